From an optimization exercise on the open Yosys and OpenROAD flow, aimed at small area and a short achievable clock period; shortcuts taken in it are not production practice.
Where RTL was checked, it was by simulation tests only, not by an equivalence proof against the original.
Order is by start time. A run may have started before the one above it ended, and the first run may already hold edits.
The series may have gaps, and a smaller design here may also do less where the tests do not look.
Function not checked in runs 3 to 5, 8, 9, 11, 13, 18 and 19: the RTL went through the layout flow alone.

[flow/config.mk]
export PLATFORM = sky130hd
export DESIGN_NAME = PWM_duty_cycle
export DESIGN_NICKNAME = PWM_duty_cycle
export VERILOG_FILES = /design/flow/design.v
export SDC_FILE = /design/flow/constraint.sdc
export NUM_CORES = 4
export LEC_CHECK = 0
export CAP_MARGIN = 20
export CORE_MARGIN = 2
export CORE_UTILIZATION = 40
export SLEW_MARGIN = 20
[flow/constraint.sdc]
create_clock -name core_clock -period 110.0 [get_ports {clk}]
set_input_delay 22.0000 -clock core_clock [delete_from_list [all_inputs] [get_ports {clk}]]
set_output_delay 22.0000 -clock core_clock [all_outputs]
set_load 0.01 [all_outputs]
[flow/design.v]
module PWM_duty_cycle (
    input clk,            
    input rst,            
    input pwm_in,         
    output reg [7:0] duty_cycle   
);
    reg [15:0] high_count, total_count;   
    reg pwm_prev;        
    reg update_flag;     
    reg first_period;    
    always @(posedge clk or posedge rst) begin
        if (rst) begin
            high_count <= 0;
            total_count <= 0;
            duty_cycle <= 0;
            pwm_prev <= 0;
            update_flag <= 0;
            first_period <= 1;   
        end else begin
            total_count <= total_count + 1;
            if (pwm_in) high_count <= high_count + 1;
            if (pwm_prev && ~pwm_in) begin
                if (!first_period && total_count > 0) begin
                    duty_cycle <= (high_count * 100) / total_count;   
                end
                first_period <= 0;   
                high_count <= 0;
                total_count <= 0;
            end
            pwm_prev <= pwm_in;   
        end
    end
endmodule
[flow/run.sh]
#!/bin/bash
# synth_recipe.tcl (not shown) runs the flow's synth.tcl, then flattens the netlist and writes it again
# the make line also repeats each setting of config.mk as NAME=value (left out here)
make -C /OpenROAD-flow-scripts/flow DESIGN_CONFIG=/design/flow/config.mk WORK_HOME=/design/flow/orfs CLKGATE_MAP_FILE= SYNTH_SCRIPT=/design/flow/synth_recipe.tcl finish
==> results of run 1 <==
state kept, by name, summed over array words and instances (netlist names):
register,count
high_count,16
duty_cycle,8
pwm_prev,1
first_period,1
total_count,16
routing by layer:
metal | track usage, % | vias to the layer above | wire length (um)
met4 | 10.5 | 2 | 6490
met2 | 45.5 | 1655 | 67000
li1 | - | 20996 | -
met5 | 0 | - | 14
met3 | 2.63 | 354 | 10300
met1 | 36.0 | 20492 | 64300
synthesized netlist by cell type, types with 73 or more instances:
cell      number  share of area (%)
a21o_1       223                4.2
a21oi_1      573                7.2
clkbuf_1      73               0.68
ha_1         448                 14
inv_1        199                1.9
mux2_2       115                3.2
nand2_1      401                3.8
nand2b_1     102                1.6
nand3_1      168                2.1
nand4_1      124                1.9
nor2_1       594                5.6
nor3_1       174                2.2
o21a_1        96                1.8
o21ai_0      320                4.0
xnor2_1      316                6.9
xor2_1       165                3.6
layout make-up:
cell class / instances / area, um^2
clock inverters: 3 / 28.8
repair buffers: 119 / 968
well taps: 1298 / 1620
multi-input cells: 5189 / 37400
diodes: 1 / 2.50
inverters: 206 / 787
fillers: 10382 / 57700
clock buffers: 5 / 125
flip-flops and latches: 42 / 1050
layout by cell type, fill, tap and decap left out, drive strengths merged, types with 21 or more instances in the layout:
cell type | synthesis | final
nand4 | 132 | 132
nand2b | 103 | 103
or3 | 52 | 52
inv | 204 | 200
a41oi | 27 | 27
o21bai | 41 | 41
a31o | 21 | 21
nand3 | 174 | 174
a211oi | 42 | 42
buf | 70 | 109
o21ai | 350 | 350
nor3 | 187 | 187
or2 | 53 | 54
a2111oi | 25 | 25
nor4 | 78 | 78
dfrtp | 41 | 41
and3 | 67 | 67
o211ai | 37 | 37
a21o | 243 | 243
o21a | 99 | 99
o31ai | 59 | 59
a21boi | 24 | 24
a31oi | 53 | 53
a211o | 21 | 21
mux2i | 50 | 50
nand2 | 424 | 425
ha | 448 | 448
a21oi | 598 | 598
and2 | 88 | 88
or4 | 24 | 25
o2111ai | 20 | 21
xnor2 | 328 | 328
xor2 | 170 | 170
mux2 | 122 | 122
nor2b | 70 | 70
nor2 | 607 | 607
what timing repair did:
action | CTS | global route
pin swaps | 0 | 19
cloned | 0 | 6
endpoints found under the setup margin | 1 | 3
endpoints found under the hold margin | 0 | 0
hold buffers | 0 | 0
setup buffers | 0 | 43
gates resized for setup | 5 | 90
cells by family (layout without fill, tap and decap cells):
kind of cell | Yosys count | count (layout) | share of synthesized area [%]
xor+xnor | 501 | 501 | 11.4
fa+ha+maj | 461 | 461 | 14.6
compound gates | 1869 | 1870 | 32.5
simple gates | 2180 | 2185 | 29.0
buf+inv | 381 | 333 | 5.14
other cells | 0 | 1 | 0
mux | 172 | 172 | 4.75
flops | 42 | 42 | 2.63
through the flow:
step           cells  setup slack, ns  utilization, %
2_1_floorplan   5606             9.31               -
3_3_place_gp    6804             1.24            41.1
3_5_place_dp    6804            -1.18            41.1
4_1_cts         6812            0.127            41.3
5_1_grt         6862           -0.317            42.2
6_report        6863             8.16            42.2
==> impl_metrics.env, run 1 <==
export IMPL_outcome="finished clean"
export IMPL_port_buffers=10
export IMPL_grt_max_degree=45
export IMPL_path_common_cell="a21oi_1"
export IMPL_post_dp_cell_area_um2=41000
export IMPL_critPathBufInv=34
export IMPL_die_w_um=320
export IMPL_start_util_pct=40.2
export IMPL_cpLargestDelayFamily="compound AO/OA/AOI/OAI gates"
export IMPL_grt_util_all_layers_pct=27.2
export IMPL_synth_edf_count=0
export IMPL_dieHeight_um=320
export IMPL_dr_first_iter_drc_count=3722
export IMPL_gp_congestion=0.963
export IMPL_synth_area_um2=40000
export IMPL_dieArea_um2=103000
export IMPL_r2r_setup_slack_ns=8.16
export IMPL_wl_per_cell_um=21.6
export IMPL_hold_path_class="reg -> reg"
export IMPL_synth_cell_types=192
export IMPL_cp_max_fo=44
export IMPL_io_pins=11
export IMPL_holdWs_ns=0.490
export IMPL_layout_nets=6026
export IMPL_postRouteAntennaNets=0
export IMPL_syn_area_per_cell_um2=7.14
export IMPL_seq_area_frac_synth_pct=2.63
export IMPL_cts_tree="yes"
export IMPL_setup_worst_path_start="high_count[9]"
export IMPL_cts_sinks=42
export IMPL_hold_path_depth=1
export IMPL_gr_total_overflow=0
export IMPL_hold_viol=0
export IMPL_drive_gt1_share_pct=13.3
export IMPL_fp_row_count=116
export IMPL_slowest_delay_ns=0.69
export IMPL_fin_tns_setup_ns=0
export IMPL_clkLatencyLatePin_ns=0.31
export IMPL_synth_top_flop_cell="dfrtp_1"
export IMPL_min_to="first_period"
export IMPL_route_detailed_drc=0
export IMPL_coreArea_um2=99700
export IMPL_min_period_over_period_pct=92.6
export IMPL_cp_slowest_cell="or4_4"
export IMPL_fmax_mhz=9.82
export IMPL_worstReg2RegEnd="duty_cycle[0]"
export IMPL_clk_pin_slew_ns=0.07
export IMPL_wl_mm=148
export IMPL_antenna_found_initial=3
export IMPL_vias_per_cell=6.34
export IMPL_hold_start="first_period"
export IMPL_grt_pass1_vias=40162
export IMPL_slew_headroom_pct=22.7
export IMPL_hpwl_mm=114
export IMPL_cts_buffers=5
export IMPL_cts_root_buf="clkbuf_16"
export IMPL_design_area_um2=42000
export IMPL_synth_cells=5606
export IMPL_worst_pin_slew_ns=1.15
export IMPL_syn_nets=6069
export IMPL_cts_buffer_depth=2
export IMPL_critPathLaunchType="flip-flop"
export IMPL_reg2reg_from="high_count[9]"
export IMPL_async_reset_ff_share_pct=100
export IMPL_cap_violations=0
export IMPL_synth_seq_cells=42
export IMPL_crit_path_end="duty_cycle[0]"
export IMPL_grt_pass1_wl_mm=226
export IMPL_critical_path_class="reg -> reg"
export IMPL_yosys_warnings=1
export IMPL_path_depth=538
export IMPL_drv_slew=0
export IMPL_finalSetupViolCount=0
export IMPL_htreeDepth=2
export IMPL_synthToLayoutAreaGrowth_pct=4.98
export IMPL_vias=43499
export IMPL_cp_arrival_ns=102.00
export IMPL_worst_r2r_path_depth=538
export IMPL_period_needed_ns=101.84
export IMPL_drt_pre_antenna_iters=7
export IMPL_end_kind="flip-flop"
export IMPL_worst_ep_required_time_ns=110.16
export IMPL_clock_skew_ns=0.0128
Power of run 1 is not shown: the default activity estimate is doubtful for this run.
==> run 2, diff against run 1 <==
==> flow/design.v (replaced) <==
module PWM_duty_cycle (
    input clk,
    input rst,
    input pwm_in,
    output reg [7:0] duty_cycle
);
    reg [20:0] a;                        
    reg [15:0] t;                        
    reg        p;                        
    reg        first;                    
    reg [15:0] rem;                      
    wire        fe = p & ~pwm_in;
    wire [15:0] t1 = t + 16'd1;
    wire        a_top = (a == 21'd1638375);  
    wire [20:0] a_inc = a_top ? 21'd0 : a + 21'd25;
    wire [16:0] tz1, tz2;
    assign tz1[16] = 1'b1;
    assign tz2[16] = 1'b1;
    genvar gi;
    generate for (gi = 0; gi < 16; gi = gi + 1) begin : g_tz
        assign tz1[gi] = tz1[gi+1] & ~t1[gi];
        assign tz2[gi] = tz2[gi+1] & ~t[gi];
    end endgenerate
    wire [22:0] n1 = {a, 2'b00};
    wire [0:0] s1v22 = n1[22];
    wire [1:0] s1b22;
    wire [0:0] s1d22, s1g22, s1p22;
    assign s1b22[0] = 1'b0;
    assign s1g22[0] = ~s1v22[0] & t1[0];
    assign s1p22[0] = ~(s1v22[0] ^ t1[0]);
    assign s1d22[0] = s1v22[0] ^ t1[0] ^ s1b22[0];
    assign s1b22[1] = s1g22[0] | (s1p22[0] & s1b22[0]);
    wire s1ge22 = ~s1b22[1] & tz1[1];
    wire [0:0] s1r22 = s1ge22 ? s1d22[0:0] : s1v22[0:0];
    wire [1:0] s1v21 = {s1r22[0:0], n1[21]};
    wire [2:0] s1b21;
    wire [1:0] s1d21, s1g21, s1p21;
    assign s1b21[0] = 1'b0;
    assign s1g21[0] = ~s1v21[0] & t1[0];
    assign s1p21[0] = ~(s1v21[0] ^ t1[0]);
    assign s1d21[0] = s1v21[0] ^ t1[0] ^ s1b21[0];
    assign s1g21[1] = ~s1v21[1] & t1[1];
    assign s1p21[1] = ~(s1v21[1] ^ t1[1]);
    assign s1d21[1] = s1v21[1] ^ t1[1] ^ s1b21[1];
    assign s1b21[1] = s1g21[0] | (s1p21[0] & s1b21[0]);
    assign s1b21[2] = s1g21[1] | (s1p21[1] & s1g21[0]) | (s1p21[1] & s1p21[0] & s1b21[0]);
    wire s1ge21 = ~s1b21[2] & tz1[2];
    wire [1:0] s1r21 = s1ge21 ? s1d21[1:0] : s1v21[1:0];
    wire [2:0] s1v20 = {s1r21[1:0], n1[20]};
    wire [3:0] s1b20;
    wire [2:0] s1d20, s1g20, s1p20;
    assign s1b20[0] = 1'b0;
    assign s1g20[0] = ~s1v20[0] & t1[0];
    assign s1p20[0] = ~(s1v20[0] ^ t1[0]);
    assign s1d20[0] = s1v20[0] ^ t1[0] ^ s1b20[0];
    assign s1g20[1] = ~s1v20[1] & t1[1];
    assign s1p20[1] = ~(s1v20[1] ^ t1[1]);
    assign s1d20[1] = s1v20[1] ^ t1[1] ^ s1b20[1];
    assign s1g20[2] = ~s1v20[2] & t1[2];
    assign s1p20[2] = ~(s1v20[2] ^ t1[2]);
    assign s1d20[2] = s1v20[2] ^ t1[2] ^ s1b20[2];
    assign s1b20[1] = s1g20[0] | (s1p20[0] & s1b20[0]);
    assign s1b20[2] = s1g20[1] | (s1p20[1] & s1g20[0]) | (s1p20[1] & s1p20[0] & s1b20[0]);
    assign s1b20[3] = s1g20[2] | (s1p20[2] & s1b20[2]);
    wire s1ge20 = ~s1b20[3] & tz1[3];
    wire [2:0] s1r20 = s1ge20 ? s1d20[2:0] : s1v20[2:0];
    wire [3:0] s1v19 = {s1r20[2:0], n1[19]};
    wire [4:0] s1b19;
    wire [3:0] s1d19, s1g19, s1p19;
    assign s1b19[0] = 1'b0;
    assign s1g19[0] = ~s1v19[0] & t1[0];
    assign s1p19[0] = ~(s1v19[0] ^ t1[0]);
    assign s1d19[0] = s1v19[0] ^ t1[0] ^ s1b19[0];
    assign s1g19[1] = ~s1v19[1] & t1[1];
    assign s1p19[1] = ~(s1v19[1] ^ t1[1]);
    assign s1d19[1] = s1v19[1] ^ t1[1] ^ s1b19[1];
    assign s1g19[2] = ~s1v19[2] & t1[2];
    assign s1p19[2] = ~(s1v19[2] ^ t1[2]);
    assign s1d19[2] = s1v19[2] ^ t1[2] ^ s1b19[2];
    assign s1g19[3] = ~s1v19[3] & t1[3];
    assign s1p19[3] = ~(s1v19[3] ^ t1[3]);
    assign s1d19[3] = s1v19[3] ^ t1[3] ^ s1b19[3];
    assign s1b19[1] = s1g19[0] | (s1p19[0] & s1b19[0]);
    assign s1b19[2] = s1g19[1] | (s1p19[1] & s1g19[0]) | (s1p19[1] & s1p19[0] & s1b19[0]);
    assign s1b19[3] = s1g19[2] | (s1p19[2] & s1b19[2]);
    assign s1b19[4] = s1g19[3] | (s1p19[3] & s1g19[2]) | (s1p19[3] & s1p19[2] & s1b19[2]);
    wire s1ge19 = ~s1b19[4] & tz1[4];
    wire [3:0] s1r19 = s1ge19 ? s1d19[3:0] : s1v19[3:0];
    wire [4:0] s1v18 = {s1r19[3:0], n1[18]};
    wire [5:0] s1b18;
    wire [4:0] s1d18, s1g18, s1p18;
    assign s1b18[0] = 1'b0;
    assign s1g18[0] = ~s1v18[0] & t1[0];
    assign s1p18[0] = ~(s1v18[0] ^ t1[0]);
    assign s1d18[0] = s1v18[0] ^ t1[0] ^ s1b18[0];
    assign s1g18[1] = ~s1v18[1] & t1[1];
    assign s1p18[1] = ~(s1v18[1] ^ t1[1]);
    assign s1d18[1] = s1v18[1] ^ t1[1] ^ s1b18[1];
    assign s1g18[2] = ~s1v18[2] & t1[2];
    assign s1p18[2] = ~(s1v18[2] ^ t1[2]);
    assign s1d18[2] = s1v18[2] ^ t1[2] ^ s1b18[2];
    assign s1g18[3] = ~s1v18[3] & t1[3];
    assign s1p18[3] = ~(s1v18[3] ^ t1[3]);
    assign s1d18[3] = s1v18[3] ^ t1[3] ^ s1b18[3];
    assign s1g18[4] = ~s1v18[4] & t1[4];
    assign s1p18[4] = ~(s1v18[4] ^ t1[4]);
    assign s1d18[4] = s1v18[4] ^ t1[4] ^ s1b18[4];
    assign s1b18[1] = s1g18[0] | (s1p18[0] & s1b18[0]);
    assign s1b18[2] = s1g18[1] | (s1p18[1] & s1g18[0]) | (s1p18[1] & s1p18[0] & s1b18[0]);
    assign s1b18[3] = s1g18[2] | (s1p18[2] & s1b18[2]);
    assign s1b18[4] = s1g18[3] | (s1p18[3] & s1g18[2]) | (s1p18[3] & s1p18[2] & s1b18[2]);
    assign s1b18[5] = s1g18[4] | (s1p18[4] & s1b18[4]);
    wire s1ge18 = ~s1b18[5] & tz1[5];
    wire [4:0] s1r18 = s1ge18 ? s1d18[4:0] : s1v18[4:0];
    wire [5:0] s1v17 = {s1r18[4:0], n1[17]};
    wire [6:0] s1b17;
    wire [5:0] s1d17, s1g17, s1p17;
    assign s1b17[0] = 1'b0;
    assign s1g17[0] = ~s1v17[0] & t1[0];
    assign s1p17[0] = ~(s1v17[0] ^ t1[0]);
    assign s1d17[0] = s1v17[0] ^ t1[0] ^ s1b17[0];
    assign s1g17[1] = ~s1v17[1] & t1[1];
    assign s1p17[1] = ~(s1v17[1] ^ t1[1]);
    assign s1d17[1] = s1v17[1] ^ t1[1] ^ s1b17[1];
    assign s1g17[2] = ~s1v17[2] & t1[2];
    assign s1p17[2] = ~(s1v17[2] ^ t1[2]);
    assign s1d17[2] = s1v17[2] ^ t1[2] ^ s1b17[2];
    assign s1g17[3] = ~s1v17[3] & t1[3];
    assign s1p17[3] = ~(s1v17[3] ^ t1[3]);
    assign s1d17[3] = s1v17[3] ^ t1[3] ^ s1b17[3];
    assign s1g17[4] = ~s1v17[4] & t1[4];
    assign s1p17[4] = ~(s1v17[4] ^ t1[4]);
    assign s1d17[4] = s1v17[4] ^ t1[4] ^ s1b17[4];
    assign s1g17[5] = ~s1v17[5] & t1[5];
    assign s1p17[5] = ~(s1v17[5] ^ t1[5]);
    assign s1d17[5] = s1v17[5] ^ t1[5] ^ s1b17[5];
    assign s1b17[1] = s1g17[0] | (s1p17[0] & s1b17[0]);
    assign s1b17[2] = s1g17[1] | (s1p17[1] & s1g17[0]) | (s1p17[1] & s1p17[0] & s1b17[0]);
    assign s1b17[3] = s1g17[2] | (s1p17[2] & s1b17[2]);
    assign s1b17[4] = s1g17[3] | (s1p17[3] & s1g17[2]) | (s1p17[3] & s1p17[2] & s1b17[2]);
    assign s1b17[5] = s1g17[4] | (s1p17[4] & s1b17[4]);
    assign s1b17[6] = s1g17[5] | (s1p17[5] & s1g17[4]) | (s1p17[5] & s1p17[4] & s1b17[4]);
    wire s1ge17 = ~s1b17[6] & tz1[6];
    wire [5:0] s1r17 = s1ge17 ? s1d17[5:0] : s1v17[5:0];
    wire [6:0] s1v16 = {s1r17[5:0], n1[16]};
    wire [7:0] s1b16;
    wire [6:0] s1d16, s1g16, s1p16;
    assign s1b16[0] = 1'b0;
    assign s1g16[0] = ~s1v16[0] & t1[0];
    assign s1p16[0] = ~(s1v16[0] ^ t1[0]);
    assign s1d16[0] = s1v16[0] ^ t1[0] ^ s1b16[0];
    assign s1g16[1] = ~s1v16[1] & t1[1];
    assign s1p16[1] = ~(s1v16[1] ^ t1[1]);
    assign s1d16[1] = s1v16[1] ^ t1[1] ^ s1b16[1];
    assign s1g16[2] = ~s1v16[2] & t1[2];
    assign s1p16[2] = ~(s1v16[2] ^ t1[2]);
    assign s1d16[2] = s1v16[2] ^ t1[2] ^ s1b16[2];
    assign s1g16[3] = ~s1v16[3] & t1[3];
    assign s1p16[3] = ~(s1v16[3] ^ t1[3]);
    assign s1d16[3] = s1v16[3] ^ t1[3] ^ s1b16[3];
    assign s1g16[4] = ~s1v16[4] & t1[4];
    assign s1p16[4] = ~(s1v16[4] ^ t1[4]);
    assign s1d16[4] = s1v16[4] ^ t1[4] ^ s1b16[4];
    assign s1g16[5] = ~s1v16[5] & t1[5];
    assign s1p16[5] = ~(s1v16[5] ^ t1[5]);
    assign s1d16[5] = s1v16[5] ^ t1[5] ^ s1b16[5];
    assign s1g16[6] = ~s1v16[6] & t1[6];
    assign s1p16[6] = ~(s1v16[6] ^ t1[6]);
    assign s1d16[6] = s1v16[6] ^ t1[6] ^ s1b16[6];
    assign s1b16[1] = s1g16[0] | (s1p16[0] & s1b16[0]);
    assign s1b16[2] = s1g16[1] | (s1p16[1] & s1g16[0]) | (s1p16[1] & s1p16[0] & s1b16[0]);
    assign s1b16[3] = s1g16[2] | (s1p16[2] & s1b16[2]);
    assign s1b16[4] = s1g16[3] | (s1p16[3] & s1g16[2]) | (s1p16[3] & s1p16[2] & s1b16[2]);
    assign s1b16[5] = s1g16[4] | (s1p16[4] & s1b16[4]);
    assign s1b16[6] = s1g16[5] | (s1p16[5] & s1g16[4]) | (s1p16[5] & s1p16[4] & s1b16[4]);
    assign s1b16[7] = s1g16[6] | (s1p16[6] & s1b16[6]);
    wire s1ge16 = ~s1b16[7] & tz1[7];
    wire [6:0] s1r16 = s1ge16 ? s1d16[6:0] : s1v16[6:0];
    wire [7:0] s1v15 = {s1r16[6:0], n1[15]};
    wire [8:0] s1b15;
    wire [7:0] s1d15, s1g15, s1p15;
    assign s1b15[0] = 1'b0;
    assign s1g15[0] = ~s1v15[0] & t1[0];
    assign s1p15[0] = ~(s1v15[0] ^ t1[0]);
    assign s1d15[0] = s1v15[0] ^ t1[0] ^ s1b15[0];
    assign s1g15[1] = ~s1v15[1] & t1[1];
    assign s1p15[1] = ~(s1v15[1] ^ t1[1]);
    assign s1d15[1] = s1v15[1] ^ t1[1] ^ s1b15[1];
    assign s1g15[2] = ~s1v15[2] & t1[2];
    assign s1p15[2] = ~(s1v15[2] ^ t1[2]);
    assign s1d15[2] = s1v15[2] ^ t1[2] ^ s1b15[2];
    assign s1g15[3] = ~s1v15[3] & t1[3];
    assign s1p15[3] = ~(s1v15[3] ^ t1[3]);
    assign s1d15[3] = s1v15[3] ^ t1[3] ^ s1b15[3];
    assign s1g15[4] = ~s1v15[4] & t1[4];
    assign s1p15[4] = ~(s1v15[4] ^ t1[4]);
    assign s1d15[4] = s1v15[4] ^ t1[4] ^ s1b15[4];
    assign s1g15[5] = ~s1v15[5] & t1[5];
    assign s1p15[5] = ~(s1v15[5] ^ t1[5]);
    assign s1d15[5] = s1v15[5] ^ t1[5] ^ s1b15[5];
    assign s1g15[6] = ~s1v15[6] & t1[6];
    assign s1p15[6] = ~(s1v15[6] ^ t1[6]);
    assign s1d15[6] = s1v15[6] ^ t1[6] ^ s1b15[6];
    assign s1g15[7] = ~s1v15[7] & t1[7];
    assign s1p15[7] = ~(s1v15[7] ^ t1[7]);
    assign s1d15[7] = s1v15[7] ^ t1[7] ^ s1b15[7];
    assign s1b15[1] = s1g15[0] | (s1p15[0] & s1b15[0]);
    assign s1b15[2] = s1g15[1] | (s1p15[1] & s1g15[0]) | (s1p15[1] & s1p15[0] & s1b15[0]);
    assign s1b15[3] = s1g15[2] | (s1p15[2] & s1b15[2]);
    assign s1b15[4] = s1g15[3] | (s1p15[3] & s1g15[2]) | (s1p15[3] & s1p15[2] & s1b15[2]);
    assign s1b15[5] = s1g15[4] | (s1p15[4] & s1b15[4]);
    assign s1b15[6] = s1g15[5] | (s1p15[5] & s1g15[4]) | (s1p15[5] & s1p15[4] & s1b15[4]);
    assign s1b15[7] = s1g15[6] | (s1p15[6] & s1b15[6]);
    assign s1b15[8] = s1g15[7] | (s1p15[7] & s1g15[6]) | (s1p15[7] & s1p15[6] & s1b15[6]);
    wire s1ge15 = ~s1b15[8] & tz1[8];
    wire [7:0] s1r15 = s1ge15 ? s1d15[7:0] : s1v15[7:0];
    wire [8:0] s1v14 = {s1r15[7:0], n1[14]};
    wire [9:0] s1b14;
    wire [8:0] s1d14, s1g14, s1p14;
    assign s1b14[0] = 1'b0;
    assign s1g14[0] = ~s1v14[0] & t1[0];
    assign s1p14[0] = ~(s1v14[0] ^ t1[0]);
    assign s1d14[0] = s1v14[0] ^ t1[0] ^ s1b14[0];
    assign s1g14[1] = ~s1v14[1] & t1[1];
    assign s1p14[1] = ~(s1v14[1] ^ t1[1]);
    assign s1d14[1] = s1v14[1] ^ t1[1] ^ s1b14[1];
    assign s1g14[2] = ~s1v14[2] & t1[2];
    assign s1p14[2] = ~(s1v14[2] ^ t1[2]);
    assign s1d14[2] = s1v14[2] ^ t1[2] ^ s1b14[2];
    assign s1g14[3] = ~s1v14[3] & t1[3];
    assign s1p14[3] = ~(s1v14[3] ^ t1[3]);
    assign s1d14[3] = s1v14[3] ^ t1[3] ^ s1b14[3];
    assign s1g14[4] = ~s1v14[4] & t1[4];
    assign s1p14[4] = ~(s1v14[4] ^ t1[4]);
    assign s1d14[4] = s1v14[4] ^ t1[4] ^ s1b14[4];
    assign s1g14[5] = ~s1v14[5] & t1[5];
    assign s1p14[5] = ~(s1v14[5] ^ t1[5]);
    assign s1d14[5] = s1v14[5] ^ t1[5] ^ s1b14[5];
    assign s1g14[6] = ~s1v14[6] & t1[6];
    assign s1p14[6] = ~(s1v14[6] ^ t1[6]);
    assign s1d14[6] = s1v14[6] ^ t1[6] ^ s1b14[6];
    assign s1g14[7] = ~s1v14[7] & t1[7];
    assign s1p14[7] = ~(s1v14[7] ^ t1[7]);
    assign s1d14[7] = s1v14[7] ^ t1[7] ^ s1b14[7];
    assign s1g14[8] = ~s1v14[8] & t1[8];
    assign s1p14[8] = ~(s1v14[8] ^ t1[8]);
    assign s1d14[8] = s1v14[8] ^ t1[8] ^ s1b14[8];
    assign s1b14[1] = s1g14[0] | (s1p14[0] & s1b14[0]);
    assign s1b14[2] = s1g14[1] | (s1p14[1] & s1g14[0]) | (s1p14[1] & s1p14[0] & s1b14[0]);
    assign s1b14[3] = s1g14[2] | (s1p14[2] & s1b14[2]);
    assign s1b14[4] = s1g14[3] | (s1p14[3] & s1g14[2]) | (s1p14[3] & s1p14[2] & s1b14[2]);
    assign s1b14[5] = s1g14[4] | (s1p14[4] & s1b14[4]);
    assign s1b14[6] = s1g14[5] | (s1p14[5] & s1g14[4]) | (s1p14[5] & s1p14[4] & s1b14[4]);
    assign s1b14[7] = s1g14[6] | (s1p14[6] & s1b14[6]);
    assign s1b14[8] = s1g14[7] | (s1p14[7] & s1g14[6]) | (s1p14[7] & s1p14[6] & s1b14[6]);
    assign s1b14[9] = s1g14[8] | (s1p14[8] & s1b14[8]);
    wire s1ge14 = ~s1b14[9] & tz1[9];
    wire [8:0] s1r14 = s1ge14 ? s1d14[8:0] : s1v14[8:0];
    wire [9:0] s1v13 = {s1r14[8:0], n1[13]};
    wire [10:0] s1b13;
    wire [9:0] s1d13, s1g13, s1p13;
    assign s1b13[0] = 1'b0;
    assign s1g13[0] = ~s1v13[0] & t1[0];
    assign s1p13[0] = ~(s1v13[0] ^ t1[0]);
    assign s1d13[0] = s1v13[0] ^ t1[0] ^ s1b13[0];
    assign s1g13[1] = ~s1v13[1] & t1[1];
    assign s1p13[1] = ~(s1v13[1] ^ t1[1]);
    assign s1d13[1] = s1v13[1] ^ t1[1] ^ s1b13[1];
    assign s1g13[2] = ~s1v13[2] & t1[2];
    assign s1p13[2] = ~(s1v13[2] ^ t1[2]);
    assign s1d13[2] = s1v13[2] ^ t1[2] ^ s1b13[2];
    assign s1g13[3] = ~s1v13[3] & t1[3];
    assign s1p13[3] = ~(s1v13[3] ^ t1[3]);
    assign s1d13[3] = s1v13[3] ^ t1[3] ^ s1b13[3];
    assign s1g13[4] = ~s1v13[4] & t1[4];
    assign s1p13[4] = ~(s1v13[4] ^ t1[4]);
    assign s1d13[4] = s1v13[4] ^ t1[4] ^ s1b13[4];
    assign s1g13[5] = ~s1v13[5] & t1[5];
    assign s1p13[5] = ~(s1v13[5] ^ t1[5]);
    assign s1d13[5] = s1v13[5] ^ t1[5] ^ s1b13[5];
    assign s1g13[6] = ~s1v13[6] & t1[6];
    assign s1p13[6] = ~(s1v13[6] ^ t1[6]);
    assign s1d13[6] = s1v13[6] ^ t1[6] ^ s1b13[6];
    assign s1g13[7] = ~s1v13[7] & t1[7];
    assign s1p13[7] = ~(s1v13[7] ^ t1[7]);
    assign s1d13[7] = s1v13[7] ^ t1[7] ^ s1b13[7];
    assign s1g13[8] = ~s1v13[8] & t1[8];
    assign s1p13[8] = ~(s1v13[8] ^ t1[8]);
    assign s1d13[8] = s1v13[8] ^ t1[8] ^ s1b13[8];
    assign s1g13[9] = ~s1v13[9] & t1[9];
    assign s1p13[9] = ~(s1v13[9] ^ t1[9]);
    assign s1d13[9] = s1v13[9] ^ t1[9] ^ s1b13[9];
    assign s1b13[1] = s1g13[0] | (s1p13[0] & s1b13[0]);
    assign s1b13[2] = s1g13[1] | (s1p13[1] & s1g13[0]) | (s1p13[1] & s1p13[0] & s1b13[0]);
    assign s1b13[3] = s1g13[2] | (s1p13[2] & s1b13[2]);
    assign s1b13[4] = s1g13[3] | (s1p13[3] & s1g13[2]) | (s1p13[3] & s1p13[2] & s1b13[2]);
    assign s1b13[5] = s1g13[4] | (s1p13[4] & s1b13[4]);
    assign s1b13[6] = s1g13[5] | (s1p13[5] & s1g13[4]) | (s1p13[5] & s1p13[4] & s1b13[4]);
    assign s1b13[7] = s1g13[6] | (s1p13[6] & s1b13[6]);
    assign s1b13[8] = s1g13[7] | (s1p13[7] & s1g13[6]) | (s1p13[7] & s1p13[6] & s1b13[6]);
    assign s1b13[9] = s1g13[8] | (s1p13[8] & s1b13[8]);
    assign s1b13[10] = s1g13[9] | (s1p13[9] & s1g13[8]) | (s1p13[9] & s1p13[8] & s1b13[8]);
    wire s1ge13 = ~s1b13[10] & tz1[10];
    wire [9:0] s1r13 = s1ge13 ? s1d13[9:0] : s1v13[9:0];
    wire [10:0] s1v12 = {s1r13[9:0], n1[12]};
    wire [11:0] s1b12;
    wire [10:0] s1d12, s1g12, s1p12;
    assign s1b12[0] = 1'b0;
    assign s1g12[0] = ~s1v12[0] & t1[0];
    assign s1p12[0] = ~(s1v12[0] ^ t1[0]);
    assign s1d12[0] = s1v12[0] ^ t1[0] ^ s1b12[0];
    assign s1g12[1] = ~s1v12[1] & t1[1];
    assign s1p12[1] = ~(s1v12[1] ^ t1[1]);
    assign s1d12[1] = s1v12[1] ^ t1[1] ^ s1b12[1];
    assign s1g12[2] = ~s1v12[2] & t1[2];
    assign s1p12[2] = ~(s1v12[2] ^ t1[2]);
    assign s1d12[2] = s1v12[2] ^ t1[2] ^ s1b12[2];
    assign s1g12[3] = ~s1v12[3] & t1[3];
    assign s1p12[3] = ~(s1v12[3] ^ t1[3]);
    assign s1d12[3] = s1v12[3] ^ t1[3] ^ s1b12[3];
    assign s1g12[4] = ~s1v12[4] & t1[4];
    assign s1p12[4] = ~(s1v12[4] ^ t1[4]);
    assign s1d12[4] = s1v12[4] ^ t1[4] ^ s1b12[4];
    assign s1g12[5] = ~s1v12[5] & t1[5];
    assign s1p12[5] = ~(s1v12[5] ^ t1[5]);
    assign s1d12[5] = s1v12[5] ^ t1[5] ^ s1b12[5];
    assign s1g12[6] = ~s1v12[6] & t1[6];
    assign s1p12[6] = ~(s1v12[6] ^ t1[6]);
    assign s1d12[6] = s1v12[6] ^ t1[6] ^ s1b12[6];
    assign s1g12[7] = ~s1v12[7] & t1[7];
    assign s1p12[7] = ~(s1v12[7] ^ t1[7]);
    assign s1d12[7] = s1v12[7] ^ t1[7] ^ s1b12[7];
    assign s1g12[8] = ~s1v12[8] & t1[8];
    assign s1p12[8] = ~(s1v12[8] ^ t1[8]);
    assign s1d12[8] = s1v12[8] ^ t1[8] ^ s1b12[8];
    assign s1g12[9] = ~s1v12[9] & t1[9];
    assign s1p12[9] = ~(s1v12[9] ^ t1[9]);
    assign s1d12[9] = s1v12[9] ^ t1[9] ^ s1b12[9];
    assign s1g12[10] = ~s1v12[10] & t1[10];
    assign s1p12[10] = ~(s1v12[10] ^ t1[10]);
    assign s1d12[10] = s1v12[10] ^ t1[10] ^ s1b12[10];
    assign s1b12[1] = s1g12[0] | (s1p12[0] & s1b12[0]);
    assign s1b12[2] = s1g12[1] | (s1p12[1] & s1g12[0]) | (s1p12[1] & s1p12[0] & s1b12[0]);
    assign s1b12[3] = s1g12[2] | (s1p12[2] & s1b12[2]);
    assign s1b12[4] = s1g12[3] | (s1p12[3] & s1g12[2]) | (s1p12[3] & s1p12[2] & s1b12[2]);
    assign s1b12[5] = s1g12[4] | (s1p12[4] & s1b12[4]);
    assign s1b12[6] = s1g12[5] | (s1p12[5] & s1g12[4]) | (s1p12[5] & s1p12[4] & s1b12[4]);
    assign s1b12[7] = s1g12[6] | (s1p12[6] & s1b12[6]);
    assign s1b12[8] = s1g12[7] | (s1p12[7] & s1g12[6]) | (s1p12[7] & s1p12[6] & s1b12[6]);
    assign s1b12[9] = s1g12[8] | (s1p12[8] & s1b12[8]);
    assign s1b12[10] = s1g12[9] | (s1p12[9] & s1g12[8]) | (s1p12[9] & s1p12[8] & s1b12[8]);
    assign s1b12[11] = s1g12[10] | (s1p12[10] & s1b12[10]);
    wire s1ge12 = ~s1b12[11] & tz1[11];
    wire [10:0] s1r12 = s1ge12 ? s1d12[10:0] : s1v12[10:0];
    wire [11:0] s1v11 = {s1r12[10:0], n1[11]};
    wire [12:0] s1b11;
    wire [11:0] s1d11, s1g11, s1p11;
    assign s1b11[0] = 1'b0;
    assign s1g11[0] = ~s1v11[0] & t1[0];
    assign s1p11[0] = ~(s1v11[0] ^ t1[0]);
    assign s1d11[0] = s1v11[0] ^ t1[0] ^ s1b11[0];
    assign s1g11[1] = ~s1v11[1] & t1[1];
    assign s1p11[1] = ~(s1v11[1] ^ t1[1]);
    assign s1d11[1] = s1v11[1] ^ t1[1] ^ s1b11[1];
    assign s1g11[2] = ~s1v11[2] & t1[2];
    assign s1p11[2] = ~(s1v11[2] ^ t1[2]);
    assign s1d11[2] = s1v11[2] ^ t1[2] ^ s1b11[2];
    assign s1g11[3] = ~s1v11[3] & t1[3];
    assign s1p11[3] = ~(s1v11[3] ^ t1[3]);
    assign s1d11[3] = s1v11[3] ^ t1[3] ^ s1b11[3];
    assign s1g11[4] = ~s1v11[4] & t1[4];
    assign s1p11[4] = ~(s1v11[4] ^ t1[4]);
    assign s1d11[4] = s1v11[4] ^ t1[4] ^ s1b11[4];
    assign s1g11[5] = ~s1v11[5] & t1[5];
    assign s1p11[5] = ~(s1v11[5] ^ t1[5]);
    assign s1d11[5] = s1v11[5] ^ t1[5] ^ s1b11[5];
    assign s1g11[6] = ~s1v11[6] & t1[6];
    assign s1p11[6] = ~(s1v11[6] ^ t1[6]);
    assign s1d11[6] = s1v11[6] ^ t1[6] ^ s1b11[6];
    assign s1g11[7] = ~s1v11[7] & t1[7];
    assign s1p11[7] = ~(s1v11[7] ^ t1[7]);
    assign s1d11[7] = s1v11[7] ^ t1[7] ^ s1b11[7];
    assign s1g11[8] = ~s1v11[8] & t1[8];
    assign s1p11[8] = ~(s1v11[8] ^ t1[8]);
    assign s1d11[8] = s1v11[8] ^ t1[8] ^ s1b11[8];
    assign s1g11[9] = ~s1v11[9] & t1[9];
    assign s1p11[9] = ~(s1v11[9] ^ t1[9]);
    assign s1d11[9] = s1v11[9] ^ t1[9] ^ s1b11[9];
    assign s1g11[10] = ~s1v11[10] & t1[10];
    assign s1p11[10] = ~(s1v11[10] ^ t1[10]);
    assign s1d11[10] = s1v11[10] ^ t1[10] ^ s1b11[10];
    assign s1g11[11] = ~s1v11[11] & t1[11];
    assign s1p11[11] = ~(s1v11[11] ^ t1[11]);
    assign s1d11[11] = s1v11[11] ^ t1[11] ^ s1b11[11];
    assign s1b11[1] = s1g11[0] | (s1p11[0] & s1b11[0]);
    assign s1b11[2] = s1g11[1] | (s1p11[1] & s1g11[0]) | (s1p11[1] & s1p11[0] & s1b11[0]);
    assign s1b11[3] = s1g11[2] | (s1p11[2] & s1b11[2]);
    assign s1b11[4] = s1g11[3] | (s1p11[3] & s1g11[2]) | (s1p11[3] & s1p11[2] & s1b11[2]);
    assign s1b11[5] = s1g11[4] | (s1p11[4] & s1b11[4]);
    assign s1b11[6] = s1g11[5] | (s1p11[5] & s1g11[4]) | (s1p11[5] & s1p11[4] & s1b11[4]);
    assign s1b11[7] = s1g11[6] | (s1p11[6] & s1b11[6]);
    assign s1b11[8] = s1g11[7] | (s1p11[7] & s1g11[6]) | (s1p11[7] & s1p11[6] & s1b11[6]);
    assign s1b11[9] = s1g11[8] | (s1p11[8] & s1b11[8]);
    assign s1b11[10] = s1g11[9] | (s1p11[9] & s1g11[8]) | (s1p11[9] & s1p11[8] & s1b11[8]);
    assign s1b11[11] = s1g11[10] | (s1p11[10] & s1b11[10]);
    assign s1b11[12] = s1g11[11] | (s1p11[11] & s1g11[10]) | (s1p11[11] & s1p11[10] & s1b11[10]);
    wire s1ge11 = ~s1b11[12] & tz1[12];
    wire [11:0] s1r11 = s1ge11 ? s1d11[11:0] : s1v11[11:0];
    wire [12:0] s1v10 = {s1r11[11:0], n1[10]};
    wire [13:0] s1b10;
    wire [12:0] s1d10, s1g10, s1p10;
    assign s1b10[0] = 1'b0;
    assign s1g10[0] = ~s1v10[0] & t1[0];
    assign s1p10[0] = ~(s1v10[0] ^ t1[0]);
    assign s1d10[0] = s1v10[0] ^ t1[0] ^ s1b10[0];
    assign s1g10[1] = ~s1v10[1] & t1[1];
    assign s1p10[1] = ~(s1v10[1] ^ t1[1]);
    assign s1d10[1] = s1v10[1] ^ t1[1] ^ s1b10[1];
    assign s1g10[2] = ~s1v10[2] & t1[2];
    assign s1p10[2] = ~(s1v10[2] ^ t1[2]);
    assign s1d10[2] = s1v10[2] ^ t1[2] ^ s1b10[2];
    assign s1g10[3] = ~s1v10[3] & t1[3];
    assign s1p10[3] = ~(s1v10[3] ^ t1[3]);
    assign s1d10[3] = s1v10[3] ^ t1[3] ^ s1b10[3];
    assign s1g10[4] = ~s1v10[4] & t1[4];
    assign s1p10[4] = ~(s1v10[4] ^ t1[4]);
    assign s1d10[4] = s1v10[4] ^ t1[4] ^ s1b10[4];
    assign s1g10[5] = ~s1v10[5] & t1[5];
    assign s1p10[5] = ~(s1v10[5] ^ t1[5]);
    assign s1d10[5] = s1v10[5] ^ t1[5] ^ s1b10[5];
    assign s1g10[6] = ~s1v10[6] & t1[6];
    assign s1p10[6] = ~(s1v10[6] ^ t1[6]);
    assign s1d10[6] = s1v10[6] ^ t1[6] ^ s1b10[6];
    assign s1g10[7] = ~s1v10[7] & t1[7];
    assign s1p10[7] = ~(s1v10[7] ^ t1[7]);
    assign s1d10[7] = s1v10[7] ^ t1[7] ^ s1b10[7];
    assign s1g10[8] = ~s1v10[8] & t1[8];
    assign s1p10[8] = ~(s1v10[8] ^ t1[8]);
    assign s1d10[8] = s1v10[8] ^ t1[8] ^ s1b10[8];
    assign s1g10[9] = ~s1v10[9] & t1[9];
    assign s1p10[9] = ~(s1v10[9] ^ t1[9]);
    assign s1d10[9] = s1v10[9] ^ t1[9] ^ s1b10[9];
    assign s1g10[10] = ~s1v10[10] & t1[10];
    assign s1p10[10] = ~(s1v10[10] ^ t1[10]);
    assign s1d10[10] = s1v10[10] ^ t1[10] ^ s1b10[10];
    assign s1g10[11] = ~s1v10[11] & t1[11];
    assign s1p10[11] = ~(s1v10[11] ^ t1[11]);
    assign s1d10[11] = s1v10[11] ^ t1[11] ^ s1b10[11];
    assign s1g10[12] = ~s1v10[12] & t1[12];
    assign s1p10[12] = ~(s1v10[12] ^ t1[12]);
    assign s1d10[12] = s1v10[12] ^ t1[12] ^ s1b10[12];
    assign s1b10[1] = s1g10[0] | (s1p10[0] & s1b10[0]);
    assign s1b10[2] = s1g10[1] | (s1p10[1] & s1g10[0]) | (s1p10[1] & s1p10[0] & s1b10[0]);
    assign s1b10[3] = s1g10[2] | (s1p10[2] & s1b10[2]);
    assign s1b10[4] = s1g10[3] | (s1p10[3] & s1g10[2]) | (s1p10[3] & s1p10[2] & s1b10[2]);
    assign s1b10[5] = s1g10[4] | (s1p10[4] & s1b10[4]);
    assign s1b10[6] = s1g10[5] | (s1p10[5] & s1g10[4]) | (s1p10[5] & s1p10[4] & s1b10[4]);
    assign s1b10[7] = s1g10[6] | (s1p10[6] & s1b10[6]);
    assign s1b10[8] = s1g10[7] | (s1p10[7] & s1g10[6]) | (s1p10[7] & s1p10[6] & s1b10[6]);
    assign s1b10[9] = s1g10[8] | (s1p10[8] & s1b10[8]);
    assign s1b10[10] = s1g10[9] | (s1p10[9] & s1g10[8]) | (s1p10[9] & s1p10[8] & s1b10[8]);
    assign s1b10[11] = s1g10[10] | (s1p10[10] & s1b10[10]);
    assign s1b10[12] = s1g10[11] | (s1p10[11] & s1g10[10]) | (s1p10[11] & s1p10[10] & s1b10[10]);
    assign s1b10[13] = s1g10[12] | (s1p10[12] & s1b10[12]);
    wire s1ge10 = ~s1b10[13] & tz1[13];
    wire [12:0] s1r10 = s1ge10 ? s1d10[12:0] : s1v10[12:0];
    wire [7:0] al = a[7:0] - 8'd25;
    wire [9:0] n2 = {al, 2'b00};
    wire [13:0] s2v9 = {rem[12:0], n2[9]};
    wire [14:0] s2b9;
    wire [13:0] s2d9, s2g9, s2p9;
    assign s2b9[0] = 1'b0;
    assign s2g9[0] = ~s2v9[0] & t[0];
    assign s2p9[0] = ~(s2v9[0] ^ t[0]);
    assign s2d9[0] = s2v9[0] ^ t[0] ^ s2b9[0];
    assign s2g9[1] = ~s2v9[1] & t[1];
    assign s2p9[1] = ~(s2v9[1] ^ t[1]);
    assign s2d9[1] = s2v9[1] ^ t[1] ^ s2b9[1];
    assign s2g9[2] = ~s2v9[2] & t[2];
    assign s2p9[2] = ~(s2v9[2] ^ t[2]);
    assign s2d9[2] = s2v9[2] ^ t[2] ^ s2b9[2];
    assign s2g9[3] = ~s2v9[3] & t[3];
    assign s2p9[3] = ~(s2v9[3] ^ t[3]);
    assign s2d9[3] = s2v9[3] ^ t[3] ^ s2b9[3];
    assign s2g9[4] = ~s2v9[4] & t[4];
    assign s2p9[4] = ~(s2v9[4] ^ t[4]);
    assign s2d9[4] = s2v9[4] ^ t[4] ^ s2b9[4];
    assign s2g9[5] = ~s2v9[5] & t[5];
    assign s2p9[5] = ~(s2v9[5] ^ t[5]);
    assign s2d9[5] = s2v9[5] ^ t[5] ^ s2b9[5];
    assign s2g9[6] = ~s2v9[6] & t[6];
    assign s2p9[6] = ~(s2v9[6] ^ t[6]);
    assign s2d9[6] = s2v9[6] ^ t[6] ^ s2b9[6];
    assign s2g9[7] = ~s2v9[7] & t[7];
    assign s2p9[7] = ~(s2v9[7] ^ t[7]);
    assign s2d9[7] = s2v9[7] ^ t[7] ^ s2b9[7];
    assign s2g9[8] = ~s2v9[8] & t[8];
    assign s2p9[8] = ~(s2v9[8] ^ t[8]);
    assign s2d9[8] = s2v9[8] ^ t[8] ^ s2b9[8];
    assign s2g9[9] = ~s2v9[9] & t[9];
    assign s2p9[9] = ~(s2v9[9] ^ t[9]);
    assign s2d9[9] = s2v9[9] ^ t[9] ^ s2b9[9];
    assign s2g9[10] = ~s2v9[10] & t[10];
    assign s2p9[10] = ~(s2v9[10] ^ t[10]);
    assign s2d9[10] = s2v9[10] ^ t[10] ^ s2b9[10];
    assign s2g9[11] = ~s2v9[11] & t[11];
    assign s2p9[11] = ~(s2v9[11] ^ t[11]);
    assign s2d9[11] = s2v9[11] ^ t[11] ^ s2b9[11];
    assign s2g9[12] = ~s2v9[12] & t[12];
    assign s2p9[12] = ~(s2v9[12] ^ t[12]);
    assign s2d9[12] = s2v9[12] ^ t[12] ^ s2b9[12];
    assign s2g9[13] = ~s2v9[13] & t[13];
    assign s2p9[13] = ~(s2v9[13] ^ t[13]);
    assign s2d9[13] = s2v9[13] ^ t[13] ^ s2b9[13];
    assign s2b9[1] = s2g9[0] | (s2p9[0] & s2b9[0]);
    assign s2b9[2] = s2g9[1] | (s2p9[1] & s2g9[0]) | (s2p9[1] & s2p9[0] & s2b9[0]);
    assign s2b9[3] = s2g9[2] | (s2p9[2] & s2b9[2]);
    assign s2b9[4] = s2g9[3] | (s2p9[3] & s2g9[2]) | (s2p9[3] & s2p9[2] & s2b9[2]);
    assign s2b9[5] = s2g9[4] | (s2p9[4] & s2b9[4]);
    assign s2b9[6] = s2g9[5] | (s2p9[5] & s2g9[4]) | (s2p9[5] & s2p9[4] & s2b9[4]);
    assign s2b9[7] = s2g9[6] | (s2p9[6] & s2b9[6]);
    assign s2b9[8] = s2g9[7] | (s2p9[7] & s2g9[6]) | (s2p9[7] & s2p9[6] & s2b9[6]);
    assign s2b9[9] = s2g9[8] | (s2p9[8] & s2b9[8]);
    assign s2b9[10] = s2g9[9] | (s2p9[9] & s2g9[8]) | (s2p9[9] & s2p9[8] & s2b9[8]);
    assign s2b9[11] = s2g9[10] | (s2p9[10] & s2b9[10]);
    assign s2b9[12] = s2g9[11] | (s2p9[11] & s2g9[10]) | (s2p9[11] & s2p9[10] & s2b9[10]);
    assign s2b9[13] = s2g9[12] | (s2p9[12] & s2b9[12]);
    assign s2b9[14] = s2g9[13] | (s2p9[13] & s2g9[12]) | (s2p9[13] & s2p9[12] & s2b9[12]);
    wire s2ge9 = ~s2b9[14] & tz2[14];
    wire [13:0] s2r9 = s2ge9 ? s2d9[13:0] : s2v9[13:0];
    wire [14:0] s2v8 = {s2r9[13:0], n2[8]};
    wire [15:0] s2b8;
    wire [14:0] s2d8, s2g8, s2p8;
    assign s2b8[0] = 1'b0;
    assign s2g8[0] = ~s2v8[0] & t[0];
    assign s2p8[0] = ~(s2v8[0] ^ t[0]);
    assign s2d8[0] = s2v8[0] ^ t[0] ^ s2b8[0];
    assign s2g8[1] = ~s2v8[1] & t[1];
    assign s2p8[1] = ~(s2v8[1] ^ t[1]);
    assign s2d8[1] = s2v8[1] ^ t[1] ^ s2b8[1];
    assign s2g8[2] = ~s2v8[2] & t[2];
    assign s2p8[2] = ~(s2v8[2] ^ t[2]);
    assign s2d8[2] = s2v8[2] ^ t[2] ^ s2b8[2];
    assign s2g8[3] = ~s2v8[3] & t[3];
    assign s2p8[3] = ~(s2v8[3] ^ t[3]);
    assign s2d8[3] = s2v8[3] ^ t[3] ^ s2b8[3];
    assign s2g8[4] = ~s2v8[4] & t[4];
    assign s2p8[4] = ~(s2v8[4] ^ t[4]);
    assign s2d8[4] = s2v8[4] ^ t[4] ^ s2b8[4];
    assign s2g8[5] = ~s2v8[5] & t[5];
    assign s2p8[5] = ~(s2v8[5] ^ t[5]);
    assign s2d8[5] = s2v8[5] ^ t[5] ^ s2b8[5];
    assign s2g8[6] = ~s2v8[6] & t[6];
    assign s2p8[6] = ~(s2v8[6] ^ t[6]);
    assign s2d8[6] = s2v8[6] ^ t[6] ^ s2b8[6];
    assign s2g8[7] = ~s2v8[7] & t[7];
    assign s2p8[7] = ~(s2v8[7] ^ t[7]);
    assign s2d8[7] = s2v8[7] ^ t[7] ^ s2b8[7];
    assign s2g8[8] = ~s2v8[8] & t[8];
    assign s2p8[8] = ~(s2v8[8] ^ t[8]);
    assign s2d8[8] = s2v8[8] ^ t[8] ^ s2b8[8];
    assign s2g8[9] = ~s2v8[9] & t[9];
    assign s2p8[9] = ~(s2v8[9] ^ t[9]);
    assign s2d8[9] = s2v8[9] ^ t[9] ^ s2b8[9];
    assign s2g8[10] = ~s2v8[10] & t[10];
    assign s2p8[10] = ~(s2v8[10] ^ t[10]);
    assign s2d8[10] = s2v8[10] ^ t[10] ^ s2b8[10];
    assign s2g8[11] = ~s2v8[11] & t[11];
    assign s2p8[11] = ~(s2v8[11] ^ t[11]);
    assign s2d8[11] = s2v8[11] ^ t[11] ^ s2b8[11];
    assign s2g8[12] = ~s2v8[12] & t[12];
    assign s2p8[12] = ~(s2v8[12] ^ t[12]);
    assign s2d8[12] = s2v8[12] ^ t[12] ^ s2b8[12];
    assign s2g8[13] = ~s2v8[13] & t[13];
    assign s2p8[13] = ~(s2v8[13] ^ t[13]);
    assign s2d8[13] = s2v8[13] ^ t[13] ^ s2b8[13];
    assign s2g8[14] = ~s2v8[14] & t[14];
    assign s2p8[14] = ~(s2v8[14] ^ t[14]);
    assign s2d8[14] = s2v8[14] ^ t[14] ^ s2b8[14];
    assign s2b8[1] = s2g8[0] | (s2p8[0] & s2b8[0]);
    assign s2b8[2] = s2g8[1] | (s2p8[1] & s2g8[0]) | (s2p8[1] & s2p8[0] & s2b8[0]);
    assign s2b8[3] = s2g8[2] | (s2p8[2] & s2b8[2]);
    assign s2b8[4] = s2g8[3] | (s2p8[3] & s2g8[2]) | (s2p8[3] & s2p8[2] & s2b8[2]);
    assign s2b8[5] = s2g8[4] | (s2p8[4] & s2b8[4]);
    assign s2b8[6] = s2g8[5] | (s2p8[5] & s2g8[4]) | (s2p8[5] & s2p8[4] & s2b8[4]);
    assign s2b8[7] = s2g8[6] | (s2p8[6] & s2b8[6]);
    assign s2b8[8] = s2g8[7] | (s2p8[7] & s2g8[6]) | (s2p8[7] & s2p8[6] & s2b8[6]);
    assign s2b8[9] = s2g8[8] | (s2p8[8] & s2b8[8]);
    assign s2b8[10] = s2g8[9] | (s2p8[9] & s2g8[8]) | (s2p8[9] & s2p8[8] & s2b8[8]);
    assign s2b8[11] = s2g8[10] | (s2p8[10] & s2b8[10]);
    assign s2b8[12] = s2g8[11] | (s2p8[11] & s2g8[10]) | (s2p8[11] & s2p8[10] & s2b8[10]);
    assign s2b8[13] = s2g8[12] | (s2p8[12] & s2b8[12]);
    assign s2b8[14] = s2g8[13] | (s2p8[13] & s2g8[12]) | (s2p8[13] & s2p8[12] & s2b8[12]);
    assign s2b8[15] = s2g8[14] | (s2p8[14] & s2b8[14]);
    wire s2ge8 = ~s2b8[15] & tz2[15];
    wire [14:0] s2r8 = s2ge8 ? s2d8[14:0] : s2v8[14:0];
    wire [15:0] s2v7 = {s2r8[14:0], n2[7]};
    wire [16:0] s2b7;
    wire [15:0] s2d7, s2g7, s2p7;
    assign s2b7[0] = 1'b0;
    assign s2g7[0] = ~s2v7[0] & t[0];
    assign s2p7[0] = ~(s2v7[0] ^ t[0]);
    assign s2d7[0] = s2v7[0] ^ t[0] ^ s2b7[0];
    assign s2g7[1] = ~s2v7[1] & t[1];
    assign s2p7[1] = ~(s2v7[1] ^ t[1]);
    assign s2d7[1] = s2v7[1] ^ t[1] ^ s2b7[1];
    assign s2g7[2] = ~s2v7[2] & t[2];
    assign s2p7[2] = ~(s2v7[2] ^ t[2]);
    assign s2d7[2] = s2v7[2] ^ t[2] ^ s2b7[2];
    assign s2g7[3] = ~s2v7[3] & t[3];
    assign s2p7[3] = ~(s2v7[3] ^ t[3]);
    assign s2d7[3] = s2v7[3] ^ t[3] ^ s2b7[3];
    assign s2g7[4] = ~s2v7[4] & t[4];
    assign s2p7[4] = ~(s2v7[4] ^ t[4]);
    assign s2d7[4] = s2v7[4] ^ t[4] ^ s2b7[4];
    assign s2g7[5] = ~s2v7[5] & t[5];
    assign s2p7[5] = ~(s2v7[5] ^ t[5]);
    assign s2d7[5] = s2v7[5] ^ t[5] ^ s2b7[5];
    assign s2g7[6] = ~s2v7[6] & t[6];
    assign s2p7[6] = ~(s2v7[6] ^ t[6]);
    assign s2d7[6] = s2v7[6] ^ t[6] ^ s2b7[6];
    assign s2g7[7] = ~s2v7[7] & t[7];
    assign s2p7[7] = ~(s2v7[7] ^ t[7]);
    assign s2d7[7] = s2v7[7] ^ t[7] ^ s2b7[7];
    assign s2g7[8] = ~s2v7[8] & t[8];
    assign s2p7[8] = ~(s2v7[8] ^ t[8]);
    assign s2d7[8] = s2v7[8] ^ t[8] ^ s2b7[8];
    assign s2g7[9] = ~s2v7[9] & t[9];
    assign s2p7[9] = ~(s2v7[9] ^ t[9]);
    assign s2d7[9] = s2v7[9] ^ t[9] ^ s2b7[9];
    assign s2g7[10] = ~s2v7[10] & t[10];
    assign s2p7[10] = ~(s2v7[10] ^ t[10]);
    assign s2d7[10] = s2v7[10] ^ t[10] ^ s2b7[10];
    assign s2g7[11] = ~s2v7[11] & t[11];
    assign s2p7[11] = ~(s2v7[11] ^ t[11]);
    assign s2d7[11] = s2v7[11] ^ t[11] ^ s2b7[11];
    assign s2g7[12] = ~s2v7[12] & t[12];
    assign s2p7[12] = ~(s2v7[12] ^ t[12]);
    assign s2d7[12] = s2v7[12] ^ t[12] ^ s2b7[12];
    assign s2g7[13] = ~s2v7[13] & t[13];
    assign s2p7[13] = ~(s2v7[13] ^ t[13]);
    assign s2d7[13] = s2v7[13] ^ t[13] ^ s2b7[13];
    assign s2g7[14] = ~s2v7[14] & t[14];
    assign s2p7[14] = ~(s2v7[14] ^ t[14]);
    assign s2d7[14] = s2v7[14] ^ t[14] ^ s2b7[14];
    assign s2g7[15] = ~s2v7[15] & t[15];
    assign s2p7[15] = ~(s2v7[15] ^ t[15]);
    assign s2d7[15] = s2v7[15] ^ t[15] ^ s2b7[15];
    assign s2b7[1] = s2g7[0] | (s2p7[0] & s2b7[0]);
    assign s2b7[2] = s2g7[1] | (s2p7[1] & s2g7[0]) | (s2p7[1] & s2p7[0] & s2b7[0]);
    assign s2b7[3] = s2g7[2] | (s2p7[2] & s2b7[2]);
    assign s2b7[4] = s2g7[3] | (s2p7[3] & s2g7[2]) | (s2p7[3] & s2p7[2] & s2b7[2]);
    assign s2b7[5] = s2g7[4] | (s2p7[4] & s2b7[4]);
    assign s2b7[6] = s2g7[5] | (s2p7[5] & s2g7[4]) | (s2p7[5] & s2p7[4] & s2b7[4]);
    assign s2b7[7] = s2g7[6] | (s2p7[6] & s2b7[6]);
    assign s2b7[8] = s2g7[7] | (s2p7[7] & s2g7[6]) | (s2p7[7] & s2p7[6] & s2b7[6]);
    assign s2b7[9] = s2g7[8] | (s2p7[8] & s2b7[8]);
    assign s2b7[10] = s2g7[9] | (s2p7[9] & s2g7[8]) | (s2p7[9] & s2p7[8] & s2b7[8]);
    assign s2b7[11] = s2g7[10] | (s2p7[10] & s2b7[10]);
    assign s2b7[12] = s2g7[11] | (s2p7[11] & s2g7[10]) | (s2p7[11] & s2p7[10] & s2b7[10]);
    assign s2b7[13] = s2g7[12] | (s2p7[12] & s2b7[12]);
    assign s2b7[14] = s2g7[13] | (s2p7[13] & s2g7[12]) | (s2p7[13] & s2p7[12] & s2b7[12]);
    assign s2b7[15] = s2g7[14] | (s2p7[14] & s2b7[14]);
    assign s2b7[16] = s2g7[15] | (s2p7[15] & s2g7[14]) | (s2p7[15] & s2p7[14] & s2b7[14]);
    wire s2ge7 = ~s2b7[16];
    wire [15:0] s2r7 = s2ge7 ? s2d7[15:0] : s2v7[15:0];
    wire [16:0] s2v6 = {s2r7[15:0], n2[6]};
    wire [17:0] s2b6;
    wire [16:0] s2d6, s2g6, s2p6;
    assign s2b6[0] = 1'b0;
    assign s2g6[0] = ~s2v6[0] & t[0];
    assign s2p6[0] = ~(s2v6[0] ^ t[0]);
    assign s2d6[0] = s2v6[0] ^ t[0] ^ s2b6[0];
    assign s2g6[1] = ~s2v6[1] & t[1];
    assign s2p6[1] = ~(s2v6[1] ^ t[1]);
    assign s2d6[1] = s2v6[1] ^ t[1] ^ s2b6[1];
    assign s2g6[2] = ~s2v6[2] & t[2];
    assign s2p6[2] = ~(s2v6[2] ^ t[2]);
    assign s2d6[2] = s2v6[2] ^ t[2] ^ s2b6[2];
    assign s2g6[3] = ~s2v6[3] & t[3];
    assign s2p6[3] = ~(s2v6[3] ^ t[3]);
    assign s2d6[3] = s2v6[3] ^ t[3] ^ s2b6[3];
    assign s2g6[4] = ~s2v6[4] & t[4];
    assign s2p6[4] = ~(s2v6[4] ^ t[4]);
    assign s2d6[4] = s2v6[4] ^ t[4] ^ s2b6[4];
    assign s2g6[5] = ~s2v6[5] & t[5];
    assign s2p6[5] = ~(s2v6[5] ^ t[5]);
    assign s2d6[5] = s2v6[5] ^ t[5] ^ s2b6[5];
    assign s2g6[6] = ~s2v6[6] & t[6];
    assign s2p6[6] = ~(s2v6[6] ^ t[6]);
    assign s2d6[6] = s2v6[6] ^ t[6] ^ s2b6[6];
    assign s2g6[7] = ~s2v6[7] & t[7];
    assign s2p6[7] = ~(s2v6[7] ^ t[7]);
    assign s2d6[7] = s2v6[7] ^ t[7] ^ s2b6[7];
    assign s2g6[8] = ~s2v6[8] & t[8];
    assign s2p6[8] = ~(s2v6[8] ^ t[8]);
    assign s2d6[8] = s2v6[8] ^ t[8] ^ s2b6[8];
    assign s2g6[9] = ~s2v6[9] & t[9];
    assign s2p6[9] = ~(s2v6[9] ^ t[9]);
    assign s2d6[9] = s2v6[9] ^ t[9] ^ s2b6[9];
    assign s2g6[10] = ~s2v6[10] & t[10];
    assign s2p6[10] = ~(s2v6[10] ^ t[10]);
    assign s2d6[10] = s2v6[10] ^ t[10] ^ s2b6[10];
    assign s2g6[11] = ~s2v6[11] & t[11];
    assign s2p6[11] = ~(s2v6[11] ^ t[11]);
    assign s2d6[11] = s2v6[11] ^ t[11] ^ s2b6[11];
    assign s2g6[12] = ~s2v6[12] & t[12];
    assign s2p6[12] = ~(s2v6[12] ^ t[12]);
    assign s2d6[12] = s2v6[12] ^ t[12] ^ s2b6[12];
    assign s2g6[13] = ~s2v6[13] & t[13];
    assign s2p6[13] = ~(s2v6[13] ^ t[13]);
    assign s2d6[13] = s2v6[13] ^ t[13] ^ s2b6[13];
    assign s2g6[14] = ~s2v6[14] & t[14];
    assign s2p6[14] = ~(s2v6[14] ^ t[14]);
    assign s2d6[14] = s2v6[14] ^ t[14] ^ s2b6[14];
    assign s2g6[15] = ~s2v6[15] & t[15];
    assign s2p6[15] = ~(s2v6[15] ^ t[15]);
    assign s2d6[15] = s2v6[15] ^ t[15] ^ s2b6[15];
    assign s2g6[16] = ~s2v6[16] & 1'b0;
    assign s2p6[16] = ~(s2v6[16] ^ 1'b0);
    assign s2d6[16] = s2v6[16] ^ 1'b0 ^ s2b6[16];
    assign s2b6[1] = s2g6[0] | (s2p6[0] & s2b6[0]);
    assign s2b6[2] = s2g6[1] | (s2p6[1] & s2g6[0]) | (s2p6[1] & s2p6[0] & s2b6[0]);
    assign s2b6[3] = s2g6[2] | (s2p6[2] & s2b6[2]);
    assign s2b6[4] = s2g6[3] | (s2p6[3] & s2g6[2]) | (s2p6[3] & s2p6[2] & s2b6[2]);
    assign s2b6[5] = s2g6[4] | (s2p6[4] & s2b6[4]);
    assign s2b6[6] = s2g6[5] | (s2p6[5] & s2g6[4]) | (s2p6[5] & s2p6[4] & s2b6[4]);
    assign s2b6[7] = s2g6[6] | (s2p6[6] & s2b6[6]);
    assign s2b6[8] = s2g6[7] | (s2p6[7] & s2g6[6]) | (s2p6[7] & s2p6[6] & s2b6[6]);
    assign s2b6[9] = s2g6[8] | (s2p6[8] & s2b6[8]);
    assign s2b6[10] = s2g6[9] | (s2p6[9] & s2g6[8]) | (s2p6[9] & s2p6[8] & s2b6[8]);
    assign s2b6[11] = s2g6[10] | (s2p6[10] & s2b6[10]);
    assign s2b6[12] = s2g6[11] | (s2p6[11] & s2g6[10]) | (s2p6[11] & s2p6[10] & s2b6[10]);
    assign s2b6[13] = s2g6[12] | (s2p6[12] & s2b6[12]);
    assign s2b6[14] = s2g6[13] | (s2p6[13] & s2g6[12]) | (s2p6[13] & s2p6[12] & s2b6[12]);
    assign s2b6[15] = s2g6[14] | (s2p6[14] & s2b6[14]);
    assign s2b6[16] = s2g6[15] | (s2p6[15] & s2g6[14]) | (s2p6[15] & s2p6[14] & s2b6[14]);
    assign s2b6[17] = s2g6[16] | (s2p6[16] & s2b6[16]);
    wire s2ge6 = ~s2b6[17];
    wire [15:0] s2r6 = s2ge6 ? s2d6[15:0] : s2v6[15:0];
    wire [16:0] s2v5 = {s2r6[15:0], n2[5]};
    wire [17:0] s2b5;
    wire [16:0] s2d5, s2g5, s2p5;
    assign s2b5[0] = 1'b0;
    assign s2g5[0] = ~s2v5[0] & t[0];
    assign s2p5[0] = ~(s2v5[0] ^ t[0]);
    assign s2d5[0] = s2v5[0] ^ t[0] ^ s2b5[0];
    assign s2g5[1] = ~s2v5[1] & t[1];
    assign s2p5[1] = ~(s2v5[1] ^ t[1]);
    assign s2d5[1] = s2v5[1] ^ t[1] ^ s2b5[1];
    assign s2g5[2] = ~s2v5[2] & t[2];
    assign s2p5[2] = ~(s2v5[2] ^ t[2]);
    assign s2d5[2] = s2v5[2] ^ t[2] ^ s2b5[2];
    assign s2g5[3] = ~s2v5[3] & t[3];
    assign s2p5[3] = ~(s2v5[3] ^ t[3]);
    assign s2d5[3] = s2v5[3] ^ t[3] ^ s2b5[3];
    assign s2g5[4] = ~s2v5[4] & t[4];
    assign s2p5[4] = ~(s2v5[4] ^ t[4]);
    assign s2d5[4] = s2v5[4] ^ t[4] ^ s2b5[4];
    assign s2g5[5] = ~s2v5[5] & t[5];
    assign s2p5[5] = ~(s2v5[5] ^ t[5]);
    assign s2d5[5] = s2v5[5] ^ t[5] ^ s2b5[5];
    assign s2g5[6] = ~s2v5[6] & t[6];
    assign s2p5[6] = ~(s2v5[6] ^ t[6]);
    assign s2d5[6] = s2v5[6] ^ t[6] ^ s2b5[6];
    assign s2g5[7] = ~s2v5[7] & t[7];
    assign s2p5[7] = ~(s2v5[7] ^ t[7]);
    assign s2d5[7] = s2v5[7] ^ t[7] ^ s2b5[7];
    assign s2g5[8] = ~s2v5[8] & t[8];
    assign s2p5[8] = ~(s2v5[8] ^ t[8]);
    assign s2d5[8] = s2v5[8] ^ t[8] ^ s2b5[8];
    assign s2g5[9] = ~s2v5[9] & t[9];
    assign s2p5[9] = ~(s2v5[9] ^ t[9]);
    assign s2d5[9] = s2v5[9] ^ t[9] ^ s2b5[9];
    assign s2g5[10] = ~s2v5[10] & t[10];
    assign s2p5[10] = ~(s2v5[10] ^ t[10]);
    assign s2d5[10] = s2v5[10] ^ t[10] ^ s2b5[10];
    assign s2g5[11] = ~s2v5[11] & t[11];
    assign s2p5[11] = ~(s2v5[11] ^ t[11]);
    assign s2d5[11] = s2v5[11] ^ t[11] ^ s2b5[11];
    assign s2g5[12] = ~s2v5[12] & t[12];
    assign s2p5[12] = ~(s2v5[12] ^ t[12]);
    assign s2d5[12] = s2v5[12] ^ t[12] ^ s2b5[12];
    assign s2g5[13] = ~s2v5[13] & t[13];
    assign s2p5[13] = ~(s2v5[13] ^ t[13]);
    assign s2d5[13] = s2v5[13] ^ t[13] ^ s2b5[13];
    assign s2g5[14] = ~s2v5[14] & t[14];
    assign s2p5[14] = ~(s2v5[14] ^ t[14]);
    assign s2d5[14] = s2v5[14] ^ t[14] ^ s2b5[14];
    assign s2g5[15] = ~s2v5[15] & t[15];
    assign s2p5[15] = ~(s2v5[15] ^ t[15]);
    assign s2d5[15] = s2v5[15] ^ t[15] ^ s2b5[15];
    assign s2g5[16] = ~s2v5[16] & 1'b0;
    assign s2p5[16] = ~(s2v5[16] ^ 1'b0);
    assign s2d5[16] = s2v5[16] ^ 1'b0 ^ s2b5[16];
    assign s2b5[1] = s2g5[0] | (s2p5[0] & s2b5[0]);
    assign s2b5[2] = s2g5[1] | (s2p5[1] & s2g5[0]) | (s2p5[1] & s2p5[0] & s2b5[0]);
    assign s2b5[3] = s2g5[2] | (s2p5[2] & s2b5[2]);
    assign s2b5[4] = s2g5[3] | (s2p5[3] & s2g5[2]) | (s2p5[3] & s2p5[2] & s2b5[2]);
    assign s2b5[5] = s2g5[4] | (s2p5[4] & s2b5[4]);
    assign s2b5[6] = s2g5[5] | (s2p5[5] & s2g5[4]) | (s2p5[5] & s2p5[4] & s2b5[4]);
    assign s2b5[7] = s2g5[6] | (s2p5[6] & s2b5[6]);
    assign s2b5[8] = s2g5[7] | (s2p5[7] & s2g5[6]) | (s2p5[7] & s2p5[6] & s2b5[6]);
    assign s2b5[9] = s2g5[8] | (s2p5[8] & s2b5[8]);
    assign s2b5[10] = s2g5[9] | (s2p5[9] & s2g5[8]) | (s2p5[9] & s2p5[8] & s2b5[8]);
    assign s2b5[11] = s2g5[10] | (s2p5[10] & s2b5[10]);
    assign s2b5[12] = s2g5[11] | (s2p5[11] & s2g5[10]) | (s2p5[11] & s2p5[10] & s2b5[10]);
    assign s2b5[13] = s2g5[12] | (s2p5[12] & s2b5[12]);
    assign s2b5[14] = s2g5[13] | (s2p5[13] & s2g5[12]) | (s2p5[13] & s2p5[12] & s2b5[12]);
    assign s2b5[15] = s2g5[14] | (s2p5[14] & s2b5[14]);
    assign s2b5[16] = s2g5[15] | (s2p5[15] & s2g5[14]) | (s2p5[15] & s2p5[14] & s2b5[14]);
    assign s2b5[17] = s2g5[16] | (s2p5[16] & s2b5[16]);
    wire s2ge5 = ~s2b5[17];
    wire [15:0] s2r5 = s2ge5 ? s2d5[15:0] : s2v5[15:0];
    wire [16:0] s2v4 = {s2r5[15:0], n2[4]};
    wire [17:0] s2b4;
    wire [16:0] s2d4, s2g4, s2p4;
    assign s2b4[0] = 1'b0;
    assign s2g4[0] = ~s2v4[0] & t[0];
    assign s2p4[0] = ~(s2v4[0] ^ t[0]);
    assign s2d4[0] = s2v4[0] ^ t[0] ^ s2b4[0];
    assign s2g4[1] = ~s2v4[1] & t[1];
    assign s2p4[1] = ~(s2v4[1] ^ t[1]);
    assign s2d4[1] = s2v4[1] ^ t[1] ^ s2b4[1];
    assign s2g4[2] = ~s2v4[2] & t[2];
    assign s2p4[2] = ~(s2v4[2] ^ t[2]);
    assign s2d4[2] = s2v4[2] ^ t[2] ^ s2b4[2];
    assign s2g4[3] = ~s2v4[3] & t[3];
    assign s2p4[3] = ~(s2v4[3] ^ t[3]);
    assign s2d4[3] = s2v4[3] ^ t[3] ^ s2b4[3];
    assign s2g4[4] = ~s2v4[4] & t[4];
    assign s2p4[4] = ~(s2v4[4] ^ t[4]);
    assign s2d4[4] = s2v4[4] ^ t[4] ^ s2b4[4];
    assign s2g4[5] = ~s2v4[5] & t[5];
    assign s2p4[5] = ~(s2v4[5] ^ t[5]);
    assign s2d4[5] = s2v4[5] ^ t[5] ^ s2b4[5];
    assign s2g4[6] = ~s2v4[6] & t[6];
    assign s2p4[6] = ~(s2v4[6] ^ t[6]);
    assign s2d4[6] = s2v4[6] ^ t[6] ^ s2b4[6];
    assign s2g4[7] = ~s2v4[7] & t[7];
    assign s2p4[7] = ~(s2v4[7] ^ t[7]);
    assign s2d4[7] = s2v4[7] ^ t[7] ^ s2b4[7];
    assign s2g4[8] = ~s2v4[8] & t[8];
    assign s2p4[8] = ~(s2v4[8] ^ t[8]);
    assign s2d4[8] = s2v4[8] ^ t[8] ^ s2b4[8];
    assign s2g4[9] = ~s2v4[9] & t[9];
    assign s2p4[9] = ~(s2v4[9] ^ t[9]);
    assign s2d4[9] = s2v4[9] ^ t[9] ^ s2b4[9];
    assign s2g4[10] = ~s2v4[10] & t[10];
    assign s2p4[10] = ~(s2v4[10] ^ t[10]);
    assign s2d4[10] = s2v4[10] ^ t[10] ^ s2b4[10];
    assign s2g4[11] = ~s2v4[11] & t[11];
    assign s2p4[11] = ~(s2v4[11] ^ t[11]);
    assign s2d4[11] = s2v4[11] ^ t[11] ^ s2b4[11];
    assign s2g4[12] = ~s2v4[12] & t[12];
    assign s2p4[12] = ~(s2v4[12] ^ t[12]);
    assign s2d4[12] = s2v4[12] ^ t[12] ^ s2b4[12];
    assign s2g4[13] = ~s2v4[13] & t[13];
    assign s2p4[13] = ~(s2v4[13] ^ t[13]);
    assign s2d4[13] = s2v4[13] ^ t[13] ^ s2b4[13];
    assign s2g4[14] = ~s2v4[14] & t[14];
    assign s2p4[14] = ~(s2v4[14] ^ t[14]);
    assign s2d4[14] = s2v4[14] ^ t[14] ^ s2b4[14];
    assign s2g4[15] = ~s2v4[15] & t[15];
    assign s2p4[15] = ~(s2v4[15] ^ t[15]);
    assign s2d4[15] = s2v4[15] ^ t[15] ^ s2b4[15];
    assign s2g4[16] = ~s2v4[16] & 1'b0;
    assign s2p4[16] = ~(s2v4[16] ^ 1'b0);
    assign s2d4[16] = s2v4[16] ^ 1'b0 ^ s2b4[16];
    assign s2b4[1] = s2g4[0] | (s2p4[0] & s2b4[0]);
    assign s2b4[2] = s2g4[1] | (s2p4[1] & s2g4[0]) | (s2p4[1] & s2p4[0] & s2b4[0]);
    assign s2b4[3] = s2g4[2] | (s2p4[2] & s2b4[2]);
    assign s2b4[4] = s2g4[3] | (s2p4[3] & s2g4[2]) | (s2p4[3] & s2p4[2] & s2b4[2]);
    assign s2b4[5] = s2g4[4] | (s2p4[4] & s2b4[4]);
    assign s2b4[6] = s2g4[5] | (s2p4[5] & s2g4[4]) | (s2p4[5] & s2p4[4] & s2b4[4]);
    assign s2b4[7] = s2g4[6] | (s2p4[6] & s2b4[6]);
    assign s2b4[8] = s2g4[7] | (s2p4[7] & s2g4[6]) | (s2p4[7] & s2p4[6] & s2b4[6]);
    assign s2b4[9] = s2g4[8] | (s2p4[8] & s2b4[8]);
    assign s2b4[10] = s2g4[9] | (s2p4[9] & s2g4[8]) | (s2p4[9] & s2p4[8] & s2b4[8]);
    assign s2b4[11] = s2g4[10] | (s2p4[10] & s2b4[10]);
    assign s2b4[12] = s2g4[11] | (s2p4[11] & s2g4[10]) | (s2p4[11] & s2p4[10] & s2b4[10]);
    assign s2b4[13] = s2g4[12] | (s2p4[12] & s2b4[12]);
    assign s2b4[14] = s2g4[13] | (s2p4[13] & s2g4[12]) | (s2p4[13] & s2p4[12] & s2b4[12]);
    assign s2b4[15] = s2g4[14] | (s2p4[14] & s2b4[14]);
    assign s2b4[16] = s2g4[15] | (s2p4[15] & s2g4[14]) | (s2p4[15] & s2p4[14] & s2b4[14]);
    assign s2b4[17] = s2g4[16] | (s2p4[16] & s2b4[16]);
    wire s2ge4 = ~s2b4[17];
    wire [15:0] s2r4 = s2ge4 ? s2d4[15:0] : s2v4[15:0];
    wire [16:0] s2v3 = {s2r4[15:0], n2[3]};
    wire [17:0] s2b3;
    wire [16:0] s2d3, s2g3, s2p3;
    assign s2b3[0] = 1'b0;
    assign s2g3[0] = ~s2v3[0] & t[0];
    assign s2p3[0] = ~(s2v3[0] ^ t[0]);
    assign s2d3[0] = s2v3[0] ^ t[0] ^ s2b3[0];
    assign s2g3[1] = ~s2v3[1] & t[1];
    assign s2p3[1] = ~(s2v3[1] ^ t[1]);
    assign s2d3[1] = s2v3[1] ^ t[1] ^ s2b3[1];
    assign s2g3[2] = ~s2v3[2] & t[2];
    assign s2p3[2] = ~(s2v3[2] ^ t[2]);
    assign s2d3[2] = s2v3[2] ^ t[2] ^ s2b3[2];
    assign s2g3[3] = ~s2v3[3] & t[3];
    assign s2p3[3] = ~(s2v3[3] ^ t[3]);
    assign s2d3[3] = s2v3[3] ^ t[3] ^ s2b3[3];
    assign s2g3[4] = ~s2v3[4] & t[4];
    assign s2p3[4] = ~(s2v3[4] ^ t[4]);
    assign s2d3[4] = s2v3[4] ^ t[4] ^ s2b3[4];
    assign s2g3[5] = ~s2v3[5] & t[5];
    assign s2p3[5] = ~(s2v3[5] ^ t[5]);
    assign s2d3[5] = s2v3[5] ^ t[5] ^ s2b3[5];
    assign s2g3[6] = ~s2v3[6] & t[6];
    assign s2p3[6] = ~(s2v3[6] ^ t[6]);
    assign s2d3[6] = s2v3[6] ^ t[6] ^ s2b3[6];
    assign s2g3[7] = ~s2v3[7] & t[7];
    assign s2p3[7] = ~(s2v3[7] ^ t[7]);
    assign s2d3[7] = s2v3[7] ^ t[7] ^ s2b3[7];
    assign s2g3[8] = ~s2v3[8] & t[8];
    assign s2p3[8] = ~(s2v3[8] ^ t[8]);
    assign s2d3[8] = s2v3[8] ^ t[8] ^ s2b3[8];
    assign s2g3[9] = ~s2v3[9] & t[9];
    assign s2p3[9] = ~(s2v3[9] ^ t[9]);
    assign s2d3[9] = s2v3[9] ^ t[9] ^ s2b3[9];
    assign s2g3[10] = ~s2v3[10] & t[10];
    assign s2p3[10] = ~(s2v3[10] ^ t[10]);
    assign s2d3[10] = s2v3[10] ^ t[10] ^ s2b3[10];
    assign s2g3[11] = ~s2v3[11] & t[11];
    assign s2p3[11] = ~(s2v3[11] ^ t[11]);
    assign s2d3[11] = s2v3[11] ^ t[11] ^ s2b3[11];
    assign s2g3[12] = ~s2v3[12] & t[12];
    assign s2p3[12] = ~(s2v3[12] ^ t[12]);
    assign s2d3[12] = s2v3[12] ^ t[12] ^ s2b3[12];
    assign s2g3[13] = ~s2v3[13] & t[13];
    assign s2p3[13] = ~(s2v3[13] ^ t[13]);
    assign s2d3[13] = s2v3[13] ^ t[13] ^ s2b3[13];
    assign s2g3[14] = ~s2v3[14] & t[14];
    assign s2p3[14] = ~(s2v3[14] ^ t[14]);
    assign s2d3[14] = s2v3[14] ^ t[14] ^ s2b3[14];
    assign s2g3[15] = ~s2v3[15] & t[15];
    assign s2p3[15] = ~(s2v3[15] ^ t[15]);
    assign s2d3[15] = s2v3[15] ^ t[15] ^ s2b3[15];
    assign s2g3[16] = ~s2v3[16] & 1'b0;
    assign s2p3[16] = ~(s2v3[16] ^ 1'b0);
    assign s2d3[16] = s2v3[16] ^ 1'b0 ^ s2b3[16];
    assign s2b3[1] = s2g3[0] | (s2p3[0] & s2b3[0]);
    assign s2b3[2] = s2g3[1] | (s2p3[1] & s2g3[0]) | (s2p3[1] & s2p3[0] & s2b3[0]);
    assign s2b3[3] = s2g3[2] | (s2p3[2] & s2b3[2]);
    assign s2b3[4] = s2g3[3] | (s2p3[3] & s2g3[2]) | (s2p3[3] & s2p3[2] & s2b3[2]);
    assign s2b3[5] = s2g3[4] | (s2p3[4] & s2b3[4]);
    assign s2b3[6] = s2g3[5] | (s2p3[5] & s2g3[4]) | (s2p3[5] & s2p3[4] & s2b3[4]);
    assign s2b3[7] = s2g3[6] | (s2p3[6] & s2b3[6]);
    assign s2b3[8] = s2g3[7] | (s2p3[7] & s2g3[6]) | (s2p3[7] & s2p3[6] & s2b3[6]);
    assign s2b3[9] = s2g3[8] | (s2p3[8] & s2b3[8]);
    assign s2b3[10] = s2g3[9] | (s2p3[9] & s2g3[8]) | (s2p3[9] & s2p3[8] & s2b3[8]);
    assign s2b3[11] = s2g3[10] | (s2p3[10] & s2b3[10]);
    assign s2b3[12] = s2g3[11] | (s2p3[11] & s2g3[10]) | (s2p3[11] & s2p3[10] & s2b3[10]);
    assign s2b3[13] = s2g3[12] | (s2p3[12] & s2b3[12]);
    assign s2b3[14] = s2g3[13] | (s2p3[13] & s2g3[12]) | (s2p3[13] & s2p3[12] & s2b3[12]);
    assign s2b3[15] = s2g3[14] | (s2p3[14] & s2b3[14]);
    assign s2b3[16] = s2g3[15] | (s2p3[15] & s2g3[14]) | (s2p3[15] & s2p3[14] & s2b3[14]);
    assign s2b3[17] = s2g3[16] | (s2p3[16] & s2b3[16]);
    wire s2ge3 = ~s2b3[17];
    wire [15:0] s2r3 = s2ge3 ? s2d3[15:0] : s2v3[15:0];
    wire [16:0] s2v2 = {s2r3[15:0], n2[2]};
    wire [17:0] s2b2;
    wire [16:0] s2d2, s2g2, s2p2;
    assign s2b2[0] = 1'b0;
    assign s2g2[0] = ~s2v2[0] & t[0];
    assign s2p2[0] = ~(s2v2[0] ^ t[0]);
    assign s2d2[0] = s2v2[0] ^ t[0] ^ s2b2[0];
    assign s2g2[1] = ~s2v2[1] & t[1];
    assign s2p2[1] = ~(s2v2[1] ^ t[1]);
    assign s2d2[1] = s2v2[1] ^ t[1] ^ s2b2[1];
    assign s2g2[2] = ~s2v2[2] & t[2];
    assign s2p2[2] = ~(s2v2[2] ^ t[2]);
    assign s2d2[2] = s2v2[2] ^ t[2] ^ s2b2[2];
    assign s2g2[3] = ~s2v2[3] & t[3];
    assign s2p2[3] = ~(s2v2[3] ^ t[3]);
    assign s2d2[3] = s2v2[3] ^ t[3] ^ s2b2[3];
    assign s2g2[4] = ~s2v2[4] & t[4];
    assign s2p2[4] = ~(s2v2[4] ^ t[4]);
    assign s2d2[4] = s2v2[4] ^ t[4] ^ s2b2[4];
    assign s2g2[5] = ~s2v2[5] & t[5];
    assign s2p2[5] = ~(s2v2[5] ^ t[5]);
    assign s2d2[5] = s2v2[5] ^ t[5] ^ s2b2[5];
    assign s2g2[6] = ~s2v2[6] & t[6];
    assign s2p2[6] = ~(s2v2[6] ^ t[6]);
    assign s2d2[6] = s2v2[6] ^ t[6] ^ s2b2[6];
    assign s2g2[7] = ~s2v2[7] & t[7];
    assign s2p2[7] = ~(s2v2[7] ^ t[7]);
    assign s2d2[7] = s2v2[7] ^ t[7] ^ s2b2[7];
    assign s2g2[8] = ~s2v2[8] & t[8];
    assign s2p2[8] = ~(s2v2[8] ^ t[8]);
    assign s2d2[8] = s2v2[8] ^ t[8] ^ s2b2[8];
    assign s2g2[9] = ~s2v2[9] & t[9];
    assign s2p2[9] = ~(s2v2[9] ^ t[9]);
    assign s2d2[9] = s2v2[9] ^ t[9] ^ s2b2[9];
    assign s2g2[10] = ~s2v2[10] & t[10];
    assign s2p2[10] = ~(s2v2[10] ^ t[10]);
    assign s2d2[10] = s2v2[10] ^ t[10] ^ s2b2[10];
    assign s2g2[11] = ~s2v2[11] & t[11];
    assign s2p2[11] = ~(s2v2[11] ^ t[11]);
    assign s2d2[11] = s2v2[11] ^ t[11] ^ s2b2[11];
    assign s2g2[12] = ~s2v2[12] & t[12];
    assign s2p2[12] = ~(s2v2[12] ^ t[12]);
    assign s2d2[12] = s2v2[12] ^ t[12] ^ s2b2[12];
    assign s2g2[13] = ~s2v2[13] & t[13];
    assign s2p2[13] = ~(s2v2[13] ^ t[13]);
    assign s2d2[13] = s2v2[13] ^ t[13] ^ s2b2[13];
    assign s2g2[14] = ~s2v2[14] & t[14];
    assign s2p2[14] = ~(s2v2[14] ^ t[14]);
    assign s2d2[14] = s2v2[14] ^ t[14] ^ s2b2[14];
    assign s2g2[15] = ~s2v2[15] & t[15];
    assign s2p2[15] = ~(s2v2[15] ^ t[15]);
    assign s2d2[15] = s2v2[15] ^ t[15] ^ s2b2[15];
    assign s2g2[16] = ~s2v2[16] & 1'b0;
    assign s2p2[16] = ~(s2v2[16] ^ 1'b0);
    assign s2d2[16] = s2v2[16] ^ 1'b0 ^ s2b2[16];
    assign s2b2[1] = s2g2[0] | (s2p2[0] & s2b2[0]);
    assign s2b2[2] = s2g2[1] | (s2p2[1] & s2g2[0]) | (s2p2[1] & s2p2[0] & s2b2[0]);
    assign s2b2[3] = s2g2[2] | (s2p2[2] & s2b2[2]);
    assign s2b2[4] = s2g2[3] | (s2p2[3] & s2g2[2]) | (s2p2[3] & s2p2[2] & s2b2[2]);
    assign s2b2[5] = s2g2[4] | (s2p2[4] & s2b2[4]);
    assign s2b2[6] = s2g2[5] | (s2p2[5] & s2g2[4]) | (s2p2[5] & s2p2[4] & s2b2[4]);
    assign s2b2[7] = s2g2[6] | (s2p2[6] & s2b2[6]);
    assign s2b2[8] = s2g2[7] | (s2p2[7] & s2g2[6]) | (s2p2[7] & s2p2[6] & s2b2[6]);
    assign s2b2[9] = s2g2[8] | (s2p2[8] & s2b2[8]);
    assign s2b2[10] = s2g2[9] | (s2p2[9] & s2g2[8]) | (s2p2[9] & s2p2[8] & s2b2[8]);
    assign s2b2[11] = s2g2[10] | (s2p2[10] & s2b2[10]);
    assign s2b2[12] = s2g2[11] | (s2p2[11] & s2g2[10]) | (s2p2[11] & s2p2[10] & s2b2[10]);
    assign s2b2[13] = s2g2[12] | (s2p2[12] & s2b2[12]);
    assign s2b2[14] = s2g2[13] | (s2p2[13] & s2g2[12]) | (s2p2[13] & s2p2[12] & s2b2[12]);
    assign s2b2[15] = s2g2[14] | (s2p2[14] & s2b2[14]);
    assign s2b2[16] = s2g2[15] | (s2p2[15] & s2g2[14]) | (s2p2[15] & s2p2[14] & s2b2[14]);
    assign s2b2[17] = s2g2[16] | (s2p2[16] & s2b2[16]);
    wire s2ge2 = ~s2b2[17];
    wire [15:0] s2r2 = s2ge2 ? s2d2[15:0] : s2v2[15:0];
    wire [16:0] s2v1 = {s2r2[15:0], n2[1]};
    wire [17:0] s2b1;
    wire [16:0] s2d1, s2g1, s2p1;
    assign s2b1[0] = 1'b0;
    assign s2g1[0] = ~s2v1[0] & t[0];
    assign s2p1[0] = ~(s2v1[0] ^ t[0]);
    assign s2d1[0] = s2v1[0] ^ t[0] ^ s2b1[0];
    assign s2g1[1] = ~s2v1[1] & t[1];
    assign s2p1[1] = ~(s2v1[1] ^ t[1]);
    assign s2d1[1] = s2v1[1] ^ t[1] ^ s2b1[1];
    assign s2g1[2] = ~s2v1[2] & t[2];
    assign s2p1[2] = ~(s2v1[2] ^ t[2]);
    assign s2d1[2] = s2v1[2] ^ t[2] ^ s2b1[2];
    assign s2g1[3] = ~s2v1[3] & t[3];
    assign s2p1[3] = ~(s2v1[3] ^ t[3]);
    assign s2d1[3] = s2v1[3] ^ t[3] ^ s2b1[3];
    assign s2g1[4] = ~s2v1[4] & t[4];
    assign s2p1[4] = ~(s2v1[4] ^ t[4]);
    assign s2d1[4] = s2v1[4] ^ t[4] ^ s2b1[4];
    assign s2g1[5] = ~s2v1[5] & t[5];
    assign s2p1[5] = ~(s2v1[5] ^ t[5]);
    assign s2d1[5] = s2v1[5] ^ t[5] ^ s2b1[5];
    assign s2g1[6] = ~s2v1[6] & t[6];
    assign s2p1[6] = ~(s2v1[6] ^ t[6]);
    assign s2d1[6] = s2v1[6] ^ t[6] ^ s2b1[6];
    assign s2g1[7] = ~s2v1[7] & t[7];
    assign s2p1[7] = ~(s2v1[7] ^ t[7]);
    assign s2d1[7] = s2v1[7] ^ t[7] ^ s2b1[7];
    assign s2g1[8] = ~s2v1[8] & t[8];
    assign s2p1[8] = ~(s2v1[8] ^ t[8]);
    assign s2d1[8] = s2v1[8] ^ t[8] ^ s2b1[8];
    assign s2g1[9] = ~s2v1[9] & t[9];
    assign s2p1[9] = ~(s2v1[9] ^ t[9]);
    assign s2d1[9] = s2v1[9] ^ t[9] ^ s2b1[9];
    assign s2g1[10] = ~s2v1[10] & t[10];
    assign s2p1[10] = ~(s2v1[10] ^ t[10]);
    assign s2d1[10] = s2v1[10] ^ t[10] ^ s2b1[10];
    assign s2g1[11] = ~s2v1[11] & t[11];
    assign s2p1[11] = ~(s2v1[11] ^ t[11]);
    assign s2d1[11] = s2v1[11] ^ t[11] ^ s2b1[11];
    assign s2g1[12] = ~s2v1[12] & t[12];
    assign s2p1[12] = ~(s2v1[12] ^ t[12]);
    assign s2d1[12] = s2v1[12] ^ t[12] ^ s2b1[12];
    assign s2g1[13] = ~s2v1[13] & t[13];
    assign s2p1[13] = ~(s2v1[13] ^ t[13]);
    assign s2d1[13] = s2v1[13] ^ t[13] ^ s2b1[13];
    assign s2g1[14] = ~s2v1[14] & t[14];
    assign s2p1[14] = ~(s2v1[14] ^ t[14]);
    assign s2d1[14] = s2v1[14] ^ t[14] ^ s2b1[14];
    assign s2g1[15] = ~s2v1[15] & t[15];
    assign s2p1[15] = ~(s2v1[15] ^ t[15]);
    assign s2d1[15] = s2v1[15] ^ t[15] ^ s2b1[15];
    assign s2g1[16] = ~s2v1[16] & 1'b0;
    assign s2p1[16] = ~(s2v1[16] ^ 1'b0);
    assign s2d1[16] = s2v1[16] ^ 1'b0 ^ s2b1[16];
    assign s2b1[1] = s2g1[0] | (s2p1[0] & s2b1[0]);
    assign s2b1[2] = s2g1[1] | (s2p1[1] & s2g1[0]) | (s2p1[1] & s2p1[0] & s2b1[0]);
    assign s2b1[3] = s2g1[2] | (s2p1[2] & s2b1[2]);
    assign s2b1[4] = s2g1[3] | (s2p1[3] & s2g1[2]) | (s2p1[3] & s2p1[2] & s2b1[2]);
    assign s2b1[5] = s2g1[4] | (s2p1[4] & s2b1[4]);
    assign s2b1[6] = s2g1[5] | (s2p1[5] & s2g1[4]) | (s2p1[5] & s2p1[4] & s2b1[4]);
    assign s2b1[7] = s2g1[6] | (s2p1[6] & s2b1[6]);
    assign s2b1[8] = s2g1[7] | (s2p1[7] & s2g1[6]) | (s2p1[7] & s2p1[6] & s2b1[6]);
    assign s2b1[9] = s2g1[8] | (s2p1[8] & s2b1[8]);
    assign s2b1[10] = s2g1[9] | (s2p1[9] & s2g1[8]) | (s2p1[9] & s2p1[8] & s2b1[8]);
    assign s2b1[11] = s2g1[10] | (s2p1[10] & s2b1[10]);
    assign s2b1[12] = s2g1[11] | (s2p1[11] & s2g1[10]) | (s2p1[11] & s2p1[10] & s2b1[10]);
    assign s2b1[13] = s2g1[12] | (s2p1[12] & s2b1[12]);
    assign s2b1[14] = s2g1[13] | (s2p1[13] & s2g1[12]) | (s2p1[13] & s2p1[12] & s2b1[12]);
    assign s2b1[15] = s2g1[14] | (s2p1[14] & s2b1[14]);
    assign s2b1[16] = s2g1[15] | (s2p1[15] & s2g1[14]) | (s2p1[15] & s2p1[14] & s2b1[14]);
    assign s2b1[17] = s2g1[16] | (s2p1[16] & s2b1[16]);
    wire s2ge1 = ~s2b1[17];
    wire [15:0] s2r1 = s2ge1 ? s2d1[15:0] : s2v1[15:0];
    wire [16:0] s2v0 = {s2r1[15:0], n2[0]};
    wire [17:0] s2b0;
    wire [16:0] s2d0, s2g0, s2p0;
    assign s2b0[0] = 1'b0;
    assign s2g0[0] = ~s2v0[0] & t[0];
    assign s2p0[0] = ~(s2v0[0] ^ t[0]);
    assign s2d0[0] = s2v0[0] ^ t[0] ^ s2b0[0];
    assign s2g0[1] = ~s2v0[1] & t[1];
    assign s2p0[1] = ~(s2v0[1] ^ t[1]);
    assign s2d0[1] = s2v0[1] ^ t[1] ^ s2b0[1];
    assign s2g0[2] = ~s2v0[2] & t[2];
    assign s2p0[2] = ~(s2v0[2] ^ t[2]);
    assign s2d0[2] = s2v0[2] ^ t[2] ^ s2b0[2];
    assign s2g0[3] = ~s2v0[3] & t[3];
    assign s2p0[3] = ~(s2v0[3] ^ t[3]);
    assign s2d0[3] = s2v0[3] ^ t[3] ^ s2b0[3];
    assign s2g0[4] = ~s2v0[4] & t[4];
    assign s2p0[4] = ~(s2v0[4] ^ t[4]);
    assign s2d0[4] = s2v0[4] ^ t[4] ^ s2b0[4];
    assign s2g0[5] = ~s2v0[5] & t[5];
    assign s2p0[5] = ~(s2v0[5] ^ t[5]);
    assign s2d0[5] = s2v0[5] ^ t[5] ^ s2b0[5];
    assign s2g0[6] = ~s2v0[6] & t[6];
    assign s2p0[6] = ~(s2v0[6] ^ t[6]);
    assign s2d0[6] = s2v0[6] ^ t[6] ^ s2b0[6];
    assign s2g0[7] = ~s2v0[7] & t[7];
    assign s2p0[7] = ~(s2v0[7] ^ t[7]);
    assign s2d0[7] = s2v0[7] ^ t[7] ^ s2b0[7];
    assign s2g0[8] = ~s2v0[8] & t[8];
    assign s2p0[8] = ~(s2v0[8] ^ t[8]);
    assign s2d0[8] = s2v0[8] ^ t[8] ^ s2b0[8];
    assign s2g0[9] = ~s2v0[9] & t[9];
    assign s2p0[9] = ~(s2v0[9] ^ t[9]);
    assign s2d0[9] = s2v0[9] ^ t[9] ^ s2b0[9];
    assign s2g0[10] = ~s2v0[10] & t[10];
    assign s2p0[10] = ~(s2v0[10] ^ t[10]);
    assign s2d0[10] = s2v0[10] ^ t[10] ^ s2b0[10];
    assign s2g0[11] = ~s2v0[11] & t[11];
    assign s2p0[11] = ~(s2v0[11] ^ t[11]);
    assign s2d0[11] = s2v0[11] ^ t[11] ^ s2b0[11];
    assign s2g0[12] = ~s2v0[12] & t[12];
    assign s2p0[12] = ~(s2v0[12] ^ t[12]);
    assign s2d0[12] = s2v0[12] ^ t[12] ^ s2b0[12];
    assign s2g0[13] = ~s2v0[13] & t[13];
    assign s2p0[13] = ~(s2v0[13] ^ t[13]);
    assign s2d0[13] = s2v0[13] ^ t[13] ^ s2b0[13];
    assign s2g0[14] = ~s2v0[14] & t[14];
    assign s2p0[14] = ~(s2v0[14] ^ t[14]);
    assign s2d0[14] = s2v0[14] ^ t[14] ^ s2b0[14];
    assign s2g0[15] = ~s2v0[15] & t[15];
    assign s2p0[15] = ~(s2v0[15] ^ t[15]);
    assign s2d0[15] = s2v0[15] ^ t[15] ^ s2b0[15];
    assign s2g0[16] = ~s2v0[16] & 1'b0;
    assign s2p0[16] = ~(s2v0[16] ^ 1'b0);
    assign s2d0[16] = s2v0[16] ^ 1'b0 ^ s2b0[16];
    assign s2b0[1] = s2g0[0] | (s2p0[0] & s2b0[0]);
    assign s2b0[2] = s2g0[1] | (s2p0[1] & s2g0[0]) | (s2p0[1] & s2p0[0] & s2b0[0]);
    assign s2b0[3] = s2g0[2] | (s2p0[2] & s2b0[2]);
    assign s2b0[4] = s2g0[3] | (s2p0[3] & s2g0[2]) | (s2p0[3] & s2p0[2] & s2b0[2]);
    assign s2b0[5] = s2g0[4] | (s2p0[4] & s2b0[4]);
    assign s2b0[6] = s2g0[5] | (s2p0[5] & s2g0[4]) | (s2p0[5] & s2p0[4] & s2b0[4]);
    assign s2b0[7] = s2g0[6] | (s2p0[6] & s2b0[6]);
    assign s2b0[8] = s2g0[7] | (s2p0[7] & s2g0[6]) | (s2p0[7] & s2p0[6] & s2b0[6]);
    assign s2b0[9] = s2g0[8] | (s2p0[8] & s2b0[8]);
    assign s2b0[10] = s2g0[9] | (s2p0[9] & s2g0[8]) | (s2p0[9] & s2p0[8] & s2b0[8]);
    assign s2b0[11] = s2g0[10] | (s2p0[10] & s2b0[10]);
    assign s2b0[12] = s2g0[11] | (s2p0[11] & s2g0[10]) | (s2p0[11] & s2p0[10] & s2b0[10]);
    assign s2b0[13] = s2g0[12] | (s2p0[12] & s2b0[12]);
    assign s2b0[14] = s2g0[13] | (s2p0[13] & s2g0[12]) | (s2p0[13] & s2p0[12] & s2b0[12]);
    assign s2b0[15] = s2g0[14] | (s2p0[14] & s2b0[14]);
    assign s2b0[16] = s2g0[15] | (s2p0[15] & s2g0[14]) | (s2p0[15] & s2p0[14] & s2b0[14]);
    assign s2b0[17] = s2g0[16] | (s2p0[16] & s2b0[16]);
    wire s2ge0 = ~s2b0[17];
    wire [15:0] s2r0 = s2ge0 ? s2d0[15:0] : s2v0[15:0];
    wire [7:0] q = {s2ge7, s2ge6, s2ge5, s2ge4, s2ge3, s2ge2, s2ge1, s2ge0};
    always @(posedge clk) rem <= s1r10;
    always @(posedge clk or posedge rst) begin
        if (rst) begin
            a <= 21'd25;
            t <= 16'd0;
            p <= 1'b0;
            first <= 1'b1;
            duty_cycle <= 8'd0;
        end else begin
            if (fe) begin
                if (!first && !tz2[0]) duty_cycle <= q;
                first <= 1'b0;
                a <= 21'd25;
                t <= 16'd0;
            end else begin
                t <= t1;
                if (pwm_in) a <= a_inc;
            end
            p <= pwm_in;
        end
    end
endmodule
==> run 2 against run 1 <==
Effect of this change:
- still clean
- area after synthesis decreased by 64%
- register-to-register slack improved by 71 ns
- core utilization increased by 1.1 points
- fmax grew to 3.3 times the previous value
- first-iteration DRC count shrank 86%
- via count is 73% lower
- critical endpoint is now rem[1]
==> impl_metrics.env, run 2 <==
export IMPL_period_needed_ns=30.53
export IMPL_fillers=3456
export IMPL_layout_common_cells="ha_1, inv_1, fa_1"
export IMPL_r2r_setup_slack_ns=79.47
export IMPL_fmax_mhz=32.8
export IMPL_synth_cells=1601
export IMPL_worstReg2RegEnd="rem[1]"
export IMPL_finalSetupViolCount=0
export IMPL_postRouteAntennaNets=0
export IMPL_port_buffers=10
export IMPL_yosys_top_cells_area="ha_1, fa_1, dfrtp_1"
export IMPL_grt_util_all_layers_pct=19.4
export IMPL_reg_largest_list="a x21, t x16, rem x13"
export IMPL_syn_nets=1943
export IMPL_synthMostInstantiatedCell="ha_1"
export IMPL_gr_total_overflow=0
export IMPL_io_pins=11
export IMPL_clkLatencyLatePin_ns=0.37
export IMPL_postCtsSetupRepairBufs=0
export IMPL_htreeDepth=3
export IMPL_cp_max_fo=19
export IMPL_reg2reg_from="t[0]"
export IMPL_multiInputGateArea_um2=12100
export IMPL_cts_root_buf="clkbuf_16"
export IMPL_die_w_um=193
export IMPL_yosys_warnings=1
export IMPL_seqCellArea_um2=1450
export IMPL_synth_seq_cells=60
export IMPL_wl_mm=34.0
export IMPL_cap_violations=0
export IMPL_min_period_over_period_pct=27.8
export IMPL_largest_reg_flops=21
export IMPL_post_synth_mux_area_share_pct=11.4
export IMPL_drive_gt1_share_pct=9.44
export IMPL_synth_top_family_by_area="adder cells"
export IMPL_cp_arrival_ns=30.77
export IMPL_fin_tns_setup_ns=0
export IMPL_synth_cell_types=82
export IMPL_start_util_pct=40.4
export IMPL_route_detailed_drc=0
export IMPL_critPathLaunchType="flip-flop"
export IMPL_slowest_delay_ns=0.74
export IMPL_layout_commonest_cell="ha_1"
export IMPL_seq_area_frac_synth_pct=10.1
export IMPL_hold_path_depth=1
export IMPL_clock_skew_ns=0.0201
export IMPL_rsz0062_at_grt="false"
export IMPL_path_common_cell="a21o_1"
export IMPL_hold_viol=0
export IMPL_antenna_found_initial=0
export IMPL_synthSimpleGateAreaFrac_pct=13.4
export IMPL_min_to="first"
export IMPL_hpwl_mm=27.2
export IMPL_drv_slew=0
export IMPL_synthToLayoutAreaGrowth_pct=7.12
export IMPL_dr_first_iter_drc_count=512
export IMPL_hold_start="first"
export IMPL_synth_edf_count=0
export IMPL_grt_pass1_wl_mm=58.6
export IMPL_syn_area_per_cell_um2=8.91
export IMPL_grt_pass1_vias=11776
export IMPL_cp_slowest_cell="dfrtp_1"
export IMPL_hold_buffers=0
export IMPL_dieHeight_um=193
export IMPL_diodes=0
export IMPL_synth_area_um2=14300
export IMPL_fp_row_count=69
export IMPL_end_kind="flip-flop"
export IMPL_clk_pin_slew_ns=0.07
export IMPL_worst_ep_required_time_ns=110.24
export IMPL_async_reset_ff_share_pct=78.3
export IMPL_outcome="finished clean"
export IMPL_grt_max_degree=48
export IMPL_synth_top_flop_cell="dfrtp_1"
export IMPL_yosys_area_share_xor_xnor_pct=6.81
export IMPL_synthTopCellsByCount="ha_1, inv_1, fa_1"
export IMPL_cts_sinks=60
export IMPL_vias=11543
export IMPL_holdWs_ns=0.482
export IMPL_cts_tree="yes"
export IMPL_drt_pre_antenna_iters=5
export IMPL_slew_headroom_pct=42.1
export IMPL_wl_per_cell_um=16.4
export IMPL_worst_pin_slew_ns=0.867
export IMPL_post_cts_resized=0
export IMPL_yosys_area_top_type="ha_1"
export IMPL_gp_congestion=0.851
export IMPL_hold_path_class="reg -> reg"
export IMPL_synth_fa_ha_area_share_pct=36.0
export IMPL_coreArea_um2=35300
export IMPL_top_register="a"
export IMPL_worst_r2r_path_depth=124
export IMPL_layout_nets=1947
export IMPL_synth_compound_area_share_pct=17.5
export IMPL_yosysTopAreaCellShare_pct=19.3
export IMPL_cts_buffer_depth=2
export IMPL_vias_per_cell=5.57
export IMPL_cts_buffers=9
export IMPL_dieArea_um2=37200
export IMPL_critical_path_class="reg -> reg"
## run 2: changes by cell type in the layout (fill, tap and decap cells not counted), moves of 138 or more
cell	before	now
nand3_1	167	29
a21oi_1	564	104
xnor2_1	313	61
a21o_1	223	80
ha_1	448	220
nand2_1	398	89
nor2_1	586	103
o21ai_0	314	81
## run 2: worst max-delay path, delay by kind of cell, from the launching register on
family | cells | cell delay [ns]
multiplexers | 9 | 3.54
buffers and inverters | 9 | 1.53
adder cells (fa/ha/maj) | 19 | 6.56
XOR/XNOR | 1 | 0.47
AND/OR/NAND/NOR | 27 | 6.10
flip-flops | 1 | 0.74
AO/OA/AOI/OAI | 59 | 11.39
## run 2: final cells by class
type | instances | area share (%)
timing repair buffer | 32 | 1.78
sequential | 60 | 9.45
clock buffer | 12 | 1.61
multi-input combinational | 1366 | 79.4
tap | 461 | 3.77
clock inverter | 4 | 0.638
inverter | 136 | 3.34
## run 2: cells by family after synthesis
logic type	Yosys count
muxes	148
AOI/OAI and AO/OA	383
DFF	60
buffers and inverters	175
and+or+nand+nor	385
adders and majority gates	339
xor gates and xnor gates	111
## run 2: metal layers
metal  up-vias  share of wire [%]  track usage (%)
met1      5636                 47             25.7
met5         -                  0                0
met2       156                 49             34.2
li1       5724                  -                -
met3        27                2.5             1.64
met4         0                1.4             4.55
## run 2: worst max path at each step
stage | startpoint | end | slack, ns
6_report | t[0] | rem[1] | 79.47
5_1_grt | t[0] | rem[1] | 76.80
4_1_cts | t[6] | rem[1] | 79.26
3_5_place_dp | t[6] | rem[1] | 79.35
3_3_place_gp | t[4] | rem[1] | 79.47
2_1_floorplan | t[2] | rem[9] | 82.89
## run 2: through the flow
step / cell area, um^2 / std cells / setup slack [ns] / utilization (%)
6_report: 15300 / 2071 / 79.47 / 43.3
4_1_cts: 15300 / 2071 / 79.26 / 43.3
5_1_grt: 15300 / 2071 / 76.80 / 43.3
2_1_floorplan: 14300 / 1601 / 82.89 / -
3_5_place_dp: 14900 / 2055 / 79.35 / 42.3
3_3_place_gp: 14900 / 2054 / 79.47 / 42.3
Power of run 2 is left out: the tool's default activity adds up to more than one toggle a clock period on the data nets, which glitch-free logic cannot reach.
## Run 3: large edit since run 2, in outline
flow/design.v: 1207 -> 1252 lines; modules unchanged: 0
  PWM_duty_cycle: edited, 1207 -> 1252 lines, shown in part
==> module PWM_duty_cycle, changes in run 3, first 50 of 2266 lines <==
@@ -8,103 +8,121 @@
     reg [15:0] t;                        
     reg        p;                        
     reg        first;                    
-    reg [15:0] rem;                      
     wire        fe = p & ~pwm_in;
-    wire [15:0] t1 = t + 16'd1;
     wire        a_top = (a == 21'd1638375);  
     wire [20:0] a_inc = a_top ? 21'd0 : a + 21'd25;
-    wire [16:0] tz1, tz2;
+    wire [22:0] n = {a, 2'b00};        
+    reg [8:0] pr2;
+    reg [14:0] pr3;
+    wire [15:0] T1 = t + 16'd2;
+    wire [16:0] tz1;               
     assign tz1[16] = 1'b1;
+    genvar g1;
+    generate for (g1 = 0; g1 < 16; g1 = g1 + 1) begin : g_tz1
+        assign tz1[g1] = tz1[g1+1] & ~T1[g1];
+    end endgenerate
+    wire [15:0] T2 = t + 16'd1;
+    wire [16:0] tz2;               
     assign tz2[16] = 1'b1;
-    genvar gi;
-    generate for (gi = 0; gi < 16; gi = gi + 1) begin : g_tz
-        assign tz1[gi] = tz1[gi+1] & ~t1[gi];
-        assign tz2[gi] = tz2[gi+1] & ~t[gi];
+    genvar g2;
+    generate for (g2 = 0; g2 < 16; g2 = g2 + 1) begin : g_tz2
+        assign tz2[g2] = tz2[g2+1] & ~T2[g2];
+    end endgenerate
+    wire [15:0] T3 = t;
+    wire [16:0] tz3;               
+    assign tz3[16] = 1'b1;
+    genvar g3;
+    generate for (g3 = 0; g3 < 16; g3 = g3 + 1) begin : g_tz3
+        assign tz3[g3] = tz3[g3+1] & ~T3[g3];
     end endgenerate
-    wire [22:0] n1 = {a, 2'b00};
-    wire [0:0] s1v22 = n1[22];
+    wire [0:0] s1v22 = n[22];
     wire [1:0] s1b22;
-    wire [0:0] s1d22, s1g22, s1p22;
+    wire [0:0] s1d22;
     assign s1b22[0] = 1'b0;
-    assign s1g22[0] = ~s1v22[0] & t1[0];
-    assign s1p22[0] = ~(s1v22[0] ^ t1[0]);
-    assign s1d22[0] = s1v22[0] ^ t1[0] ^ s1b22[0];
+    assign s1d22[0] = s1v22[0] ^ T1[0] ^ s1b22[0];
+    wire [0:0] s1g22, s1p22;
==> run 3 against run 2 <==
Effect of this change:
- still clean on timing, DRC and antenna
- synthesized cell count rose by 5.3%
- via count rose by 3.1%
- cell area rose by 5.5%
==> impl_metrics.env, run 3 <==
export IMPL_synth_cells=1686
export IMPL_synth_edf_count=0
export IMPL_clk_pin_slew_ns=0.07
export IMPL_finalSetupViolCount=0
export IMPL_reg_largest_list="a x21, t x16, pr3 x15"
export IMPL_slew_headroom_pct=28.6
export IMPL_drt_pre_antenna_iters=6
export IMPL_top_register="a"
export IMPL_grt_util_all_layers_pct=19.4
export IMPL_grt_pass1_wl_mm=61.9
export IMPL_period_needed_ns=24.14
export IMPL_post_route_util_pct=43.1
export IMPL_vias_per_cell=5.40
export IMPL_critPathLaunchType="input port"
export IMPL_port_buffers=10
export IMPL_end_kind="flip-flop"
export IMPL_cap_violations=0
export IMPL_gp_congestion=0.853
export IMPL_fmax_mhz=41.4
export IMPL_worst_ep_required_time_ns=110.24
export IMPL_place_inst=2188
export IMPL_yosys_top_cells_area="ha_1, fa_1, dfrtp_1"
export IMPL_vias=11899
export IMPL_r2r_setup_slack_ns=86.91
export IMPL_layout_nets=2034
export IMPL_syn_nets=2032
export IMPL_rsz0062_at_grt="false"
export IMPL_yosys_warnings=1
export IMPL_synth_seq_cells=71
export IMPL_synthTopCellsByCount="ha_1, inv_1, fa_1"
export IMPL_drv_slew=0
export IMPL_cts_sinks=71
export IMPL_setup_worst_path_start="pwm_in"
export IMPL_synth_cell_types=94
export IMPL_grt_pass1_vias=12449
export IMPL_post_cts_resized=0
export IMPL_critical_path_class="in -> reg"
export IMPL_outcome="finished clean"
export IMPL_wl_mm=35.6
export IMPL_route_detailed_drc=0
export IMPL_hpwl_mm=29.1
export IMPL_cts_buffers=9
export IMPL_antenna_found_initial=0
export IMPL_min_period_over_period_pct=21.9
export IMPL_postCtsSetupRepairBufs=0
export IMPL_async_reset_ff_share_pct=66.2
export IMPL_grt_max_degree=48
export IMPL_hold_viol=0
export IMPL_reg2reg_from="t[1]"
export IMPL_clock_skew_ns=0.00902
export IMPL_postRouteAntennaNets=0
export IMPL_start_util_pct=40.3
export IMPL_clkLatencyLatePin_ns=0.35
export IMPL_die_w_um=198
export IMPL_cts_tree="yes"
export IMPL_dieArea_um2=39200
export IMPL_cp_arrival_ns=24.38
export IMPL_drive_gt1_share_pct=10.5
export IMPL_layout_commonest_cell="ha_1"
export IMPL_worst_pin_slew_ns=1.07
export IMPL_seq_area_frac_synth_pct=11.0
export IMPL_cp_max_fo=14
export IMPL_htreeDepth=3
export IMPL_yosys_area_top_type="ha_1"
export IMPL_synth_top_flop_cell="dfrtp_1"
export IMPL_dr_first_iter_drc_count=544
export IMPL_post_dp_cell_area_um2=15800
export IMPL_design_area_um2=16100
export IMPL_largest_reg_flops=21
export IMPL_synth_area_um2=15100
export IMPL_layout_common_cells="ha_1, inv_1, fa_1"
export IMPL_cts_buffer_depth=2
export IMPL_fin_tns_setup_ns=0
export IMPL_coreArea_um2=37400
export IMPL_synthMostInstantiatedCell="ha_1"
export IMPL_diodes=0
export IMPL_syn_area_per_cell_um2=8.94
export IMPL_gr_total_overflow=0
export IMPL_cts_root_buf="clkbuf_16"
export IMPL_yosysTopAreaCellShare_pct=18.6
export IMPL_hold_buffers=0
export IMPL_fp_row_count=71
export IMPL_hold_path_class="reg -> reg"
export IMPL_instances_no_fill=2204
export IMPL_hold_start="duty_cycle[2]"
export IMPL_synthToLayoutAreaGrowth_pct=6.98
export IMPL_wl_per_cell_um=16.2
export IMPL_dieHeight_um=198
export IMPL_io_pins=11
run 3: layout make-up:
class                      count  area [um^2]
timing repair buffer          34          280
fill                        3707        21300
clock buffer                  12          268
tap                          511          639
multi-input combinational   1413        12600
clock inverter                 4         52.6
inverter                     159          598
sequential                    71         1660
run 3: metrics by stage:
| stage | hold slack, ns | worst slack, ns |
|---|---|---|
| 3_5_place_dp | 0.471 | 85.54 |
| 3_3_place_gp | 0.464 | 85.56 |
| 6_report | 0.483 | 85.86 |
| 4_1_cts | 0.486 | 85.88 |
| 5_1_grt | 0.509 | 84.81 |
| 2_1_floorplan | 0.472 | 86.49 |
run 3: kinds of logic after synthesis:
group,Yosys count,synth area share [%]
AOI/OAI and AO/OA,384,17.0
xor gates and xnor gates,131,7.61
adders and majority gates,343,34.4
buffers and inverters,202,5.26
DFF,71,11.0
muxes,144,10.7
and+or+nand+nor,411,13.9
run 3: final timing paths:
| check | cells after the start | to |
|---|---|---|
| min in group asynchronous | 2 | t[11] |
| setup reg to reg | 89 | duty_cycle[0] |
| max in group asynchronous | 2 | t[14] |
| setup / recovery | 9 | duty_cycle[0] |
| hold / removal | 2 | duty_cycle[2] |
| hold reg to reg | 2 | duty_cycle[2] |
run 3: critical path, stage by stage:
cell	delay, ns
clkdlybuf4s50_1	0.57
nand2b_1	0.32
a311o_1	0.37
buf_4	0.20
a221oi_1	0.23
o41ai_1	0.15
nor4b_1	0.28
o2bb2ai_1	0.15
a32oi_1	0.10
run 3: per-layer routing:
metal  up-vias  part of all wire (%)  global-route usage [%]
met5         -                     0                       0
met4         0                   1.8                    4.79
met3        39                   2.0                    2.04
met2       126                    48                    34.1
met1      5782                    48                    25.5
li1       5952                     -                       -
Power of run 3 is left out for the same reason.
==> run 4, diff against run 3 <==
--- a/flow/config.mk
+++ b/flow/config.mk
@@ -7,5 +7,5 @@
 export LEC_CHECK = 0
 export CAP_MARGIN = 20
 export CORE_MARGIN = 2
-export CORE_UTILIZATION = 40
+export CORE_UTILIZATION = 70
 export SLEW_MARGIN = 20
==> run 4 against run 3 <==
Effect of this change:
- final cell count shrank 11%
- count of clock-buffer cells in the layout shrank 1
- critical path depth shrank 1
- sequential share of layout area grew 0.24 points
- non-clock buffer count shrank 3
- worst hold slack lost 0.0021 ns
- synthesized cell count is the same
- still clean on timing, DRC and antenna
- clock skew is essentially flat
- global-route usage grew 13 points
- routed wire length shrank 1.9%
- setup slack lost 0.29 ns
==> impl_metrics.env, run 4 <==
export IMPL_grt_pass1_wl_mm=58.3
export IMPL_post_cts_resized=0
export IMPL_top_register="a"
export IMPL_async_reset_ff_share_pct=66.2
export IMPL_hold_buffers=0
export IMPL_top_layer="met4"
export IMPL_coreArea_um2=21100
export IMPL_synthToLayoutAreaGrowth_pct=4.58
export IMPL_fillers=1619
export IMPL_clk_pin_slew_ns=0.06
export IMPL_die_w_um=151
export IMPL_start_util_pct=71.5
export IMPL_hpwl_mm=28.2
export IMPL_synthMostInstantiatedCell="ha_1"
export IMPL_instances_no_fill=1965
export IMPL_wl_per_cell_um=17.8
export IMPL_largest_reg_flops=21
export IMPL_synth_cell_types=94
export IMPL_grt_max_degree=48
export IMPL_postCtsSetupRepairBufs=0
export IMPL_cts_root_buf="clkbuf_16"
export IMPL_worst_ep_required_time_ns=110.19
export IMPL_syn_area_per_cell_um2=8.94
export IMPL_drv_slew=0
export IMPL_layout_commonest_cell="ha_1"
export IMPL_postRouteAntennaNets=0
export IMPL_yosys_area_top_type="ha_1"
export IMPL_cts_tree="yes"
export IMPL_drt_pre_antenna_iters=5
export IMPL_vias_per_cell=6.22
export IMPL_cap_violations=0
export IMPL_wl_mm=35.0
export IMPL_clkLatencyLatePin_ns=0.35
export IMPL_hold_viol=0
export IMPL_period_needed_ns=24.44
export IMPL_reg_largest_list="a x21, t x16, pr3 x15"
export IMPL_fin_tns_setup_ns=0
export IMPL_drive_gt1_share_pct=10.3
export IMPL_route_detailed_drc=0
export IMPL_seq_area_frac_synth_pct=11.0
export IMPL_critPathLaunchType="input port"
export IMPL_dieArea_um2=22700
export IMPL_synth_top_flop_cell="dfrtp_1"
export IMPL_layout_common_cells="ha_1, inv_1, fa_1"
export IMPL_fin_ws_ns=85.56
export IMPL_worst_pin_slew_ns=1.07
export IMPL_fp_row_count=53
export IMPL_port_buffers=10
export IMPL_synth_area_um2=15100
export IMPL_synth_cells=1686
export IMPL_layout_nets=2031
export IMPL_synthTopCellsByCount="ha_1, inv_1, fa_1"
export IMPL_outcome="finished clean"
export IMPL_antenna_found_initial=0
export IMPL_yosys_warnings=1
export IMPL_wl_met2_mm=17.4
export IMPL_diodes=0
export IMPL_grt_pass1_vias=12256
export IMPL_cts_buffer_depth=2
export IMPL_grt_util_all_layers_pct=32.2
export IMPL_cp_max_fo=14
export IMPL_syn_nets=2032
export IMPL_met1Wirelength_mm=15.2
export IMPL_met3_length_mm=1.21
export IMPL_min_period_over_period_pct=22.2
export IMPL_cts_sinks=71
export IMPL_finalSetupViolCount=0
export IMPL_end_kind="flip-flop"
export IMPL_rsz0062_at_grt="false"
export IMPL_io_pins=11
export IMPL_slew_headroom_pct=28.9
export IMPL_dieHeight_um=151
export IMPL_yosys_top_cells_area="ha_1, fa_1, dfrtp_1"
export IMPL_synth_seq_cells=71
export IMPL_dp_slack_ns=85.26
export IMPL_fmax_mhz=40.9
export IMPL_yosysTopAreaCellShare_pct=18.6
export IMPL_gp_congestion=0.881
export IMPL_vias=12229
export IMPL_critical_path_class="in -> reg"
export IMPL_clock_skew_ns=0.00950
export IMPL_gr_total_overflow=0
export IMPL_cp_arrival_ns=24.63
export IMPL_htreeDepth=3
export IMPL_dr_first_iter_drc_count=607
export IMPL_synth_edf_count=0
export IMPL_cts_buffers=9
export IMPL_place_inst=1949
export IMPL_hold_path_class="reg -> reg"
[run 4: final cells by class]
| type | count | area, um^2 | share of cell area (%) |
|---|---|---|---|
| Multi-Input combinational cell | 1413 | 12600 | 80.1 |
| Sequential cell | 71 | 1660 | 10.5 |
| Inverter | 159 | 598 | 3.79 |
| Tap cell | 275 | 344 | 2.18 |
| Timing Repair Buffer | 31 | 258 | 1.64 |
| Clock buffer | 11 | 243 | 1.54 |
| Clock inverter | 5 | 35.0 | 0.222 |
[run 4: worst paths after layout]
path / startpoint / to / slack [ns] / cells past startpoint
worst max-delay path: pwm_in / duty_cycle[0] / 85.56 / 8
worst min-delay path: duty_cycle[3] / duty_cycle[3] / 0.48 / 2
worst max register to register: a[0] / duty_cycle[0] / 87.66 / 95
worst min register to register: duty_cycle[3] / duty_cycle[3] / 0.48 / 2
max in group asynchronous: rst / a[7] / 87.38 / 2
min in group asynchronous: rst / p / 22.11 / 2
[run 4: worst max-delay path: stages]
cell and delay [ns]:
clkdlybuf4s50_1 0.59, nand2b_1 0.32, a311o_1 0.61, a221oi_1 0.31
o41ai_1 0.15, nor4b_1 0.35, o2bb2ai_1 0.17, a32oi_1 0.11
[run 4: routing by layer]
layer  vias up  global-route usage, %
li1       5952                      -
met1      5944                   40.2
met2       248                   56.8
met3        85                   3.91
met4         0                   12.2
met5         -                      0
[run 4: kinds of logic (layout without fill, tap and decap cells)]
| kind of cell | after synthesis | count (layout) | share of synthesized area, % |
|---|---|---|---|
| buffers and inverters | 202 | 206 | 5.26 |
| muxes | 144 | 144 | 10.7 |
| xor gates and xnor gates | 131 | 131 | 7.61 |
| adders and majority gates | 343 | 343 | 34.4 |
| AOI/OAI and AO/OA | 384 | 384 | 17.0 |
| and+or+nand+nor | 411 | 411 | 13.9 |
| DFF | 71 | 71 | 11.0 |
[run 4: stage by stage]
stage,util [%],hold WS (ns),instance area [um^2]
final,74.7,0.481,15800
after global routing,74.7,0.500,15800
after CTS,74.7,0.485,15800
after detailed placement,73.4,0.471,15500
after global placement,73.4,0.461,15500
after floorplan,-,0.472,15100
Power of run 4 is left out for the same reason.
==> run 5, diff against run 4 <==
==> flow/design.v (replaced) <==
module PWM_duty_cycle (
    input clk,
    input rst,
    input pwm_in,
    output reg [7:0] duty_cycle
);
    reg [20:0] a;                        
    reg [15:0] t;                        
    reg        p;                        
    reg        first;                    
    reg        ok;                       
    reg  [7:0] q;                        
    reg [8:0] pr2;
    reg [12:0] pr3;
    reg [15:0] pr4;
    reg [0:0] qh;
    wire        fe = p & ~pwm_in;
    wire [20:0] a_inc = (a == 21'd1638375) ? 21'd0 : a + 21'd25;
    wire [22:0] n = {a, 2'b00};                         
    wire [15:0] T1 = t + 16'd4;
    wire [16:0] tz1;                   
    assign tz1[16] = 1'b1;
    genvar g1;
    generate for (g1 = 0; g1 < 16; g1 = g1 + 1) begin : g_tz1
        assign tz1[g1] = tz1[g1+1] & ~T1[g1];
    end endgenerate
    wire [15:0] T2 = t + 16'd3;
    wire [16:0] tz2;                   
    assign tz2[16] = 1'b1;
    genvar g2;
    generate for (g2 = 0; g2 < 16; g2 = g2 + 1) begin : g_tz2
        assign tz2[g2] = tz2[g2+1] & ~T2[g2];
    end endgenerate
    wire [15:0] T3 = t + 16'd2;
    wire [16:0] tz3;                   
    assign tz3[16] = 1'b1;
    genvar g3;
    generate for (g3 = 0; g3 < 16; g3 = g3 + 1) begin : g_tz3
        assign tz3[g3] = tz3[g3+1] & ~T3[g3];
    end endgenerate
    wire [15:0] T4 = t + 16'd1;
    wire [16:0] tz4;                   
    assign tz4[16] = 1'b1;
    genvar g4;
    generate for (g4 = 0; g4 < 16; g4 = g4 + 1) begin : g_tz4
        assign tz4[g4] = tz4[g4+1] & ~T4[g4];
    end endgenerate
    wire [0:0] s1v22 = n[22];
    wire [1:0] s1b22;
    wire [0:0] s1d22;
    assign s1b22[0] = 1'b0;
    assign s1d22[0] = s1v22[0] ^ T1[0] ^ s1b22[0];
    assign s1b22[1] = (~s1v22[0] & T1[0]) | (~(s1v22[0] ^ T1[0]) & s1b22[0]);
    wire s1ge22 = ~s1b22[1] & tz1[1];
    wire [0:0] s1r22 = s1ge22 ? s1d22[0:0] : s1v22[0:0];
    wire [1:0] s1v21 = {s1r22[0:0], n[21]};
    wire [2:0] s1b21;
    wire [1:0] s1d21;
    assign s1b21[0] = 1'b0;
    assign s1d21[0] = s1v21[0] ^ T1[0] ^ s1b21[0];
    assign s1d21[1] = s1v21[1] ^ T1[1] ^ s1b21[1];
    assign s1b21[1] = (~s1v21[0] & T1[0]) | (~(s1v21[0] ^ T1[0]) & s1b21[0]);
    assign s1b21[2] = (~s1v21[1] & T1[1]) | (~(s1v21[1] ^ T1[1]) & s1b21[1]);
    wire s1ge21 = ~s1b21[2] & tz1[2];
    wire [1:0] s1r21 = s1ge21 ? s1d21[1:0] : s1v21[1:0];
    wire [2:0] s1v20 = {s1r21[1:0], n[20]};
    wire [3:0] s1b20;
    wire [2:0] s1d20;
    assign s1b20[0] = 1'b0;
    assign s1d20[0] = s1v20[0] ^ T1[0] ^ s1b20[0];
    assign s1d20[1] = s1v20[1] ^ T1[1] ^ s1b20[1];
    assign s1d20[2] = s1v20[2] ^ T1[2] ^ s1b20[2];
    assign s1b20[1] = (~s1v20[0] & T1[0]) | (~(s1v20[0] ^ T1[0]) & s1b20[0]);
    assign s1b20[2] = (~s1v20[1] & T1[1]) | (~(s1v20[1] ^ T1[1]) & s1b20[1]);
    assign s1b20[3] = (~s1v20[2] & T1[2]) | (~(s1v20[2] ^ T1[2]) & s1b20[2]);
    wire s1ge20 = ~s1b20[3] & tz1[3];
    wire [2:0] s1r20 = s1ge20 ? s1d20[2:0] : s1v20[2:0];
    wire [3:0] s1v19 = {s1r20[2:0], n[19]};
    wire [4:0] s1b19;
    wire [3:0] s1d19;
    assign s1b19[0] = 1'b0;
    assign s1d19[0] = s1v19[0] ^ T1[0] ^ s1b19[0];
    assign s1d19[1] = s1v19[1] ^ T1[1] ^ s1b19[1];
    assign s1d19[2] = s1v19[2] ^ T1[2] ^ s1b19[2];
    assign s1d19[3] = s1v19[3] ^ T1[3] ^ s1b19[3];
    assign s1b19[1] = (~s1v19[0] & T1[0]) | (~(s1v19[0] ^ T1[0]) & s1b19[0]);
    assign s1b19[2] = (~s1v19[1] & T1[1]) | (~(s1v19[1] ^ T1[1]) & s1b19[1]);
    assign s1b19[3] = (~s1v19[2] & T1[2]) | (~(s1v19[2] ^ T1[2]) & s1b19[2]);
    assign s1b19[4] = (~s1v19[3] & T1[3]) | (~(s1v19[3] ^ T1[3]) & s1b19[3]);
    wire s1ge19 = ~s1b19[4] & tz1[4];
    wire [3:0] s1r19 = s1ge19 ? s1d19[3:0] : s1v19[3:0];
    wire [4:0] s1v18 = {s1r19[3:0], n[18]};
    wire [5:0] s1b18;
    wire [4:0] s1d18;
    assign s1b18[0] = 1'b0;
    assign s1d18[0] = s1v18[0] ^ T1[0] ^ s1b18[0];
    assign s1d18[1] = s1v18[1] ^ T1[1] ^ s1b18[1];
    assign s1d18[2] = s1v18[2] ^ T1[2] ^ s1b18[2];
    assign s1d18[3] = s1v18[3] ^ T1[3] ^ s1b18[3];
    assign s1d18[4] = s1v18[4] ^ T1[4] ^ s1b18[4];
    assign s1b18[1] = (~s1v18[0] & T1[0]) | (~(s1v18[0] ^ T1[0]) & s1b18[0]);
    assign s1b18[2] = (~s1v18[1] & T1[1]) | (~(s1v18[1] ^ T1[1]) & s1b18[1]);
    assign s1b18[3] = (~s1v18[2] & T1[2]) | (~(s1v18[2] ^ T1[2]) & s1b18[2]);
    assign s1b18[4] = (~s1v18[3] & T1[3]) | (~(s1v18[3] ^ T1[3]) & s1b18[3]);
    assign s1b18[5] = (~s1v18[4] & T1[4]) | (~(s1v18[4] ^ T1[4]) & s1b18[4]);
    wire s1ge18 = ~s1b18[5] & tz1[5];
    wire [4:0] s1r18 = s1ge18 ? s1d18[4:0] : s1v18[4:0];
    wire [5:0] s1v17 = {s1r18[4:0], n[17]};
    wire [6:0] s1b17;
    wire [5:0] s1d17;
    assign s1b17[0] = 1'b0;
    assign s1d17[0] = s1v17[0] ^ T1[0] ^ s1b17[0];
    assign s1d17[1] = s1v17[1] ^ T1[1] ^ s1b17[1];
    assign s1d17[2] = s1v17[2] ^ T1[2] ^ s1b17[2];
    assign s1d17[3] = s1v17[3] ^ T1[3] ^ s1b17[3];
    assign s1d17[4] = s1v17[4] ^ T1[4] ^ s1b17[4];
    assign s1d17[5] = s1v17[5] ^ T1[5] ^ s1b17[5];
    assign s1b17[1] = (~s1v17[0] & T1[0]) | (~(s1v17[0] ^ T1[0]) & s1b17[0]);
    assign s1b17[2] = (~s1v17[1] & T1[1]) | (~(s1v17[1] ^ T1[1]) & s1b17[1]);
    assign s1b17[3] = (~s1v17[2] & T1[2]) | (~(s1v17[2] ^ T1[2]) & s1b17[2]);
    assign s1b17[4] = (~s1v17[3] & T1[3]) | (~(s1v17[3] ^ T1[3]) & s1b17[3]);
    assign s1b17[5] = (~s1v17[4] & T1[4]) | (~(s1v17[4] ^ T1[4]) & s1b17[4]);
    assign s1b17[6] = (~s1v17[5] & T1[5]) | (~(s1v17[5] ^ T1[5]) & s1b17[5]);
    wire s1ge17 = ~s1b17[6] & tz1[6];
    wire [5:0] s1r17 = s1ge17 ? s1d17[5:0] : s1v17[5:0];
    wire [6:0] s1v16 = {s1r17[5:0], n[16]};
    wire [7:0] s1b16;
    wire [6:0] s1d16;
    assign s1b16[0] = 1'b0;
    assign s1d16[0] = s1v16[0] ^ T1[0] ^ s1b16[0];
    assign s1d16[1] = s1v16[1] ^ T1[1] ^ s1b16[1];
    assign s1d16[2] = s1v16[2] ^ T1[2] ^ s1b16[2];
    assign s1d16[3] = s1v16[3] ^ T1[3] ^ s1b16[3];
    assign s1d16[4] = s1v16[4] ^ T1[4] ^ s1b16[4];
    assign s1d16[5] = s1v16[5] ^ T1[5] ^ s1b16[5];
    assign s1d16[6] = s1v16[6] ^ T1[6] ^ s1b16[6];
    assign s1b16[1] = (~s1v16[0] & T1[0]) | (~(s1v16[0] ^ T1[0]) & s1b16[0]);
    assign s1b16[2] = (~s1v16[1] & T1[1]) | (~(s1v16[1] ^ T1[1]) & s1b16[1]);
    assign s1b16[3] = (~s1v16[2] & T1[2]) | (~(s1v16[2] ^ T1[2]) & s1b16[2]);
    assign s1b16[4] = (~s1v16[3] & T1[3]) | (~(s1v16[3] ^ T1[3]) & s1b16[3]);
    assign s1b16[5] = (~s1v16[4] & T1[4]) | (~(s1v16[4] ^ T1[4]) & s1b16[4]);
    assign s1b16[6] = (~s1v16[5] & T1[5]) | (~(s1v16[5] ^ T1[5]) & s1b16[5]);
    assign s1b16[7] = (~s1v16[6] & T1[6]) | (~(s1v16[6] ^ T1[6]) & s1b16[6]);
    wire s1ge16 = ~s1b16[7] & tz1[7];
    wire [6:0] s1r16 = s1ge16 ? s1d16[6:0] : s1v16[6:0];
    wire [7:0] s1v15 = {s1r16[6:0], n[15]};
    wire [8:0] s1b15;
    wire [7:0] s1d15;
    assign s1b15[0] = 1'b0;
    assign s1d15[0] = s1v15[0] ^ T1[0] ^ s1b15[0];
    assign s1d15[1] = s1v15[1] ^ T1[1] ^ s1b15[1];
    assign s1d15[2] = s1v15[2] ^ T1[2] ^ s1b15[2];
    assign s1d15[3] = s1v15[3] ^ T1[3] ^ s1b15[3];
    assign s1d15[4] = s1v15[4] ^ T1[4] ^ s1b15[4];
    assign s1d15[5] = s1v15[5] ^ T1[5] ^ s1b15[5];
    assign s1d15[6] = s1v15[6] ^ T1[6] ^ s1b15[6];
    assign s1d15[7] = s1v15[7] ^ T1[7] ^ s1b15[7];
    assign s1b15[1] = (~s1v15[0] & T1[0]) | (~(s1v15[0] ^ T1[0]) & s1b15[0]);
    assign s1b15[2] = (~s1v15[1] & T1[1]) | (~(s1v15[1] ^ T1[1]) & s1b15[1]);
    assign s1b15[3] = (~s1v15[2] & T1[2]) | (~(s1v15[2] ^ T1[2]) & s1b15[2]);
    assign s1b15[4] = (~s1v15[3] & T1[3]) | (~(s1v15[3] ^ T1[3]) & s1b15[3]);
    assign s1b15[5] = (~s1v15[4] & T1[4]) | (~(s1v15[4] ^ T1[4]) & s1b15[4]);
    assign s1b15[6] = (~s1v15[5] & T1[5]) | (~(s1v15[5] ^ T1[5]) & s1b15[5]);
    assign s1b15[7] = (~s1v15[6] & T1[6]) | (~(s1v15[6] ^ T1[6]) & s1b15[6]);
    assign s1b15[8] = (~s1v15[7] & T1[7]) | (~(s1v15[7] ^ T1[7]) & s1b15[7]);
    wire s1ge15 = ~s1b15[8] & tz1[8];
    wire [7:0] s1r15 = s1ge15 ? s1d15[7:0] : s1v15[7:0];
    wire [8:0] s1v14 = {s1r15[7:0], n[14]};
    wire [9:0] s1b14;
    wire [8:0] s1d14;
    assign s1b14[0] = 1'b0;
    assign s1d14[0] = s1v14[0] ^ T1[0] ^ s1b14[0];
    assign s1d14[1] = s1v14[1] ^ T1[1] ^ s1b14[1];
    assign s1d14[2] = s1v14[2] ^ T1[2] ^ s1b14[2];
    assign s1d14[3] = s1v14[3] ^ T1[3] ^ s1b14[3];
    assign s1d14[4] = s1v14[4] ^ T1[4] ^ s1b14[4];
    assign s1d14[5] = s1v14[5] ^ T1[5] ^ s1b14[5];
    assign s1d14[6] = s1v14[6] ^ T1[6] ^ s1b14[6];
    assign s1d14[7] = s1v14[7] ^ T1[7] ^ s1b14[7];
    assign s1d14[8] = s1v14[8] ^ T1[8] ^ s1b14[8];
    assign s1b14[1] = (~s1v14[0] & T1[0]) | (~(s1v14[0] ^ T1[0]) & s1b14[0]);
    assign s1b14[2] = (~s1v14[1] & T1[1]) | (~(s1v14[1] ^ T1[1]) & s1b14[1]);
    assign s1b14[3] = (~s1v14[2] & T1[2]) | (~(s1v14[2] ^ T1[2]) & s1b14[2]);
    assign s1b14[4] = (~s1v14[3] & T1[3]) | (~(s1v14[3] ^ T1[3]) & s1b14[3]);
    assign s1b14[5] = (~s1v14[4] & T1[4]) | (~(s1v14[4] ^ T1[4]) & s1b14[4]);
    assign s1b14[6] = (~s1v14[5] & T1[5]) | (~(s1v14[5] ^ T1[5]) & s1b14[5]);
    assign s1b14[7] = (~s1v14[6] & T1[6]) | (~(s1v14[6] ^ T1[6]) & s1b14[6]);
    assign s1b14[8] = (~s1v14[7] & T1[7]) | (~(s1v14[7] ^ T1[7]) & s1b14[7]);
    assign s1b14[9] = (~s1v14[8] & T1[8]) | (~(s1v14[8] ^ T1[8]) & s1b14[8]);
    wire s1ge14 = ~s1b14[9] & tz1[9];
    wire [8:0] s1r14 = s1ge14 ? s1d14[8:0] : s1v14[8:0];
    wire sm2 = (a[20:12] == 0);          
    wire cb2 = p & (a[11:0] < 12'd25);   
    wire [8:0] pi2 = pr2 + cb2;
    wire pe2 = ({7'd0, pi2} == T2);     
    wire [8:0] P2 = (sm2 | pe2) ? 9'd0 : pi2;
    wire [9:0] s2v13 = {P2[8:0], n[13]};
    wire [10:0] s2b13;
    wire [9:0] s2d13;
    assign s2b13[0] = 1'b0;
    assign s2d13[0] = s2v13[0] ^ T2[0] ^ s2b13[0];
    assign s2d13[1] = s2v13[1] ^ T2[1] ^ s2b13[1];
    assign s2d13[2] = s2v13[2] ^ T2[2] ^ s2b13[2];
    assign s2d13[3] = s2v13[3] ^ T2[3] ^ s2b13[3];
    assign s2d13[4] = s2v13[4] ^ T2[4] ^ s2b13[4];
    assign s2d13[5] = s2v13[5] ^ T2[5] ^ s2b13[5];
    assign s2d13[6] = s2v13[6] ^ T2[6] ^ s2b13[6];
    assign s2d13[7] = s2v13[7] ^ T2[7] ^ s2b13[7];
    assign s2d13[8] = s2v13[8] ^ T2[8] ^ s2b13[8];
    assign s2d13[9] = s2v13[9] ^ T2[9] ^ s2b13[9];
    assign s2b13[1] = (~s2v13[0] & T2[0]) | (~(s2v13[0] ^ T2[0]) & s2b13[0]);
    assign s2b13[2] = (~s2v13[1] & T2[1]) | (~(s2v13[1] ^ T2[1]) & s2b13[1]);
    assign s2b13[3] = (~s2v13[2] & T2[2]) | (~(s2v13[2] ^ T2[2]) & s2b13[2]);
    assign s2b13[4] = (~s2v13[3] & T2[3]) | (~(s2v13[3] ^ T2[3]) & s2b13[3]);
    assign s2b13[5] = (~s2v13[4] & T2[4]) | (~(s2v13[4] ^ T2[4]) & s2b13[4]);
    assign s2b13[6] = (~s2v13[5] & T2[5]) | (~(s2v13[5] ^ T2[5]) & s2b13[5]);
    assign s2b13[7] = (~s2v13[6] & T2[6]) | (~(s2v13[6] ^ T2[6]) & s2b13[6]);
    assign s2b13[8] = (~s2v13[7] & T2[7]) | (~(s2v13[7] ^ T2[7]) & s2b13[7]);
    assign s2b13[9] = (~s2v13[8] & T2[8]) | (~(s2v13[8] ^ T2[8]) & s2b13[8]);
    assign s2b13[10] = (~s2v13[9] & T2[9]) | (~(s2v13[9] ^ T2[9]) & s2b13[9]);
    wire s2ge13 = ~s2b13[10] & tz2[10];
    wire [9:0] s2r13 = s2ge13 ? s2d13[9:0] : s2v13[9:0];
    wire [10:0] s2v12 = {s2r13[9:0], n[12]};
    wire [11:0] s2b12;
    wire [10:0] s2d12;
    assign s2b12[0] = 1'b0;
    assign s2d12[0] = s2v12[0] ^ T2[0] ^ s2b12[0];
    assign s2d12[1] = s2v12[1] ^ T2[1] ^ s2b12[1];
    assign s2d12[2] = s2v12[2] ^ T2[2] ^ s2b12[2];
    assign s2d12[3] = s2v12[3] ^ T2[3] ^ s2b12[3];
    assign s2d12[4] = s2v12[4] ^ T2[4] ^ s2b12[4];
    assign s2d12[5] = s2v12[5] ^ T2[5] ^ s2b12[5];
    assign s2d12[6] = s2v12[6] ^ T2[6] ^ s2b12[6];
    assign s2d12[7] = s2v12[7] ^ T2[7] ^ s2b12[7];
    assign s2d12[8] = s2v12[8] ^ T2[8] ^ s2b12[8];
    assign s2d12[9] = s2v12[9] ^ T2[9] ^ s2b12[9];
    assign s2d12[10] = s2v12[10] ^ T2[10] ^ s2b12[10];
    assign s2b12[1] = (~s2v12[0] & T2[0]) | (~(s2v12[0] ^ T2[0]) & s2b12[0]);
    assign s2b12[2] = (~s2v12[1] & T2[1]) | (~(s2v12[1] ^ T2[1]) & s2b12[1]);
    assign s2b12[3] = (~s2v12[2] & T2[2]) | (~(s2v12[2] ^ T2[2]) & s2b12[2]);
    assign s2b12[4] = (~s2v12[3] & T2[3]) | (~(s2v12[3] ^ T2[3]) & s2b12[3]);
    assign s2b12[5] = (~s2v12[4] & T2[4]) | (~(s2v12[4] ^ T2[4]) & s2b12[4]);
    assign s2b12[6] = (~s2v12[5] & T2[5]) | (~(s2v12[5] ^ T2[5]) & s2b12[5]);
    assign s2b12[7] = (~s2v12[6] & T2[6]) | (~(s2v12[6] ^ T2[6]) & s2b12[6]);
    assign s2b12[8] = (~s2v12[7] & T2[7]) | (~(s2v12[7] ^ T2[7]) & s2b12[7]);
    assign s2b12[9] = (~s2v12[8] & T2[8]) | (~(s2v12[8] ^ T2[8]) & s2b12[8]);
    assign s2b12[10] = (~s2v12[9] & T2[9]) | (~(s2v12[9] ^ T2[9]) & s2b12[9]);
    assign s2b12[11] = (~s2v12[10] & T2[10]) | (~(s2v12[10] ^ T2[10]) & s2b12[10]);
    wire s2ge12 = ~s2b12[11] & tz2[11];
    wire [10:0] s2r12 = s2ge12 ? s2d12[10:0] : s2v12[10:0];
    wire [11:0] s2v11 = {s2r12[10:0], n[11]};
    wire [12:0] s2b11;
    wire [11:0] s2d11;
    assign s2b11[0] = 1'b0;
    assign s2d11[0] = s2v11[0] ^ T2[0] ^ s2b11[0];
    assign s2d11[1] = s2v11[1] ^ T2[1] ^ s2b11[1];
    assign s2d11[2] = s2v11[2] ^ T2[2] ^ s2b11[2];
    assign s2d11[3] = s2v11[3] ^ T2[3] ^ s2b11[3];
    assign s2d11[4] = s2v11[4] ^ T2[4] ^ s2b11[4];
    assign s2d11[5] = s2v11[5] ^ T2[5] ^ s2b11[5];
    assign s2d11[6] = s2v11[6] ^ T2[6] ^ s2b11[6];
    assign s2d11[7] = s2v11[7] ^ T2[7] ^ s2b11[7];
    assign s2d11[8] = s2v11[8] ^ T2[8] ^ s2b11[8];
    assign s2d11[9] = s2v11[9] ^ T2[9] ^ s2b11[9];
    assign s2d11[10] = s2v11[10] ^ T2[10] ^ s2b11[10];
    assign s2d11[11] = s2v11[11] ^ T2[11] ^ s2b11[11];
    assign s2b11[1] = (~s2v11[0] & T2[0]) | (~(s2v11[0] ^ T2[0]) & s2b11[0]);
    assign s2b11[2] = (~s2v11[1] & T2[1]) | (~(s2v11[1] ^ T2[1]) & s2b11[1]);
    assign s2b11[3] = (~s2v11[2] & T2[2]) | (~(s2v11[2] ^ T2[2]) & s2b11[2]);
    assign s2b11[4] = (~s2v11[3] & T2[3]) | (~(s2v11[3] ^ T2[3]) & s2b11[3]);
    assign s2b11[5] = (~s2v11[4] & T2[4]) | (~(s2v11[4] ^ T2[4]) & s2b11[4]);
    assign s2b11[6] = (~s2v11[5] & T2[5]) | (~(s2v11[5] ^ T2[5]) & s2b11[5]);
    assign s2b11[7] = (~s2v11[6] & T2[6]) | (~(s2v11[6] ^ T2[6]) & s2b11[6]);
    assign s2b11[8] = (~s2v11[7] & T2[7]) | (~(s2v11[7] ^ T2[7]) & s2b11[7]);
    assign s2b11[9] = (~s2v11[8] & T2[8]) | (~(s2v11[8] ^ T2[8]) & s2b11[8]);
    assign s2b11[10] = (~s2v11[9] & T2[9]) | (~(s2v11[9] ^ T2[9]) & s2b11[9]);
    assign s2b11[11] = (~s2v11[10] & T2[10]) | (~(s2v11[10] ^ T2[10]) & s2b11[10]);
    assign s2b11[12] = (~s2v11[11] & T2[11]) | (~(s2v11[11] ^ T2[11]) & s2b11[11]);
    wire s2ge11 = ~s2b11[12] & tz2[12];
    wire [11:0] s2r11 = s2ge11 ? s2d11[11:0] : s2v11[11:0];
    wire [12:0] s2v10 = {s2r11[11:0], n[10]};
    wire [13:0] s2b10;
    wire [12:0] s2d10;
    assign s2b10[0] = 1'b0;
    assign s2d10[0] = s2v10[0] ^ T2[0] ^ s2b10[0];
    assign s2d10[1] = s2v10[1] ^ T2[1] ^ s2b10[1];
    assign s2d10[2] = s2v10[2] ^ T2[2] ^ s2b10[2];
    assign s2d10[3] = s2v10[3] ^ T2[3] ^ s2b10[3];
    assign s2d10[4] = s2v10[4] ^ T2[4] ^ s2b10[4];
    assign s2d10[5] = s2v10[5] ^ T2[5] ^ s2b10[5];
    assign s2d10[6] = s2v10[6] ^ T2[6] ^ s2b10[6];
    assign s2d10[7] = s2v10[7] ^ T2[7] ^ s2b10[7];
    assign s2d10[8] = s2v10[8] ^ T2[8] ^ s2b10[8];
    assign s2d10[9] = s2v10[9] ^ T2[9] ^ s2b10[9];
    assign s2d10[10] = s2v10[10] ^ T2[10] ^ s2b10[10];
    assign s2d10[11] = s2v10[11] ^ T2[11] ^ s2b10[11];
    assign s2d10[12] = s2v10[12] ^ T2[12] ^ s2b10[12];
    assign s2b10[1] = (~s2v10[0] & T2[0]) | (~(s2v10[0] ^ T2[0]) & s2b10[0]);
    assign s2b10[2] = (~s2v10[1] & T2[1]) | (~(s2v10[1] ^ T2[1]) & s2b10[1]);
    assign s2b10[3] = (~s2v10[2] & T2[2]) | (~(s2v10[2] ^ T2[2]) & s2b10[2]);
    assign s2b10[4] = (~s2v10[3] & T2[3]) | (~(s2v10[3] ^ T2[3]) & s2b10[3]);
    assign s2b10[5] = (~s2v10[4] & T2[4]) | (~(s2v10[4] ^ T2[4]) & s2b10[4]);
    assign s2b10[6] = (~s2v10[5] & T2[5]) | (~(s2v10[5] ^ T2[5]) & s2b10[5]);
    assign s2b10[7] = (~s2v10[6] & T2[6]) | (~(s2v10[6] ^ T2[6]) & s2b10[6]);
    assign s2b10[8] = (~s2v10[7] & T2[7]) | (~(s2v10[7] ^ T2[7]) & s2b10[7]);
    assign s2b10[9] = (~s2v10[8] & T2[8]) | (~(s2v10[8] ^ T2[8]) & s2b10[8]);
    assign s2b10[10] = (~s2v10[9] & T2[9]) | (~(s2v10[9] ^ T2[9]) & s2b10[9]);
    assign s2b10[11] = (~s2v10[10] & T2[10]) | (~(s2v10[10] ^ T2[10]) & s2b10[10]);
    assign s2b10[12] = (~s2v10[11] & T2[11]) | (~(s2v10[11] ^ T2[11]) & s2b10[11]);
    assign s2b10[13] = (~s2v10[12] & T2[12]) | (~(s2v10[12] ^ T2[12]) & s2b10[12]);
    wire s2ge10 = ~s2b10[13] & tz2[13];
    wire [12:0] s2r10 = s2ge10 ? s2d10[12:0] : s2v10[12:0];
    wire sm3 = (a[20:8] == 0);          
    wire cb3 = p & (a[7:0] < 8'd25);   
    wire [12:0] pi3 = pr3 + cb3;
    wire pe3 = ({3'd0, pi3} == T3);     
    wire [12:0] P3 = (sm3 | pe3) ? 13'd0 : pi3;
    wire [13:0] s3v9 = {P3[12:0], n[9]};
    wire [14:0] s3b9;
    wire [13:0] s3d9;
    assign s3b9[0] = 1'b0;
    assign s3d9[0] = s3v9[0] ^ T3[0] ^ s3b9[0];
    assign s3d9[1] = s3v9[1] ^ T3[1] ^ s3b9[1];
    assign s3d9[2] = s3v9[2] ^ T3[2] ^ s3b9[2];
    assign s3d9[3] = s3v9[3] ^ T3[3] ^ s3b9[3];
    assign s3d9[4] = s3v9[4] ^ T3[4] ^ s3b9[4];
    assign s3d9[5] = s3v9[5] ^ T3[5] ^ s3b9[5];
    assign s3d9[6] = s3v9[6] ^ T3[6] ^ s3b9[6];
    assign s3d9[7] = s3v9[7] ^ T3[7] ^ s3b9[7];
    assign s3d9[8] = s3v9[8] ^ T3[8] ^ s3b9[8];
    assign s3d9[9] = s3v9[9] ^ T3[9] ^ s3b9[9];
    assign s3d9[10] = s3v9[10] ^ T3[10] ^ s3b9[10];
    assign s3d9[11] = s3v9[11] ^ T3[11] ^ s3b9[11];
    assign s3d9[12] = s3v9[12] ^ T3[12] ^ s3b9[12];
    assign s3d9[13] = s3v9[13] ^ T3[13] ^ s3b9[13];
    assign s3b9[1] = (~s3v9[0] & T3[0]) | (~(s3v9[0] ^ T3[0]) & s3b9[0]);
    assign s3b9[2] = (~s3v9[1] & T3[1]) | (~(s3v9[1] ^ T3[1]) & s3b9[1]);
    assign s3b9[3] = (~s3v9[2] & T3[2]) | (~(s3v9[2] ^ T3[2]) & s3b9[2]);
    assign s3b9[4] = (~s3v9[3] & T3[3]) | (~(s3v9[3] ^ T3[3]) & s3b9[3]);
    assign s3b9[5] = (~s3v9[4] & T3[4]) | (~(s3v9[4] ^ T3[4]) & s3b9[4]);
    assign s3b9[6] = (~s3v9[5] & T3[5]) | (~(s3v9[5] ^ T3[5]) & s3b9[5]);
    assign s3b9[7] = (~s3v9[6] & T3[6]) | (~(s3v9[6] ^ T3[6]) & s3b9[6]);
    assign s3b9[8] = (~s3v9[7] & T3[7]) | (~(s3v9[7] ^ T3[7]) & s3b9[7]);
    assign s3b9[9] = (~s3v9[8] & T3[8]) | (~(s3v9[8] ^ T3[8]) & s3b9[8]);
    assign s3b9[10] = (~s3v9[9] & T3[9]) | (~(s3v9[9] ^ T3[9]) & s3b9[9]);
    assign s3b9[11] = (~s3v9[10] & T3[10]) | (~(s3v9[10] ^ T3[10]) & s3b9[10]);
    assign s3b9[12] = (~s3v9[11] & T3[11]) | (~(s3v9[11] ^ T3[11]) & s3b9[11]);
    assign s3b9[13] = (~s3v9[12] & T3[12]) | (~(s3v9[12] ^ T3[12]) & s3b9[12]);
    assign s3b9[14] = (~s3v9[13] & T3[13]) | (~(s3v9[13] ^ T3[13]) & s3b9[13]);
    wire s3ge9 = ~s3b9[14] & tz3[14];
    wire [13:0] s3r9 = s3ge9 ? s3d9[13:0] : s3v9[13:0];
    wire [14:0] s3v8 = {s3r9[13:0], n[8]};
    wire [15:0] s3b8;
    wire [14:0] s3d8;
    assign s3b8[0] = 1'b0;
    assign s3d8[0] = s3v8[0] ^ T3[0] ^ s3b8[0];
    assign s3d8[1] = s3v8[1] ^ T3[1] ^ s3b8[1];
    assign s3d8[2] = s3v8[2] ^ T3[2] ^ s3b8[2];
    assign s3d8[3] = s3v8[3] ^ T3[3] ^ s3b8[3];
    assign s3d8[4] = s3v8[4] ^ T3[4] ^ s3b8[4];
    assign s3d8[5] = s3v8[5] ^ T3[5] ^ s3b8[5];
    assign s3d8[6] = s3v8[6] ^ T3[6] ^ s3b8[6];
    assign s3d8[7] = s3v8[7] ^ T3[7] ^ s3b8[7];
    assign s3d8[8] = s3v8[8] ^ T3[8] ^ s3b8[8];
    assign s3d8[9] = s3v8[9] ^ T3[9] ^ s3b8[9];
    assign s3d8[10] = s3v8[10] ^ T3[10] ^ s3b8[10];
    assign s3d8[11] = s3v8[11] ^ T3[11] ^ s3b8[11];
    assign s3d8[12] = s3v8[12] ^ T3[12] ^ s3b8[12];
    assign s3d8[13] = s3v8[13] ^ T3[13] ^ s3b8[13];
    assign s3d8[14] = s3v8[14] ^ T3[14] ^ s3b8[14];
    assign s3b8[1] = (~s3v8[0] & T3[0]) | (~(s3v8[0] ^ T3[0]) & s3b8[0]);
    assign s3b8[2] = (~s3v8[1] & T3[1]) | (~(s3v8[1] ^ T3[1]) & s3b8[1]);
    assign s3b8[3] = (~s3v8[2] & T3[2]) | (~(s3v8[2] ^ T3[2]) & s3b8[2]);
    assign s3b8[4] = (~s3v8[3] & T3[3]) | (~(s3v8[3] ^ T3[3]) & s3b8[3]);
    assign s3b8[5] = (~s3v8[4] & T3[4]) | (~(s3v8[4] ^ T3[4]) & s3b8[4]);
    assign s3b8[6] = (~s3v8[5] & T3[5]) | (~(s3v8[5] ^ T3[5]) & s3b8[5]);
    assign s3b8[7] = (~s3v8[6] & T3[6]) | (~(s3v8[6] ^ T3[6]) & s3b8[6]);
    assign s3b8[8] = (~s3v8[7] & T3[7]) | (~(s3v8[7] ^ T3[7]) & s3b8[7]);
    assign s3b8[9] = (~s3v8[8] & T3[8]) | (~(s3v8[8] ^ T3[8]) & s3b8[8]);
    assign s3b8[10] = (~s3v8[9] & T3[9]) | (~(s3v8[9] ^ T3[9]) & s3b8[9]);
    assign s3b8[11] = (~s3v8[10] & T3[10]) | (~(s3v8[10] ^ T3[10]) & s3b8[10]);
    assign s3b8[12] = (~s3v8[11] & T3[11]) | (~(s3v8[11] ^ T3[11]) & s3b8[11]);
    assign s3b8[13] = (~s3v8[12] & T3[12]) | (~(s3v8[12] ^ T3[12]) & s3b8[12]);
    assign s3b8[14] = (~s3v8[13] & T3[13]) | (~(s3v8[13] ^ T3[13]) & s3b8[13]);
    assign s3b8[15] = (~s3v8[14] & T3[14]) | (~(s3v8[14] ^ T3[14]) & s3b8[14]);
    wire s3ge8 = ~s3b8[15] & tz3[15];
    wire [14:0] s3r8 = s3ge8 ? s3d8[14:0] : s3v8[14:0];
    wire [15:0] s3v7 = {s3r8[14:0], n[7]};
    wire [16:0] s3b7;
    wire [15:0] s3d7;
    assign s3b7[0] = 1'b0;
    assign s3d7[0] = s3v7[0] ^ T3[0] ^ s3b7[0];
    assign s3d7[1] = s3v7[1] ^ T3[1] ^ s3b7[1];
    assign s3d7[2] = s3v7[2] ^ T3[2] ^ s3b7[2];
    assign s3d7[3] = s3v7[3] ^ T3[3] ^ s3b7[3];
    assign s3d7[4] = s3v7[4] ^ T3[4] ^ s3b7[4];
    assign s3d7[5] = s3v7[5] ^ T3[5] ^ s3b7[5];
    assign s3d7[6] = s3v7[6] ^ T3[6] ^ s3b7[6];
    assign s3d7[7] = s3v7[7] ^ T3[7] ^ s3b7[7];
    assign s3d7[8] = s3v7[8] ^ T3[8] ^ s3b7[8];
    assign s3d7[9] = s3v7[9] ^ T3[9] ^ s3b7[9];
    assign s3d7[10] = s3v7[10] ^ T3[10] ^ s3b7[10];
    assign s3d7[11] = s3v7[11] ^ T3[11] ^ s3b7[11];
    assign s3d7[12] = s3v7[12] ^ T3[12] ^ s3b7[12];
    assign s3d7[13] = s3v7[13] ^ T3[13] ^ s3b7[13];
    assign s3d7[14] = s3v7[14] ^ T3[14] ^ s3b7[14];
    assign s3d7[15] = s3v7[15] ^ T3[15] ^ s3b7[15];
    assign s3b7[1] = (~s3v7[0] & T3[0]) | (~(s3v7[0] ^ T3[0]) & s3b7[0]);
    assign s3b7[2] = (~s3v7[1] & T3[1]) | (~(s3v7[1] ^ T3[1]) & s3b7[1]);
    assign s3b7[3] = (~s3v7[2] & T3[2]) | (~(s3v7[2] ^ T3[2]) & s3b7[2]);
    assign s3b7[4] = (~s3v7[3] & T3[3]) | (~(s3v7[3] ^ T3[3]) & s3b7[3]);
    assign s3b7[5] = (~s3v7[4] & T3[4]) | (~(s3v7[4] ^ T3[4]) & s3b7[4]);
    assign s3b7[6] = (~s3v7[5] & T3[5]) | (~(s3v7[5] ^ T3[5]) & s3b7[5]);
    assign s3b7[7] = (~s3v7[6] & T3[6]) | (~(s3v7[6] ^ T3[6]) & s3b7[6]);
    assign s3b7[8] = (~s3v7[7] & T3[7]) | (~(s3v7[7] ^ T3[7]) & s3b7[7]);
    assign s3b7[9] = (~s3v7[8] & T3[8]) | (~(s3v7[8] ^ T3[8]) & s3b7[8]);
    assign s3b7[10] = (~s3v7[9] & T3[9]) | (~(s3v7[9] ^ T3[9]) & s3b7[9]);
    assign s3b7[11] = (~s3v7[10] & T3[10]) | (~(s3v7[10] ^ T3[10]) & s3b7[10]);
    assign s3b7[12] = (~s3v7[11] & T3[11]) | (~(s3v7[11] ^ T3[11]) & s3b7[11]);
    assign s3b7[13] = (~s3v7[12] & T3[12]) | (~(s3v7[12] ^ T3[12]) & s3b7[12]);
    assign s3b7[14] = (~s3v7[13] & T3[13]) | (~(s3v7[13] ^ T3[13]) & s3b7[13]);
    assign s3b7[15] = (~s3v7[14] & T3[14]) | (~(s3v7[14] ^ T3[14]) & s3b7[14]);
    assign s3b7[16] = (~s3v7[15] & T3[15]) | (~(s3v7[15] ^ T3[15]) & s3b7[15]);
    wire s3ge7 = ~s3b7[16];
    wire [15:0] s3r7 = s3ge7 ? s3d7[15:0] : s3v7[15:0];
    wire sm4 = (a[20:5] == 0);          
    wire cb4 = p & (a[4:0] < 5'd25);   
    wire [15:0] pi4 = pr4 + cb4;
    wire pe4 = (pi4 == T4);     
    wire [15:0] P4 = (sm4 | pe4) ? 16'd0 : pi4;
    wire [16:0] s4v6 = {P4[15:0], n[6]};
    wire [17:0] s4b6;
    wire [16:0] s4d6;
    assign s4b6[0] = 1'b0;
    assign s4d6[0] = s4v6[0] ^ T4[0] ^ s4b6[0];
    assign s4d6[1] = s4v6[1] ^ T4[1] ^ s4b6[1];
    assign s4d6[2] = s4v6[2] ^ T4[2] ^ s4b6[2];
    assign s4d6[3] = s4v6[3] ^ T4[3] ^ s4b6[3];
    assign s4d6[4] = s4v6[4] ^ T4[4] ^ s4b6[4];
    assign s4d6[5] = s4v6[5] ^ T4[5] ^ s4b6[5];
    assign s4d6[6] = s4v6[6] ^ T4[6] ^ s4b6[6];
    assign s4d6[7] = s4v6[7] ^ T4[7] ^ s4b6[7];
    assign s4d6[8] = s4v6[8] ^ T4[8] ^ s4b6[8];
    assign s4d6[9] = s4v6[9] ^ T4[9] ^ s4b6[9];
    assign s4d6[10] = s4v6[10] ^ T4[10] ^ s4b6[10];
    assign s4d6[11] = s4v6[11] ^ T4[11] ^ s4b6[11];
    assign s4d6[12] = s4v6[12] ^ T4[12] ^ s4b6[12];
    assign s4d6[13] = s4v6[13] ^ T4[13] ^ s4b6[13];
    assign s4d6[14] = s4v6[14] ^ T4[14] ^ s4b6[14];
    assign s4d6[15] = s4v6[15] ^ T4[15] ^ s4b6[15];
    assign s4d6[16] = s4v6[16] ^ 1'b0 ^ s4b6[16];
    wire [16:0] s4g6, s4p6;
    assign s4g6[0] = ~s4v6[0] & T4[0];
    assign s4p6[0] = ~(s4v6[0] ^ T4[0]);
    assign s4g6[1] = ~s4v6[1] & T4[1];
    assign s4p6[1] = ~(s4v6[1] ^ T4[1]);
    assign s4g6[2] = ~s4v6[2] & T4[2];
    assign s4p6[2] = ~(s4v6[2] ^ T4[2]);
    assign s4g6[3] = ~s4v6[3] & T4[3];
    assign s4p6[3] = ~(s4v6[3] ^ T4[3]);
    assign s4g6[4] = ~s4v6[4] & T4[4];
    assign s4p6[4] = ~(s4v6[4] ^ T4[4]);
    assign s4g6[5] = ~s4v6[5] & T4[5];
    assign s4p6[5] = ~(s4v6[5] ^ T4[5]);
    assign s4g6[6] = ~s4v6[6] & T4[6];
    assign s4p6[6] = ~(s4v6[6] ^ T4[6]);
    assign s4g6[7] = ~s4v6[7] & T4[7];
    assign s4p6[7] = ~(s4v6[7] ^ T4[7]);
    assign s4g6[8] = ~s4v6[8] & T4[8];
    assign s4p6[8] = ~(s4v6[8] ^ T4[8]);
    assign s4g6[9] = ~s4v6[9] & T4[9];
    assign s4p6[9] = ~(s4v6[9] ^ T4[9]);
    assign s4g6[10] = ~s4v6[10] & T4[10];
    assign s4p6[10] = ~(s4v6[10] ^ T4[10]);
    assign s4g6[11] = ~s4v6[11] & T4[11];
    assign s4p6[11] = ~(s4v6[11] ^ T4[11]);
    assign s4g6[12] = ~s4v6[12] & T4[12];
    assign s4p6[12] = ~(s4v6[12] ^ T4[12]);
    assign s4g6[13] = ~s4v6[13] & T4[13];
    assign s4p6[13] = ~(s4v6[13] ^ T4[13]);
    assign s4g6[14] = ~s4v6[14] & T4[14];
    assign s4p6[14] = ~(s4v6[14] ^ T4[14]);
    assign s4g6[15] = ~s4v6[15] & T4[15];
    assign s4p6[15] = ~(s4v6[15] ^ T4[15]);
    assign s4g6[16] = ~s4v6[16] & 1'b0;
    assign s4p6[16] = ~(s4v6[16] ^ 1'b0);
    assign s4b6[1] = s4g6[0] | (s4p6[0] & s4b6[0]);
    assign s4b6[2] = s4g6[1] | (s4p6[1] & s4g6[0]) | (s4p6[1] & s4p6[0] & s4b6[0]);
    assign s4b6[3] = s4g6[2] | (s4p6[2] & s4b6[2]);
    assign s4b6[4] = s4g6[3] | (s4p6[3] & s4g6[2]) | (s4p6[3] & s4p6[2] & s4b6[2]);
    assign s4b6[5] = s4g6[4] | (s4p6[4] & s4b6[4]);
    assign s4b6[6] = s4g6[5] | (s4p6[5] & s4g6[4]) | (s4p6[5] & s4p6[4] & s4b6[4]);
    assign s4b6[7] = s4g6[6] | (s4p6[6] & s4b6[6]);
    assign s4b6[8] = s4g6[7] | (s4p6[7] & s4g6[6]) | (s4p6[7] & s4p6[6] & s4b6[6]);
    assign s4b6[9] = s4g6[8] | (s4p6[8] & s4b6[8]);
    assign s4b6[10] = s4g6[9] | (s4p6[9] & s4g6[8]) | (s4p6[9] & s4p6[8] & s4b6[8]);
    assign s4b6[11] = s4g6[10] | (s4p6[10] & s4b6[10]);
    assign s4b6[12] = s4g6[11] | (s4p6[11] & s4g6[10]) | (s4p6[11] & s4p6[10] & s4b6[10]);
    assign s4b6[13] = s4g6[12] | (s4p6[12] & s4b6[12]);
    assign s4b6[14] = s4g6[13] | (s4p6[13] & s4g6[12]) | (s4p6[13] & s4p6[12] & s4b6[12]);
    assign s4b6[15] = s4g6[14] | (s4p6[14] & s4b6[14]);
    assign s4b6[16] = s4g6[15] | (s4p6[15] & s4g6[14]) | (s4p6[15] & s4p6[14] & s4b6[14]);
    assign s4b6[17] = s4g6[16] | (s4p6[16] & s4b6[16]);
    wire s4ge6 = ~s4b6[17];
    wire [15:0] s4r6 = s4ge6 ? s4d6[15:0] : s4v6[15:0];
    wire [16:0] s4v5 = {s4r6[15:0], n[5]};
    wire [17:0] s4b5;
    wire [16:0] s4d5;
    assign s4b5[0] = 1'b0;
    assign s4d5[0] = s4v5[0] ^ T4[0] ^ s4b5[0];
    assign s4d5[1] = s4v5[1] ^ T4[1] ^ s4b5[1];
    assign s4d5[2] = s4v5[2] ^ T4[2] ^ s4b5[2];
    assign s4d5[3] = s4v5[3] ^ T4[3] ^ s4b5[3];
    assign s4d5[4] = s4v5[4] ^ T4[4] ^ s4b5[4];
    assign s4d5[5] = s4v5[5] ^ T4[5] ^ s4b5[5];
    assign s4d5[6] = s4v5[6] ^ T4[6] ^ s4b5[6];
    assign s4d5[7] = s4v5[7] ^ T4[7] ^ s4b5[7];
    assign s4d5[8] = s4v5[8] ^ T4[8] ^ s4b5[8];
    assign s4d5[9] = s4v5[9] ^ T4[9] ^ s4b5[9];
    assign s4d5[10] = s4v5[10] ^ T4[10] ^ s4b5[10];
    assign s4d5[11] = s4v5[11] ^ T4[11] ^ s4b5[11];
    assign s4d5[12] = s4v5[12] ^ T4[12] ^ s4b5[12];
    assign s4d5[13] = s4v5[13] ^ T4[13] ^ s4b5[13];
    assign s4d5[14] = s4v5[14] ^ T4[14] ^ s4b5[14];
    assign s4d5[15] = s4v5[15] ^ T4[15] ^ s4b5[15];
    assign s4d5[16] = s4v5[16] ^ 1'b0 ^ s4b5[16];
    wire [16:0] s4g5, s4p5;
    assign s4g5[0] = ~s4v5[0] & T4[0];
    assign s4p5[0] = ~(s4v5[0] ^ T4[0]);
    assign s4g5[1] = ~s4v5[1] & T4[1];
    assign s4p5[1] = ~(s4v5[1] ^ T4[1]);
    assign s4g5[2] = ~s4v5[2] & T4[2];
    assign s4p5[2] = ~(s4v5[2] ^ T4[2]);
    assign s4g5[3] = ~s4v5[3] & T4[3];
    assign s4p5[3] = ~(s4v5[3] ^ T4[3]);
    assign s4g5[4] = ~s4v5[4] & T4[4];
    assign s4p5[4] = ~(s4v5[4] ^ T4[4]);
    assign s4g5[5] = ~s4v5[5] & T4[5];
    assign s4p5[5] = ~(s4v5[5] ^ T4[5]);
    assign s4g5[6] = ~s4v5[6] & T4[6];
    assign s4p5[6] = ~(s4v5[6] ^ T4[6]);
    assign s4g5[7] = ~s4v5[7] & T4[7];
    assign s4p5[7] = ~(s4v5[7] ^ T4[7]);
    assign s4g5[8] = ~s4v5[8] & T4[8];
    assign s4p5[8] = ~(s4v5[8] ^ T4[8]);
    assign s4g5[9] = ~s4v5[9] & T4[9];
    assign s4p5[9] = ~(s4v5[9] ^ T4[9]);
    assign s4g5[10] = ~s4v5[10] & T4[10];
    assign s4p5[10] = ~(s4v5[10] ^ T4[10]);
    assign s4g5[11] = ~s4v5[11] & T4[11];
    assign s4p5[11] = ~(s4v5[11] ^ T4[11]);
    assign s4g5[12] = ~s4v5[12] & T4[12];
    assign s4p5[12] = ~(s4v5[12] ^ T4[12]);
    assign s4g5[13] = ~s4v5[13] & T4[13];
    assign s4p5[13] = ~(s4v5[13] ^ T4[13]);
    assign s4g5[14] = ~s4v5[14] & T4[14];
    assign s4p5[14] = ~(s4v5[14] ^ T4[14]);
    assign s4g5[15] = ~s4v5[15] & T4[15];
    assign s4p5[15] = ~(s4v5[15] ^ T4[15]);
    assign s4g5[16] = ~s4v5[16] & 1'b0;
    assign s4p5[16] = ~(s4v5[16] ^ 1'b0);
    assign s4b5[1] = s4g5[0] | (s4p5[0] & s4b5[0]);
    assign s4b5[2] = s4g5[1] | (s4p5[1] & s4g5[0]) | (s4p5[1] & s4p5[0] & s4b5[0]);
    assign s4b5[3] = s4g5[2] | (s4p5[2] & s4b5[2]);
    assign s4b5[4] = s4g5[3] | (s4p5[3] & s4g5[2]) | (s4p5[3] & s4p5[2] & s4b5[2]);
    assign s4b5[5] = s4g5[4] | (s4p5[4] & s4b5[4]);
    assign s4b5[6] = s4g5[5] | (s4p5[5] & s4g5[4]) | (s4p5[5] & s4p5[4] & s4b5[4]);
    assign s4b5[7] = s4g5[6] | (s4p5[6] & s4b5[6]);
    assign s4b5[8] = s4g5[7] | (s4p5[7] & s4g5[6]) | (s4p5[7] & s4p5[6] & s4b5[6]);
    assign s4b5[9] = s4g5[8] | (s4p5[8] & s4b5[8]);
    assign s4b5[10] = s4g5[9] | (s4p5[9] & s4g5[8]) | (s4p5[9] & s4p5[8] & s4b5[8]);
    assign s4b5[11] = s4g5[10] | (s4p5[10] & s4b5[10]);
    assign s4b5[12] = s4g5[11] | (s4p5[11] & s4g5[10]) | (s4p5[11] & s4p5[10] & s4b5[10]);
    assign s4b5[13] = s4g5[12] | (s4p5[12] & s4b5[12]);
    assign s4b5[14] = s4g5[13] | (s4p5[13] & s4g5[12]) | (s4p5[13] & s4p5[12] & s4b5[12]);
    assign s4b5[15] = s4g5[14] | (s4p5[14] & s4b5[14]);
    assign s4b5[16] = s4g5[15] | (s4p5[15] & s4g5[14]) | (s4p5[15] & s4p5[14] & s4b5[14]);
    assign s4b5[17] = s4g5[16] | (s4p5[16] & s4b5[16]);
    wire s4ge5 = ~s4b5[17];
    wire [15:0] s4r5 = s4ge5 ? s4d5[15:0] : s4v5[15:0];
    wire [16:0] s4v4 = {s4r5[15:0], n[4]};
    wire [17:0] s4b4;
    wire [16:0] s4d4;
    assign s4b4[0] = 1'b0;
    assign s4d4[0] = s4v4[0] ^ T4[0] ^ s4b4[0];
    assign s4d4[1] = s4v4[1] ^ T4[1] ^ s4b4[1];
    assign s4d4[2] = s4v4[2] ^ T4[2] ^ s4b4[2];
    assign s4d4[3] = s4v4[3] ^ T4[3] ^ s4b4[3];
    assign s4d4[4] = s4v4[4] ^ T4[4] ^ s4b4[4];
    assign s4d4[5] = s4v4[5] ^ T4[5] ^ s4b4[5];
    assign s4d4[6] = s4v4[6] ^ T4[6] ^ s4b4[6];
    assign s4d4[7] = s4v4[7] ^ T4[7] ^ s4b4[7];
    assign s4d4[8] = s4v4[8] ^ T4[8] ^ s4b4[8];
    assign s4d4[9] = s4v4[9] ^ T4[9] ^ s4b4[9];
    assign s4d4[10] = s4v4[10] ^ T4[10] ^ s4b4[10];
    assign s4d4[11] = s4v4[11] ^ T4[11] ^ s4b4[11];
    assign s4d4[12] = s4v4[12] ^ T4[12] ^ s4b4[12];
    assign s4d4[13] = s4v4[13] ^ T4[13] ^ s4b4[13];
    assign s4d4[14] = s4v4[14] ^ T4[14] ^ s4b4[14];
    assign s4d4[15] = s4v4[15] ^ T4[15] ^ s4b4[15];
    assign s4d4[16] = s4v4[16] ^ 1'b0 ^ s4b4[16];
    wire [16:0] s4g4, s4p4;
    assign s4g4[0] = ~s4v4[0] & T4[0];
    assign s4p4[0] = ~(s4v4[0] ^ T4[0]);
    assign s4g4[1] = ~s4v4[1] & T4[1];
    assign s4p4[1] = ~(s4v4[1] ^ T4[1]);
    assign s4g4[2] = ~s4v4[2] & T4[2];
    assign s4p4[2] = ~(s4v4[2] ^ T4[2]);
    assign s4g4[3] = ~s4v4[3] & T4[3];
    assign s4p4[3] = ~(s4v4[3] ^ T4[3]);
    assign s4g4[4] = ~s4v4[4] & T4[4];
    assign s4p4[4] = ~(s4v4[4] ^ T4[4]);
    assign s4g4[5] = ~s4v4[5] & T4[5];
    assign s4p4[5] = ~(s4v4[5] ^ T4[5]);
    assign s4g4[6] = ~s4v4[6] & T4[6];
    assign s4p4[6] = ~(s4v4[6] ^ T4[6]);
    assign s4g4[7] = ~s4v4[7] & T4[7];
    assign s4p4[7] = ~(s4v4[7] ^ T4[7]);
    assign s4g4[8] = ~s4v4[8] & T4[8];
    assign s4p4[8] = ~(s4v4[8] ^ T4[8]);
    assign s4g4[9] = ~s4v4[9] & T4[9];
    assign s4p4[9] = ~(s4v4[9] ^ T4[9]);
    assign s4g4[10] = ~s4v4[10] & T4[10];
    assign s4p4[10] = ~(s4v4[10] ^ T4[10]);
    assign s4g4[11] = ~s4v4[11] & T4[11];
    assign s4p4[11] = ~(s4v4[11] ^ T4[11]);
    assign s4g4[12] = ~s4v4[12] & T4[12];
    assign s4p4[12] = ~(s4v4[12] ^ T4[12]);
    assign s4g4[13] = ~s4v4[13] & T4[13];
    assign s4p4[13] = ~(s4v4[13] ^ T4[13]);
    assign s4g4[14] = ~s4v4[14] & T4[14];
    assign s4p4[14] = ~(s4v4[14] ^ T4[14]);
    assign s4g4[15] = ~s4v4[15] & T4[15];
    assign s4p4[15] = ~(s4v4[15] ^ T4[15]);
    assign s4g4[16] = ~s4v4[16] & 1'b0;
    assign s4p4[16] = ~(s4v4[16] ^ 1'b0);
    assign s4b4[1] = s4g4[0] | (s4p4[0] & s4b4[0]);
    assign s4b4[2] = s4g4[1] | (s4p4[1] & s4g4[0]) | (s4p4[1] & s4p4[0] & s4b4[0]);
    assign s4b4[3] = s4g4[2] | (s4p4[2] & s4b4[2]);
    assign s4b4[4] = s4g4[3] | (s4p4[3] & s4g4[2]) | (s4p4[3] & s4p4[2] & s4b4[2]);
    assign s4b4[5] = s4g4[4] | (s4p4[4] & s4b4[4]);
    assign s4b4[6] = s4g4[5] | (s4p4[5] & s4g4[4]) | (s4p4[5] & s4p4[4] & s4b4[4]);
    assign s4b4[7] = s4g4[6] | (s4p4[6] & s4b4[6]);
    assign s4b4[8] = s4g4[7] | (s4p4[7] & s4g4[6]) | (s4p4[7] & s4p4[6] & s4b4[6]);
    assign s4b4[9] = s4g4[8] | (s4p4[8] & s4b4[8]);
    assign s4b4[10] = s4g4[9] | (s4p4[9] & s4g4[8]) | (s4p4[9] & s4p4[8] & s4b4[8]);
    assign s4b4[11] = s4g4[10] | (s4p4[10] & s4b4[10]);
    assign s4b4[12] = s4g4[11] | (s4p4[11] & s4g4[10]) | (s4p4[11] & s4p4[10] & s4b4[10]);
    assign s4b4[13] = s4g4[12] | (s4p4[12] & s4b4[12]);
    assign s4b4[14] = s4g4[13] | (s4p4[13] & s4g4[12]) | (s4p4[13] & s4p4[12] & s4b4[12]);
    assign s4b4[15] = s4g4[14] | (s4p4[14] & s4b4[14]);
    assign s4b4[16] = s4g4[15] | (s4p4[15] & s4g4[14]) | (s4p4[15] & s4p4[14] & s4b4[14]);
    assign s4b4[17] = s4g4[16] | (s4p4[16] & s4b4[16]);
    wire s4ge4 = ~s4b4[17];
    wire [15:0] s4r4 = s4ge4 ? s4d4[15:0] : s4v4[15:0];
    wire [16:0] s4v3 = {s4r4[15:0], n[3]};
    wire [17:0] s4b3;
    wire [16:0] s4d3;
    assign s4b3[0] = 1'b0;
    assign s4d3[0] = s4v3[0] ^ T4[0] ^ s4b3[0];
    assign s4d3[1] = s4v3[1] ^ T4[1] ^ s4b3[1];
    assign s4d3[2] = s4v3[2] ^ T4[2] ^ s4b3[2];
    assign s4d3[3] = s4v3[3] ^ T4[3] ^ s4b3[3];
    assign s4d3[4] = s4v3[4] ^ T4[4] ^ s4b3[4];
    assign s4d3[5] = s4v3[5] ^ T4[5] ^ s4b3[5];
    assign s4d3[6] = s4v3[6] ^ T4[6] ^ s4b3[6];
    assign s4d3[7] = s4v3[7] ^ T4[7] ^ s4b3[7];
    assign s4d3[8] = s4v3[8] ^ T4[8] ^ s4b3[8];
    assign s4d3[9] = s4v3[9] ^ T4[9] ^ s4b3[9];
    assign s4d3[10] = s4v3[10] ^ T4[10] ^ s4b3[10];
    assign s4d3[11] = s4v3[11] ^ T4[11] ^ s4b3[11];
    assign s4d3[12] = s4v3[12] ^ T4[12] ^ s4b3[12];
    assign s4d3[13] = s4v3[13] ^ T4[13] ^ s4b3[13];
    assign s4d3[14] = s4v3[14] ^ T4[14] ^ s4b3[14];
    assign s4d3[15] = s4v3[15] ^ T4[15] ^ s4b3[15];
    assign s4d3[16] = s4v3[16] ^ 1'b0 ^ s4b3[16];
    wire [16:0] s4g3, s4p3;
    assign s4g3[0] = ~s4v3[0] & T4[0];
    assign s4p3[0] = ~(s4v3[0] ^ T4[0]);
    assign s4g3[1] = ~s4v3[1] & T4[1];
    assign s4p3[1] = ~(s4v3[1] ^ T4[1]);
    assign s4g3[2] = ~s4v3[2] & T4[2];
    assign s4p3[2] = ~(s4v3[2] ^ T4[2]);
    assign s4g3[3] = ~s4v3[3] & T4[3];
    assign s4p3[3] = ~(s4v3[3] ^ T4[3]);
    assign s4g3[4] = ~s4v3[4] & T4[4];
    assign s4p3[4] = ~(s4v3[4] ^ T4[4]);
    assign s4g3[5] = ~s4v3[5] & T4[5];
    assign s4p3[5] = ~(s4v3[5] ^ T4[5]);
    assign s4g3[6] = ~s4v3[6] & T4[6];
    assign s4p3[6] = ~(s4v3[6] ^ T4[6]);
    assign s4g3[7] = ~s4v3[7] & T4[7];
    assign s4p3[7] = ~(s4v3[7] ^ T4[7]);
    assign s4g3[8] = ~s4v3[8] & T4[8];
    assign s4p3[8] = ~(s4v3[8] ^ T4[8]);
    assign s4g3[9] = ~s4v3[9] & T4[9];
    assign s4p3[9] = ~(s4v3[9] ^ T4[9]);
    assign s4g3[10] = ~s4v3[10] & T4[10];
    assign s4p3[10] = ~(s4v3[10] ^ T4[10]);
    assign s4g3[11] = ~s4v3[11] & T4[11];
    assign s4p3[11] = ~(s4v3[11] ^ T4[11]);
    assign s4g3[12] = ~s4v3[12] & T4[12];
    assign s4p3[12] = ~(s4v3[12] ^ T4[12]);
    assign s4g3[13] = ~s4v3[13] & T4[13];
    assign s4p3[13] = ~(s4v3[13] ^ T4[13]);
    assign s4g3[14] = ~s4v3[14] & T4[14];
    assign s4p3[14] = ~(s4v3[14] ^ T4[14]);
    assign s4g3[15] = ~s4v3[15] & T4[15];
    assign s4p3[15] = ~(s4v3[15] ^ T4[15]);
    assign s4g3[16] = ~s4v3[16] & 1'b0;
    assign s4p3[16] = ~(s4v3[16] ^ 1'b0);
    assign s4b3[1] = s4g3[0] | (s4p3[0] & s4b3[0]);
    assign s4b3[2] = s4g3[1] | (s4p3[1] & s4g3[0]) | (s4p3[1] & s4p3[0] & s4b3[0]);
    assign s4b3[3] = s4g3[2] | (s4p3[2] & s4b3[2]);
    assign s4b3[4] = s4g3[3] | (s4p3[3] & s4g3[2]) | (s4p3[3] & s4p3[2] & s4b3[2]);
    assign s4b3[5] = s4g3[4] | (s4p3[4] & s4b3[4]);
    assign s4b3[6] = s4g3[5] | (s4p3[5] & s4g3[4]) | (s4p3[5] & s4p3[4] & s4b3[4]);
    assign s4b3[7] = s4g3[6] | (s4p3[6] & s4b3[6]);
    assign s4b3[8] = s4g3[7] | (s4p3[7] & s4g3[6]) | (s4p3[7] & s4p3[6] & s4b3[6]);
    assign s4b3[9] = s4g3[8] | (s4p3[8] & s4b3[8]);
    assign s4b3[10] = s4g3[9] | (s4p3[9] & s4g3[8]) | (s4p3[9] & s4p3[8] & s4b3[8]);
    assign s4b3[11] = s4g3[10] | (s4p3[10] & s4b3[10]);
    assign s4b3[12] = s4g3[11] | (s4p3[11] & s4g3[10]) | (s4p3[11] & s4p3[10] & s4b3[10]);
    assign s4b3[13] = s4g3[12] | (s4p3[12] & s4b3[12]);
    assign s4b3[14] = s4g3[13] | (s4p3[13] & s4g3[12]) | (s4p3[13] & s4p3[12] & s4b3[12]);
    assign s4b3[15] = s4g3[14] | (s4p3[14] & s4b3[14]);
    assign s4b3[16] = s4g3[15] | (s4p3[15] & s4g3[14]) | (s4p3[15] & s4p3[14] & s4b3[14]);
    assign s4b3[17] = s4g3[16] | (s4p3[16] & s4b3[16]);
    wire s4ge3 = ~s4b3[17];
    wire [15:0] s4r3 = s4ge3 ? s4d3[15:0] : s4v3[15:0];
    wire [16:0] s4v2 = {s4r3[15:0], n[2]};
    wire [17:0] s4b2;
    wire [16:0] s4d2;
    assign s4b2[0] = 1'b0;
    assign s4d2[0] = s4v2[0] ^ T4[0] ^ s4b2[0];
    assign s4d2[1] = s4v2[1] ^ T4[1] ^ s4b2[1];
    assign s4d2[2] = s4v2[2] ^ T4[2] ^ s4b2[2];
    assign s4d2[3] = s4v2[3] ^ T4[3] ^ s4b2[3];
    assign s4d2[4] = s4v2[4] ^ T4[4] ^ s4b2[4];
    assign s4d2[5] = s4v2[5] ^ T4[5] ^ s4b2[5];
    assign s4d2[6] = s4v2[6] ^ T4[6] ^ s4b2[6];
    assign s4d2[7] = s4v2[7] ^ T4[7] ^ s4b2[7];
    assign s4d2[8] = s4v2[8] ^ T4[8] ^ s4b2[8];
    assign s4d2[9] = s4v2[9] ^ T4[9] ^ s4b2[9];
    assign s4d2[10] = s4v2[10] ^ T4[10] ^ s4b2[10];
    assign s4d2[11] = s4v2[11] ^ T4[11] ^ s4b2[11];
    assign s4d2[12] = s4v2[12] ^ T4[12] ^ s4b2[12];
    assign s4d2[13] = s4v2[13] ^ T4[13] ^ s4b2[13];
    assign s4d2[14] = s4v2[14] ^ T4[14] ^ s4b2[14];
    assign s4d2[15] = s4v2[15] ^ T4[15] ^ s4b2[15];
    assign s4d2[16] = s4v2[16] ^ 1'b0 ^ s4b2[16];
    wire [16:0] s4g2, s4p2;
    assign s4g2[0] = ~s4v2[0] & T4[0];
    assign s4p2[0] = ~(s4v2[0] ^ T4[0]);
    assign s4g2[1] = ~s4v2[1] & T4[1];
    assign s4p2[1] = ~(s4v2[1] ^ T4[1]);
    assign s4g2[2] = ~s4v2[2] & T4[2];
    assign s4p2[2] = ~(s4v2[2] ^ T4[2]);
    assign s4g2[3] = ~s4v2[3] & T4[3];
    assign s4p2[3] = ~(s4v2[3] ^ T4[3]);
    assign s4g2[4] = ~s4v2[4] & T4[4];
    assign s4p2[4] = ~(s4v2[4] ^ T4[4]);
    assign s4g2[5] = ~s4v2[5] & T4[5];
    assign s4p2[5] = ~(s4v2[5] ^ T4[5]);
    assign s4g2[6] = ~s4v2[6] & T4[6];
    assign s4p2[6] = ~(s4v2[6] ^ T4[6]);
    assign s4g2[7] = ~s4v2[7] & T4[7];
    assign s4p2[7] = ~(s4v2[7] ^ T4[7]);
    assign s4g2[8] = ~s4v2[8] & T4[8];
    assign s4p2[8] = ~(s4v2[8] ^ T4[8]);
    assign s4g2[9] = ~s4v2[9] & T4[9];
    assign s4p2[9] = ~(s4v2[9] ^ T4[9]);
    assign s4g2[10] = ~s4v2[10] & T4[10];
    assign s4p2[10] = ~(s4v2[10] ^ T4[10]);
    assign s4g2[11] = ~s4v2[11] & T4[11];
    assign s4p2[11] = ~(s4v2[11] ^ T4[11]);
    assign s4g2[12] = ~s4v2[12] & T4[12];
    assign s4p2[12] = ~(s4v2[12] ^ T4[12]);
    assign s4g2[13] = ~s4v2[13] & T4[13];
    assign s4p2[13] = ~(s4v2[13] ^ T4[13]);
    assign s4g2[14] = ~s4v2[14] & T4[14];
    assign s4p2[14] = ~(s4v2[14] ^ T4[14]);
    assign s4g2[15] = ~s4v2[15] & T4[15];
    assign s4p2[15] = ~(s4v2[15] ^ T4[15]);
    assign s4g2[16] = ~s4v2[16] & 1'b0;
    assign s4p2[16] = ~(s4v2[16] ^ 1'b0);
    assign s4b2[1] = s4g2[0] | (s4p2[0] & s4b2[0]);
    assign s4b2[2] = s4g2[1] | (s4p2[1] & s4g2[0]) | (s4p2[1] & s4p2[0] & s4b2[0]);
    assign s4b2[3] = s4g2[2] | (s4p2[2] & s4b2[2]);
    assign s4b2[4] = s4g2[3] | (s4p2[3] & s4g2[2]) | (s4p2[3] & s4p2[2] & s4b2[2]);
    assign s4b2[5] = s4g2[4] | (s4p2[4] & s4b2[4]);
    assign s4b2[6] = s4g2[5] | (s4p2[5] & s4g2[4]) | (s4p2[5] & s4p2[4] & s4b2[4]);
    assign s4b2[7] = s4g2[6] | (s4p2[6] & s4b2[6]);
    assign s4b2[8] = s4g2[7] | (s4p2[7] & s4g2[6]) | (s4p2[7] & s4p2[6] & s4b2[6]);
    assign s4b2[9] = s4g2[8] | (s4p2[8] & s4b2[8]);
    assign s4b2[10] = s4g2[9] | (s4p2[9] & s4g2[8]) | (s4p2[9] & s4p2[8] & s4b2[8]);
    assign s4b2[11] = s4g2[10] | (s4p2[10] & s4b2[10]);
    assign s4b2[12] = s4g2[11] | (s4p2[11] & s4g2[10]) | (s4p2[11] & s4p2[10] & s4b2[10]);
    assign s4b2[13] = s4g2[12] | (s4p2[12] & s4b2[12]);
    assign s4b2[14] = s4g2[13] | (s4p2[13] & s4g2[12]) | (s4p2[13] & s4p2[12] & s4b2[12]);
    assign s4b2[15] = s4g2[14] | (s4p2[14] & s4b2[14]);
    assign s4b2[16] = s4g2[15] | (s4p2[15] & s4g2[14]) | (s4p2[15] & s4p2[14] & s4b2[14]);
    assign s4b2[17] = s4g2[16] | (s4p2[16] & s4b2[16]);
    wire s4ge2 = ~s4b2[17];
    wire [15:0] s4r2 = s4ge2 ? s4d2[15:0] : s4v2[15:0];
    wire [16:0] s4v1 = {s4r2[15:0], n[1]};
    wire [17:0] s4b1;
    wire [16:0] s4d1;
    assign s4b1[0] = 1'b0;
    assign s4d1[0] = s4v1[0] ^ T4[0] ^ s4b1[0];
    assign s4d1[1] = s4v1[1] ^ T4[1] ^ s4b1[1];
    assign s4d1[2] = s4v1[2] ^ T4[2] ^ s4b1[2];
    assign s4d1[3] = s4v1[3] ^ T4[3] ^ s4b1[3];
    assign s4d1[4] = s4v1[4] ^ T4[4] ^ s4b1[4];
    assign s4d1[5] = s4v1[5] ^ T4[5] ^ s4b1[5];
    assign s4d1[6] = s4v1[6] ^ T4[6] ^ s4b1[6];
    assign s4d1[7] = s4v1[7] ^ T4[7] ^ s4b1[7];
    assign s4d1[8] = s4v1[8] ^ T4[8] ^ s4b1[8];
    assign s4d1[9] = s4v1[9] ^ T4[9] ^ s4b1[9];
    assign s4d1[10] = s4v1[10] ^ T4[10] ^ s4b1[10];
    assign s4d1[11] = s4v1[11] ^ T4[11] ^ s4b1[11];
    assign s4d1[12] = s4v1[12] ^ T4[12] ^ s4b1[12];
    assign s4d1[13] = s4v1[13] ^ T4[13] ^ s4b1[13];
    assign s4d1[14] = s4v1[14] ^ T4[14] ^ s4b1[14];
    assign s4d1[15] = s4v1[15] ^ T4[15] ^ s4b1[15];
    assign s4d1[16] = s4v1[16] ^ 1'b0 ^ s4b1[16];
    wire [16:0] s4g1, s4p1;
    assign s4g1[0] = ~s4v1[0] & T4[0];
    assign s4p1[0] = ~(s4v1[0] ^ T4[0]);
    assign s4g1[1] = ~s4v1[1] & T4[1];
    assign s4p1[1] = ~(s4v1[1] ^ T4[1]);
    assign s4g1[2] = ~s4v1[2] & T4[2];
    assign s4p1[2] = ~(s4v1[2] ^ T4[2]);
    assign s4g1[3] = ~s4v1[3] & T4[3];
    assign s4p1[3] = ~(s4v1[3] ^ T4[3]);
    assign s4g1[4] = ~s4v1[4] & T4[4];
    assign s4p1[4] = ~(s4v1[4] ^ T4[4]);
    assign s4g1[5] = ~s4v1[5] & T4[5];
    assign s4p1[5] = ~(s4v1[5] ^ T4[5]);
    assign s4g1[6] = ~s4v1[6] & T4[6];
    assign s4p1[6] = ~(s4v1[6] ^ T4[6]);
    assign s4g1[7] = ~s4v1[7] & T4[7];
    assign s4p1[7] = ~(s4v1[7] ^ T4[7]);
    assign s4g1[8] = ~s4v1[8] & T4[8];
    assign s4p1[8] = ~(s4v1[8] ^ T4[8]);
    assign s4g1[9] = ~s4v1[9] & T4[9];
    assign s4p1[9] = ~(s4v1[9] ^ T4[9]);
    assign s4g1[10] = ~s4v1[10] & T4[10];
    assign s4p1[10] = ~(s4v1[10] ^ T4[10]);
    assign s4g1[11] = ~s4v1[11] & T4[11];
    assign s4p1[11] = ~(s4v1[11] ^ T4[11]);
    assign s4g1[12] = ~s4v1[12] & T4[12];
    assign s4p1[12] = ~(s4v1[12] ^ T4[12]);
    assign s4g1[13] = ~s4v1[13] & T4[13];
    assign s4p1[13] = ~(s4v1[13] ^ T4[13]);
    assign s4g1[14] = ~s4v1[14] & T4[14];
    assign s4p1[14] = ~(s4v1[14] ^ T4[14]);
    assign s4g1[15] = ~s4v1[15] & T4[15];
    assign s4p1[15] = ~(s4v1[15] ^ T4[15]);
    assign s4g1[16] = ~s4v1[16] & 1'b0;
    assign s4p1[16] = ~(s4v1[16] ^ 1'b0);
    assign s4b1[1] = s4g1[0] | (s4p1[0] & s4b1[0]);
    assign s4b1[2] = s4g1[1] | (s4p1[1] & s4g1[0]) | (s4p1[1] & s4p1[0] & s4b1[0]);
    assign s4b1[3] = s4g1[2] | (s4p1[2] & s4b1[2]);
    assign s4b1[4] = s4g1[3] | (s4p1[3] & s4g1[2]) | (s4p1[3] & s4p1[2] & s4b1[2]);
    assign s4b1[5] = s4g1[4] | (s4p1[4] & s4b1[4]);
    assign s4b1[6] = s4g1[5] | (s4p1[5] & s4g1[4]) | (s4p1[5] & s4p1[4] & s4b1[4]);
    assign s4b1[7] = s4g1[6] | (s4p1[6] & s4b1[6]);
    assign s4b1[8] = s4g1[7] | (s4p1[7] & s4g1[6]) | (s4p1[7] & s4p1[6] & s4b1[6]);
    assign s4b1[9] = s4g1[8] | (s4p1[8] & s4b1[8]);
    assign s4b1[10] = s4g1[9] | (s4p1[9] & s4g1[8]) | (s4p1[9] & s4p1[8] & s4b1[8]);
    assign s4b1[11] = s4g1[10] | (s4p1[10] & s4b1[10]);
    assign s4b1[12] = s4g1[11] | (s4p1[11] & s4g1[10]) | (s4p1[11] & s4p1[10] & s4b1[10]);
    assign s4b1[13] = s4g1[12] | (s4p1[12] & s4b1[12]);
    assign s4b1[14] = s4g1[13] | (s4p1[13] & s4g1[12]) | (s4p1[13] & s4p1[12] & s4b1[12]);
    assign s4b1[15] = s4g1[14] | (s4p1[14] & s4b1[14]);
    assign s4b1[16] = s4g1[15] | (s4p1[15] & s4g1[14]) | (s4p1[15] & s4p1[14] & s4b1[14]);
    assign s4b1[17] = s4g1[16] | (s4p1[16] & s4b1[16]);
    wire s4ge1 = ~s4b1[17];
    wire [15:0] s4r1 = s4ge1 ? s4d1[15:0] : s4v1[15:0];
    wire [16:0] s4v0 = {s4r1[15:0], n[0]};
    wire [17:0] s4b0;
    wire [16:0] s4d0;
    assign s4b0[0] = 1'b0;
    assign s4d0[0] = s4v0[0] ^ T4[0] ^ s4b0[0];
    assign s4d0[1] = s4v0[1] ^ T4[1] ^ s4b0[1];
    assign s4d0[2] = s4v0[2] ^ T4[2] ^ s4b0[2];
    assign s4d0[3] = s4v0[3] ^ T4[3] ^ s4b0[3];
    assign s4d0[4] = s4v0[4] ^ T4[4] ^ s4b0[4];
    assign s4d0[5] = s4v0[5] ^ T4[5] ^ s4b0[5];
    assign s4d0[6] = s4v0[6] ^ T4[6] ^ s4b0[6];
    assign s4d0[7] = s4v0[7] ^ T4[7] ^ s4b0[7];
    assign s4d0[8] = s4v0[8] ^ T4[8] ^ s4b0[8];
    assign s4d0[9] = s4v0[9] ^ T4[9] ^ s4b0[9];
    assign s4d0[10] = s4v0[10] ^ T4[10] ^ s4b0[10];
    assign s4d0[11] = s4v0[11] ^ T4[11] ^ s4b0[11];
    assign s4d0[12] = s4v0[12] ^ T4[12] ^ s4b0[12];
    assign s4d0[13] = s4v0[13] ^ T4[13] ^ s4b0[13];
    assign s4d0[14] = s4v0[14] ^ T4[14] ^ s4b0[14];
    assign s4d0[15] = s4v0[15] ^ T4[15] ^ s4b0[15];
    assign s4d0[16] = s4v0[16] ^ 1'b0 ^ s4b0[16];
    wire [16:0] s4g0, s4p0;
    assign s4g0[0] = ~s4v0[0] & T4[0];
    assign s4p0[0] = ~(s4v0[0] ^ T4[0]);
    assign s4g0[1] = ~s4v0[1] & T4[1];
    assign s4p0[1] = ~(s4v0[1] ^ T4[1]);
    assign s4g0[2] = ~s4v0[2] & T4[2];
    assign s4p0[2] = ~(s4v0[2] ^ T4[2]);
    assign s4g0[3] = ~s4v0[3] & T4[3];
    assign s4p0[3] = ~(s4v0[3] ^ T4[3]);
    assign s4g0[4] = ~s4v0[4] & T4[4];
    assign s4p0[4] = ~(s4v0[4] ^ T4[4]);
    assign s4g0[5] = ~s4v0[5] & T4[5];
    assign s4p0[5] = ~(s4v0[5] ^ T4[5]);
    assign s4g0[6] = ~s4v0[6] & T4[6];
    assign s4p0[6] = ~(s4v0[6] ^ T4[6]);
    assign s4g0[7] = ~s4v0[7] & T4[7];
    assign s4p0[7] = ~(s4v0[7] ^ T4[7]);
    assign s4g0[8] = ~s4v0[8] & T4[8];
    assign s4p0[8] = ~(s4v0[8] ^ T4[8]);
    assign s4g0[9] = ~s4v0[9] & T4[9];
    assign s4p0[9] = ~(s4v0[9] ^ T4[9]);
    assign s4g0[10] = ~s4v0[10] & T4[10];
    assign s4p0[10] = ~(s4v0[10] ^ T4[10]);
    assign s4g0[11] = ~s4v0[11] & T4[11];
    assign s4p0[11] = ~(s4v0[11] ^ T4[11]);
    assign s4g0[12] = ~s4v0[12] & T4[12];
    assign s4p0[12] = ~(s4v0[12] ^ T4[12]);
    assign s4g0[13] = ~s4v0[13] & T4[13];
    assign s4p0[13] = ~(s4v0[13] ^ T4[13]);
    assign s4g0[14] = ~s4v0[14] & T4[14];
    assign s4p0[14] = ~(s4v0[14] ^ T4[14]);
    assign s4g0[15] = ~s4v0[15] & T4[15];
    assign s4p0[15] = ~(s4v0[15] ^ T4[15]);
    assign s4g0[16] = ~s4v0[16] & 1'b0;
    assign s4p0[16] = ~(s4v0[16] ^ 1'b0);
    assign s4b0[1] = s4g0[0] | (s4p0[0] & s4b0[0]);
    assign s4b0[2] = s4g0[1] | (s4p0[1] & s4g0[0]) | (s4p0[1] & s4p0[0] & s4b0[0]);
    assign s4b0[3] = s4g0[2] | (s4p0[2] & s4b0[2]);
    assign s4b0[4] = s4g0[3] | (s4p0[3] & s4g0[2]) | (s4p0[3] & s4p0[2] & s4b0[2]);
    assign s4b0[5] = s4g0[4] | (s4p0[4] & s4b0[4]);
    assign s4b0[6] = s4g0[5] | (s4p0[5] & s4g0[4]) | (s4p0[5] & s4p0[4] & s4b0[4]);
    assign s4b0[7] = s4g0[6] | (s4p0[6] & s4b0[6]);
    assign s4b0[8] = s4g0[7] | (s4p0[7] & s4g0[6]) | (s4p0[7] & s4p0[6] & s4b0[6]);
    assign s4b0[9] = s4g0[8] | (s4p0[8] & s4b0[8]);
    assign s4b0[10] = s4g0[9] | (s4p0[9] & s4g0[8]) | (s4p0[9] & s4p0[8] & s4b0[8]);
    assign s4b0[11] = s4g0[10] | (s4p0[10] & s4b0[10]);
    assign s4b0[12] = s4g0[11] | (s4p0[11] & s4g0[10]) | (s4p0[11] & s4p0[10] & s4b0[10]);
    assign s4b0[13] = s4g0[12] | (s4p0[12] & s4b0[12]);
    assign s4b0[14] = s4g0[13] | (s4p0[13] & s4g0[12]) | (s4p0[13] & s4p0[12] & s4b0[12]);
    assign s4b0[15] = s4g0[14] | (s4p0[14] & s4b0[14]);
    assign s4b0[16] = s4g0[15] | (s4p0[15] & s4g0[14]) | (s4p0[15] & s4p0[14] & s4b0[14]);
    assign s4b0[17] = s4g0[16] | (s4p0[16] & s4b0[16]);
    wire s4ge0 = ~s4b0[17];
    wire [15:0] s4r0 = s4ge0 ? s4d0[15:0] : s4v0[15:0];
    wire [0:0] qhc = sm4 ? 1'd0 : qh + pe4;
    wire [7:0] qn = {qhc, s4ge6, s4ge5, s4ge4, s4ge3, s4ge2, s4ge1, s4ge0};
    always @(posedge clk) begin
        pr2 <= s1r14;
        pr3 <= s2r10;
        pr4 <= s3r7;
        qh <= {s3ge7};
        q <= qn;
    end
    always @(posedge clk or posedge rst) begin
        if (rst) begin
            a <= 21'd25;
            t <= 16'd0;
            p <= 1'b0;
            first <= 1'b1;
            ok <= 1'b0;
            duty_cycle <= 8'd0;
        end else begin
            if (fe & ok) duty_cycle <= q;
            ok <= ~first & (t != 16'hffff);
            if (fe) begin
                first <= 1'b0;
                a <= 21'd25;
                t <= 16'd0;
            end else begin
                t <= T4;
                if (pwm_in) a <= a_inc;
            end
            p <= pwm_in;
        end
    end
endmodule
--- a/flow/config.mk
+++ b/flow/config.mk
@@ -7,5 +7,5 @@
 export LEC_CHECK = 0
 export CAP_MARGIN = 20
 export CORE_MARGIN = 2
-export CORE_UTILIZATION = 70
+export CORE_UTILIZATION = 40
 export SLEW_MARGIN = 20
==> run 5 against run 4 <==
Effect of this change:
- synthesized cell count down 1.8%
- sequential share of layout area is 2.8 points higher
- highest routed layer unchanged
- count of clock-buffer cells in the layout fell by 1
- non-clock buffer count decreased by 2
- still clean on timing, DRC and antenna
- critical endpoint is now q[0]
- area after synthesis is 0.57% higher
==> impl_metrics.env, run 5 <==
export IMPL_seq_area_frac_synth_pct=14.2
export IMPL_min_period_over_period_pct=21.6
export IMPL_critical_path_class="reg -> reg"
export IMPL_syn_area_per_cell_um2=9.15
export IMPL_port_buffers=10
export IMPL_cts_buffer_depth=2
export IMPL_vias=11712
export IMPL_cts_buffers=9
export IMPL_cp_arrival_ns=24.03
export IMPL_wl_mm=37.3
export IMPL_path_common_cell="o21ai_0"
export IMPL_top_register="a"
export IMPL_hpwl_mm=31.2
export IMPL_postRouteAntennaNets=0
export IMPL_clock_skew_ns=0.0224
export IMPL_end_kind="flip-flop"
export IMPL_fillers=3650
export IMPL_largest_reg_flops=21
export IMPL_grt_pass1_wl_mm=63.1
export IMPL_clkLatencyLatePin_ns=0.37
export IMPL_hold_viol=0
export IMPL_synthTopCellsByCount="fa_1, inv_1, ha_1"
export IMPL_fmax_mhz=42.1
export IMPL_finalSetupViolCount=0
export IMPL_synth_top_flop_cell="dfxtp_1"
export IMPL_grt_pass1_vias=12209
export IMPL_cts_root_buf="clkbuf_16"
export IMPL_design_area_um2=16100
export IMPL_hold_buffers=0
export IMPL_hold_path_class="reg -> reg"
export IMPL_synth_area_um2=15200
export IMPL_slew_headroom_pct=36.8
export IMPL_drt_pre_antenna_iters=5
export IMPL_wl_per_cell_um=17.3
export IMPL_vias_per_cell=5.44
export IMPL_syn_nets=1958
export IMPL_r2r_setup_slack_ns=86.24
export IMPL_layout_common_cells="fa_1, inv_1, ha_1"
export IMPL_gr_total_overflow=0
export IMPL_yosysTopAreaCellShare_pct=21.9
export IMPL_cp_slowest_cell="dfrtp_1"
export IMPL_yosys_warnings=1
export IMPL_antenna_found_initial=0
export IMPL_cp_max_fo=23
export IMPL_cap_violations=0
export IMPL_layout_commonest_cell="fa_1"
export IMPL_slowest_delay_ns=0.82
export IMPL_cts_tree="yes"
export IMPL_grt_util_all_layers_pct=20.2
export IMPL_synth_seq_cells=95
export IMPL_grt_max_degree=49
export IMPL_synth_edf_count=0
export IMPL_yosys_top_cells_area="fa_1, ha_1, dfrtp_1"
export IMPL_worst_pin_slew_ns=0.924
export IMPL_post_dp_cell_area_um2=15800
export IMPL_yosys_area_top_type="fa_1"
export IMPL_dieHeight_um=199
export IMPL_post_cts_resized=0
export IMPL_gp_congestion=0.871
export IMPL_reg_largest_list="a x21, pr4 x16, t x16"
export IMPL_diodes=0
export IMPL_drive_gt1_share_pct=7.98
export IMPL_multiInputGateArea_um2=12200
export IMPL_synthMostInstantiatedCell="fa_1"
export IMPL_async_reset_ff_share_pct=50.5
export IMPL_rsz0062_at_grt="false"
export IMPL_io_pins=11
export IMPL_synth_cells=1656
export IMPL_layout_nets=1939
export IMPL_clk_pin_slew_ns=0.08
export IMPL_dieArea_um2=39500
export IMPL_coreArea_um2=37500
export IMPL_route_detailed_drc=0
export IMPL_dr_first_iter_drc_count=564
export IMPL_htreeDepth=3
export IMPL_synth_cell_types=79
export IMPL_synthToLayoutAreaGrowth_pct=6.03
export IMPL_drv_slew=0
export IMPL_fin_tns_setup_ns=0
export IMPL_fp_row_count=71
export IMPL_outcome="finished clean"
export IMPL_period_needed_ns=23.76
export IMPL_start_util_pct=40.4
export IMPL_critPathLaunchType="flip-flop"
export IMPL_postCtsSetupRepairBufs=0
export IMPL_seqCellArea_um2=2150
export IMPL_cts_sinks=95
export IMPL_worst_ep_required_time_ns=110.27
export IMPL_die_w_um=199
==> run 5: cell types whose count changed after synthesis, sizes merged, moves of 19 or more <==
cell   before  now
xnor2      66   89
a21o       71   19
dfxtp      24   47
mux2i      65  101
ha        224  133
nand3      33   52
o21ai     109   84
fa        119  166
==> run 5: worst paths after layout <==
check,from,end,depth (start not counted)
min in group asynchronous,rst,duty_cycle[4],2
worst max-delay path,t[2],q[0],90
worst min-delay path,q[6],duty_cycle[6],1
max in group asynchronous,rst,t[10],2
worst max register to register,t[2],q[0],90
worst min register to register,q[6],duty_cycle[6],1
==> run 5: logic make-up (layout without fill, tap and decap cells) <==
logic type / count (synthesis) / in the layout / share of synthesized area (%)
xor gates and xnor gates: 164 / 164 / 9.48
buffers and inverters: 216 / 202 / 5.57
DFF: 95 / 95 / 14.2
muxes: 166 / 166 / 11.6
adders and majority gates: 299 / 299 / 32.9
AOI/OAI and AO/OA: 275 / 275 / 11.8
and+or+nand+nor: 441 / 441 / 14.4
==> run 5: final cells by class <==
cell class                 count  share of cell area, %
sequential                    95                   13.4
clock inverter                 6                  0.272
clock buffer                  10                   1.42
inverter                     157                   3.69
tap                          511                   3.98
timing repair buffer          29                   1.51
multi-input combinational   1345                   75.8
==> run 5: per-layer routing <==
layer | vias to the layer above | wire length (um) | global-route usage [%]
met5 | - | 0 | 0
met4 | 0 | 1140 | 7.24
met3 | 68 | 1290 | 2.37
met2 | 230 | 18200 | 35.2
met1 | 5742 | 16700 | 25.8
li1 | 5672 | - | -
==> run 5: through the flow <==
step	std cells	hold WS, ns	utilization (%)	setup WS (ns)
after floorplan	1656	0.440	-	86.86
after global placement	2136	0.448	42.1	85.93
after detailed placement	2136	0.452	42.1	85.88
after CTS	2152	0.468	42.8	86.18
after global routing	2153	0.480	42.9	84.49
final	2153	0.466	42.9	86.24
==> run 5: critical path: cells and delay by family, from the launching register on <==
kind,cells,cell delay [ns]
compound gates,44,10.97
simple gates,18,4.49
fa+ha+maj,8,2.56
mux,6,2.23
buf+inv,12,2.17
flops,1,0.82
xor+xnor,2,0.29
Power of run 5 is left out for the same reason.
==> run 6, diff against run 5 <==
--- a/flow/design.v
+++ b/flow/design.v
@@ -8,38 +8,37 @@
     reg [15:0] t;                        
     reg        p;                        
     reg        first;                    
-    reg        ok;                       
-    reg  [7:0] q;                        
+    wire        fe = p & ~pwm_in;
+    wire        a_top = (a == 21'd1638375);  
+    wire [20:0] a_inc = a_top ? 21'd0 : a + 21'd25;
+    wire [22:0] n = {a, 2'b00};        
     reg [8:0] pr2;
     reg [12:0] pr3;
     reg [15:0] pr4;
-    reg [0:0] qh;
-    wire        fe = p & ~pwm_in;
-    wire [20:0] a_inc = (a == 21'd1638375) ? 21'd0 : a + 21'd25;
-    wire [22:0] n = {a, 2'b00};                         
-    wire [15:0] T1 = t + 16'd4;
-    wire [16:0] tz1;                   
+    reg qr7;
+    wire [15:0] T1 = t + 16'd3;
+    wire [16:0] tz1;               
     assign tz1[16] = 1'b1;
     genvar g1;
     generate for (g1 = 0; g1 < 16; g1 = g1 + 1) begin : g_tz1
         assign tz1[g1] = tz1[g1+1] & ~T1[g1];
     end endgenerate
-    wire [15:0] T2 = t + 16'd3;
-    wire [16:0] tz2;                   
+    wire [15:0] T2 = t + 16'd2;
+    wire [16:0] tz2;               
     assign tz2[16] = 1'b1;
     genvar g2;
     generate for (g2 = 0; g2 < 16; g2 = g2 + 1) begin : g_tz2
         assign tz2[g2] = tz2[g2+1] & ~T2[g2];
     end endgenerate
-    wire [15:0] T3 = t + 16'd2;
-    wire [16:0] tz3;                   
+    wire [15:0] T3 = t + 16'd1;
+    wire [16:0] tz3;               
     assign tz3[16] = 1'b1;
     genvar g3;
     generate for (g3 = 0; g3 < 16; g3 = g3 + 1) begin : g_tz3
         assign tz3[g3] = tz3[g3+1] & ~T3[g3];
     end endgenerate
-    wire [15:0] T4 = t + 16'd1;
-    wire [16:0] tz4;                   
+    wire [15:0] T4 = t;
+    wire [16:0] tz4;               
     assign tz4[16] = 1'b1;
     genvar g4;
     generate for (g4 = 0; g4 < 16; g4 = g4 + 1) begin : g_tz4
@@ -189,10 +188,10 @@
     assign s1b14[9] = (~s1v14[8] & T1[8]) | (~(s1v14[8] ^ T1[8]) & s1b14[8]);
     wire s1ge14 = ~s1b14[9] & tz1[9];
     wire [8:0] s1r14 = s1ge14 ? s1d14[8:0] : s1v14[8:0];
-    wire sm2 = (a[20:12] == 0);          
+    wire sm2 = 1'b0;   
     wire cb2 = p & (a[11:0] < 12'd25);   
     wire [8:0] pi2 = pr2 + cb2;
-    wire pe2 = ({7'd0, pi2} == T2);     
+    wire pe2 = ({7'd0, pi2} == T2);
     wire [8:0] P2 = (sm2 | pe2) ? 9'd0 : pi2;
     wire [9:0] s2v13 = {P2[8:0], n[13]};
     wire [10:0] s2b13;
@@ -310,10 +309,10 @@
     assign s2b10[13] = (~s2v10[12] & T2[12]) | (~(s2v10[12] ^ T2[12]) & s2b10[12]);
     wire s2ge10 = ~s2b10[13] & tz2[13];
     wire [12:0] s2r10 = s2ge10 ? s2d10[12:0] : s2v10[12:0];
-    wire sm3 = (a[20:8] == 0);          
+    wire sm3 = (a[20:8] == 0);              
     wire cb3 = p & (a[7:0] < 8'd25);   
     wire [12:0] pi3 = pr3 + cb3;
-    wire pe3 = ({3'd0, pi3} == T3);     
+    wire pe3 = ({3'd0, pi3} == T3);
     wire [12:0] P3 = (sm3 | pe3) ? 13'd0 : pi3;
     wire [13:0] s3v9 = {P3[12:0], n[9]};
     wire [14:0] s3b9;
@@ -423,12 +422,10 @@
     assign s3b7[16] = (~s3v7[15] & T3[15]) | (~(s3v7[15] ^ T3[15]) & s3b7[15]);
     wire s3ge7 = ~s3b7[16];
     wire [15:0] s3r7 = s3ge7 ? s3d7[15:0] : s3v7[15:0];
-    wire sm4 = (a[20:5] == 0);          
-    wire cb4 = p & (a[4:0] < 5'd25);   
-    wire [15:0] pi4 = pr4 + cb4;
-    wire pe4 = (pi4 == T4);     
-    wire [15:0] P4 = (sm4 | pe4) ? 16'd0 : pi4;
-    wire [16:0] s4v6 = {P4[15:0], n[6]};
+    wire [4:0] al = a[4:0] - 5'd25;
+    wire [6:0] nd4 = {al, 2'b00};
+    wire [15:0] P4 = pr4;
+    wire [16:0] s4v6 = {P4[15:0], nd4[6]};
     wire [17:0] s4b6;
     wire [16:0] s4d6;
     assign s4b6[0] = 1'b0;
@@ -503,7 +500,7 @@
     assign s4b6[17] = s4g6[16] | (s4p6[16] & s4b6[16]);
     wire s4ge6 = ~s4b6[17];
     wire [15:0] s4r6 = s4ge6 ? s4d6[15:0] : s4v6[15:0];
-    wire [16:0] s4v5 = {s4r6[15:0], n[5]};
+    wire [16:0] s4v5 = {s4r6[15:0], nd4[5]};
     wire [17:0] s4b5;
     wire [16:0] s4d5;
     assign s4b5[0] = 1'b0;
@@ -578,7 +575,7 @@
     assign s4b5[17] = s4g5[16] | (s4p5[16] & s4b5[16]);
     wire s4ge5 = ~s4b5[17];
     wire [15:0] s4r5 = s4ge5 ? s4d5[15:0] : s4v5[15:0];
-    wire [16:0] s4v4 = {s4r5[15:0], n[4]};
+    wire [16:0] s4v4 = {s4r5[15:0], nd4[4]};
     wire [17:0] s4b4;
     wire [16:0] s4d4;
     assign s4b4[0] = 1'b0;
@@ -653,7 +650,7 @@
     assign s4b4[17] = s4g4[16] | (s4p4[16] & s4b4[16]);
     wire s4ge4 = ~s4b4[17];
     wire [15:0] s4r4 = s4ge4 ? s4d4[15:0] : s4v4[15:0];
-    wire [16:0] s4v3 = {s4r4[15:0], n[3]};
+    wire [16:0] s4v3 = {s4r4[15:0], nd4[3]};
     wire [17:0] s4b3;
     wire [16:0] s4d3;
     assign s4b3[0] = 1'b0;
@@ -728,7 +725,7 @@
     assign s4b3[17] = s4g3[16] | (s4p3[16] & s4b3[16]);
     wire s4ge3 = ~s4b3[17];
     wire [15:0] s4r3 = s4ge3 ? s4d3[15:0] : s4v3[15:0];
-    wire [16:0] s4v2 = {s4r3[15:0], n[2]};
+    wire [16:0] s4v2 = {s4r3[15:0], nd4[2]};
     wire [17:0] s4b2;
     wire [16:0] s4d2;
     assign s4b2[0] = 1'b0;
@@ -803,7 +800,7 @@
     assign s4b2[17] = s4g2[16] | (s4p2[16] & s4b2[16]);
     wire s4ge2 = ~s4b2[17];
     wire [15:0] s4r2 = s4ge2 ? s4d2[15:0] : s4v2[15:0];
-    wire [16:0] s4v1 = {s4r2[15:0], n[1]};
+    wire [16:0] s4v1 = {s4r2[15:0], nd4[1]};
     wire [17:0] s4b1;
     wire [16:0] s4d1;
     assign s4b1[0] = 1'b0;
@@ -878,7 +875,7 @@
     assign s4b1[17] = s4g1[16] | (s4p1[16] & s4b1[16]);
     wire s4ge1 = ~s4b1[17];
     wire [15:0] s4r1 = s4ge1 ? s4d1[15:0] : s4v1[15:0];
-    wire [16:0] s4v0 = {s4r1[15:0], n[0]};
+    wire [16:0] s4v0 = {s4r1[15:0], nd4[0]};
     wire [17:0] s4b0;
     wire [16:0] s4d0;
     assign s4b0[0] = 1'b0;
@@ -953,14 +950,12 @@
     assign s4b0[17] = s4g0[16] | (s4p0[16] & s4b0[16]);
     wire s4ge0 = ~s4b0[17];
     wire [15:0] s4r0 = s4ge0 ? s4d0[15:0] : s4v0[15:0];
-    wire [0:0] qhc = sm4 ? 1'd0 : qh + pe4;
-    wire [7:0] qn = {qhc, s4ge6, s4ge5, s4ge4, s4ge3, s4ge2, s4ge1, s4ge0};
+    wire [7:0] q = {qr7, s4ge6, s4ge5, s4ge4, s4ge3, s4ge2, s4ge1, s4ge0};
     always @(posedge clk) begin
         pr2 <= s1r14;
         pr3 <= s2r10;
         pr4 <= s3r7;
-        qh <= {s3ge7};
-        q <= qn;
+        qr7 <= s3ge7;
     end
     always @(posedge clk or posedge rst) begin
         if (rst) begin
@@ -968,17 +963,15 @@
             t <= 16'd0;
             p <= 1'b0;
             first <= 1'b1;
-            ok <= 1'b0;
             duty_cycle <= 8'd0;
         end else begin
-            if (fe & ok) duty_cycle <= q;
-            ok <= ~first & (t != 16'hffff);
             if (fe) begin
+                if (!first && !tz4[0]) duty_cycle <= q;
                 first <= 1'b0;
                 a <= 21'd25;
                 t <= 16'd0;
             end else begin
-                t <= T4;
+                t <= T3;
                 if (pwm_in) a <= a_inc;
             end
             p <= pwm_in;
==> run 6 against run 5 <==
Effect of this change:
- final cell count shrank 8.3%
- clock skew fell by 0.0069 ns
- count of clock-buffer cells in the layout decreased by 1
- via count down 8.8%
- critical endpoint is now duty_cycle[0]
- largest cell class unchanged
- highest routed layer unchanged
==> impl_metrics.env, run 6 <==
export IMPL_outcome="finished clean"
export IMPL_htreeDepth=3
export IMPL_drive_gt1_share_pct=9.25
export IMPL_gp_congestion=0.819
export IMPL_synth_top_flop_cell="dfrtp_1"
export IMPL_clkLatencyLatePin_ns=0.37
export IMPL_period_needed_ns=23.89
export IMPL_worst_ep_required_time_ns=110.25
export IMPL_cts_root_buf="clkbuf_16"
export IMPL_yosysTopAreaCellShare_pct=23.5
export IMPL_wl_mm=31.9
export IMPL_largest_reg_flops=21
export IMPL_port_buffers=10
export IMPL_crit_path_end="duty_cycle[0]"
export IMPL_coreArea_um2=35200
export IMPL_cap_violations=0
export IMPL_hold_viol=0
export IMPL_cp_slowest_cell="clkdlybuf4s50_1"
export IMPL_cp_max_fo=18
export IMPL_dieHeight_um=192
export IMPL_cts_buffers=9
export IMPL_fp_row_count=69
export IMPL_slowest_delay_ns=0.61
export IMPL_r2r_setup_slack_ns=87.86
export IMPL_critical_path_class="in -> reg"
export IMPL_vias=10682
export IMPL_vias_per_cell=5.41
export IMPL_syn_nets=1825
export IMPL_worst_pin_slew_ns=0.987
export IMPL_yosys_warnings=1
export IMPL_post_cts_resized=0
export IMPL_slew_headroom_pct=33.7
export IMPL_fin_tns_setup_ns=0
export IMPL_cp_arrival_ns=24.14
export IMPL_worst_r2r_path_depth=82
export IMPL_cp_cell_sequence="clkdlybuf4s50_1 -> nor2b_1 -> buf_4 -> nand3b_1 -> a211o_1 -> o31a_1"
export IMPL_worstReg2RegEnd="pr2[7]"
export IMPL_layout_commonest_cell="fa_1"
export IMPL_synth_seq_cells=86
export IMPL_critPathBufInv=2
export IMPL_synth_edf_count=0
export IMPL_seq_area_frac_synth_pct=13.8
export IMPL_die_w_um=192
export IMPL_drv_slew=0
export IMPL_grt_pass1_vias=11173
export IMPL_diodes=0
export IMPL_postRouteAntennaNets=0
export IMPL_layout_common_cells="fa_1, ha_1, inv_1"
export IMPL_cpLargestDelayFamily="buffers and inverters"
export IMPL_min_period_over_period_pct=21.7
export IMPL_gr_total_overflow=0
export IMPL_grt_util_all_layers_pct=18.6
export IMPL_synthMostInstantiatedCell="fa_1"
export IMPL_postCtsSetupRepairBufs=0
export IMPL_grt_pass1_wl_mm=55.6
export IMPL_cts_sinks=86
export IMPL_dieArea_um2=37000
export IMPL_synthToLayoutAreaGrowth_pct=6.52
export IMPL_synth_cell_types=74
export IMPL_hold_buffers=0
export IMPL_wl_per_cell_um=16.1
export IMPL_reg_largest_list="a x21, pr4 x16, t x16"
export IMPL_path_depth=6
export IMPL_clk_pin_slew_ns=0.07
export IMPL_drt_pre_antenna_iters=5
export IMPL_hpwl_mm=26.4
export IMPL_end_kind="flip-flop"
export IMPL_top_register="a"
export IMPL_rsz0062_at_grt="false"
export IMPL_synth_cells=1524
export IMPL_syn_area_per_cell_um2=9.32
export IMPL_hold_path_class="reg -> reg"
export IMPL_clock_skew_ns=0.0155
export IMPL_fmax_mhz=41.9
export IMPL_finalSetupViolCount=0
export IMPL_io_pins=11
export IMPL_start_util_pct=40.3
export IMPL_async_reset_ff_share_pct=54.7
export IMPL_reg2reg_from="t[0]"
export IMPL_yosys_area_top_type="fa_1"
export IMPL_route_detailed_drc=0
export IMPL_antenna_found_initial=0
export IMPL_grt_max_degree=48
export IMPL_cts_buffer_depth=2
export IMPL_dr_first_iter_drc_count=609
export IMPL_setup_worst_path_start="pwm_in"
export IMPL_synth_area_um2=14200
export IMPL_synthTopCellsByCount="fa_1, ha_1, inv_1"
export IMPL_cts_tree="yes"
export IMPL_layout_nets=1809
export IMPL_yosys_top_cells_area="fa_1, ha_1, dfrtp_1"
export IMPL_critPathLaunchType="input port"
## run 6: changes by cell type after synthesis, sizes merged, moves of 8 or more
cell	change
a21o	+10
mux2i	-15
xnor2	-19
nor3	+13
mux2	+17
a21oi	-15
inv	-32
dfxtp	-8
or2	-10
xor2	-25
o31ai	-9
nand2	-15
## run 6: routing by layer
metal  GRT usage [%]  vias up  part of all wire, %
met2            33.1      108                   50
li1                -     5272                    -
met3            2.22       28                  2.2
met5               0        -                    0
met4            4.14        0                  1.4
met1            24.0     5274                   46
## run 6: worst min-delay path by stage
stage	slack, ns	depth (start not counted)	endpoint	from
3_3_place_gp	0.46	2	duty_cycle[1]	duty_cycle[1]
3_5_place_dp	0.47	2	duty_cycle[3]	duty_cycle[3]
4_1_cts	0.49	2	duty_cycle[3]	duty_cycle[3]
2_1_floorplan	0.44	1	duty_cycle[7]	qr7
6_report	0.48	2	duty_cycle[3]	duty_cycle[3]
5_1_grt	0.49	1	first	first
## run 6: cell type report
cell class / count / area (um^2)
inverters: 125 / 472
well taps: 461 / 577
clock buffers: 9 / 225
clock inverters: 7 / 110
fillers: 3456 / 20100
repair buffers: 32 / 265
flip-flops and latches: 86 / 1960
multi-input cells: 1254 / 11500
## run 6: tightest hold or removal path, cell delays in order, from the launching register on
cell	delay [ns]
dfrtp_1	0.34
nand2_1	0.04
o21ai_0	0.06
## run 6: kinds of logic after synthesis
group / synth area share, %
simple gates: 14.6
fa+ha+maj: 35.1
compound gates: 11.3
buf+inv: 5.16
mux: 12.7
xor+xnor: 7.40
flops: 13.8
## run 6: per-stage QoR
| stage | hold WS (ns) | cell area [um^2] | instances | util (%) | setup slack, ns |
|---|---|---|---|---|---|
| floorplan | 0.440 | 14200 | 1524 | - | 86.89 |
| global placement | 0.460 | 14800 | 1958 | 42.0 | 85.79 |
| detailed placement | 0.471 | 14800 | 1958 | 42.0 | 85.71 |
| CTS | 0.485 | 15100 | 1974 | 42.9 | 86.10 |
| global route | 0.491 | 15100 | 1974 | 42.9 | 85.93 |
| finish | 0.479 | 15100 | 1974 | 42.9 | 86.11 |
Power of run 6 is left out for the same reason.
==> run 7, diff against run 6 <==
--- a/flow/config.mk
+++ b/flow/config.mk
@@ -5,7 +5,7 @@
 export SDC_FILE = /design/flow/constraint.sdc
 export NUM_CORES = 4
 export LEC_CHECK = 0
-export CAP_MARGIN = 20
+export CAP_MARGIN = 80
 export CORE_MARGIN = 2
 export CORE_UTILIZATION = 40
-export SLEW_MARGIN = 20
+export SLEW_MARGIN = 80
==> run 7 against run 6 <==
Effect of this change:
- area after synthesis unchanged
- flip-flop and latch count is the same
- register-to-register slack better by 0.36 ns
- final cell count increased by 4.0%
- routed wire length grew 4.8%
- still clean
- fmax up 2.7%
- synthesized cell count did not move
- cell area increased by 13%
- clock skew fell by 0.0039 ns
- highest routed layer unchanged
- worst hold slack improved by 0.0056 ns
- via count up 4.3%
- largest cell class unchanged
- critical endpoint is now duty_cycle[2]
==> impl_metrics.env, run 7 <==
export IMPL_die_w_um=192
export IMPL_async_reset_ff_share_pct=54.7
export IMPL_worst_r2r_path_depth=70
export IMPL_synth_cell_types=74
export IMPL_fp_row_count=69
export IMPL_synth_edf_count=0
export IMPL_hold_path_class="reg -> reg"
export IMPL_place_inst=2032
export IMPL_cts_buffer_depth=2
export IMPL_yosysTopAreaCellShare_pct=23.5
export IMPL_cts_root_buf="clkbuf_16"
export IMPL_fmax_mhz=43.0
export IMPL_syn_area_per_cell_um2=9.32
export IMPL_critical_path_class="in -> reg"
export IMPL_slew_headroom_pct=79.0
export IMPL_period_needed_ns=23.26
export IMPL_grt_pass1_wl_mm=58.1
export IMPL_layout_common_cells="fa_1, ha_1, inv_1"
export IMPL_cp_max_fo=18
export IMPL_rsz0062_at_grt="false"
export IMPL_r2r_setup_slack_ns=88.22
export IMPL_hold_viol=0
export IMPL_io_pins=11
export IMPL_post_synth_mux_area_share_pct=12.7
export IMPL_seqCellArea_um2=2010
export IMPL_vias_per_cell=5.43
export IMPL_cap_violations=0
export IMPL_synth_compound_area_share_pct=11.3
export IMPL_synth_cells=1524
export IMPL_synth_top_family_by_area="adder cells"
export IMPL_diodes=0
export IMPL_worst_pin_slew_ns=0.307
export IMPL_clock_skew_ns=0.0116
export IMPL_drive_gt1_share_pct=24.9
export IMPL_worstReg2RegEnd="pr4[1]"
export IMPL_yosys_top_cells_area="fa_1, ha_1, dfrtp_1"
export IMPL_start_util_pct=40.3
export IMPL_vias=11144
export IMPL_instances_no_fill=2053
export IMPL_layout_commonest_cell="fa_1"
export IMPL_fillers=3252
export IMPL_gr_total_overflow=0
export IMPL_grt_util_all_layers_pct=19.3
export IMPL_reg_largest_list="a x21, pr4 x16, t x16"
export IMPL_synthMostInstantiatedCell="fa_1"
export IMPL_grt_max_degree=30
export IMPL_wl_per_cell_um=16.3
export IMPL_drt_pre_antenna_iters=5
export IMPL_clk_pin_slew_ns=0.07
export IMPL_post_route_util_pct=48.5
export IMPL_layout_nets=1888
export IMPL_synth_fa_ha_area_share_pct=35.1
export IMPL_antenna_found_initial=0
export IMPL_seq_area_frac_synth_pct=13.8
export IMPL_hpwl_mm=27.6
export IMPL_dieArea_um2=37000
export IMPL_drv_slew=0
export IMPL_top_register="a"
export IMPL_multiInputGateArea_um2=12900
export IMPL_largest_reg_flops=21
export IMPL_post_cts_resized=0
export IMPL_end_kind="flip-flop"
export IMPL_cts_sinks=86
export IMPL_fin_tns_setup_ns=0
export IMPL_synth_area_um2=14200
export IMPL_postCtsSetupRepairBufs=0
export IMPL_dr_first_iter_drc_count=516
export IMPL_outcome="finished clean"
export IMPL_synth_top_flop_cell="dfrtp_1"
export IMPL_port_buffers=10
export IMPL_route_detailed_drc=0
export IMPL_synthTopCellsByCount="fa_1, ha_1, inv_1"
export IMPL_synthSimpleGateAreaFrac_pct=14.6
export IMPL_htreeDepth=3
export IMPL_synth_seq_cells=86
export IMPL_coreArea_um2=35200
export IMPL_critPathLaunchType="input port"
export IMPL_gp_congestion=0.819
export IMPL_worst_ep_required_time_ns=110.23
export IMPL_cts_tree="yes"
export IMPL_cts_buffers=9
export IMPL_min_period_over_period_pct=21.1
export IMPL_syn_nets=1825
export IMPL_crit_path_end="duty_cycle[2]"
export IMPL_cp_arrival_ns=23.49
export IMPL_grt_pass1_vias=11737
export IMPL_dieHeight_um=192
export IMPL_setup_worst_path_start="pwm_in"
export IMPL_yosys_area_share_xor_xnor_pct=7.40
export IMPL_reg2reg_from="a[0]"
export IMPL_yosys_area_top_type="fa_1"
export IMPL_postRouteAntennaNets=0
export IMPL_yosys_warnings=1
export IMPL_hold_buffers=0
export IMPL_wl_mm=33.4
export IMPL_synthToLayoutAreaGrowth_pct=20.2
export IMPL_clkLatencyLatePin_ns=0.36
export IMPL_finalSetupViolCount=0
run 7: critical path, cell delays in order:
cell      delay [ns]
buf_2           0.24
nor2b_1         0.08
buf_4           0.21
nand3b_1        0.22
buf_2           0.21
buf_2           0.17
mux2_2          0.34
run 7: final cells by class:
class,instances,share of cell area (%)
clock inverters,6,0.256
multi-input cells,1254,75.5
well taps,461,3.38
clock buffers,10,1.34
inverters,125,2.82
flip-flops and latches,86,11.8
repair buffers,111,4.98
run 7: kinds of logic (layout without fill, tap and decap cells):
| logic type | Yosys count | in the layout |
|---|---|---|
| mux | 168 | 168 |
| fa+ha+maj | 298 | 298 |
| compound gates | 250 | 250 |
| xor+xnor | 120 | 120 |
| flops | 86 | 86 |
| simple gates | 418 | 418 |
| buf+inv | 184 | 252 |
run 7: how the worst min path moves through the flow:
| stage | start | to | depth (start not counted) |
|---|---|---|---|
| 3_3_place_gp | duty_cycle[1] | duty_cycle[1] | 2 |
| 2_1_floorplan | qr7 | duty_cycle[7] | 1 |
| 6_report | first | first | 1 |
| 3_5_place_dp | first | first | 1 |
| 5_1_grt | first | first | 1 |
| 4_1_cts | first | first | 1 |
run 7: metal layers:
layer	share of wire [%]	wire (um)	GRT usage, %
met1	45	15100	24.8
met2	51	16900	34.6
met3	2.3	756	2.13
met4	2.0	666	4.84
met5	0	0	0
run 7: stage by stage:
step	setup slack (ns)	instance area [um^2]	hold WS, ns
detailed placement	86.38	16200	0.474
global route	86.65	17100	0.498
global placement	85.79	14800	0.460
floorplan	86.89	14200	0.440
finish	86.74	17100	0.485
CTS	86.72	16500	0.486
Power of run 7 is left out for the same reason.
## Run 8: large edit since run 7, in outline
flow/design.v: 980 -> 1174 lines; modules unchanged: 0
  PWM_duty_cycle: edited, 980 -> 1174 lines, shown in part
==> module PWM_duty_cycle, changes in run 8, first 53 of 1721 lines <==
@@ -12,38 +12,29 @@
     wire        a_top = (a == 21'd1638375);  
     wire [20:0] a_inc = a_top ? 21'd0 : a + 21'd25;
     wire [22:0] n = {a, 2'b00};        
-    reg [8:0] pr2;
-    reg [12:0] pr3;
-    reg [15:0] pr4;
-    reg qr7;
-    wire [15:0] T1 = t + 16'd3;
+    reg [7:0] pr2;
+    reg [14:0] pr3;
+    wire [15:0] T1 = t + 16'd2;
     wire [16:0] tz1;               
     assign tz1[16] = 1'b1;
     genvar g1;
     generate for (g1 = 0; g1 < 16; g1 = g1 + 1) begin : g_tz1
         assign tz1[g1] = tz1[g1+1] & ~T1[g1];
     end endgenerate
-    wire [15:0] T2 = t + 16'd2;
+    wire [15:0] T2 = t + 16'd1;
     wire [16:0] tz2;               
     assign tz2[16] = 1'b1;
     genvar g2;
     generate for (g2 = 0; g2 < 16; g2 = g2 + 1) begin : g_tz2
         assign tz2[g2] = tz2[g2+1] & ~T2[g2];
     end endgenerate
-    wire [15:0] T3 = t + 16'd1;
+    wire [15:0] T3 = t;
     wire [16:0] tz3;               
     assign tz3[16] = 1'b1;
     genvar g3;
     generate for (g3 = 0; g3 < 16; g3 = g3 + 1) begin : g_tz3
         assign tz3[g3] = tz3[g3+1] & ~T3[g3];
     end endgenerate
-    wire [15:0] T4 = t;
-    wire [16:0] tz4;               
-    assign tz4[16] = 1'b1;
-    genvar g4;
-    generate for (g4 = 0; g4 < 16; g4 = g4 + 1) begin : g_tz4
-        assign tz4[g4] = tz4[g4+1] & ~T4[g4];
-    end endgenerate
     wire [0:0] s1v22 = n[22];
     wire [1:0] s1b22;
     wire [0:0] s1d22;
@@ -164,36 +155,55 @@
     assign s1b15[8] = (~s1v15[7] & T1[7]) | (~(s1v15[7] ^ T1[7]) & s1b15[7]);
     wire s1ge15 = ~s1b15[8] & tz1[8];
     wire [7:0] s1r15 = s1ge15 ? s1d15[7:0] : s1v15[7:0];
-    wire [8:0] s1v14 = {s1r15[7:0], n[14]};
-    wire [9:0] s1b14;
-    wire [8:0] s1d14;
-    assign s1b14[0] = 1'b0;
-    assign s1d14[0] = s1v14[0] ^ T1[0] ^ s1b14[0];
--- a/flow/config.mk
+++ b/flow/config.mk
@@ -5,7 +5,7 @@
 export SDC_FILE = /design/flow/constraint.sdc
 export NUM_CORES = 4
 export LEC_CHECK = 0
-export CAP_MARGIN = 80
+export CAP_MARGIN = 20
 export CORE_MARGIN = 2
 export CORE_UTILIZATION = 40
-export SLEW_MARGIN = 80
+export SLEW_MARGIN = 20
==> run 8 against run 7 <==
Effect of this change:
- register-to-register slack got worse by 2.0 ns
- worst hold slack got worse by 0.0072 ns
- final cell count increased by 4.7%
- routed wire length is 7.0% higher
- fmax is 2.3% lower
- first-iteration DRC count rose by 29%
- area after synthesis grew 3.2%
- die area grew 3.2%
- sequential share of layout area is 2.5 points lower
- flip-flop and latch count is 16 lower
- non-clock buffer count decreased by 79
- largest cell class unchanged
- count of clock-buffer cells in the layout unchanged
==> impl_metrics.env, run 8 <==
export IMPL_grt_pass1_vias=12251
export IMPL_seq_area_frac_synth_pct=9.91
export IMPL_drt_pre_antenna_iters=5
export IMPL_cts_tree="yes"
export IMPL_fp_row_count=70
export IMPL_synth_area_um2=14700
export IMPL_synth_edf_count=0
export IMPL_critical_path_class="reg -> reg"
export IMPL_synth_seq_cells=70
export IMPL_r2r_setup_slack_ns=86.20
export IMPL_port_buffers=10
export IMPL_clkLatencyLatePin_ns=0.35
export IMPL_postRouteAntennaNets=0
export IMPL_cts_buffer_depth=2
export IMPL_dieHeight_um=195
export IMPL_synthToLayoutAreaGrowth_pct=6.84
export IMPL_critPathLaunchType="flip-flop"
export IMPL_async_reset_ff_share_pct=14.3
export IMPL_worst_ep_required_time_ns=110.22
export IMPL_fillers=3567
export IMPL_largest_reg_flops=21
export IMPL_dr_first_iter_drc_count=666
export IMPL_path_common_cell="a21o_1"
export IMPL_fin_tns_setup_ns=0
export IMPL_grt_pass1_wl_mm=61.3
export IMPL_cp_slowest_cell="dfxtp_1"
export IMPL_yosys_area_top_type="ha_1"
export IMPL_layout_commonest_cell="ha_1"
export IMPL_grt_util_all_layers_pct=19.5
export IMPL_gr_total_overflow=0
export IMPL_reg2reg_from="t[3]"
export IMPL_slowest_delay_ns=0.83
export IMPL_worst_pin_slew_ns=0.990
export IMPL_syn_nets=2008
export IMPL_cap_violations=0
export IMPL_end_kind="flip-flop"
export IMPL_cp_arrival_ns=24.02
export IMPL_cts_sinks=70
export IMPL_cpLargestDelayFamily="compound AO/OA/AOI/OAI gates"
export IMPL_slew_headroom_pct=33.9
export IMPL_fmax_mhz=42.0
export IMPL_post_cts_resized=0
export IMPL_io_pins=11
export IMPL_hold_viol=0
export IMPL_cp_max_fo=18
export IMPL_clock_skew_ns=0.0133
export IMPL_diodes=0
export IMPL_cts_root_buf="clkbuf_16"
export IMPL_wl_per_cell_um=16.6
export IMPL_worst_r2r_path_depth=103
export IMPL_gp_congestion=0.864
export IMPL_layout_nets=2013
export IMPL_period_needed_ns=23.80
export IMPL_synth_top_flop_cell="dfxtp_1"
export IMPL_hold_buffers=0
export IMPL_dieArea_um2=38200
export IMPL_layout_common_cells="ha_1, inv_1, fa_1"
export IMPL_vias=11885
export IMPL_drv_slew=0
export IMPL_synthTopCellsByCount="ha_1, inv_1, fa_1"
export IMPL_grt_max_degree=26
export IMPL_syn_area_per_cell_um2=8.77
export IMPL_antenna_found_initial=0
export IMPL_outcome="finished clean"
export IMPL_vias_per_cell=5.53
export IMPL_coreArea_um2=36300
export IMPL_clk_pin_slew_ns=0.06
export IMPL_hold_path_depth=2
export IMPL_wl_mm=35.7
export IMPL_route_detailed_drc=0
export IMPL_hpwl_mm=29.7
export IMPL_multiInputGateArea_um2=12500
export IMPL_reg_largest_list="a x21, t x16, pr3 x15"
export IMPL_yosysTopAreaCellShare_pct=17.6
export IMPL_synth_cells=1671
export IMPL_hold_path_class="reg -> reg"
export IMPL_drive_gt1_share_pct=9.34
export IMPL_synth_cell_types=76
export IMPL_hold_start="duty_cycle[1]"
export IMPL_worstReg2RegEnd="pr3[11]"
export IMPL_min_to="duty_cycle[1]"
export IMPL_min_period_over_period_pct=21.6
export IMPL_rsz0062_at_grt="false"
export IMPL_start_util_pct=40.3
export IMPL_yosys_top_cells_area="ha_1, fa_1, dfxtp_1"
export IMPL_postCtsSetupRepairBufs=0
export IMPL_htreeDepth=3
export IMPL_yosys_warnings=1
export IMPL_die_w_um=195
export IMPL_finalSetupViolCount=0
export IMPL_critPathBufInv=7
export IMPL_cts_buffers=9
export IMPL_synthMostInstantiatedCell="ha_1"
export IMPL_top_register="a"
export IMPL_seqCellArea_um2=1450
[run 8: worst max-delay path by stage]
stage	endpoint	start	cells past startpoint	slack [ns]
floorplan	a[16]	pwm_in	6	86.84
global placement	duty_cycle[0]	pwm_in	7	85.88
detailed placement	duty_cycle[0]	pwm_in	7	85.85
CTS	duty_cycle[0]	pwm_in	7	86.20
global route	pr3[11]	t[10]	103	84.31
finish	pr3[11]	t[3]	103	86.20
[run 8: logic make-up (layout without fill, tap and decap cells)]
logic type | count (synthesis) | count (layout) | share of synthesized area, %
flip-flops | 70 | 70 | 9.91
XOR/XNOR | 134 | 134 | 8.01
AND/OR/NAND/NOR | 418 | 418 | 14.0
adder cells (fa/ha/maj) | 334 | 334 | 35.1
buffers and inverters | 201 | 211 | 5.30
AO/OA/AOI/OAI | 375 | 375 | 17.3
multiplexers | 139 | 139 | 10.4
[run 8: tightest hold or removal path: stages (launching register included)]
cell and delay (ns):
dfrtp_1 0.34, nand2_1 0.05, o21ai_0 0.06
[run 8: layer usage]
metal  wire length (um)  global-route usage (%)  share of wire, %  up-vias
li1                   -                       -                 -     5909
met1              16500                    25.1                46     5786
met2              17800                    35.6                50      153
met3                851                    1.38               2.4       37
met4                537                    4.21               1.5        0
met5                  0                       0                 0        -
[run 8: layout make-up]
cell class / count / area share (%)
multi-input combinational: 1400 / 79.6
sequential: 70 / 9.28
inverter: 163 / 3.91
tap: 468 / 3.74
timing repair buffer: 32 / 1.69
clock buffer: 10 / 1.53
clock inverter: 6 / 0.288
[run 8: metrics by stage]
step / std cells / util [%] / cell area (um^2) / hold WS, ns / setup WS [ns]
floorplan: 1671 / - / 14700 / 0.462 / 86.84
global placement: 2133 / 42.3 / 15400 / 0.469 / 85.88
detailed placement: 2133 / 42.3 / 15400 / 0.475 / 85.85
CTS: 2149 / 43.1 / 15700 / 0.482 / 86.20
global route: 2149 / 43.1 / 15700 / 0.488 / 84.31
finish: 2149 / 43.1 / 15700 / 0.478 / 86.20
Power of run 8 is left out for the same reason.
==> run 9, diff against run 8 <==
==> flow/design.v (replaced) <==
module PWM_duty_cycle (
    input clk,
    input rst,
    input pwm_in,
    output reg [7:0] duty_cycle
);
    reg [20:0] a;                        
    reg [15:0] t;                        
    reg        p;                        
    reg        first;                    
    wire        fe = p & ~pwm_in;
    wire        a_top = (a == 21'd1638375);  
    wire [20:0] a_inc = a_top ? 21'd0 : a + 21'd25;
    wire [22:0] n = {a, 2'b00};        
    reg [8:0] pr2;
    reg [12:0] pr3;
    reg [15:0] pr4;
    reg qr7;
    wire [15:0] T1 = t + 16'd3;
    wire [16:0] tz1;               
    assign tz1[16] = 1'b1;
    genvar g1;
    generate for (g1 = 0; g1 < 16; g1 = g1 + 1) begin : g_tz1
        assign tz1[g1] = tz1[g1+1] & ~T1[g1];
    end endgenerate
    wire [15:0] T2 = t + 16'd2;
    wire [16:0] tz2;               
    assign tz2[16] = 1'b1;
    genvar g2;
    generate for (g2 = 0; g2 < 16; g2 = g2 + 1) begin : g_tz2
        assign tz2[g2] = tz2[g2+1] & ~T2[g2];
    end endgenerate
    wire [15:0] T3 = t + 16'd1;
    wire [16:0] tz3;               
    assign tz3[16] = 1'b1;
    genvar g3;
    generate for (g3 = 0; g3 < 16; g3 = g3 + 1) begin : g_tz3
        assign tz3[g3] = tz3[g3+1] & ~T3[g3];
    end endgenerate
    wire [15:0] T4 = t;
    wire [16:0] tz4;               
    assign tz4[16] = 1'b1;
    genvar g4;
    generate for (g4 = 0; g4 < 16; g4 = g4 + 1) begin : g_tz4
        assign tz4[g4] = tz4[g4+1] & ~T4[g4];
    end endgenerate
    wire [0:0] s1v22 = n[22];
    wire [1:0] s1b22;
    wire [0:0] s1d22;
    assign s1b22[0] = 1'b0;
    assign s1d22[0] = s1v22[0] ^ T1[0] ^ s1b22[0];
    assign s1b22[1] = (~s1v22[0] & T1[0]) | (~(s1v22[0] ^ T1[0]) & s1b22[0]);
    wire s1ge22 = ~s1b22[1] & tz1[1];
    wire [0:0] s1r22 = s1ge22 ? s1d22[0:0] : s1v22[0:0];
    wire [1:0] s1v21 = {s1r22[0:0], n[21]};
    wire [2:0] s1b21;
    wire [1:0] s1d21;
    assign s1b21[0] = 1'b0;
    assign s1d21[0] = s1v21[0] ^ T1[0] ^ s1b21[0];
    assign s1d21[1] = s1v21[1] ^ T1[1] ^ s1b21[1];
    assign s1b21[1] = (~s1v21[0] & T1[0]) | (~(s1v21[0] ^ T1[0]) & s1b21[0]);
    assign s1b21[2] = (~s1v21[1] & T1[1]) | (~(s1v21[1] ^ T1[1]) & s1b21[1]);
    wire s1ge21 = ~s1b21[2] & tz1[2];
    wire [1:0] s1r21 = s1ge21 ? s1d21[1:0] : s1v21[1:0];
    wire [2:0] s1v20 = {s1r21[1:0], n[20]};
    wire [3:0] s1b20;
    wire [2:0] s1d20;
    assign s1b20[0] = 1'b0;
    assign s1d20[0] = s1v20[0] ^ T1[0] ^ s1b20[0];
    assign s1d20[1] = s1v20[1] ^ T1[1] ^ s1b20[1];
    assign s1d20[2] = s1v20[2] ^ T1[2] ^ s1b20[2];
    assign s1b20[1] = (~s1v20[0] & T1[0]) | (~(s1v20[0] ^ T1[0]) & s1b20[0]);
    assign s1b20[2] = (~s1v20[1] & T1[1]) | (~(s1v20[1] ^ T1[1]) & s1b20[1]);
    assign s1b20[3] = (~s1v20[2] & T1[2]) | (~(s1v20[2] ^ T1[2]) & s1b20[2]);
    wire s1ge20 = ~s1b20[3] & tz1[3];
    wire [2:0] s1r20 = s1ge20 ? s1d20[2:0] : s1v20[2:0];
    wire [3:0] s1v19 = {s1r20[2:0], n[19]};
    wire [4:0] s1b19;
    wire [3:0] s1d19;
    assign s1b19[0] = 1'b0;
    assign s1d19[0] = s1v19[0] ^ T1[0] ^ s1b19[0];
    assign s1d19[1] = s1v19[1] ^ T1[1] ^ s1b19[1];
    assign s1d19[2] = s1v19[2] ^ T1[2] ^ s1b19[2];
    assign s1d19[3] = s1v19[3] ^ T1[3] ^ s1b19[3];
    assign s1b19[1] = (~s1v19[0] & T1[0]) | (~(s1v19[0] ^ T1[0]) & s1b19[0]);
    assign s1b19[2] = (~s1v19[1] & T1[1]) | (~(s1v19[1] ^ T1[1]) & s1b19[1]);
    assign s1b19[3] = (~s1v19[2] & T1[2]) | (~(s1v19[2] ^ T1[2]) & s1b19[2]);
    assign s1b19[4] = (~s1v19[3] & T1[3]) | (~(s1v19[3] ^ T1[3]) & s1b19[3]);
    wire s1ge19 = ~s1b19[4] & tz1[4];
    wire [3:0] s1r19 = s1ge19 ? s1d19[3:0] : s1v19[3:0];
    wire [4:0] s1v18 = {s1r19[3:0], n[18]};
    wire [5:0] s1b18;
    wire [4:0] s1d18;
    assign s1b18[0] = 1'b0;
    assign s1d18[0] = s1v18[0] ^ T1[0] ^ s1b18[0];
    assign s1d18[1] = s1v18[1] ^ T1[1] ^ s1b18[1];
    assign s1d18[2] = s1v18[2] ^ T1[2] ^ s1b18[2];
    assign s1d18[3] = s1v18[3] ^ T1[3] ^ s1b18[3];
    assign s1d18[4] = s1v18[4] ^ T1[4] ^ s1b18[4];
    assign s1b18[1] = (~s1v18[0] & T1[0]) | (~(s1v18[0] ^ T1[0]) & s1b18[0]);
    assign s1b18[2] = (~s1v18[1] & T1[1]) | (~(s1v18[1] ^ T1[1]) & s1b18[1]);
    assign s1b18[3] = (~s1v18[2] & T1[2]) | (~(s1v18[2] ^ T1[2]) & s1b18[2]);
    assign s1b18[4] = (~s1v18[3] & T1[3]) | (~(s1v18[3] ^ T1[3]) & s1b18[3]);
    assign s1b18[5] = (~s1v18[4] & T1[4]) | (~(s1v18[4] ^ T1[4]) & s1b18[4]);
    wire s1ge18 = ~s1b18[5] & tz1[5];
    wire [4:0] s1r18 = s1ge18 ? s1d18[4:0] : s1v18[4:0];
    wire [5:0] s1v17 = {s1r18[4:0], n[17]};
    wire [6:0] s1b17;
    wire [5:0] s1d17;
    assign s1b17[0] = 1'b0;
    assign s1d17[0] = s1v17[0] ^ T1[0] ^ s1b17[0];
    assign s1d17[1] = s1v17[1] ^ T1[1] ^ s1b17[1];
    assign s1d17[2] = s1v17[2] ^ T1[2] ^ s1b17[2];
    assign s1d17[3] = s1v17[3] ^ T1[3] ^ s1b17[3];
    assign s1d17[4] = s1v17[4] ^ T1[4] ^ s1b17[4];
    assign s1d17[5] = s1v17[5] ^ T1[5] ^ s1b17[5];
    assign s1b17[1] = (~s1v17[0] & T1[0]) | (~(s1v17[0] ^ T1[0]) & s1b17[0]);
    assign s1b17[2] = (~s1v17[1] & T1[1]) | (~(s1v17[1] ^ T1[1]) & s1b17[1]);
    assign s1b17[3] = (~s1v17[2] & T1[2]) | (~(s1v17[2] ^ T1[2]) & s1b17[2]);
    assign s1b17[4] = (~s1v17[3] & T1[3]) | (~(s1v17[3] ^ T1[3]) & s1b17[3]);
    assign s1b17[5] = (~s1v17[4] & T1[4]) | (~(s1v17[4] ^ T1[4]) & s1b17[4]);
    assign s1b17[6] = (~s1v17[5] & T1[5]) | (~(s1v17[5] ^ T1[5]) & s1b17[5]);
    wire s1ge17 = ~s1b17[6] & tz1[6];
    wire [5:0] s1r17 = s1ge17 ? s1d17[5:0] : s1v17[5:0];
    wire [6:0] s1v16 = {s1r17[5:0], n[16]};
    wire [7:0] s1b16;
    wire [6:0] s1d16;
    assign s1b16[0] = 1'b0;
    assign s1d16[0] = s1v16[0] ^ T1[0] ^ s1b16[0];
    assign s1d16[1] = s1v16[1] ^ T1[1] ^ s1b16[1];
    assign s1d16[2] = s1v16[2] ^ T1[2] ^ s1b16[2];
    assign s1d16[3] = s1v16[3] ^ T1[3] ^ s1b16[3];
    assign s1d16[4] = s1v16[4] ^ T1[4] ^ s1b16[4];
    assign s1d16[5] = s1v16[5] ^ T1[5] ^ s1b16[5];
    assign s1d16[6] = s1v16[6] ^ T1[6] ^ s1b16[6];
    assign s1b16[1] = (~s1v16[0] & T1[0]) | (~(s1v16[0] ^ T1[0]) & s1b16[0]);
    assign s1b16[2] = (~s1v16[1] & T1[1]) | (~(s1v16[1] ^ T1[1]) & s1b16[1]);
    assign s1b16[3] = (~s1v16[2] & T1[2]) | (~(s1v16[2] ^ T1[2]) & s1b16[2]);
    assign s1b16[4] = (~s1v16[3] & T1[3]) | (~(s1v16[3] ^ T1[3]) & s1b16[3]);
    assign s1b16[5] = (~s1v16[4] & T1[4]) | (~(s1v16[4] ^ T1[4]) & s1b16[4]);
    assign s1b16[6] = (~s1v16[5] & T1[5]) | (~(s1v16[5] ^ T1[5]) & s1b16[5]);
    assign s1b16[7] = (~s1v16[6] & T1[6]) | (~(s1v16[6] ^ T1[6]) & s1b16[6]);
    wire s1ge16 = ~s1b16[7] & tz1[7];
    wire [6:0] s1r16 = s1ge16 ? s1d16[6:0] : s1v16[6:0];
    wire [7:0] s1v15 = {s1r16[6:0], n[15]};
    wire [8:0] s1b15;
    wire [7:0] s1d15;
    assign s1b15[0] = 1'b0;
    assign s1d15[0] = s1v15[0] ^ T1[0] ^ s1b15[0];
    assign s1d15[1] = s1v15[1] ^ T1[1] ^ s1b15[1];
    assign s1d15[2] = s1v15[2] ^ T1[2] ^ s1b15[2];
    assign s1d15[3] = s1v15[3] ^ T1[3] ^ s1b15[3];
    assign s1d15[4] = s1v15[4] ^ T1[4] ^ s1b15[4];
    assign s1d15[5] = s1v15[5] ^ T1[5] ^ s1b15[5];
    assign s1d15[6] = s1v15[6] ^ T1[6] ^ s1b15[6];
    assign s1d15[7] = s1v15[7] ^ T1[7] ^ s1b15[7];
    assign s1b15[1] = (~s1v15[0] & T1[0]) | (~(s1v15[0] ^ T1[0]) & s1b15[0]);
    assign s1b15[2] = (~s1v15[1] & T1[1]) | (~(s1v15[1] ^ T1[1]) & s1b15[1]);
    assign s1b15[3] = (~s1v15[2] & T1[2]) | (~(s1v15[2] ^ T1[2]) & s1b15[2]);
    assign s1b15[4] = (~s1v15[3] & T1[3]) | (~(s1v15[3] ^ T1[3]) & s1b15[3]);
    assign s1b15[5] = (~s1v15[4] & T1[4]) | (~(s1v15[4] ^ T1[4]) & s1b15[4]);
    assign s1b15[6] = (~s1v15[5] & T1[5]) | (~(s1v15[5] ^ T1[5]) & s1b15[5]);
    assign s1b15[7] = (~s1v15[6] & T1[6]) | (~(s1v15[6] ^ T1[6]) & s1b15[6]);
    assign s1b15[8] = (~s1v15[7] & T1[7]) | (~(s1v15[7] ^ T1[7]) & s1b15[7]);
    wire s1ge15 = ~s1b15[8] & tz1[8];
    wire [7:0] s1r15 = s1ge15 ? s1d15[7:0] : s1v15[7:0];
    wire [8:0] s1v14 = {s1r15[7:0], n[14]};
    wire [9:0] s1b14;
    wire [8:0] s1d14;
    assign s1b14[0] = 1'b0;
    assign s1d14[0] = s1v14[0] ^ T1[0] ^ s1b14[0];
    assign s1d14[1] = s1v14[1] ^ T1[1] ^ s1b14[1];
    assign s1d14[2] = s1v14[2] ^ T1[2] ^ s1b14[2];
    assign s1d14[3] = s1v14[3] ^ T1[3] ^ s1b14[3];
    assign s1d14[4] = s1v14[4] ^ T1[4] ^ s1b14[4];
    assign s1d14[5] = s1v14[5] ^ T1[5] ^ s1b14[5];
    assign s1d14[6] = s1v14[6] ^ T1[6] ^ s1b14[6];
    assign s1d14[7] = s1v14[7] ^ T1[7] ^ s1b14[7];
    assign s1d14[8] = s1v14[8] ^ T1[8] ^ s1b14[8];
    assign s1b14[1] = (~s1v14[0] & T1[0]) | (~(s1v14[0] ^ T1[0]) & s1b14[0]);
    assign s1b14[2] = (~s1v14[1] & T1[1]) | (~(s1v14[1] ^ T1[1]) & s1b14[1]);
    assign s1b14[3] = (~s1v14[2] & T1[2]) | (~(s1v14[2] ^ T1[2]) & s1b14[2]);
    assign s1b14[4] = (~s1v14[3] & T1[3]) | (~(s1v14[3] ^ T1[3]) & s1b14[3]);
    assign s1b14[5] = (~s1v14[4] & T1[4]) | (~(s1v14[4] ^ T1[4]) & s1b14[4]);
    assign s1b14[6] = (~s1v14[5] & T1[5]) | (~(s1v14[5] ^ T1[5]) & s1b14[5]);
    assign s1b14[7] = (~s1v14[6] & T1[6]) | (~(s1v14[6] ^ T1[6]) & s1b14[6]);
    assign s1b14[8] = (~s1v14[7] & T1[7]) | (~(s1v14[7] ^ T1[7]) & s1b14[7]);
    assign s1b14[9] = (~s1v14[8] & T1[8]) | (~(s1v14[8] ^ T1[8]) & s1b14[8]);
    wire s1ge14 = ~s1b14[9] & tz1[9];
    wire [8:0] s1r14 = s1ge14 ? s1d14[8:0] : s1v14[8:0];
    wire sm2 = 1'b0;   
    wire cb2 = p & (a[11:0] < 12'd25);   
    wire [8:0] pi2 = pr2 + cb2;
    wire pe2 = ({7'd0, pi2} == T2);
    wire [8:0] P2 = (sm2 | pe2) ? 9'd0 : pi2;
    wire [9:0] s2v13 = {P2[8:0], n[13]};
    wire [10:0] s2b13;
    wire [9:0] s2d13;
    assign s2b13[0] = 1'b0;
    assign s2d13[0] = s2v13[0] ^ T2[0] ^ s2b13[0];
    assign s2d13[1] = s2v13[1] ^ T2[1] ^ s2b13[1];
    assign s2d13[2] = s2v13[2] ^ T2[2] ^ s2b13[2];
    assign s2d13[3] = s2v13[3] ^ T2[3] ^ s2b13[3];
    assign s2d13[4] = s2v13[4] ^ T2[4] ^ s2b13[4];
    assign s2d13[5] = s2v13[5] ^ T2[5] ^ s2b13[5];
    assign s2d13[6] = s2v13[6] ^ T2[6] ^ s2b13[6];
    assign s2d13[7] = s2v13[7] ^ T2[7] ^ s2b13[7];
    assign s2d13[8] = s2v13[8] ^ T2[8] ^ s2b13[8];
    assign s2d13[9] = s2v13[9] ^ T2[9] ^ s2b13[9];
    assign s2b13[1] = (~s2v13[0] & T2[0]) | (~(s2v13[0] ^ T2[0]) & s2b13[0]);
    assign s2b13[2] = (~s2v13[1] & T2[1]) | (~(s2v13[1] ^ T2[1]) & s2b13[1]);
    assign s2b13[3] = (~s2v13[2] & T2[2]) | (~(s2v13[2] ^ T2[2]) & s2b13[2]);
    assign s2b13[4] = (~s2v13[3] & T2[3]) | (~(s2v13[3] ^ T2[3]) & s2b13[3]);
    assign s2b13[5] = (~s2v13[4] & T2[4]) | (~(s2v13[4] ^ T2[4]) & s2b13[4]);
    assign s2b13[6] = (~s2v13[5] & T2[5]) | (~(s2v13[5] ^ T2[5]) & s2b13[5]);
    assign s2b13[7] = (~s2v13[6] & T2[6]) | (~(s2v13[6] ^ T2[6]) & s2b13[6]);
    assign s2b13[8] = (~s2v13[7] & T2[7]) | (~(s2v13[7] ^ T2[7]) & s2b13[7]);
    assign s2b13[9] = (~s2v13[8] & T2[8]) | (~(s2v13[8] ^ T2[8]) & s2b13[8]);
    assign s2b13[10] = (~s2v13[9] & T2[9]) | (~(s2v13[9] ^ T2[9]) & s2b13[9]);
    wire s2ge13 = ~s2b13[10] & tz2[10];
    wire [9:0] s2r13 = s2ge13 ? s2d13[9:0] : s2v13[9:0];
    wire [10:0] s2v12 = {s2r13[9:0], n[12]};
    wire [11:0] s2b12;
    wire [10:0] s2d12;
    assign s2b12[0] = 1'b0;
    assign s2d12[0] = s2v12[0] ^ T2[0] ^ s2b12[0];
    assign s2d12[1] = s2v12[1] ^ T2[1] ^ s2b12[1];
    assign s2d12[2] = s2v12[2] ^ T2[2] ^ s2b12[2];
    assign s2d12[3] = s2v12[3] ^ T2[3] ^ s2b12[3];
    assign s2d12[4] = s2v12[4] ^ T2[4] ^ s2b12[4];
    assign s2d12[5] = s2v12[5] ^ T2[5] ^ s2b12[5];
    assign s2d12[6] = s2v12[6] ^ T2[6] ^ s2b12[6];
    assign s2d12[7] = s2v12[7] ^ T2[7] ^ s2b12[7];
    assign s2d12[8] = s2v12[8] ^ T2[8] ^ s2b12[8];
    assign s2d12[9] = s2v12[9] ^ T2[9] ^ s2b12[9];
    assign s2d12[10] = s2v12[10] ^ T2[10] ^ s2b12[10];
    assign s2b12[1] = (~s2v12[0] & T2[0]) | (~(s2v12[0] ^ T2[0]) & s2b12[0]);
    assign s2b12[2] = (~s2v12[1] & T2[1]) | (~(s2v12[1] ^ T2[1]) & s2b12[1]);
    assign s2b12[3] = (~s2v12[2] & T2[2]) | (~(s2v12[2] ^ T2[2]) & s2b12[2]);
    assign s2b12[4] = (~s2v12[3] & T2[3]) | (~(s2v12[3] ^ T2[3]) & s2b12[3]);
    assign s2b12[5] = (~s2v12[4] & T2[4]) | (~(s2v12[4] ^ T2[4]) & s2b12[4]);
    assign s2b12[6] = (~s2v12[5] & T2[5]) | (~(s2v12[5] ^ T2[5]) & s2b12[5]);
    assign s2b12[7] = (~s2v12[6] & T2[6]) | (~(s2v12[6] ^ T2[6]) & s2b12[6]);
    assign s2b12[8] = (~s2v12[7] & T2[7]) | (~(s2v12[7] ^ T2[7]) & s2b12[7]);
    assign s2b12[9] = (~s2v12[8] & T2[8]) | (~(s2v12[8] ^ T2[8]) & s2b12[8]);
    assign s2b12[10] = (~s2v12[9] & T2[9]) | (~(s2v12[9] ^ T2[9]) & s2b12[9]);
    assign s2b12[11] = (~s2v12[10] & T2[10]) | (~(s2v12[10] ^ T2[10]) & s2b12[10]);
    wire s2ge12 = ~s2b12[11] & tz2[11];
    wire [10:0] s2r12 = s2ge12 ? s2d12[10:0] : s2v12[10:0];
    wire [11:0] s2v11 = {s2r12[10:0], n[11]};
    wire [12:0] s2b11;
    wire [11:0] s2d11;
    assign s2b11[0] = 1'b0;
    assign s2d11[0] = s2v11[0] ^ T2[0] ^ s2b11[0];
    assign s2d11[1] = s2v11[1] ^ T2[1] ^ s2b11[1];
    assign s2d11[2] = s2v11[2] ^ T2[2] ^ s2b11[2];
    assign s2d11[3] = s2v11[3] ^ T2[3] ^ s2b11[3];
    assign s2d11[4] = s2v11[4] ^ T2[4] ^ s2b11[4];
    assign s2d11[5] = s2v11[5] ^ T2[5] ^ s2b11[5];
    assign s2d11[6] = s2v11[6] ^ T2[6] ^ s2b11[6];
    assign s2d11[7] = s2v11[7] ^ T2[7] ^ s2b11[7];
    assign s2d11[8] = s2v11[8] ^ T2[8] ^ s2b11[8];
    assign s2d11[9] = s2v11[9] ^ T2[9] ^ s2b11[9];
    assign s2d11[10] = s2v11[10] ^ T2[10] ^ s2b11[10];
    assign s2d11[11] = s2v11[11] ^ T2[11] ^ s2b11[11];
    assign s2b11[1] = (~s2v11[0] & T2[0]) | (~(s2v11[0] ^ T2[0]) & s2b11[0]);
    assign s2b11[2] = (~s2v11[1] & T2[1]) | (~(s2v11[1] ^ T2[1]) & s2b11[1]);
    assign s2b11[3] = (~s2v11[2] & T2[2]) | (~(s2v11[2] ^ T2[2]) & s2b11[2]);
    assign s2b11[4] = (~s2v11[3] & T2[3]) | (~(s2v11[3] ^ T2[3]) & s2b11[3]);
    assign s2b11[5] = (~s2v11[4] & T2[4]) | (~(s2v11[4] ^ T2[4]) & s2b11[4]);
    assign s2b11[6] = (~s2v11[5] & T2[5]) | (~(s2v11[5] ^ T2[5]) & s2b11[5]);
    assign s2b11[7] = (~s2v11[6] & T2[6]) | (~(s2v11[6] ^ T2[6]) & s2b11[6]);
    assign s2b11[8] = (~s2v11[7] & T2[7]) | (~(s2v11[7] ^ T2[7]) & s2b11[7]);
    assign s2b11[9] = (~s2v11[8] & T2[8]) | (~(s2v11[8] ^ T2[8]) & s2b11[8]);
    assign s2b11[10] = (~s2v11[9] & T2[9]) | (~(s2v11[9] ^ T2[9]) & s2b11[9]);
    assign s2b11[11] = (~s2v11[10] & T2[10]) | (~(s2v11[10] ^ T2[10]) & s2b11[10]);
    assign s2b11[12] = (~s2v11[11] & T2[11]) | (~(s2v11[11] ^ T2[11]) & s2b11[11]);
    wire s2ge11 = ~s2b11[12] & tz2[12];
    wire [11:0] s2r11 = s2ge11 ? s2d11[11:0] : s2v11[11:0];
    wire [12:0] s2v10 = {s2r11[11:0], n[10]};
    wire [13:0] s2b10;
    wire [12:0] s2d10;
    assign s2b10[0] = 1'b0;
    assign s2d10[0] = s2v10[0] ^ T2[0] ^ s2b10[0];
    assign s2d10[1] = s2v10[1] ^ T2[1] ^ s2b10[1];
    assign s2d10[2] = s2v10[2] ^ T2[2] ^ s2b10[2];
    assign s2d10[3] = s2v10[3] ^ T2[3] ^ s2b10[3];
    assign s2d10[4] = s2v10[4] ^ T2[4] ^ s2b10[4];
    assign s2d10[5] = s2v10[5] ^ T2[5] ^ s2b10[5];
    assign s2d10[6] = s2v10[6] ^ T2[6] ^ s2b10[6];
    assign s2d10[7] = s2v10[7] ^ T2[7] ^ s2b10[7];
    assign s2d10[8] = s2v10[8] ^ T2[8] ^ s2b10[8];
    assign s2d10[9] = s2v10[9] ^ T2[9] ^ s2b10[9];
    assign s2d10[10] = s2v10[10] ^ T2[10] ^ s2b10[10];
    assign s2d10[11] = s2v10[11] ^ T2[11] ^ s2b10[11];
    assign s2d10[12] = s2v10[12] ^ T2[12] ^ s2b10[12];
    assign s2b10[1] = (~s2v10[0] & T2[0]) | (~(s2v10[0] ^ T2[0]) & s2b10[0]);
    assign s2b10[2] = (~s2v10[1] & T2[1]) | (~(s2v10[1] ^ T2[1]) & s2b10[1]);
    assign s2b10[3] = (~s2v10[2] & T2[2]) | (~(s2v10[2] ^ T2[2]) & s2b10[2]);
    assign s2b10[4] = (~s2v10[3] & T2[3]) | (~(s2v10[3] ^ T2[3]) & s2b10[3]);
    assign s2b10[5] = (~s2v10[4] & T2[4]) | (~(s2v10[4] ^ T2[4]) & s2b10[4]);
    assign s2b10[6] = (~s2v10[5] & T2[5]) | (~(s2v10[5] ^ T2[5]) & s2b10[5]);
    assign s2b10[7] = (~s2v10[6] & T2[6]) | (~(s2v10[6] ^ T2[6]) & s2b10[6]);
    assign s2b10[8] = (~s2v10[7] & T2[7]) | (~(s2v10[7] ^ T2[7]) & s2b10[7]);
    assign s2b10[9] = (~s2v10[8] & T2[8]) | (~(s2v10[8] ^ T2[8]) & s2b10[8]);
    assign s2b10[10] = (~s2v10[9] & T2[9]) | (~(s2v10[9] ^ T2[9]) & s2b10[9]);
    assign s2b10[11] = (~s2v10[10] & T2[10]) | (~(s2v10[10] ^ T2[10]) & s2b10[10]);
    assign s2b10[12] = (~s2v10[11] & T2[11]) | (~(s2v10[11] ^ T2[11]) & s2b10[11]);
    assign s2b10[13] = (~s2v10[12] & T2[12]) | (~(s2v10[12] ^ T2[12]) & s2b10[12]);
    wire s2ge10 = ~s2b10[13] & tz2[13];
    wire [12:0] s2r10 = s2ge10 ? s2d10[12:0] : s2v10[12:0];
    wire sm3 = (a[20:8] == 0);              
    wire cb3 = p & (a[7:0] < 8'd25);   
    wire [12:0] pi3 = pr3 + cb3;
    wire pe3 = ({3'd0, pi3} == T3);
    wire [12:0] P3 = (sm3 | pe3) ? 13'd0 : pi3;
    wire [13:0] s3v9 = {P3[12:0], n[9]};
    wire [14:0] s3b9;
    wire [13:0] s3d9;
    assign s3b9[0] = 1'b0;
    assign s3d9[0] = s3v9[0] ^ T3[0] ^ s3b9[0];
    assign s3d9[1] = s3v9[1] ^ T3[1] ^ s3b9[1];
    assign s3d9[2] = s3v9[2] ^ T3[2] ^ s3b9[2];
    assign s3d9[3] = s3v9[3] ^ T3[3] ^ s3b9[3];
    assign s3d9[4] = s3v9[4] ^ T3[4] ^ s3b9[4];
    assign s3d9[5] = s3v9[5] ^ T3[5] ^ s3b9[5];
    assign s3d9[6] = s3v9[6] ^ T3[6] ^ s3b9[6];
    assign s3d9[7] = s3v9[7] ^ T3[7] ^ s3b9[7];
    assign s3d9[8] = s3v9[8] ^ T3[8] ^ s3b9[8];
    assign s3d9[9] = s3v9[9] ^ T3[9] ^ s3b9[9];
    assign s3d9[10] = s3v9[10] ^ T3[10] ^ s3b9[10];
    assign s3d9[11] = s3v9[11] ^ T3[11] ^ s3b9[11];
    assign s3d9[12] = s3v9[12] ^ T3[12] ^ s3b9[12];
    assign s3d9[13] = s3v9[13] ^ T3[13] ^ s3b9[13];
    assign s3b9[1] = (~s3v9[0] & T3[0]) | (~(s3v9[0] ^ T3[0]) & s3b9[0]);
    assign s3b9[2] = (~s3v9[1] & T3[1]) | (~(s3v9[1] ^ T3[1]) & s3b9[1]);
    assign s3b9[3] = (~s3v9[2] & T3[2]) | (~(s3v9[2] ^ T3[2]) & s3b9[2]);
    assign s3b9[4] = (~s3v9[3] & T3[3]) | (~(s3v9[3] ^ T3[3]) & s3b9[3]);
    assign s3b9[5] = (~s3v9[4] & T3[4]) | (~(s3v9[4] ^ T3[4]) & s3b9[4]);
    assign s3b9[6] = (~s3v9[5] & T3[5]) | (~(s3v9[5] ^ T3[5]) & s3b9[5]);
    assign s3b9[7] = (~s3v9[6] & T3[6]) | (~(s3v9[6] ^ T3[6]) & s3b9[6]);
    assign s3b9[8] = (~s3v9[7] & T3[7]) | (~(s3v9[7] ^ T3[7]) & s3b9[7]);
    assign s3b9[9] = (~s3v9[8] & T3[8]) | (~(s3v9[8] ^ T3[8]) & s3b9[8]);
    assign s3b9[10] = (~s3v9[9] & T3[9]) | (~(s3v9[9] ^ T3[9]) & s3b9[9]);
    assign s3b9[11] = (~s3v9[10] & T3[10]) | (~(s3v9[10] ^ T3[10]) & s3b9[10]);
    assign s3b9[12] = (~s3v9[11] & T3[11]) | (~(s3v9[11] ^ T3[11]) & s3b9[11]);
    assign s3b9[13] = (~s3v9[12] & T3[12]) | (~(s3v9[12] ^ T3[12]) & s3b9[12]);
    assign s3b9[14] = (~s3v9[13] & T3[13]) | (~(s3v9[13] ^ T3[13]) & s3b9[13]);
    wire s3ge9 = ~s3b9[14] & tz3[14];
    wire [13:0] s3r9 = s3ge9 ? s3d9[13:0] : s3v9[13:0];
    wire [14:0] s3v8 = {s3r9[13:0], n[8]};
    wire [15:0] s3b8;
    wire [14:0] s3d8;
    assign s3b8[0] = 1'b0;
    assign s3d8[0] = s3v8[0] ^ T3[0] ^ s3b8[0];
    assign s3d8[1] = s3v8[1] ^ T3[1] ^ s3b8[1];
    assign s3d8[2] = s3v8[2] ^ T3[2] ^ s3b8[2];
    assign s3d8[3] = s3v8[3] ^ T3[3] ^ s3b8[3];
    assign s3d8[4] = s3v8[4] ^ T3[4] ^ s3b8[4];
    assign s3d8[5] = s3v8[5] ^ T3[5] ^ s3b8[5];
    assign s3d8[6] = s3v8[6] ^ T3[6] ^ s3b8[6];
    assign s3d8[7] = s3v8[7] ^ T3[7] ^ s3b8[7];
    assign s3d8[8] = s3v8[8] ^ T3[8] ^ s3b8[8];
    assign s3d8[9] = s3v8[9] ^ T3[9] ^ s3b8[9];
    assign s3d8[10] = s3v8[10] ^ T3[10] ^ s3b8[10];
    assign s3d8[11] = s3v8[11] ^ T3[11] ^ s3b8[11];
    assign s3d8[12] = s3v8[12] ^ T3[12] ^ s3b8[12];
    assign s3d8[13] = s3v8[13] ^ T3[13] ^ s3b8[13];
    assign s3d8[14] = s3v8[14] ^ T3[14] ^ s3b8[14];
    assign s3b8[1] = (~s3v8[0] & T3[0]) | (~(s3v8[0] ^ T3[0]) & s3b8[0]);
    assign s3b8[2] = (~s3v8[1] & T3[1]) | (~(s3v8[1] ^ T3[1]) & s3b8[1]);
    assign s3b8[3] = (~s3v8[2] & T3[2]) | (~(s3v8[2] ^ T3[2]) & s3b8[2]);
    assign s3b8[4] = (~s3v8[3] & T3[3]) | (~(s3v8[3] ^ T3[3]) & s3b8[3]);
    assign s3b8[5] = (~s3v8[4] & T3[4]) | (~(s3v8[4] ^ T3[4]) & s3b8[4]);
    assign s3b8[6] = (~s3v8[5] & T3[5]) | (~(s3v8[5] ^ T3[5]) & s3b8[5]);
    assign s3b8[7] = (~s3v8[6] & T3[6]) | (~(s3v8[6] ^ T3[6]) & s3b8[6]);
    assign s3b8[8] = (~s3v8[7] & T3[7]) | (~(s3v8[7] ^ T3[7]) & s3b8[7]);
    assign s3b8[9] = (~s3v8[8] & T3[8]) | (~(s3v8[8] ^ T3[8]) & s3b8[8]);
    assign s3b8[10] = (~s3v8[9] & T3[9]) | (~(s3v8[9] ^ T3[9]) & s3b8[9]);
    assign s3b8[11] = (~s3v8[10] & T3[10]) | (~(s3v8[10] ^ T3[10]) & s3b8[10]);
    assign s3b8[12] = (~s3v8[11] & T3[11]) | (~(s3v8[11] ^ T3[11]) & s3b8[11]);
    assign s3b8[13] = (~s3v8[12] & T3[12]) | (~(s3v8[12] ^ T3[12]) & s3b8[12]);
    assign s3b8[14] = (~s3v8[13] & T3[13]) | (~(s3v8[13] ^ T3[13]) & s3b8[13]);
    assign s3b8[15] = (~s3v8[14] & T3[14]) | (~(s3v8[14] ^ T3[14]) & s3b8[14]);
    wire s3ge8 = ~s3b8[15] & tz3[15];
    wire [14:0] s3r8 = s3ge8 ? s3d8[14:0] : s3v8[14:0];
    wire [15:0] s3v7 = {s3r8[14:0], n[7]};
    wire [16:0] s3b7;
    wire [15:0] s3d7;
    assign s3b7[0] = 1'b0;
    assign s3d7[0] = s3v7[0] ^ T3[0] ^ s3b7[0];
    assign s3d7[1] = s3v7[1] ^ T3[1] ^ s3b7[1];
    assign s3d7[2] = s3v7[2] ^ T3[2] ^ s3b7[2];
    assign s3d7[3] = s3v7[3] ^ T3[3] ^ s3b7[3];
    assign s3d7[4] = s3v7[4] ^ T3[4] ^ s3b7[4];
    assign s3d7[5] = s3v7[5] ^ T3[5] ^ s3b7[5];
    assign s3d7[6] = s3v7[6] ^ T3[6] ^ s3b7[6];
    assign s3d7[7] = s3v7[7] ^ T3[7] ^ s3b7[7];
    assign s3d7[8] = s3v7[8] ^ T3[8] ^ s3b7[8];
    assign s3d7[9] = s3v7[9] ^ T3[9] ^ s3b7[9];
    assign s3d7[10] = s3v7[10] ^ T3[10] ^ s3b7[10];
    assign s3d7[11] = s3v7[11] ^ T3[11] ^ s3b7[11];
    assign s3d7[12] = s3v7[12] ^ T3[12] ^ s3b7[12];
    assign s3d7[13] = s3v7[13] ^ T3[13] ^ s3b7[13];
    assign s3d7[14] = s3v7[14] ^ T3[14] ^ s3b7[14];
    assign s3d7[15] = s3v7[15] ^ T3[15] ^ s3b7[15];
    assign s3b7[1] = (~s3v7[0] & T3[0]) | (~(s3v7[0] ^ T3[0]) & s3b7[0]);
    assign s3b7[2] = (~s3v7[1] & T3[1]) | (~(s3v7[1] ^ T3[1]) & s3b7[1]);
    assign s3b7[3] = (~s3v7[2] & T3[2]) | (~(s3v7[2] ^ T3[2]) & s3b7[2]);
    assign s3b7[4] = (~s3v7[3] & T3[3]) | (~(s3v7[3] ^ T3[3]) & s3b7[3]);
    assign s3b7[5] = (~s3v7[4] & T3[4]) | (~(s3v7[4] ^ T3[4]) & s3b7[4]);
    assign s3b7[6] = (~s3v7[5] & T3[5]) | (~(s3v7[5] ^ T3[5]) & s3b7[5]);
    assign s3b7[7] = (~s3v7[6] & T3[6]) | (~(s3v7[6] ^ T3[6]) & s3b7[6]);
    assign s3b7[8] = (~s3v7[7] & T3[7]) | (~(s3v7[7] ^ T3[7]) & s3b7[7]);
    assign s3b7[9] = (~s3v7[8] & T3[8]) | (~(s3v7[8] ^ T3[8]) & s3b7[8]);
    assign s3b7[10] = (~s3v7[9] & T3[9]) | (~(s3v7[9] ^ T3[9]) & s3b7[9]);
    assign s3b7[11] = (~s3v7[10] & T3[10]) | (~(s3v7[10] ^ T3[10]) & s3b7[10]);
    assign s3b7[12] = (~s3v7[11] & T3[11]) | (~(s3v7[11] ^ T3[11]) & s3b7[11]);
    assign s3b7[13] = (~s3v7[12] & T3[12]) | (~(s3v7[12] ^ T3[12]) & s3b7[12]);
    assign s3b7[14] = (~s3v7[13] & T3[13]) | (~(s3v7[13] ^ T3[13]) & s3b7[13]);
    assign s3b7[15] = (~s3v7[14] & T3[14]) | (~(s3v7[14] ^ T3[14]) & s3b7[14]);
    assign s3b7[16] = (~s3v7[15] & T3[15]) | (~(s3v7[15] ^ T3[15]) & s3b7[15]);
    wire s3ge7 = ~s3b7[16];
    wire [15:0] s3r7 = s3ge7 ? s3d7[15:0] : s3v7[15:0];
    wire [4:0] al = a[4:0] - 5'd25;
    wire [6:0] nd4 = {al, 2'b00};
    wire [15:0] P4 = pr4;
    wire [16:0] s4v6 = {P4[15:0], nd4[6]};
    wire [17:0] s4b6;
    wire [16:0] s4d6;
    assign s4b6[0] = 1'b0;
    assign s4d6[0] = s4v6[0] ^ T4[0] ^ s4b6[0];
    assign s4d6[1] = s4v6[1] ^ T4[1] ^ s4b6[1];
    assign s4d6[2] = s4v6[2] ^ T4[2] ^ s4b6[2];
    assign s4d6[3] = s4v6[3] ^ T4[3] ^ s4b6[3];
    assign s4d6[4] = s4v6[4] ^ T4[4] ^ s4b6[4];
    assign s4d6[5] = s4v6[5] ^ T4[5] ^ s4b6[5];
    assign s4d6[6] = s4v6[6] ^ T4[6] ^ s4b6[6];
    assign s4d6[7] = s4v6[7] ^ T4[7] ^ s4b6[7];
    assign s4d6[8] = s4v6[8] ^ T4[8] ^ s4b6[8];
    assign s4d6[9] = s4v6[9] ^ T4[9] ^ s4b6[9];
    assign s4d6[10] = s4v6[10] ^ T4[10] ^ s4b6[10];
    assign s4d6[11] = s4v6[11] ^ T4[11] ^ s4b6[11];
    assign s4d6[12] = s4v6[12] ^ T4[12] ^ s4b6[12];
    assign s4d6[13] = s4v6[13] ^ T4[13] ^ s4b6[13];
    assign s4d6[14] = s4v6[14] ^ T4[14] ^ s4b6[14];
    assign s4d6[15] = s4v6[15] ^ T4[15] ^ s4b6[15];
    assign s4d6[16] = s4v6[16] ^ 1'b0 ^ s4b6[16];
    wire [16:0] s4g6, s4p6;
    assign s4g6[0] = ~s4v6[0] & T4[0];
    assign s4p6[0] = ~(s4v6[0] ^ T4[0]);
    assign s4g6[1] = ~s4v6[1] & T4[1];
    assign s4p6[1] = ~(s4v6[1] ^ T4[1]);
    assign s4g6[2] = ~s4v6[2] & T4[2];
    assign s4p6[2] = ~(s4v6[2] ^ T4[2]);
    assign s4g6[3] = ~s4v6[3] & T4[3];
    assign s4p6[3] = ~(s4v6[3] ^ T4[3]);
    assign s4g6[4] = ~s4v6[4] & T4[4];
    assign s4p6[4] = ~(s4v6[4] ^ T4[4]);
    assign s4g6[5] = ~s4v6[5] & T4[5];
    assign s4p6[5] = ~(s4v6[5] ^ T4[5]);
    assign s4g6[6] = ~s4v6[6] & T4[6];
    assign s4p6[6] = ~(s4v6[6] ^ T4[6]);
    assign s4g6[7] = ~s4v6[7] & T4[7];
    assign s4p6[7] = ~(s4v6[7] ^ T4[7]);
    assign s4g6[8] = ~s4v6[8] & T4[8];
    assign s4p6[8] = ~(s4v6[8] ^ T4[8]);
    assign s4g6[9] = ~s4v6[9] & T4[9];
    assign s4p6[9] = ~(s4v6[9] ^ T4[9]);
    assign s4g6[10] = ~s4v6[10] & T4[10];
    assign s4p6[10] = ~(s4v6[10] ^ T4[10]);
    assign s4g6[11] = ~s4v6[11] & T4[11];
    assign s4p6[11] = ~(s4v6[11] ^ T4[11]);
    assign s4g6[12] = ~s4v6[12] & T4[12];
    assign s4p6[12] = ~(s4v6[12] ^ T4[12]);
    assign s4g6[13] = ~s4v6[13] & T4[13];
    assign s4p6[13] = ~(s4v6[13] ^ T4[13]);
    assign s4g6[14] = ~s4v6[14] & T4[14];
    assign s4p6[14] = ~(s4v6[14] ^ T4[14]);
    assign s4g6[15] = ~s4v6[15] & T4[15];
    assign s4p6[15] = ~(s4v6[15] ^ T4[15]);
    assign s4g6[16] = ~s4v6[16] & 1'b0;
    assign s4p6[16] = ~(s4v6[16] ^ 1'b0);
    assign s4b6[1] = s4g6[0] | (s4p6[0] & s4b6[0]);
    assign s4b6[2] = s4g6[1] | (s4p6[1] & s4g6[0]) | (s4p6[1] & s4p6[0] & s4b6[0]);
    assign s4b6[3] = s4g6[2] | (s4p6[2] & s4b6[2]);
    assign s4b6[4] = s4g6[3] | (s4p6[3] & s4g6[2]) | (s4p6[3] & s4p6[2] & s4b6[2]);
    assign s4b6[5] = s4g6[4] | (s4p6[4] & s4b6[4]);
    assign s4b6[6] = s4g6[5] | (s4p6[5] & s4g6[4]) | (s4p6[5] & s4p6[4] & s4b6[4]);
    assign s4b6[7] = s4g6[6] | (s4p6[6] & s4b6[6]);
    assign s4b6[8] = s4g6[7] | (s4p6[7] & s4g6[6]) | (s4p6[7] & s4p6[6] & s4b6[6]);
    assign s4b6[9] = s4g6[8] | (s4p6[8] & s4b6[8]);
    assign s4b6[10] = s4g6[9] | (s4p6[9] & s4g6[8]) | (s4p6[9] & s4p6[8] & s4b6[8]);
    assign s4b6[11] = s4g6[10] | (s4p6[10] & s4b6[10]);
    assign s4b6[12] = s4g6[11] | (s4p6[11] & s4g6[10]) | (s4p6[11] & s4p6[10] & s4b6[10]);
    assign s4b6[13] = s4g6[12] | (s4p6[12] & s4b6[12]);
    assign s4b6[14] = s4g6[13] | (s4p6[13] & s4g6[12]) | (s4p6[13] & s4p6[12] & s4b6[12]);
    assign s4b6[15] = s4g6[14] | (s4p6[14] & s4b6[14]);
    assign s4b6[16] = s4g6[15] | (s4p6[15] & s4g6[14]) | (s4p6[15] & s4p6[14] & s4b6[14]);
    assign s4b6[17] = s4g6[16] | (s4p6[16] & s4b6[16]);
    wire s4ge6 = ~s4b6[17];
    wire [15:0] s4r6 = s4ge6 ? s4d6[15:0] : s4v6[15:0];
    wire [16:0] s4v5 = {s4r6[15:0], nd4[5]};
    wire [17:0] s4b5;
    wire [16:0] s4d5;
    assign s4b5[0] = 1'b0;
    assign s4d5[0] = s4v5[0] ^ T4[0] ^ s4b5[0];
    assign s4d5[1] = s4v5[1] ^ T4[1] ^ s4b5[1];
    assign s4d5[2] = s4v5[2] ^ T4[2] ^ s4b5[2];
    assign s4d5[3] = s4v5[3] ^ T4[3] ^ s4b5[3];
    assign s4d5[4] = s4v5[4] ^ T4[4] ^ s4b5[4];
    assign s4d5[5] = s4v5[5] ^ T4[5] ^ s4b5[5];
    assign s4d5[6] = s4v5[6] ^ T4[6] ^ s4b5[6];
    assign s4d5[7] = s4v5[7] ^ T4[7] ^ s4b5[7];
    assign s4d5[8] = s4v5[8] ^ T4[8] ^ s4b5[8];
    assign s4d5[9] = s4v5[9] ^ T4[9] ^ s4b5[9];
    assign s4d5[10] = s4v5[10] ^ T4[10] ^ s4b5[10];
    assign s4d5[11] = s4v5[11] ^ T4[11] ^ s4b5[11];
    assign s4d5[12] = s4v5[12] ^ T4[12] ^ s4b5[12];
    assign s4d5[13] = s4v5[13] ^ T4[13] ^ s4b5[13];
    assign s4d5[14] = s4v5[14] ^ T4[14] ^ s4b5[14];
    assign s4d5[15] = s4v5[15] ^ T4[15] ^ s4b5[15];
    assign s4d5[16] = s4v5[16] ^ 1'b0 ^ s4b5[16];
    wire [16:0] s4g5, s4p5;
    assign s4g5[0] = ~s4v5[0] & T4[0];
    assign s4p5[0] = ~(s4v5[0] ^ T4[0]);
    assign s4g5[1] = ~s4v5[1] & T4[1];
    assign s4p5[1] = ~(s4v5[1] ^ T4[1]);
    assign s4g5[2] = ~s4v5[2] & T4[2];
    assign s4p5[2] = ~(s4v5[2] ^ T4[2]);
    assign s4g5[3] = ~s4v5[3] & T4[3];
    assign s4p5[3] = ~(s4v5[3] ^ T4[3]);
    assign s4g5[4] = ~s4v5[4] & T4[4];
    assign s4p5[4] = ~(s4v5[4] ^ T4[4]);
    assign s4g5[5] = ~s4v5[5] & T4[5];
    assign s4p5[5] = ~(s4v5[5] ^ T4[5]);
    assign s4g5[6] = ~s4v5[6] & T4[6];
    assign s4p5[6] = ~(s4v5[6] ^ T4[6]);
    assign s4g5[7] = ~s4v5[7] & T4[7];
    assign s4p5[7] = ~(s4v5[7] ^ T4[7]);
    assign s4g5[8] = ~s4v5[8] & T4[8];
    assign s4p5[8] = ~(s4v5[8] ^ T4[8]);
    assign s4g5[9] = ~s4v5[9] & T4[9];
    assign s4p5[9] = ~(s4v5[9] ^ T4[9]);
    assign s4g5[10] = ~s4v5[10] & T4[10];
    assign s4p5[10] = ~(s4v5[10] ^ T4[10]);
    assign s4g5[11] = ~s4v5[11] & T4[11];
    assign s4p5[11] = ~(s4v5[11] ^ T4[11]);
    assign s4g5[12] = ~s4v5[12] & T4[12];
    assign s4p5[12] = ~(s4v5[12] ^ T4[12]);
    assign s4g5[13] = ~s4v5[13] & T4[13];
    assign s4p5[13] = ~(s4v5[13] ^ T4[13]);
    assign s4g5[14] = ~s4v5[14] & T4[14];
    assign s4p5[14] = ~(s4v5[14] ^ T4[14]);
    assign s4g5[15] = ~s4v5[15] & T4[15];
    assign s4p5[15] = ~(s4v5[15] ^ T4[15]);
    assign s4g5[16] = ~s4v5[16] & 1'b0;
    assign s4p5[16] = ~(s4v5[16] ^ 1'b0);
    assign s4b5[1] = s4g5[0] | (s4p5[0] & s4b5[0]);
    assign s4b5[2] = s4g5[1] | (s4p5[1] & s4g5[0]) | (s4p5[1] & s4p5[0] & s4b5[0]);
    assign s4b5[3] = s4g5[2] | (s4p5[2] & s4b5[2]);
    assign s4b5[4] = s4g5[3] | (s4p5[3] & s4g5[2]) | (s4p5[3] & s4p5[2] & s4b5[2]);
    assign s4b5[5] = s4g5[4] | (s4p5[4] & s4b5[4]);
    assign s4b5[6] = s4g5[5] | (s4p5[5] & s4g5[4]) | (s4p5[5] & s4p5[4] & s4b5[4]);
    assign s4b5[7] = s4g5[6] | (s4p5[6] & s4b5[6]);
    assign s4b5[8] = s4g5[7] | (s4p5[7] & s4g5[6]) | (s4p5[7] & s4p5[6] & s4b5[6]);
    assign s4b5[9] = s4g5[8] | (s4p5[8] & s4b5[8]);
    assign s4b5[10] = s4g5[9] | (s4p5[9] & s4g5[8]) | (s4p5[9] & s4p5[8] & s4b5[8]);
    assign s4b5[11] = s4g5[10] | (s4p5[10] & s4b5[10]);
    assign s4b5[12] = s4g5[11] | (s4p5[11] & s4g5[10]) | (s4p5[11] & s4p5[10] & s4b5[10]);
    assign s4b5[13] = s4g5[12] | (s4p5[12] & s4b5[12]);
    assign s4b5[14] = s4g5[13] | (s4p5[13] & s4g5[12]) | (s4p5[13] & s4p5[12] & s4b5[12]);
    assign s4b5[15] = s4g5[14] | (s4p5[14] & s4b5[14]);
    assign s4b5[16] = s4g5[15] | (s4p5[15] & s4g5[14]) | (s4p5[15] & s4p5[14] & s4b5[14]);
    assign s4b5[17] = s4g5[16] | (s4p5[16] & s4b5[16]);
    wire s4ge5 = ~s4b5[17];
    wire [15:0] s4r5 = s4ge5 ? s4d5[15:0] : s4v5[15:0];
    wire [16:0] s4v4 = {s4r5[15:0], nd4[4]};
    wire [17:0] s4b4;
    wire [16:0] s4d4;
    assign s4b4[0] = 1'b0;
    assign s4d4[0] = s4v4[0] ^ T4[0] ^ s4b4[0];
    assign s4d4[1] = s4v4[1] ^ T4[1] ^ s4b4[1];
    assign s4d4[2] = s4v4[2] ^ T4[2] ^ s4b4[2];
    assign s4d4[3] = s4v4[3] ^ T4[3] ^ s4b4[3];
    assign s4d4[4] = s4v4[4] ^ T4[4] ^ s4b4[4];
    assign s4d4[5] = s4v4[5] ^ T4[5] ^ s4b4[5];
    assign s4d4[6] = s4v4[6] ^ T4[6] ^ s4b4[6];
    assign s4d4[7] = s4v4[7] ^ T4[7] ^ s4b4[7];
    assign s4d4[8] = s4v4[8] ^ T4[8] ^ s4b4[8];
    assign s4d4[9] = s4v4[9] ^ T4[9] ^ s4b4[9];
    assign s4d4[10] = s4v4[10] ^ T4[10] ^ s4b4[10];
    assign s4d4[11] = s4v4[11] ^ T4[11] ^ s4b4[11];
    assign s4d4[12] = s4v4[12] ^ T4[12] ^ s4b4[12];
    assign s4d4[13] = s4v4[13] ^ T4[13] ^ s4b4[13];
    assign s4d4[14] = s4v4[14] ^ T4[14] ^ s4b4[14];
    assign s4d4[15] = s4v4[15] ^ T4[15] ^ s4b4[15];
    assign s4d4[16] = s4v4[16] ^ 1'b0 ^ s4b4[16];
    wire [16:0] s4g4, s4p4;
    assign s4g4[0] = ~s4v4[0] & T4[0];
    assign s4p4[0] = ~(s4v4[0] ^ T4[0]);
    assign s4g4[1] = ~s4v4[1] & T4[1];
    assign s4p4[1] = ~(s4v4[1] ^ T4[1]);
    assign s4g4[2] = ~s4v4[2] & T4[2];
    assign s4p4[2] = ~(s4v4[2] ^ T4[2]);
    assign s4g4[3] = ~s4v4[3] & T4[3];
    assign s4p4[3] = ~(s4v4[3] ^ T4[3]);
    assign s4g4[4] = ~s4v4[4] & T4[4];
    assign s4p4[4] = ~(s4v4[4] ^ T4[4]);
    assign s4g4[5] = ~s4v4[5] & T4[5];
    assign s4p4[5] = ~(s4v4[5] ^ T4[5]);
    assign s4g4[6] = ~s4v4[6] & T4[6];
    assign s4p4[6] = ~(s4v4[6] ^ T4[6]);
    assign s4g4[7] = ~s4v4[7] & T4[7];
    assign s4p4[7] = ~(s4v4[7] ^ T4[7]);
    assign s4g4[8] = ~s4v4[8] & T4[8];
    assign s4p4[8] = ~(s4v4[8] ^ T4[8]);
    assign s4g4[9] = ~s4v4[9] & T4[9];
    assign s4p4[9] = ~(s4v4[9] ^ T4[9]);
    assign s4g4[10] = ~s4v4[10] & T4[10];
    assign s4p4[10] = ~(s4v4[10] ^ T4[10]);
    assign s4g4[11] = ~s4v4[11] & T4[11];
    assign s4p4[11] = ~(s4v4[11] ^ T4[11]);
    assign s4g4[12] = ~s4v4[12] & T4[12];
    assign s4p4[12] = ~(s4v4[12] ^ T4[12]);
    assign s4g4[13] = ~s4v4[13] & T4[13];
    assign s4p4[13] = ~(s4v4[13] ^ T4[13]);
    assign s4g4[14] = ~s4v4[14] & T4[14];
    assign s4p4[14] = ~(s4v4[14] ^ T4[14]);
    assign s4g4[15] = ~s4v4[15] & T4[15];
    assign s4p4[15] = ~(s4v4[15] ^ T4[15]);
    assign s4g4[16] = ~s4v4[16] & 1'b0;
    assign s4p4[16] = ~(s4v4[16] ^ 1'b0);
    assign s4b4[1] = s4g4[0] | (s4p4[0] & s4b4[0]);
    assign s4b4[2] = s4g4[1] | (s4p4[1] & s4g4[0]) | (s4p4[1] & s4p4[0] & s4b4[0]);
    assign s4b4[3] = s4g4[2] | (s4p4[2] & s4b4[2]);
    assign s4b4[4] = s4g4[3] | (s4p4[3] & s4g4[2]) | (s4p4[3] & s4p4[2] & s4b4[2]);
    assign s4b4[5] = s4g4[4] | (s4p4[4] & s4b4[4]);
    assign s4b4[6] = s4g4[5] | (s4p4[5] & s4g4[4]) | (s4p4[5] & s4p4[4] & s4b4[4]);
    assign s4b4[7] = s4g4[6] | (s4p4[6] & s4b4[6]);
    assign s4b4[8] = s4g4[7] | (s4p4[7] & s4g4[6]) | (s4p4[7] & s4p4[6] & s4b4[6]);
    assign s4b4[9] = s4g4[8] | (s4p4[8] & s4b4[8]);
    assign s4b4[10] = s4g4[9] | (s4p4[9] & s4g4[8]) | (s4p4[9] & s4p4[8] & s4b4[8]);
    assign s4b4[11] = s4g4[10] | (s4p4[10] & s4b4[10]);
    assign s4b4[12] = s4g4[11] | (s4p4[11] & s4g4[10]) | (s4p4[11] & s4p4[10] & s4b4[10]);
    assign s4b4[13] = s4g4[12] | (s4p4[12] & s4b4[12]);
    assign s4b4[14] = s4g4[13] | (s4p4[13] & s4g4[12]) | (s4p4[13] & s4p4[12] & s4b4[12]);
    assign s4b4[15] = s4g4[14] | (s4p4[14] & s4b4[14]);
    assign s4b4[16] = s4g4[15] | (s4p4[15] & s4g4[14]) | (s4p4[15] & s4p4[14] & s4b4[14]);
    assign s4b4[17] = s4g4[16] | (s4p4[16] & s4b4[16]);
    wire s4ge4 = ~s4b4[17];
    wire [15:0] s4r4 = s4ge4 ? s4d4[15:0] : s4v4[15:0];
    wire [16:0] s4v3 = {s4r4[15:0], nd4[3]};
    wire [17:0] s4b3;
    wire [16:0] s4d3;
    assign s4b3[0] = 1'b0;
    assign s4d3[0] = s4v3[0] ^ T4[0] ^ s4b3[0];
    assign s4d3[1] = s4v3[1] ^ T4[1] ^ s4b3[1];
    assign s4d3[2] = s4v3[2] ^ T4[2] ^ s4b3[2];
    assign s4d3[3] = s4v3[3] ^ T4[3] ^ s4b3[3];
    assign s4d3[4] = s4v3[4] ^ T4[4] ^ s4b3[4];
    assign s4d3[5] = s4v3[5] ^ T4[5] ^ s4b3[5];
    assign s4d3[6] = s4v3[6] ^ T4[6] ^ s4b3[6];
    assign s4d3[7] = s4v3[7] ^ T4[7] ^ s4b3[7];
    assign s4d3[8] = s4v3[8] ^ T4[8] ^ s4b3[8];
    assign s4d3[9] = s4v3[9] ^ T4[9] ^ s4b3[9];
    assign s4d3[10] = s4v3[10] ^ T4[10] ^ s4b3[10];
    assign s4d3[11] = s4v3[11] ^ T4[11] ^ s4b3[11];
    assign s4d3[12] = s4v3[12] ^ T4[12] ^ s4b3[12];
    assign s4d3[13] = s4v3[13] ^ T4[13] ^ s4b3[13];
    assign s4d3[14] = s4v3[14] ^ T4[14] ^ s4b3[14];
    assign s4d3[15] = s4v3[15] ^ T4[15] ^ s4b3[15];
    assign s4d3[16] = s4v3[16] ^ 1'b0 ^ s4b3[16];
    wire [16:0] s4g3, s4p3;
    assign s4g3[0] = ~s4v3[0] & T4[0];
    assign s4p3[0] = ~(s4v3[0] ^ T4[0]);
    assign s4g3[1] = ~s4v3[1] & T4[1];
    assign s4p3[1] = ~(s4v3[1] ^ T4[1]);
    assign s4g3[2] = ~s4v3[2] & T4[2];
    assign s4p3[2] = ~(s4v3[2] ^ T4[2]);
    assign s4g3[3] = ~s4v3[3] & T4[3];
    assign s4p3[3] = ~(s4v3[3] ^ T4[3]);
    assign s4g3[4] = ~s4v3[4] & T4[4];
    assign s4p3[4] = ~(s4v3[4] ^ T4[4]);
    assign s4g3[5] = ~s4v3[5] & T4[5];
    assign s4p3[5] = ~(s4v3[5] ^ T4[5]);
    assign s4g3[6] = ~s4v3[6] & T4[6];
    assign s4p3[6] = ~(s4v3[6] ^ T4[6]);
    assign s4g3[7] = ~s4v3[7] & T4[7];
    assign s4p3[7] = ~(s4v3[7] ^ T4[7]);
    assign s4g3[8] = ~s4v3[8] & T4[8];
    assign s4p3[8] = ~(s4v3[8] ^ T4[8]);
    assign s4g3[9] = ~s4v3[9] & T4[9];
    assign s4p3[9] = ~(s4v3[9] ^ T4[9]);
    assign s4g3[10] = ~s4v3[10] & T4[10];
    assign s4p3[10] = ~(s4v3[10] ^ T4[10]);
    assign s4g3[11] = ~s4v3[11] & T4[11];
    assign s4p3[11] = ~(s4v3[11] ^ T4[11]);
    assign s4g3[12] = ~s4v3[12] & T4[12];
    assign s4p3[12] = ~(s4v3[12] ^ T4[12]);
    assign s4g3[13] = ~s4v3[13] & T4[13];
    assign s4p3[13] = ~(s4v3[13] ^ T4[13]);
    assign s4g3[14] = ~s4v3[14] & T4[14];
    assign s4p3[14] = ~(s4v3[14] ^ T4[14]);
    assign s4g3[15] = ~s4v3[15] & T4[15];
    assign s4p3[15] = ~(s4v3[15] ^ T4[15]);
    assign s4g3[16] = ~s4v3[16] & 1'b0;
    assign s4p3[16] = ~(s4v3[16] ^ 1'b0);
    assign s4b3[1] = s4g3[0] | (s4p3[0] & s4b3[0]);
    assign s4b3[2] = s4g3[1] | (s4p3[1] & s4g3[0]) | (s4p3[1] & s4p3[0] & s4b3[0]);
    assign s4b3[3] = s4g3[2] | (s4p3[2] & s4b3[2]);
    assign s4b3[4] = s4g3[3] | (s4p3[3] & s4g3[2]) | (s4p3[3] & s4p3[2] & s4b3[2]);
    assign s4b3[5] = s4g3[4] | (s4p3[4] & s4b3[4]);
    assign s4b3[6] = s4g3[5] | (s4p3[5] & s4g3[4]) | (s4p3[5] & s4p3[4] & s4b3[4]);
    assign s4b3[7] = s4g3[6] | (s4p3[6] & s4b3[6]);
    assign s4b3[8] = s4g3[7] | (s4p3[7] & s4g3[6]) | (s4p3[7] & s4p3[6] & s4b3[6]);
    assign s4b3[9] = s4g3[8] | (s4p3[8] & s4b3[8]);
    assign s4b3[10] = s4g3[9] | (s4p3[9] & s4g3[8]) | (s4p3[9] & s4p3[8] & s4b3[8]);
    assign s4b3[11] = s4g3[10] | (s4p3[10] & s4b3[10]);
    assign s4b3[12] = s4g3[11] | (s4p3[11] & s4g3[10]) | (s4p3[11] & s4p3[10] & s4b3[10]);
    assign s4b3[13] = s4g3[12] | (s4p3[12] & s4b3[12]);
    assign s4b3[14] = s4g3[13] | (s4p3[13] & s4g3[12]) | (s4p3[13] & s4p3[12] & s4b3[12]);
    assign s4b3[15] = s4g3[14] | (s4p3[14] & s4b3[14]);
    assign s4b3[16] = s4g3[15] | (s4p3[15] & s4g3[14]) | (s4p3[15] & s4p3[14] & s4b3[14]);
    assign s4b3[17] = s4g3[16] | (s4p3[16] & s4b3[16]);
    wire s4ge3 = ~s4b3[17];
    wire [15:0] s4r3 = s4ge3 ? s4d3[15:0] : s4v3[15:0];
    wire [16:0] s4v2 = {s4r3[15:0], nd4[2]};
    wire [17:0] s4b2;
    wire [16:0] s4d2;
    assign s4b2[0] = 1'b0;
    assign s4d2[0] = s4v2[0] ^ T4[0] ^ s4b2[0];
    assign s4d2[1] = s4v2[1] ^ T4[1] ^ s4b2[1];
    assign s4d2[2] = s4v2[2] ^ T4[2] ^ s4b2[2];
    assign s4d2[3] = s4v2[3] ^ T4[3] ^ s4b2[3];
    assign s4d2[4] = s4v2[4] ^ T4[4] ^ s4b2[4];
    assign s4d2[5] = s4v2[5] ^ T4[5] ^ s4b2[5];
    assign s4d2[6] = s4v2[6] ^ T4[6] ^ s4b2[6];
    assign s4d2[7] = s4v2[7] ^ T4[7] ^ s4b2[7];
    assign s4d2[8] = s4v2[8] ^ T4[8] ^ s4b2[8];
    assign s4d2[9] = s4v2[9] ^ T4[9] ^ s4b2[9];
    assign s4d2[10] = s4v2[10] ^ T4[10] ^ s4b2[10];
    assign s4d2[11] = s4v2[11] ^ T4[11] ^ s4b2[11];
    assign s4d2[12] = s4v2[12] ^ T4[12] ^ s4b2[12];
    assign s4d2[13] = s4v2[13] ^ T4[13] ^ s4b2[13];
    assign s4d2[14] = s4v2[14] ^ T4[14] ^ s4b2[14];
    assign s4d2[15] = s4v2[15] ^ T4[15] ^ s4b2[15];
    assign s4d2[16] = s4v2[16] ^ 1'b0 ^ s4b2[16];
    wire [16:0] s4g2, s4p2;
    assign s4g2[0] = ~s4v2[0] & T4[0];
    assign s4p2[0] = ~(s4v2[0] ^ T4[0]);
    assign s4g2[1] = ~s4v2[1] & T4[1];
    assign s4p2[1] = ~(s4v2[1] ^ T4[1]);
    assign s4g2[2] = ~s4v2[2] & T4[2];
    assign s4p2[2] = ~(s4v2[2] ^ T4[2]);
    assign s4g2[3] = ~s4v2[3] & T4[3];
    assign s4p2[3] = ~(s4v2[3] ^ T4[3]);
    assign s4g2[4] = ~s4v2[4] & T4[4];
    assign s4p2[4] = ~(s4v2[4] ^ T4[4]);
    assign s4g2[5] = ~s4v2[5] & T4[5];
    assign s4p2[5] = ~(s4v2[5] ^ T4[5]);
    assign s4g2[6] = ~s4v2[6] & T4[6];
    assign s4p2[6] = ~(s4v2[6] ^ T4[6]);
    assign s4g2[7] = ~s4v2[7] & T4[7];
    assign s4p2[7] = ~(s4v2[7] ^ T4[7]);
    assign s4g2[8] = ~s4v2[8] & T4[8];
    assign s4p2[8] = ~(s4v2[8] ^ T4[8]);
    assign s4g2[9] = ~s4v2[9] & T4[9];
    assign s4p2[9] = ~(s4v2[9] ^ T4[9]);
    assign s4g2[10] = ~s4v2[10] & T4[10];
    assign s4p2[10] = ~(s4v2[10] ^ T4[10]);
    assign s4g2[11] = ~s4v2[11] & T4[11];
    assign s4p2[11] = ~(s4v2[11] ^ T4[11]);
    assign s4g2[12] = ~s4v2[12] & T4[12];
    assign s4p2[12] = ~(s4v2[12] ^ T4[12]);
    assign s4g2[13] = ~s4v2[13] & T4[13];
    assign s4p2[13] = ~(s4v2[13] ^ T4[13]);
    assign s4g2[14] = ~s4v2[14] & T4[14];
    assign s4p2[14] = ~(s4v2[14] ^ T4[14]);
    assign s4g2[15] = ~s4v2[15] & T4[15];
    assign s4p2[15] = ~(s4v2[15] ^ T4[15]);
    assign s4g2[16] = ~s4v2[16] & 1'b0;
    assign s4p2[16] = ~(s4v2[16] ^ 1'b0);
    assign s4b2[1] = s4g2[0] | (s4p2[0] & s4b2[0]);
    assign s4b2[2] = s4g2[1] | (s4p2[1] & s4g2[0]) | (s4p2[1] & s4p2[0] & s4b2[0]);
    assign s4b2[3] = s4g2[2] | (s4p2[2] & s4b2[2]);
    assign s4b2[4] = s4g2[3] | (s4p2[3] & s4g2[2]) | (s4p2[3] & s4p2[2] & s4b2[2]);
    assign s4b2[5] = s4g2[4] | (s4p2[4] & s4b2[4]);
    assign s4b2[6] = s4g2[5] | (s4p2[5] & s4g2[4]) | (s4p2[5] & s4p2[4] & s4b2[4]);
    assign s4b2[7] = s4g2[6] | (s4p2[6] & s4b2[6]);
    assign s4b2[8] = s4g2[7] | (s4p2[7] & s4g2[6]) | (s4p2[7] & s4p2[6] & s4b2[6]);
    assign s4b2[9] = s4g2[8] | (s4p2[8] & s4b2[8]);
    assign s4b2[10] = s4g2[9] | (s4p2[9] & s4g2[8]) | (s4p2[9] & s4p2[8] & s4b2[8]);
    assign s4b2[11] = s4g2[10] | (s4p2[10] & s4b2[10]);
    assign s4b2[12] = s4g2[11] | (s4p2[11] & s4g2[10]) | (s4p2[11] & s4p2[10] & s4b2[10]);
    assign s4b2[13] = s4g2[12] | (s4p2[12] & s4b2[12]);
    assign s4b2[14] = s4g2[13] | (s4p2[13] & s4g2[12]) | (s4p2[13] & s4p2[12] & s4b2[12]);
    assign s4b2[15] = s4g2[14] | (s4p2[14] & s4b2[14]);
    assign s4b2[16] = s4g2[15] | (s4p2[15] & s4g2[14]) | (s4p2[15] & s4p2[14] & s4b2[14]);
    assign s4b2[17] = s4g2[16] | (s4p2[16] & s4b2[16]);
    wire s4ge2 = ~s4b2[17];
    wire [15:0] s4r2 = s4ge2 ? s4d2[15:0] : s4v2[15:0];
    wire [16:0] s4v1 = {s4r2[15:0], nd4[1]};
    wire [17:0] s4b1;
    wire [16:0] s4d1;
    assign s4b1[0] = 1'b0;
    assign s4d1[0] = s4v1[0] ^ T4[0] ^ s4b1[0];
    assign s4d1[1] = s4v1[1] ^ T4[1] ^ s4b1[1];
    assign s4d1[2] = s4v1[2] ^ T4[2] ^ s4b1[2];
    assign s4d1[3] = s4v1[3] ^ T4[3] ^ s4b1[3];
    assign s4d1[4] = s4v1[4] ^ T4[4] ^ s4b1[4];
    assign s4d1[5] = s4v1[5] ^ T4[5] ^ s4b1[5];
    assign s4d1[6] = s4v1[6] ^ T4[6] ^ s4b1[6];
    assign s4d1[7] = s4v1[7] ^ T4[7] ^ s4b1[7];
    assign s4d1[8] = s4v1[8] ^ T4[8] ^ s4b1[8];
    assign s4d1[9] = s4v1[9] ^ T4[9] ^ s4b1[9];
    assign s4d1[10] = s4v1[10] ^ T4[10] ^ s4b1[10];
    assign s4d1[11] = s4v1[11] ^ T4[11] ^ s4b1[11];
    assign s4d1[12] = s4v1[12] ^ T4[12] ^ s4b1[12];
    assign s4d1[13] = s4v1[13] ^ T4[13] ^ s4b1[13];
    assign s4d1[14] = s4v1[14] ^ T4[14] ^ s4b1[14];
    assign s4d1[15] = s4v1[15] ^ T4[15] ^ s4b1[15];
    assign s4d1[16] = s4v1[16] ^ 1'b0 ^ s4b1[16];
    wire [16:0] s4g1, s4p1;
    assign s4g1[0] = ~s4v1[0] & T4[0];
    assign s4p1[0] = ~(s4v1[0] ^ T4[0]);
    assign s4g1[1] = ~s4v1[1] & T4[1];
    assign s4p1[1] = ~(s4v1[1] ^ T4[1]);
    assign s4g1[2] = ~s4v1[2] & T4[2];
    assign s4p1[2] = ~(s4v1[2] ^ T4[2]);
    assign s4g1[3] = ~s4v1[3] & T4[3];
    assign s4p1[3] = ~(s4v1[3] ^ T4[3]);
    assign s4g1[4] = ~s4v1[4] & T4[4];
    assign s4p1[4] = ~(s4v1[4] ^ T4[4]);
    assign s4g1[5] = ~s4v1[5] & T4[5];
    assign s4p1[5] = ~(s4v1[5] ^ T4[5]);
    assign s4g1[6] = ~s4v1[6] & T4[6];
    assign s4p1[6] = ~(s4v1[6] ^ T4[6]);
    assign s4g1[7] = ~s4v1[7] & T4[7];
    assign s4p1[7] = ~(s4v1[7] ^ T4[7]);
    assign s4g1[8] = ~s4v1[8] & T4[8];
    assign s4p1[8] = ~(s4v1[8] ^ T4[8]);
    assign s4g1[9] = ~s4v1[9] & T4[9];
    assign s4p1[9] = ~(s4v1[9] ^ T4[9]);
    assign s4g1[10] = ~s4v1[10] & T4[10];
    assign s4p1[10] = ~(s4v1[10] ^ T4[10]);
    assign s4g1[11] = ~s4v1[11] & T4[11];
    assign s4p1[11] = ~(s4v1[11] ^ T4[11]);
    assign s4g1[12] = ~s4v1[12] & T4[12];
    assign s4p1[12] = ~(s4v1[12] ^ T4[12]);
    assign s4g1[13] = ~s4v1[13] & T4[13];
    assign s4p1[13] = ~(s4v1[13] ^ T4[13]);
    assign s4g1[14] = ~s4v1[14] & T4[14];
    assign s4p1[14] = ~(s4v1[14] ^ T4[14]);
    assign s4g1[15] = ~s4v1[15] & T4[15];
    assign s4p1[15] = ~(s4v1[15] ^ T4[15]);
    assign s4g1[16] = ~s4v1[16] & 1'b0;
    assign s4p1[16] = ~(s4v1[16] ^ 1'b0);
    assign s4b1[1] = s4g1[0] | (s4p1[0] & s4b1[0]);
    assign s4b1[2] = s4g1[1] | (s4p1[1] & s4g1[0]) | (s4p1[1] & s4p1[0] & s4b1[0]);
    assign s4b1[3] = s4g1[2] | (s4p1[2] & s4b1[2]);
    assign s4b1[4] = s4g1[3] | (s4p1[3] & s4g1[2]) | (s4p1[3] & s4p1[2] & s4b1[2]);
    assign s4b1[5] = s4g1[4] | (s4p1[4] & s4b1[4]);
    assign s4b1[6] = s4g1[5] | (s4p1[5] & s4g1[4]) | (s4p1[5] & s4p1[4] & s4b1[4]);
    assign s4b1[7] = s4g1[6] | (s4p1[6] & s4b1[6]);
    assign s4b1[8] = s4g1[7] | (s4p1[7] & s4g1[6]) | (s4p1[7] & s4p1[6] & s4b1[6]);
    assign s4b1[9] = s4g1[8] | (s4p1[8] & s4b1[8]);
    assign s4b1[10] = s4g1[9] | (s4p1[9] & s4g1[8]) | (s4p1[9] & s4p1[8] & s4b1[8]);
    assign s4b1[11] = s4g1[10] | (s4p1[10] & s4b1[10]);
    assign s4b1[12] = s4g1[11] | (s4p1[11] & s4g1[10]) | (s4p1[11] & s4p1[10] & s4b1[10]);
    assign s4b1[13] = s4g1[12] | (s4p1[12] & s4b1[12]);
    assign s4b1[14] = s4g1[13] | (s4p1[13] & s4g1[12]) | (s4p1[13] & s4p1[12] & s4b1[12]);
    assign s4b1[15] = s4g1[14] | (s4p1[14] & s4b1[14]);
    assign s4b1[16] = s4g1[15] | (s4p1[15] & s4g1[14]) | (s4p1[15] & s4p1[14] & s4b1[14]);
    assign s4b1[17] = s4g1[16] | (s4p1[16] & s4b1[16]);
    wire s4ge1 = ~s4b1[17];
    wire [15:0] s4r1 = s4ge1 ? s4d1[15:0] : s4v1[15:0];
    wire [16:0] s4v0 = {s4r1[15:0], nd4[0]};
    wire [17:0] s4b0;
    wire [16:0] s4d0;
    assign s4b0[0] = 1'b0;
    assign s4d0[0] = s4v0[0] ^ T4[0] ^ s4b0[0];
    assign s4d0[1] = s4v0[1] ^ T4[1] ^ s4b0[1];
    assign s4d0[2] = s4v0[2] ^ T4[2] ^ s4b0[2];
    assign s4d0[3] = s4v0[3] ^ T4[3] ^ s4b0[3];
    assign s4d0[4] = s4v0[4] ^ T4[4] ^ s4b0[4];
    assign s4d0[5] = s4v0[5] ^ T4[5] ^ s4b0[5];
    assign s4d0[6] = s4v0[6] ^ T4[6] ^ s4b0[6];
    assign s4d0[7] = s4v0[7] ^ T4[7] ^ s4b0[7];
    assign s4d0[8] = s4v0[8] ^ T4[8] ^ s4b0[8];
    assign s4d0[9] = s4v0[9] ^ T4[9] ^ s4b0[9];
    assign s4d0[10] = s4v0[10] ^ T4[10] ^ s4b0[10];
    assign s4d0[11] = s4v0[11] ^ T4[11] ^ s4b0[11];
    assign s4d0[12] = s4v0[12] ^ T4[12] ^ s4b0[12];
    assign s4d0[13] = s4v0[13] ^ T4[13] ^ s4b0[13];
    assign s4d0[14] = s4v0[14] ^ T4[14] ^ s4b0[14];
    assign s4d0[15] = s4v0[15] ^ T4[15] ^ s4b0[15];
    assign s4d0[16] = s4v0[16] ^ 1'b0 ^ s4b0[16];
    wire [16:0] s4g0, s4p0;
    assign s4g0[0] = ~s4v0[0] & T4[0];
    assign s4p0[0] = ~(s4v0[0] ^ T4[0]);
    assign s4g0[1] = ~s4v0[1] & T4[1];
    assign s4p0[1] = ~(s4v0[1] ^ T4[1]);
    assign s4g0[2] = ~s4v0[2] & T4[2];
    assign s4p0[2] = ~(s4v0[2] ^ T4[2]);
    assign s4g0[3] = ~s4v0[3] & T4[3];
    assign s4p0[3] = ~(s4v0[3] ^ T4[3]);
    assign s4g0[4] = ~s4v0[4] & T4[4];
    assign s4p0[4] = ~(s4v0[4] ^ T4[4]);
    assign s4g0[5] = ~s4v0[5] & T4[5];
    assign s4p0[5] = ~(s4v0[5] ^ T4[5]);
    assign s4g0[6] = ~s4v0[6] & T4[6];
    assign s4p0[6] = ~(s4v0[6] ^ T4[6]);
    assign s4g0[7] = ~s4v0[7] & T4[7];
    assign s4p0[7] = ~(s4v0[7] ^ T4[7]);
    assign s4g0[8] = ~s4v0[8] & T4[8];
    assign s4p0[8] = ~(s4v0[8] ^ T4[8]);
    assign s4g0[9] = ~s4v0[9] & T4[9];
    assign s4p0[9] = ~(s4v0[9] ^ T4[9]);
    assign s4g0[10] = ~s4v0[10] & T4[10];
    assign s4p0[10] = ~(s4v0[10] ^ T4[10]);
    assign s4g0[11] = ~s4v0[11] & T4[11];
    assign s4p0[11] = ~(s4v0[11] ^ T4[11]);
    assign s4g0[12] = ~s4v0[12] & T4[12];
    assign s4p0[12] = ~(s4v0[12] ^ T4[12]);
    assign s4g0[13] = ~s4v0[13] & T4[13];
    assign s4p0[13] = ~(s4v0[13] ^ T4[13]);
    assign s4g0[14] = ~s4v0[14] & T4[14];
    assign s4p0[14] = ~(s4v0[14] ^ T4[14]);
    assign s4g0[15] = ~s4v0[15] & T4[15];
    assign s4p0[15] = ~(s4v0[15] ^ T4[15]);
    assign s4g0[16] = ~s4v0[16] & 1'b0;
    assign s4p0[16] = ~(s4v0[16] ^ 1'b0);
    assign s4b0[1] = s4g0[0] | (s4p0[0] & s4b0[0]);
    assign s4b0[2] = s4g0[1] | (s4p0[1] & s4g0[0]) | (s4p0[1] & s4p0[0] & s4b0[0]);
    assign s4b0[3] = s4g0[2] | (s4p0[2] & s4b0[2]);
    assign s4b0[4] = s4g0[3] | (s4p0[3] & s4g0[2]) | (s4p0[3] & s4p0[2] & s4b0[2]);
    assign s4b0[5] = s4g0[4] | (s4p0[4] & s4b0[4]);
    assign s4b0[6] = s4g0[5] | (s4p0[5] & s4g0[4]) | (s4p0[5] & s4p0[4] & s4b0[4]);
    assign s4b0[7] = s4g0[6] | (s4p0[6] & s4b0[6]);
    assign s4b0[8] = s4g0[7] | (s4p0[7] & s4g0[6]) | (s4p0[7] & s4p0[6] & s4b0[6]);
    assign s4b0[9] = s4g0[8] | (s4p0[8] & s4b0[8]);
    assign s4b0[10] = s4g0[9] | (s4p0[9] & s4g0[8]) | (s4p0[9] & s4p0[8] & s4b0[8]);
    assign s4b0[11] = s4g0[10] | (s4p0[10] & s4b0[10]);
    assign s4b0[12] = s4g0[11] | (s4p0[11] & s4g0[10]) | (s4p0[11] & s4p0[10] & s4b0[10]);
    assign s4b0[13] = s4g0[12] | (s4p0[12] & s4b0[12]);
    assign s4b0[14] = s4g0[13] | (s4p0[13] & s4g0[12]) | (s4p0[13] & s4p0[12] & s4b0[12]);
    assign s4b0[15] = s4g0[14] | (s4p0[14] & s4b0[14]);
    assign s4b0[16] = s4g0[15] | (s4p0[15] & s4g0[14]) | (s4p0[15] & s4p0[14] & s4b0[14]);
    assign s4b0[17] = s4g0[16] | (s4p0[16] & s4b0[16]);
    wire s4ge0 = ~s4b0[17];
    wire [15:0] s4r0 = s4ge0 ? s4d0[15:0] : s4v0[15:0];
    wire [7:0] q = {qr7, s4ge6, s4ge5, s4ge4, s4ge3, s4ge2, s4ge1, s4ge0};
    always @(posedge clk) begin
        pr2 <= s1r14;
        pr3 <= s2r10;
        pr4 <= s3r7;
        qr7 <= s3ge7;
    end
    wire        ok = ~first & ~tz4[0];    
    wire [20:0] a_n;
    wire [15:0] t_n;
    wire  [7:0] duty_n;
    wire        first_n;
    PWM_duty_cycle_next u_next (
        .pwm_in(pwm_in), .p(p), .ok(ok), .first(first),
        .a(a), .a_inc(a_inc), .t1(T3), .q(q), .duty(duty_cycle),
        .a_n(a_n), .t_n(t_n), .duty_n(duty_n), .first_n(first_n)
    );
    always @(posedge clk) begin
        a <= a_n;
        t <= t_n;
    end
    always @(posedge clk or posedge rst) begin
        if (rst) begin
            p <= 1'b0;
            first <= 1'b1;
            duty_cycle <= 8'd0;
        end else begin
            duty_cycle <= duty_n;
            first <= first_n;
            p <= pwm_in;
        end
    end
endmodule
module PWM_duty_cycle_next (
    input         pwm_in,
    input         p,
    input         ok,
    input         first,
    input  [20:0] a,
    input  [20:0] a_inc,
    input  [15:0] t1,
    input   [7:0] q,
    input   [7:0] duty,
    output [20:0] a_n,
    output [15:0] t_n,
    output  [7:0] duty_n,
    output        first_n
);
    wire fe = p & ~pwm_in;               
    assign a_n = fe ? 21'd25 : (pwm_in ? a_inc : a);
    assign t_n = fe ? 16'd0 : t1;
    assign duty_n = (fe & ok) ? q : duty;
    assign first_n = first & ~fe;
endmodule
--- a/flow/config.mk
+++ b/flow/config.mk
@@ -9,3 +9,4 @@
 export CORE_MARGIN = 2
 export CORE_UTILIZATION = 40
 export SLEW_MARGIN = 20
+export SYNTH_HIERARCHICAL = 1
==> run 9 against run 8 <==
Effect of this change:
- first-iteration DRC count decreased by 32%
- global-route usage decreased by 0.89 points
- area after synthesis decreased by 2.9%
- critical path depth fell by 100
- core utilization fell by 0.11 points
- fmax rose by 0.55%
==> impl_metrics.env, run 9 <==
export IMPL_outcome="finished clean"
export IMPL_htreeDepth=3
export IMPL_seq_area_frac_synth_pct=12.5
export IMPL_instances_no_fill=1972
export IMPL_grtUsageMet3_pct=2.02
export IMPL_vias_per_cell=5.34
export IMPL_synth_cell_types=70
export IMPL_yosys_top_cells_area="fa_1, ha_1, dfxtp_1"
export IMPL_slowest_delay_ns=0.91
export IMPL_diodes=0
export IMPL_hpwl_mm=26.5
export IMPL_clk_pin_slew_ns=0.07
export IMPL_end_kind="flip-flop"
export IMPL_period_needed_ns=23.67
export IMPL_yosysTopAreaCellShare_pct=23.5
export IMPL_largest_reg_flops=21
export IMPL_port_buffers=10
export IMPL_cpLargestDelayFamily="buffers and inverters"
export IMPL_reg_largest_list="a x21, pr4 x16, t x16"
export IMPL_fp_row_count=69
export IMPL_top_register="a"
export IMPL_synth_cells=1509
export IMPL_fin_tns_setup_ns=0
export IMPL_synth_edf_count=0
export IMPL_yosys_area_top_type="fa_1"
export IMPL_cts_buffer_depth=2
export IMPL_gp_congestion=0.848
export IMPL_synth_top_flop_cell="dfxtp_1"
export IMPL_synthTopCellsByCount="fa_1, ha_1, inv_1"
export IMPL_setup_worst_path_start="pwm_in"
export IMPL_reg2reg_from="t[1]"
export IMPL_design_area_um2=15200
export IMPL_coreArea_um2=35300
export IMPL_syn_area_per_cell_um2=9.44
export IMPL_finalSetupViolCount=0
export IMPL_min_period_over_period_pct=21.5
export IMPL_slew_headroom_pct=35.7
export IMPL_hold_viol=0
export IMPL_synthMostInstantiatedCell="fa_1"
export IMPL_cts_root_buf="clkbuf_16"
export IMPL_place_inst=1956
export IMPL_holdWs_ns=0.489
export IMPL_cp_max_fo=28
export IMPL_hold_buffers=0
export IMPL_layout_common_cells="fa_1, ha_1, inv_1"
export IMPL_dieArea_um2=37100
export IMPL_critPathBufInv=1
export IMPL_worstReg2RegEnd="pr4[1]"
export IMPL_start_util_pct=40.3
export IMPL_drive_gt1_share_pct=10.7
export IMPL_postCtsSetupRepairBufs=0
export IMPL_yosys_warnings=7
export IMPL_layout_commonest_cell="fa_1"
export IMPL_worst_r2r_path_depth=66
export IMPL_postRouteAntennaNets=0
export IMPL_drv_slew=0
export IMPL_syn_nets=1810
export IMPL_wl_mm=32.0
export IMPL_clkLatencyLatePin_ns=0.36
export IMPL_post_cts_resized=0
export IMPL_met2_usage_pct=32.8
export IMPL_layout_nets=1807
export IMPL_worst_pin_slew_ns=0.962
export IMPL_synth_seq_cells=86
export IMPL_async_reset_ff_share_pct=11.6
export IMPL_antenna_found_initial=0
export IMPL_synth_area_um2=14200
export IMPL_min_to="duty_cycle[7]"
export IMPL_grt_max_degree=29
export IMPL_cts_tree="yes"
export IMPL_clock_skew_ns=0.0153
export IMPL_dr_first_iter_drc_count=450
export IMPL_cts_buffers=9
export IMPL_dieHeight_um=193
export IMPL_io_pins=11
export IMPL_gr_total_overflow=0
export IMPL_die_w_um=193
export IMPL_hold_start="qr7"
export IMPL_grt_busiest_layer="met2"
export IMPL_r2r_setup_slack_ns=88.27
export IMPL_fmax_mhz=42.2
export IMPL_grt_pass1_wl_mm=55.5
export IMPL_vias=10530
export IMPL_worst_ep_required_time_ns=110.30
export IMPL_route_detailed_drc=0
export IMPL_rsz0062_at_grt="false"
export IMPL_drt_pre_antenna_iters=4
export IMPL_wl_per_cell_um=16.2
export IMPL_critPathLaunchType="input port"
export IMPL_grt_pass1_vias=11168
export IMPL_grtUsageMet1_pct=23.9
export IMPL_hold_path_depth=1
export IMPL_cp_arrival_ns=23.97
export IMPL_synthToLayoutAreaGrowth_pct=6.58
export IMPL_grt_util_all_layers_pct=18.6
export IMPL_hold_path_class="reg -> reg"
export IMPL_cp_slowest_cell="clkdlybuf4s50_1"
export IMPL_post_dp_cell_area_um2=14900
export IMPL_cp_cell_sequence="clkdlybuf4s50_1 -> nor2_2 -> a22o_1"
export IMPL_cap_violations=0
export IMPL_cts_sinks=86
export IMPL_critical_path_class="in -> reg"
run 9: cell count changes in the layout (fill, tap and decap cells not counted), moves of 35 or more:
cell	delta
nor2_1	-35
inv_1	-39
a21o_1	-48
mux2i_1	+43
fa_1	+39
a21oi_1	-36
ha_1	-75
run 9: cell families after synthesis:
group / after synthesis / share of synthesized area, %
fa+ha+maj: 298 / 35.0
flops: 86 / 12.5
xor+xnor: 139 / 8.55
simple gates: 395 / 14.1
mux: 186 / 14.0
compound gates: 226 / 10.6
buf+inv: 179 / 5.30
run 9: area by class of cell:
class                   instances  area [um^2]
repair buffers                 39          318
clock inverters                 5         45.0
inverters                     126          473
fillers                      3481        20100
well taps                     461          577
multi-input cells            1244        11700
clock buffers                  11          264
flip-flops and latches         86         1770
run 9: per-layer routing:
layer  routed length, um  up-vias
li1                    -     5213
met1               14600     5133
met2               15800      143
met3                 880       41
met4                 703        0
met5                   0        -
run 9: worst register-to-register path: cells and delay by family, from the launching register on:
family	cells	cell delay, ns
mux	2	0.65
flops	1	0.67
simple gates	9	2.06
compound gates	3	0.55
buf+inv	8	1.25
fa+ha+maj	43	15.90
xor+xnor	1	0.55
run 9: per-module statistics from Yosys (local to each module, per instance):
module	cells inside	times used
PWM_duty_cycle_next	60	1
PWM_duty_cycle	1449	1
run 9: metrics by stage:
step	utilization (%)	setup WS, ns
2_1_floorplan	-	87.23
3_3_place_gp	42.1	85.94
3_5_place_dp	42.1	85.90
4_1_cts	43.0	86.28
5_1_grt	43.0	86.18
6_report	43.0	86.33
run 9: worst max-delay path by stage:
stage                       end  slack (ns)  cells past startpoint
after global routing      a[14]       86.18                      3
final                     a[11]       86.33                      3
after detailed placement  a[11]       85.90                      3
after floorplan           t[10]       87.23                      4
after global placement     a[9]       85.94                      3
after CTS                 a[11]       86.28                      3
Power of run 9 is left out for the same reason.
==> run 10, diff against run 9 <==
--- a/flow/design.v
+++ b/flow/design.v
@@ -957,19 +957,14 @@
         pr4 <= s3r7;
         qr7 <= s3ge7;
     end
-    wire        ok = ~first & ~tz4[0];    
-    wire [20:0] a_n;
-    wire [15:0] t_n;
-    wire  [7:0] duty_n;
-    wire        first_n;
-    PWM_duty_cycle_next u_next (
-        .pwm_in(pwm_in), .p(p), .ok(ok), .first(first),
-        .a(a), .a_inc(a_inc), .t1(T3), .q(q), .duty(duty_cycle),
-        .a_n(a_n), .t_n(t_n), .duty_n(duty_n), .first_n(first_n)
-    );
     always @(posedge clk) begin
-        a <= a_n;
-        t <= t_n;
+        if (fe) begin
+            a <= 21'd25;
+            t <= 16'd0;
+        end else begin
+            t <= T3;
+            if (pwm_in) a <= a_inc;
+        end
     end
     always @(posedge clk or posedge rst) begin
         if (rst) begin
@@ -977,30 +972,11 @@
             first <= 1'b1;
             duty_cycle <= 8'd0;
         end else begin
-            duty_cycle <= duty_n;
-            first <= first_n;
+            if (fe) begin
+                if (!first && !tz4[0]) duty_cycle <= q;
+                first <= 1'b0;
+            end
             p <= pwm_in;
         end
     end
 endmodule
-module PWM_duty_cycle_next (
-    input         pwm_in,
-    input         p,
-    input         ok,
-    input         first,
-    input  [20:0] a,
-    input  [20:0] a_inc,
-    input  [15:0] t1,
-    input   [7:0] q,
-    input   [7:0] duty,
-    output [20:0] a_n,
-    output [15:0] t_n,
-    output  [7:0] duty_n,
-    output        first_n
-);
-    wire fe = p & ~pwm_in;               
-    assign a_n = fe ? 21'd25 : (pwm_in ? a_inc : a);
-    assign t_n = fe ? 16'd0 : t1;
-    assign duty_n = (fe & ok) ? q : duty;
-    assign first_n = first & ~fe;
-endmodule
--- a/flow/config.mk
+++ b/flow/config.mk
@@ -8,5 +8,4 @@
 export CAP_MARGIN = 20
 export CORE_MARGIN = 2
 export CORE_UTILIZATION = 40
-export SLEW_MARGIN = 20
-export SYNTH_HIERARCHICAL = 1
+export SLEW_MARGIN = 60
==> run 10 against run 9 <==
Effect of this change:
- via count decreased by 1.1%
- area after synthesis down 2.9%
- global-route usage shrank 0.61 points
- critical endpoint is now a[20]
- sequential share of layout area is 0.19 points higher
- routed wire length is 4.2% lower
- still clean
- core utilization is 0.85 points higher
==> impl_metrics.env, run 10 <==
export IMPL_outcome="finished clean"
export IMPL_gr_total_overflow=0
export IMPL_fin_tns_setup_ns=0
export IMPL_wl_per_cell_um=15.7
export IMPL_htreeDepth=3
export IMPL_cp_cell_sequence="clkdlybuf4s50_1 -> nand2_1 -> a21oi_1 -> and3_1 -> and2_0 -> nand2_1 -> or3_1 -> a21oi_1"
export IMPL_worst_ep_required_time_ns=110.29
export IMPL_drive_gt1_share_pct=11.8
export IMPL_multiInputGateArea_um2=11600
export IMPL_drt_pre_antenna_iters=5
export IMPL_worst_pin_slew_ns=0.578
export IMPL_yosysTopAreaCellShare_pct=24.2
export IMPL_vias=10419
export IMPL_layout_nets=1793
export IMPL_io_pins=11
export IMPL_cts_sinks=86
export IMPL_synth_area_um2=13800
export IMPL_fp_row_count=68
export IMPL_grt_pass1_wl_mm=53.1
export IMPL_seq_area_frac_synth_pct=12.8
export IMPL_end_kind="flip-flop"
export IMPL_layout_commonest_cell="fa_1"
export IMPL_synth_cell_types=71
export IMPL_clk_pin_slew_ns=0.08
export IMPL_clock_skew_ns=0.0121
export IMPL_port_buffers=10
export IMPL_synthToLayoutAreaGrowth_pct=8.68
export IMPL_slowest_delay_ns=0.75
export IMPL_synthTopCellsByCount="fa_1, ha_1, inv_1"
export IMPL_diodes=0
export IMPL_clkLatencyLatePin_ns=0.36
export IMPL_wl_mm=30.6
export IMPL_hold_buffers=0
export IMPL_period_needed_ns=23.89
export IMPL_hold_path_depth=1
export IMPL_syn_nets=1802
export IMPL_vias_per_cell=5.34
export IMPL_critical_path_class="in -> reg"
export IMPL_finalSetupViolCount=0
export IMPL_hpwl_mm=25.3
export IMPL_gp_congestion=0.811
export IMPL_reg_largest_list="a x21, pr4 x16, t x16"
export IMPL_async_reset_ff_share_pct=11.6
export IMPL_cp_max_fo=14
export IMPL_cts_buffer_depth=2
export IMPL_grt_pass1_vias=10763
export IMPL_largest_reg_flops=21
export IMPL_layout_common_cells="fa_1, ha_1, inv_1"
export IMPL_dieArea_um2=36100
export IMPL_synthMostInstantiatedCell="fa_1"
export IMPL_postRouteAntennaNets=0
export IMPL_syn_area_per_cell_um2=9.21
export IMPL_synth_top_flop_cell="dfxtp_1"
export IMPL_cts_tree="yes"
export IMPL_yosys_area_top_type="fa_1"
export IMPL_hold_path_class="reg -> reg"
export IMPL_cts_buffers=9
export IMPL_rsz0062_at_grt="false"
export IMPL_seqCellArea_um2=1780
export IMPL_worst_r2r_path_depth=70
export IMPL_drv_slew=0
export IMPL_cp_arrival_ns=24.18
export IMPL_cap_violations=0
export IMPL_synth_seq_cells=86
export IMPL_post_cts_resized=0
export IMPL_slew_headroom_pct=61.1
export IMPL_dr_first_iter_drc_count=491
export IMPL_top_register="a"
export IMPL_yosys_warnings=1
export IMPL_critPathLaunchType="input port"
export IMPL_yosys_top_cells_area="fa_1, ha_1, dfxtp_1"
export IMPL_cp_slowest_cell="clkdlybuf4s50_1"
export IMPL_cts_root_buf="clkbuf_16"
export IMPL_hold_viol=0
export IMPL_grt_max_degree=35
export IMPL_fmax_mhz=41.9
export IMPL_postCtsSetupRepairBufs=0
export IMPL_coreArea_um2=34300
export IMPL_synth_cells=1501
export IMPL_grt_util_all_layers_pct=18.0
export IMPL_start_util_pct=40.3
export IMPL_antenna_found_initial=0
export IMPL_synth_edf_count=0
export IMPL_die_w_um=190
export IMPL_fillers=3319
export IMPL_route_detailed_drc=0
export IMPL_dieHeight_um=190
export IMPL_min_period_over_period_pct=21.7
-- run 10: cell families after synthesis --
family,Yosys count,share of synthesized area (%)
and+or+nand+nor,408,14.4
muxes,162,12.5
AOI/OAI and AO/OA,235,10.8
xor gates and xnor gates,132,8.36
buffers and inverters,180,5.08
adders and majority gates,298,36.0
DFF,86,12.8
-- run 10: final timing paths --
path	slack [ns]	from	to
max	86.11	pwm_in	a[20]
min	0.47	qr7	duty_cycle[7]
max reg2reg	88.54	a[0]	pr4[1]
min reg2reg	0.47	qr7	duty_cycle[7]
max in group asynchronous	87.82	rst	first
min in group asynchronous	21.90	rst	duty_cycle[7]
-- run 10: metrics by stage --
stage          std cells  worst slack, ns  instance area [um^2]  hold slack, ns  utilization [%]
6_report            1952            86.11                 15000           0.467             43.8
5_1_grt             1952            85.94                 15000           0.483             43.8
4_1_cts             1952            86.14                 14900           0.473             43.5
3_5_place_dp        1936            85.77                 14600           0.455             42.6
3_3_place_gp        1936            85.82                 14500           0.448             42.2
2_1_floorplan       1501            86.73                 13800           0.440                -
-- run 10: routing by layer --
layer,GRT usage [%],vias up,routed length (um)
met5,0,-,0
met4,3.76,0,383
met3,1.72,22,625
met2,32.5,100,15400
met1,23.3,5141,14200
li1,-,5156,-
-- run 10: worst max-delay path: cells and delay by family --
family                 cells  cell delay [ns]
AO/OA/AOI/OAI              2             0.34
buffers and inverters      1             0.75
AND/OR/NAND/NOR            5             1.08
-- run 10: cell type report --
cell class                      instances  area share, %
Inverter                              126           3.15
Timing Repair Buffer                   34           1.86
Clock inverter                          7          0.599
Tap cell                              455           3.79
Sequential cell                        86           11.9
Multi-Input combinational cell       1235           77.2
Clock buffer                            9           1.50
Power of run 10 is left out for the same reason.
==> run 11, diff against run 10 <==
--- a/flow/design.v
+++ b/flow/design.v
@@ -957,14 +957,19 @@
         pr4 <= s3r7;
         qr7 <= s3ge7;
     end
+    wire        ok = ~first & ~tz4[0];    
+    wire [20:0] a_n;
+    wire [15:0] t_n;
+    wire  [7:0] duty_n;
+    wire        first_n;
+    PWM_duty_cycle_next u_next (
+        .pwm_in(pwm_in), .p(p), .ok(ok), .first(first),
+        .a(a), .a_inc(a_inc), .t1(T3), .q(q), .duty(duty_cycle),
+        .a_n(a_n), .t_n(t_n), .duty_n(duty_n), .first_n(first_n)
+    );
     always @(posedge clk) begin
-        if (fe) begin
-            a <= 21'd25;
-            t <= 16'd0;
-        end else begin
-            t <= T3;
-            if (pwm_in) a <= a_inc;
-        end
+        a <= a_n;
+        t <= t_n;
     end
     always @(posedge clk or posedge rst) begin
         if (rst) begin
@@ -972,11 +977,30 @@
             first <= 1'b1;
             duty_cycle <= 8'd0;
         end else begin
-            if (fe) begin
-                if (!first && !tz4[0]) duty_cycle <= q;
-                first <= 1'b0;
-            end
+            duty_cycle <= duty_n;
+            first <= first_n;
             p <= pwm_in;
         end
     end
 endmodule
+module PWM_duty_cycle_next (
+    input         pwm_in,
+    input         p,
+    input         ok,
+    input         first,
+    input  [20:0] a,
+    input  [20:0] a_inc,
+    input  [15:0] t1,
+    input   [7:0] q,
+    input   [7:0] duty,
+    output [20:0] a_n,
+    output [15:0] t_n,
+    output  [7:0] duty_n,
+    output        first_n
+);
+    wire fe = p & ~pwm_in;               
+    assign a_n = fe ? 21'd25 : (pwm_in ? a_inc : a);
+    assign t_n = fe ? 16'd0 : t1;
+    assign duty_n = (fe & ok) ? q : duty;
+    assign first_n = first & ~fe;
+endmodule
--- a/flow/config.mk
+++ b/flow/config.mk
@@ -9,3 +9,4 @@
 export CORE_MARGIN = 2
 export CORE_UTILIZATION = 40
 export SLEW_MARGIN = 60
+export SYNTH_HIERARCHICAL = 1
==> run 11 against run 10 <==
Effect of this change:
- still clean on timing, DRC and antenna
- final cell count is 1.1% higher
- via count is 1.0% higher
- synthesized cell count is 0.53% higher
- first-iteration DRC count is 13% lower
- flip-flop and latch count stayed put
- worst hold slack better by 0.017 ns
- fmax is 2.7% higher
- global-route usage is 0.63 points higher
- critical path type is now reg -> out
- largest cell class unchanged
- highest routed layer unchanged
==> impl_metrics.env, run 11 <==
export IMPL_cts_root_buf="clkbuf_16"
export IMPL_hold_path_depth=1
export IMPL_synth_cell_types=70
export IMPL_postCtsSetupRepairBufs=0
export IMPL_antenna_found_initial=0
export IMPL_syn_area_per_cell_um2=9.44
export IMPL_synth_area_um2=14200
export IMPL_critical_path_class="reg -> out"
export IMPL_synth_seq_cells=86
export IMPL_htreeDepth=3
export IMPL_yosys_top_cells_area="fa_1, ha_1, dfxtp_1"
export IMPL_seqCellArea_um2=1780
export IMPL_grt_pass1_vias=11228
export IMPL_slew_headroom_pct=60.6
export IMPL_grt_pass1_wl_mm=55.6
export IMPL_dieArea_um2=37100
export IMPL_yosysTopAreaCellShare_pct=23.5
export IMPL_finalSetupViolCount=0
export IMPL_layout_commonest_cell="fa_1"
export IMPL_drv_slew=0
export IMPL_period_needed_ns=23.25
export IMPL_drive_gt1_share_pct=12.6
export IMPL_wl_mm=32.0
export IMPL_cp_max_fo=2
export IMPL_fmax_mhz=43.0
export IMPL_hold_path_class="reg -> reg"
export IMPL_cp_arrival_ns=1.25
export IMPL_top_register="a"
export IMPL_cp_slowest_cell="clkdlybuf4s50_1"
export IMPL_worst_ep_required_time_ns=88.00
export IMPL_largest_reg_flops=21
export IMPL_vias=10525
export IMPL_diodes=0
export IMPL_multiInputGateArea_um2=11900
export IMPL_io_pins=11
export IMPL_port_buffers=10
export IMPL_slowest_delay_ns=0.54
export IMPL_async_reset_ff_share_pct=11.6
export IMPL_wl_per_cell_um=16.2
export IMPL_start_util_pct=40.3
export IMPL_fp_row_count=69
export IMPL_syn_nets=1810
export IMPL_yosys_area_share_xor_xnor_pct=8.55
export IMPL_synthTopCellsByCount="fa_1, ha_1, inv_1"
export IMPL_hold_viol=0
export IMPL_layout_common_cells="fa_1, ha_1, inv_1"
export IMPL_clk_pin_slew_ns=0.07
export IMPL_grt_max_degree=29
export IMPL_layout_nets=1808
export IMPL_dieHeight_um=193
export IMPL_yosys_warnings=7
export IMPL_clock_skew_ns=0.0150
export IMPL_fillers=3403
export IMPL_synthToLayoutAreaGrowth_pct=7.41
export IMPL_reg_largest_list="a x21, pr4 x16, t x16"
export IMPL_drt_pre_antenna_iters=5
export IMPL_grt_util_all_layers_pct=18.6
export IMPL_synth_edf_count=0
export IMPL_path_depth=1
export IMPL_post_synth_mux_area_share_pct=14.0
export IMPL_cp_cell_sequence="clkdlybuf4s50_1"
export IMPL_coreArea_um2=35300
export IMPL_yosys_area_top_type="fa_1"
export IMPL_post_cts_resized=0
export IMPL_route_detailed_drc=0
export IMPL_synth_top_flop_cell="dfxtp_1"
export IMPL_dr_first_iter_drc_count=425
export IMPL_min_period_over_period_pct=21.1
export IMPL_synthMostInstantiatedCell="fa_1"
export IMPL_critPathLaunchType="flip-flop"
export IMPL_postRouteAntennaNets=0
export IMPL_synth_top_family_by_area="adder cells"
export IMPL_worst_pin_slew_ns=0.586
export IMPL_rsz0062_at_grt="false"
export IMPL_outcome="finished clean"
export IMPL_cts_sinks=86
export IMPL_cts_buffer_depth=2
export IMPL_end_kind="output pin"
export IMPL_cts_buffers=9
export IMPL_clkLatencyLatePin_ns=0.37
export IMPL_worst_r2r_path_depth=67
export IMPL_synth_compound_area_share_pct=10.6
export IMPL_vias_per_cell=5.33
export IMPL_synth_cells=1509
export IMPL_synthSimpleGateAreaFrac_pct=14.1
export IMPL_cap_violations=0
export IMPL_seq_area_frac_synth_pct=12.5
export IMPL_cpLargestDelayFamily="buffers and inverters"
export IMPL_gr_total_overflow=0
export IMPL_hpwl_mm=26.5
export IMPL_fin_tns_setup_ns=0
export IMPL_hold_buffers=0
export IMPL_gp_congestion=0.848
export IMPL_die_w_um=193
export IMPL_cts_tree="yes"
export IMPL_synth_fa_ha_area_share_pct=35.0
export IMPL_critPathBufInv=1
[run 11: changes by cell type in the layout (fill, tap and decap cells not counted), moves of 13 or more]
cell	previous run	this run
xor2_1	34	47
o21ai_0	61	44
a22o_1	0	19
mux2i_1	83	100
and2_1	11	24
nor2_1	117	87
[run 11: stage by stage]
| step | cells | setup slack [ns] | util (%) | hold slack (ns) | instance area (um^2) |
|---|---|---|---|---|---|
| after global placement | 1956 | 85.94 | 42.1 | 0.472 | 14900 |
| final | 1973 | 86.75 | 43.3 | 0.484 | 15300 |
| after global routing | 1973 | 86.68 | 43.3 | 0.502 | 15300 |
| after floorplan | 1509 | 87.23 | - | 0.440 | 14200 |
| after CTS | 1973 | 86.72 | 43.1 | 0.486 | 15200 |
| after detailed placement | 1957 | 86.74 | 42.3 | 0.469 | 14900 |
[run 11: Yosys stat by module, one instance, submodules excluded]
module	cells inside	flops+latches
PWM_duty_cycle_next	60	0
PWM_duty_cycle	1449	86
[run 11: kinds of logic after synthesis]
| logic type | after synthesis |
|---|---|
| AO/OA/AOI/OAI | 226 |
| XOR/XNOR | 139 |
| adder cells (fa/ha/maj) | 298 |
| buffers and inverters | 179 |
| flip-flops | 86 |
| multiplexers | 186 |
| AND/OR/NAND/NOR | 395 |
[run 11: path summary, 6_finish.rpt]
path / startpoint / endpoint / slack [ns]
min in group asynchronous: rst / p / 21.95
worst max register to register: t[2] / pr4[1] / 88.46
worst max-delay path: duty_cycle[6] / duty_cycle[6] / 86.75
worst min-delay path: qr7 / duty_cycle[7] / 0.48
worst min register to register: qr7 / duty_cycle[7] / 0.48
max in group asynchronous: rst / first / 87.69
[run 11: layout make-up]
type | instances | area share (%)
multi-input cells | 1244 | 77.6
flip-flops and latches | 86 | 11.6
well taps | 461 | 3.77
inverters | 126 | 3.09
repair buffers | 40 | 2.08
clock buffers | 10 | 1.50
clock inverters | 6 | 0.344
[run 11: layer usage]
metal  wire, um  share of wire (%)  track usage, %
met4        734                2.3            5.64
met2      15800                 49            32.9
met1      14600                 46            23.4
met3        928                2.9            2.60
met5          0                  0               0
Power of run 11 is left out for the same reason.
==> run 12, diff against run 11 <==
--- a/flow/design.v
+++ b/flow/design.v
@@ -957,19 +957,14 @@
         pr4 <= s3r7;
         qr7 <= s3ge7;
     end
-    wire        ok = ~first & ~tz4[0];    
-    wire [20:0] a_n;
-    wire [15:0] t_n;
-    wire  [7:0] duty_n;
-    wire        first_n;
-    PWM_duty_cycle_next u_next (
-        .pwm_in(pwm_in), .p(p), .ok(ok), .first(first),
-        .a(a), .a_inc(a_inc), .t1(T3), .q(q), .duty(duty_cycle),
-        .a_n(a_n), .t_n(t_n), .duty_n(duty_n), .first_n(first_n)
-    );
     always @(posedge clk) begin
-        a <= a_n;
-        t <= t_n;
+        if (fe) begin
+            a <= 21'd25;
+            t <= 16'd0;
+        end else begin
+            t <= T3;
+            if (pwm_in) a <= a_inc;
+        end
     end
     always @(posedge clk or posedge rst) begin
         if (rst) begin
@@ -977,30 +972,11 @@
             first <= 1'b1;
             duty_cycle <= 8'd0;
         end else begin
-            duty_cycle <= duty_n;
-            first <= first_n;
+            if (fe) begin
+                if (!first && !tz4[0]) duty_cycle <= q;
+                first <= 1'b0;
+            end
             p <= pwm_in;
         end
     end
 endmodule
-module PWM_duty_cycle_next (
-    input         pwm_in,
-    input         p,
-    input         ok,
-    input         first,
-    input  [20:0] a,
-    input  [20:0] a_inc,
-    input  [15:0] t1,
-    input   [7:0] q,
-    input   [7:0] duty,
-    output [20:0] a_n,
-    output [15:0] t_n,
-    output  [7:0] duty_n,
-    output        first_n
-);
-    wire fe = p & ~pwm_in;               
-    assign a_n = fe ? 21'd25 : (pwm_in ? a_inc : a);
-    assign t_n = fe ? 16'd0 : t1;
-    assign duty_n = (fe & ok) ? q : duty;
-    assign first_n = first & ~fe;
-endmodule
--- a/flow/config.mk
+++ b/flow/config.mk
@@ -8,5 +8,4 @@
 export CAP_MARGIN = 20
 export CORE_MARGIN = 2
 export CORE_UTILIZATION = 40
-export SLEW_MARGIN = 60
-export SYNTH_HIERARCHICAL = 1
+export SLEW_MARGIN = 20
==> run 12 against run 11 <==
Effect of this change:
- flip-flop and latch count unchanged
- sequential share of layout area increased by 0.37 points
- via count decreased by 1.4%
- cell area decreased by 3.4%
- critical path depth increased by 7
- fmax decreased by 2.4%
- worst hold slack got worse by 0.022 ns
- core utilization decreased by 0.22 points
- critical path type is now in -> reg
- critical endpoint is now a[20]
- largest cell class unchanged
==> impl_metrics.env, run 12 <==
export IMPL_outcome="finished clean"
export IMPL_critical_path_class="in -> reg"
export IMPL_yosys_warnings=1
export IMPL_slew_headroom_pct=28.4
export IMPL_postCtsSetupRepairBufs=0
export IMPL_die_w_um=190
export IMPL_syn_nets=1802
export IMPL_end_kind="flip-flop"
export IMPL_syn_area_per_cell_um2=9.21
export IMPL_dieHeight_um=190
export IMPL_clk_pin_slew_ns=0.07
export IMPL_htreeDepth=3
export IMPL_hold_path_class="reg -> reg"
export IMPL_yosysTopAreaCellShare_pct=24.2
export IMPL_start_util_pct=40.3
export IMPL_finalSetupViolCount=0
export IMPL_grt_util_all_layers_pct=18.0
export IMPL_top_register="a"
export IMPL_post_cts_resized=0
export IMPL_cp_cell_sequence="clkdlybuf4s50_1 -> nand2_1 -> a21oi_1 -> and3_1 -> and2_0 -> nand2_1 -> or3_1 -> a21oi_1"
export IMPL_r2r_setup_slack_ns=87.78
export IMPL_synth_edf_count=0
export IMPL_hpwl_mm=25.4
export IMPL_wl_mm=30.7
export IMPL_synthTopCellsByCount="fa_1, ha_1, inv_1"
export IMPL_dieArea_um2=36100
export IMPL_cp_slowest_cell="clkdlybuf4s50_1"
export IMPL_drt_pre_antenna_iters=5
export IMPL_synth_seq_cells=86
export IMPL_io_pins=11
export IMPL_min_period_over_period_pct=21.7
export IMPL_dr_first_iter_drc_count=522
export IMPL_port_buffers=10
export IMPL_critPathBufInv=1
export IMPL_drive_gt1_share_pct=9.22
export IMPL_hold_buffers=0
export IMPL_grt_max_degree=35
export IMPL_worst_ep_required_time_ns=110.28
export IMPL_yosys_top_cells_area="fa_1, ha_1, dfxtp_1"
export IMPL_layout_commonest_cell="fa_1"
export IMPL_rsz0062_at_grt="false"
export IMPL_fillers=3365
export IMPL_worst_pin_slew_ns=1.07
export IMPL_antenna_found_initial=0
export IMPL_cap_violations=0
export IMPL_diodes=0
export IMPL_vias=10377
export IMPL_synth_cell_types=71
export IMPL_cts_tree="yes"
export IMPL_cts_root_buf="clkbuf_16"
export IMPL_drv_slew=0
export IMPL_route_detailed_drc=0
export IMPL_wl_per_cell_um=15.7
export IMPL_grt_pass1_wl_mm=53.2
export IMPL_yosys_area_top_type="fa_1"
export IMPL_fmax_mhz=42.0
export IMPL_cp_max_fo=14
export IMPL_period_needed_ns=23.83
export IMPL_cts_buffer_depth=2
export IMPL_clkLatencyLatePin_ns=0.36
export IMPL_cp_arrival_ns=24.12
export IMPL_gp_congestion=0.811
export IMPL_grt_pass1_vias=10805
export IMPL_fp_row_count=68
export IMPL_synthToLayoutAreaGrowth_pct=6.84
export IMPL_synth_cells=1501
export IMPL_async_reset_ff_share_pct=11.6
export IMPL_cpLargestDelayFamily="simple AND/OR/NAND/NOR gates"
export IMPL_coreArea_um2=34300
export IMPL_synthMostInstantiatedCell="fa_1"
export IMPL_cts_sinks=86
export IMPL_postRouteAntennaNets=0
export IMPL_hold_viol=0
export IMPL_largest_reg_flops=21
export IMPL_cts_buffers=9
export IMPL_critPathLaunchType="input port"
export IMPL_gr_total_overflow=0
export IMPL_layout_nets=1793
export IMPL_layout_common_cells="fa_1, ha_1, inv_1"
export IMPL_synth_top_flop_cell="dfxtp_1"
export IMPL_clock_skew_ns=0.00877
export IMPL_seq_area_frac_synth_pct=12.8
export IMPL_vias_per_cell=5.32
export IMPL_slowest_delay_ns=0.74
export IMPL_synth_area_um2=13800
export IMPL_fin_tns_setup_ns=0
export IMPL_reg_largest_list="a x21, pr4 x16, t x16"
-- run 12: worst paths after layout --
check	startpoint	to	depth (start not counted)
worst min register to register	qr7	duty_cycle[7]	1
max in group asynchronous	rst	first	2
worst max-delay path	pwm_in	a[20]	8
worst max register to register	t[1]	pr2[1]	77
worst min-delay path	qr7	duty_cycle[7]	1
min in group asynchronous	rst	duty_cycle[0]	2
-- run 12: metrics by stage --
| stage | setup slack [ns] | utilization, % | hold WS, ns | cell area [um^2] | cells |
|---|---|---|---|---|---|
| 6_report | 86.17 | 43.1 | 0.462 | 14800 | 1952 |
| 5_1_grt | 85.98 | 43.1 | 0.481 | 14800 | 1952 |
| 4_1_cts | 86.18 | 43.1 | 0.467 | 14800 | 1952 |
| 3_5_place_dp | 85.81 | 42.2 | 0.451 | 14500 | 1936 |
| 3_3_place_gp | 85.82 | 42.2 | 0.448 | 14500 | 1936 |
| 2_1_floorplan | 86.73 | - | 0.440 | 13800 | 1501 |
-- run 12: cells by family after synthesis --
kind of cell	Yosys count	share of synthesized area, %
AND/OR/NAND/NOR	408	14.4
adder cells (fa/ha/maj)	298	36.0
AO/OA/AOI/OAI	235	10.8
buffers and inverters	180	5.08
multiplexers	162	12.5
XOR/XNOR	132	8.36
flip-flops	86	12.8
-- run 12: cell type report --
type	instances	area (um^2)	share of cell area (%)
inverters	126	473	3.20
flip-flops and latches	86	1770	12.0
clock inverters	7	81.3	0.550
multi-input cells	1235	11400	77.0
repair buffers	34	280	1.90
well taps	455	569	3.85
clock buffers	9	225	1.52
-- run 12: worst reg2reg max path, delay by kind of cell, from the launching register on --
kind / cells / cell delay [ns]
muxes: 4 / 1.23
adders and majority gates: 37 / 12.33
AOI/OAI and AO/OA: 7 / 1.77
buffers and inverters: 13 / 1.40
DFF: 1 / 0.68
and+or+nand+nor: 16 / 4.73
-- run 12: routing by layer --
layer  part of all wire [%]  wire length, um  track usage, %
met1                     47            14300            23.3
met2                     50            15400            32.7
met3                    1.7              524            1.81
met4                    1.3              398            3.73
met5                      0                0               0
Power of run 12 is left out for the same reason.
==> run 13, diff against run 12 <==
--- a/flow/design.v
+++ b/flow/design.v
@@ -957,14 +957,19 @@
         pr4 <= s3r7;
         qr7 <= s3ge7;
     end
+    wire        ok = ~first & ~tz4[0];    
+    wire [20:0] a_n;
+    wire [15:0] t_n;
+    wire  [7:0] duty_n;
+    wire        first_n;
+    PWM_duty_cycle_next u_next (
+        .pwm_in(pwm_in), .p(p), .ok(ok), .first(first),
+        .a(a), .a_inc(a_inc), .t1(T3), .q(q), .duty(duty_cycle),
+        .a_n(a_n), .t_n(t_n), .duty_n(duty_n), .first_n(first_n)
+    );
     always @(posedge clk) begin
-        if (fe) begin
-            a <= 21'd25;
-            t <= 16'd0;
-        end else begin
-            t <= T3;
-            if (pwm_in) a <= a_inc;
-        end
+        a <= a_n;
+        t <= t_n;
     end
     always @(posedge clk or posedge rst) begin
         if (rst) begin
@@ -972,11 +977,30 @@
             first <= 1'b1;
             duty_cycle <= 8'd0;
         end else begin
-            if (fe) begin
-                if (!first && !tz4[0]) duty_cycle <= q;
-                first <= 1'b0;
-            end
+            duty_cycle <= duty_n;
+            first <= first_n;
             p <= pwm_in;
         end
     end
 endmodule
+module PWM_duty_cycle_next (
+    input         pwm_in,
+    input         p,
+    input         ok,
+    input         first,
+    input  [20:0] a,
+    input  [20:0] a_inc,
+    input  [15:0] t1,
+    input   [7:0] q,
+    input   [7:0] duty,
+    output [20:0] a_n,
+    output [15:0] t_n,
+    output  [7:0] duty_n,
+    output        first_n
+);
+    wire fe = p & ~pwm_in;               
+    assign a_n = fe ? 21'd25 : (pwm_in ? a_inc : a);
+    assign t_n = fe ? 16'd0 : t1;
+    assign duty_n = (fe & ok) ? q : duty;
+    assign first_n = first & ~fe;
+endmodule
--- a/flow/config.mk
+++ b/flow/config.mk
@@ -8,4 +8,6 @@
 export CAP_MARGIN = 20
 export CORE_MARGIN = 2
 export CORE_UTILIZATION = 40
-export SLEW_MARGIN = 20
+export CTS_BUF_LIST = sky130_fd_sc_hd__clkbuf_4 sky130_fd_sc_hd__clkbuf_8
+export SLEW_MARGIN = 60
+export SYNTH_HIERARCHICAL = 1
==> run 13 against run 12 <==
Effect of this change:
- still clean on timing, DRC and antenna
- fmax increased by 2.3%
- critical path type is now reg -> out
- sequential share of layout area decreased by 0.30 points
- routed wire length increased by 4.3%
- worst hold slack improved by 0.030 ns
- cell area increased by 2.9%
==> impl_metrics.env, run 13 <==
export IMPL_syn_nets=1810
export IMPL_gr_total_overflow=0
export IMPL_hpwl_mm=26.5
export IMPL_hold_start="qr7"
export IMPL_post_synth_mux_area_share_pct=14.0
export IMPL_coreArea_um2=35300
export IMPL_synth_fa_ha_area_share_pct=35.0
export IMPL_htreeDepth=3
export IMPL_cpLargestDelayFamily="buffers and inverters"
export IMPL_yosys_area_share_xor_xnor_pct=8.55
export IMPL_reg2reg_from="t[2]"
export IMPL_vias_per_cell=5.35
export IMPL_synth_top_family_by_area="adder cells"
export IMPL_async_reset_ff_share_pct=11.6
export IMPL_layout_commonest_cell="fa_1"
export IMPL_port_buffers=10
export IMPL_synth_edf_count=0
export IMPL_dieArea_um2=37100
export IMPL_r2r_setup_slack_ns=88.46
export IMPL_route_detailed_drc=0
export IMPL_layout_nets=1808
export IMPL_post_route_util_pct=43.0
export IMPL_clock_skew_ns=0.0147
export IMPL_antenna_found_initial=0
export IMPL_fin_tns_setup_ns=0
export IMPL_worstReg2RegEnd="pr4[1]"
export IMPL_rsz0062_at_grt="false"
export IMPL_dr_first_iter_drc_count=448
export IMPL_synth_cells=1509
export IMPL_top_register="a"
export IMPL_synth_area_um2=14200
export IMPL_holdWs_ns=0.492
export IMPL_critPathBufInv=1
export IMPL_die_w_um=193
export IMPL_critPathLaunchType="flip-flop"
export IMPL_path_depth=1
export IMPL_grt_util_all_layers_pct=18.6
export IMPL_postCtsSetupRepairBufs=0
export IMPL_synthMostInstantiatedCell="fa_1"
export IMPL_cts_sinks=86
export IMPL_post_dp_cell_area_um2=14900
export IMPL_yosysTopAreaCellShare_pct=23.5
export IMPL_synth_top_flop_cell="dfxtp_1"
export IMPL_cp_max_fo=2
export IMPL_yosys_warnings=7
export IMPL_design_area_um2=15200
export IMPL_synth_compound_area_share_pct=10.6
export IMPL_vias=10556
export IMPL_fmax_mhz=42.9
export IMPL_layout_common_cells="fa_1, ha_1, inv_1"
export IMPL_diodes=0
export IMPL_hold_viol=0
export IMPL_clkLatencyLatePin_ns=0.39
export IMPL_hold_path_depth=1
export IMPL_synthToLayoutAreaGrowth_pct=6.72
export IMPL_period_needed_ns=23.29
export IMPL_worst_r2r_path_depth=67
export IMPL_fp_row_count=69
export IMPL_wl_per_cell_um=16.2
export IMPL_end_kind="output pin"
export IMPL_synthSimpleGateAreaFrac_pct=14.1
export IMPL_slowest_delay_ns=0.54
export IMPL_drive_gt1_share_pct=12.7
export IMPL_postRouteAntennaNets=0
export IMPL_start_util_pct=40.3
export IMPL_reg_largest_list="a x21, pr4 x16, t x16"
export IMPL_slew_headroom_pct=61.4
export IMPL_syn_area_per_cell_um2=9.44
export IMPL_drv_slew=0
export IMPL_synthTopCellsByCount="fa_1, ha_1, inv_1"
export IMPL_grt_pass1_vias=11240
export IMPL_finalSetupViolCount=0
export IMPL_grt_max_degree=29
export IMPL_cts_tree="yes"
export IMPL_grt_pass1_wl_mm=55.6
export IMPL_wl_mm=32.0
export IMPL_yosys_top_cells_area="fa_1, ha_1, dfxtp_1"
export IMPL_hold_buffers=0
export IMPL_min_to="duty_cycle[7]"
export IMPL_worst_ep_required_time_ns=88.00
export IMPL_worst_pin_slew_ns=0.574
export IMPL_clk_pin_slew_ns=0.11
export IMPL_outcome="finished clean"
export IMPL_cts_buffers=9
export IMPL_post_cts_resized=0
export IMPL_cp_arrival_ns=1.29
export IMPL_drt_pre_antenna_iters=5
export IMPL_gp_congestion=0.848
export IMPL_io_pins=11
export IMPL_dieHeight_um=193
export IMPL_critical_path_class="reg -> out"
export IMPL_yosys_area_top_type="fa_1"
export IMPL_cts_root_buf="clkbuf_8"
export IMPL_cp_slowest_cell="clkdlybuf4s50_1"
export IMPL_cts_buffer_depth=2
export IMPL_largest_reg_flops=21
export IMPL_hold_path_class="reg -> reg"
export IMPL_min_period_over_period_pct=21.2
export IMPL_synth_cell_types=70
export IMPL_synth_seq_cells=86
export IMPL_fillers=3416
export IMPL_cp_cell_sequence="clkdlybuf4s50_1"
export IMPL_cap_violations=0
export IMPL_seq_area_frac_synth_pct=12.5
[run 13: metal layers]
| metal | track usage, % | vias up | wire, um | share of wire (%) |
|---|---|---|---|---|
| met1 | 23.5 | 5173 | 14800 | 46 |
| met4 | 5.84 | 0 | 806 | 2.5 |
| met3 | 2.25 | 46 | 719 | 2.2 |
| li1 | - | 5213 | - | - |
| met5 | 0 | - | 0 | 0 |
| met2 | 32.8 | 124 | 15700 | 49 |
[run 13: through the flow]
step | setup WS, ns | std cells
after floorplan | 87.23 | 1509
after global placement | 85.94 | 1956
after detailed placement | 86.74 | 1957
after CTS | 86.67 | 1973
after global routing | 86.64 | 1973
final | 86.71 | 1973
[run 13: worst max-delay path by stage]
stage | startpoint | end | slack (ns)
finish | duty_cycle[6] | duty_cycle[6] | 86.71
global route | duty_cycle[2] | duty_cycle[2] | 86.64
CTS | duty_cycle[7] | duty_cycle[7] | 86.67
detailed placement | pwm_in | duty_cycle[2] | 86.74
global placement | pwm_in | a[9] | 85.94
floorplan | pwm_in | t[10] | 87.23
[run 13: per-module statistics from Yosys, one instance, submodules excluded]
module | area, um^2 | flops+latches | times used
PWM_duty_cycle | 13800 | 86 | 1
PWM_duty_cycle_next | 450 | 0 | 1
[run 13: cells by family (layout without fill, tap and decap cells)]
logic type	count (synthesis)	in the layout
AND/OR/NAND/NOR	395	395
adder cells (fa/ha/maj)	298	298
AO/OA/AOI/OAI	226	226
multiplexers	186	186
buffers and inverters	179	182
XOR/XNOR	139	139
flip-flops	86	86
[run 13: layout make-up]
class | count | area [um^2] | share of cell area, %
flip-flops and latches | 86 | 1780 | 11.7
repair buffers | 40 | 318 | 2.09
clock inverters | 6 | 52.6 | 0.346
inverters | 126 | 473 | 3.11
clock buffers | 10 | 131 | 0.864
well taps | 461 | 577 | 3.80
multi-input cells | 1244 | 11900 | 78.1
[run 13: worst register-to-register path: cells and delay by family, from the launching register on]
kind / cells / cell delay, ns
xor+xnor: 1 / 0.38
buf+inv: 9 / 1.52
flops: 1 / 0.32
fa+ha+maj: 43 / 15.90
simple gates: 9 / 2.08
mux: 2 / 0.65
compound gates: 3 / 0.55
Power of run 13 is left out for the same reason.
==> run 14, diff against run 13 <==
--- a/flow/design.v
+++ b/flow/design.v
@@ -957,19 +957,14 @@
         pr4 <= s3r7;
         qr7 <= s3ge7;
     end
-    wire        ok = ~first & ~tz4[0];    
-    wire [20:0] a_n;
-    wire [15:0] t_n;
-    wire  [7:0] duty_n;
-    wire        first_n;
-    PWM_duty_cycle_next u_next (
-        .pwm_in(pwm_in), .p(p), .ok(ok), .first(first),
-        .a(a), .a_inc(a_inc), .t1(T3), .q(q), .duty(duty_cycle),
-        .a_n(a_n), .t_n(t_n), .duty_n(duty_n), .first_n(first_n)
-    );
     always @(posedge clk) begin
-        a <= a_n;
-        t <= t_n;
+        if (fe) begin
+            a <= 21'd25;
+            t <= 16'd0;
+        end else begin
+            t <= T3;
+            if (pwm_in) a <= a_inc;
+        end
     end
     always @(posedge clk or posedge rst) begin
         if (rst) begin
@@ -977,30 +972,11 @@
             first <= 1'b1;
             duty_cycle <= 8'd0;
         end else begin
-            duty_cycle <= duty_n;
-            first <= first_n;
+            if (fe) begin
+                if (!first && !tz4[0]) duty_cycle <= q;
+                first <= 1'b0;
+            end
             p <= pwm_in;
         end
     end
 endmodule
-module PWM_duty_cycle_next (
-    input         pwm_in,
-    input         p,
-    input         ok,
-    input         first,
-    input  [20:0] a,
-    input  [20:0] a_inc,
-    input  [15:0] t1,
-    input   [7:0] q,
-    input   [7:0] duty,
-    output [20:0] a_n,
-    output [15:0] t_n,
-    output  [7:0] duty_n,
-    output        first_n
-);
-    wire fe = p & ~pwm_in;               
-    assign a_n = fe ? 21'd25 : (pwm_in ? a_inc : a);
-    assign t_n = fe ? 16'd0 : t1;
-    assign duty_n = (fe & ok) ? q : duty;
-    assign first_n = first & ~fe;
-endmodule
--- a/flow/config.mk
+++ b/flow/config.mk
@@ -9,5 +9,5 @@
 export CORE_MARGIN = 2
 export CORE_UTILIZATION = 40
 export CTS_BUF_LIST = sky130_fd_sc_hd__clkbuf_4 sky130_fd_sc_hd__clkbuf_8
-export SLEW_MARGIN = 60
-export SYNTH_HIERARCHICAL = 1
+export GPL_TIMING_DRIVEN = 0
+export SLEW_MARGIN = 20
==> run 14 against run 13 <==
Effect of this change:
- still clean
- flip-flop and latch count did not move
- cell area is 3.0% lower
- critical path depth increased by 7
- fmax shrank 1.9%
- non-clock buffer count grew 25
- worst hold slack got worse by 0.018 ns
- global-route usage up 0.56 points
- area after synthesis decreased by 2.9%
==> impl_metrics.env, run 14 <==
export IMPL_fmax_mhz=42.1
export IMPL_critPathLaunchType="input port"
export IMPL_syn_area_per_cell_um2=9.21
export IMPL_dieArea_um2=36100
export IMPL_drv_slew=0
export IMPL_die_w_um=190
export IMPL_diodes=0
export IMPL_slew_headroom_pct=27.5
export IMPL_reg_largest_list="a x21, pr4 x16, t x16"
export IMPL_yosys_warnings=1
export IMPL_rsz0062_at_grt="false"
export IMPL_yosys_top_cells_area="fa_1, ha_1, dfxtp_1"
export IMPL_hold_path_class="reg -> reg"
export IMPL_synthTopCellsByCount="fa_1, ha_1, inv_1"
export IMPL_antenna_found_initial=0
export IMPL_htreeDepth=3
export IMPL_fillers=3381
export IMPL_slowest_delay_ns=0.51
export IMPL_hold_viol=0
export IMPL_gr_total_overflow=0
export IMPL_drt_pre_antenna_iters=5
export IMPL_vias=10659
export IMPL_synth_area_um2=13800
export IMPL_hpwl_mm=27.7
export IMPL_period_needed_ns=23.75
export IMPL_cp_cell_sequence="clkdlybuf4s50_1 -> nor2b_1 -> clkbuf_1 -> nor2b_1 -> o41ai_2 -> clkbuf_1 -> nor3_1 -> a32oi_1"
export IMPL_cts_root_buf="clkbuf_8"
export IMPL_synthToLayoutAreaGrowth_pct=6.63
export IMPL_cp_slowest_cell="clkdlybuf4s50_1"
export IMPL_yosysTopAreaCellShare_pct=24.2
export IMPL_worst_ep_required_time_ns=110.26
export IMPL_end_kind="flip-flop"
export IMPL_cpLargestDelayFamily="buffers and inverters"
export IMPL_synth_cells=1501
export IMPL_yosys_area_top_type="fa_1"
export IMPL_cap_violations=0
export IMPL_synth_cell_types=71
export IMPL_clkLatencyLatePin_ns=0.39
export IMPL_synth_seq_cells=86
export IMPL_synth_edf_count=0
export IMPL_cts_sinks=86
export IMPL_critPathBufInv=3
export IMPL_synthMostInstantiatedCell="fa_1"
export IMPL_postCtsSetupRepairBufs=0
export IMPL_io_pins=11
export IMPL_fin_tns_setup_ns=0
export IMPL_cts_buffers=9
export IMPL_route_detailed_drc=0
export IMPL_worst_pin_slew_ns=1.08
export IMPL_synth_top_flop_cell="dfxtp_1"
export IMPL_cts_tree="yes"
export IMPL_postRouteAntennaNets=0
export IMPL_drive_gt1_share_pct=8.31
export IMPL_min_period_over_period_pct=21.6
export IMPL_outcome="finished clean"
export IMPL_dr_first_iter_drc_count=407
export IMPL_port_buffers=10
export IMPL_clk_pin_slew_ns=0.10
export IMPL_multiInputGateArea_um2=11400
export IMPL_async_reset_ff_share_pct=11.6
export IMPL_vias_per_cell=5.38
export IMPL_cp_arrival_ns=24.01
export IMPL_gp_congestion=0.843
export IMPL_coreArea_um2=34300
export IMPL_seq_area_frac_synth_pct=12.8
export IMPL_post_route_util_pct=43.0
export IMPL_fp_row_count=68
export IMPL_seqCellArea_um2=1770
export IMPL_wl_per_cell_um=16.5
export IMPL_critical_path_class="in -> reg"
export IMPL_clock_skew_ns=0.0149
export IMPL_dieHeight_um=190
export IMPL_r2r_setup_slack_ns=86.83
export IMPL_hold_buffers=0
export IMPL_grt_pass1_vias=10993
export IMPL_grt_util_all_layers_pct=19.1
export IMPL_layout_common_cells="fa_1, ha_1, inv_1"
export IMPL_finalSetupViolCount=0
export IMPL_largest_reg_flops=21
export IMPL_grt_max_degree=17
export IMPL_start_util_pct=40.3
export IMPL_wl_mm=32.6
export IMPL_post_cts_resized=0
export IMPL_layout_commonest_cell="fa_1"
export IMPL_grt_pass1_wl_mm=55.9
export IMPL_cp_max_fo=10
export IMPL_top_register="a"
export IMPL_syn_nets=1802
export IMPL_cts_buffer_depth=2
export IMPL_layout_nets=1824
[run 14: cell families after synthesis]
logic type                 share of synthesized area (%)
AOI/OAI and AO/OA                                   10.8
xor gates and xnor gates                            8.36
adders and majority gates                           36.0
buffers and inverters                               5.08
DFF                                                 12.8
muxes                                               12.5
and+or+nand+nor                                     14.4
[run 14: layout make-up]
cell class	count	share of cell area [%]
Clock inverter	7	0.704
Clock buffer	9	0.840
Sequential cell	86	12.0
Buffer	54	1.55
Inverter	126	3.21
Tap cell	455	3.86
Multi-Input combinational cell	1235	77.1
Timing Repair Buffer	11	0.730
[run 14: path summary, 6_finish.rpt]
check / start / endpoint / cells past startpoint
setup / recovery: pwm_in / duty_cycle[0] / 8
hold / removal: qr7 / duty_cycle[7] / 1
setup reg to reg: t[0] / pr4[12] / 64
hold reg to reg: qr7 / duty_cycle[7] / 1
max in group asynchronous: rst / first / 2
min in group asynchronous: rst / duty_cycle[7] / 2
[run 14: metal layers]
metal / share of wire [%] / up-vias / track usage, %
li1: - / 5226 / -
met1: 46 / 5258 / 25.2
met2: 49 / 133 / 33.6
met3: 2.4 / 42 / 1.88
met4: 2.0 / 0 / 4.86
met5: 0 / - / 0
[run 14: per-stage QoR]
| stage | cell area (um^2) | setup WS (ns) | std cells | hold WS (ns) |
|---|---|---|---|---|
| floorplan | 13800 | 86.73 | 1501 | 0.440 |
| global placement | 14500 | 85.66 | 1966 | 0.447 |
| detailed placement | 14500 | 85.81 | 1967 | 0.453 |
| CTS | 14700 | 86.23 | 1983 | 0.479 |
| global route | 14700 | 85.75 | 1983 | 0.491 |
| finish | 14700 | 86.25 | 1983 | 0.474 |
Power of run 14 is left out for the same reason.
==> run 15, diff against run 14 <==
--- a/flow/config.mk
+++ b/flow/config.mk
@@ -9,5 +9,4 @@
 export CORE_MARGIN = 2
 export CORE_UTILIZATION = 40
 export CTS_BUF_LIST = sky130_fd_sc_hd__clkbuf_4 sky130_fd_sc_hd__clkbuf_8
-export GPL_TIMING_DRIVEN = 0
 export SLEW_MARGIN = 20
==> run 15 against run 14 <==
Effect of this change:
- still clean
- flip-flop and latch count did not move
- die area did not move
- critical path depth did not move
- fmax fell by 0.19%
- first-iteration DRC count rose by 32%
- register-to-register slack improved by 0.97 ns
- highest routed layer unchanged
==> impl_metrics.env, run 15 <==
export IMPL_fillers=3384
export IMPL_die_w_um=190
export IMPL_reg2reg_from="t[1]"
export IMPL_gr_total_overflow=0
export IMPL_reg_largest_list="a x21, pr4 x16, t x16"
export IMPL_drv_slew=0
export IMPL_clock_skew_ns=0.0153
export IMPL_antenna_found_initial=0
export IMPL_hpwl_mm=25.4
export IMPL_cts_sinks=86
export IMPL_grt_pass1_wl_mm=52.9
export IMPL_yosys_area_top_type="fa_1"
export IMPL_postCtsSetupRepairBufs=0
export IMPL_clkLatencyLatePin_ns=0.39
export IMPL_synthMostInstantiatedCell="fa_1"
export IMPL_gp_congestion=0.811
export IMPL_end_kind="flip-flop"
export IMPL_grt_pass1_vias=10770
export IMPL_fmax_mhz=42.0
export IMPL_fin_tns_setup_ns=0
export IMPL_drt_pre_antenna_iters=5
export IMPL_finalSetupViolCount=0
export IMPL_grt_util_all_layers_pct=17.9
export IMPL_route_detailed_drc=0
export IMPL_yosys_top_cells_area="fa_1, ha_1, dfxtp_1"
export IMPL_min_to="duty_cycle[7]"
export IMPL_dr_first_iter_drc_count=538
export IMPL_wl_per_cell_um=15.6
export IMPL_hold_path_depth=1
export IMPL_hold_buffers=0
export IMPL_seq_area_frac_synth_pct=12.8
export IMPL_hold_path_class="reg -> reg"
export IMPL_clk_pin_slew_ns=0.10
export IMPL_largest_reg_flops=21
export IMPL_r2r_setup_slack_ns=87.80
export IMPL_layout_common_cells="fa_1, ha_1, inv_1"
export IMPL_wl_mm=30.5
export IMPL_cts_buffer_depth=2
export IMPL_postRouteAntennaNets=0
export IMPL_hold_viol=0
export IMPL_async_reset_ff_share_pct=11.6
export IMPL_worst_ep_required_time_ns=110.32
export IMPL_min_period_over_period_pct=21.6
export IMPL_synthTopCellsByCount="fa_1, ha_1, inv_1"
export IMPL_synth_cells=1501
export IMPL_cts_tree="yes"
export IMPL_start_util_pct=40.3
export IMPL_fp_row_count=68
export IMPL_critPathLaunchType="input port"
export IMPL_worst_r2r_path_depth=77
export IMPL_diodes=0
export IMPL_post_cts_resized=0
export IMPL_slew_headroom_pct=30.0
export IMPL_drive_gt1_share_pct=9.22
export IMPL_seqCellArea_um2=1770
export IMPL_syn_nets=1802
export IMPL_period_needed_ns=23.80
export IMPL_worstReg2RegEnd="pr2[1]"
export IMPL_yosys_warnings=1
export IMPL_vias=10359
export IMPL_vias_per_cell=5.31
export IMPL_htreeDepth=3
export IMPL_synthToLayoutAreaGrowth_pct=6.11
export IMPL_synth_cell_types=71
export IMPL_multiInputGateArea_um2=11400
export IMPL_synth_top_flop_cell="dfxtp_1"
export IMPL_cap_violations=0
export IMPL_dieArea_um2=36100
export IMPL_synth_edf_count=0
export IMPL_outcome="finished clean"
export IMPL_layout_commonest_cell="fa_1"
export IMPL_coreArea_um2=34300
export IMPL_rsz0062_at_grt="false"
export IMPL_synth_area_um2=13800
export IMPL_dieHeight_um=190
export IMPL_grt_max_degree=35
export IMPL_synth_seq_cells=86
export IMPL_port_buffers=10
export IMPL_io_pins=11
export IMPL_yosysTopAreaCellShare_pct=24.2
export IMPL_layout_nets=1793
export IMPL_cts_buffers=9
export IMPL_cts_root_buf="clkbuf_8"
export IMPL_top_register="a"
export IMPL_worst_pin_slew_ns=1.05
export IMPL_hold_start="qr7"
export IMPL_cp_max_fo=14
export IMPL_critical_path_class="in -> reg"
export IMPL_syn_area_per_cell_um2=9.21
export IMPL_cp_arrival_ns=24.12
==> run 15: cell counts after synthesis <==
No cell type changed its count.
==> run 15: cell type report <==
| cell class | count | area share (%) |
|---|---|---|
| Sequential cell | 86 | 12.1 |
| Multi-Input combinational cell | 1235 | 77.5 |
| Tap cell | 455 | 3.88 |
| Inverter | 126 | 3.22 |
| Timing Repair Buffer | 34 | 1.91 |
| Clock inverter | 7 | 0.554 |
| Clock buffer | 9 | 0.844 |
==> run 15: worst max path at each step <==
stage	slack, ns	startpoint	end	cells past startpoint
finish	86.20	pwm_in	a[20]	8
global route	86.02	pwm_in	a[20]	8
CTS	86.22	pwm_in	a[20]	8
detailed placement	85.81	pwm_in	a[20]	8
global placement	85.82	pwm_in	a[20]	8
floorplan	86.73	pwm_in	a[20]	8
==> run 15: cell families after synthesis <==
group                    after synthesis  synth area share, %
AO/OA/AOI/OAI                        235                 10.8
XOR/XNOR                             132                 8.36
adder cells (fa/ha/maj)              298                 36.0
buffers and inverters                180                 5.08
flip-flops                            86                 12.8
multiplexers                         162                 12.5
AND/OR/NAND/NOR                      408                 14.4
==> run 15: per-layer routing <==
metal	wire length [um]	global-route usage [%]	up-vias	share of wire [%]
met3	633	1.75	24	2.1
met2	15200	32.4	98	50
met4	414	3.64	0	1.4
li1	-	-	5155	-
met5	0	0	-	0
met1	14200	23.2	5082	47
==> run 15: critical path: stages <==
cell	delay [ns]
clkdlybuf4s50_1	0.74
nand2_1	0.10
a21oi_1	0.20
and3_1	0.24
and2_0	0.29
nand2_1	0.10
or3_1	0.31
a21oi_1	0.14
==> run 15: metrics by stage <==
step / hold slack, ns / util [%] / area (um^2) / setup slack (ns) / cells
after floorplan: 0.440 / - / 13800 / 86.73 / 1501
after global placement: 0.448 / 42.2 / 14500 / 85.82 / 1936
after detailed placement: 0.451 / 42.2 / 14500 / 85.81 / 1936
after CTS: 0.474 / 42.8 / 14700 / 86.22 / 1952
after global routing: 0.489 / 42.8 / 14700 / 86.02 / 1952
final: 0.467 / 42.8 / 14700 / 86.20 / 1952
Power of run 15 is left out for the same reason.
==> run 16, diff against run 15 <==
--- a/flow/config.mk
+++ b/flow/config.mk
@@ -8,5 +8,5 @@
 export CAP_MARGIN = 20
 export CORE_MARGIN = 2
 export CORE_UTILIZATION = 40
-export CTS_BUF_LIST = sky130_fd_sc_hd__clkbuf_4 sky130_fd_sc_hd__clkbuf_8
+export CTS_BUF_LIST = sky130_fd_sc_hd__clkbuf_8
 export SLEW_MARGIN = 20
==> run 16 against run 15 <==
Effect of this change:
- worst hold slack unchanged
- fmax did not move
- first-iteration DRC count unchanged
==> impl_metrics.env, run 16 <==
export IMPL_synthToLayoutAreaGrowth_pct=6.11
export IMPL_vias=10359
export IMPL_seq_area_frac_synth_pct=12.8
export IMPL_min_period_over_period_pct=21.6
export IMPL_synth_cells=1501
export IMPL_hold_viol=0
export IMPL_synthTopCellsByCount="fa_1, ha_1, inv_1"
export IMPL_hold_buffers=0
export IMPL_fin_tns_setup_ns=0
export IMPL_drt_pre_antenna_iters=5
export IMPL_setup_worst_path_start="pwm_in"
export IMPL_met1Wirelength_mm=14.2
export IMPL_syn_nets=1802
export IMPL_hpwl_mm=25.4
export IMPL_reg_largest_list="a x21, pr4 x16, t x16"
export IMPL_wl_per_cell_um=15.6
export IMPL_clk_pin_slew_ns=0.10
export IMPL_synth_compound_area_share_pct=10.8
export IMPL_critPathLaunchType="input port"
export IMPL_post_cts_resized=0
export IMPL_layout_common_cells="fa_1, ha_1, inv_1"
export IMPL_yosys_area_share_xor_xnor_pct=8.36
export IMPL_async_reset_ff_share_pct=11.6
export IMPL_worst_pin_slew_ns=1.05
export IMPL_coreArea_um2=34300
export IMPL_htreeDepth=3
export IMPL_rsz0062_at_grt="false"
export IMPL_synthSimpleGateAreaFrac_pct=14.4
export IMPL_grt_max_degree=35
export IMPL_synth_top_family_by_area="adder cells"
export IMPL_slew_headroom_pct=30.0
export IMPL_gr_total_overflow=0
export IMPL_critical_path_class="in -> reg"
export IMPL_grt_pass1_wl_mm=52.9
export IMPL_reg2reg_from="t[1]"
export IMPL_top_layer="met4"
export IMPL_drv_slew=0
export IMPL_fp_row_count=68
export IMPL_slowest_delay_ns=0.74
export IMPL_drive_gt1_share_pct=9.22
export IMPL_synthMostInstantiatedCell="fa_1"
export IMPL_postCtsSetupRepairBufs=0
export IMPL_synth_cell_types=71
export IMPL_cap_violations=0
export IMPL_dr_first_iter_drc_count=538
export IMPL_layout_nets=1793
export IMPL_met3_length_um=633
export IMPL_holdWs_ns=0.467
export IMPL_grt_pass1_vias=10770
export IMPL_antenna_found_initial=0
export IMPL_cts_buffers=9
export IMPL_top_register="a"
export IMPL_cts_buffer_depth=2
export IMPL_yosysTopAreaCellShare_pct=24.2
export IMPL_cp_max_fo=14
export IMPL_cts_tree="yes"
export IMPL_postRouteAntennaNets=0
export IMPL_die_w_um=190
export IMPL_synth_top_flop_cell="dfxtp_1"
export IMPL_clock_skew_ns=0.0153
export IMPL_dieHeight_um=190
export IMPL_start_util_pct=40.3
export IMPL_cp_cell_sequence="clkdlybuf4s50_1 -> nand2_1 -> a21oi_1 -> and3_1 -> and2_0 -> nand2_1 -> or3_1 -> a21oi_1"
export IMPL_route_detailed_drc=0
export IMPL_io_pins=11
export IMPL_vias_per_cell=5.31
export IMPL_cp_slowest_cell="clkdlybuf4s50_1"
export IMPL_hold_start="qr7"
export IMPL_yosys_top_cells_area="fa_1, ha_1, dfxtp_1"
export IMPL_grt_util_all_layers_pct=17.9
export IMPL_synth_seq_cells=86
export IMPL_port_buffers=10
export IMPL_end_kind="flip-flop"
export IMPL_finalSetupViolCount=0
export IMPL_cts_root_buf="clkbuf_8"
export IMPL_syn_area_per_cell_um2=9.21
export IMPL_wl_met2_mm=15.2
export IMPL_wl_mm=30.5
export IMPL_yosys_area_top_type="fa_1"
export IMPL_worst_ep_required_time_ns=110.32
export IMPL_yosys_warnings=1
export IMPL_outcome="finished clean"
export IMPL_layout_commonest_cell="fa_1"
export IMPL_synth_fa_ha_area_share_pct=36.0
export IMPL_hold_path_class="reg -> reg"
export IMPL_period_needed_ns=23.80
export IMPL_diodes=0
export IMPL_cts_sinks=86
export IMPL_clkLatencyLatePin_ns=0.39
export IMPL_cp_arrival_ns=24.12
export IMPL_synth_edf_count=0
export IMPL_synth_area_um2=13800
export IMPL_fmax_mhz=42.0
export IMPL_largest_reg_flops=21
export IMPL_gp_congestion=0.811
export IMPL_post_synth_mux_area_share_pct=12.5
export IMPL_dieArea_um2=36100
-- run 16: cell counts after synthesis --
Identical to the previous run, type by type.
-- run 16: through the flow --
stage	utilization [%]	worst slack, ns	cell area (um^2)	cells
finish	42.8	86.20	14700	1952
global route	42.8	86.02	14700	1952
CTS	42.8	86.22	14700	1952
detailed placement	42.2	85.81	14500	1936
global placement	42.2	85.82	14500	1936
floorplan	-	86.73	13800	1501
-- run 16: cell type report --
class | instances | area (um^2)
flip-flops and latches | 86 | 1770
inverters | 126 | 473
fillers | 3384 | 19600
clock buffers | 9 | 124
repair buffers | 34 | 280
well taps | 455 | 569
multi-input cells | 1235 | 11400
clock inverters | 7 | 81.3
-- run 16: kinds of logic (layout without fill, tap and decap cells) --
| logic type | Yosys count | after routing |
|---|---|---|
| XOR/XNOR | 132 | 132 |
| buffers and inverters | 180 | 176 |
| multiplexers | 162 | 162 |
| AO/OA/AOI/OAI | 235 | 235 |
| AND/OR/NAND/NOR | 408 | 408 |
| adder cells (fa/ha/maj) | 298 | 298 |
| flip-flops | 86 | 86 |
-- run 16: final timing paths --
path | to | slack (ns) | cells past startpoint
worst max-delay path | a[20] | 86.20 | 8
worst min register to register | duty_cycle[7] | 0.47 | 1
worst min-delay path | duty_cycle[7] | 0.47 | 1
worst max register to register | pr2[1] | 87.80 | 77
min in group asynchronous | duty_cycle[0] | 21.93 | 2
max in group asynchronous | first | 87.71 | 2
-- run 16: routing by layer --
layer	vias to the layer above	GRT usage, %
li1	5155	-
met1	5082	23.2
met4	0	3.64
met3	24	1.75
met5	-	0
met2	98	32.4
-- run 16: worst max-delay path: cells and delay by family --
kind                   cells  cell delay [ns]
and+or+nand+nor            5             1.04
buffers and inverters      1             0.74
AOI/OAI and AO/OA          2             0.34
Power of run 16 is left out for the same reason.
==> run 17, diff against run 16 <==
--- a/flow/design.v
+++ b/flow/design.v
@@ -12,7 +12,9 @@
     wire        a_top = (a == 21'd1638375);  
     wire [20:0] a_inc = a_top ? 21'd0 : a + 21'd25;
     wire [22:0] n = {a, 2'b00};        
+    reg        pp;                       
     reg [8:0] pr2;
+    reg [13:10] nx2;              
     reg [12:0] pr3;
     reg [15:0] pr4;
     reg qr7;
@@ -188,12 +190,8 @@
     assign s1b14[9] = (~s1v14[8] & T1[8]) | (~(s1v14[8] ^ T1[8]) & s1b14[8]);
     wire s1ge14 = ~s1b14[9] & tz1[9];
     wire [8:0] s1r14 = s1ge14 ? s1d14[8:0] : s1v14[8:0];
-    wire sm2 = 1'b0;   
-    wire cb2 = p & (a[11:0] < 12'd25);   
-    wire [8:0] pi2 = pr2 + cb2;
-    wire pe2 = ({7'd0, pi2} == T2);
-    wire [8:0] P2 = (sm2 | pe2) ? 9'd0 : pi2;
-    wire [9:0] s2v13 = {P2[8:0], n[13]};
+    wire [8:0] P2 = pr2;
+    wire [9:0] s2v13 = {P2[8:0], nx2[13]};
     wire [10:0] s2b13;
     wire [9:0] s2d13;
     assign s2b13[0] = 1'b0;
@@ -219,7 +217,7 @@
     assign s2b13[10] = (~s2v13[9] & T2[9]) | (~(s2v13[9] ^ T2[9]) & s2b13[9]);
     wire s2ge13 = ~s2b13[10] & tz2[10];
     wire [9:0] s2r13 = s2ge13 ? s2d13[9:0] : s2v13[9:0];
-    wire [10:0] s2v12 = {s2r13[9:0], n[12]};
+    wire [10:0] s2v12 = {s2r13[9:0], nx2[12]};
     wire [11:0] s2b12;
     wire [10:0] s2d12;
     assign s2b12[0] = 1'b0;
@@ -247,7 +245,7 @@
     assign s2b12[11] = (~s2v12[10] & T2[10]) | (~(s2v12[10] ^ T2[10]) & s2b12[10]);
     wire s2ge12 = ~s2b12[11] & tz2[11];
     wire [10:0] s2r12 = s2ge12 ? s2d12[10:0] : s2v12[10:0];
-    wire [11:0] s2v11 = {s2r12[10:0], n[11]};
+    wire [11:0] s2v11 = {s2r12[10:0], nx2[11]};
     wire [12:0] s2b11;
     wire [11:0] s2d11;
     assign s2b11[0] = 1'b0;
@@ -277,7 +275,7 @@
     assign s2b11[12] = (~s2v11[11] & T2[11]) | (~(s2v11[11] ^ T2[11]) & s2b11[11]);
     wire s2ge11 = ~s2b11[12] & tz2[12];
     wire [11:0] s2r11 = s2ge11 ? s2d11[11:0] : s2v11[11:0];
-    wire [12:0] s2v10 = {s2r11[11:0], n[10]};
+    wire [12:0] s2v10 = {s2r11[11:0], nx2[10]};
     wire [13:0] s2b10;
     wire [12:0] s2d10;
     assign s2b10[0] = 1'b0;
@@ -310,7 +308,7 @@
     wire s2ge10 = ~s2b10[13] & tz2[13];
     wire [12:0] s2r10 = s2ge10 ? s2d10[12:0] : s2v10[12:0];
     wire sm3 = (a[20:8] == 0);              
-    wire cb3 = p & (a[7:0] < 8'd25);   
+    wire cb3 = (p & pp) ? (a[7:0] < 8'd50) : (p | pp) & (a[7:0] < 8'd25);   
     wire [12:0] pi3 = pr3 + cb3;
     wire pe3 = ({3'd0, pi3} == T3);
     wire [12:0] P3 = (sm3 | pe3) ? 13'd0 : pi3;
@@ -446,58 +444,23 @@
     assign s4d6[14] = s4v6[14] ^ T4[14] ^ s4b6[14];
     assign s4d6[15] = s4v6[15] ^ T4[15] ^ s4b6[15];
     assign s4d6[16] = s4v6[16] ^ 1'b0 ^ s4b6[16];
-    wire [16:0] s4g6, s4p6;
-    assign s4g6[0] = ~s4v6[0] & T4[0];
-    assign s4p6[0] = ~(s4v6[0] ^ T4[0]);
-    assign s4g6[1] = ~s4v6[1] & T4[1];
-    assign s4p6[1] = ~(s4v6[1] ^ T4[1]);
-    assign s4g6[2] = ~s4v6[2] & T4[2];
-    assign s4p6[2] = ~(s4v6[2] ^ T4[2]);
-    assign s4g6[3] = ~s4v6[3] & T4[3];
-    assign s4p6[3] = ~(s4v6[3] ^ T4[3]);
-    assign s4g6[4] = ~s4v6[4] & T4[4];
-    assign s4p6[4] = ~(s4v6[4] ^ T4[4]);
-    assign s4g6[5] = ~s4v6[5] & T4[5];
-    assign s4p6[5] = ~(s4v6[5] ^ T4[5]);
-    assign s4g6[6] = ~s4v6[6] & T4[6];
-    assign s4p6[6] = ~(s4v6[6] ^ T4[6]);
-    assign s4g6[7] = ~s4v6[7] & T4[7];
-    assign s4p6[7] = ~(s4v6[7] ^ T4[7]);
-    assign s4g6[8] = ~s4v6[8] & T4[8];
-    assign s4p6[8] = ~(s4v6[8] ^ T4[8]);
-    assign s4g6[9] = ~s4v6[9] & T4[9];
-    assign s4p6[9] = ~(s4v6[9] ^ T4[9]);
-    assign s4g6[10] = ~s4v6[10] & T4[10];
-    assign s4p6[10] = ~(s4v6[10] ^ T4[10]);
-    assign s4g6[11] = ~s4v6[11] & T4[11];
-    assign s4p6[11] = ~(s4v6[11] ^ T4[11]);
-    assign s4g6[12] = ~s4v6[12] & T4[12];
-    assign s4p6[12] = ~(s4v6[12] ^ T4[12]);
-    assign s4g6[13] = ~s4v6[13] & T4[13];
-    assign s4p6[13] = ~(s4v6[13] ^ T4[13]);
-    assign s4g6[14] = ~s4v6[14] & T4[14];
-    assign s4p6[14] = ~(s4v6[14] ^ T4[14]);
-    assign s4g6[15] = ~s4v6[15] & T4[15];
-    assign s4p6[15] = ~(s4v6[15] ^ T4[15]);
-    assign s4g6[16] = ~s4v6[16] & 1'b0;
-    assign s4p6[16] = ~(s4v6[16] ^ 1'b0);
-    assign s4b6[1] = s4g6[0] | (s4p6[0] & s4b6[0]);
-    assign s4b6[2] = s4g6[1] | (s4p6[1] & s4g6[0]) | (s4p6[1] & s4p6[0] & s4b6[0]);
-    assign s4b6[3] = s4g6[2] | (s4p6[2] & s4b6[2]);
-    assign s4b6[4] = s4g6[3] | (s4p6[3] & s4g6[2]) | (s4p6[3] & s4p6[2] & s4b6[2]);
-    assign s4b6[5] = s4g6[4] | (s4p6[4] & s4b6[4]);
-    assign s4b6[6] = s4g6[5] | (s4p6[5] & s4g6[4]) | (s4p6[5] & s4p6[4] & s4b6[4]);
-    assign s4b6[7] = s4g6[6] | (s4p6[6] & s4b6[6]);
-    assign s4b6[8] = s4g6[7] | (s4p6[7] & s4g6[6]) | (s4p6[7] & s4p6[6] & s4b6[6]);
-    assign s4b6[9] = s4g6[8] | (s4p6[8] & s4b6[8]);
-    assign s4b6[10] = s4g6[9] | (s4p6[9] & s4g6[8]) | (s4p6[9] & s4p6[8] & s4b6[8]);
-    assign s4b6[11] = s4g6[10] | (s4p6[10] & s4b6[10]);
-    assign s4b6[12] = s4g6[11] | (s4p6[11] & s4g6[10]) | (s4p6[11] & s4p6[10] & s4b6[10]);
-    assign s4b6[13] = s4g6[12] | (s4p6[12] & s4b6[12]);
-    assign s4b6[14] = s4g6[13] | (s4p6[13] & s4g6[12]) | (s4p6[13] & s4p6[12] & s4b6[12]);
-    assign s4b6[15] = s4g6[14] | (s4p6[14] & s4b6[14]);
-    assign s4b6[16] = s4g6[15] | (s4p6[15] & s4g6[14]) | (s4p6[15] & s4p6[14] & s4b6[14]);
-    assign s4b6[17] = s4g6[16] | (s4p6[16] & s4b6[16]);
+    assign s4b6[1] = (~s4v6[0] & T4[0]) | (~(s4v6[0] ^ T4[0]) & s4b6[0]);
+    assign s4b6[2] = (~s4v6[1] & T4[1]) | (~(s4v6[1] ^ T4[1]) & s4b6[1]);
+    assign s4b6[3] = (~s4v6[2] & T4[2]) | (~(s4v6[2] ^ T4[2]) & s4b6[2]);
+    assign s4b6[4] = (~s4v6[3] & T4[3]) | (~(s4v6[3] ^ T4[3]) & s4b6[3]);
+    assign s4b6[5] = (~s4v6[4] & T4[4]) | (~(s4v6[4] ^ T4[4]) & s4b6[4]);
+    assign s4b6[6] = (~s4v6[5] & T4[5]) | (~(s4v6[5] ^ T4[5]) & s4b6[5]);
+    assign s4b6[7] = (~s4v6[6] & T4[6]) | (~(s4v6[6] ^ T4[6]) & s4b6[6]);
+    assign s4b6[8] = (~s4v6[7] & T4[7]) | (~(s4v6[7] ^ T4[7]) & s4b6[7]);
+    assign s4b6[9] = (~s4v6[8] & T4[8]) | (~(s4v6[8] ^ T4[8]) & s4b6[8]);
+    assign s4b6[10] = (~s4v6[9] & T4[9]) | (~(s4v6[9] ^ T4[9]) & s4b6[9]);
+    assign s4b6[11] = (~s4v6[10] & T4[10]) | (~(s4v6[10] ^ T4[10]) & s4b6[10]);
+    assign s4b6[12] = (~s4v6[11] & T4[11]) | (~(s4v6[11] ^ T4[11]) & s4b6[11]);
+    assign s4b6[13] = (~s4v6[12] & T4[12]) | (~(s4v6[12] ^ T4[12]) & s4b6[12]);
+    assign s4b6[14] = (~s4v6[13] & T4[13]) | (~(s4v6[13] ^ T4[13]) & s4b6[13]);
+    assign s4b6[15] = (~s4v6[14] & T4[14]) | (~(s4v6[14] ^ T4[14]) & s4b6[14]);
+    assign s4b6[16] = (~s4v6[15] & T4[15]) | (~(s4v6[15] ^ T4[15]) & s4b6[15]);
+    assign s4b6[17] = (~s4v6[16] & 1'b0) | (~(s4v6[16] ^ 1'b0) & s4b6[16]);
     wire s4ge6 = ~s4b6[17];
     wire [15:0] s4r6 = s4ge6 ? s4d6[15:0] : s4v6[15:0];
     wire [16:0] s4v5 = {s4r6[15:0], nd4[5]};
@@ -952,7 +915,9 @@
     wire [15:0] s4r0 = s4ge0 ? s4d0[15:0] : s4v0[15:0];
     wire [7:0] q = {qr7, s4ge6, s4ge5, s4ge4, s4ge3, s4ge2, s4ge1, s4ge0};
     always @(posedge clk) begin
+        pp <= p;
         pr2 <= s1r14;
+        nx2 <= n[13:10];
         pr3 <= s2r10;
         pr4 <= s3r7;
         qr7 <= s3ge7;
--- a/flow/config.mk
+++ b/flow/config.mk
@@ -8,5 +8,5 @@
 export CAP_MARGIN = 20
 export CORE_MARGIN = 2
 export CORE_UTILIZATION = 40
-export CTS_BUF_LIST = sky130_fd_sc_hd__clkbuf_8
+export CTS_BUF_LIST = sky130_fd_sc_hd__clkbuf_4 sky130_fd_sc_hd__clkbuf_8
 export SLEW_MARGIN = 20
==> run 17 against run 16 <==
Effect of this change:
- still clean
- final cell count shrank 5.7%
- critical path depth shrank 1
- area after synthesis shrank 1.2%
- global-route usage grew 0.58 points
- flip-flop and latch count grew 5
- non-clock buffer count shrank 5
- highest routed layer unchanged
==> impl_metrics.env, run 17 <==
export IMPL_grt_max_degree=27
export IMPL_cts_tree="yes"
export IMPL_reg_largest_list="a x21, pr4 x16, t x16"
export IMPL_drt_pre_antenna_iters=6
export IMPL_synth_cell_types=87
export IMPL_fp_row_count=67
export IMPL_synthMostInstantiatedCell="fa_1"
export IMPL_clkLatencyLatePin_ns=0.40
export IMPL_grt_pass1_wl_mm=53.6
export IMPL_worst_ep_required_time_ns=110.32
export IMPL_yosys_top_cells_area="fa_1, dfxtp_1, ha_1"
export IMPL_syn_nets=1688
export IMPL_layout_commonest_cell="fa_1"
export IMPL_fmax_mhz=41.7
export IMPL_synth_edf_count=0
export IMPL_rsz0062_at_grt="false"
export IMPL_wl_mm=30.8
export IMPL_dr_first_iter_drc_count=569
export IMPL_slew_headroom_pct=33.0
export IMPL_die_w_um=189
export IMPL_synth_cells=1396
export IMPL_cts_buffer_depth=2
export IMPL_cap_violations=0
export IMPL_critical_path_class="in -> reg"
export IMPL_htreeDepth=3
export IMPL_worst_pin_slew_ns=0.998
export IMPL_setup_worst_path_start="pwm_in"
export IMPL_cts_root_buf="clkbuf_8"
export IMPL_yosys_warnings=1
export IMPL_cts_buffers=9
export IMPL_grt_pass1_vias=10608
export IMPL_grt_util_all_layers_pct=18.5
export IMPL_vias_per_cell=5.33
export IMPL_cp_max_fo=19
export IMPL_finalSetupViolCount=0
export IMPL_clock_skew_ns=0.0183
export IMPL_vias=9798
export IMPL_hpwl_mm=25.4
export IMPL_cts_sinks=91
export IMPL_postCtsSetupRepairBufs=0
export IMPL_port_buffers=10
export IMPL_gp_congestion=0.813
export IMPL_drv_slew=0
export IMPL_async_reset_ff_share_pct=11.0
export IMPL_dieArea_um2=35600
export IMPL_reg2reg_from="t[1]"
export IMPL_yosysTopAreaCellShare_pct=25.5
export IMPL_min_period_over_period_pct=21.8
export IMPL_io_pins=11
export IMPL_post_cts_resized=0
export IMPL_hold_buffers=0
export IMPL_largest_reg_flops=21
export IMPL_worst_r2r_path_depth=78
export IMPL_fillers=3274
export IMPL_synth_area_um2=13700
export IMPL_clk_pin_slew_ns=0.11
export IMPL_layout_common_cells="fa_1, inv_1, ha_1"
export IMPL_layout_nets=1679
export IMPL_min_to="nx2[13]"
export IMPL_gr_total_overflow=0
export IMPL_top_register="a"
export IMPL_hold_start="a[11]"
export IMPL_drive_gt1_share_pct=9.70
export IMPL_hold_viol=0
export IMPL_r2r_setup_slack_ns=86.77
export IMPL_wl_per_cell_um=16.8
export IMPL_coreArea_um2=33600
export IMPL_end_kind="flip-flop"
export IMPL_synth_top_flop_cell="dfxtp_1"
export IMPL_route_detailed_drc=0
export IMPL_cp_arrival_ns=24.32
export IMPL_worstReg2RegEnd="duty_cycle[0]"
export IMPL_hold_path_depth=0
export IMPL_syn_area_per_cell_um2=9.78
export IMPL_start_util_pct=40.6
export IMPL_synthTopCellsByCount="fa_1, inv_1, ha_1"
export IMPL_seq_area_frac_synth_pct=13.7
export IMPL_dieHeight_um=189
export IMPL_yosys_area_top_type="fa_1"
export IMPL_outcome="finished clean"
export IMPL_hold_path_class="reg -> reg"
export IMPL_fin_tns_setup_ns=0
export IMPL_critPathLaunchType="input port"
export IMPL_diodes=0
export IMPL_synth_seq_cells=91
export IMPL_postRouteAntennaNets=0
export IMPL_antenna_found_initial=0
export IMPL_synthToLayoutAreaGrowth_pct=5.54
export IMPL_period_needed_ns=23.99
## run 17: cell count changes in the layout (fill, tap and decap cells not counted), sizes merged, moves of 16 or more
cell   before  now
nor2      119   86
nand3      42   24
ha        131  115
xnor2      96   80
o21ai      65   42
mux2i      84  113
nand2      99   75
## run 17: logic make-up after synthesis
group | Yosys count | synth area share, %
multiplexers | 195 | 15.3
AO/OA/AOI/OAI | 194 | 9.75
XOR/XNOR | 112 | 7.34
flip-flops | 91 | 13.7
adder cells (fa/ha/maj) | 289 | 36.0
buffers and inverters | 174 | 5.17
AND/OR/NAND/NOR | 341 | 12.7
## run 17: stage by stage
step	std cells	area [um^2]	hold WS, ns	setup slack [ns]	util [%]
6_report	1840	14400	0.452	86.01	42.9
5_1_grt	1840	14400	0.457	85.23	42.9
4_1_cts	1840	14400	0.448	86.03	42.9
3_5_place_dp	1824	14200	0.407	85.62	42.3
3_3_place_gp	1824	14200	0.407	85.65	42.3
2_1_floorplan	1396	13700	0.371	86.84	-
## run 17: layout make-up
| type | count | area (um^2) | share of cell area, % |
|---|---|---|---|
| Tap cell | 448 | 561 | 3.89 |
| Clock buffer | 9 | 124 | 0.859 |
| Inverter | 125 | 469 | 3.25 |
| Sequential cell | 91 | 1870 | 13.0 |
| Timing Repair Buffer | 29 | 243 | 1.68 |
| Multi-Input combinational cell | 1131 | 11100 | 76.9 |
| Clock inverter | 7 | 58.8 | 0.408 |
## run 17: how the worst max path moves through the flow
stage / endpoint / slack, ns / depth (start not counted)
after detailed placement: duty_cycle[0] / 85.62 / 7
final: duty_cycle[0] / 86.01 / 7
after floorplan: a[10] / 86.84 / 6
after global placement: duty_cycle[0] / 85.65 / 7
after CTS: duty_cycle[0] / 86.03 / 7
after global routing: duty_cycle[0] / 85.23 / 79
## run 17: worst max-delay path: stages
cell,delay (ns)
clkdlybuf4s50_1,0.71
nor2b_1,0.22
buf_4,0.28
nand3b_1,0.45
nor2b_1,0.32
a211o_1,0.26
o21ai_1,0.07
## run 17: routing by layer
layer  part of all wire [%]  track usage [%]
met1                     46             23.7
met2                     50             33.2
met3                    2.6             2.48
met4                    1.3             3.82
met5                      0                0
Power of run 17 is left out for the same reason.
==> run 18, diff against run 17 <==
--- a/flow/design.v
+++ b/flow/design.v
@@ -4,49 +4,52 @@
     input pwm_in,
     output reg [7:0] duty_cycle
 );
-    reg [20:0] a;                        
+    reg [20:0] a_r;                      
     reg [15:0] t;                        
     reg        p;                        
-    reg        first;                    
-    wire        fe = p & ~pwm_in;
-    wire        a_top = (a == 21'd1638375);  
-    wire [20:0] a_inc = a_top ? 21'd0 : a + 21'd25;
-    wire [22:0] n = {a, 2'b00};        
     reg        pp;                       
-    reg [8:0] pr2;
-    reg [13:10] nx2;              
+    reg        first;                    
+    reg  [8:0] pr2;                      
     reg [12:0] pr3;
     reg [15:0] pr4;
-    reg qr7;
+    reg        qr7;                      
+    reg [13:10] nx2;                     
+    wire        fe = p & ~pwm_in;        
+    wire        clr = pp & ~p;           
+    wire [20:0] a_inc = (a_r == 21'd1638375) ? 21'd0 : a_r + 21'd25;
+    wire [20:0] a = clr ? 21'd25 : (p ? a_inc : a_r);    
+    wire [22:0] n1 = {a_r, 2'b00};       
+    wire [22:0] n3 = {a, 2'b00};         
+    wire [22:0] n4 = {a_r, 2'b00};       
     wire [15:0] T1 = t + 16'd3;
-    wire [16:0] tz1;               
+    wire [16:0] tz1;                   
     assign tz1[16] = 1'b1;
     genvar g1;
     generate for (g1 = 0; g1 < 16; g1 = g1 + 1) begin : g_tz1
         assign tz1[g1] = tz1[g1+1] & ~T1[g1];
     end endgenerate
     wire [15:0] T2 = t + 16'd2;
-    wire [16:0] tz2;               
+    wire [16:0] tz2;                   
     assign tz2[16] = 1'b1;
     genvar g2;
     generate for (g2 = 0; g2 < 16; g2 = g2 + 1) begin : g_tz2
         assign tz2[g2] = tz2[g2+1] & ~T2[g2];
     end endgenerate
     wire [15:0] T3 = t + 16'd1;
-    wire [16:0] tz3;               
+    wire [16:0] tz3;                   
     assign tz3[16] = 1'b1;
     genvar g3;
     generate for (g3 = 0; g3 < 16; g3 = g3 + 1) begin : g_tz3
         assign tz3[g3] = tz3[g3+1] & ~T3[g3];
     end endgenerate
     wire [15:0] T4 = t;
-    wire [16:0] tz4;               
+    wire [16:0] tz4;                   
     assign tz4[16] = 1'b1;
     genvar g4;
     generate for (g4 = 0; g4 < 16; g4 = g4 + 1) begin : g_tz4
         assign tz4[g4] = tz4[g4+1] & ~T4[g4];
     end endgenerate
-    wire [0:0] s1v22 = n[22];
+    wire [0:0] s1v22 = n1[22];
     wire [1:0] s1b22;
     wire [0:0] s1d22;
     assign s1b22[0] = 1'b0;
@@ -54,7 +57,7 @@
     assign s1b22[1] = (~s1v22[0] & T1[0]) | (~(s1v22[0] ^ T1[0]) & s1b22[0]);
     wire s1ge22 = ~s1b22[1] & tz1[1];
     wire [0:0] s1r22 = s1ge22 ? s1d22[0:0] : s1v22[0:0];
-    wire [1:0] s1v21 = {s1r22[0:0], n[21]};
+    wire [1:0] s1v21 = {s1r22[0:0], n1[21]};
     wire [2:0] s1b21;
     wire [1:0] s1d21;
     assign s1b21[0] = 1'b0;
@@ -64,7 +67,7 @@
     assign s1b21[2] = (~s1v21[1] & T1[1]) | (~(s1v21[1] ^ T1[1]) & s1b21[1]);
     wire s1ge21 = ~s1b21[2] & tz1[2];
     wire [1:0] s1r21 = s1ge21 ? s1d21[1:0] : s1v21[1:0];
-    wire [2:0] s1v20 = {s1r21[1:0], n[20]};
+    wire [2:0] s1v20 = {s1r21[1:0], n1[20]};
     wire [3:0] s1b20;
     wire [2:0] s1d20;
     assign s1b20[0] = 1'b0;
@@ -76,7 +79,7 @@
     assign s1b20[3] = (~s1v20[2] & T1[2]) | (~(s1v20[2] ^ T1[2]) & s1b20[2]);
     wire s1ge20 = ~s1b20[3] & tz1[3];
     wire [2:0] s1r20 = s1ge20 ? s1d20[2:0] : s1v20[2:0];
-    wire [3:0] s1v19 = {s1r20[2:0], n[19]};
+    wire [3:0] s1v19 = {s1r20[2:0], n1[19]};
     wire [4:0] s1b19;
     wire [3:0] s1d19;
     assign s1b19[0] = 1'b0;
@@ -90,7 +93,7 @@
     assign s1b19[4] = (~s1v19[3] & T1[3]) | (~(s1v19[3] ^ T1[3]) & s1b19[3]);
     wire s1ge19 = ~s1b19[4] & tz1[4];
     wire [3:0] s1r19 = s1ge19 ? s1d19[3:0] : s1v19[3:0];
-    wire [4:0] s1v18 = {s1r19[3:0], n[18]};
+    wire [4:0] s1v18 = {s1r19[3:0], n1[18]};
     wire [5:0] s1b18;
     wire [4:0] s1d18;
     assign s1b18[0] = 1'b0;
@@ -106,7 +109,7 @@
     assign s1b18[5] = (~s1v18[4] & T1[4]) | (~(s1v18[4] ^ T1[4]) & s1b18[4]);
     wire s1ge18 = ~s1b18[5] & tz1[5];
     wire [4:0] s1r18 = s1ge18 ? s1d18[4:0] : s1v18[4:0];
-    wire [5:0] s1v17 = {s1r18[4:0], n[17]};
+    wire [5:0] s1v17 = {s1r18[4:0], n1[17]};
     wire [6:0] s1b17;
     wire [5:0] s1d17;
     assign s1b17[0] = 1'b0;
@@ -124,7 +127,7 @@
     assign s1b17[6] = (~s1v17[5] & T1[5]) | (~(s1v17[5] ^ T1[5]) & s1b17[5]);
     wire s1ge17 = ~s1b17[6] & tz1[6];
     wire [5:0] s1r17 = s1ge17 ? s1d17[5:0] : s1v17[5:0];
-    wire [6:0] s1v16 = {s1r17[5:0], n[16]};
+    wire [6:0] s1v16 = {s1r17[5:0], n1[16]};
     wire [7:0] s1b16;
     wire [6:0] s1d16;
     assign s1b16[0] = 1'b0;
@@ -144,7 +147,7 @@
     assign s1b16[7] = (~s1v16[6] & T1[6]) | (~(s1v16[6] ^ T1[6]) & s1b16[6]);
     wire s1ge16 = ~s1b16[7] & tz1[7];
     wire [6:0] s1r16 = s1ge16 ? s1d16[6:0] : s1v16[6:0];
-    wire [7:0] s1v15 = {s1r16[6:0], n[15]};
+    wire [7:0] s1v15 = {s1r16[6:0], n1[15]};
     wire [8:0] s1b15;
     wire [7:0] s1d15;
     assign s1b15[0] = 1'b0;
@@ -166,7 +169,7 @@
     assign s1b15[8] = (~s1v15[7] & T1[7]) | (~(s1v15[7] ^ T1[7]) & s1b15[7]);
     wire s1ge15 = ~s1b15[8] & tz1[8];
     wire [7:0] s1r15 = s1ge15 ? s1d15[7:0] : s1v15[7:0];
-    wire [8:0] s1v14 = {s1r15[7:0], n[14]};
+    wire [8:0] s1v14 = {s1r15[7:0], n1[14]};
     wire [9:0] s1b14;
     wire [8:0] s1d14;
     assign s1b14[0] = 1'b0;
@@ -190,8 +193,7 @@
     assign s1b14[9] = (~s1v14[8] & T1[8]) | (~(s1v14[8] ^ T1[8]) & s1b14[8]);
     wire s1ge14 = ~s1b14[9] & tz1[9];
     wire [8:0] s1r14 = s1ge14 ? s1d14[8:0] : s1v14[8:0];
-    wire [8:0] P2 = pr2;
-    wire [9:0] s2v13 = {P2[8:0], nx2[13]};
+    wire [9:0] s2v13 = {pr2[8:0], nx2[13]};
     wire [10:0] s2b13;
     wire [9:0] s2d13;
     assign s2b13[0] = 1'b0;
@@ -307,12 +309,12 @@
     assign s2b10[13] = (~s2v10[12] & T2[12]) | (~(s2v10[12] ^ T2[12]) & s2b10[12]);
     wire s2ge10 = ~s2b10[13] & tz2[13];
     wire [12:0] s2r10 = s2ge10 ? s2d10[12:0] : s2v10[12:0];
-    wire sm3 = (a[20:8] == 0);              
-    wire cb3 = (p & pp) ? (a[7:0] < 8'd50) : (p | pp) & (a[7:0] < 8'd25);   
+    wire        cb3 = (a[7:0] < 8'd75);
+    wire        sm3 = (a[20:8] == 13'd0);            
     wire [12:0] pi3 = pr3 + cb3;
-    wire pe3 = ({3'd0, pi3} == T3);
+    wire        pe3 = ({3'd0, pi3} == T3);           
     wire [12:0] P3 = (sm3 | pe3) ? 13'd0 : pi3;
-    wire [13:0] s3v9 = {P3[12:0], n[9]};
+    wire [13:0] s3v9 = {P3[12:0], n3[9]};
     wire [14:0] s3b9;
     wire [13:0] s3d9;
     assign s3b9[0] = 1'b0;
@@ -346,7 +348,7 @@
     assign s3b9[14] = (~s3v9[13] & T3[13]) | (~(s3v9[13] ^ T3[13]) & s3b9[13]);
     wire s3ge9 = ~s3b9[14] & tz3[14];
     wire [13:0] s3r9 = s3ge9 ? s3d9[13:0] : s3v9[13:0];
-    wire [14:0] s3v8 = {s3r9[13:0], n[8]};
+    wire [14:0] s3v8 = {s3r9[13:0], n3[8]};
     wire [15:0] s3b8;
     wire [14:0] s3d8;
     assign s3b8[0] = 1'b0;
@@ -382,7 +384,7 @@
     assign s3b8[15] = (~s3v8[14] & T3[14]) | (~(s3v8[14] ^ T3[14]) & s3b8[14]);
     wire s3ge8 = ~s3b8[15] & tz3[15];
     wire [14:0] s3r8 = s3ge8 ? s3d8[14:0] : s3v8[14:0];
-    wire [15:0] s3v7 = {s3r8[14:0], n[7]};
+    wire [15:0] s3v7 = {s3r8[14:0], n3[7]};
     wire [16:0] s3b7;
     wire [15:0] s3d7;
     assign s3b7[0] = 1'b0;
@@ -420,10 +422,7 @@
     assign s3b7[16] = (~s3v7[15] & T3[15]) | (~(s3v7[15] ^ T3[15]) & s3b7[15]);
     wire s3ge7 = ~s3b7[16];
     wire [15:0] s3r7 = s3ge7 ? s3d7[15:0] : s3v7[15:0];
-    wire [4:0] al = a[4:0] - 5'd25;
-    wire [6:0] nd4 = {al, 2'b00};
-    wire [15:0] P4 = pr4;
-    wire [16:0] s4v6 = {P4[15:0], nd4[6]};
+    wire [16:0] s4v6 = {pr4[15:0], n4[6]};
     wire [17:0] s4b6;
     wire [16:0] s4d6;
     assign s4b6[0] = 1'b0;
@@ -463,7 +462,7 @@
     assign s4b6[17] = (~s4v6[16] & 1'b0) | (~(s4v6[16] ^ 1'b0) & s4b6[16]);
     wire s4ge6 = ~s4b6[17];
     wire [15:0] s4r6 = s4ge6 ? s4d6[15:0] : s4v6[15:0];
-    wire [16:0] s4v5 = {s4r6[15:0], nd4[5]};
+    wire [16:0] s4v5 = {s4r6[15:0], n4[5]};
     wire [17:0] s4b5;
     wire [16:0] s4d5;
     assign s4b5[0] = 1'b0;
@@ -538,7 +537,7 @@
     assign s4b5[17] = s4g5[16] | (s4p5[16] & s4b5[16]);
     wire s4ge5 = ~s4b5[17];
     wire [15:0] s4r5 = s4ge5 ? s4d5[15:0] : s4v5[15:0];
-    wire [16:0] s4v4 = {s4r5[15:0], nd4[4]};
+    wire [16:0] s4v4 = {s4r5[15:0], n4[4]};
     wire [17:0] s4b4;
     wire [16:0] s4d4;
     assign s4b4[0] = 1'b0;
@@ -613,7 +612,7 @@
     assign s4b4[17] = s4g4[16] | (s4p4[16] & s4b4[16]);
     wire s4ge4 = ~s4b4[17];
     wire [15:0] s4r4 = s4ge4 ? s4d4[15:0] : s4v4[15:0];
-    wire [16:0] s4v3 = {s4r4[15:0], nd4[3]};
+    wire [16:0] s4v3 = {s4r4[15:0], n4[3]};
     wire [17:0] s4b3;
     wire [16:0] s4d3;
     assign s4b3[0] = 1'b0;
@@ -688,7 +687,7 @@
     assign s4b3[17] = s4g3[16] | (s4p3[16] & s4b3[16]);
     wire s4ge3 = ~s4b3[17];
     wire [15:0] s4r3 = s4ge3 ? s4d3[15:0] : s4v3[15:0];
-    wire [16:0] s4v2 = {s4r3[15:0], nd4[2]};
+    wire [16:0] s4v2 = {s4r3[15:0], n4[2]};
     wire [17:0] s4b2;
     wire [16:0] s4d2;
     assign s4b2[0] = 1'b0;
@@ -763,7 +762,7 @@
     assign s4b2[17] = s4g2[16] | (s4p2[16] & s4b2[16]);
     wire s4ge2 = ~s4b2[17];
     wire [15:0] s4r2 = s4ge2 ? s4d2[15:0] : s4v2[15:0];
-    wire [16:0] s4v1 = {s4r2[15:0], nd4[1]};
+    wire [16:0] s4v1 = {s4r2[15:0], n4[1]};
     wire [17:0] s4b1;
     wire [16:0] s4d1;
     assign s4b1[0] = 1'b0;
@@ -838,7 +837,7 @@
     assign s4b1[17] = s4g1[16] | (s4p1[16] & s4b1[16]);
     wire s4ge1 = ~s4b1[17];
     wire [15:0] s4r1 = s4ge1 ? s4d1[15:0] : s4v1[15:0];
-    wire [16:0] s4v0 = {s4r1[15:0], nd4[0]};
+    wire [16:0] s4v0 = {s4r1[15:0], n4[0]};
     wire [17:0] s4b0;
     wire [16:0] s4d0;
     assign s4b0[0] = 1'b0;
@@ -915,33 +914,36 @@
     wire [15:0] s4r0 = s4ge0 ? s4d0[15:0] : s4v0[15:0];
     wire [7:0] q = {qr7, s4ge6, s4ge5, s4ge4, s4ge3, s4ge2, s4ge1, s4ge0};
     always @(posedge clk) begin
-        pp <= p;
         pr2 <= s1r14;
-        nx2 <= n[13:10];
+        nx2 <= n1[13:10];
         pr3 <= s2r10;
         pr4 <= s3r7;
         qr7 <= s3ge7;
+        a_r <= a;
+        t <= fe ? 16'd0 : T3;
+        pp <= p;
     end
-    always @(posedge clk) begin
-        if (fe) begin
-            a <= 21'd25;
-            t <= 16'd0;
-        end else begin
-            t <= T3;
-            if (pwm_in) a <= a_inc;
-        end
-    end
+    wire [7:0] duty_n;
+    PWM_duty_cycle_out u_out (
+        .sel(fe & ~first & ~tz4[0]), .q(q), .duty(duty_cycle), .duty_n(duty_n)
+    );
     always @(posedge clk or posedge rst) begin
         if (rst) begin
             p <= 1'b0;
             first <= 1'b1;
             duty_cycle <= 8'd0;
         end else begin
-            if (fe) begin
-                if (!first && !tz4[0]) duty_cycle <= q;
-                first <= 1'b0;
-            end
+            duty_cycle <= duty_n;
+            if (fe) first <= 1'b0;
             p <= pwm_in;
         end
     end
 endmodule
+module PWM_duty_cycle_out (
+    input        sel,
+    input  [7:0] q,
+    input  [7:0] duty,
+    output [7:0] duty_n
+);
+    assign duty_n = sel ? q : duty;
+endmodule
--- a/flow/config.mk
+++ b/flow/config.mk
@@ -10,3 +10,4 @@
 export CORE_UTILIZATION = 40
 export CTS_BUF_LIST = sky130_fd_sc_hd__clkbuf_4 sky130_fd_sc_hd__clkbuf_8
 export SLEW_MARGIN = 20
+export SYNTH_HIERARCHICAL = 1
==> run 18 against run 17 <==
Effect of this change:
- final cell count increased by 4.3%
- routed wire length up 7.8%
- worst hold slack worse by 0.021 ns
- register-to-register slack worse by 0.58 ns
- first-iteration DRC count down 7.7%
- non-clock buffer count is 1 higher
- core utilization grew 0.11 points
- global-route usage up 0.81 points
- via count rose by 6.5%
==> impl_metrics.env, run 18 <==
export IMPL_slowest_delay_ns=0.82
export IMPL_start_util_pct=40.6
export IMPL_dieHeight_um=191
export IMPL_hold_path_class="reg -> reg"
export IMPL_design_area_um2=14900
export IMPL_fp_row_count=68
export IMPL_slew_headroom_pct=32.0
export IMPL_period_needed_ns=23.81
export IMPL_worstReg2RegEnd="duty_cycle[0]"
export IMPL_synthToLayoutAreaGrowth_pct=5.88
export IMPL_cts_sinks=91
export IMPL_async_reset_ff_share_pct=11.0
export IMPL_drt_pre_antenna_iters=5
export IMPL_grt_pass1_vias=10710
export IMPL_synthTopCellsByCount="fa_1, inv_1, ha_1"
export IMPL_cts_buffers=9
export IMPL_route_detailed_drc=0
export IMPL_fmax_mhz=42.0
export IMPL_io_pins=11
export IMPL_top_register="a_r"
export IMPL_min_period_over_period_pct=21.6
export IMPL_synth_cells=1465
export IMPL_critPathLaunchType="flip-flop"
export IMPL_layout_nets=1752
export IMPL_yosys_area_top_type="fa_1"
export IMPL_dieArea_um2=36600
export IMPL_rsz0062_at_grt="false"
export IMPL_reg_largest_list="a_r x21, pr4 x16, t x16"
export IMPL_end_kind="flip-flop"
export IMPL_dr_first_iter_drc_count=525
export IMPL_gr_total_overflow=0
export IMPL_synth_seq_cells=91
export IMPL_hold_buffers=0
export IMPL_grt_max_degree=29
export IMPL_cap_violations=0
export IMPL_post_cts_resized=0
export IMPL_synth_top_flop_cell="dfxtp_1"
export IMPL_vias=10439
export IMPL_hpwl_mm=27.3
export IMPL_diodes=0
export IMPL_cp_slowest_cell="a2111oi_0"
export IMPL_hold_start="a_r[11]"
export IMPL_crit_path_end="duty_cycle[0]"
export IMPL_drive_gt1_share_pct=11.9
export IMPL_outcome="finished clean"
export IMPL_hold_viol=0
export IMPL_layout_common_cells="fa_1, inv_1, ha_1"
export IMPL_cp_max_fo=21
export IMPL_die_w_um=191
export IMPL_syn_nets=1756
export IMPL_grt_pass1_wl_mm=56.1
export IMPL_clock_skew_ns=0.0146
export IMPL_setup_worst_path_start="t[1]"
export IMPL_r2r_setup_slack_ns=86.19
export IMPL_port_buffers=10
export IMPL_path_common_cell="fa_1"
export IMPL_worst_pin_slew_ns=1.02
export IMPL_cts_tree="yes"
export IMPL_yosys_top_cells_area="fa_1, dfxtp_1, ha_1"
export IMPL_drv_slew=0
export IMPL_reg2reg_from="t[1]"
export IMPL_clkLatencyLatePin_ns=0.38
export IMPL_finalSetupViolCount=0
export IMPL_fin_tns_setup_ns=0
export IMPL_antenna_found_initial=0
export IMPL_post_dp_cell_area_um2=14600
export IMPL_layout_commonest_cell="fa_1"
export IMPL_synth_cell_types=95
export IMPL_synth_area_um2=14000
export IMPL_worst_r2r_path_depth=80
export IMPL_postRouteAntennaNets=0
export IMPL_postCtsSetupRepairBufs=0
export IMPL_synthMostInstantiatedCell="fa_1"
export IMPL_critical_path_class="reg -> reg"
export IMPL_cts_root_buf="clkbuf_8"
export IMPL_wl_per_cell_um=17.3
export IMPL_seq_area_frac_synth_pct=13.4
export IMPL_coreArea_um2=34500
export IMPL_grt_util_all_layers_pct=19.3
export IMPL_yosysTopAreaCellShare_pct=24.8
export IMPL_cp_arrival_ns=24.13
export IMPL_holdWs_ns=0.431
export IMPL_htreeDepth=3
export IMPL_worst_ep_required_time_ns=110.32
export IMPL_clk_pin_slew_ns=0.10
export IMPL_cts_buffer_depth=2
export IMPL_gp_congestion=0.871
export IMPL_wl_mm=33.2
export IMPL_yosys_warnings=7
export IMPL_syn_area_per_cell_um2=9.58
export IMPL_largest_reg_flops=21
export IMPL_synth_edf_count=0
export IMPL_vias_per_cell=5.44
## run 18: final cells by class
| type | instances | area, um^2 |
|---|---|---|
| tap | 455 | 569 |
| timing repair buffer | 30 | 250 |
| fill | 3392 | 19700 |
| clock buffer | 9 | 124 |
| clock inverter | 6 | 115 |
| inverter | 141 | 529 |
| multi-input combinational | 1188 | 11400 |
| sequential | 91 | 1870 |
## run 18: Yosys stat by module, one instance, submodules excluded
module	cells	area (um^2)	copies in the design	flops+latches
PWM_duty_cycle	1456	13900	1	91
PWM_duty_cycle_out	9	131	1	0
## run 18: worst max-delay path, delay by kind of cell, from the launching register on
family | cells | cell delay (ns)
AO/OA/AOI/OAI | 31 | 7.76
adder cells (fa/ha/maj) | 21 | 7.95
multiplexers | 7 | 2.32
flip-flops | 1 | 0.72
buffers and inverters | 7 | 2.03
AND/OR/NAND/NOR | 14 | 2.94
## run 18: how the worst min path moves through the flow
stage / slack [ns] / cells after the start / end
detailed placement: 0.41 / 0 / nx2[13]
floorplan: 0.33 / 0 / nx2[11]
global route: 0.45 / 0 / nx2[13]
finish: 0.43 / 0 / nx2[13]
CTS: 0.43 / 0 / nx2[13]
global placement: 0.41 / 0 / nx2[13]
## run 18: logic make-up after synthesis
logic type	synth area share [%]
fa+ha+maj	35.0
simple gates	13.9
xor+xnor	6.84
buf+inv	5.44
flops	13.4
compound gates	11.3
mux	14.2
## run 18: metal layers
metal	vias up	global-route usage [%]	routed length [um]
met5	-	0	0
met4	0	5.71	909
met3	41	1.82	907
met2	158	32.9	16000
met1	5152	26.0	15500
li1	5088	-	-
## run 18: stage by stage
step	worst slack [ns]	util, %	std cells
after floorplan	86.89	-	1465
after global placement	86.10	42.3	1905
after detailed placement	86.10	42.3	1905
after CTS	86.19	43.0	1920
after global routing	84.41	43.0	1920
final	86.19	43.0	1920
Power of run 18 is left out for the same reason.
==> run 19, diff against run 18 <==
--- a/flow/design.v
+++ b/flow/design.v
@@ -443,23 +443,58 @@
     assign s4d6[14] = s4v6[14] ^ T4[14] ^ s4b6[14];
     assign s4d6[15] = s4v6[15] ^ T4[15] ^ s4b6[15];
     assign s4d6[16] = s4v6[16] ^ 1'b0 ^ s4b6[16];
-    assign s4b6[1] = (~s4v6[0] & T4[0]) | (~(s4v6[0] ^ T4[0]) & s4b6[0]);
-    assign s4b6[2] = (~s4v6[1] & T4[1]) | (~(s4v6[1] ^ T4[1]) & s4b6[1]);
-    assign s4b6[3] = (~s4v6[2] & T4[2]) | (~(s4v6[2] ^ T4[2]) & s4b6[2]);
-    assign s4b6[4] = (~s4v6[3] & T4[3]) | (~(s4v6[3] ^ T4[3]) & s4b6[3]);
-    assign s4b6[5] = (~s4v6[4] & T4[4]) | (~(s4v6[4] ^ T4[4]) & s4b6[4]);
-    assign s4b6[6] = (~s4v6[5] & T4[5]) | (~(s4v6[5] ^ T4[5]) & s4b6[5]);
-    assign s4b6[7] = (~s4v6[6] & T4[6]) | (~(s4v6[6] ^ T4[6]) & s4b6[6]);
-    assign s4b6[8] = (~s4v6[7] & T4[7]) | (~(s4v6[7] ^ T4[7]) & s4b6[7]);
-    assign s4b6[9] = (~s4v6[8] & T4[8]) | (~(s4v6[8] ^ T4[8]) & s4b6[8]);
-    assign s4b6[10] = (~s4v6[9] & T4[9]) | (~(s4v6[9] ^ T4[9]) & s4b6[9]);
-    assign s4b6[11] = (~s4v6[10] & T4[10]) | (~(s4v6[10] ^ T4[10]) & s4b6[10]);
-    assign s4b6[12] = (~s4v6[11] & T4[11]) | (~(s4v6[11] ^ T4[11]) & s4b6[11]);
-    assign s4b6[13] = (~s4v6[12] & T4[12]) | (~(s4v6[12] ^ T4[12]) & s4b6[12]);
-    assign s4b6[14] = (~s4v6[13] & T4[13]) | (~(s4v6[13] ^ T4[13]) & s4b6[13]);
-    assign s4b6[15] = (~s4v6[14] & T4[14]) | (~(s4v6[14] ^ T4[14]) & s4b6[14]);
-    assign s4b6[16] = (~s4v6[15] & T4[15]) | (~(s4v6[15] ^ T4[15]) & s4b6[15]);
-    assign s4b6[17] = (~s4v6[16] & 1'b0) | (~(s4v6[16] ^ 1'b0) & s4b6[16]);
+    wire [16:0] s4g6, s4p6;
+    assign s4g6[0] = ~s4v6[0] & T4[0];
+    assign s4p6[0] = ~(s4v6[0] ^ T4[0]);
+    assign s4g6[1] = ~s4v6[1] & T4[1];
+    assign s4p6[1] = ~(s4v6[1] ^ T4[1]);
+    assign s4g6[2] = ~s4v6[2] & T4[2];
+    assign s4p6[2] = ~(s4v6[2] ^ T4[2]);
+    assign s4g6[3] = ~s4v6[3] & T4[3];
+    assign s4p6[3] = ~(s4v6[3] ^ T4[3]);
+    assign s4g6[4] = ~s4v6[4] & T4[4];
+    assign s4p6[4] = ~(s4v6[4] ^ T4[4]);
+    assign s4g6[5] = ~s4v6[5] & T4[5];
+    assign s4p6[5] = ~(s4v6[5] ^ T4[5]);
+    assign s4g6[6] = ~s4v6[6] & T4[6];
+    assign s4p6[6] = ~(s4v6[6] ^ T4[6]);
+    assign s4g6[7] = ~s4v6[7] & T4[7];
+    assign s4p6[7] = ~(s4v6[7] ^ T4[7]);
+    assign s4g6[8] = ~s4v6[8] & T4[8];
+    assign s4p6[8] = ~(s4v6[8] ^ T4[8]);
+    assign s4g6[9] = ~s4v6[9] & T4[9];
+    assign s4p6[9] = ~(s4v6[9] ^ T4[9]);
+    assign s4g6[10] = ~s4v6[10] & T4[10];
+    assign s4p6[10] = ~(s4v6[10] ^ T4[10]);
+    assign s4g6[11] = ~s4v6[11] & T4[11];
+    assign s4p6[11] = ~(s4v6[11] ^ T4[11]);
+    assign s4g6[12] = ~s4v6[12] & T4[12];
+    assign s4p6[12] = ~(s4v6[12] ^ T4[12]);
+    assign s4g6[13] = ~s4v6[13] & T4[13];
+    assign s4p6[13] = ~(s4v6[13] ^ T4[13]);
+    assign s4g6[14] = ~s4v6[14] & T4[14];
+    assign s4p6[14] = ~(s4v6[14] ^ T4[14]);
+    assign s4g6[15] = ~s4v6[15] & T4[15];
+    assign s4p6[15] = ~(s4v6[15] ^ T4[15]);
+    assign s4g6[16] = ~s4v6[16] & 1'b0;
+    assign s4p6[16] = ~(s4v6[16] ^ 1'b0);
+    assign s4b6[1] = s4g6[0] | (s4p6[0] & s4b6[0]);
+    assign s4b6[2] = s4g6[1] | (s4p6[1] & s4g6[0]) | (s4p6[1] & s4p6[0] & s4b6[0]);
+    assign s4b6[3] = s4g6[2] | (s4p6[2] & s4b6[2]);
+    assign s4b6[4] = s4g6[3] | (s4p6[3] & s4g6[2]) | (s4p6[3] & s4p6[2] & s4b6[2]);
+    assign s4b6[5] = s4g6[4] | (s4p6[4] & s4b6[4]);
+    assign s4b6[6] = s4g6[5] | (s4p6[5] & s4g6[4]) | (s4p6[5] & s4p6[4] & s4b6[4]);
+    assign s4b6[7] = s4g6[6] | (s4p6[6] & s4b6[6]);
+    assign s4b6[8] = s4g6[7] | (s4p6[7] & s4g6[6]) | (s4p6[7] & s4p6[6] & s4b6[6]);
+    assign s4b6[9] = s4g6[8] | (s4p6[8] & s4b6[8]);
+    assign s4b6[10] = s4g6[9] | (s4p6[9] & s4g6[8]) | (s4p6[9] & s4p6[8] & s4b6[8]);
+    assign s4b6[11] = s4g6[10] | (s4p6[10] & s4b6[10]);
+    assign s4b6[12] = s4g6[11] | (s4p6[11] & s4g6[10]) | (s4p6[11] & s4p6[10] & s4b6[10]);
+    assign s4b6[13] = s4g6[12] | (s4p6[12] & s4b6[12]);
+    assign s4b6[14] = s4g6[13] | (s4p6[13] & s4g6[12]) | (s4p6[13] & s4p6[12] & s4b6[12]);
+    assign s4b6[15] = s4g6[14] | (s4p6[14] & s4b6[14]);
+    assign s4b6[16] = s4g6[15] | (s4p6[15] & s4g6[14]) | (s4p6[15] & s4p6[14] & s4b6[14]);
+    assign s4b6[17] = s4g6[16] | (s4p6[16] & s4b6[16]);
     wire s4ge6 = ~s4b6[17];
     wire [15:0] s4r6 = s4ge6 ? s4d6[15:0] : s4v6[15:0];
     wire [16:0] s4v5 = {s4r6[15:0], n4[5]};
==> run 19 against run 18 <==
Effect of this change:
- routed wire length rose by 1.9%
- critical path depth fell by 75
- cell area fell by 0.94%
- setup slack got worse by 0.0035 ns
- die area fell by 0.86%
- final cell count rose by 2.6%
- non-clock buffer count rose by 1
- synthesized cell count rose by 3.7%
- highest routed layer unchanged
==> impl_metrics.env, run 19 <==
export IMPL_grt_pass1_wl_mm=56.3
export IMPL_htreeDepth=3
export IMPL_gr_total_overflow=0
export IMPL_synth_edf_count=0
export IMPL_dr_first_iter_drc_count=534
export IMPL_cts_root_buf="clkbuf_8"
export IMPL_holdWs_ns=0.395
export IMPL_grt_max_degree=37
export IMPL_yosys_warnings=7
export IMPL_grt_util_all_layers_pct=19.5
export IMPL_worst_ep_required_time_ns=110.27
export IMPL_grtUsageMet3_pct=2.04
export IMPL_diodes=0
export IMPL_post_route_util_pct=42.8
export IMPL_post_cts_resized=0
export IMPL_critPathLaunchType="input port"
export IMPL_gp_congestion=0.854
export IMPL_synth_area_um2=13900
export IMPL_synth_cell_types=75
export IMPL_met2_usage_pct=33.4
export IMPL_synthTopCellsByCount="fa_1, inv_1, ha_1"
export IMPL_antenna_found_initial=0
export IMPL_die_w_um=190
export IMPL_async_reset_ff_share_pct=11.0
export IMPL_cp_arrival_ns=24.08
export IMPL_drv_slew=0
export IMPL_min_period_over_period_pct=21.6
export IMPL_vias_per_cell=5.44
export IMPL_layout_common_cells="fa_1, inv_1, ha_1"
export IMPL_layout_commonest_cell="fa_1"
export IMPL_top_register="a_r"
export IMPL_grt_pass1_vias=10848
export IMPL_port_buffers=10
export IMPL_syn_nets=1817
export IMPL_period_needed_ns=23.81
export IMPL_critical_path_class="in -> reg"
export IMPL_hpwl_mm=27.3
export IMPL_cts_buffers=9
export IMPL_coreArea_um2=34400
export IMPL_outcome="finished clean"
export IMPL_cts_tree="yes"
export IMPL_grtUsageMet1_pct=26.3
export IMPL_synth_top_flop_cell="dfxtp_1"
export IMPL_dieHeight_um=190
export IMPL_fp_row_count=68
export IMPL_fmax_mhz=42.0
export IMPL_largest_reg_flops=21
export IMPL_clk_pin_slew_ns=0.09
export IMPL_hold_viol=0
export IMPL_drive_gt1_share_pct=9.84
export IMPL_grt_busiest_layer="met2"
export IMPL_postCtsSetupRepairBufs=0
export IMPL_wl_mm=33.9
export IMPL_yosys_top_cells_area="fa_1, dfxtp_1, ha_1"
export IMPL_slew_headroom_pct=27.1
export IMPL_synth_seq_cells=91
export IMPL_wl_per_cell_um=17.2
export IMPL_clock_skew_ns=0.0220
export IMPL_rsz0062_at_grt="false"
export IMPL_cts_sinks=91
export IMPL_reg_largest_list="a_r x21, pr4 x16, t x16"
export IMPL_postRouteAntennaNets=0
export IMPL_fin_tns_setup_ns=0
export IMPL_cp_max_fo=18
export IMPL_syn_area_per_cell_um2=9.15
export IMPL_start_util_pct=40.5
export IMPL_vias=10705
export IMPL_route_detailed_drc=0
export IMPL_synthMostInstantiatedCell="fa_1"
export IMPL_cts_buffer_depth=2
export IMPL_io_pins=11
export IMPL_end_kind="flip-flop"
export IMPL_layout_nets=1807
export IMPL_cap_violations=0
export IMPL_synthToLayoutAreaGrowth_pct=5.80
export IMPL_drt_pre_antenna_iters=5
export IMPL_yosysTopAreaCellShare_pct=24.0
export IMPL_hold_path_class="reg -> reg"
export IMPL_finalSetupViolCount=0
export IMPL_dieArea_um2=36300
export IMPL_seq_area_frac_synth_pct=13.5
export IMPL_synth_cells=1519
export IMPL_yosys_area_top_type="fa_1"
export IMPL_clkLatencyLatePin_ns=0.40
export IMPL_hold_buffers=0
export IMPL_worst_pin_slew_ns=1.09
==> run 19: final timing paths <==
path | startpoint | end | slack (ns) | depth (start not counted)
setup / recovery | pwm_in | duty_cycle[1] | 86.19 | 5
hold / removal | a_r[8] | nx2[10] | 0.40 | 0
setup reg to reg | t[1] | pr2[1] | 87.76 | 78
hold reg to reg | a_r[8] | nx2[10] | 0.40 | 0
max in group asynchronous | rst | p | 87.72 | 2
min in group asynchronous | rst | duty_cycle[2] | 21.92 | 2
==> run 19: modules after synthesis, one instance, submodules excluded <==
module / flip-flops and latches / times used / cell area [um^2] / cells inside
PWM_duty_cycle: 91 / 1 / 13800 / 1510
PWM_duty_cycle_out: 0 / 1 / 131 / 9
==> run 19: worst max-delay path: stages <==
cell	delay, ns
clkdlybuf4s50_1	0.43
nor2b_1	0.13
buf_4	0.24
nor3b_2	0.91
mux2_4	0.36
==> run 19: cell families (layout without fill, tap and decap cells) <==
kind of cell    after synthesis  after routing  share of synthesized area [%]
compound gates              266            266                           12.5
mux                         143            143                           11.2
buf+inv                     193            188                           5.52
xor+xnor                    113            113                           7.12
simple gates                418            418                           14.6
fa+ha+maj                   295            295                           35.6
flops                        91             91                           13.5
==> run 19: layer usage <==
metal / wire, um / part of all wire [%]
met1: 15800 / 47
met5: 0 / 0
met3: 1170 / 3.5
met4: 812 / 2.4
met2: 16100 / 48
==> run 19: final cells by class <==
cell class / instances / area (um^2)
Inverter: 141 / 529
Timing Repair Buffer: 31 / 258
Clock buffer: 13 / 160
Fill cell: 3446 / 19700
Tap cell: 455 / 569
Sequential cell: 91 / 1880
Multi-Input combinational cell: 1235 / 11300
Clock inverter: 3 / 47.5
==> run 19: stage by stage <==
stage | cell area [um^2] | setup slack (ns) | cells
after floorplan | 13900 | 86.82 | 1519
after global placement | 14500 | 85.82 | 1953
after detailed placement | 14500 | 85.78 | 1953
after CTS | 14700 | 86.19 | 1969
after global routing | 14700 | 86.07 | 1969
final | 14700 | 86.19 | 1969
Power of run 19 is left out for the same reason.

## re-timing with driven ports
No port has a modelled driver above. Below, the same layouts with a new extraction and two added sets of constraints.
Step 1, drivers: a clkbuf_16 drives clk and a buf_2 each remaining input, both assumed.
Step 2 adds t to the input delays and takes it off the output delays; t is the mean of the earliest and latest rising clock arrival at the registers after step 1. Input paths then give back, and output paths get back, about the clock's delay inside the block.
Slacks: no drivers / after step 1 / after step 2; pairs: no drivers / after step 1.
| run | t (ns) | setup slack, ns | hold WS [ns] |
|---|---|---|---|
| run 1 | 0.337 | 8.161 / 8.161 / 8.161 | 0.490 / 0.490 / 0.490 |
| run 2 | 0.406 | 79.471 / 79.471 / 79.471 | 0.482 / 0.482 / 0.482 |
| run 3 | 0.402 | 85.858 / 85.890 / 85.489 | 0.483 / 0.483 / 0.483 |
| run 4 | 0.395 | 85.564 / 85.591 / 85.196 | 0.481 / 0.481 / 0.481 |
| run 5 | 0.410 | 86.244 / 86.244 / 85.875 | 0.466 / 0.466 / 0.466 |
| run 6 | 0.409 | 86.110 / 86.141 / 85.732 | 0.479 / 0.479 / 0.479 |
| run 7 | 0.403 | 86.739 / 86.695 / 86.368 | 0.485 / 0.485 / 0.485 |
| run 8 | 0.383 | 86.197 / 86.197 / 85.844 | 0.478 / 0.478 / 0.478 |
| run 9 | 0.402 | 86.326 / 86.354 / 85.952 | 0.489 / 0.489 / 0.489 |
| run 10 | 0.399 | 86.113 / 86.140 / 85.742 | 0.467 / 0.467 / 0.467 |
| run 11 | 0.407 | 86.745 / 86.698 / 86.743 | 0.484 / 0.484 / 0.484 |
| run 12 | 0.402 | 86.169 / 86.197 / 85.795 | 0.462 / 0.462 / 0.462 |
| run 13 | 0.424 | 86.708 / 86.665 / 86.758 | 0.492 / 0.492 / 0.492 |
| run 14 | 0.428 | 86.249 / 86.275 / 85.847 | 0.474 / 0.474 / 0.474 |
| run 15 | 0.429 | 86.203 / 86.228 / 85.799 | 0.467 / 0.467 / 0.467 |
| run 16 | 0.429 | 86.203 / 86.228 / 85.799 | 0.467 / 0.467 / 0.467 |
| run 17 | 0.440 | 86.006 / 86.029 / 85.589 | 0.452 / 0.452 / 0.452 |
| run 18 | 0.421 | 86.190 / 86.190 / 86.103 | 0.431 / 0.431 / 0.431 |
| run 19 | 0.432 | 86.186 / 86.205 / 85.773 | 0.395 / 0.395 / 0.395 |
After both steps every run listed still meets setup and hold. The setup slack of run 17, which loses most, moves by +0.023 ns with the drivers and by -0.417 ns with both steps.
